Background: an optimization exercise with open tools, aiming at small area. Do not read the settings as production practice.
At most, simulation tests tie the RTL to the original design; equivalence was not proved.
Order is by start time. A run may have started before the one above it ended, and the first run may already hold edits.
Some runs may be left out. An edit can pass the tests and still lose a function that they never use.
For runs 1, 3 and 4, only the layout was checked, not whether the RTL still works.

`run.sh`:
```
#!/bin/bash
# synth_recipe.tcl (not shown) runs the flow's synth.tcl, then flattens the netlist and writes it again
# the make line also repeats each setting of config.mk as NAME=value (left out here)
make -C /OpenROAD-flow-scripts/flow DESIGN_CONFIG=/design/flow/config.mk WORK_HOME=/design/flow/orfs CLKGATE_MAP_FILE= SYNTH_SCRIPT=/design/flow/synth_recipe.tcl finish
```
`design.v`:
```
module fft_compute #(
  parameter DATA_WIDTH = 16
) (
  input  logic clk,
  input  logic [DATA_WIDTH-1:0] x_N,
  input  logic [DATA_WIDTH-1:0] x_M,
  input  logic [DATA_WIDTH-1:0] w_N,
  output logic [DATA_WIDTH-1:0] y_N,
  output logic [DATA_WIDTH-1:0] y_M
);
  logic [1*DATA_WIDTH-1:0] reg_x_N;
  logic [1*DATA_WIDTH-1:0] reg_x_M;
  logic [1*DATA_WIDTH-1:0] reg_w_N;
  logic [2*DATA_WIDTH-1:0] mul_y_N;
  logic [2*DATA_WIDTH-1:0] mul_y_M;
  always_ff @(posedge clk) begin
    reg_x_N <= x_N;
    reg_x_M <= x_M;
    reg_w_N <= w_N;
  end
  always_ff @(posedge clk) begin
    mul_y_N <= {{DATA_WIDTH{reg_x_N[DATA_WIDTH-1]}},reg_x_N} + reg_w_N*reg_x_M;
    mul_y_M <= {{DATA_WIDTH{reg_x_N[DATA_WIDTH-1]}},reg_x_N} - reg_w_N*reg_x_M;
  end
  assign y_N = mul_y_N[2*DATA_WIDTH-1:DATA_WIDTH] ^ mul_y_N[DATA_WIDTH-1:0];
  assign y_M = mul_y_M[2*DATA_WIDTH-1:DATA_WIDTH] ^ mul_y_M[DATA_WIDTH-1:0];
endmodule
module fft_n_point_core #(
  parameter NO_STAGES = 4,
  parameter DATA_WIDTH = 16,
  parameter N_POINT_FFT = 2**NO_STAGES
) (
  input  logic clk,
  input  logic [N_POINT_FFT*DATA_WIDTH-1:0] x_N,
  input  logic [NO_STAGES*N_POINT_FFT/2*DATA_WIDTH-1:0] w_N,
  output logic [N_POINT_FFT*DATA_WIDTH-1:0] y_N
);
  logic [N_POINT_FFT*DATA_WIDTH-1:0] x_i[NO_STAGES+1];
  assign x_i[0] = x_N;
  genvar i;
  generate for (i=1; i<=NO_STAGES; i++) begin : gen
    fft_n_point_stage #(i,DATA_WIDTH,N_POINT_FFT) fft_stage_inst (
      .clk (clk),
      .x_N (x_i[i-1]),
      .w_N (w_N[(i-1)*N_POINT_FFT/2*DATA_WIDTH +: N_POINT_FFT/2*DATA_WIDTH]),
      .y_N (x_i[i])
    );
  end endgenerate
  assign y_N = x_i[NO_STAGES];
endmodule
module fft_n_point_stage #(
  parameter STAGE = 1,
  parameter DATA_WIDTH = 16,
  parameter N_POINT_FFT = 16
) (
  input  logic clk,
  input  logic [N_POINT_FFT*DATA_WIDTH-1:0] x_N,
  input  logic [N_POINT_FFT/2*DATA_WIDTH-1:0] w_N,
  output logic [N_POINT_FFT*DATA_WIDTH-1:0] y_N
);
  localparam N_POINT_DFT = 2**STAGE;
  genvar i;
  generate for (i=0; i<N_POINT_FFT/N_POINT_DFT; i++) begin : gen
    fft_n_point_compute #(DATA_WIDTH,N_POINT_DFT) dft_n_point_inst (
      .clk (clk),
      .x_N (x_N[N_POINT_DFT*i*DATA_WIDTH   +: N_POINT_DFT*DATA_WIDTH]),
      .w_N (w_N[N_POINT_DFT/2*i*DATA_WIDTH +: N_POINT_DFT/2*DATA_WIDTH]),
      .y_N (y_N[N_POINT_DFT*i*DATA_WIDTH   +: N_POINT_DFT*DATA_WIDTH])
    );
  end endgenerate
endmodule
module fft_n_point_compute #(
  parameter DATA_WIDTH = 16,
  parameter N_POINT_FFT = 16
) (
  input  logic clk,
  input  logic [N_POINT_FFT*DATA_WIDTH-1:0] x_N,
  input  logic [N_POINT_FFT/2*DATA_WIDTH-1:0] w_N,
  output logic [N_POINT_FFT*DATA_WIDTH-1:0] y_N
);
  genvar i;
  generate for (i=0; i<N_POINT_FFT/2; i++) begin : gen
    fft_compute #(DATA_WIDTH) fft_compute_inst (
      .clk (clk),
      .x_N (x_N[i*DATA_WIDTH +: DATA_WIDTH]),
      .x_M (x_N[(i+N_POINT_FFT/2)*DATA_WIDTH +: DATA_WIDTH]),
      .w_N (w_N[i*DATA_WIDTH +: DATA_WIDTH]),
      .y_N (y_N[i*DATA_WIDTH +: DATA_WIDTH]),
      .y_M (y_N[(i+N_POINT_FFT/2)*DATA_WIDTH +: DATA_WIDTH])
    );
  end endgenerate
endmodule
module fft8_top (
  input  logic         clk,
  input  logic [127:0] x_flat,   
  input  logic [191:0] w_flat,   
  output logic [127:0] y_flat    
);
  fft_n_point_core #(3,16) fft_core_inst (
    .clk (clk),
    .x_N (x_flat),
    .w_N (w_flat),
    .y_N (y_flat)
  );
endmodule
```
`constraint.sdc`:
```
create_clock -name core_clock -period 10.0 [get_ports {clk}]
set_input_delay 2.0000 -clock core_clock [delete_from_list [all_inputs] [get_ports {clk}]]
set_output_delay 2.0000 -clock core_clock [all_outputs]
set_load 0.01 [all_outputs]
```
`config.mk`:
```
export PLATFORM = sky130hd
export DESIGN_NAME = fft8_top
export DESIGN_NICKNAME = fft8_top
export VERILOG_FILES = /design/flow/design.v
export SDC_FILE = /design/flow/constraint.sdc
export NUM_CORES = 4
export LEC_CHECK = 0
export CAP_MARGIN = 20
export CORE_MARGIN = 2
export CORE_UTILIZATION = 40
export SLEW_MARGIN = 20
```
==> flow_metrics.tcl, run 1 <==
set metrics [dict create \
    outcome "timing/DRC/antenna clean" \
    min_period_ns 8.866 \
    cp_common_cell "fa_1" \
    hold_viol_final 0 \
    drive_gt1_share_pct 2.390 \
    postCtsResizedCells 0 \
    top_usage_layer "met2" \
    htree_levels 4 \
    port-buffer-count 448 \
    grt_pass1_wl_um 716300 \
    ys.flop_type "dfxtp_1" \
    dp_hpwl_um 373900 \
    dr.pass1.iters 6 \
    gr-usage-all-layers_pct 21.47 \
    drc 0 \
    cp-end-kind "flop" \
    layout.nets 23400 \
    async_flop_share_pct 0 \
    fillers 40780 \
    cts.sinks 1332 \
    viasPerCell 4.989 \
    fp.coreArea_um2 415700 \
    finalCritPeriodShare_pct 88.66 \
    seq_area_um2 26670 \
    synth_edf_count 0 \
    place.gp.congestion 0.9083 \
    met3_usage_pct 2.865 \
    cts_buffer_depth 4 \
    post_synth_inst_count 18610 \
    max_freq_mhz 112.8 \
    critPathMaxStageDelay_ns 0.82 \
    ys_seq_area_share_pct 16.00 \
    grt-ovfl-total 0 \
    critical_path_class "reg -> reg" \
    cts.reportedPaths.clkPinSlew_ns 0.07 \
    ys_types 86 \
    hold_class "reg -> reg" \
    cts_hold_buf 0 \
    rows 237 \
    fin_skew_ns 0.07804 \
    place_ws_ns 1.283 \
    critPathRequiredTime_ns 10.81 \
    tns_ns 0 \
    dieArea_um2 421800 \
    tightest_slew_ns 1.084 \
    area_growth_pct 9.364 \
    ys_seq_elements 1332 \
    worst_slack_ns 1.134 \
    drt_iter0_markers 7369 \
    yosysMostFrequentCell "inv_1" \
    cts_setup_buffers 0 \
    max_slew_margin_pct 27.48 \
    grtUsageMet2_pct 34.85 \
    wl_per_cell_um 18.63 \
    grt_max_degree 42 \
    ant_nets 0 \
    crit_path_max_fanout 16 \
    yosysWarnings 4 \
    syn-cell-area_um2 166600 \
    die-height_um 649.5 \
    pin_count 449 \
    fp.dieW_um 649.5 \
    initial_core_util_pct 40.08 \
    yosys.area.top_type "fa_1" \
    synthTopCellsByArea "fa_1 28%, dfxtp_1 16%, ha_1 15%" \
    final_util_pct 43.84 \
    clock_latency_ns 0.93 \
    vias 121600 \
    cp.arrival_ns 9.68 \
    worst_path_max_delay_cell "dfxtp_1" \
    grt_antenna_before_repair 47 \
    totalWireLength_um 454000 \
    rsz0062_at_grt "false" \
    slew_violations 0 \
    setup_viol 0 \
    max_cap_viol_count 0 \
    grt_pass1_vias 124800 \
    cts_buffers 169 \
    cts_tree "done" \
    hold_slack_ns 0.3907 \
    use_met1_pct 29.67 \
    cts-root-buf "clkbuf_16" \
    syn_avg_cell_area_um2 8.954 \
    cp-start-kind "flop" \
    multi_input_area_um2 124600 \
    yosys-top-cells-count "3456 x inv_1, 2352 x fa_1, 2034 x ha_1, 1931 x nand2_1, 1430 x and2_1" \
    yosysTopAreaCellShare_pct 28.25 \
]
metal layers:
layer	share of wire, %	routed length [µm]	vias to the layer above
met4	3.4	15420	14
met2	45	206100	3024
met1	46	208600	60020
met3	5.3	23920	583
met5	0.019	87	-
li1	-	-	57910
through the flow:
stage	instances	area [µm²]
after floorplan	18610	166600
after global placement	24020	176300
after detailed placement	24020	176300
after CTS	24330	182100
after global routing	24360	182200
final	24370	182200
cell usage in the layout (no fill, tap or decap), types with 21 or more instances in the layout:
master	n
o31ai_1	56
nand4_1	44
a211oi_1	52
o21a_1	104
a21o_1	300
nand2_1	1931
o211ai_1	43
clkdlybuf4s50_1	448
and2_1	1430
or2_2	25
o21ai_1	105
a21oi_1	860
nor2_1	747
xnor2_1	775
inv_2	24
fa_1	2352
nor4_1	41
a31oi_1	76
o21bai_1	229
diode_2	41
dfxtp_1	1332
and3_1	50
nand3_1	125
inv_6	23
or4_1	25
or3_1	53
o21ai_0	265
o22ai_1	21
nor2b_1	118
nor3_1	156
clkinv_2	22
o31a_1	31
buf_4	82
nand2b_1	129
xor2_1	669
clkbuf_16	170
ha_1	2034
inv_1	3456
critical path: cells and delay by family (launching register included):
family	cells	cell delay [ns]
xor gates and xnor gates	2	0.30
AOI/OAI and AO/OA	10	2.51
buffers and inverters	3	0.14
DFF	1	0.82
and+or+nand+nor	6	1.24
adders and majority gates	8	3.75
cells by family (layout without fill, tap and decap cells):
logic type / count (synthesis) / after routing / synth area share [%]
DFF: 1332 / 1332 / 16.00
buffers and inverters: 4100 / 4317 / 9.243
AOI/OAI and AO/OA: 2421 / 2421 / 9.289
and+or+nand+nor: 4926 / 4926 / 14.34
adders and majority gates: 4386 / 4386 / 43.53
other: 0 / 41 / 0
xor gates and xnor gates: 1444 / 1444 / 7.589
muxes: 2 / 2 / 0.01276
path summary, 6_finish.rpt:
| check | startpoint | depth (start not counted) | end | slack [ns] |
|---|---|---|---|---|
| worst max-delay path | flop | 29 | flop | 1.13 |
| worst min-delay path | flop | 1 | flop | 0.39 |
| worst max register to register | flop | 29 | flop | 1.13 |
| worst min register to register | flop | 1 | flop | 0.39 |
area by class of cell:
cell class	count	share of cell area, %
Antenna cell	41	0.05630
Clock buffer	203	2.507
Clock inverter	104	0.7112
Inverter	3480	7.167
Multi-Input combinational cell	13180	68.35
Sequential cell	1332	14.63
Tap cell	5497	3.774
Timing Repair Buffer	530	2.798
Power of run 1 is not shown: default switching activity piles up to over one toggle a cycle in this logic, so the estimate is an artifact.
==> run 2: changes to the inputs <==
==> design.v (replaced) <==
module fft_compute #(
  parameter DATA_WIDTH = 16
) (
  input  logic [15:0] x_N,
  input  logic [15:0] x_M,
  input  logic [15:0] w_N,
  output logic [15:0] y_N,
  output logic [15:0] y_M
);
  wire [255:0] npp;
  wire [15:0] na;
  genvar gi, gj;
  generate
    for (gi = 0; gi < 16; gi++) begin : g_pp
      for (gj = 0; gj < 16; gj++) begin : g_b
        bf_nand2 u_pp (.a(w_N[gi]), .b(x_M[gj]), .y(npp[16*gi+gj]));
      end
      bf_inv u_na (.a(x_N[gi]), .y(na[gi]));
    end
  endgenerate
  wire n1;
  bf_inv u1_1 (.a(na[11]), .y(n1));
  wire n2;
  bf_xnor2 u2_3 (.a(na[12]), .b(npp[12]), .y(n2));
  wire n3;
  bf_or2 u3_5 (.a(na[12]), .b(npp[12]), .y(n3));
  wire n4, n5;
  bf_ha u5_7 (.a(npp[27]), .b(npp[42]), .s(n4), .co(n5));
  wire n6;
  bf_xnor2 u6_9 (.a(na[13]), .b(npp[13]), .y(n6));
  wire n7;
  bf_or2 u7_11 (.a(na[13]), .b(npp[13]), .y(n7));
  wire n8, n9;
  bf_fa u9_13 (.a(npp[28]), .b(npp[43]), .c(npp[58]), .s(n8), .co(n9));
  wire n10, n11;
  bf_ha u11_15 (.a(npp[73]), .b(npp[88]), .s(n10), .co(n11));
  wire n12;
  bf_xnor2 u12_17 (.a(na[14]), .b(npp[14]), .y(n12));
  wire n13;
  bf_or2 u13_19 (.a(na[14]), .b(npp[14]), .y(n13));
  wire n14, n15;
  bf_fa u15_21 (.a(npp[29]), .b(npp[44]), .c(npp[59]), .s(n14), .co(n15));
  wire n16, n17;
  bf_fa u17_23 (.a(npp[74]), .b(npp[89]), .c(npp[104]), .s(n16), .co(n17));
  wire n18, n19;
  bf_ha u19_25 (.a(npp[119]), .b(npp[134]), .s(n18), .co(n19));
  wire n20, n21;
  bf_fa u21_27 (.a(x_N[15]), .b(npp[15]), .c(npp[30]), .s(n20), .co(n21));
  wire n22, n23;
  bf_fa u23_29 (.a(npp[45]), .b(npp[60]), .c(npp[75]), .s(n22), .co(n23));
  wire n24, n25;
  bf_fa u25_31 (.a(npp[90]), .b(npp[105]), .c(npp[120]), .s(n24), .co(n25));
  wire n26, n27;
  bf_fa u27_33 (.a(npp[135]), .b(npp[150]), .c(npp[165]), .s(n26), .co(n27));
  wire n28;
  bf_xnor2 u28_35 (.a(npp[31]), .b(npp[46]), .y(n28));
  wire n29;
  bf_or2 u29_37 (.a(npp[31]), .b(npp[46]), .y(n29));
  wire n30, n31;
  bf_fa u31_39 (.a(npp[61]), .b(npp[76]), .c(npp[91]), .s(n30), .co(n31));
  wire n32, n33;
  bf_fa u33_41 (.a(npp[106]), .b(npp[121]), .c(npp[136]), .s(n32), .co(n33));
  wire n34, n35;
  bf_ha u35_43 (.a(npp[151]), .b(npp[166]), .s(n34), .co(n35));
  wire n36, n37;
  bf_fa u37_45 (.a(npp[47]), .b(npp[62]), .c(npp[77]), .s(n36), .co(n37));
  wire n38, n39;
  bf_fa u39_47 (.a(npp[92]), .b(npp[107]), .c(npp[122]), .s(n38), .co(n39));
  wire n40, n41;
  bf_ha u41_49 (.a(npp[137]), .b(npp[152]), .s(n40), .co(n41));
  wire n42, n43;
  bf_fa u43_51 (.a(npp[63]), .b(npp[78]), .c(npp[93]), .s(n42), .co(n43));
  wire n44, n45;
  bf_ha u45_53 (.a(npp[108]), .b(npp[123]), .s(n44), .co(n45));
  wire n46, n47;
  bf_ha u47_55 (.a(npp[79]), .b(npp[94]), .s(n46), .co(n47));
  wire n48;
  bf_inv u48_57 (.a(na[7]), .y(n48));
  wire n49;
  bf_xnor2 u49_59 (.a(na[8]), .b(npp[8]), .y(n49));
  wire n50;
  bf_or2 u50_61 (.a(na[8]), .b(npp[8]), .y(n50));
  wire n51, n52;
  bf_ha u52_63 (.a(npp[23]), .b(npp[38]), .s(n51), .co(n52));
  wire n53;
  bf_xnor2 u53_65 (.a(na[9]), .b(npp[9]), .y(n53));
  wire n54;
  bf_or2 u54_67 (.a(na[9]), .b(npp[9]), .y(n54));
  wire n55, n56;
  bf_fa u56_69 (.a(npp[24]), .b(npp[39]), .c(npp[54]), .s(n55), .co(n56));
  wire n57, n58;
  bf_ha u58_71 (.a(npp[69]), .b(npp[84]), .s(n57), .co(n58));
  wire n59;
  bf_xnor2 u59_73 (.a(na[10]), .b(npp[10]), .y(n59));
  wire n60;
  bf_or2 u60_75 (.a(na[10]), .b(npp[10]), .y(n60));
  wire n61, n62;
  bf_fa u62_77 (.a(npp[25]), .b(npp[40]), .c(npp[55]), .s(n61), .co(n62));
  wire n63, n64;
  bf_fa u64_79 (.a(npp[70]), .b(npp[85]), .c(npp[100]), .s(n63), .co(n64));
  wire n65, n66;
  bf_ha u66_81 (.a(npp[115]), .b(npp[130]), .s(n65), .co(n66));
  wire n67, n68;
  bf_fa u68_83 (.a(n1), .b(npp[11]), .c(npp[26]), .s(n67), .co(n68));
  wire n69, n70;
  bf_fa u70_85 (.a(npp[41]), .b(npp[56]), .c(npp[71]), .s(n69), .co(n70));
  wire n71, n72;
  bf_fa u72_87 (.a(npp[86]), .b(npp[101]), .c(npp[116]), .s(n71), .co(n72));
  wire n73, n74;
  bf_fa u74_89 (.a(npp[131]), .b(npp[146]), .c(npp[161]), .s(n73), .co(n74));
  wire n75, n76;
  bf_fa u76_91 (.a(na[11]), .b(npp[57]), .c(npp[72]), .s(n75), .co(n76));
  wire n77, n78;
  bf_fa u78_93 (.a(npp[87]), .b(npp[102]), .c(npp[117]), .s(n77), .co(n78));
  wire n79, n80;
  bf_fa u80_95 (.a(npp[132]), .b(npp[147]), .c(npp[162]), .s(n79), .co(n80));
  wire n81, n82;
  bf_fa u82_97 (.a(npp[177]), .b(npp[192]), .c(n2), .s(n81), .co(n82));
  wire n83, n84;
  bf_fa u84_99 (.a(npp[103]), .b(npp[118]), .c(npp[133]), .s(n83), .co(n84));
  wire n85, n86;
  bf_fa u86_101 (.a(npp[148]), .b(npp[163]), .c(npp[178]), .s(n85), .co(n86));
  wire n87, n88;
  bf_fa u88_103 (.a(npp[193]), .b(npp[208]), .c(n3), .s(n87), .co(n88));
  wire n89, n90;
  bf_fa u90_105 (.a(n5), .b(n6), .c(n10), .s(n89), .co(n90));
  wire n91, n92;
  bf_fa u92_107 (.a(npp[149]), .b(npp[164]), .c(npp[179]), .s(n91), .co(n92));
  wire n93, n94;
  bf_fa u94_109 (.a(npp[194]), .b(npp[209]), .c(npp[224]), .s(n93), .co(n94));
  wire n95, n96;
  bf_fa u96_111 (.a(n7), .b(n11), .c(n12), .s(n95), .co(n96));
  wire n97, n98;
  bf_fa u98_113 (.a(n18), .b(n9), .c(n14), .s(n97), .co(n98));
  wire n99, n100;
  bf_fa u100_115 (.a(npp[180]), .b(npp[195]), .c(npp[210]), .s(n99), .co(n100));
  wire n101, n102;
  bf_fa u102_117 (.a(npp[225]), .b(npp[240]), .c(n13), .s(n101), .co(n102));
  wire n103, n104;
  bf_fa u104_119 (.a(n19), .b(n15), .c(n17), .s(n103), .co(n104));
  wire n105, n106;
  bf_fa u106_121 (.a(n20), .b(n22), .c(n24), .s(n105), .co(n106));
  wire n107, n108;
  bf_fa u108_123 (.a(npp[181]), .b(npp[196]), .c(npp[211]), .s(n107), .co(n108));
  wire n109, n110;
  bf_fa u110_125 (.a(npp[226]), .b(npp[241]), .c(n28), .s(n109), .co(n110));
  wire n111, n112;
  bf_fa u112_127 (.a(n34), .b(n21), .c(n23), .s(n111), .co(n112));
  wire n113, n114;
  bf_fa u114_129 (.a(n25), .b(n27), .c(n30), .s(n113), .co(n114));
  wire n115, n116;
  bf_fa u116_131 (.a(npp[167]), .b(npp[182]), .c(npp[197]), .s(n115), .co(n116));
  wire n117, n118;
  bf_fa u118_133 (.a(npp[212]), .b(npp[227]), .c(npp[242]), .s(n117), .co(n118));
  wire n119, n120;
  bf_fa u120_135 (.a(n29), .b(n35), .c(n40), .s(n119), .co(n120));
  wire n121, n122;
  bf_fa u122_137 (.a(n31), .b(n33), .c(n36), .s(n121), .co(n122));
  wire n123, n124;
  bf_fa u124_139 (.a(npp[138]), .b(npp[153]), .c(npp[168]), .s(n123), .co(n124));
  wire n125, n126;
  bf_fa u126_141 (.a(npp[183]), .b(npp[198]), .c(npp[213]), .s(n125), .co(n126));
  wire n127, n128;
  bf_fa u128_143 (.a(npp[228]), .b(npp[243]), .c(n41), .s(n127), .co(n128));
  wire n129, n130;
  bf_fa u130_145 (.a(n44), .b(n37), .c(n39), .s(n129), .co(n130));
  wire n131, n132;
  bf_fa u132_147 (.a(npp[109]), .b(npp[124]), .c(npp[139]), .s(n131), .co(n132));
  wire n133, n134;
  bf_fa u134_149 (.a(npp[154]), .b(npp[169]), .c(npp[184]), .s(n133), .co(n134));
  wire n135, n136;
  bf_fa u136_151 (.a(npp[199]), .b(npp[214]), .c(npp[229]), .s(n135), .co(n136));
  wire n137, n138;
  bf_fa u138_153 (.a(npp[244]), .b(n45), .c(n46), .s(n137), .co(n138));
  wire n139, n140;
  bf_fa u140_155 (.a(npp[95]), .b(npp[110]), .c(npp[125]), .s(n139), .co(n140));
  wire n141, n142;
  bf_fa u142_157 (.a(npp[140]), .b(npp[155]), .c(npp[170]), .s(n141), .co(n142));
  wire n143, n144;
  bf_fa u144_159 (.a(npp[185]), .b(npp[200]), .c(npp[215]), .s(n143), .co(n144));
  wire n145, n146;
  bf_ha u146_161 (.a(npp[230]), .b(npp[245]), .s(n145), .co(n146));
  wire n147, n148;
  bf_fa u148_163 (.a(npp[111]), .b(npp[126]), .c(npp[141]), .s(n147), .co(n148));
  wire n149, n150;
  bf_fa u150_165 (.a(npp[156]), .b(npp[171]), .c(npp[186]), .s(n149), .co(n150));
  wire n151, n152;
  bf_ha u152_167 (.a(npp[201]), .b(npp[216]), .s(n151), .co(n152));
  wire n153, n154;
  bf_fa u154_169 (.a(npp[127]), .b(npp[142]), .c(npp[157]), .s(n153), .co(n154));
  wire n155, n156;
  bf_ha u156_171 (.a(npp[172]), .b(npp[187]), .s(n155), .co(n156));
  wire n157, n158;
  bf_ha u158_173 (.a(npp[143]), .b(npp[158]), .s(n157), .co(n158));
  wire n159;
  bf_inv u159_175 (.a(na[4]), .y(n159));
  wire n160;
  bf_xnor2 u160_177 (.a(na[5]), .b(npp[5]), .y(n160));
  wire n161;
  bf_or2 u161_179 (.a(na[5]), .b(npp[5]), .y(n161));
  wire n162, n163;
  bf_ha u163_181 (.a(npp[20]), .b(npp[35]), .s(n162), .co(n163));
  wire n164;
  bf_xnor2 u164_183 (.a(na[6]), .b(npp[6]), .y(n164));
  wire n165;
  bf_or2 u165_185 (.a(na[6]), .b(npp[6]), .y(n165));
  wire n166, n167;
  bf_fa u167_187 (.a(npp[21]), .b(npp[36]), .c(npp[51]), .s(n166), .co(n167));
  wire n168, n169;
  bf_ha u169_189 (.a(npp[66]), .b(npp[81]), .s(n168), .co(n169));
  wire n170, n171;
  bf_fa u171_191 (.a(n48), .b(npp[7]), .c(npp[22]), .s(n170), .co(n171));
  wire n172, n173;
  bf_fa u173_193 (.a(npp[37]), .b(npp[52]), .c(npp[67]), .s(n172), .co(n173));
  wire n174, n175;
  bf_fa u175_195 (.a(npp[82]), .b(npp[97]), .c(npp[112]), .s(n174), .co(n175));
  wire n176, n177;
  bf_fa u177_197 (.a(na[7]), .b(npp[53]), .c(npp[68]), .s(n176), .co(n177));
  wire n178, n179;
  bf_fa u179_199 (.a(npp[83]), .b(npp[98]), .c(npp[113]), .s(n178), .co(n179));
  wire n180, n181;
  bf_fa u181_201 (.a(npp[128]), .b(n49), .c(n51), .s(n180), .co(n181));
  wire n182, n183;
  bf_fa u183_203 (.a(npp[99]), .b(npp[114]), .c(npp[129]), .s(n182), .co(n183));
  wire n184, n185;
  bf_fa u185_205 (.a(npp[144]), .b(n50), .c(n52), .s(n184), .co(n185));
  wire n186, n187;
  bf_fa u187_207 (.a(n53), .b(n57), .c(n55), .s(n186), .co(n187));
  wire n188, n189;
  bf_fa u189_209 (.a(npp[145]), .b(npp[160]), .c(n54), .s(n188), .co(n189));
  wire n190, n191;
  bf_fa u191_211 (.a(n58), .b(n59), .c(n65), .s(n190), .co(n191));
  wire n192, n193;
  bf_fa u193_213 (.a(n56), .b(n61), .c(n63), .s(n192), .co(n193));
  wire n194, n195;
  bf_fa u195_215 (.a(npp[176]), .b(n60), .c(n66), .s(n194), .co(n195));
  wire n196, n197;
  bf_fa u197_217 (.a(n62), .b(n64), .c(n67), .s(n196), .co(n197));
  wire n198, n199;
  bf_fa u199_219 (.a(n69), .b(n71), .c(n73), .s(n198), .co(n199));
  wire n200, n201;
  bf_fa u201_221 (.a(n4), .b(n68), .c(n70), .s(n200), .co(n201));
  wire n202, n203;
  bf_fa u203_223 (.a(n72), .b(n74), .c(n75), .s(n202), .co(n203));
  wire n204, n205;
  bf_fa u205_225 (.a(n77), .b(n79), .c(n81), .s(n204), .co(n205));
  wire n206, n207;
  bf_fa u207_227 (.a(n76), .b(n78), .c(n80), .s(n206), .co(n207));
  wire n208, n209;
  bf_fa u209_229 (.a(n83), .b(n85), .c(n8), .s(n208), .co(n209));
  wire n210, n211;
  bf_fa u211_231 (.a(n82), .b(n87), .c(n89), .s(n210), .co(n211));
  wire n212, n213;
  bf_fa u213_233 (.a(n84), .b(n86), .c(n91), .s(n212), .co(n213));
  wire n214, n215;
  bf_fa u215_235 (.a(n93), .b(n16), .c(n88), .s(n214), .co(n215));
  wire n216, n217;
  bf_fa u217_237 (.a(n90), .b(n95), .c(n97), .s(n216), .co(n217));
  wire n218, n219;
  bf_fa u219_239 (.a(n92), .b(n94), .c(n99), .s(n218), .co(n219));
  wire n220, n221;
  bf_fa u221_241 (.a(n26), .b(n96), .c(n101), .s(n220), .co(n221));
  wire n222, n223;
  bf_fa u223_243 (.a(n98), .b(n103), .c(n105), .s(n222), .co(n223));
  wire n224, n225;
  bf_fa u225_245 (.a(n100), .b(n107), .c(n32), .s(n224), .co(n225));
  wire n226, n227;
  bf_fa u227_247 (.a(n102), .b(n109), .c(n104), .s(n226), .co(n227));
  wire n228, n229;
  bf_fa u229_249 (.a(n106), .b(n111), .c(n113), .s(n228), .co(n229));
  wire n230, n231;
  bf_fa u231_251 (.a(n108), .b(n115), .c(n117), .s(n230), .co(n231));
  wire n232, n233;
  bf_fa u233_253 (.a(n38), .b(n110), .c(n119), .s(n232), .co(n233));
  wire n234, n235;
  bf_fa u235_255 (.a(n112), .b(n114), .c(n121), .s(n234), .co(n235));
  wire n236, n237;
  bf_fa u237_257 (.a(n116), .b(n118), .c(n123), .s(n236), .co(n237));
  wire n238, n239;
  bf_fa u239_259 (.a(n125), .b(n42), .c(n120), .s(n238), .co(n239));
  wire n240, n241;
  bf_fa u241_261 (.a(n127), .b(n122), .c(n129), .s(n240), .co(n241));
  wire n242, n243;
  bf_fa u243_263 (.a(n124), .b(n126), .c(n43), .s(n242), .co(n243));
  wire n244, n245;
  bf_fa u245_265 (.a(n131), .b(n133), .c(n135), .s(n244), .co(n245));
  wire n246, n247;
  bf_fa u247_267 (.a(n128), .b(n137), .c(n130), .s(n246), .co(n247));
  wire n248, n249;
  bf_fa u249_269 (.a(n47), .b(n145), .c(n132), .s(n248), .co(n249));
  wire n250, n251;
  bf_fa u251_271 (.a(n134), .b(n136), .c(n139), .s(n250), .co(n251));
  wire n252, n253;
  bf_fa u253_273 (.a(n141), .b(n143), .c(n138), .s(n252), .co(n253));
  wire n254, n255;
  bf_fa u255_275 (.a(npp[231]), .b(npp[246]), .c(n146), .s(n254), .co(n255));
  wire n256, n257;
  bf_fa u257_277 (.a(n151), .b(n140), .c(n142), .s(n256), .co(n257));
  wire n258, n259;
  bf_fa u259_279 (.a(n144), .b(n147), .c(n149), .s(n258), .co(n259));
  wire n260, n261;
  bf_fa u261_281 (.a(npp[202]), .b(npp[217]), .c(npp[232]), .s(n260), .co(n261));
  wire n262, n263;
  bf_fa u263_283 (.a(npp[247]), .b(n152), .c(n155), .s(n262), .co(n263));
  wire n264, n265;
  bf_fa u265_285 (.a(n148), .b(n150), .c(n153), .s(n264), .co(n265));
  wire n266, n267;
  bf_fa u267_287 (.a(npp[173]), .b(npp[188]), .c(npp[203]), .s(n266), .co(n267));
  wire n268, n269;
  bf_fa u269_289 (.a(npp[218]), .b(npp[233]), .c(npp[248]), .s(n268), .co(n269));
  wire n270, n271;
  bf_fa u271_291 (.a(n156), .b(n157), .c(n154), .s(n270), .co(n271));
  wire n272, n273;
  bf_fa u273_293 (.a(npp[159]), .b(npp[174]), .c(npp[189]), .s(n272), .co(n273));
  wire n274, n275;
  bf_fa u275_295 (.a(npp[204]), .b(npp[219]), .c(npp[234]), .s(n274), .co(n275));
  wire n276, n277;
  bf_ha u277_297 (.a(npp[249]), .b(n158), .s(n276), .co(n277));
  wire n278, n279;
  bf_fa u279_299 (.a(npp[175]), .b(npp[190]), .c(npp[205]), .s(n278), .co(n279));
  wire n280, n281;
  bf_ha u281_301 (.a(npp[220]), .b(npp[235]), .s(n280), .co(n281));
  wire n282, n283;
  bf_ha u283_303 (.a(npp[191]), .b(npp[206]), .s(n282), .co(n283));
  wire n284;
  bf_inv u284_305 (.a(na[2]), .y(n284));
  wire n285;
  bf_xnor2 u285_307 (.a(na[3]), .b(npp[3]), .y(n285));
  wire n286;
  bf_or2 u286_309 (.a(na[3]), .b(npp[3]), .y(n286));
  wire n287, n288;
  bf_ha u288_311 (.a(npp[18]), .b(npp[33]), .s(n287), .co(n288));
  wire n289, n290;
  bf_fa u290_313 (.a(n159), .b(npp[4]), .c(npp[19]), .s(n289), .co(n290));
  wire n291, n292;
  bf_fa u292_315 (.a(npp[34]), .b(npp[49]), .c(npp[64]), .s(n291), .co(n292));
  wire n293, n294;
  bf_fa u294_317 (.a(na[4]), .b(npp[50]), .c(npp[65]), .s(n293), .co(n294));
  wire n295, n296;
  bf_fa u296_319 (.a(npp[80]), .b(n160), .c(n162), .s(n295), .co(n296));
  wire n297, n298;
  bf_fa u298_321 (.a(npp[96]), .b(n161), .c(n163), .s(n297), .co(n298));
  wire n299, n300;
  bf_fa u300_323 (.a(n164), .b(n168), .c(n166), .s(n299), .co(n300));
  wire n301, n302;
  bf_fa u302_325 (.a(n165), .b(n169), .c(n167), .s(n301), .co(n302));
  wire n303, n304;
  bf_fa u304_327 (.a(n170), .b(n172), .c(n174), .s(n303), .co(n304));
  wire n305, n306;
  bf_fa u306_329 (.a(n171), .b(n173), .c(n175), .s(n305), .co(n306));
  wire n307, n308;
  bf_fa u308_331 (.a(n176), .b(n178), .c(n180), .s(n307), .co(n308));
  wire n309, n310;
  bf_fa u310_333 (.a(n177), .b(n179), .c(n182), .s(n309), .co(n310));
  wire n311, n312;
  bf_fa u312_335 (.a(n181), .b(n184), .c(n186), .s(n311), .co(n312));
  wire n313, n314;
  bf_fa u314_337 (.a(n183), .b(n185), .c(n188), .s(n313), .co(n314));
  wire n315, n316;
  bf_fa u316_339 (.a(n190), .b(n187), .c(n192), .s(n315), .co(n316));
  wire n317, n318;
  bf_fa u318_341 (.a(n189), .b(n191), .c(n194), .s(n317), .co(n318));
  wire n319, n320;
  bf_fa u320_343 (.a(n193), .b(n196), .c(n198), .s(n319), .co(n320));
  wire n321, n322;
  bf_fa u322_345 (.a(n195), .b(n197), .c(n199), .s(n321), .co(n322));
  wire n323, n324;
  bf_fa u324_347 (.a(n200), .b(n202), .c(n204), .s(n323), .co(n324));
  wire n325, n326;
  bf_fa u326_349 (.a(n201), .b(n203), .c(n206), .s(n325), .co(n326));
  wire n327, n328;
  bf_fa u328_351 (.a(n208), .b(n205), .c(n210), .s(n327), .co(n328));
  wire n329, n330;
  bf_fa u330_353 (.a(n207), .b(n209), .c(n212), .s(n329), .co(n330));
  wire n331, n332;
  bf_fa u332_355 (.a(n214), .b(n211), .c(n216), .s(n331), .co(n332));
  wire n333, n334;
  bf_fa u334_357 (.a(n213), .b(n215), .c(n218), .s(n333), .co(n334));
  wire n335, n336;
  bf_fa u336_359 (.a(n220), .b(n217), .c(n222), .s(n335), .co(n336));
  wire n337, n338;
  bf_fa u338_361 (.a(n219), .b(n224), .c(n221), .s(n337), .co(n338));
  wire n339, n340;
  bf_fa u340_363 (.a(n226), .b(n223), .c(n228), .s(n339), .co(n340));
  wire n341, n342;
  bf_fa u342_365 (.a(n225), .b(n230), .c(n227), .s(n341), .co(n342));
  wire n343, n344;
  bf_fa u344_367 (.a(n232), .b(n229), .c(n234), .s(n343), .co(n344));
  wire n345, n346;
  bf_fa u346_369 (.a(n231), .b(n236), .c(n233), .s(n345), .co(n346));
  wire n347, n348;
  bf_fa u348_371 (.a(n238), .b(n235), .c(n240), .s(n347), .co(n348));
  wire n349, n350;
  bf_fa u350_373 (.a(n237), .b(n242), .c(n244), .s(n349), .co(n350));
  wire n351, n352;
  bf_fa u352_375 (.a(n239), .b(n241), .c(n246), .s(n351), .co(n352));
  wire n353, n354;
  bf_fa u354_377 (.a(n243), .b(n245), .c(n248), .s(n353), .co(n354));
  wire n355, n356;
  bf_fa u356_379 (.a(n250), .b(n252), .c(n247), .s(n355), .co(n356));
  wire n357, n358;
  bf_fa u358_381 (.a(n254), .b(n249), .c(n251), .s(n357), .co(n358));
  wire n359, n360;
  bf_fa u360_383 (.a(n256), .b(n258), .c(n253), .s(n359), .co(n360));
  wire n361, n362;
  bf_fa u362_385 (.a(n260), .b(n255), .c(n262), .s(n361), .co(n362));
  wire n363, n364;
  bf_fa u364_387 (.a(n257), .b(n259), .c(n264), .s(n363), .co(n364));
  wire n365, n366;
  bf_fa u366_389 (.a(n261), .b(n266), .c(n268), .s(n365), .co(n366));
  wire n367, n368;
  bf_fa u368_391 (.a(n263), .b(n265), .c(n270), .s(n367), .co(n368));
  wire n369, n370;
  bf_fa u370_393 (.a(n267), .b(n269), .c(n276), .s(n369), .co(n370));
  wire n371, n372;
  bf_fa u372_395 (.a(n272), .b(n274), .c(n271), .s(n371), .co(n372));
  wire n373, n374;
  bf_fa u374_397 (.a(npp[250]), .b(n280), .c(n273), .s(n373), .co(n374));
  wire n375, n376;
  bf_fa u376_399 (.a(n275), .b(n277), .c(n278), .s(n375), .co(n376));
  wire n377, n378;
  bf_fa u378_401 (.a(npp[221]), .b(npp[236]), .c(npp[251]), .s(n377), .co(n378));
  wire n379, n380;
  bf_fa u380_403 (.a(n281), .b(n282), .c(n279), .s(n379), .co(n380));
  wire n381, n382;
  bf_fa u382_405 (.a(npp[207]), .b(npp[222]), .c(npp[237]), .s(n381), .co(n382));
  wire n383, n384;
  bf_ha u384_407 (.a(npp[252]), .b(n283), .s(n383), .co(n384));
  wire n385, n386;
  bf_ha u386_409 (.a(npp[223]), .b(npp[238]), .s(n385), .co(n386));
  wire n387;
  bf_inv u387_411 (.a(na[1]), .y(n387));
  wire n388, n389;
  bf_fa u389_413 (.a(n284), .b(npp[2]), .c(npp[17]), .s(n388), .co(n389));
  wire n390, n391;
  bf_fa u391_415 (.a(na[2]), .b(npp[48]), .c(n285), .s(n390), .co(n391));
  wire n392, n393;
  bf_fa u393_417 (.a(n286), .b(n288), .c(n289), .s(n392), .co(n393));
  wire n394, n395;
  bf_fa u395_419 (.a(n290), .b(n292), .c(n293), .s(n394), .co(n395));
  wire n396, n397;
  bf_fa u397_421 (.a(n294), .b(n296), .c(n297), .s(n396), .co(n397));
  wire n398, n399;
  bf_fa u399_423 (.a(n298), .b(n300), .c(n301), .s(n398), .co(n399));
  wire n400, n401;
  bf_fa u401_425 (.a(n302), .b(n304), .c(n305), .s(n400), .co(n401));
  wire n402, n403;
  bf_fa u403_427 (.a(n306), .b(n309), .c(n308), .s(n402), .co(n403));
  wire n404, n405;
  bf_fa u405_429 (.a(n310), .b(n313), .c(n312), .s(n404), .co(n405));
  wire n406, n407;
  bf_fa u407_431 (.a(n314), .b(n317), .c(n316), .s(n406), .co(n407));
  wire n408, n409;
  bf_fa u409_433 (.a(n318), .b(n320), .c(n321), .s(n408), .co(n409));
  wire n410, n411;
  bf_fa u411_435 (.a(n322), .b(n325), .c(n324), .s(n410), .co(n411));
  wire n412, n413;
  bf_fa u413_437 (.a(n326), .b(n329), .c(n328), .s(n412), .co(n413));
  wire n414, n415;
  bf_fa u415_439 (.a(n330), .b(n333), .c(n332), .s(n414), .co(n415));
  wire n416, n417;
  bf_fa u417_441 (.a(n334), .b(n337), .c(n336), .s(n416), .co(n417));
  wire n418, n419;
  bf_fa u419_443 (.a(n338), .b(n341), .c(n340), .s(n418), .co(n419));
  wire n420, n421;
  bf_fa u421_445 (.a(n342), .b(n345), .c(n344), .s(n420), .co(n421));
  wire n422, n423;
  bf_fa u423_447 (.a(n349), .b(n346), .c(n348), .s(n422), .co(n423));
  wire n424, n425;
  bf_fa u425_449 (.a(n350), .b(n353), .c(n352), .s(n424), .co(n425));
  wire n426, n427;
  bf_fa u427_451 (.a(n354), .b(n357), .c(n359), .s(n426), .co(n427));
  wire n428, n429;
  bf_fa u429_453 (.a(n361), .b(n358), .c(n360), .s(n428), .co(n429));
  wire n430, n431;
  bf_fa u431_455 (.a(n365), .b(n362), .c(n364), .s(n430), .co(n431));
  wire n432, n433;
  bf_fa u433_457 (.a(n366), .b(n369), .c(n368), .s(n432), .co(n433));
  wire n434, n435;
  bf_fa u435_459 (.a(n370), .b(n373), .c(n375), .s(n434), .co(n435));
  wire n436, n437;
  bf_fa u437_461 (.a(n377), .b(n374), .c(n376), .s(n436), .co(n437));
  wire n438, n439;
  bf_fa u439_463 (.a(n378), .b(n383), .c(n381), .s(n438), .co(n439));
  wire n440, n441;
  bf_fa u441_465 (.a(npp[253]), .b(n385), .c(n382), .s(n440), .co(n441));
  wire n442, n443;
  bf_ha u443_467 (.a(npp[239]), .b(npp[254]), .s(n442), .co(n443));
  wire n444;
  bf_inv u444_469 (.a(na[0]), .y(n444));
  wire n445, n446;
  bf_fa u446_471 (.a(n387), .b(npp[1]), .c(npp[16]), .s(n445), .co(n446));
  wire n447, n448;
  bf_fa u448_473 (.a(na[1]), .b(npp[32]), .c(n388), .s(n447), .co(n448));
  wire n449, n450;
  bf_fa u450_475 (.a(n287), .b(n389), .c(n390), .s(n449), .co(n450));
  wire n451, n452;
  bf_fa u452_477 (.a(n291), .b(n391), .c(n392), .s(n451), .co(n452));
  wire n453, n454;
  bf_fa u454_479 (.a(n295), .b(n393), .c(n394), .s(n453), .co(n454));
  wire n455, n456;
  bf_fa u456_481 (.a(n395), .b(n299), .c(n396), .s(n455), .co(n456));
  wire n457, n458;
  bf_fa u458_483 (.a(n303), .b(n397), .c(n398), .s(n457), .co(n458));
  wire n459, n460;
  bf_fa u460_485 (.a(n307), .b(n399), .c(n400), .s(n459), .co(n460));
  wire n461, n462;
  bf_fa u462_487 (.a(n401), .b(n311), .c(n402), .s(n461), .co(n462));
  wire n463, n464;
  bf_fa u464_489 (.a(n315), .b(n403), .c(n404), .s(n463), .co(n464));
  wire n465, n466;
  bf_fa u466_491 (.a(n319), .b(n405), .c(n406), .s(n465), .co(n466));
  wire n467, n468;
  bf_fa u468_493 (.a(n323), .b(n407), .c(n408), .s(n467), .co(n468));
  wire n469, n470;
  bf_fa u470_495 (.a(n327), .b(n409), .c(n410), .s(n469), .co(n470));
  wire n471, n472;
  bf_fa u472_497 (.a(n331), .b(n411), .c(n412), .s(n471), .co(n472));
  wire n473, n474;
  bf_fa u474_499 (.a(n335), .b(n413), .c(n414), .s(n473), .co(n474));
  wire n475, n476;
  bf_fa u476_501 (.a(n339), .b(n415), .c(n416), .s(n475), .co(n476));
  wire n477, n478;
  bf_fa u478_503 (.a(n343), .b(n417), .c(n418), .s(n477), .co(n478));
  wire n479, n480;
  bf_fa u480_505 (.a(n347), .b(n419), .c(n420), .s(n479), .co(n480));
  wire n481, n482;
  bf_fa u482_507 (.a(n351), .b(n421), .c(n422), .s(n481), .co(n482));
  wire n483, n484;
  bf_fa u484_509 (.a(n355), .b(n423), .c(n424), .s(n483), .co(n484));
  wire n485, n486;
  bf_fa u486_511 (.a(n356), .b(n426), .c(n425), .s(n485), .co(n486));
  wire n487, n488;
  bf_fa u488_513 (.a(n363), .b(n427), .c(n428), .s(n487), .co(n488));
  wire n489, n490;
  bf_fa u490_515 (.a(n367), .b(n429), .c(n430), .s(n489), .co(n490));
  wire n491, n492;
  bf_fa u492_517 (.a(n371), .b(n431), .c(n432), .s(n491), .co(n492));
  wire n493, n494;
  bf_fa u494_519 (.a(n372), .b(n434), .c(n433), .s(n493), .co(n494));
  wire n495, n496;
  bf_fa u496_521 (.a(n379), .b(n435), .c(n436), .s(n495), .co(n496));
  wire n497, n498;
  bf_fa u498_523 (.a(n380), .b(n438), .c(n437), .s(n497), .co(n498));
  wire n499, n500;
  bf_fa u500_525 (.a(n384), .b(n439), .c(n440), .s(n499), .co(n500));
  wire n501, n502;
  bf_fa u502_527 (.a(n386), .b(n442), .c(n441), .s(n501), .co(n502));
  wire n503, n504;
  bf_ha u504_529 (.a(npp[255]), .b(n443), .s(n503), .co(n504));
  wire n505;
  bf_inv u505_531 (.a(na[15]), .y(n505));
  wire n506;
  bf_inv u506_533 (.a(n476), .y(n506));
  wire n507;
  bf_inv u507_535 (.a(n478), .y(n507));
  wire n508;
  bf_inv u508_537 (.a(n480), .y(n508));
  wire n509;
  bf_inv u509_539 (.a(n482), .y(n509));
  wire n510;
  bf_inv u510_541 (.a(n484), .y(n510));
  wire n511;
  bf_inv u511_543 (.a(n487), .y(n511));
  wire n512;
  bf_inv u512_545 (.a(n488), .y(n512));
  wire n513;
  bf_inv u513_547 (.a(n490), .y(n513));
  wire n514;
  bf_inv u514_549 (.a(n492), .y(n514));
  wire n515;
  bf_inv u515_551 (.a(n495), .y(n515));
  wire n516;
  bf_inv u516_553 (.a(n496), .y(n516));
  wire n517;
  bf_inv u517_555 (.a(n499), .y(n517));
  wire n518;
  bf_inv u518_557 (.a(n500), .y(n518));
  wire n519;
  bf_inv u519_559 (.a(n503), .y(n519));
  wire n520;
  bf_inv u520_561 (.a(n444), .y(n520));
  wire n521, n522;
  bf_fa u522_563 (.a(x_N[0]), .b(na[0]), .c(n445), .s(n521), .co(n522));
  wire n523, n524;
  bf_fa u524_565 (.a(x_N[1]), .b(n446), .c(n447), .s(n523), .co(n524));
  wire n525, n526;
  bf_fa u526_567 (.a(x_N[2]), .b(n448), .c(n449), .s(n525), .co(n526));
  wire n527, n528;
  bf_fa u528_569 (.a(x_N[3]), .b(n450), .c(n451), .s(n527), .co(n528));
  wire n529, n530;
  bf_fa u530_571 (.a(x_N[4]), .b(n452), .c(n453), .s(n529), .co(n530));
  wire n531, n532;
  bf_fa u532_573 (.a(x_N[5]), .b(n454), .c(n455), .s(n531), .co(n532));
  wire n533, n534;
  bf_fa u534_575 (.a(x_N[6]), .b(n456), .c(n457), .s(n533), .co(n534));
  wire n535, n536;
  bf_fa u536_577 (.a(x_N[7]), .b(n458), .c(n459), .s(n535), .co(n536));
  wire n537, n538;
  bf_fa u538_579 (.a(x_N[8]), .b(n460), .c(n461), .s(n537), .co(n538));
  wire n539, n540;
  bf_fa u540_581 (.a(x_N[9]), .b(n462), .c(n463), .s(n539), .co(n540));
  wire n541, n542;
  bf_fa u542_583 (.a(x_N[10]), .b(n464), .c(n465), .s(n541), .co(n542));
  wire n543, n544;
  bf_fa u544_585 (.a(x_N[11]), .b(n466), .c(n467), .s(n543), .co(n544));
  wire n545, n546;
  bf_fa u546_587 (.a(x_N[12]), .b(n468), .c(n469), .s(n545), .co(n546));
  wire n547, n548;
  bf_fa u548_589 (.a(x_N[13]), .b(n470), .c(n471), .s(n547), .co(n548));
  wire n549, n550;
  bf_fa u550_591 (.a(x_N[14]), .b(n472), .c(n473), .s(n549), .co(n550));
  wire n551, n552;
  bf_fa u552_593 (.a(n505), .b(n474), .c(n475), .s(n551), .co(n552));
  wire n553, n554;
  bf_fa u554_595 (.a(na[15]), .b(n506), .c(n477), .s(n553), .co(n554));
  wire n555, n556;
  bf_fa u556_597 (.a(n476), .b(n507), .c(n479), .s(n555), .co(n556));
  wire n557, n558;
  bf_fa u558_599 (.a(n478), .b(n481), .c(n508), .s(n557), .co(n558));
  wire n559, n560;
  bf_fa u560_601 (.a(n483), .b(n509), .c(n480), .s(n559), .co(n560));
  wire n561, n562;
  bf_fa u562_603 (.a(n485), .b(n510), .c(n482), .s(n561), .co(n562));
  wire n563, n564;
  bf_fa u564_605 (.a(n511), .b(n486), .c(n484), .s(n563), .co(n564));
  wire n565, n566;
  bf_fa u566_607 (.a(n512), .b(n489), .c(n487), .s(n565), .co(n566));
  wire n567, n568;
  bf_fa u568_609 (.a(n491), .b(n488), .c(n513), .s(n567), .co(n568));
  wire n569, n570;
  bf_fa u570_611 (.a(n493), .b(n514), .c(n490), .s(n569), .co(n570));
  wire n571, n572;
  bf_fa u572_613 (.a(n515), .b(n494), .c(n492), .s(n571), .co(n572));
  wire n573, n574;
  bf_fa u574_615 (.a(n497), .b(n516), .c(n495), .s(n573), .co(n574));
  wire n575, n576;
  bf_fa u576_617 (.a(n517), .b(n498), .c(n496), .s(n575), .co(n576));
  wire n577, n578;
  bf_fa u578_619 (.a(n501), .b(n518), .c(n499), .s(n577), .co(n578));
  wire n579, n580;
  bf_fa u580_621 (.a(n519), .b(n502), .c(n500), .s(n579), .co(n580));
  wire n581;
  bf_xnor2 u581_623 (.a(n504), .b(n503), .y(n581));
  wire n582;
  bf_or2 u582_625 (.a(n504), .b(n503), .y(n582));
  wire n583, n584;
  bf_ha u584_627 (.a(n444), .b(npp[0]), .s(n583), .co(n584));
  wire n585, n586;
  bf_fa u586_629 (.a(na[0]), .b(n445), .c(n584), .s(n585), .co(n586));
  wire n587, n588;
  bf_fa u588_631 (.a(n446), .b(n447), .c(n586), .s(n587), .co(n588));
  wire n589, n590;
  bf_fa u590_633 (.a(n448), .b(n449), .c(n588), .s(n589), .co(n590));
  wire n591, n592;
  bf_fa u592_635 (.a(n450), .b(n451), .c(n590), .s(n591), .co(n592));
  wire n593, n594;
  bf_fa u594_637 (.a(n452), .b(n453), .c(n592), .s(n593), .co(n594));
  wire n595, n596;
  bf_fa u596_639 (.a(n454), .b(n455), .c(n594), .s(n595), .co(n596));
  wire n597, n598;
  bf_fa u598_641 (.a(n456), .b(n457), .c(n596), .s(n597), .co(n598));
  wire n599, n600;
  bf_fa u600_643 (.a(n458), .b(n459), .c(n598), .s(n599), .co(n600));
  wire n601, n602;
  bf_ha u602_645 (.a(n460), .b(n461), .s(n601), .co(n602));
  wire n603, n604;
  bf_ha u604_647 (.a(n462), .b(n463), .s(n603), .co(n604));
  wire n605, n606;
  bf_ha u606_649 (.a(n464), .b(n465), .s(n605), .co(n606));
  wire n607, n608;
  bf_ha u608_651 (.a(n466), .b(n467), .s(n607), .co(n608));
  wire n609, n610;
  bf_ha u610_653 (.a(n468), .b(n469), .s(n609), .co(n610));
  wire n611, n612;
  bf_ha u612_655 (.a(n470), .b(n471), .s(n611), .co(n612));
  wire n613, n614;
  bf_ha u614_657 (.a(n472), .b(n473), .s(n613), .co(n614));
  wire n615, n616;
  bf_ha u616_659 (.a(n474), .b(n475), .s(n615), .co(n616));
  wire n617, n618;
  bf_ha u618_661 (.a(n476), .b(n477), .s(n617), .co(n618));
  wire n619, n620;
  bf_ha u620_663 (.a(n478), .b(n479), .s(n619), .co(n620));
  wire n621, n622;
  bf_ha u622_665 (.a(n480), .b(n481), .s(n621), .co(n622));
  wire n623, n624;
  bf_ha u624_667 (.a(n482), .b(n483), .s(n623), .co(n624));
  wire n625, n626;
  bf_ha u626_669 (.a(n484), .b(n485), .s(n625), .co(n626));
  wire n627, n628;
  bf_ha u628_671 (.a(n486), .b(n487), .s(n627), .co(n628));
  wire n629, n630;
  bf_ha u630_673 (.a(n488), .b(n489), .s(n629), .co(n630));
  wire n631, n632;
  bf_ha u632_675 (.a(n490), .b(n491), .s(n631), .co(n632));
  wire n633, n634;
  bf_ha u634_677 (.a(n492), .b(n493), .s(n633), .co(n634));
  wire n635, n636;
  bf_ha u636_679 (.a(n494), .b(n495), .s(n635), .co(n636));
  wire n637, n638;
  bf_ha u638_681 (.a(n496), .b(n497), .s(n637), .co(n638));
  wire n639, n640;
  bf_ha u640_683 (.a(n498), .b(n499), .s(n639), .co(n640));
  wire n641, n642;
  bf_ha u642_685 (.a(n500), .b(n501), .s(n641), .co(n642));
  wire n643, n644;
  bf_ha u644_687 (.a(n502), .b(n503), .s(n643), .co(n644));
  wire n645;
  bf_a21oi u645_689 (.a1(n601), .a2(n600), .b1(n602), .y(n645));
  wire n646;
  bf_inv u646_691 (.a(n645), .y(n646));
  wire n647;
  bf_a21oi u647_693 (.a1(n603), .a2(n646), .b1(n604), .y(n647));
  wire n648;
  bf_nand2 u648_695 (.a(n603), .b(n601), .y(n648));
  wire n649;
  bf_a21oi u649_697 (.a1(n607), .a2(n606), .b1(n608), .y(n649));
  wire n650;
  bf_nand2 u650_699 (.a(n607), .b(n605), .y(n650));
  wire n651;
  bf_a21oi u651_701 (.a1(n611), .a2(n610), .b1(n612), .y(n651));
  wire n652;
  bf_nand2 u652_703 (.a(n611), .b(n609), .y(n652));
  wire n653;
  bf_a21oi u653_705 (.a1(n615), .a2(n614), .b1(n616), .y(n653));
  wire n654;
  bf_nand2 u654_707 (.a(n615), .b(n613), .y(n654));
  wire n655;
  bf_a21oi u655_709 (.a1(n619), .a2(n618), .b1(n620), .y(n655));
  wire n656;
  bf_nand2 u656_711 (.a(n619), .b(n617), .y(n656));
  wire n657;
  bf_a21oi u657_713 (.a1(n623), .a2(n622), .b1(n624), .y(n657));
  wire n658;
  bf_nand2 u658_715 (.a(n623), .b(n621), .y(n658));
  wire n659;
  bf_a21oi u659_717 (.a1(n627), .a2(n626), .b1(n628), .y(n659));
  wire n660;
  bf_nand2 u660_719 (.a(n627), .b(n625), .y(n660));
  wire n661;
  bf_a21oi u661_721 (.a1(n631), .a2(n630), .b1(n632), .y(n661));
  wire n662;
  bf_nand2 u662_723 (.a(n631), .b(n629), .y(n662));
  wire n663;
  bf_a21oi u663_725 (.a1(n635), .a2(n634), .b1(n636), .y(n663));
  wire n664;
  bf_nand2 u664_727 (.a(n635), .b(n633), .y(n664));
  wire n665;
  bf_a21oi u665_729 (.a1(n639), .a2(n638), .b1(n640), .y(n665));
  wire n666;
  bf_nand2 u666_731 (.a(n639), .b(n637), .y(n666));
  wire n667;
  bf_a21oi u667_733 (.a1(n643), .a2(n642), .b1(n644), .y(n667));
  wire n668;
  bf_nand2 u668_735 (.a(n643), .b(n641), .y(n668));
  wire n669;
  bf_o21ai u669_737 (.a1(n650), .a2(n647), .b1(n649), .y(n669));
  wire n670;
  bf_nor2 u670_739 (.a(n650), .b(n648), .y(n670));
  wire n671;
  bf_o21ai u671_741 (.a1(n654), .a2(n651), .b1(n653), .y(n671));
  wire n672;
  bf_nor2 u672_743 (.a(n654), .b(n652), .y(n672));
  wire n673;
  bf_o21ai u673_745 (.a1(n658), .a2(n655), .b1(n657), .y(n673));
  wire n674;
  bf_nor2 u674_747 (.a(n658), .b(n656), .y(n674));
  wire n675;
  bf_o21ai u675_749 (.a1(n662), .a2(n659), .b1(n661), .y(n675));
  wire n676;
  bf_nor2 u676_751 (.a(n662), .b(n660), .y(n676));
  wire n677;
  bf_o21ai u677_753 (.a1(n666), .a2(n663), .b1(n665), .y(n677));
  wire n678;
  bf_nor2 u678_755 (.a(n666), .b(n664), .y(n678));
  wire n679;
  bf_a21oi u679_757 (.a1(n672), .a2(n669), .b1(n671), .y(n679));
  wire n680;
  bf_nand2 u680_759 (.a(n672), .b(n670), .y(n680));
  wire n681;
  bf_a21oi u681_761 (.a1(n676), .a2(n673), .b1(n675), .y(n681));
  wire n682;
  bf_nand2 u682_763 (.a(n676), .b(n674), .y(n682));
  wire n683;
  bf_o21ai u683_765 (.a1(n682), .a2(n679), .b1(n681), .y(n683));
  wire n684;
  bf_nor2 u684_767 (.a(n682), .b(n680), .y(n684));
  wire n685;
  bf_inv u685_769 (.a(n679), .y(n685));
  wire n686;
  bf_a21oi u686_771 (.a1(n674), .a2(n685), .b1(n673), .y(n686));
  wire n687;
  bf_inv u687_773 (.a(n680), .y(n687));
  wire n688;
  bf_nand2 u688_775 (.a(n674), .b(n687), .y(n688));
  wire n689;
  bf_a21oi u689_777 (.a1(n678), .a2(n683), .b1(n677), .y(n689));
  wire n690;
  bf_nand2 u690_779 (.a(n678), .b(n684), .y(n690));
  wire n691;
  bf_inv u691_781 (.a(n669), .y(n691));
  wire n692;
  bf_o21ai u692_783 (.a1(n652), .a2(n691), .b1(n651), .y(n692));
  wire n693;
  bf_inv u693_785 (.a(n652), .y(n693));
  wire n694;
  bf_nand2 u694_787 (.a(n693), .b(n670), .y(n694));
  wire n695;
  bf_o21ai u695_789 (.a1(n656), .a2(n679), .b1(n655), .y(n695));
  wire n696;
  bf_nor2 u696_791 (.a(n656), .b(n680), .y(n696));
  wire n697;
  bf_o21ai u697_793 (.a1(n660), .a2(n686), .b1(n659), .y(n697));
  wire n698;
  bf_nor2 u698_795 (.a(n660), .b(n688), .y(n698));
  wire n699;
  bf_inv u699_797 (.a(n683), .y(n699));
  wire n700;
  bf_o21ai u700_799 (.a1(n664), .a2(n699), .b1(n663), .y(n700));
  wire n701;
  bf_inv u701_801 (.a(n664), .y(n701));
  wire n702;
  bf_nand2 u702_803 (.a(n701), .b(n684), .y(n702));
  wire n703;
  bf_o21ai u703_805 (.a1(n668), .a2(n689), .b1(n667), .y(n703));
  wire n704;
  bf_nor2 u704_807 (.a(n668), .b(n690), .y(n704));
  wire n705;
  bf_inv u705_809 (.a(n647), .y(n705));
  wire n706;
  bf_a21oi u706_811 (.a1(n605), .a2(n705), .b1(n606), .y(n706));
  wire n707;
  bf_inv u707_813 (.a(n648), .y(n707));
  wire n708;
  bf_nand2 u708_815 (.a(n605), .b(n707), .y(n708));
  wire n709;
  bf_a21oi u709_817 (.a1(n609), .a2(n669), .b1(n610), .y(n709));
  wire n710;
  bf_nand2 u710_819 (.a(n609), .b(n670), .y(n710));
  wire n711;
  bf_a21oi u711_821 (.a1(n613), .a2(n692), .b1(n614), .y(n711));
  wire n712;
  bf_inv u712_823 (.a(n694), .y(n712));
  wire n713;
  bf_nand2 u713_825 (.a(n613), .b(n712), .y(n713));
  wire n714;
  bf_inv u714_827 (.a(n679), .y(n714));
  wire n715;
  bf_a21oi u715_829 (.a1(n617), .a2(n714), .b1(n618), .y(n715));
  wire n716;
  bf_inv u716_831 (.a(n680), .y(n716));
  wire n717;
  bf_nand2 u717_833 (.a(n617), .b(n716), .y(n717));
  wire n718;
  bf_a21oi u718_835 (.a1(n621), .a2(n695), .b1(n622), .y(n718));
  wire n719;
  bf_nand2 u719_837 (.a(n621), .b(n696), .y(n719));
  wire n720;
  bf_inv u720_839 (.a(n686), .y(n720));
  wire n721;
  bf_a21oi u721_841 (.a1(n625), .a2(n720), .b1(n626), .y(n721));
  wire n722;
  bf_inv u722_843 (.a(n688), .y(n722));
  wire n723;
  bf_nand2 u723_845 (.a(n625), .b(n722), .y(n723));
  wire n724;
  bf_a21oi u724_847 (.a1(n629), .a2(n697), .b1(n630), .y(n724));
  wire n725;
  bf_nand2 u725_849 (.a(n629), .b(n698), .y(n725));
  wire n726;
  bf_a21oi u726_851 (.a1(n633), .a2(n683), .b1(n634), .y(n726));
  wire n727;
  bf_nand2 u727_853 (.a(n633), .b(n684), .y(n727));
  wire n728;
  bf_a21oi u728_855 (.a1(n637), .a2(n700), .b1(n638), .y(n728));
  wire n729;
  bf_inv u729_857 (.a(n702), .y(n729));
  wire n730;
  bf_nand2 u730_859 (.a(n637), .b(n729), .y(n730));
  wire n731;
  bf_inv u731_861 (.a(n689), .y(n731));
  wire n732;
  bf_a21oi u732_863 (.a1(n641), .a2(n731), .b1(n642), .y(n732));
  wire n733;
  bf_inv u733_865 (.a(n690), .y(n733));
  wire n734;
  bf_nand2 u734_867 (.a(n641), .b(n733), .y(n734));
  wire n735;
  bf_nand2 u735_869 (.a(n504), .b(n703), .y(n735));
  wire n736;
  bf_nand2 u736_871 (.a(n504), .b(n704), .y(n736));
  wire n737;
  bf_xor2 u737_873 (.a(n601), .b(n600), .y(n737));
  wire n738;
  bf_xnor2 u738_875 (.a(n603), .b(n645), .y(n738));
  wire n739;
  bf_xnor2 u739_877 (.a(n605), .b(n647), .y(n739));
  wire n740;
  bf_xnor2 u740_879 (.a(n607), .b(n706), .y(n740));
  wire n741;
  bf_xor2 u741_881 (.a(n609), .b(n669), .y(n741));
  wire n742;
  bf_xnor2 u742_883 (.a(n611), .b(n709), .y(n742));
  wire n743;
  bf_xor2 u743_885 (.a(n613), .b(n692), .y(n743));
  wire n744;
  bf_xnor2 u744_887 (.a(n615), .b(n711), .y(n744));
  wire n745;
  bf_xnor2 u745_889 (.a(n617), .b(n679), .y(n745));
  wire n746;
  bf_xnor2 u746_891 (.a(n619), .b(n715), .y(n746));
  wire n747;
  bf_xor2 u747_893 (.a(n621), .b(n695), .y(n747));
  wire n748;
  bf_xnor2 u748_895 (.a(n623), .b(n718), .y(n748));
  wire n749;
  bf_xnor2 u749_897 (.a(n625), .b(n686), .y(n749));
  wire n750;
  bf_xnor2 u750_899 (.a(n627), .b(n721), .y(n750));
  wire n751;
  bf_xor2 u751_901 (.a(n629), .b(n697), .y(n751));
  wire n752;
  bf_xnor2 u752_903 (.a(n631), .b(n724), .y(n752));
  wire n753;
  bf_xor2 u753_905 (.a(n633), .b(n683), .y(n753));
  wire n754;
  bf_xnor2 u754_907 (.a(n635), .b(n726), .y(n754));
  wire n755;
  bf_xor2 u755_909 (.a(n637), .b(n700), .y(n755));
  wire n756;
  bf_xnor2 u756_911 (.a(n639), .b(n728), .y(n756));
  wire n757;
  bf_xnor2 u757_913 (.a(n641), .b(n689), .y(n757));
  wire n758;
  bf_xnor2 u758_915 (.a(n643), .b(n732), .y(n758));
  wire n759;
  bf_xor2 u759_917 (.a(n504), .b(n703), .y(n759));
  wire n760, n761;
  bf_ha u761_919 (.a(n520), .b(npp[0]), .s(n760), .co(n761));
  wire n762, n763;
  bf_fa u763_921 (.a(n444), .b(n521), .c(n761), .s(n762), .co(n763));
  wire n764, n765;
  bf_fa u765_923 (.a(n522), .b(n523), .c(n763), .s(n764), .co(n765));
  wire n766, n767;
  bf_fa u767_925 (.a(n524), .b(n525), .c(n765), .s(n766), .co(n767));
  wire n768, n769;
  bf_fa u769_927 (.a(n526), .b(n527), .c(n767), .s(n768), .co(n769));
  wire n770, n771;
  bf_fa u771_929 (.a(n528), .b(n529), .c(n769), .s(n770), .co(n771));
  wire n772, n773;
  bf_fa u773_931 (.a(n530), .b(n531), .c(n771), .s(n772), .co(n773));
  wire n774, n775;
  bf_fa u775_933 (.a(n532), .b(n533), .c(n773), .s(n774), .co(n775));
  wire n776, n777;
  bf_fa u777_935 (.a(n534), .b(n535), .c(n775), .s(n776), .co(n777));
  wire n778, n779;
  bf_ha u779_937 (.a(n536), .b(n537), .s(n778), .co(n779));
  wire n780, n781;
  bf_ha u781_939 (.a(n538), .b(n539), .s(n780), .co(n781));
  wire n782, n783;
  bf_ha u783_941 (.a(n540), .b(n541), .s(n782), .co(n783));
  wire n784, n785;
  bf_ha u785_943 (.a(n542), .b(n543), .s(n784), .co(n785));
  wire n786, n787;
  bf_ha u787_945 (.a(n544), .b(n545), .s(n786), .co(n787));
  wire n788, n789;
  bf_ha u789_947 (.a(n546), .b(n547), .s(n788), .co(n789));
  wire n790, n791;
  bf_ha u791_949 (.a(n548), .b(n549), .s(n790), .co(n791));
  wire n792, n793;
  bf_ha u793_951 (.a(n550), .b(n551), .s(n792), .co(n793));
  wire n794, n795;
  bf_ha u795_953 (.a(n552), .b(n553), .s(n794), .co(n795));
  wire n796, n797;
  bf_ha u797_955 (.a(n554), .b(n555), .s(n796), .co(n797));
  wire n798, n799;
  bf_ha u799_957 (.a(n556), .b(n557), .s(n798), .co(n799));
  wire n800, n801;
  bf_ha u801_959 (.a(n558), .b(n559), .s(n800), .co(n801));
  wire n802, n803;
  bf_ha u803_961 (.a(n560), .b(n561), .s(n802), .co(n803));
  wire n804, n805;
  bf_ha u805_963 (.a(n562), .b(n563), .s(n804), .co(n805));
  wire n806, n807;
  bf_ha u807_965 (.a(n564), .b(n565), .s(n806), .co(n807));
  wire n808, n809;
  bf_ha u809_967 (.a(n566), .b(n567), .s(n808), .co(n809));
  wire n810, n811;
  bf_ha u811_969 (.a(n568), .b(n569), .s(n810), .co(n811));
  wire n812, n813;
  bf_ha u813_971 (.a(n570), .b(n571), .s(n812), .co(n813));
  wire n814, n815;
  bf_ha u815_973 (.a(n572), .b(n573), .s(n814), .co(n815));
  wire n816, n817;
  bf_ha u817_975 (.a(n574), .b(n575), .s(n816), .co(n817));
  wire n818, n819;
  bf_ha u819_977 (.a(n576), .b(n577), .s(n818), .co(n819));
  wire n820, n821;
  bf_ha u821_979 (.a(n578), .b(n579), .s(n820), .co(n821));
  wire n822, n823;
  bf_ha u823_981 (.a(n580), .b(n581), .s(n822), .co(n823));
  wire n824;
  bf_a21oi u824_983 (.a1(n778), .a2(n777), .b1(n779), .y(n824));
  wire n825;
  bf_inv u825_985 (.a(n824), .y(n825));
  wire n826;
  bf_a21oi u826_987 (.a1(n780), .a2(n825), .b1(n781), .y(n826));
  wire n827;
  bf_nand2 u827_989 (.a(n780), .b(n778), .y(n827));
  wire n828;
  bf_a21oi u828_991 (.a1(n784), .a2(n783), .b1(n785), .y(n828));
  wire n829;
  bf_nand2 u829_993 (.a(n784), .b(n782), .y(n829));
  wire n830;
  bf_a21oi u830_995 (.a1(n788), .a2(n787), .b1(n789), .y(n830));
  wire n831;
  bf_nand2 u831_997 (.a(n788), .b(n786), .y(n831));
  wire n832;
  bf_a21oi u832_999 (.a1(n792), .a2(n791), .b1(n793), .y(n832));
  wire n833;
  bf_nand2 u833_1001 (.a(n792), .b(n790), .y(n833));
  wire n834;
  bf_a21oi u834_1003 (.a1(n796), .a2(n795), .b1(n797), .y(n834));
  wire n835;
  bf_nand2 u835_1005 (.a(n796), .b(n794), .y(n835));
  wire n836;
  bf_a21oi u836_1007 (.a1(n800), .a2(n799), .b1(n801), .y(n836));
  wire n837;
  bf_nand2 u837_1009 (.a(n800), .b(n798), .y(n837));
  wire n838;
  bf_a21oi u838_1011 (.a1(n804), .a2(n803), .b1(n805), .y(n838));
  wire n839;
  bf_nand2 u839_1013 (.a(n804), .b(n802), .y(n839));
  wire n840;
  bf_a21oi u840_1015 (.a1(n808), .a2(n807), .b1(n809), .y(n840));
  wire n841;
  bf_nand2 u841_1017 (.a(n808), .b(n806), .y(n841));
  wire n842;
  bf_a21oi u842_1019 (.a1(n812), .a2(n811), .b1(n813), .y(n842));
  wire n843;
  bf_nand2 u843_1021 (.a(n812), .b(n810), .y(n843));
  wire n844;
  bf_a21oi u844_1023 (.a1(n816), .a2(n815), .b1(n817), .y(n844));
  wire n845;
  bf_nand2 u845_1025 (.a(n816), .b(n814), .y(n845));
  wire n846;
  bf_a21oi u846_1027 (.a1(n820), .a2(n819), .b1(n821), .y(n846));
  wire n847;
  bf_nand2 u847_1029 (.a(n820), .b(n818), .y(n847));
  wire n848;
  bf_o21ai u848_1031 (.a1(n829), .a2(n826), .b1(n828), .y(n848));
  wire n849;
  bf_nor2 u849_1033 (.a(n829), .b(n827), .y(n849));
  wire n850;
  bf_o21ai u850_1035 (.a1(n833), .a2(n830), .b1(n832), .y(n850));
  wire n851;
  bf_nor2 u851_1037 (.a(n833), .b(n831), .y(n851));
  wire n852;
  bf_o21ai u852_1039 (.a1(n837), .a2(n834), .b1(n836), .y(n852));
  wire n853;
  bf_nor2 u853_1041 (.a(n837), .b(n835), .y(n853));
  wire n854;
  bf_o21ai u854_1043 (.a1(n841), .a2(n838), .b1(n840), .y(n854));
  wire n855;
  bf_nor2 u855_1045 (.a(n841), .b(n839), .y(n855));
  wire n856;
  bf_o21ai u856_1047 (.a1(n845), .a2(n842), .b1(n844), .y(n856));
  wire n857;
  bf_nor2 u857_1049 (.a(n845), .b(n843), .y(n857));
  wire n858;
  bf_a21oi u858_1051 (.a1(n851), .a2(n848), .b1(n850), .y(n858));
  wire n859;
  bf_nand2 u859_1053 (.a(n851), .b(n849), .y(n859));
  wire n860;
  bf_a21oi u860_1055 (.a1(n855), .a2(n852), .b1(n854), .y(n860));
  wire n861;
  bf_nand2 u861_1057 (.a(n855), .b(n853), .y(n861));
  wire n862;
  bf_o21ai u862_1059 (.a1(n861), .a2(n858), .b1(n860), .y(n862));
  wire n863;
  bf_nor2 u863_1061 (.a(n861), .b(n859), .y(n863));
  wire n864;
  bf_inv u864_1063 (.a(n858), .y(n864));
  wire n865;
  bf_a21oi u865_1065 (.a1(n853), .a2(n864), .b1(n852), .y(n865));
  wire n866;
  bf_inv u866_1067 (.a(n859), .y(n866));
  wire n867;
  bf_nand2 u867_1069 (.a(n853), .b(n866), .y(n867));
  wire n868;
  bf_a21oi u868_1071 (.a1(n857), .a2(n862), .b1(n856), .y(n868));
  wire n869;
  bf_nand2 u869_1073 (.a(n857), .b(n863), .y(n869));
  wire n870;
  bf_inv u870_1075 (.a(n848), .y(n870));
  wire n871;
  bf_o21ai u871_1077 (.a1(n831), .a2(n870), .b1(n830), .y(n871));
  wire n872;
  bf_inv u872_1079 (.a(n831), .y(n872));
  wire n873;
  bf_nand2 u873_1081 (.a(n872), .b(n849), .y(n873));
  wire n874;
  bf_o21ai u874_1083 (.a1(n835), .a2(n858), .b1(n834), .y(n874));
  wire n875;
  bf_nor2 u875_1085 (.a(n835), .b(n859), .y(n875));
  wire n876;
  bf_o21ai u876_1087 (.a1(n839), .a2(n865), .b1(n838), .y(n876));
  wire n877;
  bf_nor2 u877_1089 (.a(n839), .b(n867), .y(n877));
  wire n878;
  bf_inv u878_1091 (.a(n862), .y(n878));
  wire n879;
  bf_o21ai u879_1093 (.a1(n843), .a2(n878), .b1(n842), .y(n879));
  wire n880;
  bf_inv u880_1095 (.a(n843), .y(n880));
  wire n881;
  bf_nand2 u881_1097 (.a(n880), .b(n863), .y(n881));
  wire n882;
  bf_o21ai u882_1099 (.a1(n847), .a2(n868), .b1(n846), .y(n882));
  wire n883;
  bf_nor2 u883_1101 (.a(n847), .b(n869), .y(n883));
  wire n884;
  bf_inv u884_1103 (.a(n826), .y(n884));
  wire n885;
  bf_a21oi u885_1105 (.a1(n782), .a2(n884), .b1(n783), .y(n885));
  wire n886;
  bf_inv u886_1107 (.a(n827), .y(n886));
  wire n887;
  bf_nand2 u887_1109 (.a(n782), .b(n886), .y(n887));
  wire n888;
  bf_a21oi u888_1111 (.a1(n786), .a2(n848), .b1(n787), .y(n888));
  wire n889;
  bf_nand2 u889_1113 (.a(n786), .b(n849), .y(n889));
  wire n890;
  bf_a21oi u890_1115 (.a1(n790), .a2(n871), .b1(n791), .y(n890));
  wire n891;
  bf_inv u891_1117 (.a(n873), .y(n891));
  wire n892;
  bf_nand2 u892_1119 (.a(n790), .b(n891), .y(n892));
  wire n893;
  bf_inv u893_1121 (.a(n858), .y(n893));
  wire n894;
  bf_a21oi u894_1123 (.a1(n794), .a2(n893), .b1(n795), .y(n894));
  wire n895;
  bf_inv u895_1125 (.a(n859), .y(n895));
  wire n896;
  bf_nand2 u896_1127 (.a(n794), .b(n895), .y(n896));
  wire n897;
  bf_a21oi u897_1129 (.a1(n798), .a2(n874), .b1(n799), .y(n897));
  wire n898;
  bf_nand2 u898_1131 (.a(n798), .b(n875), .y(n898));
  wire n899;
  bf_inv u899_1133 (.a(n865), .y(n899));
  wire n900;
  bf_a21oi u900_1135 (.a1(n802), .a2(n899), .b1(n803), .y(n900));
  wire n901;
  bf_inv u901_1137 (.a(n867), .y(n901));
  wire n902;
  bf_nand2 u902_1139 (.a(n802), .b(n901), .y(n902));
  wire n903;
  bf_a21oi u903_1141 (.a1(n806), .a2(n876), .b1(n807), .y(n903));
  wire n904;
  bf_nand2 u904_1143 (.a(n806), .b(n877), .y(n904));
  wire n905;
  bf_a21oi u905_1145 (.a1(n810), .a2(n862), .b1(n811), .y(n905));
  wire n906;
  bf_nand2 u906_1147 (.a(n810), .b(n863), .y(n906));
  wire n907;
  bf_a21oi u907_1149 (.a1(n814), .a2(n879), .b1(n815), .y(n907));
  wire n908;
  bf_inv u908_1151 (.a(n881), .y(n908));
  wire n909;
  bf_nand2 u909_1153 (.a(n814), .b(n908), .y(n909));
  wire n910;
  bf_inv u910_1155 (.a(n868), .y(n910));
  wire n911;
  bf_a21oi u911_1157 (.a1(n818), .a2(n910), .b1(n819), .y(n911));
  wire n912;
  bf_inv u912_1159 (.a(n869), .y(n912));
  wire n913;
  bf_nand2 u913_1161 (.a(n818), .b(n912), .y(n913));
  wire n914;
  bf_a21oi u914_1163 (.a1(n822), .a2(n882), .b1(n823), .y(n914));
  wire n915;
  bf_nand2 u915_1165 (.a(n822), .b(n883), .y(n915));
  wire n916;
  bf_xor2 u916_1167 (.a(n778), .b(n777), .y(n916));
  wire n917;
  bf_xnor2 u917_1169 (.a(n780), .b(n824), .y(n917));
  wire n918;
  bf_xnor2 u918_1171 (.a(n782), .b(n826), .y(n918));
  wire n919;
  bf_xnor2 u919_1173 (.a(n784), .b(n885), .y(n919));
  wire n920;
  bf_xor2 u920_1175 (.a(n786), .b(n848), .y(n920));
  wire n921;
  bf_xnor2 u921_1177 (.a(n788), .b(n888), .y(n921));
  wire n922;
  bf_xor2 u922_1179 (.a(n790), .b(n871), .y(n922));
  wire n923;
  bf_xnor2 u923_1181 (.a(n792), .b(n890), .y(n923));
  wire n924;
  bf_xnor2 u924_1183 (.a(n794), .b(n858), .y(n924));
  wire n925;
  bf_xnor2 u925_1185 (.a(n796), .b(n894), .y(n925));
  wire n926;
  bf_xor2 u926_1187 (.a(n798), .b(n874), .y(n926));
  wire n927;
  bf_xnor2 u927_1189 (.a(n800), .b(n897), .y(n927));
  wire n928;
  bf_xnor2 u928_1191 (.a(n802), .b(n865), .y(n928));
  wire n929;
  bf_xnor2 u929_1193 (.a(n804), .b(n900), .y(n929));
  wire n930;
  bf_xor2 u930_1195 (.a(n806), .b(n876), .y(n930));
  wire n931;
  bf_xnor2 u931_1197 (.a(n808), .b(n903), .y(n931));
  wire n932;
  bf_xor2 u932_1199 (.a(n810), .b(n862), .y(n932));
  wire n933;
  bf_xnor2 u933_1201 (.a(n812), .b(n905), .y(n933));
  wire n934;
  bf_xor2 u934_1203 (.a(n814), .b(n879), .y(n934));
  wire n935;
  bf_xnor2 u935_1205 (.a(n816), .b(n907), .y(n935));
  wire n936;
  bf_xnor2 u936_1207 (.a(n818), .b(n868), .y(n936));
  wire n937;
  bf_xnor2 u937_1209 (.a(n820), .b(n911), .y(n937));
  wire n938;
  bf_xor2 u938_1211 (.a(n822), .b(n882), .y(n938));
  wire n939;
  bf_xor2 u939_1213 (.a(n744), .b(n583), .y(n939));
  wire n940;
  bf_xor2 u940_1215 (.a(n745), .b(n585), .y(n940));
  wire n941;
  bf_xor2 u941_1217 (.a(n746), .b(n587), .y(n941));
  wire n942;
  bf_xor2 u942_1219 (.a(n747), .b(n589), .y(n942));
  wire n943;
  bf_xor2 u943_1221 (.a(n748), .b(n591), .y(n943));
  wire n944;
  bf_xor2 u944_1223 (.a(n749), .b(n593), .y(n944));
  wire n945;
  bf_xor2 u945_1225 (.a(n750), .b(n595), .y(n945));
  wire n946;
  bf_xor2 u946_1227 (.a(n751), .b(n597), .y(n946));
  wire n947;
  bf_xor2 u947_1229 (.a(n752), .b(n599), .y(n947));
  wire n948;
  bf_xor2 u948_1231 (.a(n753), .b(n737), .y(n948));
  wire n949;
  bf_xor2 u949_1233 (.a(n754), .b(n738), .y(n949));
  wire n950;
  bf_xor2 u950_1235 (.a(n755), .b(n739), .y(n950));
  wire n951;
  bf_xor2 u951_1237 (.a(n756), .b(n740), .y(n951));
  wire n952;
  bf_xor2 u952_1239 (.a(n757), .b(n741), .y(n952));
  wire n953;
  bf_xor2 u953_1241 (.a(n758), .b(n742), .y(n953));
  wire n954;
  bf_xor2 u954_1243 (.a(n759), .b(n743), .y(n954));
  wire n955;
  bf_xor2 u955_1245 (.a(n923), .b(n760), .y(n955));
  wire n956;
  bf_xor2 u956_1247 (.a(n924), .b(n762), .y(n956));
  wire n957;
  bf_xor2 u957_1249 (.a(n925), .b(n764), .y(n957));
  wire n958;
  bf_xor2 u958_1251 (.a(n926), .b(n766), .y(n958));
  wire n959;
  bf_xor2 u959_1253 (.a(n927), .b(n768), .y(n959));
  wire n960;
  bf_xor2 u960_1255 (.a(n928), .b(n770), .y(n960));
  wire n961;
  bf_xor2 u961_1257 (.a(n929), .b(n772), .y(n961));
  wire n962;
  bf_xor2 u962_1259 (.a(n930), .b(n774), .y(n962));
  wire n963;
  bf_xor2 u963_1261 (.a(n931), .b(n776), .y(n963));
  wire n964;
  bf_xor2 u964_1263 (.a(n932), .b(n916), .y(n964));
  wire n965;
  bf_xor2 u965_1265 (.a(n933), .b(n917), .y(n965));
  wire n966;
  bf_xor2 u966_1267 (.a(n934), .b(n918), .y(n966));
  wire n967;
  bf_xor2 u967_1269 (.a(n935), .b(n919), .y(n967));
  wire n968;
  bf_xor2 u968_1271 (.a(n936), .b(n920), .y(n968));
  wire n969;
  bf_xor2 u969_1273 (.a(n937), .b(n921), .y(n969));
  wire n970;
  bf_xor2 u970_1275 (.a(n938), .b(n922), .y(n970));
  assign y_N = {n954, n953, n952, n951, n950, n949, n948, n947, n946, n945, n944, n943, n942, n941, n940, n939};
  assign y_M = {n970, n969, n968, n967, n966, n965, n964, n963, n962, n961, n960, n959, n958, n957, n956, n955};
endmodule
module bf_a21oi (
  input  logic a1,
  input  logic a2,
  input  logic b1,
  output logic y
);
  assign y = ~((a1 & a2) | b1);
endmodule
module bf_fa (
  input  logic a,
  input  logic b,
  input  logic c,
  output logic s,
  output logic co
);
  assign s  = a ^ b ^ c;
  assign co = (a & b) | (a & c) | (b & c);
endmodule
module bf_ha (
  input  logic a,
  input  logic b,
  output logic s,
  output logic co
);
  assign s  = a ^ b;
  assign co = a & b;
endmodule
module bf_inv (
  input  logic a,
  output logic y
);
  assign y = ~a;
endmodule
module bf_nand2 (
  input  logic a,
  input  logic b,
  output logic y
);
  assign y = ~(a & b);
endmodule
module bf_nor2 (
  input  logic a,
  input  logic b,
  output logic y
);
  assign y = ~(a | b);
endmodule
module bf_o21ai (
  input  logic a1,
  input  logic a2,
  input  logic b1,
  output logic y
);
  assign y = ~((a1 | a2) & b1);
endmodule
module bf_or2 (
  input  logic a,
  input  logic b,
  output logic y
);
  assign y = a | b;
endmodule
module bf_xnor2 (
  input  logic a,
  input  logic b,
  output logic y
);
  assign y = ~(a ^ b);
endmodule
module bf_xor2 (
  input  logic a,
  input  logic b,
  output logic y
);
  assign y = a ^ b;
endmodule
module fft_n_point_stage #(
  parameter STAGE = 1,
  parameter DATA_WIDTH = 16,
  parameter N_POINT_FFT = 8
) (
  input  logic [N_POINT_FFT*DATA_WIDTH-1:0]   x_N,
  input  logic [N_POINT_FFT/2*DATA_WIDTH-1:0] w_N,
  output logic [N_POINT_FFT*DATA_WIDTH-1:0]   y_N
);
  localparam N_POINT_DFT = 2**STAGE;
  localparam H = N_POINT_DFT/2;
  genvar g, i;
  generate
    for (g = 0; g < N_POINT_FFT/N_POINT_DFT; g++) begin : grp
      for (i = 0; i < H; i++) begin : bf
        fft_compute #(DATA_WIDTH) u (
          .x_N (x_N[(N_POINT_DFT*g+i)*DATA_WIDTH   +: DATA_WIDTH]),
          .x_M (x_N[(N_POINT_DFT*g+i+H)*DATA_WIDTH +: DATA_WIDTH]),
          .w_N (w_N[(H*g+i)*DATA_WIDTH             +: DATA_WIDTH]),
          .y_N (y_N[(N_POINT_DFT*g+i)*DATA_WIDTH   +: DATA_WIDTH]),
          .y_M (y_N[(N_POINT_DFT*g+i+H)*DATA_WIDTH +: DATA_WIDTH])
        );
      end
    end
  endgenerate
endmodule
module fft8_top (
  input  logic         clk,
  input  logic [127:0] x_flat,
  input  logic [191:0] w_flat,
  output logic [127:0] y_flat
);
  logic [127:0] s0, s1, s2;
  logic [127:0] r1, r2, r3, r4, r5, r6;
  fft_n_point_stage #(1,16,8) st0 (.x_N(x_flat), .w_N(w_flat[  0 +: 64]), .y_N(s0));
  fft_n_point_stage #(2,16,8) st1 (.x_N(r2),     .w_N(w_flat[ 64 +: 64]), .y_N(s1));
  fft_n_point_stage #(3,16,8) st2 (.x_N(r4),     .w_N(w_flat[128 +: 64]), .y_N(s2));
  always_ff @(posedge clk) begin
    r1 <= s0;
    r2 <= r1;
    r3 <= s1;
    r4 <= r3;
    r5 <= s2;
    r6 <= r5;
  end
  assign y_flat = r6;
endmodule
--- a/config.mk
+++ b/config.mk
@@ -5,7 +5,10 @@
 export SDC_FILE = /design/flow/constraint.sdc
 export NUM_CORES = 4
 export LEC_CHECK = 0
+export ABC_AREA = 0
 export CAP_MARGIN = 20
 export CORE_MARGIN = 2
 export CORE_UTILIZATION = 40
 export SLEW_MARGIN = 20
+export SYNTH_HIERARCHICAL = 1
+export SYNTH_MINIMUM_KEEP_SIZE = 0
==> flow_metrics.tcl, run 2 <==
set metrics [dict create \
    ant_nets 0 \
    drt_iter0_markers 5848 \
    final_common_cell "nand2_1" \
    grt_antenna_before_repair 70 \
    yosysWarnings 7 \
    design_area_um2 134900 \
    cts.reportedPaths.clkPinSlew_ns 0.06 \
    gr-usage-all-layers_pct 22.97 \
    synth_edf_count 0 \
    layout.nets 15920 \
    yosys-top-cells-count "3336 x nand2_1, 3132 x fa_1, 852 x ha_1, 768 x dfxtp_1, 648 x inv_1" \
    critical_path_class "in -> reg" \
    ys_types 12 \
    dp_hpwl_um 296600 \
    die-height_um 560.4 \
    cts_hold_buf 0 \
    ys_seq_elements 768 \
    min_period_ns 8.610 \
    wl_per_cell_um 22.62 \
    synth_fa_ha_area_share_pct 59.25 \
    synthTopCellsByArea "fa_1 51%, dfxtp_1 12%, nand2_1 10%" \
    dr.pass1.iters 6 \
    max_slew_margin_pct 27.48 \
    yosysMostFrequentCell "nand2_1" \
    setup_viol 0 \
    synth_xor_area_share_pct 7.554 \
    dieArea_um2 314000 \
    rows 204 \
    synth-simple-area-share_pct 11.01 \
    postCtsResizedCells 0 \
    cts_setup_buffers 0 \
    grt-ovfl-total 0 \
    syn_avg_cell_area_um2 10.97 \
    grt_pass1_vias 90270 \
    viasPerCell 5.181 \
    cp-end-kind "flop" \
    rsz0062_at_grt "false" \
    max_freq_mhz 116.1 \
    cp-start-kind "primary input" \
    synth_top_family_by_area "adder cells" \
    critPathRequiredTime_ns 10.63 \
    initial_core_util_pct 40.16 \
    cts_tree "done" \
    cts.sinks 768 \
    max_cap_viol_count 0 \
    vias 82050 \
    fin_skew_ns 0.04354 \
    pin_count 449 \
    fp.coreArea_um2 308300 \
    drc 0 \
    placed_cell_area_um2 131900 \
    syn-cell-area_um2 123800 \
    totalWireLength_um 358200 \
    yosysTopAreaCellShare_pct 50.64 \
    ys_seq_area_share_pct 12.42 \
    grt_pass1_wl_um 550200 \
    clock_latency_ns 0.71 \
    ys.flop_type "dfxtp_1" \
    area_growth_pct 8.906 \
    cp.arrival_ns 9.24 \
    tightest_slew_ns 1.084 \
    crit_path_max_fanout 10 \
    synth_compound_area_share_pct 5.481 \
    cts_buffer_depth 3 \
    tns_ns 0 \
    outcome "timing/DRC/antenna clean" \
    finalCritPeriodShare_pct 86.10 \
    fp.dieW_um 560.4 \
    cts_buffers 84 \
    slew_violations 0 \
    cts-root-buf "clkbuf_16" \
    drive_gt1_share_pct 8.062 \
    synthMuxAreaShare_pct 0 \
    layout_common_cells "3336 x nand2_1, 3132 x fa_1, 852 x ha_1, 768 x dfxtp_1, 648 x inv_1" \
    async_flop_share_pct 0 \
    port-buffer-count 448 \
    grt_max_degree 17 \
    post_synth_inst_count 11290 \
    place.gp.congestion 0.9341 \
    hold_class "reg -> reg" \
    yosys.area.top_type "fa_1" \
    htree_levels 3 \
    hold_viol_final 0 \
]
[run 2: changes by cell type in the layout (fill, tap and decap cells not counted), moves of 229 or more]
cell / previous run / this run
inv_1: 3456 / 648
and2_1: 1430 / 0
nand2_1: 1931 / 3336
ha_1: 2034 / 852
a21oi_1: 860 / 0
fa_1: 2352 / 3132
nor2_1: 747 / 96
a21oi_2: 2 / 624
dfxtp_1: 1332 / 768
a21o_1: 300 / 0
xnor2_1: 775 / 492
o21ai_0: 265 / 0
o21bai_1: 229 / 0
[run 2: routing by layer]
metal / track usage [%] / vias up / share of wire (%)
met4: 6.417 / 30 / 2.6
met3: 4.864 / 479 / 8.5
met2: 35.91 / 3377 / 46
met1: 32.23 / 42680 / 43
met5: 0 / - / 0.052
li1: - / 35480 / -
[run 2: area by class of cell]
type,count,area [µm²]
inverters,648,2432
repair buffers,624,5806
clock inverters,47,556.8
fillers,29420,173500
diodes,32,80.08
multi-input cells,9492,103100
clock buffers,105,2313
well taps,4120,5155
flip-flops and latches,768,15370
[run 2: through the flow]
stage	utilization [%]	hold WS [ns]	worst slack, ns	instances
after floorplan	-	0.3096	1.867	11290
after global placement	42.78	0.3095	0.8480	15650
after detailed placement	42.78	0.3121	0.7623	15650
after CTS	43.71	0.3158	1.533	15800
after global routing	43.73	0.3192	1.153	15830
final	43.74	0.3174	1.390	15840
[run 2: logic make-up (layout without fill, tap and decap cells)]
| family | Yosys count | in the layout |
|---|---|---|
| buffers and inverters | 1032 | 1424 |
| AO/OA/AOI/OAI | 888 | 888 |
| adder cells (fa/ha/maj) | 3984 | 3984 |
| flip-flops | 768 | 768 |
| AND/OR/NAND/NOR | 3552 | 3552 |
| XOR/XNOR | 1068 | 1068 |
| other | 0 | 32 |
[run 2: worst paths after layout]
kind                  startpoint         endpoint  slack [ns]  cells past startpoint
setup / recovery      w_flat[16]   r1[62]$_DFF_P_        1.39                     23
hold / removal    r5[51]$_DFF_P_   r6[51]$_DFF_P_        0.32                      0
setup reg to reg  r2[98]$_DFF_P_  r3[110]$_DFF_P_        2.61                     22
hold reg to reg   r5[51]$_DFF_P_   r6[51]$_DFF_P_        0.32                      0
[run 2: Yosys stat by module (local to each module, per instance), a selection]
module / flip-flops and latches / copies in the design
bf_ha: 0 / 852
bf_or2: 0 / 120
bf_nand2: 0 / 3336
bf_xnor2: 0 / 492
bf_inv: 0 / 648
bf_xor2: 0 / 576
[run 2: worst max-delay path, stage by stage]
cell and delay (ns):
clkdlybuf4s50_1 0.71, nand2_1 0.13, fa_1 0.49, fa_1 0.56, fa_1 0.45, fa_1 0.41, fa_1 0.41, fa_1 0.40
fa_1 0.41, fa_1 0.39, fa_1 0.41, fa_1 0.47, a21oi_2 0.20, inv_1 0.07, a21oi_2 0.18, o21ai_1 0.19
a21oi_2 0.36, o21ai_1 0.24, a21oi_2 0.25, inv_1 0.07, a21oi_2 0.14, xnor2_1 0.14, xor2_1 0.16
Power of run 2 is left out for the same reason.
==> run 3: changes to the inputs <==
==> design.v (replaced) <==
module fft_compute #(
  parameter DATA_WIDTH = 16
) (
  input  logic [15:0] x_N,
  input  logic [15:0] x_M,
  input  logic [15:0] w_N,
  output logic [15:0] y_N,
  output logic [15:0] y_M
);
  wire [15:0] na, nb, nw;
  wire [7:0] none, ntwo, t2;
  wire [135:0] nbe;
  wire [135:0] sel;
  wire [15:0] npp8;
  genvar gi, gj;
  generate
    for (gi = 0; gi < 16; gi++) begin : g_inv
      bf_inv u_na (.a(x_N[gi]), .y(na[gi]));
      bf_inv u_nb (.a(x_M[gi]), .y(nb[gi]));
      bf_inv u_nw (.a(w_N[gi]), .y(nw[gi]));
      bf_nand2 u_pp8 (.a(x_M[15]), .b(w_N[gi]), .y(npp8[gi]));
    end
    for (gj = 0; gj < 8; gj++) begin : g_row
      if (gj == 0) begin : g_e0
        assign none[0] = nb[0];
        bf_xor2  u_t2 (.a(x_M[1]), .b(x_M[0]), .y(t2[0]));
        bf_nand2 u_n2 (.a(nb[0]), .b(t2[0]), .y(ntwo[0]));
      end else begin : g_enc
        bf_xnor2 u_n1 (.a(x_M[2*gj]), .b(x_M[2*gj-1]), .y(none[gj]));
        bf_xor2  u_t2 (.a(x_M[2*gj+1]), .b(x_M[2*gj]), .y(t2[gj]));
        bf_nand2 u_n2 (.a(none[gj]), .b(t2[gj]), .y(ntwo[gj]));
      end
      bf_nor2 u_s0 (.a(none[gj]), .b(nw[0]), .y(sel[17*gj]));
      for (gi = 1; gi < 16; gi++) begin : g_sel
        bf_o22ai u_s (.a1(none[gj]), .a2(nw[gi]), .b1(ntwo[gj]), .b2(nw[gi-1]), .y(sel[17*gj+gi]));
      end
      bf_nor2 u_s16 (.a(ntwo[gj]), .b(nw[15]), .y(sel[17*gj+16]));
      for (gi = 0; gi < 17; gi++) begin : g_e
        bf_xnor2 u_e (.a(sel[17*gj+gi]), .b(x_M[2*gj+1]), .y(nbe[17*gj+gi]));
      end
    end
  endgenerate
  wire n1, n2;
  bf_ha u2_1 (.a(na[14]), .b(nb[15]), .s(n1), .co(n2));
  wire n3;
  bf_xnor2 u3_3 (.a(x_N[15]), .b(nbe[15]), .y(n3));
  wire n4;
  bf_or2 u4_5 (.a(x_N[15]), .b(nbe[15]), .y(n4));
  wire n5, n6;
  bf_ha u6_7 (.a(npp8[0]), .b(nbe[16]), .s(n5), .co(n6));
  wire n7;
  bf_xnor2 u7_9 (.a(x_M[1]), .b(npp8[1]), .y(n7));
  wire n8;
  bf_or2 u8_11 (.a(x_M[1]), .b(npp8[1]), .y(n8));
  wire n9;
  bf_inv u9_13 (.a(npp8[2]), .y(n9));
  wire n10, n11;
  bf_ha u11_15 (.a(na[8]), .b(nb[9]), .s(n10), .co(n11));
  wire n12, n13;
  bf_ha u13_17 (.a(na[9]), .b(nbe[9]), .s(n12), .co(n13));
  wire n14, n15;
  bf_fa u15_19 (.a(na[10]), .b(nb[11]), .c(nbe[10]), .s(n14), .co(n15));
  wire n16, n17;
  bf_ha u17_21 (.a(nbe[25]), .b(nbe[40]), .s(n16), .co(n17));
  wire n18, n19;
  bf_fa u19_23 (.a(na[11]), .b(nbe[11]), .c(nbe[26]), .s(n18), .co(n19));
  wire n20, n21;
  bf_ha u21_25 (.a(nbe[41]), .b(nbe[56]), .s(n20), .co(n21));
  wire n22, n23;
  bf_fa u23_27 (.a(na[12]), .b(nb[13]), .c(nbe[12]), .s(n22), .co(n23));
  wire n24, n25;
  bf_fa u25_29 (.a(nbe[27]), .b(nbe[42]), .c(nbe[57]), .s(n24), .co(n25));
  wire n26, n27;
  bf_ha u27_31 (.a(nbe[72]), .b(nbe[87]), .s(n26), .co(n27));
  wire n28, n29;
  bf_fa u29_33 (.a(na[13]), .b(nbe[13]), .c(nbe[28]), .s(n28), .co(n29));
  wire n30, n31;
  bf_fa u31_35 (.a(nbe[43]), .b(nbe[58]), .c(nbe[73]), .s(n30), .co(n31));
  wire n32, n33;
  bf_ha u33_37 (.a(nbe[88]), .b(nbe[103]), .s(n32), .co(n33));
  wire n34, n35;
  bf_fa u35_39 (.a(n1), .b(nbe[14]), .c(nbe[29]), .s(n34), .co(n35));
  wire n36, n37;
  bf_fa u37_41 (.a(nbe[44]), .b(nbe[59]), .c(nbe[74]), .s(n36), .co(n37));
  wire n38, n39;
  bf_fa u39_43 (.a(nbe[89]), .b(nbe[104]), .c(nbe[119]), .s(n38), .co(n39));
  wire n40, n41;
  bf_fa u41_45 (.a(n2), .b(nbe[30]), .c(nbe[45]), .s(n40), .co(n41));
  wire n42, n43;
  bf_fa u43_47 (.a(nbe[60]), .b(nbe[75]), .c(nbe[90]), .s(n42), .co(n43));
  wire n44, n45;
  bf_fa u45_49 (.a(nbe[105]), .b(nbe[120]), .c(n3), .s(n44), .co(n45));
  wire n46, n47;
  bf_fa u47_51 (.a(nbe[31]), .b(nbe[46]), .c(nbe[61]), .s(n46), .co(n47));
  wire n48, n49;
  bf_fa u49_53 (.a(nbe[76]), .b(nbe[91]), .c(nbe[106]), .s(n48), .co(n49));
  wire n50, n51;
  bf_fa u51_55 (.a(nbe[121]), .b(n4), .c(n5), .s(n50), .co(n51));
  wire n52, n53;
  bf_fa u53_57 (.a(n7), .b(nbe[32]), .c(nbe[47]), .s(n52), .co(n53));
  wire n54, n55;
  bf_fa u55_59 (.a(nbe[62]), .b(nbe[77]), .c(nbe[92]), .s(n54), .co(n55));
  wire n56, n57;
  bf_fa u57_61 (.a(nbe[107]), .b(nbe[122]), .c(n6), .s(n56), .co(n57));
  wire n58, n59;
  bf_fa u59_63 (.a(n9), .b(n8), .c(nbe[33]), .s(n58), .co(n59));
  wire n60, n61;
  bf_fa u61_65 (.a(nbe[48]), .b(nbe[63]), .c(nbe[78]), .s(n60), .co(n61));
  wire n62, n63;
  bf_fa u63_67 (.a(nbe[93]), .b(nbe[108]), .c(nbe[123]), .s(n62), .co(n63));
  wire n64, n65;
  bf_fa u65_69 (.a(npp8[2]), .b(x_M[3]), .c(npp8[3]), .s(n64), .co(n65));
  wire n66, n67;
  bf_fa u67_71 (.a(nbe[49]), .b(nbe[64]), .c(nbe[79]), .s(n66), .co(n67));
  wire n68, n69;
  bf_fa u69_73 (.a(nbe[94]), .b(nbe[109]), .c(nbe[124]), .s(n68), .co(n69));
  wire n70;
  bf_xnor2 u70_75 (.a(npp8[4]), .b(nbe[50]), .y(n70));
  wire n71;
  bf_or2 u71_77 (.a(npp8[4]), .b(nbe[50]), .y(n71));
  wire n72, n73;
  bf_fa u73_79 (.a(nbe[65]), .b(nbe[80]), .c(nbe[95]), .s(n72), .co(n73));
  wire n74, n75;
  bf_ha u75_81 (.a(nbe[110]), .b(nbe[125]), .s(n74), .co(n75));
  wire n76, n77;
  bf_fa u77_83 (.a(x_M[5]), .b(npp8[5]), .c(nbe[66]), .s(n76), .co(n77));
  wire n78, n79;
  bf_fa u79_85 (.a(nbe[81]), .b(nbe[96]), .c(nbe[111]), .s(n78), .co(n79));
  wire n80;
  bf_xnor2 u80_87 (.a(npp8[6]), .b(nbe[67]), .y(n80));
  wire n81;
  bf_or2 u81_89 (.a(npp8[6]), .b(nbe[67]), .y(n81));
  wire n82, n83;
  bf_ha u83_91 (.a(nbe[82]), .b(nbe[97]), .s(n82), .co(n83));
  wire n84, n85;
  bf_fa u85_93 (.a(x_M[7]), .b(npp8[7]), .c(nbe[83]), .s(n84), .co(n85));
  wire n86;
  bf_inv u86_95 (.a(npp8[8]), .y(n86));
  wire n87, n88;
  bf_ha u88_97 (.a(na[4]), .b(nb[5]), .s(n87), .co(n88));
  wire n89, n90;
  bf_ha u90_99 (.a(na[5]), .b(nbe[5]), .s(n89), .co(n90));
  wire n91, n92;
  bf_fa u92_101 (.a(na[6]), .b(nb[7]), .c(nbe[6]), .s(n91), .co(n92));
  wire n93, n94;
  bf_ha u94_103 (.a(nbe[21]), .b(nbe[36]), .s(n93), .co(n94));
  wire n95, n96;
  bf_fa u96_105 (.a(na[7]), .b(nbe[7]), .c(nbe[22]), .s(n95), .co(n96));
  wire n97, n98;
  bf_ha u98_107 (.a(nbe[37]), .b(nbe[52]), .s(n97), .co(n98));
  wire n99, n100;
  bf_fa u100_109 (.a(n10), .b(nbe[8]), .c(nbe[23]), .s(n99), .co(n100));
  wire n101, n102;
  bf_fa u102_111 (.a(nbe[38]), .b(nbe[53]), .c(nbe[68]), .s(n101), .co(n102));
  wire n103, n104;
  bf_fa u104_113 (.a(n11), .b(nbe[24]), .c(nbe[39]), .s(n103), .co(n104));
  wire n105, n106;
  bf_fa u106_115 (.a(nbe[54]), .b(nbe[69]), .c(n12), .s(n105), .co(n106));
  wire n107, n108;
  bf_fa u108_117 (.a(nbe[55]), .b(nbe[70]), .c(nbe[85]), .s(n107), .co(n108));
  wire n109, n110;
  bf_fa u110_119 (.a(n13), .b(n16), .c(n14), .s(n109), .co(n110));
  wire n111, n112;
  bf_fa u112_121 (.a(nbe[71]), .b(nbe[86]), .c(n17), .s(n111), .co(n112));
  wire n113, n114;
  bf_fa u114_123 (.a(n20), .b(n15), .c(n18), .s(n113), .co(n114));
  wire n115, n116;
  bf_fa u116_125 (.a(nbe[102]), .b(n21), .c(n26), .s(n115), .co(n116));
  wire n117, n118;
  bf_fa u118_127 (.a(n19), .b(n22), .c(n24), .s(n117), .co(n118));
  wire n119, n120;
  bf_fa u120_129 (.a(n27), .b(n32), .c(n23), .s(n119), .co(n120));
  wire n121, n122;
  bf_fa u122_131 (.a(n25), .b(n28), .c(n30), .s(n121), .co(n122));
  wire n123, n124;
  bf_fa u124_133 (.a(n33), .b(n29), .c(n31), .s(n123), .co(n124));
  wire n125, n126;
  bf_fa u126_135 (.a(n34), .b(n36), .c(n38), .s(n125), .co(n126));
  wire n127, n128;
  bf_fa u128_137 (.a(n35), .b(n37), .c(n39), .s(n127), .co(n128));
  wire n129, n130;
  bf_fa u130_139 (.a(n40), .b(n42), .c(n44), .s(n129), .co(n130));
  wire n131, n132;
  bf_fa u132_141 (.a(n41), .b(n43), .c(n46), .s(n131), .co(n132));
  wire n133, n134;
  bf_fa u134_143 (.a(n48), .b(n45), .c(n50), .s(n133), .co(n134));
  wire n135, n136;
  bf_fa u136_145 (.a(n47), .b(n49), .c(n52), .s(n135), .co(n136));
  wire n137, n138;
  bf_fa u138_147 (.a(n54), .b(n51), .c(n56), .s(n137), .co(n138));
  wire n139, n140;
  bf_fa u140_149 (.a(n53), .b(n55), .c(n58), .s(n139), .co(n140));
  wire n141, n142;
  bf_fa u142_151 (.a(n60), .b(n62), .c(n57), .s(n141), .co(n142));
  wire n143, n144;
  bf_fa u144_153 (.a(n64), .b(n59), .c(n61), .s(n143), .co(n144));
  wire n145, n146;
  bf_fa u146_155 (.a(n63), .b(n66), .c(n68), .s(n145), .co(n146));
  wire n147, n148;
  bf_fa u148_157 (.a(n65), .b(n70), .c(n74), .s(n147), .co(n148));
  wire n149, n150;
  bf_fa u150_159 (.a(n67), .b(n69), .c(n72), .s(n149), .co(n150));
  wire n151, n152;
  bf_fa u152_161 (.a(nbe[126]), .b(n71), .c(n75), .s(n151), .co(n152));
  wire n153, n154;
  bf_fa u154_163 (.a(n73), .b(n76), .c(n78), .s(n153), .co(n154));
  wire n155, n156;
  bf_fa u156_165 (.a(nbe[112]), .b(nbe[127]), .c(n80), .s(n155), .co(n156));
  wire n157, n158;
  bf_fa u158_167 (.a(n82), .b(n77), .c(n79), .s(n157), .co(n158));
  wire n159, n160;
  bf_fa u160_169 (.a(nbe[98]), .b(nbe[113]), .c(nbe[128]), .s(n159), .co(n160));
  wire n161, n162;
  bf_fa u162_171 (.a(n81), .b(n83), .c(n84), .s(n161), .co(n162));
  wire n163, n164;
  bf_fa u164_173 (.a(n86), .b(nbe[84]), .c(nbe[99]), .s(n163), .co(n164));
  wire n165, n166;
  bf_fa u166_175 (.a(nbe[114]), .b(nbe[129]), .c(n85), .s(n165), .co(n166));
  wire n167, n168;
  bf_fa u168_177 (.a(npp8[8]), .b(x_M[9]), .c(npp8[9]), .s(n167), .co(n168));
  wire n169, n170;
  bf_fa u170_179 (.a(nbe[100]), .b(nbe[115]), .c(nbe[130]), .s(n169), .co(n170));
  wire n171;
  bf_xnor2 u171_181 (.a(npp8[10]), .b(nbe[101]), .y(n171));
  wire n172;
  bf_or2 u172_183 (.a(npp8[10]), .b(nbe[101]), .y(n172));
  wire n173, n174;
  bf_ha u174_185 (.a(nbe[116]), .b(nbe[131]), .s(n173), .co(n174));
  wire n175, n176;
  bf_fa u176_187 (.a(x_M[11]), .b(npp8[11]), .c(nbe[117]), .s(n175), .co(n176));
  wire n177;
  bf_inv u177_189 (.a(npp8[12]), .y(n177));
  wire n178, n179;
  bf_ha u179_191 (.a(na[2]), .b(nb[3]), .s(n178), .co(n179));
  wire n180, n181;
  bf_ha u181_193 (.a(na[3]), .b(nbe[3]), .s(n180), .co(n181));
  wire n182, n183;
  bf_fa u183_195 (.a(n87), .b(nbe[4]), .c(nbe[19]), .s(n182), .co(n183));
  wire n184, n185;
  bf_fa u185_197 (.a(n88), .b(nbe[20]), .c(nbe[35]), .s(n184), .co(n185));
  wire n186, n187;
  bf_fa u187_199 (.a(nbe[51]), .b(n90), .c(n93), .s(n186), .co(n187));
  wire n188, n189;
  bf_fa u189_201 (.a(n94), .b(n97), .c(n92), .s(n188), .co(n189));
  wire n190, n191;
  bf_fa u191_203 (.a(n98), .b(n96), .c(n99), .s(n190), .co(n191));
  wire n192, n193;
  bf_fa u193_205 (.a(n100), .b(n102), .c(n103), .s(n192), .co(n193));
  wire n194, n195;
  bf_fa u195_207 (.a(n104), .b(n107), .c(n106), .s(n194), .co(n195));
  wire n196, n197;
  bf_fa u197_209 (.a(n108), .b(n111), .c(n110), .s(n196), .co(n197));
  wire n198, n199;
  bf_fa u199_211 (.a(n112), .b(n115), .c(n114), .s(n198), .co(n199));
  wire n200, n201;
  bf_fa u201_213 (.a(n116), .b(n118), .c(n119), .s(n200), .co(n201));
  wire n202, n203;
  bf_fa u203_215 (.a(n120), .b(n122), .c(n123), .s(n202), .co(n203));
  wire n204, n205;
  bf_fa u205_217 (.a(n124), .b(n126), .c(n127), .s(n204), .co(n205));
  wire n206, n207;
  bf_fa u207_219 (.a(n128), .b(n131), .c(n130), .s(n206), .co(n207));
  wire n208, n209;
  bf_fa u209_221 (.a(n132), .b(n135), .c(n134), .s(n208), .co(n209));
  wire n210, n211;
  bf_fa u211_223 (.a(n136), .b(n139), .c(n138), .s(n210), .co(n211));
  wire n212, n213;
  bf_fa u213_225 (.a(n140), .b(n143), .c(n142), .s(n212), .co(n213));
  wire n214, n215;
  bf_fa u215_227 (.a(n147), .b(n144), .c(n146), .s(n214), .co(n215));
  wire n216, n217;
  bf_fa u217_229 (.a(n148), .b(n151), .c(n150), .s(n216), .co(n217));
  wire n218, n219;
  bf_fa u219_231 (.a(n152), .b(n155), .c(n154), .s(n218), .co(n219));
  wire n220, n221;
  bf_fa u221_233 (.a(n159), .b(n156), .c(n158), .s(n220), .co(n221));
  wire n222, n223;
  bf_fa u223_235 (.a(n160), .b(n163), .c(n162), .s(n222), .co(n223));
  wire n224, n225;
  bf_fa u225_237 (.a(n167), .b(n164), .c(n169), .s(n224), .co(n225));
  wire n226, n227;
  bf_fa u227_239 (.a(n168), .b(n171), .c(n173), .s(n226), .co(n227));
  wire n228, n229;
  bf_fa u229_241 (.a(nbe[132]), .b(n172), .c(n174), .s(n228), .co(n229));
  wire n230, n231;
  bf_fa u231_243 (.a(n177), .b(nbe[118]), .c(nbe[133]), .s(n230), .co(n231));
  wire n232, n233;
  bf_fa u233_245 (.a(npp8[12]), .b(x_M[13]), .c(npp8[13]), .s(n232), .co(n233));
  wire n234;
  bf_inv u234_247 (.a(npp8[14]), .y(n234));
  wire n235, n236;
  bf_ha u236_249 (.a(na[0]), .b(nb[1]), .s(n235), .co(n236));
  wire n237, n238;
  bf_ha u238_251 (.a(na[1]), .b(nbe[1]), .s(n237), .co(n238));
  wire n239, n240;
  bf_fa u240_253 (.a(n178), .b(nbe[2]), .c(nbe[17]), .s(n239), .co(n240));
  wire n241, n242;
  bf_fa u242_255 (.a(n179), .b(nbe[18]), .c(n180), .s(n241), .co(n242));
  wire n243, n244;
  bf_fa u244_257 (.a(nbe[34]), .b(n181), .c(n182), .s(n243), .co(n244));
  wire n245, n246;
  bf_fa u246_259 (.a(n89), .b(n183), .c(n184), .s(n245), .co(n246));
  wire n247, n248;
  bf_fa u248_261 (.a(n185), .b(n91), .c(n186), .s(n247), .co(n248));
  wire n249, n250;
  bf_fa u250_263 (.a(n95), .b(n187), .c(n188), .s(n249), .co(n250));
  wire n251, n252;
  bf_fa u252_265 (.a(n101), .b(n189), .c(n190), .s(n251), .co(n252));
  wire n253, n254;
  bf_fa u254_267 (.a(n105), .b(n191), .c(n192), .s(n253), .co(n254));
  wire n255, n256;
  bf_fa u256_269 (.a(n193), .b(n109), .c(n194), .s(n255), .co(n256));
  wire n257, n258;
  bf_fa u258_271 (.a(n113), .b(n195), .c(n196), .s(n257), .co(n258));
  wire n259, n260;
  bf_fa u260_273 (.a(n117), .b(n197), .c(n198), .s(n259), .co(n260));
  wire n261, n262;
  bf_fa u262_275 (.a(n121), .b(n199), .c(n200), .s(n261), .co(n262));
  wire n263, n264;
  bf_fa u264_277 (.a(n125), .b(n201), .c(n202), .s(n263), .co(n264));
  wire n265, n266;
  bf_fa u266_279 (.a(n129), .b(n203), .c(n204), .s(n265), .co(n266));
  wire n267, n268;
  bf_fa u268_281 (.a(n133), .b(n205), .c(n206), .s(n267), .co(n268));
  wire n269, n270;
  bf_fa u270_283 (.a(n137), .b(n207), .c(n208), .s(n269), .co(n270));
  wire n271, n272;
  bf_fa u272_285 (.a(n141), .b(n209), .c(n210), .s(n271), .co(n272));
  wire n273, n274;
  bf_fa u274_287 (.a(n145), .b(n211), .c(n212), .s(n273), .co(n274));
  wire n275, n276;
  bf_fa u276_289 (.a(n149), .b(n213), .c(n214), .s(n275), .co(n276));
  wire n277, n278;
  bf_fa u278_291 (.a(n153), .b(n215), .c(n216), .s(n277), .co(n278));
  wire n279, n280;
  bf_fa u280_293 (.a(n157), .b(n217), .c(n218), .s(n279), .co(n280));
  wire n281, n282;
  bf_fa u282_295 (.a(n161), .b(n219), .c(n220), .s(n281), .co(n282));
  wire n283, n284;
  bf_fa u284_297 (.a(n165), .b(n221), .c(n222), .s(n283), .co(n284));
  wire n285, n286;
  bf_fa u286_299 (.a(n166), .b(n224), .c(n223), .s(n285), .co(n286));
  wire n287, n288;
  bf_fa u288_301 (.a(n170), .b(n226), .c(n225), .s(n287), .co(n288));
  wire n289, n290;
  bf_fa u290_303 (.a(n175), .b(n227), .c(n228), .s(n289), .co(n290));
  wire n291, n292;
  bf_fa u292_305 (.a(n176), .b(n230), .c(n229), .s(n291), .co(n292));
  wire n293, n294;
  bf_fa u294_307 (.a(nbe[134]), .b(n232), .c(n231), .s(n293), .co(n294));
  wire n295, n296;
  bf_fa u296_309 (.a(n234), .b(n233), .c(nbe[135]), .s(n295), .co(n296));
  wire n297, n298;
  bf_fa u298_311 (.a(npp8[14]), .b(x_M[15]), .c(npp8[15]), .s(n297), .co(n298));
  wire n299;
  bf_inv u299_313 (.a(na[15]), .y(n299));
  wire n300;
  bf_inv u300_315 (.a(n268), .y(n300));
  wire n301;
  bf_inv u301_317 (.a(n270), .y(n301));
  wire n302;
  bf_inv u302_319 (.a(n272), .y(n302));
  wire n303;
  bf_inv u303_321 (.a(n274), .y(n303));
  wire n304;
  bf_inv u304_323 (.a(n276), .y(n304));
  wire n305;
  bf_inv u305_325 (.a(n278), .y(n305));
  wire n306;
  bf_inv u306_327 (.a(n280), .y(n306));
  wire n307;
  bf_inv u307_329 (.a(n282), .y(n307));
  wire n308;
  bf_inv u308_331 (.a(n284), .y(n308));
  wire n309;
  bf_inv u309_333 (.a(n287), .y(n309));
  wire n310;
  bf_inv u310_335 (.a(n289), .y(n310));
  wire n311;
  bf_inv u311_337 (.a(n290), .y(n311));
  wire n312;
  bf_inv u312_339 (.a(n293), .y(n312));
  wire n313;
  bf_inv u313_341 (.a(n295), .y(n313));
  wire n314;
  bf_inv u314_343 (.a(n297), .y(n314));
  wire n315;
  bf_inv u315_345 (.a(n235), .y(n315));
  wire n316, n317;
  bf_fa u317_347 (.a(x_N[0]), .b(n236), .c(n237), .s(n316), .co(n317));
  wire n318, n319;
  bf_fa u319_349 (.a(x_N[1]), .b(n238), .c(n239), .s(n318), .co(n319));
  wire n320, n321;
  bf_fa u321_351 (.a(x_N[2]), .b(n240), .c(n241), .s(n320), .co(n321));
  wire n322, n323;
  bf_fa u323_353 (.a(x_N[3]), .b(n242), .c(n243), .s(n322), .co(n323));
  wire n324, n325;
  bf_fa u325_355 (.a(x_N[4]), .b(n244), .c(n245), .s(n324), .co(n325));
  wire n326, n327;
  bf_fa u327_357 (.a(x_N[5]), .b(n246), .c(n247), .s(n326), .co(n327));
  wire n328, n329;
  bf_fa u329_359 (.a(x_N[6]), .b(n248), .c(n249), .s(n328), .co(n329));
  wire n330, n331;
  bf_fa u331_361 (.a(x_N[7]), .b(n250), .c(n251), .s(n330), .co(n331));
  wire n332, n333;
  bf_fa u333_363 (.a(x_N[8]), .b(n252), .c(n253), .s(n332), .co(n333));
  wire n334, n335;
  bf_fa u335_365 (.a(x_N[9]), .b(n254), .c(n255), .s(n334), .co(n335));
  wire n336, n337;
  bf_fa u337_367 (.a(x_N[10]), .b(n256), .c(n257), .s(n336), .co(n337));
  wire n338, n339;
  bf_fa u339_369 (.a(x_N[11]), .b(n258), .c(n259), .s(n338), .co(n339));
  wire n340, n341;
  bf_fa u341_371 (.a(x_N[12]), .b(n260), .c(n261), .s(n340), .co(n341));
  wire n342, n343;
  bf_fa u343_373 (.a(x_N[13]), .b(n262), .c(n263), .s(n342), .co(n343));
  wire n344, n345;
  bf_fa u345_375 (.a(x_N[14]), .b(n264), .c(n265), .s(n344), .co(n345));
  wire n346, n347;
  bf_fa u347_377 (.a(n299), .b(n266), .c(n267), .s(n346), .co(n347));
  wire n348, n349;
  bf_fa u349_379 (.a(na[15]), .b(n300), .c(n269), .s(n348), .co(n349));
  wire n350, n351;
  bf_fa u351_381 (.a(n268), .b(n301), .c(n271), .s(n350), .co(n351));
  wire n352, n353;
  bf_fa u353_383 (.a(n273), .b(n270), .c(n302), .s(n352), .co(n353));
  wire n354, n355;
  bf_fa u355_385 (.a(n275), .b(n303), .c(n272), .s(n354), .co(n355));
  wire n356, n357;
  bf_fa u357_387 (.a(n304), .b(n274), .c(n277), .s(n356), .co(n357));
  wire n358, n359;
  bf_fa u359_389 (.a(n276), .b(n305), .c(n279), .s(n358), .co(n359));
  wire n360, n361;
  bf_fa u361_391 (.a(n278), .b(n281), .c(n306), .s(n360), .co(n361));
  wire n362, n363;
  bf_fa u363_393 (.a(n307), .b(n280), .c(n283), .s(n362), .co(n363));
  wire n364, n365;
  bf_fa u365_395 (.a(n282), .b(n285), .c(n308), .s(n364), .co(n365));
  wire n366, n367;
  bf_fa u367_397 (.a(n309), .b(n286), .c(n284), .s(n366), .co(n367));
  wire n368, n369;
  bf_fa u369_399 (.a(n310), .b(n288), .c(n287), .s(n368), .co(n369));
  wire n370, n371;
  bf_fa u371_401 (.a(n291), .b(n311), .c(n289), .s(n370), .co(n371));
  wire n372, n373;
  bf_fa u373_403 (.a(n312), .b(n292), .c(n290), .s(n372), .co(n373));
  wire n374, n375;
  bf_fa u375_405 (.a(n313), .b(n294), .c(n293), .s(n374), .co(n375));
  wire n376, n377;
  bf_fa u377_407 (.a(n314), .b(n296), .c(n295), .s(n376), .co(n377));
  wire n378, n379;
  bf_ha u379_409 (.a(n235), .b(nbe[0]), .s(n378), .co(n379));
  wire n380, n381;
  bf_fa u381_411 (.a(n236), .b(n237), .c(n379), .s(n380), .co(n381));
  wire n382, n383;
  bf_fa u383_413 (.a(n238), .b(n239), .c(n381), .s(n382), .co(n383));
  wire n384, n385;
  bf_fa u385_415 (.a(n240), .b(n241), .c(n383), .s(n384), .co(n385));
  wire n386, n387;
  bf_fa u387_417 (.a(n242), .b(n243), .c(n385), .s(n386), .co(n387));
  wire n388, n389;
  bf_fa u389_419 (.a(n244), .b(n245), .c(n387), .s(n388), .co(n389));
  wire n390, n391;
  bf_fa u391_421 (.a(n246), .b(n247), .c(n389), .s(n390), .co(n391));
  wire n392, n393;
  bf_fa u393_423 (.a(n248), .b(n249), .c(n391), .s(n392), .co(n393));
  wire n394, n395;
  bf_fa u395_425 (.a(n250), .b(n251), .c(n393), .s(n394), .co(n395));
  wire n396, n397;
  bf_ha u397_427 (.a(n252), .b(n253), .s(n396), .co(n397));
  wire n398, n399;
  bf_ha u399_429 (.a(n254), .b(n255), .s(n398), .co(n399));
  wire n400, n401;
  bf_ha u401_431 (.a(n256), .b(n257), .s(n400), .co(n401));
  wire n402, n403;
  bf_ha u403_433 (.a(n258), .b(n259), .s(n402), .co(n403));
  wire n404, n405;
  bf_ha u405_435 (.a(n260), .b(n261), .s(n404), .co(n405));
  wire n406, n407;
  bf_ha u407_437 (.a(n262), .b(n263), .s(n406), .co(n407));
  wire n408, n409;
  bf_ha u409_439 (.a(n264), .b(n265), .s(n408), .co(n409));
  wire n410, n411;
  bf_ha u411_441 (.a(n266), .b(n267), .s(n410), .co(n411));
  wire n412, n413;
  bf_ha u413_443 (.a(n268), .b(n269), .s(n412), .co(n413));
  wire n414, n415;
  bf_ha u415_445 (.a(n270), .b(n271), .s(n414), .co(n415));
  wire n416, n417;
  bf_ha u417_447 (.a(n272), .b(n273), .s(n416), .co(n417));
  wire n418, n419;
  bf_ha u419_449 (.a(n274), .b(n275), .s(n418), .co(n419));
  wire n420, n421;
  bf_ha u421_451 (.a(n276), .b(n277), .s(n420), .co(n421));
  wire n422, n423;
  bf_ha u423_453 (.a(n278), .b(n279), .s(n422), .co(n423));
  wire n424, n425;
  bf_ha u425_455 (.a(n280), .b(n281), .s(n424), .co(n425));
  wire n426, n427;
  bf_ha u427_457 (.a(n282), .b(n283), .s(n426), .co(n427));
  wire n428, n429;
  bf_ha u429_459 (.a(n284), .b(n285), .s(n428), .co(n429));
  wire n430, n431;
  bf_ha u431_461 (.a(n286), .b(n287), .s(n430), .co(n431));
  wire n432, n433;
  bf_ha u433_463 (.a(n288), .b(n289), .s(n432), .co(n433));
  wire n434, n435;
  bf_ha u435_465 (.a(n290), .b(n291), .s(n434), .co(n435));
  wire n436, n437;
  bf_ha u437_467 (.a(n292), .b(n293), .s(n436), .co(n437));
  wire n438, n439;
  bf_ha u439_469 (.a(n294), .b(n295), .s(n438), .co(n439));
  wire n440, n441;
  bf_ha u441_471 (.a(n296), .b(n297), .s(n440), .co(n441));
  wire n442;
  bf_a21oi u442_473 (.a1(n396), .a2(n395), .b1(n397), .y(n442));
  wire n443;
  bf_inv u443_475 (.a(n442), .y(n443));
  wire n444;
  bf_a21oi u444_477 (.a1(n398), .a2(n443), .b1(n399), .y(n444));
  wire n445;
  bf_nand2 u445_479 (.a(n398), .b(n396), .y(n445));
  wire n446;
  bf_a21oi u446_481 (.a1(n402), .a2(n401), .b1(n403), .y(n446));
  wire n447;
  bf_nand2 u447_483 (.a(n402), .b(n400), .y(n447));
  wire n448;
  bf_a21oi u448_485 (.a1(n406), .a2(n405), .b1(n407), .y(n448));
  wire n449;
  bf_nand2 u449_487 (.a(n406), .b(n404), .y(n449));
  wire n450;
  bf_a21oi u450_489 (.a1(n410), .a2(n409), .b1(n411), .y(n450));
  wire n451;
  bf_nand2 u451_491 (.a(n410), .b(n408), .y(n451));
  wire n452;
  bf_a21oi u452_493 (.a1(n414), .a2(n413), .b1(n415), .y(n452));
  wire n453;
  bf_nand2 u453_495 (.a(n414), .b(n412), .y(n453));
  wire n454;
  bf_a21oi u454_497 (.a1(n418), .a2(n417), .b1(n419), .y(n454));
  wire n455;
  bf_nand2 u455_499 (.a(n418), .b(n416), .y(n455));
  wire n456;
  bf_a21oi u456_501 (.a1(n422), .a2(n421), .b1(n423), .y(n456));
  wire n457;
  bf_nand2 u457_503 (.a(n422), .b(n420), .y(n457));
  wire n458;
  bf_a21oi u458_505 (.a1(n426), .a2(n425), .b1(n427), .y(n458));
  wire n459;
  bf_nand2 u459_507 (.a(n426), .b(n424), .y(n459));
  wire n460;
  bf_a21oi u460_509 (.a1(n430), .a2(n429), .b1(n431), .y(n460));
  wire n461;
  bf_nand2 u461_511 (.a(n430), .b(n428), .y(n461));
  wire n462;
  bf_a21oi u462_513 (.a1(n434), .a2(n433), .b1(n435), .y(n462));
  wire n463;
  bf_nand2 u463_515 (.a(n434), .b(n432), .y(n463));
  wire n464;
  bf_a21oi u464_517 (.a1(n438), .a2(n437), .b1(n439), .y(n464));
  wire n465;
  bf_nand2 u465_519 (.a(n438), .b(n436), .y(n465));
  wire n466;
  bf_o21ai u466_521 (.a1(n447), .a2(n444), .b1(n446), .y(n466));
  wire n467;
  bf_nor2 u467_523 (.a(n447), .b(n445), .y(n467));
  wire n468;
  bf_o21ai u468_525 (.a1(n451), .a2(n448), .b1(n450), .y(n468));
  wire n469;
  bf_nor2 u469_527 (.a(n451), .b(n449), .y(n469));
  wire n470;
  bf_o21ai u470_529 (.a1(n455), .a2(n452), .b1(n454), .y(n470));
  wire n471;
  bf_nor2 u471_531 (.a(n455), .b(n453), .y(n471));
  wire n472;
  bf_o21ai u472_533 (.a1(n459), .a2(n456), .b1(n458), .y(n472));
  wire n473;
  bf_nor2 u473_535 (.a(n459), .b(n457), .y(n473));
  wire n474;
  bf_o21ai u474_537 (.a1(n463), .a2(n460), .b1(n462), .y(n474));
  wire n475;
  bf_nor2 u475_539 (.a(n463), .b(n461), .y(n475));
  wire n476;
  bf_a21oi u476_541 (.a1(n469), .a2(n466), .b1(n468), .y(n476));
  wire n477;
  bf_nand2 u477_543 (.a(n469), .b(n467), .y(n477));
  wire n478;
  bf_a21oi u478_545 (.a1(n473), .a2(n470), .b1(n472), .y(n478));
  wire n479;
  bf_nand2 u479_547 (.a(n473), .b(n471), .y(n479));
  wire n480;
  bf_o21ai u480_549 (.a1(n479), .a2(n476), .b1(n478), .y(n480));
  wire n481;
  bf_nor2 u481_551 (.a(n479), .b(n477), .y(n481));
  wire n482;
  bf_inv u482_553 (.a(n476), .y(n482));
  wire n483;
  bf_a21oi u483_555 (.a1(n471), .a2(n482), .b1(n470), .y(n483));
  wire n484;
  bf_inv u484_557 (.a(n477), .y(n484));
  wire n485;
  bf_nand2 u485_559 (.a(n471), .b(n484), .y(n485));
  wire n486;
  bf_a21oi u486_561 (.a1(n475), .a2(n480), .b1(n474), .y(n486));
  wire n487;
  bf_nand2 u487_563 (.a(n475), .b(n481), .y(n487));
  wire n488;
  bf_inv u488_565 (.a(n466), .y(n488));
  wire n489;
  bf_o21ai u489_567 (.a1(n449), .a2(n488), .b1(n448), .y(n489));
  wire n490;
  bf_inv u490_569 (.a(n449), .y(n490));
  wire n491;
  bf_nand2 u491_571 (.a(n490), .b(n467), .y(n491));
  wire n492;
  bf_o21ai u492_573 (.a1(n453), .a2(n476), .b1(n452), .y(n492));
  wire n493;
  bf_nor2 u493_575 (.a(n453), .b(n477), .y(n493));
  wire n494;
  bf_o21ai u494_577 (.a1(n457), .a2(n483), .b1(n456), .y(n494));
  wire n495;
  bf_nor2 u495_579 (.a(n457), .b(n485), .y(n495));
  wire n496;
  bf_inv u496_581 (.a(n480), .y(n496));
  wire n497;
  bf_o21ai u497_583 (.a1(n461), .a2(n496), .b1(n460), .y(n497));
  wire n498;
  bf_inv u498_585 (.a(n461), .y(n498));
  wire n499;
  bf_nand2 u499_587 (.a(n498), .b(n481), .y(n499));
  wire n500;
  bf_o21ai u500_589 (.a1(n465), .a2(n486), .b1(n464), .y(n500));
  wire n501;
  bf_nor2 u501_591 (.a(n465), .b(n487), .y(n501));
  wire n502;
  bf_inv u502_593 (.a(n444), .y(n502));
  wire n503;
  bf_a21oi u503_595 (.a1(n400), .a2(n502), .b1(n401), .y(n503));
  wire n504;
  bf_inv u504_597 (.a(n445), .y(n504));
  wire n505;
  bf_nand2 u505_599 (.a(n400), .b(n504), .y(n505));
  wire n506;
  bf_a21oi u506_601 (.a1(n404), .a2(n466), .b1(n405), .y(n506));
  wire n507;
  bf_nand2 u507_603 (.a(n404), .b(n467), .y(n507));
  wire n508;
  bf_a21oi u508_605 (.a1(n408), .a2(n489), .b1(n409), .y(n508));
  wire n509;
  bf_inv u509_607 (.a(n491), .y(n509));
  wire n510;
  bf_nand2 u510_609 (.a(n408), .b(n509), .y(n510));
  wire n511;
  bf_inv u511_611 (.a(n476), .y(n511));
  wire n512;
  bf_a21oi u512_613 (.a1(n412), .a2(n511), .b1(n413), .y(n512));
  wire n513;
  bf_inv u513_615 (.a(n477), .y(n513));
  wire n514;
  bf_nand2 u514_617 (.a(n412), .b(n513), .y(n514));
  wire n515;
  bf_a21oi u515_619 (.a1(n416), .a2(n492), .b1(n417), .y(n515));
  wire n516;
  bf_nand2 u516_621 (.a(n416), .b(n493), .y(n516));
  wire n517;
  bf_inv u517_623 (.a(n483), .y(n517));
  wire n518;
  bf_a21oi u518_625 (.a1(n420), .a2(n517), .b1(n421), .y(n518));
  wire n519;
  bf_inv u519_627 (.a(n485), .y(n519));
  wire n520;
  bf_nand2 u520_629 (.a(n420), .b(n519), .y(n520));
  wire n521;
  bf_a21oi u521_631 (.a1(n424), .a2(n494), .b1(n425), .y(n521));
  wire n522;
  bf_nand2 u522_633 (.a(n424), .b(n495), .y(n522));
  wire n523;
  bf_a21oi u523_635 (.a1(n428), .a2(n480), .b1(n429), .y(n523));
  wire n524;
  bf_nand2 u524_637 (.a(n428), .b(n481), .y(n524));
  wire n525;
  bf_a21oi u525_639 (.a1(n432), .a2(n497), .b1(n433), .y(n525));
  wire n526;
  bf_inv u526_641 (.a(n499), .y(n526));
  wire n527;
  bf_nand2 u527_643 (.a(n432), .b(n526), .y(n527));
  wire n528;
  bf_inv u528_645 (.a(n486), .y(n528));
  wire n529;
  bf_a21oi u529_647 (.a1(n436), .a2(n528), .b1(n437), .y(n529));
  wire n530;
  bf_inv u530_649 (.a(n487), .y(n530));
  wire n531;
  bf_nand2 u531_651 (.a(n436), .b(n530), .y(n531));
  wire n532;
  bf_a21oi u532_653 (.a1(n440), .a2(n500), .b1(n441), .y(n532));
  wire n533;
  bf_nand2 u533_655 (.a(n440), .b(n501), .y(n533));
  wire n534;
  bf_xor2 u534_657 (.a(n396), .b(n395), .y(n534));
  wire n535;
  bf_xnor2 u535_659 (.a(n398), .b(n442), .y(n535));
  wire n536;
  bf_xnor2 u536_661 (.a(n400), .b(n444), .y(n536));
  wire n537;
  bf_xnor2 u537_663 (.a(n402), .b(n503), .y(n537));
  wire n538;
  bf_xor2 u538_665 (.a(n404), .b(n466), .y(n538));
  wire n539;
  bf_xnor2 u539_667 (.a(n406), .b(n506), .y(n539));
  wire n540;
  bf_xor2 u540_669 (.a(n408), .b(n489), .y(n540));
  wire n541;
  bf_xnor2 u541_671 (.a(n410), .b(n508), .y(n541));
  wire n542;
  bf_xnor2 u542_673 (.a(n412), .b(n476), .y(n542));
  wire n543;
  bf_xnor2 u543_675 (.a(n414), .b(n512), .y(n543));
  wire n544;
  bf_xor2 u544_677 (.a(n416), .b(n492), .y(n544));
  wire n545;
  bf_xnor2 u545_679 (.a(n418), .b(n515), .y(n545));
  wire n546;
  bf_xnor2 u546_681 (.a(n420), .b(n483), .y(n546));
  wire n547;
  bf_xnor2 u547_683 (.a(n422), .b(n518), .y(n547));
  wire n548;
  bf_xor2 u548_685 (.a(n424), .b(n494), .y(n548));
  wire n549;
  bf_xnor2 u549_687 (.a(n426), .b(n521), .y(n549));
  wire n550;
  bf_xor2 u550_689 (.a(n428), .b(n480), .y(n550));
  wire n551;
  bf_xnor2 u551_691 (.a(n430), .b(n523), .y(n551));
  wire n552;
  bf_xor2 u552_693 (.a(n432), .b(n497), .y(n552));
  wire n553;
  bf_xnor2 u553_695 (.a(n434), .b(n525), .y(n553));
  wire n554;
  bf_xnor2 u554_697 (.a(n436), .b(n486), .y(n554));
  wire n555;
  bf_xnor2 u555_699 (.a(n438), .b(n529), .y(n555));
  wire n556;
  bf_xor2 u556_701 (.a(n440), .b(n500), .y(n556));
  wire n557, n558;
  bf_ha u558_703 (.a(n315), .b(nbe[0]), .s(n557), .co(n558));
  wire n559, n560;
  bf_fa u560_705 (.a(n235), .b(n316), .c(n558), .s(n559), .co(n560));
  wire n561, n562;
  bf_fa u562_707 (.a(n317), .b(n318), .c(n560), .s(n561), .co(n562));
  wire n563, n564;
  bf_fa u564_709 (.a(n319), .b(n320), .c(n562), .s(n563), .co(n564));
  wire n565, n566;
  bf_fa u566_711 (.a(n321), .b(n322), .c(n564), .s(n565), .co(n566));
  wire n567, n568;
  bf_fa u568_713 (.a(n323), .b(n324), .c(n566), .s(n567), .co(n568));
  wire n569, n570;
  bf_fa u570_715 (.a(n325), .b(n326), .c(n568), .s(n569), .co(n570));
  wire n571, n572;
  bf_fa u572_717 (.a(n327), .b(n328), .c(n570), .s(n571), .co(n572));
  wire n573, n574;
  bf_fa u574_719 (.a(n329), .b(n330), .c(n572), .s(n573), .co(n574));
  wire n575, n576;
  bf_ha u576_721 (.a(n331), .b(n332), .s(n575), .co(n576));
  wire n577, n578;
  bf_ha u578_723 (.a(n333), .b(n334), .s(n577), .co(n578));
  wire n579, n580;
  bf_ha u580_725 (.a(n335), .b(n336), .s(n579), .co(n580));
  wire n581, n582;
  bf_ha u582_727 (.a(n337), .b(n338), .s(n581), .co(n582));
  wire n583, n584;
  bf_ha u584_729 (.a(n339), .b(n340), .s(n583), .co(n584));
  wire n585, n586;
  bf_ha u586_731 (.a(n341), .b(n342), .s(n585), .co(n586));
  wire n587, n588;
  bf_ha u588_733 (.a(n343), .b(n344), .s(n587), .co(n588));
  wire n589, n590;
  bf_ha u590_735 (.a(n345), .b(n346), .s(n589), .co(n590));
  wire n591, n592;
  bf_ha u592_737 (.a(n347), .b(n348), .s(n591), .co(n592));
  wire n593, n594;
  bf_ha u594_739 (.a(n349), .b(n350), .s(n593), .co(n594));
  wire n595, n596;
  bf_ha u596_741 (.a(n351), .b(n352), .s(n595), .co(n596));
  wire n597, n598;
  bf_ha u598_743 (.a(n353), .b(n354), .s(n597), .co(n598));
  wire n599, n600;
  bf_ha u600_745 (.a(n355), .b(n356), .s(n599), .co(n600));
  wire n601, n602;
  bf_ha u602_747 (.a(n357), .b(n358), .s(n601), .co(n602));
  wire n603, n604;
  bf_ha u604_749 (.a(n359), .b(n360), .s(n603), .co(n604));
  wire n605, n606;
  bf_ha u606_751 (.a(n361), .b(n362), .s(n605), .co(n606));
  wire n607, n608;
  bf_ha u608_753 (.a(n363), .b(n364), .s(n607), .co(n608));
  wire n609, n610;
  bf_ha u610_755 (.a(n365), .b(n366), .s(n609), .co(n610));
  wire n611, n612;
  bf_ha u612_757 (.a(n367), .b(n368), .s(n611), .co(n612));
  wire n613, n614;
  bf_ha u614_759 (.a(n369), .b(n370), .s(n613), .co(n614));
  wire n615, n616;
  bf_ha u616_761 (.a(n371), .b(n372), .s(n615), .co(n616));
  wire n617, n618;
  bf_ha u618_763 (.a(n373), .b(n374), .s(n617), .co(n618));
  wire n619, n620;
  bf_ha u620_765 (.a(n375), .b(n376), .s(n619), .co(n620));
  wire n621;
  bf_a21oi u621_767 (.a1(n575), .a2(n574), .b1(n576), .y(n621));
  wire n622;
  bf_inv u622_769 (.a(n621), .y(n622));
  wire n623;
  bf_a21oi u623_771 (.a1(n577), .a2(n622), .b1(n578), .y(n623));
  wire n624;
  bf_nand2 u624_773 (.a(n577), .b(n575), .y(n624));
  wire n625;
  bf_a21oi u625_775 (.a1(n581), .a2(n580), .b1(n582), .y(n625));
  wire n626;
  bf_nand2 u626_777 (.a(n581), .b(n579), .y(n626));
  wire n627;
  bf_a21oi u627_779 (.a1(n585), .a2(n584), .b1(n586), .y(n627));
  wire n628;
  bf_nand2 u628_781 (.a(n585), .b(n583), .y(n628));
  wire n629;
  bf_a21oi u629_783 (.a1(n589), .a2(n588), .b1(n590), .y(n629));
  wire n630;
  bf_nand2 u630_785 (.a(n589), .b(n587), .y(n630));
  wire n631;
  bf_a21oi u631_787 (.a1(n593), .a2(n592), .b1(n594), .y(n631));
  wire n632;
  bf_nand2 u632_789 (.a(n593), .b(n591), .y(n632));
  wire n633;
  bf_a21oi u633_791 (.a1(n597), .a2(n596), .b1(n598), .y(n633));
  wire n634;
  bf_nand2 u634_793 (.a(n597), .b(n595), .y(n634));
  wire n635;
  bf_a21oi u635_795 (.a1(n601), .a2(n600), .b1(n602), .y(n635));
  wire n636;
  bf_nand2 u636_797 (.a(n601), .b(n599), .y(n636));
  wire n637;
  bf_a21oi u637_799 (.a1(n605), .a2(n604), .b1(n606), .y(n637));
  wire n638;
  bf_nand2 u638_801 (.a(n605), .b(n603), .y(n638));
  wire n639;
  bf_a21oi u639_803 (.a1(n609), .a2(n608), .b1(n610), .y(n639));
  wire n640;
  bf_nand2 u640_805 (.a(n609), .b(n607), .y(n640));
  wire n641;
  bf_a21oi u641_807 (.a1(n613), .a2(n612), .b1(n614), .y(n641));
  wire n642;
  bf_nand2 u642_809 (.a(n613), .b(n611), .y(n642));
  wire n643;
  bf_a21oi u643_811 (.a1(n617), .a2(n616), .b1(n618), .y(n643));
  wire n644;
  bf_nand2 u644_813 (.a(n617), .b(n615), .y(n644));
  wire n645;
  bf_o21ai u645_815 (.a1(n626), .a2(n623), .b1(n625), .y(n645));
  wire n646;
  bf_nor2 u646_817 (.a(n626), .b(n624), .y(n646));
  wire n647;
  bf_o21ai u647_819 (.a1(n630), .a2(n627), .b1(n629), .y(n647));
  wire n648;
  bf_nor2 u648_821 (.a(n630), .b(n628), .y(n648));
  wire n649;
  bf_o21ai u649_823 (.a1(n634), .a2(n631), .b1(n633), .y(n649));
  wire n650;
  bf_nor2 u650_825 (.a(n634), .b(n632), .y(n650));
  wire n651;
  bf_o21ai u651_827 (.a1(n638), .a2(n635), .b1(n637), .y(n651));
  wire n652;
  bf_nor2 u652_829 (.a(n638), .b(n636), .y(n652));
  wire n653;
  bf_o21ai u653_831 (.a1(n642), .a2(n639), .b1(n641), .y(n653));
  wire n654;
  bf_nor2 u654_833 (.a(n642), .b(n640), .y(n654));
  wire n655;
  bf_a21oi u655_835 (.a1(n648), .a2(n645), .b1(n647), .y(n655));
  wire n656;
  bf_nand2 u656_837 (.a(n648), .b(n646), .y(n656));
  wire n657;
  bf_a21oi u657_839 (.a1(n652), .a2(n649), .b1(n651), .y(n657));
  wire n658;
  bf_nand2 u658_841 (.a(n652), .b(n650), .y(n658));
  wire n659;
  bf_o21ai u659_843 (.a1(n658), .a2(n655), .b1(n657), .y(n659));
  wire n660;
  bf_nor2 u660_845 (.a(n658), .b(n656), .y(n660));
  wire n661;
  bf_inv u661_847 (.a(n655), .y(n661));
  wire n662;
  bf_a21oi u662_849 (.a1(n650), .a2(n661), .b1(n649), .y(n662));
  wire n663;
  bf_inv u663_851 (.a(n656), .y(n663));
  wire n664;
  bf_nand2 u664_853 (.a(n650), .b(n663), .y(n664));
  wire n665;
  bf_a21oi u665_855 (.a1(n654), .a2(n659), .b1(n653), .y(n665));
  wire n666;
  bf_nand2 u666_857 (.a(n654), .b(n660), .y(n666));
  wire n667;
  bf_inv u667_859 (.a(n645), .y(n667));
  wire n668;
  bf_o21ai u668_861 (.a1(n628), .a2(n667), .b1(n627), .y(n668));
  wire n669;
  bf_inv u669_863 (.a(n628), .y(n669));
  wire n670;
  bf_nand2 u670_865 (.a(n669), .b(n646), .y(n670));
  wire n671;
  bf_o21ai u671_867 (.a1(n632), .a2(n655), .b1(n631), .y(n671));
  wire n672;
  bf_nor2 u672_869 (.a(n632), .b(n656), .y(n672));
  wire n673;
  bf_o21ai u673_871 (.a1(n636), .a2(n662), .b1(n635), .y(n673));
  wire n674;
  bf_nor2 u674_873 (.a(n636), .b(n664), .y(n674));
  wire n675;
  bf_inv u675_875 (.a(n659), .y(n675));
  wire n676;
  bf_o21ai u676_877 (.a1(n640), .a2(n675), .b1(n639), .y(n676));
  wire n677;
  bf_inv u677_879 (.a(n640), .y(n677));
  wire n678;
  bf_nand2 u678_881 (.a(n677), .b(n660), .y(n678));
  wire n679;
  bf_o21ai u679_883 (.a1(n644), .a2(n665), .b1(n643), .y(n679));
  wire n680;
  bf_nor2 u680_885 (.a(n644), .b(n666), .y(n680));
  wire n681;
  bf_inv u681_887 (.a(n623), .y(n681));
  wire n682;
  bf_a21oi u682_889 (.a1(n579), .a2(n681), .b1(n580), .y(n682));
  wire n683;
  bf_inv u683_891 (.a(n624), .y(n683));
  wire n684;
  bf_nand2 u684_893 (.a(n579), .b(n683), .y(n684));
  wire n685;
  bf_a21oi u685_895 (.a1(n583), .a2(n645), .b1(n584), .y(n685));
  wire n686;
  bf_nand2 u686_897 (.a(n583), .b(n646), .y(n686));
  wire n687;
  bf_a21oi u687_899 (.a1(n587), .a2(n668), .b1(n588), .y(n687));
  wire n688;
  bf_inv u688_901 (.a(n670), .y(n688));
  wire n689;
  bf_nand2 u689_903 (.a(n587), .b(n688), .y(n689));
  wire n690;
  bf_inv u690_905 (.a(n655), .y(n690));
  wire n691;
  bf_a21oi u691_907 (.a1(n591), .a2(n690), .b1(n592), .y(n691));
  wire n692;
  bf_inv u692_909 (.a(n656), .y(n692));
  wire n693;
  bf_nand2 u693_911 (.a(n591), .b(n692), .y(n693));
  wire n694;
  bf_a21oi u694_913 (.a1(n595), .a2(n671), .b1(n596), .y(n694));
  wire n695;
  bf_nand2 u695_915 (.a(n595), .b(n672), .y(n695));
  wire n696;
  bf_inv u696_917 (.a(n662), .y(n696));
  wire n697;
  bf_a21oi u697_919 (.a1(n599), .a2(n696), .b1(n600), .y(n697));
  wire n698;
  bf_inv u698_921 (.a(n664), .y(n698));
  wire n699;
  bf_nand2 u699_923 (.a(n599), .b(n698), .y(n699));
  wire n700;
  bf_a21oi u700_925 (.a1(n603), .a2(n673), .b1(n604), .y(n700));
  wire n701;
  bf_nand2 u701_927 (.a(n603), .b(n674), .y(n701));
  wire n702;
  bf_a21oi u702_929 (.a1(n607), .a2(n659), .b1(n608), .y(n702));
  wire n703;
  bf_nand2 u703_931 (.a(n607), .b(n660), .y(n703));
  wire n704;
  bf_a21oi u704_933 (.a1(n611), .a2(n676), .b1(n612), .y(n704));
  wire n705;
  bf_inv u705_935 (.a(n678), .y(n705));
  wire n706;
  bf_nand2 u706_937 (.a(n611), .b(n705), .y(n706));
  wire n707;
  bf_inv u707_939 (.a(n665), .y(n707));
  wire n708;
  bf_a21oi u708_941 (.a1(n615), .a2(n707), .b1(n616), .y(n708));
  wire n709;
  bf_inv u709_943 (.a(n666), .y(n709));
  wire n710;
  bf_nand2 u710_945 (.a(n615), .b(n709), .y(n710));
  wire n711;
  bf_a21oi u711_947 (.a1(n619), .a2(n679), .b1(n620), .y(n711));
  wire n712;
  bf_nand2 u712_949 (.a(n619), .b(n680), .y(n712));
  wire n713;
  bf_xor2 u713_951 (.a(n575), .b(n574), .y(n713));
  wire n714;
  bf_xnor2 u714_953 (.a(n577), .b(n621), .y(n714));
  wire n715;
  bf_xnor2 u715_955 (.a(n579), .b(n623), .y(n715));
  wire n716;
  bf_xnor2 u716_957 (.a(n581), .b(n682), .y(n716));
  wire n717;
  bf_xor2 u717_959 (.a(n583), .b(n645), .y(n717));
  wire n718;
  bf_xnor2 u718_961 (.a(n585), .b(n685), .y(n718));
  wire n719;
  bf_xor2 u719_963 (.a(n587), .b(n668), .y(n719));
  wire n720;
  bf_xnor2 u720_965 (.a(n589), .b(n687), .y(n720));
  wire n721;
  bf_xnor2 u721_967 (.a(n591), .b(n655), .y(n721));
  wire n722;
  bf_xnor2 u722_969 (.a(n593), .b(n691), .y(n722));
  wire n723;
  bf_xor2 u723_971 (.a(n595), .b(n671), .y(n723));
  wire n724;
  bf_xnor2 u724_973 (.a(n597), .b(n694), .y(n724));
  wire n725;
  bf_xnor2 u725_975 (.a(n599), .b(n662), .y(n725));
  wire n726;
  bf_xnor2 u726_977 (.a(n601), .b(n697), .y(n726));
  wire n727;
  bf_xor2 u727_979 (.a(n603), .b(n673), .y(n727));
  wire n728;
  bf_xnor2 u728_981 (.a(n605), .b(n700), .y(n728));
  wire n729;
  bf_xor2 u729_983 (.a(n607), .b(n659), .y(n729));
  wire n730;
  bf_xnor2 u730_985 (.a(n609), .b(n702), .y(n730));
  wire n731;
  bf_xor2 u731_987 (.a(n611), .b(n676), .y(n731));
  wire n732;
  bf_xnor2 u732_989 (.a(n613), .b(n704), .y(n732));
  wire n733;
  bf_xnor2 u733_991 (.a(n615), .b(n665), .y(n733));
  wire n734;
  bf_xnor2 u734_993 (.a(n617), .b(n708), .y(n734));
  wire n735;
  bf_xor2 u735_995 (.a(n619), .b(n679), .y(n735));
  wire n736;
  bf_xor2 u736_997 (.a(n541), .b(n378), .y(n736));
  wire n737;
  bf_xor2 u737_999 (.a(n542), .b(n380), .y(n737));
  wire n738;
  bf_xor2 u738_1001 (.a(n543), .b(n382), .y(n738));
  wire n739;
  bf_xor2 u739_1003 (.a(n544), .b(n384), .y(n739));
  wire n740;
  bf_xor2 u740_1005 (.a(n545), .b(n386), .y(n740));
  wire n741;
  bf_xor2 u741_1007 (.a(n546), .b(n388), .y(n741));
  wire n742;
  bf_xor2 u742_1009 (.a(n547), .b(n390), .y(n742));
  wire n743;
  bf_xor2 u743_1011 (.a(n548), .b(n392), .y(n743));
  wire n744;
  bf_xor2 u744_1013 (.a(n549), .b(n394), .y(n744));
  wire n745;
  bf_xor2 u745_1015 (.a(n550), .b(n534), .y(n745));
  wire n746;
  bf_xor2 u746_1017 (.a(n551), .b(n535), .y(n746));
  wire n747;
  bf_xor2 u747_1019 (.a(n552), .b(n536), .y(n747));
  wire n748;
  bf_xor2 u748_1021 (.a(n553), .b(n537), .y(n748));
  wire n749;
  bf_xor2 u749_1023 (.a(n554), .b(n538), .y(n749));
  wire n750;
  bf_xor2 u750_1025 (.a(n555), .b(n539), .y(n750));
  wire n751;
  bf_xor2 u751_1027 (.a(n556), .b(n540), .y(n751));
  wire n752;
  bf_xor2 u752_1029 (.a(n720), .b(n557), .y(n752));
  wire n753;
  bf_xor2 u753_1031 (.a(n721), .b(n559), .y(n753));
  wire n754;
  bf_xor2 u754_1033 (.a(n722), .b(n561), .y(n754));
  wire n755;
  bf_xor2 u755_1035 (.a(n723), .b(n563), .y(n755));
  wire n756;
  bf_xor2 u756_1037 (.a(n724), .b(n565), .y(n756));
  wire n757;
  bf_xor2 u757_1039 (.a(n725), .b(n567), .y(n757));
  wire n758;
  bf_xor2 u758_1041 (.a(n726), .b(n569), .y(n758));
  wire n759;
  bf_xor2 u759_1043 (.a(n727), .b(n571), .y(n759));
  wire n760;
  bf_xor2 u760_1045 (.a(n728), .b(n573), .y(n760));
  wire n761;
  bf_xor2 u761_1047 (.a(n729), .b(n713), .y(n761));
  wire n762;
  bf_xor2 u762_1049 (.a(n730), .b(n714), .y(n762));
  wire n763;
  bf_xor2 u763_1051 (.a(n731), .b(n715), .y(n763));
  wire n764;
  bf_xor2 u764_1053 (.a(n732), .b(n716), .y(n764));
  wire n765;
  bf_xor2 u765_1055 (.a(n733), .b(n717), .y(n765));
  wire n766;
  bf_xor2 u766_1057 (.a(n734), .b(n718), .y(n766));
  wire n767;
  bf_xor2 u767_1059 (.a(n735), .b(n719), .y(n767));
  assign y_N = {n751, n750, n749, n748, n747, n746, n745, n744, n743, n742, n741, n740, n739, n738, n737, n736};
  assign y_M = {n767, n766, n765, n764, n763, n762, n761, n760, n759, n758, n757, n756, n755, n754, n753, n752};
endmodule
module bf_a21oi (
  input  logic a1,
  input  logic a2,
  input  logic b1,
  output logic y
);
  assign y = ~((a1 & a2) | b1);
endmodule
module bf_fa (
  input  logic a,
  input  logic b,
  input  logic c,
  output logic s,
  output logic co
);
  assign s  = a ^ b ^ c;
  assign co = (a & b) | (a & c) | (b & c);
endmodule
module bf_ha (
  input  logic a,
  input  logic b,
  output logic s,
  output logic co
);
  assign s  = a ^ b;
  assign co = a & b;
endmodule
module bf_inv (
  input  logic a,
  output logic y
);
  assign y = ~a;
endmodule
module bf_nand2 (
  input  logic a,
  input  logic b,
  output logic y
);
  assign y = ~(a & b);
endmodule
module bf_nor2 (
  input  logic a,
  input  logic b,
  output logic y
);
  assign y = ~(a | b);
endmodule
module bf_o21ai (
  input  logic a1,
  input  logic a2,
  input  logic b1,
  output logic y
);
  assign y = ~((a1 | a2) & b1);
endmodule
module bf_o22ai (
  input  logic a1,
  input  logic a2,
  input  logic b1,
  input  logic b2,
  output logic y
);
  assign y = ~((a1 | a2) & (b1 | b2));
endmodule
module bf_or2 (
  input  logic a,
  input  logic b,
  output logic y
);
  assign y = a | b;
endmodule
module bf_xnor2 (
  input  logic a,
  input  logic b,
  output logic y
);
  assign y = ~(a ^ b);
endmodule
module bf_xor2 (
  input  logic a,
  input  logic b,
  output logic y
);
  assign y = a ^ b;
endmodule
module fft_n_point_stage #(
  parameter STAGE = 1,
  parameter DATA_WIDTH = 16,
  parameter N_POINT_FFT = 8
) (
  input  logic [N_POINT_FFT*DATA_WIDTH-1:0]   x_N,
  input  logic [N_POINT_FFT/2*DATA_WIDTH-1:0] w_N,
  output logic [N_POINT_FFT*DATA_WIDTH-1:0]   y_N
);
  localparam N_POINT_DFT = 2**STAGE;
  localparam H = N_POINT_DFT/2;
  genvar g, i;
  generate
    for (g = 0; g < N_POINT_FFT/N_POINT_DFT; g++) begin : grp
      for (i = 0; i < H; i++) begin : bf
        fft_compute #(DATA_WIDTH) u (
          .x_N (x_N[(N_POINT_DFT*g+i)*DATA_WIDTH   +: DATA_WIDTH]),
          .x_M (x_N[(N_POINT_DFT*g+i+H)*DATA_WIDTH +: DATA_WIDTH]),
          .w_N (w_N[(H*g+i)*DATA_WIDTH             +: DATA_WIDTH]),
          .y_N (y_N[(N_POINT_DFT*g+i)*DATA_WIDTH   +: DATA_WIDTH]),
          .y_M (y_N[(N_POINT_DFT*g+i+H)*DATA_WIDTH +: DATA_WIDTH])
        );
      end
    end
  endgenerate
endmodule
module fft8_top (
  input  logic         clk,
  input  logic [127:0] x_flat,
  input  logic [191:0] w_flat,
  output logic [127:0] y_flat
);
  logic [127:0] s0, s1, s2;
  logic [127:0] r1, r2, r3, r4, r5, r6;
  fft_n_point_stage #(1,16,8) st0 (.x_N(x_flat), .w_N(w_flat[  0 +: 64]), .y_N(s0));
  fft_n_point_stage #(2,16,8) st1 (.x_N(r2),     .w_N(w_flat[ 64 +: 64]), .y_N(s1));
  fft_n_point_stage #(3,16,8) st2 (.x_N(r4),     .w_N(w_flat[128 +: 64]), .y_N(s2));
  always_ff @(posedge clk) begin
    r1 <= s0;
    r2 <= r1;
    r3 <= s1;
    r4 <= r3;
    r5 <= s2;
    r6 <= r5;
  end
  assign y_flat = r6;
endmodule
--- a/config.mk
+++ b/config.mk
@@ -8,7 +8,9 @@
 export ABC_AREA = 0
 export CAP_MARGIN = 20
 export CORE_MARGIN = 2
-export CORE_UTILIZATION = 40
+export CORE_UTILIZATION = 60
+export CTS_BUF_LIST = sky130_fd_sc_hd__clkbuf_4 sky130_fd_sc_hd__clkbuf_8
+export PLACE_DENSITY = 0.7
 export SLEW_MARGIN = 20
 export SYNTH_HIERARCHICAL = 1
 export SYNTH_MINIMUM_KEEP_SIZE = 0
==> flow_metrics.tcl, run 3 <==
set metrics [dict create \
    r2r_slack_ns 1.82 \
    crit_path_max_fanout 16 \
    reg2reg_to "r5[78]$_DFF_P_" \
    critical_path_class "in -> reg" \
    slew_violations 0 \
    dr.pass1.iters 8 \
    grt_pass1_wl_um 536000 \
    crit_path_start "w_flat[161]" \
    worstHoldPathCells 0 \
    grt_pass1_vias 89900 \
    ys.flop_type "dfxtp_1" \
    cts.sinks 768 \
    grt_max_degree 37 \
    critPathRequiredTime_ns 10.74 \
    synthTopCellsByArea "fa_1 35%, xnor2_1 16%, dfxtp_1 13%" \
    ys_seq_elements 768 \
    yosys.area.top_type "fa_1" \
    drc 0 \
    syn-cell-area_um2 116600 \
    dieArea_um2 197900 \
    grt_antenna_before_repair 26 \
    yosysWarnings 7 \
    dp_hpwl_um 279900 \
    fin_skew_ns 0.07509 \
    port-buffer-count 448 \
    syn_avg_cell_area_um2 10.63 \
    ys_types 13 \
    final_common_cell "xnor2_1" \
    synth_top_family_by_area "adder cells" \
    async_flop_share_pct 0 \
    drt_iter0_markers 8467 \
    vias 85760 \
    r2r_start "r4[64]$_DFF_P_" \
    cts_setup_buffers 0 \
    clock_latency_ns 0.90 \
    outcome "timing/DRC/antenna clean" \
    wl_per_cell_um 24.86 \
    tns_ns 0 \
    cp.depth 25 \
    layout_common_cells "2113 x xnor2_1, 2040 x fa_1, 1440 x o22ai_1, 936 x inv_1, 804 x ha_1" \
    cp_common_cell "fa_1" \
    synth_xor_area_share_pct 21.09 \
    fillers 15620 \
    fp.coreArea_um2 192800 \
    setup_viol 0 \
    initial_core_util_pct 60.48 \
    area_growth_pct 8.250 \
    cts_buffers 131 \
    cts_buffer_depth 3 \
    gr-usage-all-layers_pct 35.11 \
    htree_levels 4 \
    die-height_um 444.8 \
    post_synth_inst_count 10970 \
    crit_family "adder cells" \
    dp.cells 13800 \
    cp.arrival_ns 9.40 \
    rsz0062_at_grt "false" \
    worst_path_max_delay_cell "inv_1" \
    fin_cells 14050 \
    finalCritPeriodShare_pct 86.64 \
    min_period_ns 8.664 \
    pin_count 449 \
    tightest_slew_ns 1.187 \
    max_freq_mhz 115.4 \
    reg2reg_depth 25 \
    yosysMostFrequentCell "xnor2_1" \
    cp-start-kind "primary input" \
    cts_tree "done" \
    critPathCapture "r5[110]$_DFF_P_" \
    cp-end-kind "flop" \
    synth-simple-area-share_pct 3.026 \
    postCtsResizedCells 0 \
    cts_hold_buf 0 \
    fp.dieW_um 444.8 \
    synthMuxAreaShare_pct 0 \
    rows 161 \
    max_slew_margin_pct 20.48 \
    synth_edf_count 0 \
    grt-ovfl-total 0 \
    synth_fa_ha_area_share_pct 43.66 \
    drive_gt1_share_pct 9.790 \
    yosys-top-cells-count "2136 x xnor2_1, 2040 x fa_1, 1440 x o22ai_1, 936 x inv_1, 804 x ha_1" \
    layout.nets 14570 \
    max_cap_viol_count 0 \
    ys_seq_area_share_pct 13.19 \
    synth_compound_area_share_pct 13.55 \
    path_buf_inv 4 \
    place.gp.congestion 0.9998 \
    critPathMaxStageDelay_ns 0.49 \
    ant_nets 0 \
    yosysTopAreaCellShare_pct 35.03 \
    viasPerCell 6.102 \
    hold_class "reg -> reg" \
    cts-root-buf "clkbuf_8" \
    totalWireLength_um 349300 \
    cts.reportedPaths.clkPinSlew_ns 0.06 \
    hold_viol_final 0 \
]
run 3: worst min-delay path by stage:
stage                 endpoint  slack, ns             from
2_1_floorplan    r2[0]$_DFF_P_       0.31    r1[0]$_DFF_P_
3_3_place_gp   r2[100]$_DFF_P_       0.31  r1[100]$_DFF_P_
3_5_place_dp    r2[80]$_DFF_P_       0.31   r1[80]$_DFF_P_
4_1_cts         r4[28]$_DFF_P_       0.27   r3[28]$_DFF_P_
5_1_grt         r4[28]$_DFF_P_       0.28   r3[28]$_DFF_P_
6_report        r4[28]$_DFF_P_       0.28   r3[28]$_DFF_P_
run 3: per-module statistics from Yosys, one instance, submodules excluded, excerpt:
module / copies in the design / cells / flip-flops and latches
fft8_top: 1 / 768 / 768
bf_fa: 2040 / 1 / 0
bf_ha: 804 / 1 / 0
bf_a21oi: 624 / 1 / 0
bf_xnor2: 2136 / 1 / 0
bf_xor2: 672 / 1 / 0
bf_o22ai: 1440 / 1 / 0
bf_or2: 60 / 1 / 0
bf_o21ai: 264 / 1 / 0
bf_inv: 936 / 1 / 0
bf_nand2: 552 / 1 / 0
bf_nor2: 288 / 1 / 0
run 3: metrics by stage:
stage	utilization [%]	cell area, µm²	hold slack, ns	setup WS (ns)
after floorplan	-	116600	0.3096	1.239
after detailed placement	63.96	123300	0.3121	0.5355
after global placement	63.96	123300	0.3095	0.6562
after CTS	65.43	126100	0.2675	1.493
after global routing	65.46	126200	0.2824	1.006
final	65.47	126200	0.2802	1.336
run 3: logic make-up after synthesis:
family                   after synthesis
buffers and inverters               1320
XOR/XNOR                            2808
flip-flops                           768
AND/OR/NAND/NOR                      900
AO/OA/AOI/OAI                       2328
adder cells (fa/ha/maj)             2844
run 3: metal layers:
layer / routed length [µm] / vias up / global-route usage (%)
met5: 41 / - / 0
li1: - / 37340 / -
met4: 14940 / 6 / 13.50
met2: 159600 / 4461 / 55.17
met1: 143600 / 43260 / 48.66
met3: 31150 / 690 / 6.061
run 3: area by class of cell:
cell class / instances / area [µm²] / area share, %
multi-input combinational: 8880 / 94990 / 75.27
clock inverter: 56 / 585.6 / 0.4640
sequential: 768 / 15380 / 12.19
timing repair buffer: 687 / 6264 / 4.963
inverter: 936 / 3513 / 2.784
antenna: 26 / 65.06 / 0.05155
tap: 2526 / 3161 / 2.504
clock buffer: 175 / 2246 / 1.780
run 3: worst register-to-register path, stage by stage, from the launching register on:
cell and delay [ns]:
dfxtp_1 0.32, inv_1 0.53, nand2_1 0.66, o22ai_1 0.44
xnor2_1 0.18, ha_1 0.30, fa_1 0.47, fa_1 0.42
fa_1 0.40, fa_1 0.40, fa_1 0.39, fa_1 0.38
fa_1 0.40, fa_1 0.39, fa_1 0.43, a21oi_2 0.19
inv_1 0.07, a21oi_2 0.20, o21ai_1 0.23, a21oi_2 0.38
o21ai_1 0.25, a21oi_2 0.24, inv_1 0.07, a21oi_2 0.14
xnor2_1 0.15, xor2_1 0.15
Power of run 3 is left out for the same reason.
==> run 4: changes to the inputs <==
--- a/design.v
+++ b/design.v
@@ -451,7 +451,7 @@
   wire n378, n379;
   bf_ha u379_409 (.a(n235), .b(nbe[0]), .s(n378), .co(n379));
   wire n380, n381;
-  bf_fa u381_411 (.a(n236), .b(n237), .c(n379), .s(n380), .co(n381));
+  bf_fa u381_411 (.a(n236), .b(n379), .c(n237), .s(n380), .co(n381));
   wire n382, n383;
   bf_fa u383_413 (.a(n238), .b(n239), .c(n381), .s(n382), .co(n383));
   wire n384, n385;
@@ -467,9 +467,9 @@
   wire n394, n395;
   bf_fa u395_425 (.a(n250), .b(n251), .c(n393), .s(n394), .co(n395));
   wire n396, n397;
-  bf_ha u397_427 (.a(n252), .b(n253), .s(n396), .co(n397));
+  bf_fa u397_427 (.a(n252), .b(n253), .c(n395), .s(n396), .co(n397));
   wire n398, n399;
-  bf_ha u399_429 (.a(n254), .b(n255), .s(n398), .co(n399));
+  bf_fa u399_429 (.a(n254), .b(n255), .c(n397), .s(n398), .co(n399));
   wire n400, n401;
   bf_ha u401_431 (.a(n256), .b(n257), .s(n400), .co(n401));
   wire n402, n403;
@@ -513,595 +513,579 @@
   wire n440, n441;
   bf_ha u441_471 (.a(n296), .b(n297), .s(n440), .co(n441));
   wire n442;
-  bf_a21oi u442_473 (.a1(n396), .a2(n395), .b1(n397), .y(n442));
+  bf_a21oi u442_473 (.a1(n400), .a2(n399), .b1(n401), .y(n442));
   wire n443;
   bf_inv u443_475 (.a(n442), .y(n443));
   wire n444;
-  bf_a21oi u444_477 (.a1(n398), .a2(n443), .b1(n399), .y(n444));
+  bf_a21oi u444_477 (.a1(n402), .a2(n443), .b1(n403), .y(n444));
   wire n445;
-  bf_nand2 u445_479 (.a(n398), .b(n396), .y(n445));
+  bf_nand2 u445_479 (.a(n402), .b(n400), .y(n445));
   wire n446;
-  bf_a21oi u446_481 (.a1(n402), .a2(n401), .b1(n403), .y(n446));
+  bf_a21oi u446_481 (.a1(n406), .a2(n405), .b1(n407), .y(n446));
   wire n447;
-  bf_nand2 u447_483 (.a(n402), .b(n400), .y(n447));
+  bf_nand2 u447_483 (.a(n406), .b(n404), .y(n447));
   wire n448;
-  bf_a21oi u448_485 (.a1(n406), .a2(n405), .b1(n407), .y(n448));
+  bf_a21oi u448_485 (.a1(n410), .a2(n409), .b1(n411), .y(n448));
   wire n449;
-  bf_nand2 u449_487 (.a(n406), .b(n404), .y(n449));
+  bf_nand2 u449_487 (.a(n410), .b(n408), .y(n449));
   wire n450;
-  bf_a21oi u450_489 (.a1(n410), .a2(n409), .b1(n411), .y(n450));
+  bf_a21oi u450_489 (.a1(n414), .a2(n413), .b1(n415), .y(n450));
   wire n451;
-  bf_nand2 u451_491 (.a(n410), .b(n408), .y(n451));
+  bf_nand2 u451_491 (.a(n414), .b(n412), .y(n451));
   wire n452;
-  bf_a21oi u452_493 (.a1(n414), .a2(n413), .b1(n415), .y(n452));
+  bf_a21oi u452_493 (.a1(n418), .a2(n417), .b1(n419), .y(n452));
   wire n453;
-  bf_nand2 u453_495 (.a(n414), .b(n412), .y(n453));
+  bf_nand2 u453_495 (.a(n418), .b(n416), .y(n453));
   wire n454;
-  bf_a21oi u454_497 (.a1(n418), .a2(n417), .b1(n419), .y(n454));
+  bf_a21oi u454_497 (.a1(n422), .a2(n421), .b1(n423), .y(n454));
   wire n455;
-  bf_nand2 u455_499 (.a(n418), .b(n416), .y(n455));
+  bf_nand2 u455_499 (.a(n422), .b(n420), .y(n455));
   wire n456;
-  bf_a21oi u456_501 (.a1(n422), .a2(n421), .b1(n423), .y(n456));
+  bf_a21oi u456_501 (.a1(n426), .a2(n425), .b1(n427), .y(n456));
   wire n457;
-  bf_nand2 u457_503 (.a(n422), .b(n420), .y(n457));
+  bf_nand2 u457_503 (.a(n426), .b(n424), .y(n457));
   wire n458;
-  bf_a21oi u458_505 (.a1(n426), .a2(n425), .b1(n427), .y(n458));
+  bf_a21oi u458_505 (.a1(n430), .a2(n429), .b1(n431), .y(n458));
   wire n459;
-  bf_nand2 u459_507 (.a(n426), .b(n424), .y(n459));
+  bf_nand2 u459_507 (.a(n430), .b(n428), .y(n459));
   wire n460;
-  bf_a21oi u460_509 (.a1(n430), .a2(n429), .b1(n431), .y(n460));
+  bf_a21oi u460_509 (.a1(n434), .a2(n433), .b1(n435), .y(n460));
   wire n461;
-  bf_nand2 u461_511 (.a(n430), .b(n428), .y(n461));
+  bf_nand2 u461_511 (.a(n434), .b(n432), .y(n461));
   wire n462;
-  bf_a21oi u462_513 (.a1(n434), .a2(n433), .b1(n435), .y(n462));
+  bf_a21oi u462_513 (.a1(n438), .a2(n437), .b1(n439), .y(n462));
   wire n463;
-  bf_nand2 u463_515 (.a(n434), .b(n432), .y(n463));
+  bf_nand2 u463_515 (.a(n438), .b(n436), .y(n463));
   wire n464;
-  bf_a21oi u464_517 (.a1(n438), .a2(n437), .b1(n439), .y(n464));
+  bf_o21ai u464_517 (.a1(n447), .a2(n444), .b1(n446), .y(n464));
   wire n465;
-  bf_nand2 u465_519 (.a(n438), .b(n436), .y(n465));
+  bf_nor2 u465_519 (.a(n447), .b(n445), .y(n465));
   wire n466;
-  bf_o21ai u466_521 (.a1(n447), .a2(n444), .b1(n446), .y(n466));
+  bf_o21ai u466_521 (.a1(n451), .a2(n448), .b1(n450), .y(n466));
   wire n467;
-  bf_nor2 u467_523 (.a(n447), .b(n445), .y(n467));
+  bf_nor2 u467_523 (.a(n451), .b(n449), .y(n467));
   wire n468;
-  bf_o21ai u468_525 (.a1(n451), .a2(n448), .b1(n450), .y(n468));
+  bf_o21ai u468_525 (.a1(n455), .a2(n452), .b1(n454), .y(n468));
   wire n469;
-  bf_nor2 u469_527 (.a(n451), .b(n449), .y(n469));
+  bf_nor2 u469_527 (.a(n455), .b(n453), .y(n469));
   wire n470;
-  bf_o21ai u470_529 (.a1(n455), .a2(n452), .b1(n454), .y(n470));
+  bf_o21ai u470_529 (.a1(n459), .a2(n456), .b1(n458), .y(n470));
   wire n471;
-  bf_nor2 u471_531 (.a(n455), .b(n453), .y(n471));
+  bf_nor2 u471_531 (.a(n459), .b(n457), .y(n471));
   wire n472;
-  bf_o21ai u472_533 (.a1(n459), .a2(n456), .b1(n458), .y(n472));
+  bf_o21ai u472_533 (.a1(n463), .a2(n460), .b1(n462), .y(n472));
   wire n473;
-  bf_nor2 u473_535 (.a(n459), .b(n457), .y(n473));
+  bf_nor2 u473_535 (.a(n463), .b(n461), .y(n473));
   wire n474;
-  bf_o21ai u474_537 (.a1(n463), .a2(n460), .b1(n462), .y(n474));
+  bf_a21oi u474_537 (.a1(n467), .a2(n464), .b1(n466), .y(n474));
   wire n475;
-  bf_nor2 u475_539 (.a(n463), .b(n461), .y(n475));
+  bf_nand2 u475_539 (.a(n467), .b(n465), .y(n475));
   wire n476;
-  bf_a21oi u476_541 (.a1(n469), .a2(n466), .b1(n468), .y(n476));
+  bf_a21oi u476_541 (.a1(n471), .a2(n468), .b1(n470), .y(n476));
   wire n477;
-  bf_nand2 u477_543 (.a(n469), .b(n467), .y(n477));
+  bf_nand2 u477_543 (.a(n471), .b(n469), .y(n477));
   wire n478;
-  bf_a21oi u478_545 (.a1(n473), .a2(n470), .b1(n472), .y(n478));
+  bf_o21ai u478_545 (.a1(n477), .a2(n474), .b1(n476), .y(n478));
   wire n479;
-  bf_nand2 u479_547 (.a(n473), .b(n471), .y(n479));
+  bf_nor2 u479_547 (.a(n477), .b(n475), .y(n479));
   wire n480;
-  bf_o21ai u480_549 (.a1(n479), .a2(n476), .b1(n478), .y(n480));
+  bf_inv u480_549 (.a(n474), .y(n480));
   wire n481;
-  bf_nor2 u481_551 (.a(n479), .b(n477), .y(n481));
+  bf_a21oi u481_551 (.a1(n469), .a2(n480), .b1(n468), .y(n481));
   wire n482;
-  bf_inv u482_553 (.a(n476), .y(n482));
+  bf_inv u482_553 (.a(n475), .y(n482));
   wire n483;
-  bf_a21oi u483_555 (.a1(n471), .a2(n482), .b1(n470), .y(n483));
+  bf_nand2 u483_555 (.a(n469), .b(n482), .y(n483));
   wire n484;
-  bf_inv u484_557 (.a(n477), .y(n484));
+  bf_a21oi u484_557 (.a1(n473), .a2(n478), .b1(n472), .y(n484));
   wire n485;
-  bf_nand2 u485_559 (.a(n471), .b(n484), .y(n485));
+  bf_nand2 u485_559 (.a(n473), .b(n479), .y(n485));
   wire n486;
-  bf_a21oi u486_561 (.a1(n475), .a2(n480), .b1(n474), .y(n486));
+  bf_inv u486_561 (.a(n464), .y(n486));
   wire n487;
-  bf_nand2 u487_563 (.a(n475), .b(n481), .y(n487));
+  bf_o21ai u487_563 (.a1(n449), .a2(n486), .b1(n448), .y(n487));
   wire n488;
-  bf_inv u488_565 (.a(n466), .y(n488));
+  bf_inv u488_565 (.a(n449), .y(n488));
   wire n489;
-  bf_o21ai u489_567 (.a1(n449), .a2(n488), .b1(n448), .y(n489));
+  bf_nand2 u489_567 (.a(n488), .b(n465), .y(n489));
   wire n490;
-  bf_inv u490_569 (.a(n449), .y(n490));
+  bf_o21ai u490_569 (.a1(n453), .a2(n474), .b1(n452), .y(n490));
   wire n491;
-  bf_nand2 u491_571 (.a(n490), .b(n467), .y(n491));
+  bf_nor2 u491_571 (.a(n453), .b(n475), .y(n491));
   wire n492;
-  bf_o21ai u492_573 (.a1(n453), .a2(n476), .b1(n452), .y(n492));
+  bf_o21ai u492_573 (.a1(n457), .a2(n481), .b1(n456), .y(n492));
   wire n493;
-  bf_nor2 u493_575 (.a(n453), .b(n477), .y(n493));
+  bf_nor2 u493_575 (.a(n457), .b(n483), .y(n493));
   wire n494;
-  bf_o21ai u494_577 (.a1(n457), .a2(n483), .b1(n456), .y(n494));
+  bf_inv u494_577 (.a(n478), .y(n494));
   wire n495;
-  bf_nor2 u495_579 (.a(n457), .b(n485), .y(n495));
+  bf_o21ai u495_579 (.a1(n461), .a2(n494), .b1(n460), .y(n495));
   wire n496;
-  bf_inv u496_581 (.a(n480), .y(n496));
+  bf_inv u496_581 (.a(n461), .y(n496));
   wire n497;
-  bf_o21ai u497_583 (.a1(n461), .a2(n496), .b1(n460), .y(n497));
+  bf_nand2 u497_583 (.a(n496), .b(n479), .y(n497));
   wire n498;
-  bf_inv u498_585 (.a(n461), .y(n498));
+  bf_inv u498_585 (.a(n444), .y(n498));
   wire n499;
-  bf_nand2 u499_587 (.a(n498), .b(n481), .y(n499));
+  bf_a21oi u499_587 (.a1(n404), .a2(n498), .b1(n405), .y(n499));
   wire n500;
-  bf_o21ai u500_589 (.a1(n465), .a2(n486), .b1(n464), .y(n500));
+  bf_inv u500_589 (.a(n445), .y(n500));
   wire n501;
-  bf_nor2 u501_591 (.a(n465), .b(n487), .y(n501));
+  bf_nand2 u501_591 (.a(n404), .b(n500), .y(n501));
   wire n502;
-  bf_inv u502_593 (.a(n444), .y(n502));
+  bf_a21oi u502_593 (.a1(n408), .a2(n464), .b1(n409), .y(n502));
   wire n503;
-  bf_a21oi u503_595 (.a1(n400), .a2(n502), .b1(n401), .y(n503));
+  bf_nand2 u503_595 (.a(n408), .b(n465), .y(n503));
   wire n504;
-  bf_inv u504_597 (.a(n445), .y(n504));
+  bf_a21oi u504_597 (.a1(n412), .a2(n487), .b1(n413), .y(n504));
   wire n505;
-  bf_nand2 u505_599 (.a(n400), .b(n504), .y(n505));
+  bf_inv u505_599 (.a(n489), .y(n505));
   wire n506;
-  bf_a21oi u506_601 (.a1(n404), .a2(n466), .b1(n405), .y(n506));
+  bf_nand2 u506_601 (.a(n412), .b(n505), .y(n506));
   wire n507;
-  bf_nand2 u507_603 (.a(n404), .b(n467), .y(n507));
+  bf_inv u507_603 (.a(n474), .y(n507));
   wire n508;
-  bf_a21oi u508_605 (.a1(n408), .a2(n489), .b1(n409), .y(n508));
+  bf_a21oi u508_605 (.a1(n416), .a2(n507), .b1(n417), .y(n508));
   wire n509;
-  bf_inv u509_607 (.a(n491), .y(n509));
+  bf_inv u509_607 (.a(n475), .y(n509));
   wire n510;
-  bf_nand2 u510_609 (.a(n408), .b(n509), .y(n510));
+  bf_nand2 u510_609 (.a(n416), .b(n509), .y(n510));
   wire n511;
-  bf_inv u511_611 (.a(n476), .y(n511));
+  bf_a21oi u511_611 (.a1(n420), .a2(n490), .b1(n421), .y(n511));
   wire n512;
-  bf_a21oi u512_613 (.a1(n412), .a2(n511), .b1(n413), .y(n512));
+  bf_nand2 u512_613 (.a(n420), .b(n491), .y(n512));
   wire n513;
-  bf_inv u513_615 (.a(n477), .y(n513));
+  bf_inv u513_615 (.a(n481), .y(n513));
   wire n514;
-  bf_nand2 u514_617 (.a(n412), .b(n513), .y(n514));
+  bf_a21oi u514_617 (.a1(n424), .a2(n513), .b1(n425), .y(n514));
   wire n515;
-  bf_a21oi u515_619 (.a1(n416), .a2(n492), .b1(n417), .y(n515));
+  bf_inv u515_619 (.a(n483), .y(n515));
   wire n516;
-  bf_nand2 u516_621 (.a(n416), .b(n493), .y(n516));
+  bf_nand2 u516_621 (.a(n424), .b(n515), .y(n516));
   wire n517;
-  bf_inv u517_623 (.a(n483), .y(n517));
+  bf_a21oi u517_623 (.a1(n428), .a2(n492), .b1(n429), .y(n517));
   wire n518;
-  bf_a21oi u518_625 (.a1(n420), .a2(n517), .b1(n421), .y(n518));
+  bf_nand2 u518_625 (.a(n428), .b(n493), .y(n518));
   wire n519;
-  bf_inv u519_627 (.a(n485), .y(n519));
+  bf_a21oi u519_627 (.a1(n432), .a2(n478), .b1(n433), .y(n519));
   wire n520;
-  bf_nand2 u520_629 (.a(n420), .b(n519), .y(n520));
+  bf_nand2 u520_629 (.a(n432), .b(n479), .y(n520));
   wire n521;
-  bf_a21oi u521_631 (.a1(n424), .a2(n494), .b1(n425), .y(n521));
+  bf_a21oi u521_631 (.a1(n436), .a2(n495), .b1(n437), .y(n521));
   wire n522;
-  bf_nand2 u522_633 (.a(n424), .b(n495), .y(n522));
+  bf_inv u522_633 (.a(n497), .y(n522));
   wire n523;
-  bf_a21oi u523_635 (.a1(n428), .a2(n480), .b1(n429), .y(n523));
+  bf_nand2 u523_635 (.a(n436), .b(n522), .y(n523));
   wire n524;
-  bf_nand2 u524_637 (.a(n428), .b(n481), .y(n524));
+  bf_inv u524_637 (.a(n484), .y(n524));
   wire n525;
-  bf_a21oi u525_639 (.a1(n432), .a2(n497), .b1(n433), .y(n525));
+  bf_a21oi u525_639 (.a1(n440), .a2(n524), .b1(n441), .y(n525));
   wire n526;
-  bf_inv u526_641 (.a(n499), .y(n526));
+  bf_inv u526_641 (.a(n485), .y(n526));
   wire n527;
-  bf_nand2 u527_643 (.a(n432), .b(n526), .y(n527));
+  bf_nand2 u527_643 (.a(n440), .b(n526), .y(n527));
   wire n528;
-  bf_inv u528_645 (.a(n486), .y(n528));
+  bf_xor2 u528_645 (.a(n400), .b(n399), .y(n528));
   wire n529;
-  bf_a21oi u529_647 (.a1(n436), .a2(n528), .b1(n437), .y(n529));
+  bf_xnor2 u529_647 (.a(n402), .b(n442), .y(n529));
   wire n530;
-  bf_inv u530_649 (.a(n487), .y(n530));
+  bf_xnor2 u530_649 (.a(n404), .b(n444), .y(n530));
   wire n531;
-  bf_nand2 u531_651 (.a(n436), .b(n530), .y(n531));
+  bf_xnor2 u531_651 (.a(n406), .b(n499), .y(n531));
   wire n532;
-  bf_a21oi u532_653 (.a1(n440), .a2(n500), .b1(n441), .y(n532));
+  bf_xor2 u532_653 (.a(n408), .b(n464), .y(n532));
   wire n533;
-  bf_nand2 u533_655 (.a(n440), .b(n501), .y(n533));
+  bf_xnor2 u533_655 (.a(n410), .b(n502), .y(n533));
   wire n534;
-  bf_xor2 u534_657 (.a(n396), .b(n395), .y(n534));
+  bf_xor2 u534_657 (.a(n412), .b(n487), .y(n534));
   wire n535;
-  bf_xnor2 u535_659 (.a(n398), .b(n442), .y(n535));
+  bf_xnor2 u535_659 (.a(n414), .b(n504), .y(n535));
   wire n536;
-  bf_xnor2 u536_661 (.a(n400), .b(n444), .y(n536));
+  bf_xnor2 u536_661 (.a(n416), .b(n474), .y(n536));
   wire n537;
-  bf_xnor2 u537_663 (.a(n402), .b(n503), .y(n537));
+  bf_xnor2 u537_663 (.a(n418), .b(n508), .y(n537));
   wire n538;
-  bf_xor2 u538_665 (.a(n404), .b(n466), .y(n538));
+  bf_xor2 u538_665 (.a(n420), .b(n490), .y(n538));
   wire n539;
-  bf_xnor2 u539_667 (.a(n406), .b(n506), .y(n539));
+  bf_xnor2 u539_667 (.a(n422), .b(n511), .y(n539));
   wire n540;
-  bf_xor2 u540_669 (.a(n408), .b(n489), .y(n540));
+  bf_xnor2 u540_669 (.a(n424), .b(n481), .y(n540));
   wire n541;
-  bf_xnor2 u541_671 (.a(n410), .b(n508), .y(n541));
+  bf_xnor2 u541_671 (.a(n426), .b(n514), .y(n541));
   wire n542;
-  bf_xnor2 u542_673 (.a(n412), .b(n476), .y(n542));
+  bf_xor2 u542_673 (.a(n428), .b(n492), .y(n542));
   wire n543;
-  bf_xnor2 u543_675 (.a(n414), .b(n512), .y(n543));
+  bf_xnor2 u543_675 (.a(n430), .b(n517), .y(n543));
   wire n544;
-  bf_xor2 u544_677 (.a(n416), .b(n492), .y(n544));
+  bf_xor2 u544_677 (.a(n432), .b(n478), .y(n544));
   wire n545;
-  bf_xnor2 u545_679 (.a(n418), .b(n515), .y(n545));
+  bf_xnor2 u545_679 (.a(n434), .b(n519), .y(n545));
   wire n546;
-  bf_xnor2 u546_681 (.a(n420), .b(n483), .y(n546));
+  bf_xor2 u546_681 (.a(n436), .b(n495), .y(n546));
   wire n547;
-  bf_xnor2 u547_683 (.a(n422), .b(n518), .y(n547));
+  bf_xnor2 u547_683 (.a(n438), .b(n521), .y(n547));
   wire n548;
-  bf_xor2 u548_685 (.a(n424), .b(n494), .y(n548));
-  wire n549;
-  bf_xnor2 u549_687 (.a(n426), .b(n521), .y(n549));
-  wire n550;
-  bf_xor2 u550_689 (.a(n428), .b(n480), .y(n550));
-  wire n551;
-  bf_xnor2 u551_691 (.a(n430), .b(n523), .y(n551));
-  wire n552;
-  bf_xor2 u552_693 (.a(n432), .b(n497), .y(n552));
-  wire n553;
-  bf_xnor2 u553_695 (.a(n434), .b(n525), .y(n553));
-  wire n554;
-  bf_xnor2 u554_697 (.a(n436), .b(n486), .y(n554));
-  wire n555;
-  bf_xnor2 u555_699 (.a(n438), .b(n529), .y(n555));
-  wire n556;
-  bf_xor2 u556_701 (.a(n440), .b(n500), .y(n556));
+  bf_xnor2 u548_685 (.a(n440), .b(n484), .y(n548));
+  wire n549, n550;
+  bf_ha u550_687 (.a(n315), .b(nbe[0]), .s(n549), .co(n550));
+  wire n551, n552;
+  bf_fa u552_689 (.a(n235), .b(n550), .c(n316), .s(n551), .co(n552));
+  wire n553, n554;
+  bf_fa u554_691 (.a(n317), .b(n318), .c(n552), .s(n553), .co(n554));
+  wire n555, n556;
+  bf_fa u556_693 (.a(n319), .b(n320), .c(n554), .s(n555), .co(n556));
   wire n557, n558;
-  bf_ha u558_703 (.a(n315), .b(nbe[0]), .s(n557), .co(n558));
+  bf_fa u558_695 (.a(n321), .b(n322), .c(n556), .s(n557), .co(n558));
   wire n559, n560;
-  bf_fa u560_705 (.a(n235), .b(n316), .c(n558), .s(n559), .co(n560));
+  bf_fa u560_697 (.a(n323), .b(n324), .c(n558), .s(n559), .co(n560));
   wire n561, n562;
-  bf_fa u562_707 (.a(n317), .b(n318), .c(n560), .s(n561), .co(n562));
+  bf_fa u562_699 (.a(n325), .b(n326), .c(n560), .s(n561), .co(n562));
   wire n563, n564;
-  bf_fa u564_709 (.a(n319), .b(n320), .c(n562), .s(n563), .co(n564));
+  bf_fa u564_701 (.a(n327), .b(n328), .c(n562), .s(n563), .co(n564));
   wire n565, n566;
-  bf_fa u566_711 (.a(n321), .b(n322), .c(n564), .s(n565), .co(n566));
+  bf_fa u566_703 (.a(n329), .b(n330), .c(n564), .s(n565), .co(n566));
   wire n567, n568;
-  bf_fa u568_713 (.a(n323), .b(n324), .c(n566), .s(n567), .co(n568));
+  bf_ha u568_705 (.a(n331), .b(n332), .s(n567), .co(n568));
   wire n569, n570;
-  bf_fa u570_715 (.a(n325), .b(n326), .c(n568), .s(n569), .co(n570));
+  bf_ha u570_707 (.a(n333), .b(n334), .s(n569), .co(n570));
   wire n571, n572;
-  bf_fa u572_717 (.a(n327), .b(n328), .c(n570), .s(n571), .co(n572));
+  bf_ha u572_709 (.a(n335), .b(n336), .s(n571), .co(n572));
   wire n573, n574;
-  bf_fa u574_719 (.a(n329), .b(n330), .c(n572), .s(n573), .co(n574));
+  bf_ha u574_711 (.a(n337), .b(n338), .s(n573), .co(n574));
   wire n575, n576;
-  bf_ha u576_721 (.a(n331), .b(n332), .s(n575), .co(n576));
+  bf_ha u576_713 (.a(n339), .b(n340), .s(n575), .co(n576));
   wire n577, n578;
-  bf_ha u578_723 (.a(n333), .b(n334), .s(n577), .co(n578));
+  bf_ha u578_715 (.a(n341), .b(n342), .s(n577), .co(n578));
   wire n579, n580;
-  bf_ha u580_725 (.a(n335), .b(n336), .s(n579), .co(n580));
+  bf_ha u580_717 (.a(n343), .b(n344), .s(n579), .co(n580));
   wire n581, n582;
-  bf_ha u582_727 (.a(n337), .b(n338), .s(n581), .co(n582));
+  bf_ha u582_719 (.a(n345), .b(n346), .s(n581), .co(n582));
   wire n583, n584;
-  bf_ha u584_729 (.a(n339), .b(n340), .s(n583), .co(n584));
+  bf_ha u584_721 (.a(n347), .b(n348), .s(n583), .co(n584));
   wire n585, n586;
-  bf_ha u586_731 (.a(n341), .b(n342), .s(n585), .co(n586));
+  bf_ha u586_723 (.a(n349), .b(n350), .s(n585), .co(n586));
   wire n587, n588;
-  bf_ha u588_733 (.a(n343), .b(n344), .s(n587), .co(n588));
+  bf_ha u588_725 (.a(n351), .b(n352), .s(n587), .co(n588));
   wire n589, n590;
-  bf_ha u590_735 (.a(n345), .b(n346), .s(n589), .co(n590));
+  bf_ha u590_727 (.a(n353), .b(n354), .s(n589), .co(n590));
   wire n591, n592;
-  bf_ha u592_737 (.a(n347), .b(n348), .s(n591), .co(n592));
+  bf_ha u592_729 (.a(n355), .b(n356), .s(n591), .co(n592));
   wire n593, n594;
-  bf_ha u594_739 (.a(n349), .b(n350), .s(n593), .co(n594));
+  bf_ha u594_731 (.a(n357), .b(n358), .s(n593), .co(n594));
   wire n595, n596;
-  bf_ha u596_741 (.a(n351), .b(n352), .s(n595), .co(n596));
+  bf_ha u596_733 (.a(n359), .b(n360), .s(n595), .co(n596));
   wire n597, n598;
-  bf_ha u598_743 (.a(n353), .b(n354), .s(n597), .co(n598));
+  bf_ha u598_735 (.a(n361), .b(n362), .s(n597), .co(n598));
   wire n599, n600;
-  bf_ha u600_745 (.a(n355), .b(n356), .s(n599), .co(n600));
+  bf_ha u600_737 (.a(n363), .b(n364), .s(n599), .co(n600));
   wire n601, n602;
-  bf_ha u602_747 (.a(n357), .b(n358), .s(n601), .co(n602));
+  bf_ha u602_739 (.a(n365), .b(n366), .s(n601), .co(n602));
   wire n603, n604;
-  bf_ha u604_749 (.a(n359), .b(n360), .s(n603), .co(n604));
+  bf_ha u604_741 (.a(n367), .b(n368), .s(n603), .co(n604));
   wire n605, n606;
-  bf_ha u606_751 (.a(n361), .b(n362), .s(n605), .co(n606));
+  bf_ha u606_743 (.a(n369), .b(n370), .s(n605), .co(n606));
   wire n607, n608;
-  bf_ha u608_753 (.a(n363), .b(n364), .s(n607), .co(n608));
+  bf_ha u608_745 (.a(n371), .b(n372), .s(n607), .co(n608));
   wire n609, n610;
-  bf_ha u610_755 (.a(n365), .b(n366), .s(n609), .co(n610));
+  bf_ha u610_747 (.a(n373), .b(n374), .s(n609), .co(n610));
   wire n611, n612;
-  bf_ha u612_757 (.a(n367), .b(n368), .s(n611), .co(n612));
-  wire n613, n614;
-  bf_ha u614_759 (.a(n369), .b(n370), .s(n613), .co(n614));
-  wire n615, n616;
-  bf_ha u616_761 (.a(n371), .b(n372), .s(n615), .co(n616));
-  wire n617, n618;
-  bf_ha u618_763 (.a(n373), .b(n374), .s(n617), .co(n618));
-  wire n619, n620;
-  bf_ha u620_765 (.a(n375), .b(n376), .s(n619), .co(n620));
+  bf_ha u612_749 (.a(n375), .b(n376), .s(n611), .co(n612));
+  wire n613;
+  bf_a21oi u613_751 (.a1(n567), .a2(n566), .b1(n568), .y(n613));
+  wire n614;
+  bf_inv u614_753 (.a(n613), .y(n614));
+  wire n615;
+  bf_a21oi u615_755 (.a1(n569), .a2(n614), .b1(n570), .y(n615));
+  wire n616;
+  bf_nand2 u616_757 (.a(n569), .b(n567), .y(n616));
+  wire n617;
+  bf_a21oi u617_759 (.a1(n573), .a2(n572), .b1(n574), .y(n617));
+  wire n618;
+  bf_nand2 u618_761 (.a(n573), .b(n571), .y(n618));
+  wire n619;
+  bf_a21oi u619_763 (.a1(n577), .a2(n576), .b1(n578), .y(n619));
+  wire n620;
+  bf_nand2 u620_765 (.a(n577), .b(n575), .y(n620));
   wire n621;
-  bf_a21oi u621_767 (.a1(n575), .a2(n574), .b1(n576), .y(n621));
+  bf_a21oi u621_767 (.a1(n581), .a2(n580), .b1(n582), .y(n621));
   wire n622;
-  bf_inv u622_769 (.a(n621), .y(n622));
+  bf_nand2 u622_769 (.a(n581), .b(n579), .y(n622));
   wire n623;
-  bf_a21oi u623_771 (.a1(n577), .a2(n622), .b1(n578), .y(n623));
+  bf_a21oi u623_771 (.a1(n585), .a2(n584), .b1(n586), .y(n623));
   wire n624;
-  bf_nand2 u624_773 (.a(n577), .b(n575), .y(n624));
+  bf_nand2 u624_773 (.a(n585), .b(n583), .y(n624));
   wire n625;
-  bf_a21oi u625_775 (.a1(n581), .a2(n580), .b1(n582), .y(n625));
+  bf_a21oi u625_775 (.a1(n589), .a2(n588), .b1(n590), .y(n625));
   wire n626;
-  bf_nand2 u626_777 (.a(n581), .b(n579), .y(n626));
+  bf_nand2 u626_777 (.a(n589), .b(n587), .y(n626));
   wire n627;
-  bf_a21oi u627_779 (.a1(n585), .a2(n584), .b1(n586), .y(n627));
+  bf_a21oi u627_779 (.a1(n593), .a2(n592), .b1(n594), .y(n627));
   wire n628;
-  bf_nand2 u628_781 (.a(n585), .b(n583), .y(n628));
+  bf_nand2 u628_781 (.a(n593), .b(n591), .y(n628));
   wire n629;
-  bf_a21oi u629_783 (.a1(n589), .a2(n588), .b1(n590), .y(n629));
+  bf_a21oi u629_783 (.a1(n597), .a2(n596), .b1(n598), .y(n629));
   wire n630;
-  bf_nand2 u630_785 (.a(n589), .b(n587), .y(n630));
+  bf_nand2 u630_785 (.a(n597), .b(n595), .y(n630));
   wire n631;
-  bf_a21oi u631_787 (.a1(n593), .a2(n592), .b1(n594), .y(n631));
+  bf_a21oi u631_787 (.a1(n601), .a2(n600), .b1(n602), .y(n631));
   wire n632;
-  bf_nand2 u632_789 (.a(n593), .b(n591), .y(n632));
+  bf_nand2 u632_789 (.a(n601), .b(n599), .y(n632));
   wire n633;
-  bf_a21oi u633_791 (.a1(n597), .a2(n596), .b1(n598), .y(n633));
+  bf_a21oi u633_791 (.a1(n605), .a2(n604), .b1(n606), .y(n633));
   wire n634;
-  bf_nand2 u634_793 (.a(n597), .b(n595), .y(n634));
+  bf_nand2 u634_793 (.a(n605), .b(n603), .y(n634));
   wire n635;
-  bf_a21oi u635_795 (.a1(n601), .a2(n600), .b1(n602), .y(n635));
+  bf_a21oi u635_795 (.a1(n609), .a2(n608), .b1(n610), .y(n635));
   wire n636;
-  bf_nand2 u636_797 (.a(n601), .b(n599), .y(n636));
+  bf_nand2 u636_797 (.a(n609), .b(n607), .y(n636));
   wire n637;
-  bf_a21oi u637_799 (.a1(n605), .a2(n604), .b1(n606), .y(n637));
+  bf_o21ai u637_799 (.a1(n618), .a2(n615), .b1(n617), .y(n637));
   wire n638;
-  bf_nand2 u638_801 (.a(n605), .b(n603), .y(n638));
+  bf_nor2 u638_801 (.a(n618), .b(n616), .y(n638));
   wire n639;
-  bf_a21oi u639_803 (.a1(n609), .a2(n608), .b1(n610), .y(n639));
+  bf_o21ai u639_803 (.a1(n622), .a2(n619), .b1(n621), .y(n639));
   wire n640;
-  bf_nand2 u640_805 (.a(n609), .b(n607), .y(n640));
+  bf_nor2 u640_805 (.a(n622), .b(n620), .y(n640));
   wire n641;
-  bf_a21oi u641_807 (.a1(n613), .a2(n612), .b1(n614), .y(n641));
+  bf_o21ai u641_807 (.a1(n626), .a2(n623), .b1(n625), .y(n641));
   wire n642;
-  bf_nand2 u642_809 (.a(n613), .b(n611), .y(n642));
+  bf_nor2 u642_809 (.a(n626), .b(n624), .y(n642));
   wire n643;
-  bf_a21oi u643_811 (.a1(n617), .a2(n616), .b1(n618), .y(n643));
+  bf_o21ai u643_811 (.a1(n630), .a2(n627), .b1(n629), .y(n643));
   wire n644;
-  bf_nand2 u644_813 (.a(n617), .b(n615), .y(n644));
+  bf_nor2 u644_813 (.a(n630), .b(n628), .y(n644));
   wire n645;
-  bf_o21ai u645_815 (.a1(n626), .a2(n623), .b1(n625), .y(n645));
+  bf_o21ai u645_815 (.a1(n634), .a2(n631), .b1(n633), .y(n645));
   wire n646;
-  bf_nor2 u646_817 (.a(n626), .b(n624), .y(n646));
+  bf_nor2 u646_817 (.a(n634), .b(n632), .y(n646));
   wire n647;
-  bf_o21ai u647_819 (.a1(n630), .a2(n627), .b1(n629), .y(n647));
+  bf_a21oi u647_819 (.a1(n640), .a2(n637), .b1(n639), .y(n647));
   wire n648;
-  bf_nor2 u648_821 (.a(n630), .b(n628), .y(n648));
+  bf_nand2 u648_821 (.a(n640), .b(n638), .y(n648));
   wire n649;
-  bf_o21ai u649_823 (.a1(n634), .a2(n631), .b1(n633), .y(n649));
+  bf_a21oi u649_823 (.a1(n644), .a2(n641), .b1(n643), .y(n649));
   wire n650;
-  bf_nor2 u650_825 (.a(n634), .b(n632), .y(n650));
+  bf_nand2 u650_825 (.a(n644), .b(n642), .y(n650));
   wire n651;
-  bf_o21ai u651_827 (.a1(n638), .a2(n635), .b1(n637), .y(n651));
+  bf_o21ai u651_827 (.a1(n650), .a2(n647), .b1(n649), .y(n651));
   wire n652;
-  bf_nor2 u652_829 (.a(n638), .b(n636), .y(n652));
+  bf_nor2 u652_829 (.a(n650), .b(n648), .y(n652));
   wire n653;
-  bf_o21ai u653_831 (.a1(n642), .a2(n639), .b1(n641), .y(n653));
+  bf_inv u653_831 (.a(n647), .y(n653));
   wire n654;
-  bf_nor2 u654_833 (.a(n642), .b(n640), .y(n654));
+  bf_a21oi u654_833 (.a1(n642), .a2(n653), .b1(n641), .y(n654));
   wire n655;
-  bf_a21oi u655_835 (.a1(n648), .a2(n645), .b1(n647), .y(n655));
+  bf_inv u655_835 (.a(n648), .y(n655));
   wire n656;
-  bf_nand2 u656_837 (.a(n648), .b(n646), .y(n656));
+  bf_nand2 u656_837 (.a(n642), .b(n655), .y(n656));
   wire n657;
-  bf_a21oi u657_839 (.a1(n652), .a2(n649), .b1(n651), .y(n657));
+  bf_a21oi u657_839 (.a1(n646), .a2(n651), .b1(n645), .y(n657));
   wire n658;
-  bf_nand2 u658_841 (.a(n652), .b(n650), .y(n658));
+  bf_nand2 u658_841 (.a(n646), .b(n652), .y(n658));
   wire n659;
-  bf_o21ai u659_843 (.a1(n658), .a2(n655), .b1(n657), .y(n659));
+  bf_inv u659_843 (.a(n637), .y(n659));
   wire n660;
-  bf_nor2 u660_845 (.a(n658), .b(n656), .y(n660));
+  bf_o21ai u660_845 (.a1(n620), .a2(n659), .b1(n619), .y(n660));
   wire n661;
-  bf_inv u661_847 (.a(n655), .y(n661));
+  bf_inv u661_847 (.a(n620), .y(n661));
   wire n662;
-  bf_a21oi u662_849 (.a1(n650), .a2(n661), .b1(n649), .y(n662));
+  bf_nand2 u662_849 (.a(n661), .b(n638), .y(n662));
   wire n663;
-  bf_inv u663_851 (.a(n656), .y(n663));
+  bf_o21ai u663_851 (.a1(n624), .a2(n647), .b1(n623), .y(n663));
   wire n664;
-  bf_nand2 u664_853 (.a(n650), .b(n663), .y(n664));
+  bf_nor2 u664_853 (.a(n624), .b(n648), .y(n664));
   wire n665;
-  bf_a21oi u665_855 (.a1(n654), .a2(n659), .b1(n653), .y(n665));
+  bf_o21ai u665_855 (.a1(n628), .a2(n654), .b1(n627), .y(n665));
   wire n666;
-  bf_nand2 u666_857 (.a(n654), .b(n660), .y(n666));
+  bf_nor2 u666_857 (.a(n628), .b(n656), .y(n666));
   wire n667;
-  bf_inv u667_859 (.a(n645), .y(n667));
+  bf_inv u667_859 (.a(n651), .y(n667));
   wire n668;
-  bf_o21ai u668_861 (.a1(n628), .a2(n667), .b1(n627), .y(n668));
+  bf_o21ai u668_861 (.a1(n632), .a2(n667), .b1(n631), .y(n668));
   wire n669;
-  bf_inv u669_863 (.a(n628), .y(n669));
+  bf_inv u669_863 (.a(n632), .y(n669));
   wire n670;
-  bf_nand2 u670_865 (.a(n669), .b(n646), .y(n670));
+  bf_nand2 u670_865 (.a(n669), .b(n652), .y(n670));
   wire n671;
-  bf_o21ai u671_867 (.a1(n632), .a2(n655), .b1(n631), .y(n671));
+  bf_o21ai u671_867 (.a1(n636), .a2(n657), .b1(n635), .y(n671));
   wire n672;
-  bf_nor2 u672_869 (.a(n632), .b(n656), .y(n672));
+  bf_nor2 u672_869 (.a(n636), .b(n658), .y(n672));
   wire n673;
-  bf_o21ai u673_871 (.a1(n636), .a2(n662), .b1(n635), .y(n673));
+  bf_inv u673_871 (.a(n615), .y(n673));
   wire n674;
-  bf_nor2 u674_873 (.a(n636), .b(n664), .y(n674));
+  bf_a21oi u674_873 (.a1(n571), .a2(n673), .b1(n572), .y(n674));
   wire n675;
-  bf_inv u675_875 (.a(n659), .y(n675));
+  bf_inv u675_875 (.a(n616), .y(n675));
   wire n676;
-  bf_o21ai u676_877 (.a1(n640), .a2(n675), .b1(n639), .y(n676));
+  bf_nand2 u676_877 (.a(n571), .b(n675), .y(n676));
   wire n677;
-  bf_inv u677_879 (.a(n640), .y(n677));
+  bf_a21oi u677_879 (.a1(n575), .a2(n637), .b1(n576), .y(n677));
   wire n678;
-  bf_nand2 u678_881 (.a(n677), .b(n660), .y(n678));
+  bf_nand2 u678_881 (.a(n575), .b(n638), .y(n678));
   wire n679;
-  bf_o21ai u679_883 (.a1(n644), .a2(n665), .b1(n643), .y(n679));
+  bf_a21oi u679_883 (.a1(n579), .a2(n660), .b1(n580), .y(n679));
   wire n680;
-  bf_nor2 u680_885 (.a(n644), .b(n666), .y(n680));
+  bf_inv u680_885 (.a(n662), .y(n680));
   wire n681;
-  bf_inv u681_887 (.a(n623), .y(n681));
+  bf_nand2 u681_887 (.a(n579), .b(n680), .y(n681));
   wire n682;
-  bf_a21oi u682_889 (.a1(n579), .a2(n681), .b1(n580), .y(n682));
+  bf_inv u682_889 (.a(n647), .y(n682));
   wire n683;
-  bf_inv u683_891 (.a(n624), .y(n683));
+  bf_a21oi u683_891 (.a1(n583), .a2(n682), .b1(n584), .y(n683));
   wire n684;
-  bf_nand2 u684_893 (.a(n579), .b(n683), .y(n684));
+  bf_inv u684_893 (.a(n648), .y(n684));
   wire n685;
-  bf_a21oi u685_895 (.a1(n583), .a2(n645), .b1(n584), .y(n685));
+  bf_nand2 u685_895 (.a(n583), .b(n684), .y(n685));
   wire n686;
-  bf_nand2 u686_897 (.a(n583), .b(n646), .y(n686));
+  bf_a21oi u686_897 (.a1(n587), .a2(n663), .b1(n588), .y(n686));
   wire n687;
-  bf_a21oi u687_899 (.a1(n587), .a2(n668), .b1(n588), .y(n687));
+  bf_nand2 u687_899 (.a(n587), .b(n664), .y(n687));
   wire n688;
-  bf_inv u688_901 (.a(n670), .y(n688));
+  bf_inv u688_901 (.a(n654), .y(n688));
   wire n689;
-  bf_nand2 u689_903 (.a(n587), .b(n688), .y(n689));
+  bf_a21oi u689_903 (.a1(n591), .a2(n688), .b1(n592), .y(n689));
   wire n690;
-  bf_inv u690_905 (.a(n655), .y(n690));
+  bf_inv u690_905 (.a(n656), .y(n690));
   wire n691;
-  bf_a21oi u691_907 (.a1(n591), .a2(n690), .b1(n592), .y(n691));
+  bf_nand2 u691_907 (.a(n591), .b(n690), .y(n691));
   wire n692;
-  bf_inv u692_909 (.a(n656), .y(n692));
+  bf_a21oi u692_909 (.a1(n595), .a2(n665), .b1(n596), .y(n692));
   wire n693;
-  bf_nand2 u693_911 (.a(n591), .b(n692), .y(n693));
+  bf_nand2 u693_911 (.a(n595), .b(n666), .y(n693));
   wire n694;
-  bf_a21oi u694_913 (.a1(n595), .a2(n671), .b1(n596), .y(n694));
+  bf_a21oi u694_913 (.a1(n599), .a2(n651), .b1(n600), .y(n694));
   wire n695;
-  bf_nand2 u695_915 (.a(n595), .b(n672), .y(n695));
+  bf_nand2 u695_915 (.a(n599), .b(n652), .y(n695));
   wire n696;
-  bf_inv u696_917 (.a(n662), .y(n696));
+  bf_a21oi u696_917 (.a1(n603), .a2(n668), .b1(n604), .y(n696));
   wire n697;
-  bf_a21oi u697_919 (.a1(n599), .a2(n696), .b1(n600), .y(n697));
+  bf_inv u697_919 (.a(n670), .y(n697));
   wire n698;
-  bf_inv u698_921 (.a(n664), .y(n698));
+  bf_nand2 u698_921 (.a(n603), .b(n697), .y(n698));
   wire n699;
-  bf_nand2 u699_923 (.a(n599), .b(n698), .y(n699));
+  bf_inv u699_923 (.a(n657), .y(n699));
   wire n700;
-  bf_a21oi u700_925 (.a1(n603), .a2(n673), .b1(n604), .y(n700));
+  bf_a21oi u700_925 (.a1(n607), .a2(n699), .b1(n608), .y(n700));
   wire n701;
-  bf_nand2 u701_927 (.a(n603), .b(n674), .y(n701));
+  bf_inv u701_927 (.a(n658), .y(n701));
   wire n702;
-  bf_a21oi u702_929 (.a1(n607), .a2(n659), .b1(n608), .y(n702));
+  bf_nand2 u702_929 (.a(n607), .b(n701), .y(n702));
   wire n703;
-  bf_nand2 u703_931 (.a(n607), .b(n660), .y(n703));
+  bf_a21oi u703_931 (.a1(n611), .a2(n671), .b1(n612), .y(n703));
   wire n704;
-  bf_a21oi u704_933 (.a1(n611), .a2(n676), .b1(n612), .y(n704));
+  bf_nand2 u704_933 (.a(n611), .b(n672), .y(n704));
   wire n705;
-  bf_inv u705_935 (.a(n678), .y(n705));
+  bf_xor2 u705_935 (.a(n567), .b(n566), .y(n705));
   wire n706;
-  bf_nand2 u706_937 (.a(n611), .b(n705), .y(n706));
+  bf_xnor2 u706_937 (.a(n569), .b(n613), .y(n706));
   wire n707;
-  bf_inv u707_939 (.a(n665), .y(n707));
+  bf_xnor2 u707_939 (.a(n571), .b(n615), .y(n707));
   wire n708;
-  bf_a21oi u708_941 (.a1(n615), .a2(n707), .b1(n616), .y(n708));
+  bf_xnor2 u708_941 (.a(n573), .b(n674), .y(n708));
   wire n709;
-  bf_inv u709_943 (.a(n666), .y(n709));
+  bf_xor2 u709_943 (.a(n575), .b(n637), .y(n709));
   wire n710;
-  bf_nand2 u710_945 (.a(n615), .b(n709), .y(n710));
+  bf_xnor2 u710_945 (.a(n577), .b(n677), .y(n710));
   wire n711;
-  bf_a21oi u711_947 (.a1(n619), .a2(n679), .b1(n620), .y(n711));
+  bf_xor2 u711_947 (.a(n579), .b(n660), .y(n711));
   wire n712;
-  bf_nand2 u712_949 (.a(n619), .b(n680), .y(n712));
+  bf_xnor2 u712_949 (.a(n581), .b(n679), .y(n712));
   wire n713;
-  bf_xor2 u713_951 (.a(n575), .b(n574), .y(n713));
+  bf_xnor2 u713_951 (.a(n583), .b(n647), .y(n713));
   wire n714;
-  bf_xnor2 u714_953 (.a(n577), .b(n621), .y(n714));
+  bf_xnor2 u714_953 (.a(n585), .b(n683), .y(n714));
   wire n715;
-  bf_xnor2 u715_955 (.a(n579), .b(n623), .y(n715));
+  bf_xor2 u715_955 (.a(n587), .b(n663), .y(n715));
   wire n716;
-  bf_xnor2 u716_957 (.a(n581), .b(n682), .y(n716));
+  bf_xnor2 u716_957 (.a(n589), .b(n686), .y(n716));
   wire n717;
-  bf_xor2 u717_959 (.a(n583), .b(n645), .y(n717));
+  bf_xnor2 u717_959 (.a(n591), .b(n654), .y(n717));
   wire n718;
-  bf_xnor2 u718_961 (.a(n585), .b(n685), .y(n718));
+  bf_xnor2 u718_961 (.a(n593), .b(n689), .y(n718));
   wire n719;
-  bf_xor2 u719_963 (.a(n587), .b(n668), .y(n719));
+  bf_xor2 u719_963 (.a(n595), .b(n665), .y(n719));
   wire n720;
-  bf_xnor2 u720_965 (.a(n589), .b(n687), .y(n720));
+  bf_xnor2 u720_965 (.a(n597), .b(n692), .y(n720));
   wire n721;
-  bf_xnor2 u721_967 (.a(n591), .b(n655), .y(n721));
+  bf_xor2 u721_967 (.a(n599), .b(n651), .y(n721));
   wire n722;
-  bf_xnor2 u722_969 (.a(n593), .b(n691), .y(n722));
+  bf_xnor2 u722_969 (.a(n601), .b(n694), .y(n722));
   wire n723;
-  bf_xor2 u723_971 (.a(n595), .b(n671), .y(n723));
+  bf_xor2 u723_971 (.a(n603), .b(n668), .y(n723));
   wire n724;
-  bf_xnor2 u724_973 (.a(n597), .b(n694), .y(n724));
+  bf_xnor2 u724_973 (.a(n605), .b(n696), .y(n724));
   wire n725;
-  bf_xnor2 u725_975 (.a(n599), .b(n662), .y(n725));
+  bf_xnor2 u725_975 (.a(n607), .b(n657), .y(n725));
   wire n726;
-  bf_xnor2 u726_977 (.a(n601), .b(n697), .y(n726));
+  bf_xnor2 u726_977 (.a(n609), .b(n700), .y(n726));
   wire n727;
-  bf_xor2 u727_979 (.a(n603), .b(n673), .y(n727));
+  bf_xor2 u727_979 (.a(n611), .b(n671), .y(n727));
   wire n728;
-  bf_xnor2 u728_981 (.a(n605), .b(n700), .y(n728));
+  bf_xor2 u728_981 (.a(n533), .b(n378), .y(n728));
   wire n729;
-  bf_xor2 u729_983 (.a(n607), .b(n659), .y(n729));
+  bf_xor2 u729_983 (.a(n534), .b(n380), .y(n729));
   wire n730;
-  bf_xnor2 u730_985 (.a(n609), .b(n702), .y(n730));
+  bf_xor2 u730_985 (.a(n535), .b(n382), .y(n730));
   wire n731;
-  bf_xor2 u731_987 (.a(n611), .b(n676), .y(n731));
+  bf_xor2 u731_987 (.a(n536), .b(n384), .y(n731));
   wire n732;
-  bf_xnor2 u732_989 (.a(n613), .b(n704), .y(n732));
+  bf_xor2 u732_989 (.a(n537), .b(n386), .y(n732));
   wire n733;
-  bf_xnor2 u733_991 (.a(n615), .b(n665), .y(n733));
+  bf_xor2 u733_991 (.a(n538), .b(n388), .y(n733));
   wire n734;
-  bf_xnor2 u734_993 (.a(n617), .b(n708), .y(n734));
+  bf_xor2 u734_993 (.a(n539), .b(n390), .y(n734));
   wire n735;
-  bf_xor2 u735_995 (.a(n619), .b(n679), .y(n735));
+  bf_xor2 u735_995 (.a(n540), .b(n392), .y(n735));
   wire n736;
-  bf_xor2 u736_997 (.a(n541), .b(n378), .y(n736));
+  bf_xor2 u736_997 (.a(n541), .b(n394), .y(n736));
   wire n737;
-  bf_xor2 u737_999 (.a(n542), .b(n380), .y(n737));
+  bf_xor2 u737_999 (.a(n542), .b(n396), .y(n737));
   wire n738;
-  bf_xor2 u738_1001 (.a(n543), .b(n382), .y(n738));
+  bf_xor2 u738_1001 (.a(n543), .b(n398), .y(n738));
   wire n739;
-  bf_xor2 u739_1003 (.a(n544), .b(n384), .y(n739));
+  bf_xor2 u739_1003 (.a(n544), .b(n528), .y(n739));
   wire n740;
-  bf_xor2 u740_1005 (.a(n545), .b(n386), .y(n740));
+  bf_xor2 u740_1005 (.a(n545), .b(n529), .y(n740));
   wire n741;
-  bf_xor2 u741_1007 (.a(n546), .b(n388), .y(n741));
+  bf_xor2 u741_1007 (.a(n546), .b(n530), .y(n741));
   wire n742;
-  bf_xor2 u742_1009 (.a(n547), .b(n390), .y(n742));
+  bf_xor2 u742_1009 (.a(n547), .b(n531), .y(n742));
   wire n743;
-  bf_xor2 u743_1011 (.a(n548), .b(n392), .y(n743));
+  bf_xor2 u743_1011 (.a(n548), .b(n532), .y(n743));
   wire n744;
-  bf_xor2 u744_1013 (.a(n549), .b(n394), .y(n744));
+  bf_xor2 u744_1013 (.a(n712), .b(n549), .y(n744));
   wire n745;
-  bf_xor2 u745_1015 (.a(n550), .b(n534), .y(n745));
+  bf_xor2 u745_1015 (.a(n713), .b(n551), .y(n745));
   wire n746;
-  bf_xor2 u746_1017 (.a(n551), .b(n535), .y(n746));
+  bf_xor2 u746_1017 (.a(n714), .b(n553), .y(n746));
   wire n747;
-  bf_xor2 u747_1019 (.a(n552), .b(n536), .y(n747));
+  bf_xor2 u747_1019 (.a(n715), .b(n555), .y(n747));
   wire n748;
-  bf_xor2 u748_1021 (.a(n553), .b(n537), .y(n748));
+  bf_xor2 u748_1021 (.a(n716), .b(n557), .y(n748));
   wire n749;
-  bf_xor2 u749_1023 (.a(n554), .b(n538), .y(n749));
+  bf_xor2 u749_1023 (.a(n717), .b(n559), .y(n749));
   wire n750;
-  bf_xor2 u750_1025 (.a(n555), .b(n539), .y(n750));
+  bf_xor2 u750_1025 (.a(n718), .b(n561), .y(n750));
   wire n751;
-  bf_xor2 u751_1027 (.a(n556), .b(n540), .y(n751));
+  bf_xor2 u751_1027 (.a(n719), .b(n563), .y(n751));
   wire n752;
-  bf_xor2 u752_1029 (.a(n720), .b(n557), .y(n752));
+  bf_xor2 u752_1029 (.a(n720), .b(n565), .y(n752));
   wire n753;
-  bf_xor2 u753_1031 (.a(n721), .b(n559), .y(n753));
+  bf_xor2 u753_1031 (.a(n721), .b(n705), .y(n753));
   wire n754;
-  bf_xor2 u754_1033 (.a(n722), .b(n561), .y(n754));
+  bf_xor2 u754_1033 (.a(n722), .b(n706), .y(n754));
   wire n755;
-  bf_xor2 u755_1035 (.a(n723), .b(n563), .y(n755));
+  bf_xor2 u755_1035 (.a(n723), .b(n707), .y(n755));
   wire n756;
-  bf_xor2 u756_1037 (.a(n724), .b(n565), .y(n756));
+  bf_xor2 u756_1037 (.a(n724), .b(n708), .y(n756));
   wire n757;
-  bf_xor2 u757_1039 (.a(n725), .b(n567), .y(n757));
+  bf_xor2 u757_1039 (.a(n725), .b(n709), .y(n757));
   wire n758;
-  bf_xor2 u758_1041 (.a(n726), .b(n569), .y(n758));
+  bf_xor2 u758_1041 (.a(n726), .b(n710), .y(n758));
   wire n759;
-  bf_xor2 u759_1043 (.a(n727), .b(n571), .y(n759));
-  wire n760;
-  bf_xor2 u760_1045 (.a(n728), .b(n573), .y(n760));
-  wire n761;
-  bf_xor2 u761_1047 (.a(n729), .b(n713), .y(n761));
-  wire n762;
-  bf_xor2 u762_1049 (.a(n730), .b(n714), .y(n762));
-  wire n763;
-  bf_xor2 u763_1051 (.a(n731), .b(n715), .y(n763));
-  wire n764;
-  bf_xor2 u764_1053 (.a(n732), .b(n716), .y(n764));
-  wire n765;
-  bf_xor2 u765_1055 (.a(n733), .b(n717), .y(n765));
-  wire n766;
-  bf_xor2 u766_1057 (.a(n734), .b(n718), .y(n766));
-  wire n767;
-  bf_xor2 u767_1059 (.a(n735), .b(n719), .y(n767));
-  assign y_N = {n751, n750, n749, n748, n747, n746, n745, n744, n743, n742, n741, n740, n739, n738, n737, n736};
-  assign y_M = {n767, n766, n765, n764, n763, n762, n761, n760, n759, n758, n757, n756, n755, n754, n753, n752};
+  bf_xor2 u759_1043 (.a(n727), .b(n711), .y(n759));
+  assign y_N = {n743, n742, n741, n740, n739, n738, n737, n736, n735, n734, n733, n732, n731, n730, n729, n728};
+  assign y_M = {n759, n758, n757, n756, n755, n754, n753, n752, n751, n750, n749, n748, n747, n746, n745, n744};
 endmodule
 module bf_a21oi (
   input  logic a1,
==> flow/run.sh (new file) <==
#!/bin/bash
# Own layout flow: the standard flow (standard.sh, with its synthesis unchanged), with
# the port buffers made of the smallest buffer cell (buf_1) and clock tree synthesis
# without dummy loads.  Each tool's output goes to a log file of its own in this folder.
set -euo pipefail
bash standard.sh synth > synth.log 2>&1
export BUFFER_PORTS_ARGS="-buffer_cell sky130_fd_sc_hd__buf_1"
export CTS_ARGS="-sink_clustering_enable -repair_clock_nets -dont_use_dummy_load -buf_list {sky130_fd_sc_hd__clkbuf_4 sky130_fd_sc_hd__clkbuf_8}"
bash standard.sh finish > layout.log 2>&1
==> standard.sh (new file) <==
#!/bin/bash
# synth_recipe.tcl (not shown) runs the flow's synth.tcl, then flattens the netlist and writes it again
# the make line also repeats each setting of config.mk as NAME=value (left out here)
make -C /OpenROAD-flow-scripts/flow DESIGN_CONFIG=/design/flow/config.mk WORK_HOME=/design/flow/orfs CLKGATE_MAP_FILE= SYNTH_SCRIPT=/design/flow/synth_recipe.tcl "${@:-finish}"
--- a/config.mk
+++ b/config.mk
@@ -9,7 +9,6 @@
 export CAP_MARGIN = 20
 export CORE_MARGIN = 2
 export CORE_UTILIZATION = 60
-export CTS_BUF_LIST = sky130_fd_sc_hd__clkbuf_4 sky130_fd_sc_hd__clkbuf_8
 export PLACE_DENSITY = 0.7
 export SLEW_MARGIN = 20
 export SYNTH_HIERARCHICAL = 1
removed: run.sh
==> flow_metrics.tcl, run 4 <==
set metrics [dict create \
    dr.pass1.iters 6 \
    cts.sinks 768 \
    clock_latency_ns 0.89 \
    path_buf_inv 3 \
    drt_iter0_markers 8522 \
    synthMuxAreaShare_pct 0 \
    synth_fa_ha_area_share_pct 43.96 \
    yosys-top-cells-count "2124 x xnor2_1, 2064 x fa_1, 1440 x o22ai_1, 924 x inv_1, 780 x ha_1" \
    max_cap_viol_count 0 \
    ys_seq_area_share_pct 13.23 \
    reg2reg_depth 25 \
    grt_pass1_wl_um 521000 \
    hold_viol_final 0 \
    hold_slack_ns 0.2005 \
    yosysWarnings 7 \
    finalCritPeriodShare_pct 86.88 \
    critPathRequiredTime_ns 10.77 \
    yosysTopAreaCellShare_pct 35.56 \
    synth_xor_area_share_pct 20.98 \
    r2r_slack_ns 1.53 \
    pin_count 449 \
    cts-root-buf "clkbuf_8" \
    synth-simple-area-share_pct 2.998 \
    critPathMaxStageDelay_ns 0.57 \
    hold_end "r4[44]$_DFF_P_" \
    async_flop_share_pct 0 \
    drc 0 \
    ys_types 13 \
    synthTopCellsByArea "fa_1 36%, xnor2_1 16%, dfxtp_1 13%" \
    ys_seq_elements 768 \
    rows 161 \
    rsz0062_at_grt "false" \
    port-buffer-count 448 \
    max_freq_mhz 115.1 \
    worstHoldPathCells 0 \
    syn-cell-area_um2 116200 \
    cts_setup_buffers 0 \
    gr-usage-all-layers_pct 33.92 \
    grt_pass1_vias 88740 \
    cts_buffers 117 \
    reg2reg_to "r5[126]$_DFF_P_" \
    layout_common_cells "2095 x xnor2_1, 2064 x fa_1, 1440 x o22ai_1, 924 x inv_1, 780 x ha_1" \
    wl_per_cell_um 24.30 \
    setup_viol 0 \
    synth_top_family_by_area "adder cells" \
    outcome "timing/DRC/antenna clean" \
    fp.dieW_um 444.1 \
    totalWireLength_um 336600 \
    hp-start "r3[44]$_DFF_P_" \
    placed_cell_area_um2 120200 \
    htree_levels 3 \
    cp.arrival_ns 9.46 \
    worst_path_max_delay_cell "xnor2_1" \
    critical_path_class "in -> reg" \
    final_common_cell "xnor2_1" \
    yosys.area.top_type "fa_1" \
    initial_core_util_pct 60.34 \
    dp_hpwl_um 268700 \
    cts.reportedPaths.clkPinSlew_ns 0.06 \
    yosysMostFrequentCell "xnor2_1" \
    max_slew_margin_pct 23.36 \
    drive_gt1_share_pct 8.788 \
    synth_edf_count 0 \
    ant_nets 0 \
    layout.nets 14470 \
    ys.flop_type "dfxtp_1" \
    dieArea_um2 197200 \
    synth_compound_area_share_pct 13.36 \
    crit_family "adder cells" \
    syn_avg_cell_area_um2 10.68 \
    vias 84880 \
    cts_tree "done" \
    slew_violations 0 \
    fp.coreArea_um2 192600 \
    tightest_slew_ns 1.144 \
    postCtsResizedCells 0 \
    crit_path_max_fanout 16 \
    grt_antenna_before_repair 30 \
    area_growth_pct 4.856 \
    die-height_um 444.1 \
    grt_max_degree 37 \
    place.gp.congestion 0.9849 \
    min_period_ns 8.688 \
    hold_class "reg -> reg" \
    cts_hold_buf 0 \
    fin_skew_ns 0.1260 \
    cp-start-kind "primary input" \
    cp_common_cell "fa_1" \
    design_area_um2 121800 \
    r2r_start "r4[112]$_DFF_P_" \
    post_synth_inst_count 10880 \
    final_util_pct 63.27 \
    cts_buffer_depth 3 \
    viasPerCell 6.128 \
    tns_ns 0 \
    cp-end-kind "flop" \
    grt-ovfl-total 0 \
]
## run 4: cell count changes after synthesis
cell / previous run / this run
xnor2_1: 2136 / 2124
xor2_1: 672 / 660
o21ai_1: 264 / 252
nand2_1: 552 / 540
ha_1: 804 / 780
inv_1: 936 / 924
fa_1: 2040 / 2064
a21oi_2: 624 / 600
## run 4: per-stage QoR
stage	std cells	setup WS, ns
2_1_floorplan	10880	1.029
3_3_place_gp	13710	0.7474
3_5_place_dp	13710	0.5209
4_1_cts	13830	1.441
5_1_grt	13850	0.8823
6_report	13850	1.312
## run 4: Yosys stat by module, one instance, submodules excluded, a selection
| module | cells | copies in the design | cell area [µm²] | flip-flops and latches |
|---|---|---|---|---|
| bf_inv | 1 | 924 | 3.754 | 0 |
| bf_nor2 | 1 | 288 | 3.754 | 0 |
| bf_ha | 1 | 780 | 12.51 | 0 |
| bf_xnor2 | 1 | 2124 | 8.758 | 0 |
| fft8_top | 768 | 1 | 15370 | 768 |
| bf_fa | 1 | 2064 | 20.02 | 0 |
| bf_o21ai | 1 | 252 | 5.005 | 0 |
| bf_nand2 | 1 | 540 | 3.754 | 0 |
| bf_or2 | 1 | 60 | 6.256 | 0 |
| bf_a21oi | 1 | 600 | 8.758 | 0 |
| bf_o22ai | 1 | 1440 | 6.256 | 0 |
| bf_xor2 | 1 | 660 | 8.758 | 0 |
## run 4: worst max-delay path by stage
stage                start  cells past startpoint               to  slack [ns]
6_report       x_flat[113]                     25  r1[110]$_DFF_P_        1.31
5_1_grt        x_flat[113]                     25  r1[110]$_DFF_P_        0.88
4_1_cts        x_flat[113]                     25  r1[110]$_DFF_P_        1.44
3_5_place_dp   x_flat[113]                     25  r1[110]$_DFF_P_        0.52
3_3_place_gp    x_flat[81]                     27   r1[78]$_DFF_P_        0.75
2_1_floorplan  x_flat[113]                     25  r1[106]$_DFF_P_        1.03
## run 4: metal layers
| layer | vias to the layer above | GRT usage [%] | wire length (µm) |
|---|---|---|---|
| li1 | 36920 | - | - |
| met1 | 42440 | 46.63 | 136100 |
| met2 | 4835 | 53.83 | 153400 |
| met3 | 683 | 6.080 | 32830 |
| met4 | 4 | 12.67 | 14190 |
| met5 | - | 0 | 27 |
## run 4: kinds of logic after synthesis
| family | Yosys count |
|---|---|
| simple gates | 888 |
| flops | 768 |
| fa+ha+maj | 2844 |
| buf+inv | 1308 |
| xor+xnor | 2784 |
| compound gates | 2292 |
## run 4: cell type report
type / count / area (µm²)
Clock buffer: 117 / 1610
Timing Repair Buffer: 683 / 3451
Fill cell: 15850 / 70740
Sequential cell: 768 / 15380
Inverter: 924 / 3468
Antenna cell: 26 / 65.06
Multi-Input combinational cell: 8808 / 94700
Tap cell: 2526 / 3161
Power of run 4 is left out for the same reason.
==> run 5: changes to the inputs <==
==> design.v (replaced) <==
module fft_compute_front (
  input  logic [15:0] x_N,
  input  logic [15:0] x_M,
  input  logic [15:0] w_N,
  output logic [31:0] xs
);
  wire [15:0] na, nb, nw;
  wire [7:0] none, ntwo, t2;
  wire [135:0] nbe;
  wire [135:0] sel;
  wire [15:0] npp8;
  genvar gi, gj;
  generate
    for (gi = 0; gi < 16; gi++) begin : g_inv
      bf_inv u_na (.a(x_N[gi]), .y(na[gi]));
      bf_inv u_nb (.a(x_M[gi]), .y(nb[gi]));
      bf_inv u_nw (.a(w_N[gi]), .y(nw[gi]));
      bf_nand2 u_pp8 (.a(x_M[15]), .b(w_N[gi]), .y(npp8[gi]));
    end
    for (gj = 0; gj < 8; gj++) begin : g_row
      if (gj == 0) begin : g_e0
        assign none[0] = nb[0];
        bf_xor2  u_t2 (.a(x_M[1]), .b(x_M[0]), .y(t2[0]));
        bf_nand2 u_n2 (.a(nb[0]), .b(t2[0]), .y(ntwo[0]));
      end else begin : g_enc
        bf_xnor2 u_n1 (.a(x_M[2*gj]), .b(x_M[2*gj-1]), .y(none[gj]));
        bf_xor2  u_t2 (.a(x_M[2*gj+1]), .b(x_M[2*gj]), .y(t2[gj]));
        bf_nand2 u_n2 (.a(none[gj]), .b(t2[gj]), .y(ntwo[gj]));
      end
      bf_nor2 u_s0 (.a(none[gj]), .b(nw[0]), .y(sel[17*gj]));
      for (gi = 1; gi < 16; gi++) begin : g_sel
        bf_o22ai u_s (.a1(none[gj]), .a2(nw[gi]), .b1(ntwo[gj]), .b2(nw[gi-1]), .y(sel[17*gj+gi]));
      end
      bf_nor2 u_s16 (.a(ntwo[gj]), .b(nw[15]), .y(sel[17*gj+16]));
      for (gi = 0; gi < 17; gi++) begin : g_e
        bf_xnor2 u_e (.a(sel[17*gj+gi]), .b(x_M[2*gj+1]), .y(nbe[17*gj+gi]));
      end
    end
  endgenerate
  wire n1, n2;
  bf_ha u2_1 (.a(na[14]), .b(nb[15]), .s(n1), .co(n2));
  wire n3;
  bf_xnor2 u3_3 (.a(x_N[15]), .b(nbe[15]), .y(n3));
  wire n4;
  bf_or2 u4_5 (.a(x_N[15]), .b(nbe[15]), .y(n4));
  wire n5, n6;
  bf_ha u6_7 (.a(npp8[0]), .b(nbe[16]), .s(n5), .co(n6));
  wire n7;
  bf_xnor2 u7_9 (.a(x_M[1]), .b(npp8[1]), .y(n7));
  wire n8;
  bf_or2 u8_11 (.a(x_M[1]), .b(npp8[1]), .y(n8));
  wire n9;
  bf_inv u9_13 (.a(npp8[2]), .y(n9));
  wire n10, n11;
  bf_ha u11_15 (.a(na[8]), .b(nb[9]), .s(n10), .co(n11));
  wire n12, n13;
  bf_ha u13_17 (.a(na[9]), .b(nbe[9]), .s(n12), .co(n13));
  wire n14, n15;
  bf_fa u15_19 (.a(na[10]), .b(nb[11]), .c(nbe[10]), .s(n14), .co(n15));
  wire n16, n17;
  bf_ha u17_21 (.a(nbe[25]), .b(nbe[40]), .s(n16), .co(n17));
  wire n18, n19;
  bf_fa u19_23 (.a(na[11]), .b(nbe[11]), .c(nbe[26]), .s(n18), .co(n19));
  wire n20, n21;
  bf_ha u21_25 (.a(nbe[41]), .b(nbe[56]), .s(n20), .co(n21));
  wire n22, n23;
  bf_fa u23_27 (.a(na[12]), .b(nb[13]), .c(nbe[12]), .s(n22), .co(n23));
  wire n24, n25;
  bf_fa u25_29 (.a(nbe[27]), .b(nbe[42]), .c(nbe[57]), .s(n24), .co(n25));
  wire n26, n27;
  bf_ha u27_31 (.a(nbe[72]), .b(nbe[87]), .s(n26), .co(n27));
  wire n28, n29;
  bf_fa u29_33 (.a(na[13]), .b(nbe[13]), .c(nbe[28]), .s(n28), .co(n29));
  wire n30, n31;
  bf_fa u31_35 (.a(nbe[43]), .b(nbe[58]), .c(nbe[73]), .s(n30), .co(n31));
  wire n32, n33;
  bf_ha u33_37 (.a(nbe[88]), .b(nbe[103]), .s(n32), .co(n33));
  wire n34, n35;
  bf_fa u35_39 (.a(n1), .b(nbe[14]), .c(nbe[29]), .s(n34), .co(n35));
  wire n36, n37;
  bf_fa u37_41 (.a(nbe[44]), .b(nbe[59]), .c(nbe[74]), .s(n36), .co(n37));
  wire n38, n39;
  bf_fa u39_43 (.a(nbe[89]), .b(nbe[104]), .c(nbe[119]), .s(n38), .co(n39));
  wire n40, n41;
  bf_fa u41_45 (.a(n2), .b(nbe[30]), .c(nbe[45]), .s(n40), .co(n41));
  wire n42, n43;
  bf_fa u43_47 (.a(nbe[60]), .b(nbe[75]), .c(nbe[90]), .s(n42), .co(n43));
  wire n44, n45;
  bf_fa u45_49 (.a(nbe[105]), .b(nbe[120]), .c(n3), .s(n44), .co(n45));
  wire n46, n47;
  bf_fa u47_51 (.a(nbe[31]), .b(nbe[46]), .c(nbe[61]), .s(n46), .co(n47));
  wire n48, n49;
  bf_fa u49_53 (.a(nbe[76]), .b(nbe[91]), .c(nbe[106]), .s(n48), .co(n49));
  wire n50, n51;
  bf_fa u51_55 (.a(nbe[121]), .b(n4), .c(n5), .s(n50), .co(n51));
  wire n52, n53;
  bf_fa u53_57 (.a(n7), .b(nbe[32]), .c(nbe[47]), .s(n52), .co(n53));
  wire n54, n55;
  bf_fa u55_59 (.a(nbe[62]), .b(nbe[77]), .c(nbe[92]), .s(n54), .co(n55));
  wire n56, n57;
  bf_fa u57_61 (.a(nbe[107]), .b(nbe[122]), .c(n6), .s(n56), .co(n57));
  wire n58, n59;
  bf_fa u59_63 (.a(n9), .b(n8), .c(nbe[33]), .s(n58), .co(n59));
  wire n60, n61;
  bf_fa u61_65 (.a(nbe[48]), .b(nbe[63]), .c(nbe[78]), .s(n60), .co(n61));
  wire n62, n63;
  bf_fa u63_67 (.a(nbe[93]), .b(nbe[108]), .c(nbe[123]), .s(n62), .co(n63));
  wire n64, n65;
  bf_fa u65_69 (.a(npp8[2]), .b(x_M[3]), .c(npp8[3]), .s(n64), .co(n65));
  wire n66, n67;
  bf_fa u67_71 (.a(nbe[49]), .b(nbe[64]), .c(nbe[79]), .s(n66), .co(n67));
  wire n68, n69;
  bf_fa u69_73 (.a(nbe[94]), .b(nbe[109]), .c(nbe[124]), .s(n68), .co(n69));
  wire n70;
  bf_xnor2 u70_75 (.a(npp8[4]), .b(nbe[50]), .y(n70));
  wire n71;
  bf_or2 u71_77 (.a(npp8[4]), .b(nbe[50]), .y(n71));
  wire n72, n73;
  bf_fa u73_79 (.a(nbe[65]), .b(nbe[80]), .c(nbe[95]), .s(n72), .co(n73));
  wire n74, n75;
  bf_ha u75_81 (.a(nbe[110]), .b(nbe[125]), .s(n74), .co(n75));
  wire n76, n77;
  bf_fa u77_83 (.a(x_M[5]), .b(npp8[5]), .c(nbe[66]), .s(n76), .co(n77));
  wire n78, n79;
  bf_fa u79_85 (.a(nbe[81]), .b(nbe[96]), .c(nbe[111]), .s(n78), .co(n79));
  wire n80;
  bf_xnor2 u80_87 (.a(npp8[6]), .b(nbe[67]), .y(n80));
  wire n81;
  bf_or2 u81_89 (.a(npp8[6]), .b(nbe[67]), .y(n81));
  wire n82, n83;
  bf_ha u83_91 (.a(nbe[82]), .b(nbe[97]), .s(n82), .co(n83));
  wire n84, n85;
  bf_fa u85_93 (.a(x_M[7]), .b(npp8[7]), .c(nbe[83]), .s(n84), .co(n85));
  wire n86;
  bf_inv u86_95 (.a(npp8[8]), .y(n86));
  wire n87, n88;
  bf_ha u88_97 (.a(na[4]), .b(nb[5]), .s(n87), .co(n88));
  wire n89, n90;
  bf_ha u90_99 (.a(na[5]), .b(nbe[5]), .s(n89), .co(n90));
  wire n91, n92;
  bf_fa u92_101 (.a(na[6]), .b(nb[7]), .c(nbe[6]), .s(n91), .co(n92));
  wire n93, n94;
  bf_ha u94_103 (.a(nbe[21]), .b(nbe[36]), .s(n93), .co(n94));
  wire n95, n96;
  bf_fa u96_105 (.a(na[7]), .b(nbe[7]), .c(nbe[22]), .s(n95), .co(n96));
  wire n97, n98;
  bf_ha u98_107 (.a(nbe[37]), .b(nbe[52]), .s(n97), .co(n98));
  wire n99, n100;
  bf_fa u100_109 (.a(n10), .b(nbe[8]), .c(nbe[23]), .s(n99), .co(n100));
  wire n101, n102;
  bf_fa u102_111 (.a(nbe[38]), .b(nbe[53]), .c(nbe[68]), .s(n101), .co(n102));
  wire n103, n104;
  bf_fa u104_113 (.a(n11), .b(nbe[24]), .c(nbe[39]), .s(n103), .co(n104));
  wire n105, n106;
  bf_fa u106_115 (.a(nbe[54]), .b(nbe[69]), .c(n12), .s(n105), .co(n106));
  wire n107, n108;
  bf_fa u108_117 (.a(nbe[55]), .b(nbe[70]), .c(nbe[85]), .s(n107), .co(n108));
  wire n109, n110;
  bf_fa u110_119 (.a(n13), .b(n16), .c(n14), .s(n109), .co(n110));
  wire n111, n112;
  bf_fa u112_121 (.a(nbe[71]), .b(nbe[86]), .c(n17), .s(n111), .co(n112));
  wire n113, n114;
  bf_fa u114_123 (.a(n20), .b(n15), .c(n18), .s(n113), .co(n114));
  wire n115, n116;
  bf_fa u116_125 (.a(nbe[102]), .b(n21), .c(n26), .s(n115), .co(n116));
  wire n117, n118;
  bf_fa u118_127 (.a(n19), .b(n22), .c(n24), .s(n117), .co(n118));
  wire n119, n120;
  bf_fa u120_129 (.a(n27), .b(n32), .c(n23), .s(n119), .co(n120));
  wire n121, n122;
  bf_fa u122_131 (.a(n25), .b(n28), .c(n30), .s(n121), .co(n122));
  wire n123, n124;
  bf_fa u124_133 (.a(n33), .b(n29), .c(n31), .s(n123), .co(n124));
  wire n125, n126;
  bf_fa u126_135 (.a(n34), .b(n36), .c(n38), .s(n125), .co(n126));
  wire n127, n128;
  bf_fa u128_137 (.a(n35), .b(n37), .c(n39), .s(n127), .co(n128));
  wire n129, n130;
  bf_fa u130_139 (.a(n40), .b(n42), .c(n44), .s(n129), .co(n130));
  wire n131, n132;
  bf_fa u132_141 (.a(n41), .b(n43), .c(n46), .s(n131), .co(n132));
  wire n133, n134;
  bf_fa u134_143 (.a(n48), .b(n45), .c(n50), .s(n133), .co(n134));
  wire n135, n136;
  bf_fa u136_145 (.a(n47), .b(n49), .c(n52), .s(n135), .co(n136));
  wire n137, n138;
  bf_fa u138_147 (.a(n54), .b(n51), .c(n56), .s(n137), .co(n138));
  wire n139, n140;
  bf_fa u140_149 (.a(n53), .b(n55), .c(n58), .s(n139), .co(n140));
  wire n141, n142;
  bf_fa u142_151 (.a(n60), .b(n62), .c(n57), .s(n141), .co(n142));
  wire n143, n144;
  bf_fa u144_153 (.a(n64), .b(n59), .c(n61), .s(n143), .co(n144));
  wire n145, n146;
  bf_fa u146_155 (.a(n63), .b(n66), .c(n68), .s(n145), .co(n146));
  wire n147, n148;
  bf_fa u148_157 (.a(n65), .b(n70), .c(n74), .s(n147), .co(n148));
  wire n149, n150;
  bf_fa u150_159 (.a(n67), .b(n69), .c(n72), .s(n149), .co(n150));
  wire n151, n152;
  bf_fa u152_161 (.a(nbe[126]), .b(n71), .c(n75), .s(n151), .co(n152));
  wire n153, n154;
  bf_fa u154_163 (.a(n73), .b(n76), .c(n78), .s(n153), .co(n154));
  wire n155, n156;
  bf_fa u156_165 (.a(nbe[112]), .b(nbe[127]), .c(n80), .s(n155), .co(n156));
  wire n157, n158;
  bf_fa u158_167 (.a(n82), .b(n77), .c(n79), .s(n157), .co(n158));
  wire n159, n160;
  bf_fa u160_169 (.a(nbe[98]), .b(nbe[113]), .c(nbe[128]), .s(n159), .co(n160));
  wire n161, n162;
  bf_fa u162_171 (.a(n81), .b(n83), .c(n84), .s(n161), .co(n162));
  wire n163, n164;
  bf_fa u164_173 (.a(n86), .b(nbe[84]), .c(nbe[99]), .s(n163), .co(n164));
  wire n165, n166;
  bf_fa u166_175 (.a(nbe[114]), .b(nbe[129]), .c(n85), .s(n165), .co(n166));
  wire n167, n168;
  bf_fa u168_177 (.a(npp8[8]), .b(x_M[9]), .c(npp8[9]), .s(n167), .co(n168));
  wire n169, n170;
  bf_fa u170_179 (.a(nbe[100]), .b(nbe[115]), .c(nbe[130]), .s(n169), .co(n170));
  wire n171;
  bf_xnor2 u171_181 (.a(npp8[10]), .b(nbe[101]), .y(n171));
  wire n172;
  bf_or2 u172_183 (.a(npp8[10]), .b(nbe[101]), .y(n172));
  wire n173, n174;
  bf_ha u174_185 (.a(nbe[116]), .b(nbe[131]), .s(n173), .co(n174));
  wire n175, n176;
  bf_fa u176_187 (.a(x_M[11]), .b(npp8[11]), .c(nbe[117]), .s(n175), .co(n176));
  wire n177;
  bf_inv u177_189 (.a(npp8[12]), .y(n177));
  wire n178, n179;
  bf_ha u179_191 (.a(na[2]), .b(nb[3]), .s(n178), .co(n179));
  wire n180, n181;
  bf_ha u181_193 (.a(na[3]), .b(nbe[3]), .s(n180), .co(n181));
  wire n182, n183;
  bf_fa u183_195 (.a(n87), .b(nbe[4]), .c(nbe[19]), .s(n182), .co(n183));
  wire n184, n185;
  bf_fa u185_197 (.a(n88), .b(nbe[20]), .c(nbe[35]), .s(n184), .co(n185));
  wire n186, n187;
  bf_fa u187_199 (.a(nbe[51]), .b(n90), .c(n93), .s(n186), .co(n187));
  wire n188, n189;
  bf_fa u189_201 (.a(n94), .b(n97), .c(n92), .s(n188), .co(n189));
  wire n190, n191;
  bf_fa u191_203 (.a(n98), .b(n96), .c(n99), .s(n190), .co(n191));
  wire n192, n193;
  bf_fa u193_205 (.a(n100), .b(n102), .c(n103), .s(n192), .co(n193));
  wire n194, n195;
  bf_fa u195_207 (.a(n104), .b(n107), .c(n106), .s(n194), .co(n195));
  wire n196, n197;
  bf_fa u197_209 (.a(n108), .b(n111), .c(n110), .s(n196), .co(n197));
  wire n198, n199;
  bf_fa u199_211 (.a(n112), .b(n115), .c(n114), .s(n198), .co(n199));
  wire n200, n201;
  bf_fa u201_213 (.a(n116), .b(n118), .c(n119), .s(n200), .co(n201));
  wire n202, n203;
  bf_fa u203_215 (.a(n120), .b(n122), .c(n123), .s(n202), .co(n203));
  wire n204, n205;
  bf_fa u205_217 (.a(n124), .b(n126), .c(n127), .s(n204), .co(n205));
  wire n206, n207;
  bf_fa u207_219 (.a(n128), .b(n131), .c(n130), .s(n206), .co(n207));
  wire n208, n209;
  bf_fa u209_221 (.a(n132), .b(n135), .c(n134), .s(n208), .co(n209));
  wire n210, n211;
  bf_fa u211_223 (.a(n136), .b(n139), .c(n138), .s(n210), .co(n211));
  wire n212, n213;
  bf_fa u213_225 (.a(n140), .b(n143), .c(n142), .s(n212), .co(n213));
  wire n214, n215;
  bf_fa u215_227 (.a(n147), .b(n144), .c(n146), .s(n214), .co(n215));
  wire n216, n217;
  bf_fa u217_229 (.a(n148), .b(n151), .c(n150), .s(n216), .co(n217));
  wire n218, n219;
  bf_fa u219_231 (.a(n152), .b(n155), .c(n154), .s(n218), .co(n219));
  wire n220, n221;
  bf_fa u221_233 (.a(n159), .b(n156), .c(n158), .s(n220), .co(n221));
  wire n222, n223;
  bf_fa u223_235 (.a(n160), .b(n163), .c(n162), .s(n222), .co(n223));
  wire n224, n225;
  bf_fa u225_237 (.a(n167), .b(n164), .c(n169), .s(n224), .co(n225));
  wire n226, n227;
  bf_fa u227_239 (.a(n168), .b(n171), .c(n173), .s(n226), .co(n227));
  wire n228, n229;
  bf_fa u229_241 (.a(nbe[132]), .b(n172), .c(n174), .s(n228), .co(n229));
  wire n230, n231;
  bf_fa u231_243 (.a(n177), .b(nbe[118]), .c(nbe[133]), .s(n230), .co(n231));
  wire n232, n233;
  bf_fa u233_245 (.a(npp8[12]), .b(x_M[13]), .c(npp8[13]), .s(n232), .co(n233));
  wire n234;
  bf_inv u234_247 (.a(npp8[14]), .y(n234));
  wire n235, n236;
  bf_ha u236_249 (.a(na[0]), .b(nb[1]), .s(n235), .co(n236));
  wire n237, n238;
  bf_ha u238_251 (.a(na[1]), .b(nbe[1]), .s(n237), .co(n238));
  wire n239, n240;
  bf_fa u240_253 (.a(n178), .b(nbe[2]), .c(nbe[17]), .s(n239), .co(n240));
  wire n241, n242;
  bf_fa u242_255 (.a(n179), .b(nbe[18]), .c(n180), .s(n241), .co(n242));
  wire n243, n244;
  bf_fa u244_257 (.a(nbe[34]), .b(n181), .c(n182), .s(n243), .co(n244));
  wire n245, n246;
  bf_fa u246_259 (.a(n89), .b(n183), .c(n184), .s(n245), .co(n246));
  wire n247, n248;
  bf_fa u248_261 (.a(n185), .b(n91), .c(n186), .s(n247), .co(n248));
  wire n249, n250;
  bf_fa u250_263 (.a(n95), .b(n187), .c(n188), .s(n249), .co(n250));
  wire n251, n252;
  bf_fa u252_265 (.a(n101), .b(n189), .c(n190), .s(n251), .co(n252));
  wire n253, n254;
  bf_fa u254_267 (.a(n105), .b(n191), .c(n192), .s(n253), .co(n254));
  wire n255, n256;
  bf_fa u256_269 (.a(n193), .b(n109), .c(n194), .s(n255), .co(n256));
  wire n257, n258;
  bf_fa u258_271 (.a(n113), .b(n195), .c(n196), .s(n257), .co(n258));
  wire n259, n260;
  bf_fa u260_273 (.a(n117), .b(n197), .c(n198), .s(n259), .co(n260));
  wire n261, n262;
  bf_fa u262_275 (.a(n121), .b(n199), .c(n200), .s(n261), .co(n262));
  wire n263, n264;
  bf_fa u264_277 (.a(n125), .b(n201), .c(n202), .s(n263), .co(n264));
  wire n265, n266;
  bf_fa u266_279 (.a(n129), .b(n203), .c(n204), .s(n265), .co(n266));
  wire n267, n268;
  bf_fa u268_281 (.a(n133), .b(n205), .c(n206), .s(n267), .co(n268));
  wire n269, n270;
  bf_fa u270_283 (.a(n137), .b(n207), .c(n208), .s(n269), .co(n270));
  wire n271, n272;
  bf_fa u272_285 (.a(n141), .b(n209), .c(n210), .s(n271), .co(n272));
  wire n273, n274;
  bf_fa u274_287 (.a(n145), .b(n211), .c(n212), .s(n273), .co(n274));
  wire n275, n276;
  bf_fa u276_289 (.a(n149), .b(n213), .c(n214), .s(n275), .co(n276));
  wire n277, n278;
  bf_fa u278_291 (.a(n153), .b(n215), .c(n216), .s(n277), .co(n278));
  wire n279, n280;
  bf_fa u280_293 (.a(n157), .b(n217), .c(n218), .s(n279), .co(n280));
  wire n281, n282;
  bf_fa u282_295 (.a(n161), .b(n219), .c(n220), .s(n281), .co(n282));
  wire n283, n284;
  bf_fa u284_297 (.a(n165), .b(n221), .c(n222), .s(n283), .co(n284));
  wire n285, n286;
  bf_fa u286_299 (.a(n166), .b(n224), .c(n223), .s(n285), .co(n286));
  wire n287, n288;
  bf_fa u288_301 (.a(n170), .b(n226), .c(n225), .s(n287), .co(n288));
  wire n289, n290;
  bf_fa u290_303 (.a(n175), .b(n227), .c(n228), .s(n289), .co(n290));
  wire n291, n292;
  bf_fa u292_305 (.a(n176), .b(n230), .c(n229), .s(n291), .co(n292));
  wire n293, n294;
  bf_fa u294_307 (.a(nbe[134]), .b(n232), .c(n231), .s(n293), .co(n294));
  wire n295, n296;
  bf_fa u296_309 (.a(n234), .b(n233), .c(nbe[135]), .s(n295), .co(n296));
  wire n297, n298;
  bf_fa u298_311 (.a(npp8[14]), .b(x_M[15]), .c(npp8[15]), .s(n297), .co(n298));
  wire n299, n300;
  bf_ha u300_313 (.a(n235), .b(nbe[0]), .s(n299), .co(n300));
  wire n301, n302;
  bf_fa u302_315 (.a(n236), .b(n300), .c(n237), .s(n301), .co(n302));
  wire n303, n304;
  bf_fa u304_317 (.a(n238), .b(n239), .c(n302), .s(n303), .co(n304));
  wire n305, n306;
  bf_fa u306_319 (.a(n240), .b(n241), .c(n304), .s(n305), .co(n306));
  wire n307, n308;
  bf_fa u308_321 (.a(n242), .b(n243), .c(n306), .s(n307), .co(n308));
  wire n309, n310;
  bf_fa u310_323 (.a(n244), .b(n245), .c(n308), .s(n309), .co(n310));
  wire n311, n312;
  bf_fa u312_325 (.a(n246), .b(n247), .c(n310), .s(n311), .co(n312));
  wire n313, n314;
  bf_fa u314_327 (.a(n248), .b(n249), .c(n312), .s(n313), .co(n314));
  wire n315, n316;
  bf_fa u316_329 (.a(n250), .b(n251), .c(n314), .s(n315), .co(n316));
  wire n317, n318;
  bf_fa u318_331 (.a(n252), .b(n253), .c(n316), .s(n317), .co(n318));
  wire n319, n320;
  bf_fa u320_333 (.a(n254), .b(n255), .c(n318), .s(n319), .co(n320));
  wire n321, n322;
  bf_fa u322_335 (.a(n256), .b(n257), .c(n320), .s(n321), .co(n322));
  wire n323, n324;
  bf_ha u324_337 (.a(n258), .b(n259), .s(n323), .co(n324));
  wire n325, n326;
  bf_ha u326_339 (.a(n260), .b(n261), .s(n325), .co(n326));
  wire n327, n328;
  bf_ha u328_341 (.a(n262), .b(n263), .s(n327), .co(n328));
  wire n329, n330;
  bf_ha u330_343 (.a(n264), .b(n265), .s(n329), .co(n330));
  wire n331, n332;
  bf_ha u332_345 (.a(n266), .b(n267), .s(n331), .co(n332));
  wire n333, n334;
  bf_ha u334_347 (.a(n268), .b(n269), .s(n333), .co(n334));
  wire n335, n336;
  bf_ha u336_349 (.a(n270), .b(n271), .s(n335), .co(n336));
  wire n337, n338;
  bf_ha u338_351 (.a(n272), .b(n273), .s(n337), .co(n338));
  wire n339, n340;
  bf_ha u340_353 (.a(n274), .b(n275), .s(n339), .co(n340));
  wire n341, n342;
  bf_ha u342_355 (.a(n276), .b(n277), .s(n341), .co(n342));
  wire n343, n344;
  bf_ha u344_357 (.a(n278), .b(n279), .s(n343), .co(n344));
  wire n345, n346;
  bf_ha u346_359 (.a(n280), .b(n281), .s(n345), .co(n346));
  wire n347, n348;
  bf_ha u348_361 (.a(n282), .b(n283), .s(n347), .co(n348));
  wire n349, n350;
  bf_ha u350_363 (.a(n284), .b(n285), .s(n349), .co(n350));
  wire n351, n352;
  bf_ha u352_365 (.a(n286), .b(n287), .s(n351), .co(n352));
  wire n353, n354;
  bf_ha u354_367 (.a(n288), .b(n289), .s(n353), .co(n354));
  wire n355, n356;
  bf_ha u356_369 (.a(n290), .b(n291), .s(n355), .co(n356));
  wire n357, n358;
  bf_ha u358_371 (.a(n292), .b(n293), .s(n357), .co(n358));
  wire n359, n360;
  bf_ha u360_373 (.a(n294), .b(n295), .s(n359), .co(n360));
  wire n361, n362;
  bf_ha u362_375 (.a(n296), .b(n297), .s(n361), .co(n362));
  wire n363;
  bf_a21oi u363_377 (.a1(n323), .a2(n322), .b1(n324), .y(n363));
  wire n364;
  bf_inv u364_379 (.a(n363), .y(n364));
  wire n365;
  bf_a21oi u365_381 (.a1(n325), .a2(n364), .b1(n326), .y(n365));
  wire n366;
  bf_nand2 u366_383 (.a(n325), .b(n323), .y(n366));
  wire n367;
  bf_a21oi u367_385 (.a1(n329), .a2(n328), .b1(n330), .y(n367));
  wire n368;
  bf_nand2 u368_387 (.a(n329), .b(n327), .y(n368));
  wire n369;
  bf_a21oi u369_389 (.a1(n333), .a2(n332), .b1(n334), .y(n369));
  wire n370;
  bf_nand2 u370_391 (.a(n333), .b(n331), .y(n370));
  wire n371;
  bf_a21oi u371_393 (.a1(n337), .a2(n336), .b1(n338), .y(n371));
  wire n372;
  bf_nand2 u372_395 (.a(n337), .b(n335), .y(n372));
  wire n373;
  bf_a21oi u373_397 (.a1(n341), .a2(n340), .b1(n342), .y(n373));
  wire n374;
  bf_nand2 u374_399 (.a(n341), .b(n339), .y(n374));
  wire n375;
  bf_a21oi u375_401 (.a1(n345), .a2(n344), .b1(n346), .y(n375));
  wire n376;
  bf_nand2 u376_403 (.a(n345), .b(n343), .y(n376));
  wire n377;
  bf_a21oi u377_405 (.a1(n349), .a2(n348), .b1(n350), .y(n377));
  wire n378;
  bf_nand2 u378_407 (.a(n349), .b(n347), .y(n378));
  wire n379;
  bf_a21oi u379_409 (.a1(n353), .a2(n352), .b1(n354), .y(n379));
  wire n380;
  bf_nand2 u380_411 (.a(n353), .b(n351), .y(n380));
  wire n381;
  bf_a21oi u381_413 (.a1(n357), .a2(n356), .b1(n358), .y(n381));
  wire n382;
  bf_nand2 u382_415 (.a(n357), .b(n355), .y(n382));
  wire n383;
  bf_a21oi u383_417 (.a1(n361), .a2(n360), .b1(n362), .y(n383));
  wire n384;
  bf_nand2 u384_419 (.a(n361), .b(n359), .y(n384));
  wire n385;
  bf_o21ai u385_421 (.a1(n368), .a2(n365), .b1(n367), .y(n385));
  wire n386;
  bf_nor2 u386_423 (.a(n368), .b(n366), .y(n386));
  wire n387;
  bf_o21ai u387_425 (.a1(n372), .a2(n369), .b1(n371), .y(n387));
  wire n388;
  bf_nor2 u388_427 (.a(n372), .b(n370), .y(n388));
  wire n389;
  bf_o21ai u389_429 (.a1(n376), .a2(n373), .b1(n375), .y(n389));
  wire n390;
  bf_nor2 u390_431 (.a(n376), .b(n374), .y(n390));
  wire n391;
  bf_o21ai u391_433 (.a1(n380), .a2(n377), .b1(n379), .y(n391));
  wire n392;
  bf_nor2 u392_435 (.a(n380), .b(n378), .y(n392));
  wire n393;
  bf_o21ai u393_437 (.a1(n384), .a2(n381), .b1(n383), .y(n393));
  wire n394;
  bf_nor2 u394_439 (.a(n384), .b(n382), .y(n394));
  wire n395;
  bf_a21oi u395_441 (.a1(n388), .a2(n385), .b1(n387), .y(n395));
  wire n396;
  bf_nand2 u396_443 (.a(n388), .b(n386), .y(n396));
  wire n397;
  bf_a21oi u397_445 (.a1(n392), .a2(n389), .b1(n391), .y(n397));
  wire n398;
  bf_nand2 u398_447 (.a(n392), .b(n390), .y(n398));
  wire n399;
  bf_o21ai u399_449 (.a1(n398), .a2(n395), .b1(n397), .y(n399));
  wire n400;
  bf_nor2 u400_451 (.a(n398), .b(n396), .y(n400));
  wire n401;
  bf_inv u401_453 (.a(n395), .y(n401));
  wire n402;
  bf_a21oi u402_455 (.a1(n390), .a2(n401), .b1(n389), .y(n402));
  wire n403;
  bf_inv u403_457 (.a(n396), .y(n403));
  wire n404;
  bf_nand2 u404_459 (.a(n390), .b(n403), .y(n404));
  wire n405;
  bf_a21oi u405_461 (.a1(n394), .a2(n399), .b1(n393), .y(n405));
  wire n406;
  bf_nand2 u406_463 (.a(n394), .b(n400), .y(n406));
  wire n407;
  bf_inv u407_465 (.a(n385), .y(n407));
  wire n408;
  bf_o21ai u408_467 (.a1(n370), .a2(n407), .b1(n369), .y(n408));
  wire n409;
  bf_inv u409_469 (.a(n370), .y(n409));
  wire n410;
  bf_nand2 u410_471 (.a(n409), .b(n386), .y(n410));
  wire n411;
  bf_o21ai u411_473 (.a1(n374), .a2(n395), .b1(n373), .y(n411));
  wire n412;
  bf_nor2 u412_475 (.a(n374), .b(n396), .y(n412));
  wire n413;
  bf_o21ai u413_477 (.a1(n378), .a2(n402), .b1(n377), .y(n413));
  wire n414;
  bf_nor2 u414_479 (.a(n378), .b(n404), .y(n414));
  wire n415;
  bf_inv u415_481 (.a(n399), .y(n415));
  wire n416;
  bf_o21ai u416_483 (.a1(n382), .a2(n415), .b1(n381), .y(n416));
  wire n417;
  bf_inv u417_485 (.a(n382), .y(n417));
  wire n418;
  bf_nand2 u418_487 (.a(n417), .b(n400), .y(n418));
  wire n419;
  bf_inv u419_489 (.a(n365), .y(n419));
  wire n420;
  bf_a21oi u420_491 (.a1(n327), .a2(n419), .b1(n328), .y(n420));
  wire n421;
  bf_inv u421_493 (.a(n366), .y(n421));
  wire n422;
  bf_nand2 u422_495 (.a(n327), .b(n421), .y(n422));
  wire n423;
  bf_a21oi u423_497 (.a1(n331), .a2(n385), .b1(n332), .y(n423));
  wire n424;
  bf_nand2 u424_499 (.a(n331), .b(n386), .y(n424));
  wire n425;
  bf_a21oi u425_501 (.a1(n335), .a2(n408), .b1(n336), .y(n425));
  wire n426;
  bf_inv u426_503 (.a(n410), .y(n426));
  wire n427;
  bf_nand2 u427_505 (.a(n335), .b(n426), .y(n427));
  wire n428;
  bf_inv u428_507 (.a(n395), .y(n428));
  wire n429;
  bf_a21oi u429_509 (.a1(n339), .a2(n428), .b1(n340), .y(n429));
  wire n430;
  bf_inv u430_511 (.a(n396), .y(n430));
  wire n431;
  bf_nand2 u431_513 (.a(n339), .b(n430), .y(n431));
  wire n432;
  bf_a21oi u432_515 (.a1(n343), .a2(n411), .b1(n344), .y(n432));
  wire n433;
  bf_nand2 u433_517 (.a(n343), .b(n412), .y(n433));
  wire n434;
  bf_inv u434_519 (.a(n402), .y(n434));
  wire n435;
  bf_a21oi u435_521 (.a1(n347), .a2(n434), .b1(n348), .y(n435));
  wire n436;
  bf_inv u436_523 (.a(n404), .y(n436));
  wire n437;
  bf_nand2 u437_525 (.a(n347), .b(n436), .y(n437));
  wire n438;
  bf_a21oi u438_527 (.a1(n351), .a2(n413), .b1(n352), .y(n438));
  wire n439;
  bf_nand2 u439_529 (.a(n351), .b(n414), .y(n439));
  wire n440;
  bf_a21oi u440_531 (.a1(n355), .a2(n399), .b1(n356), .y(n440));
  wire n441;
  bf_nand2 u441_533 (.a(n355), .b(n400), .y(n441));
  wire n442;
  bf_a21oi u442_535 (.a1(n359), .a2(n416), .b1(n360), .y(n442));
  wire n443;
  bf_inv u443_537 (.a(n418), .y(n443));
  wire n444;
  bf_nand2 u444_539 (.a(n359), .b(n443), .y(n444));
  wire n445;
  bf_xor2 u445_541 (.a(n323), .b(n322), .y(n445));
  wire n446;
  bf_xnor2 u446_543 (.a(n325), .b(n363), .y(n446));
  wire n447;
  bf_xnor2 u447_545 (.a(n327), .b(n365), .y(n447));
  wire n448;
  bf_xnor2 u448_547 (.a(n329), .b(n420), .y(n448));
  wire n449;
  bf_xor2 u449_549 (.a(n331), .b(n385), .y(n449));
  wire n450;
  bf_xnor2 u450_551 (.a(n333), .b(n423), .y(n450));
  wire n451;
  bf_xor2 u451_553 (.a(n335), .b(n408), .y(n451));
  wire n452;
  bf_xnor2 u452_555 (.a(n337), .b(n425), .y(n452));
  wire n453;
  bf_xnor2 u453_557 (.a(n339), .b(n395), .y(n453));
  wire n454;
  bf_xnor2 u454_559 (.a(n341), .b(n429), .y(n454));
  wire n455;
  bf_xor2 u455_561 (.a(n343), .b(n411), .y(n455));
  wire n456;
  bf_xnor2 u456_563 (.a(n345), .b(n432), .y(n456));
  wire n457;
  bf_xnor2 u457_565 (.a(n347), .b(n402), .y(n457));
  wire n458;
  bf_xnor2 u458_567 (.a(n349), .b(n435), .y(n458));
  wire n459;
  bf_xor2 u459_569 (.a(n351), .b(n413), .y(n459));
  wire n460;
  bf_xnor2 u460_571 (.a(n353), .b(n438), .y(n460));
  wire n461;
  bf_xor2 u461_573 (.a(n355), .b(n399), .y(n461));
  wire n462;
  bf_xnor2 u462_575 (.a(n357), .b(n440), .y(n462));
  wire n463;
  bf_xor2 u463_577 (.a(n359), .b(n416), .y(n463));
  wire n464;
  bf_xnor2 u464_579 (.a(n361), .b(n442), .y(n464));
  assign xs = {n464, n463, n462, n461, n460, n459, n458, n457, n456, n455, n454, n453, n452, n451, n450, n449, n448, n447, n446, n445, n321, n319, n317, n315, n313, n311, n309, n307, n305, n303, n301, n299};
endmodule
module fft_compute_back (
  input  logic [31:0] xs,
  input  logic [15:0] x_N,
  output logic [15:0] y_N,
  output logic [15:0] y_M
);
  wire [16:0] c;
  wire [31:0] d;
  assign c[1] = xs[0];
  bf_inv u_d0 (.a(xs[0]), .y(d[0]));
  genvar k;
  generate
    for (k = 1; k < 16; k++) begin : g_lo
      bf_fa u_fa (.a(x_N[k-1]), .b(xs[k]), .c(c[k]), .s(d[k]), .co(c[k+1]));
    end
  endgenerate
  bf_incdec u_hi (.x(xs[31:16]), .c16(c[16]), .a15(x_N[15]), .y(d[31:16]));
  assign y_N = xs[31:16] ^ xs[15:0];
  assign y_M = d[31:16] ^ d[15:0];
endmodule
module bf_incdec (
  input  logic [15:0] x,
  input  logic        c16,
  input  logic        a15,
  output logic [15:0] y
);
  wire inc = c16 & ~a15;
  wire dec = a15 & ~c16;
  wire [15:0] p1, p0;
  assign p1[0] = 1'b1;
  assign p0[0] = 1'b1;
  genvar k;
  generate
    for (k = 1; k < 16; k++) begin : g_p
      assign p1[k] = p1[k-1] & x[k-1];
      assign p0[k] = p0[k-1] & ~x[k-1];
    end
  endgenerate
  assign y = x ^ (({16{inc}} & p1) | ({16{dec}} & p0));
endmodule
module bf_a21oi (
  input  logic a1,
  input  logic a2,
  input  logic b1,
  output logic y
);
  assign y = ~((a1 & a2) | b1);
endmodule
module bf_fa (
  input  logic a,
  input  logic b,
  input  logic c,
  output logic s,
  output logic co
);
  assign s  = a ^ b ^ c;
  assign co = (a & b) | (a & c) | (b & c);
endmodule
module bf_ha (
  input  logic a,
  input  logic b,
  output logic s,
  output logic co
);
  assign s  = a ^ b;
  assign co = a & b;
endmodule
module bf_inv (
  input  logic a,
  output logic y
);
  assign y = ~a;
endmodule
module bf_nand2 (
  input  logic a,
  input  logic b,
  output logic y
);
  assign y = ~(a & b);
endmodule
module bf_nor2 (
  input  logic a,
  input  logic b,
  output logic y
);
  assign y = ~(a | b);
endmodule
module bf_o21ai (
  input  logic a1,
  input  logic a2,
  input  logic b1,
  output logic y
);
  assign y = ~((a1 | a2) & b1);
endmodule
module bf_o22ai (
  input  logic a1,
  input  logic a2,
  input  logic b1,
  input  logic b2,
  output logic y
);
  assign y = ~((a1 | a2) & (b1 | b2));
endmodule
module bf_or2 (
  input  logic a,
  input  logic b,
  output logic y
);
  assign y = a | b;
endmodule
module bf_xnor2 (
  input  logic a,
  input  logic b,
  output logic y
);
  assign y = ~(a ^ b);
endmodule
module bf_xor2 (
  input  logic a,
  input  logic b,
  output logic y
);
  assign y = a ^ b;
endmodule
module fft_stage_front #(
  parameter STAGE = 1
) (
  input  logic [127:0] x_N,
  input  logic [63:0]  w_N,
  output logic [127:0] xs_N,    
  output logic [63:0]  a_N      
);
  localparam H = 2**(STAGE-1);
  genvar g, i;
  generate
    for (g = 0; g < 4/H; g++) begin : grp
      for (i = 0; i < H; i++) begin : bf
        localparam N = H*g + i;
        localparam A = 2*H*g + i;
        assign a_N[16*N +: 16] = x_N[16*A +: 16];
        fft_compute_front u (
          .x_N (x_N[16*A +: 16]),
          .x_M (x_N[16*(A+H) +: 16]),
          .w_N (w_N[16*N +: 16]),
          .xs  (xs_N[32*N +: 32])
        );
      end
    end
  endgenerate
endmodule
module fft_stage_back #(
  parameter STAGE = 1
) (
  input  logic [127:0] xs_N,
  input  logic [63:0]  a_N,
  output logic [127:0] y_N
);
  localparam H = 2**(STAGE-1);
  genvar g, i;
  generate
    for (g = 0; g < 4/H; g++) begin : grp
      for (i = 0; i < H; i++) begin : bf
        localparam N = H*g + i;
        localparam A = 2*H*g + i;
        fft_compute_back u (
          .xs  (xs_N[32*N +: 32]),
          .x_N (a_N[16*N +: 16]),
          .y_N (y_N[16*A +: 16]),
          .y_M (y_N[16*(A+H) +: 16])
        );
      end
    end
  endgenerate
endmodule
module fft8_top (
  input  logic         clk,
  input  logic [127:0] x_flat,
  input  logic [191:0] w_flat,
  output logic [127:0] y_flat
);
  logic [127:0] f0_x, f1_x, f2_x;    
  logic [63:0]  f0_a, f1_a, f2_a;    
  logic [127:0] b0_y, b1_y, b2_y;    
  logic [127:0] r1x, r3x, r5x;
  logic [63:0]  r1a, r3a, r5a;
  logic [127:0] r2, r4, r6;
  fft_stage_front #(1) sf0 (.x_N(x_flat), .w_N(w_flat[  0 +: 64]), .xs_N(f0_x), .a_N(f0_a));
  fft_stage_back  #(1) sb0 (.xs_N(r1x), .a_N(r1a), .y_N(b0_y));
  fft_stage_front #(2) sf1 (.x_N(r2),     .w_N(w_flat[ 64 +: 64]), .xs_N(f1_x), .a_N(f1_a));
  fft_stage_back  #(2) sb1 (.xs_N(r3x), .a_N(r3a), .y_N(b1_y));
  fft_stage_front #(3) sf2 (.x_N(r4),     .w_N(w_flat[128 +: 64]), .xs_N(f2_x), .a_N(f2_a));
  fft_stage_back  #(3) sb2 (.xs_N(r5x), .a_N(r5a), .y_N(b2_y));
  always_ff @(posedge clk) begin
    r1x <= f0_x;
    r1a <= f0_a;
    r2  <= b0_y;
    r3x <= f1_x;
    r3a <= f1_a;
    r4  <= b1_y;
    r5x <= f2_x;
    r5a <= f2_a;
    r6  <= b2_y;
  end
  assign y_flat = r6;
endmodule
==> run.sh (new file) <==
#!/bin/bash
# synth_recipe.tcl (not shown) runs the flow's synth.tcl, then flattens the netlist and writes it again
# the make line also repeats each setting of config.mk as NAME=value (left out here)
make -C /OpenROAD-flow-scripts/flow DESIGN_CONFIG=/design/flow/config.mk WORK_HOME=/design/flow/orfs CLKGATE_MAP_FILE= SYNTH_SCRIPT=/design/flow/synth_recipe.tcl finish
--- a/config.mk
+++ b/config.mk
@@ -9,6 +9,7 @@
 export CAP_MARGIN = 20
 export CORE_MARGIN = 2
 export CORE_UTILIZATION = 60
+export CTS_BUF_LIST = sky130_fd_sc_hd__clkbuf_4 sky130_fd_sc_hd__clkbuf_8
 export PLACE_DENSITY = 0.7
 export SLEW_MARGIN = 20
 export SYNTH_HIERARCHICAL = 1
removed: flow/run.sh
removed: standard.sh
==> flow_metrics.tcl, run 5 <==
set metrics [dict create \
    crit_path_max_fanout 21 \
    port-buffer-count 448 \
    totalWireLength_um 320500 \
    synth_compound_area_share_pct 11.56 \
    fin_skew_ns 0.06862 \
    dp.cells 12850 \
    cp-end-kind "flop" \
    r2r_slack_ns 1.61 \
    postCtsResizedCells 0 \
    drc 0 \
    rows 157 \
    worstHoldPathCells 0 \
    ant_nets 0 \
    grt_max_degree 37 \
    ys.flop_type "dfxtp_1" \
    synth_edf_count 0 \
    cts_buffers 166 \
    pin_count 449 \
    htree_levels 4 \
    hold_class "reg -> reg" \
    hp-start "r4[39]$_DFF_P_" \
    final_util_pct 65.29 \
    finalCritPeriodShare_pct 89.37 \
    max_slew_margin_pct 23.69 \
    fp.dieW_um 434 \
    cts_setup_buffers 0 \
    die-height_um 434 \
    post_synth_inst_count 10300 \
    dp_hpwl_um 246900 \
    max_cap_viol_count 0 \
    cts_tree "done" \
    layout_common_cells "2005 x xnor2_1, 1788 x fa_1, 1452 x o22ai_1, 953 x dfxtp_1" \
    yosysTopAreaCellShare_pct 32.26 \
    rsz0062_at_grt "false" \
    fp.coreArea_um2 183500 \
    viasPerCell 6.096 \
    syn-cell-area_um2 110900 \
    cts_buffer_depth 3 \
    ys_seq_elements 960 \
    async_flop_share_pct 0 \
    grt_antenna_before_repair 32 \
    synth_fa_ha_area_share_pct 37.95 \
    cp-start-kind "primary input" \
    hold_end "r5a[39]$_DFF_P_" \
    wl_per_cell_um 24.34 \
    cts.reportedPaths.clkPinSlew_ns 0.07 \
    critical_path_class "in -> reg" \
    syn_avg_cell_area_um2 10.78 \
    crit_family "adder cells" \
    ys_types 35 \
    worst_path_max_delay_cell "clkdlybuf4s50_1" \
    drive_gt1_share_pct 9.173 \
    reg2reg_depth 26 \
    hold_viol_final 0 \
    critPathRequiredTime_ns 10.89 \
    synth_xor_area_share_pct 21.22 \
    layout.nets 13170 \
    drt_iter0_markers 8558 \
    cts_hold_buf 0 \
    ys_seq_area_share_pct 17.32 \
    synth_top_family_by_area "adder cells" \
    gr-usage-all-layers_pct 33.75 \
    cts.sinks 960 \
    yosys.area.top_type "fa_1" \
    initial_core_util_pct 60.47 \
    setup_viol 0 \
    reg2reg_to "r5x[27]$_DFF_P_" \
    min_period_ns 8.937 \
    dr.pass1.iters 6 \
    path_buf_inv 5 \
    cts-root-buf "clkbuf_8" \
    synthTopCellsByArea "fa_1 32%, dfxtp_1 17%, xnor2_1 16%" \
    synth-simple-area-share_pct 5.143 \
    outcome "timing/DRC/antenna clean" \
    final_common_cell "xnor2_1" \
    clock_latency_ns 0.98 \
    r2r_start "r4[64]$_DFF_P_" \
    place.gp.congestion 0.9796 \
    grt_pass1_vias 82680 \
    vias 80280 \
    yosysWarnings 7 \
    tightest_slew_ns 1.139 \
    tns_ns 0 \
    fillers 14800 \
    dieArea_um2 188400 \
    synthMuxAreaShare_pct 0.2165 \
    cp_common_cell "fa_1" \
    grt_pass1_wl_um 490600 \
    cp.arrival_ns 9.83 \
    grt-ovfl-total 0 \
    critPathMaxStageDelay_ns 0.53 \
    slew_violations 0 \
    area_growth_pct 7.981 \
    yosysMostFrequentCell "xnor2_1" \
    max_freq_mhz 111.9 \
    fin_cells 13170 \
    yosys-top-cells-count "2028 x xnor2_1, 1788 x fa_1, 1452 x o22ai_1, 960 x dfxtp_1" \
]
-- run 5: changes by cell type in the layout (fill, tap and decap cells not counted), moves of 48 or more --
| cell | delta |
|---|---|
| nor3_1 | +48 |
| clkdlybuf4s50_1 | +446 |
| fa_1 | -276 |
| nand2_1 | -48 |
| a21oi_2 | -336 |
| inv_1 | -264 |
| xnor2_1 | -90 |
| ha_1 | -276 |
| buf_1 | -444 |
| dfxtp_1 | +193 |
| clkbuf_8 | +76 |
| buf_4 | +53 |
| o21ai_1 | -144 |
-- run 5: worst register-to-register path, cell delays in order, from the launching register on --
cell and delay [ns]:
dfxtp_1 0.31, inv_1 0.45, nand2_1 0.57, o22ai_1 0.38, xnor2_1 0.20, ha_1 0.29, fa_1 0.39, fa_1 0.39
fa_1 0.40, fa_1 0.39, fa_1 0.42, fa_1 0.41, fa_1 0.39, fa_1 0.40, fa_1 0.43, fa_1 0.40
fa_1 0.43, a21oi_2 0.19, inv_1 0.07, a21oi_2 0.19, o21ai_1 0.19, a21oi_2 0.30, inv_1 0.09, a21oi_2 0.20
o21ai_1 0.15, a21oi_2 0.15, xnor2_1 0.12
-- run 5: through the flow --
step	hold WS [ns]	area, µm²	setup slack, ns
final	0.3356	119800	1.063
after global placement	0.3376	116000	0.3374
after detailed placement	0.3407	116000	0.1785
after global routing	0.3437	119800	0.8525
after CTS	0.3328	119700	1.250
after floorplan	0.4220	110900	0.8438
-- run 5: modules after synthesis (local to each module, per instance), a selection --
module             area (µm²)  flip-flops and latches  copies in the design
bf_xor2                 8.758                       0                   180
bf_o22ai                6.256                       0                  1440
bf_ha                   12.51                       0                   480
bf_a21oi                8.758                       0                   264
bf_nor2                 3.754                       0                   228
fft_compute_back        280.3                       0                    12
bf_or2                  6.256                       0                    60
bf_nand2                3.754                       0                   396
bf_incdec               568.0                       0                    12
bf_inv                  3.754                       0                   624
bf_fa                   20.02                       0                  1788
bf_xnor2                8.758                       0                  1932
fft8_top                19220                     960                     1
fft_compute_front       240.2                       0                    12
bf_o21ai                5.005                       0                   108
-- run 5: layer usage --
| layer | wire length (µm) | GRT usage (%) | vias up |
|---|---|---|---|
| met1 | 131800 | 47.06 | 39910 |
| li1 | - | - | 34890 |
| met2 | 143700 | 51.65 | 4771 |
| met3 | 32050 | 7.198 | 701 |
| met5 | 44 | 0 | - |
| met4 | 12870 | 12.99 | 6 |
-- run 5: kinds of logic after synthesis --
kind of cell / after synthesis
mux: 24
fa+ha+maj: 2292
xor+xnor: 2688
simple gates: 1080
flops: 960
compound gates: 1944
buf+inv: 1308
-- run 5: layout make-up --
cell class	count	area (µm²)	area share [%]
Timing Repair Buffer	737	6648	5.549
Antenna cell	20	50.05	0.04178
Sequential cell	960	19230	16.05
Multi-Input combinational cell	8028	84580	70.61
Clock buffer	230	2934	2.449
Inverter	660	2477	2.068
Tap cell	2464	3083	2.574
Clock inverter	69	793.3	0.6622
-- run 5: how the worst max path moves through the flow --
stage | end | slack, ns | depth (start not counted) | startpoint
2_1_floorplan | r1x[123]$_DFF_P_ | 0.84 | 25 | x_flat[113]
3_3_place_gp | r1x[123]$_DFF_P_ | 0.34 | 27 | x_flat[113]
3_5_place_dp | r1x[59]$_DFF_P_ | 0.18 | 26 | x_flat[49]
4_1_cts | r1x[59]$_DFF_P_ | 1.25 | 26 | x_flat[49]
5_1_grt | r1x[123]$_DFF_P_ | 0.85 | 27 | x_flat[113]
6_report | r1x[59]$_DFF_P_ | 1.06 | 26 | x_flat[49]
Power of run 5 is left out for the same reason.
==> run 6: changes to the inputs <==
--- a/design.v
+++ b/design.v
@@ -645,19 +645,26 @@
   input  logic        a15,
   output logic [15:0] y
 );
-  wire inc = c16 & ~a15;
-  wire dec = a15 & ~c16;
-  wire [15:0] p1, p0;
-  assign p1[0] = 1'b1;
-  assign p0[0] = 1'b1;
+  wire nc16, inc, ndec, f0;
+  wire [15:0] p1, np0, flip;
+  bf_inv   u_nc (.a(c16), .y(nc16));
+  bf_nor2  u_inc (.a(nc16), .b(a15), .y(inc));
+  bf_nand2 u_dec (.a(a15), .b(nc16), .y(ndec));
+  bf_xor2  u_f0 (.a(c16), .b(a15), .y(f0));
+  bf_xor2  u_y0 (.a(x[0]), .b(f0), .y(y[0]));
+  assign p1[1] = x[0];
+  assign np0[1] = x[0];
   genvar k;
   generate
-    for (k = 1; k < 16; k++) begin : g_p
-      assign p1[k] = p1[k-1] & x[k-1];
-      assign p0[k] = p0[k-1] & ~x[k-1];
+    for (k = 2; k < 16; k++) begin : g_p
+      bf_and2 u_p1 (.a(p1[k-1]), .b(x[k-1]), .y(p1[k]));
+      bf_or2  u_p0 (.a(np0[k-1]), .b(x[k-1]), .y(np0[k]));
+    end
+    for (k = 1; k < 16; k++) begin : g_y
+      bf_a2bb2o u_f (.a1_n(np0[k]), .a2_n(ndec), .b1(inc), .b2(p1[k]), .x(flip[k]));
+      bf_xor2   u_y (.a(x[k]), .b(flip[k]), .y(y[k]));
     end
   endgenerate
-  assign y = x ^ (({16{inc}} & p1) | ({16{dec}} & p0));
 endmodule
 module bf_a21oi (
   input  logic a1,
@@ -667,6 +674,22 @@
 );
   assign y = ~((a1 & a2) | b1);
 endmodule
+module bf_a2bb2o (
+  input  logic a1_n,
+  input  logic a2_n,
+  input  logic b1,
+  input  logic b2,
+  output logic x
+);
+  assign x = (~a1_n & ~a2_n) | (b1 & b2);
+endmodule
+module bf_and2 (
+  input  logic a,
+  input  logic b,
+  output logic y
+);
+  assign y = a & b;
+endmodule
 module bf_fa (
   input  logic a,
   input  logic b,
==> flow/run.sh (new file) <==
#!/bin/bash
# Own layout flow: the standard flow (standard.sh, with its synthesis unchanged), with
# the port buffers made of the smallest buffer cell (buf_1) and clock tree synthesis
# without dummy loads.  Each tool's output goes to a log file of its own in this folder.
set -euo pipefail
bash standard.sh synth > synth.log 2>&1
export BUFFER_PORTS_ARGS="-buffer_cell sky130_fd_sc_hd__buf_1"
export CTS_ARGS="-sink_clustering_enable -repair_clock_nets -dont_use_dummy_load -buf_list {sky130_fd_sc_hd__clkbuf_4 sky130_fd_sc_hd__clkbuf_8}"
bash standard.sh finish > layout.log 2>&1
==> standard.sh (new file) <==
#!/bin/bash
# synth_recipe.tcl (not shown) runs the flow's synth.tcl, then flattens the netlist and writes it again
# the make line also repeats each setting of config.mk as NAME=value (left out here)
make -C /OpenROAD-flow-scripts/flow DESIGN_CONFIG=/design/flow/config.mk WORK_HOME=/design/flow/orfs CLKGATE_MAP_FILE= SYNTH_SCRIPT=/design/flow/synth_recipe.tcl "${@:-finish}"
--- a/config.mk
+++ b/config.mk
@@ -9,7 +9,6 @@
 export CAP_MARGIN = 20
 export CORE_MARGIN = 2
 export CORE_UTILIZATION = 60
-export CTS_BUF_LIST = sky130_fd_sc_hd__clkbuf_4 sky130_fd_sc_hd__clkbuf_8
 export PLACE_DENSITY = 0.7
 export SLEW_MARGIN = 20
 export SYNTH_HIERARCHICAL = 1
removed: run.sh
==> flow_metrics.tcl, run 6 <==
set metrics [dict create \
    layout.nets 13090 \
    cts-root-buf "clkbuf_8" \
    fin_skew_ns 0.09052 \
    fp.dieW_um 433.8 \
    cp.arrival_ns 9.78 \
    syn-cell-area_um2 110900 \
    viasPerCell 6.077 \
    grt_pass1_wl_um 481700 \
    vias 79000 \
    initial_core_util_pct 60.48 \
    gr-usage-all-layers_pct 33.00 \
    area_growth_pct 4.691 \
    dp_hpwl_um 239700 \
    cts.sinks 960 \
    drive_gt1_share_pct 8.913 \
    dr.pass1.iters 7 \
    finalCritPeriodShare_pct 89.71 \
    place.gp.congestion 0.9772 \
    hold_class "reg -> reg" \
    yosysTopAreaCellShare_pct 32.29 \
    cts_hold_buf 0 \
    synth_edf_count 0 \
    ys_seq_elements 960 \
    synth_top_family_by_area "adder cells" \
    cts_tree "done" \
    cts.reportedPaths.clkPinSlew_ns 0.06 \
    dieArea_um2 188200 \
    max_freq_mhz 111.5 \
    pin_count 449 \
    synthMuxAreaShare_pct 0 \
    synthTopCellsByArea "fa_1 32%, dfxtp_1 17%, xnor2_1 15%" \
    yosysMostFrequentCell "xnor2_1" \
    critical_path_class "in -> reg" \
    drt_iter0_markers 7843 \
    grt_max_degree 37 \
    drc 0 \
    tightest_slew_ns 1.151 \
    ant_nets 1 \
    cp-start-kind "primary input" \
    cts_buffers 167 \
    hold_viol_final 0 \
    max_slew_margin_pct 22.86 \
    async_flop_share_pct 0 \
    syn_avg_cell_area_um2 10.89 \
    ys.flop_type "dfxtp_1" \
    grt-ovfl-total 0 \
    synth_fa_ha_area_share_pct 37.71 \
    synth_xor_area_share_pct 21.33 \
    r2r_start "r2[112]$_DFF_P_" \
    ys_seq_area_share_pct 17.34 \
    grt_pass1_vias 82980 \
    yosys-top-cells-count "1932 x xnor2_1, 1788 x fa_1, 1440 x o22ai_1, 960 x dfxtp_1, 768 x xor2_1" \
    max_cap_viol_count 0 \
    clock_latency_ns 0.93 \
    cts_setup_buffers 0 \
    die-height_um 433.8 \
    tns_ns 0 \
    cts_buffer_depth 3 \
    final_common_cell "xnor2_1" \
    critPathRequiredTime_ns 10.81 \
    crit_path_start "x_flat[48]" \
    outcome "failed layout checks" \
    yosys.area.top_type "fa_1" \
    yosysWarnings 7 \
    ys_types 15 \
    totalWireLength_um 311100 \
    post_synth_inst_count 10180 \
    rows 157 \
    min_period_ns 8.971 \
    crit_path_max_fanout 17 \
    fp.coreArea_um2 183300 \
    setup_viol 0 \
    cp-end-kind "flop" \
    htree_levels 4 \
    port-buffer-count 448 \
    rsz0062_at_grt "false" \
    synth_compound_area_share_pct 13.14 \
    slew_violations 0 \
    wl_per_cell_um 23.93 \
    hp-start "r4[20]$_DFF_P_" \
    postCtsResizedCells 0 \
    synth-simple-area-share_pct 4.429 \
    grt_antenna_before_repair 44 \
    so_faults "antenna violations" \
    layout_common_cells "1904 x xnor2_1, 1788 x fa_1, 1440 x o22ai_1, 953 x dfxtp_1, 768 x xor2_1" \
]
-- run 6: cell types whose count changed after synthesis, moves of 36 or more --
cell and delta:
or2_1 +168, o21ai_0 -36, and2_1 +156, nand4_1 -36, o2bb2ai_2 +180, nor4_1 -36, a31oi_1 -36, buf_2 -48
nor3_1 -48, xor2_1 +108, nand2_1 -84, xnor2_1 -96
-- run 6: per-layer routing --
metal  wire [µm]  global-route usage (%)
met3       30050                   6.971
met2      141200                   50.90
met1      126600                   45.25
met5          51                       0
met4       13180                   13.80
-- run 6: logic make-up after synthesis --
family                   after synthesis
adder cells (fa/ha/maj)             2268
flip-flops                           960
buffers and inverters               1212
AO/OA/AOI/OAI                       1992
AND/OR/NAND/NOR                     1044
XOR/XNOR                            2700
-- run 6: area by class of cell --
type / instances / area [µm²]
Antenna cell: 36 / 90.09
Clock buffer: 167 / 2298
Fill cell: 14970 / 67230
Inverter: 636 / 2387
Multi-Input combinational cell: 8004 / 85130
Sequential cell: 960 / 19230
Tap cell: 2464 / 3083
Timing Repair Buffer: 734 / 3834
-- run 6: stage by stage --
stage               utilization [%]  area [µm²]  std cells  setup WS [ns]  hold slack, ns
global placement              62.02      113700      12800         0.3397          0.3392
global route                  63.31      116000      12990         0.5448          0.3558
finish                        63.32      116100      13000          1.029          0.3470
CTS                           63.27      116000      12970          1.191          0.3511
detailed placement            62.02      113700      12800         0.1722          0.3400
floorplan                         -      110900      10180         0.8438          0.4236
-- run 6: final timing paths --
kind	end	slack, ns	depth (start not counted)
max	r1x[59]$_DFF_P_	1.03	27
min	r5a[20]$_DFF_P_	0.35	0
max reg2reg	r3x[123]$_DFF_P_	1.55	26
min reg2reg	r5a[20]$_DFF_P_	0.35	0
-- run 6: worst max-delay path, stage by stage --
cell     delay [ns]
buf_1          0.10
inv_1          0.41
nand2_1        0.47
o22ai_1        0.29
xnor2_1        0.19
ha_1           0.28
fa_1           0.38
fa_1           0.38
fa_1           0.38
fa_1           0.38
fa_1           0.41
fa_1           0.45
fa_1           0.40
fa_1           0.41
fa_1           0.41
fa_1           0.41
fa_1           0.43
a21oi_2        0.18
inv_1          0.07
a21oi_2        0.18
o21ai_1        0.18
a21oi_2        0.30
inv_1          0.09
a21oi_2        0.19
o21ai_1        0.14
a21oi_2        0.15
xnor2_1        0.12
-- run 6: Yosys stat by module, one instance, submodules excluded, excerpt --
| module | copies in the design | flip-flops and latches |
|---|---|---|
| bf_a21oi | 264 | 0 |
| bf_a2bb2o | 180 | 0 |
| bf_and2 | 168 | 0 |
| bf_fa | 1788 | 0 |
| bf_ha | 480 | 0 |
| bf_inv | 636 | 0 |
| bf_o22ai | 1440 | 0 |
| bf_xnor2 | 1932 | 0 |
| fft8_top | 1 | 960 |
Power of run 6 is left out for the same reason.
==> run 7: changes to the inputs <==
==> flow/run.sh (replaced) <==
#!/bin/bash
# Own layout flow: the standard flow (standard.sh, with its synthesis unchanged), with
# the port buffers made of the smallest buffer cell (buf_1) and clock tree synthesis
# without dummy loads, and non-critical gates downsized (RECOVER_POWER) after global routing.  Each tool's output goes to a log file of its own in this folder.
set -euo pipefail
bash standard.sh synth > synth.log 2>&1
export BUFFER_PORTS_ARGS="-buffer_cell sky130_fd_sc_hd__buf_1"
export CTS_ARGS="-sink_clustering_enable -repair_clock_nets -dont_use_dummy_load -buf_list {sky130_fd_sc_hd__clkbuf_4 sky130_fd_sc_hd__clkbuf_8}"
export RECOVER_POWER=100
bash standard.sh finish > layout.log 2>&1
==> flow_metrics.tcl, run 7 <==
set metrics [dict create \
    outcome "failed layout checks" \
    so_faults "antenna violations, max-capacitance violations, max-slew violations" \
    grt_antenna_before_repair 44 \
    fin_skew_ns 0.09199 \
    ys_types 15 \
    syn_avg_cell_area_um2 10.89 \
    dieArea_um2 188200 \
    drive_gt1_share_pct 6.399 \
    tightest_slew_ns 1.657 \
    design_area_um2 114600 \
    dp.cells 12800 \
    synth_edf_count 0 \
    layout_common_cells "1904 x xnor2_1, 1788 x fa_1, 1440 x o22ai_1, 953 x dfxtp_1, 768 x xor2_1" \
    critical_path_class "in -> reg" \
    dp_hpwl_um 239700 \
    drt_iter0_markers 7790 \
    port-buffer-count 448 \
    cts-root-buf "clkbuf_8" \
    cp-end-kind "flop" \
    cts_hold_buf 0 \
    place.gp.congestion 0.9772 \
    fin_cells 13000 \
    highest_layer "met5" \
    crit_path_max_fanout 18 \
    grt_pass1_vias 82980 \
    worstHoldPathCells 0 \
    finalCritPeriodShare_pct 93.11 \
    setup_viol 0 \
    max_slew_margin_pct -10.48 \
    grt-ovfl-total 0 \
    yosysWarnings 7 \
    cts.sinks 960 \
    multi_input_area_um2 83720 \
    yosys.area.top_type "fa_1" \
    hold_viol_final 0 \
    min_period_ns 9.311 \
    cts_setup_buffers 0 \
    dr_wl_met3_um 30340 \
    ys.flop_type "dfxtp_1" \
    dr.pass1.iters 6 \
    post_synth_inst_count 10180 \
    ys_seq_area_share_pct 17.34 \
    rows 157 \
    met2_length_um 140900 \
    tns_ns 0 \
    final_util_pct 62.53 \
    max_cap_viol_count 2 \
    totalWireLength_um 311000 \
    hp-start "r4[20]$_DFF_P_" \
    drc 0 \
    placed_cell_area_um2 113700 \
    gr-usage-all-layers_pct 33.00 \
    cp.arrival_ns 10.12 \
    slew_violations 46 \
    fp.dieW_um 433.8 \
    final_common_cell "xnor2_1" \
    grt_max_degree 37 \
    viasPerCell 6.075 \
    yosysTopAreaCellShare_pct 32.29 \
    die-height_um 433.8 \
    r2r_start "r2[33]$_DFF_P_" \
    cts_buffers 167 \
    clock_latency_ns 0.93 \
    seq_area_um2 19230 \
    vias 78980 \
    cts_tree "done" \
    grt_pass1_wl_um 481700 \
    yosysMostFrequentCell "xnor2_1" \
    pin_count 449 \
    async_flop_share_pct 0 \
    fillers 15330 \
    fp.coreArea_um2 183300 \
    layout.nets 13090 \
    area_growth_pct 3.388 \
    htree_levels 4 \
    rsz0062_at_grt "false" \
    ant_nets 1 \
    reg2reg_depth 27 \
    synthTopCellsByArea "fa_1 32%, dfxtp_1 17%, xnor2_1 15%" \
    syn-cell-area_um2 110900 \
    critPathRequiredTime_ns 10.81 \
    cp-start-kind "primary input" \
    hold_class "reg -> reg" \
    met1Wirelength_um 126300 \
    cts.reportedPaths.clkPinSlew_ns 0.06 \
    wl_per_cell_um 23.92 \
    crit_path_start "x_flat[113]" \
    max_freq_mhz 107.4 \
    postCtsResizedCells 0 \
    cts_buffer_depth 3 \
    initial_core_util_pct 60.48 \
    yosys-top-cells-count "1932 x xnor2_1, 1788 x fa_1, 1440 x o22ai_1, 960 x dfxtp_1, 768 x xor2_1" \
    ys_seq_elements 960 \
]
==> run 7: cell count changes in the layout (fill, tap and decap cells not counted), sizes merged <==
| cell | before | now |
|---|---|---|
| buf | 730 | 707 |
| clkbuf | 171 | 194 |
| diode | 36 | 35 |
==> run 7: path summary, 6_finish.rpt <==
kind,to,slack (ns)
min reg2reg,r5a[20]$_DFF_P_,0.35
max reg2reg,r3x[31]$_DFF_P_,0.81
max,r1x[127]$_DFF_P_,0.69
min,r5a[20]$_DFF_P_,0.35
==> run 7: final cells by class <==
cell class              instances  share of cell area (%)
well taps                    2464                   2.690
flip-flops and latches        960                   16.78
multi-input cells            8004                   73.05
inverters                     636                   2.083
diodes                         35                 0.07642
clock buffers                 167                   2.006
repair buffers                734                   3.322
==> run 7: per-layer routing <==
layer / GRT usage (%) / vias up
met3: 6.971 / 735
met5: 0 / -
met4: 13.80 / 8
met2: 50.90 / 4528
met1: 45.25 / 39420
li1: - / 34290
==> run 7: worst max-delay path, cell delays in order <==
cell	delay [ns]
clkbuf_1	0.32
clkbuf_1	0.87
inv_1	0.12
ha_1	0.31
ha_1	0.22
fa_1	0.40
fa_1	0.39
fa_1	0.40
fa_1	0.40
fa_1	0.40
fa_1	0.40
fa_1	0.42
fa_1	0.40
fa_1	0.39
fa_1	0.39
fa_1	0.42
a21oi_2	0.17
inv_1	0.07
a21oi_2	0.18
o21ai_1	0.24
a21oi_2	0.39
o21ai_0	0.26
inv_1	0.10
o21ai_0	0.15
a21oi_2	0.16
xnor2_1	0.07
==> run 7: cells by family after synthesis <==
group / count (synthesis) / share of synthesized area (%)
AO/OA/AOI/OAI: 1992 / 13.14
XOR/XNOR: 2700 / 21.33
adder cells (fa/ha/maj): 2268 / 37.71
buffers and inverters: 1212 / 6.054
flip-flops: 960 / 17.34
AND/OR/NAND/NOR: 1044 / 4.429
==> run 7: per-module statistics from Yosys, one instance, submodules excluded, excerpt <==
module,flip-flops and latches,times used,cells,area [µm²]
bf_o21ai,0,108,1,5.005
bf_o22ai,0,1440,1,6.256
bf_inv,0,636,1,3.754
fft_compute_back,0,12,32,280.3
bf_a2bb2o,0,180,1,15.01
bf_fa,0,1788,1,20.02
fft_compute_front,0,12,32,240.2
bf_nand2,0,408,1,3.754
bf_xnor2,0,1932,1,8.758
bf_or2,0,228,1,6.256
bf_a21oi,0,264,1,8.758
bf_nor2,0,240,1,3.754
bf_and2,0,168,1,6.256
==> run 7: through the flow <==
step                setup WS, ns  hold slack (ns)
finish                    0.6895           0.3455
global route              0.2732           0.3558
CTS                        1.191           0.3511
detailed placement        0.1722           0.3400
global placement          0.3397           0.3392
floorplan                 0.8438           0.4236
Power of run 7 is left out for the same reason.
==> run 8: changes to the inputs <==
==> flow/run.sh (replaced) <==
#!/bin/bash
# Own layout flow: the standard flow (standard.sh, with its synthesis unchanged) with
# - the port buffers made of the smallest buffer cell (buf_1),
# - the standard timing-driven placement (it removes the buffers ABC inserted),
# - clock tree synthesis without dummy loads.
# If the routed layout still has an antenna violation, the layout (not the synthesis) is
# made again with a slightly different placement density.
# Each tool's output goes to a log file of its own in this folder.
set -uo pipefail
bash standard.sh synth > synth.log 2>&1 || exit 1
export BUFFER_PORTS_ARGS="-buffer_cell sky130_fd_sc_hd__buf_1"
export CTS_ARGS="-sink_clustering_enable -repair_clock_nets -dont_use_dummy_load -buf_list {sky130_fd_sc_hd__clkbuf_4 sky130_fd_sc_hd__clkbuf_8}"
RES=orfs/results/${FLOW_PLATFORM}/fft8_top/base
for addon in "" 0.12 0.2; do
  tag=${addon:-0}
  if [[ -n "$addon" ]]; then
    export PLACE_DENSITY_LB_ADDON=$addon
    # keep the synthesis, redo everything from the floorplan on
    find "$RES" -maxdepth 1 -type f ! -name '1_*' -delete
    rm -f out/final.def
  fi
  bash standard.sh finish > layout_$tag.log 2>&1 || continue
  printf 'read_db %s\nputs "ANTENNAS [check_antennas]"\n' "$RES/6_final.odb" > ant_$tag.tcl
  openroad -no_init -exit ant_$tag.tcl > antenna_$tag.log 2>&1
  if grep -q "^ANTENNAS 0$" antenna_$tag.log; then exit 0; fi
done
exit 0
==> flow_metrics.tcl, run 8 <==
set metrics [dict create \
    outcome "timing/DRC/antenna clean" \
    syn-cell-area_um2 110900 \
    final_common_cell "xnor2_1" \
    post_synth_inst_count 10180 \
    critPathMaxStageDelay_ns 0.74 \
    hold_class "reg -> reg" \
    cp_common_cell "fa_1" \
    yosysWarnings 7 \
    slew_violations 0 \
    tns_ns 0 \
    grtUsageMet2_pct 51.44 \
    max_freq_mhz 112.1 \
    placed_cell_area_um2 113600 \
    critical_path_class "in -> reg" \
    synth_edf_count 0 \
    finalCritPeriodShare_pct 89.19 \
    critPathRequiredTime_ns 10.81 \
    ys_types 15 \
    max_cap_viol_count 0 \
    dp.cells 12790 \
    tightest_slew_ns 1.139 \
    use_met1_pct 45.73 \
    clock_latency_ns 0.97 \
    cp.arrival_ns 9.73 \
    viasPerCell 6.065 \
    rows 157 \
    drc 0 \
    drive_gt1_share_pct 8.834 \
    wl_per_cell_um 23.97 \
    drt_iter0_markers 7779 \
    rsz0062_at_grt "false" \
    pin_count 449 \
    cp-end-kind "flop" \
    dr.pass1.iters 8 \
    fin_cells 12990 \
    fp.coreArea_um2 183300 \
    totalWireLength_um 311400 \
    gr-usage-all-layers_pct 32.98 \
    r2r_slack_ns 1.53 \
    yosysMostFrequentCell "xnor2_1" \
    syn_avg_cell_area_um2 10.89 \
    place.gp.congestion 0.9747 \
    dieArea_um2 188200 \
    dp_hpwl_um 240300 \
    cp-start-kind "primary input" \
    met3_usage_pct 6.658 \
    yosysTopAreaCellShare_pct 32.29 \
    fp.dieW_um 433.8 \
    final_util_pct 63.27 \
    fin_skew_ns 0.1001 \
    vias 78800 \
    ant_nets 0 \
    async_flop_share_pct 0 \
    max_slew_margin_pct 23.71 \
    hold_viol_final 0 \
    min_period_ns 8.919 \
    grt-ovfl-total 0 \
    yosys-top-cells-count "1932 x xnor2_1, 1788 x fa_1, 1440 x o22ai_1, 960 x dfxtp_1, 768 x xor2_1" \
    yosys.area.top_type "fa_1" \
    cts.reportedPaths.clkPinSlew_ns 0.06 \
    setup_viol 0 \
    initial_core_util_pct 60.48 \
    htree_levels 4 \
    cts-root-buf "clkbuf_8" \
    crit_path_max_fanout 16 \
    top_usage_layer "met2" \
    ys_seq_elements 960 \
    ys_seq_area_share_pct 17.34 \
    grt_pass1_vias 82350 \
    worst_path_max_delay_cell "xnor2_1" \
    cts.sinks 960 \
    cts_setup_buffers 0 \
    grt_antenna_before_repair 42 \
    postCtsResizedCells 0 \
    synthTopCellsByArea "fa_1 32%, dfxtp_1 17%, xnor2_1 15%" \
    grt_pass1_wl_um 480600 \
    cts_tree "done" \
    ys.flop_type "dfxtp_1" \
    cts_buffers 163 \
    grt_max_degree 37 \
    cts_hold_buf 0 \
    die-height_um 433.8 \
    port-buffer-count 448 \
    layout_common_cells "1905 x xnor2_1, 1788 x fa_1, 1440 x o22ai_1, 953 x dfxtp_1, 768 x xor2_1" \
    area_growth_pct 4.603 \
    layout.nets 13080 \
    cts_buffer_depth 3 \
    design_area_um2 116000 \
]
[run 8: cells by family (layout without fill, tap and decap cells)]
logic type / Yosys count / after routing / share of synthesized area [%]
DFF: 960 / 960 / 17.34
adders and majority gates: 2268 / 2268 / 37.71
buffers and inverters: 1212 / 1529 / 6.054
xor gates and xnor gates: 2700 / 2700 / 21.33
other: 0 / 34 / 0
and+or+nand+nor: 1044 / 1044 / 4.429
AOI/OAI and AO/OA: 1992 / 1992 / 13.14
[run 8: per-module statistics from Yosys (local to each module, per instance), excerpt]
module	cells inside	area, µm²
bf_o22ai	1	6.256
bf_a2bb2o	1	15.01
bf_nor2	1	3.754
bf_fa	1	20.02
bf_xnor2	1	8.758
bf_nand2	1	3.754
bf_or2	1	6.256
fft_compute_front	32	240.2
[run 8: worst paths after layout]
path | to | startpoint | depth (start not counted)
max | r1x[91]$_DFF_P_ | x_flat[81] | 25
min | r5a[48]$_DFF_P_ | r4[48]$_DFF_P_ | 0
max reg2reg | r3x[91]$_DFF_P_ | r2[96]$_DFF_P_ | 26
min reg2reg | r5a[48]$_DFF_P_ | r4[48]$_DFF_P_ | 0
[run 8: critical path: cells and delay by family]
| family | cells | cell delay [ns] |
|---|---|---|
| buffers and inverters | 3 | 0.28 |
| xor gates and xnor gates | 3 | 1.06 |
| and+or+nand+nor | 1 | 0.55 |
| adders and majority gates | 10 | 4.13 |
| AOI/OAI and AO/OA | 8 | 1.68 |
[run 8: cell type report]
| cell class | count | area [µm²] |
|---|---|---|
| well taps | 2464 | 3083 |
| inverters | 636 | 2387 |
| diodes | 34 | 85.08 |
| flip-flops and latches | 960 | 19230 |
| clock buffers | 163 | 2243 |
| repair buffers | 730 | 3804 |
| multi-input cells | 8004 | 85120 |
| fillers | 15150 | 67320 |
[run 8: layer usage]
metal | vias to the layer above | part of all wire (%)
li1 | 34310 | -
met1 | 39420 | 41
met2 | 4366 | 46
met3 | 696 | 9.8
met4 | 4 | 3.6
met5 | - | 0.0090
[run 8: metrics by stage]
step | worst slack, ns | hold slack (ns)
final | 1.081 | 0.3461
after global routing | 0.6979 | 0.3506
after CTS | 1.244 | 0.3402
after detailed placement | 0.2594 | 0.3369
after global placement | 0.4497 | 0.3372
after floorplan | 0.8438 | 0.4236
Power of run 8 is left out for the same reason.
==> run 9: changes to the inputs <==
--- a/flow/run.sh
+++ b/flow/run.sh
@@ -1,7 +1,6 @@
 #!/bin/bash
 # Own layout flow: the standard flow (standard.sh, with its synthesis unchanged) with
 # - the port buffers made of the smallest buffer cell (buf_1),
-# - the standard timing-driven placement (it removes the buffers ABC inserted),
 # - clock tree synthesis without dummy loads.
 # If the routed layout still has an antenna violation, the layout (not the synthesis) is
 # made again with a slightly different placement density.
@@ -9,6 +8,7 @@
 set -uo pipefail
 bash standard.sh synth > synth.log 2>&1 || exit 1
 export BUFFER_PORTS_ARGS="-buffer_cell sky130_fd_sc_hd__buf_1"
+export REMOVE_ABC_BUFFERS=1
 export CTS_ARGS="-sink_clustering_enable -repair_clock_nets -dont_use_dummy_load -buf_list {sky130_fd_sc_hd__clkbuf_4 sky130_fd_sc_hd__clkbuf_8}"
 RES=orfs/results/${FLOW_PLATFORM}/fft8_top/base
 for addon in "" 0.12 0.2; do
--- a/config.mk
+++ b/config.mk
@@ -9,6 +9,7 @@
 export CAP_MARGIN = 20
 export CORE_MARGIN = 2
 export CORE_UTILIZATION = 60
+export GPL_TIMING_DRIVEN = 0
 export PLACE_DENSITY = 0.7
 export SLEW_MARGIN = 20
 export SYNTH_HIERARCHICAL = 1
==> flow_metrics.tcl, run 9 <==
set metrics [dict create \
    port-buffer-count 448 \
    yosysTopAreaCellShare_pct 32.29 \
    place.gp.congestion 0.9673 \
    drc 0 \
    cts.sinks 960 \
    fp.coreArea_um2 183300 \
    critPathMaxStageDelay_ns 0.78 \
    place_ws_ns -0.3554 \
    die-height_um 433.8 \
    syn-cell-area_um2 110900 \
    fillers 14870 \
    worst_slack_ns 0.2275 \
    viasPerCell 6.221 \
    initial_core_util_pct 60.48 \
    grt_max_degree 32 \
    rsz0062_at_grt "false" \
    cp-end-kind "flop" \
    grt_pass1_wl_um 484000 \
    totalWireLength_um 313000 \
    seq_area_um2 19300 \
    async_flop_share_pct 0 \
    cts_buffer_depth 3 \
    cts_setup_buffers 0 \
    crit_family "adder cells" \
    worst_path_max_delay_cell "nand2_1" \
    slew_violations 0 \
    layout_common_cells "1848 x xnor2_1, 1788 x fa_1, 1440 x o22ai_1, 896 x dfxtp_1, 768 x xor2_1" \
    fp.dieW_um 433.8 \
    cp.arrival_ns 10.49 \
    max_slew_margin_pct 33.54 \
    fin_skew_ns 0.08230 \
    critical_path_class "in -> reg" \
    yosys-top-cells-count "1932 x xnor2_1, 1788 x fa_1, 1440 x o22ai_1, 960 x dfxtp_1, 768 x xor2_1" \
    dieArea_um2 188200 \
    design_area_um2 115700 \
    critPathRequiredTime_ns 10.72 \
    ant_nets 0 \
    placed_cell_area_um2 113300 \
    cts.reportedPaths.clkPinSlew_ns 0.06 \
    hold_viol_final 0 \
    synth_edf_count 0 \
    final_common_cell "xnor2_1" \
    ys_seq_elements 960 \
    syn_avg_cell_area_um2 10.89 \
    layout.nets 12900 \
    cts_tree "done" \
    path_buf_inv 3 \
    drive_gt1_share_pct 8.701 \
    hold_class "reg -> reg" \
    met3_usage_pct 7.823 \
    yosysWarnings 7 \
    pin_count 449 \
    top_usage_layer "met2" \
    area_growth_pct 4.367 \
    cp_common_cell "fa_1" \
    reg2reg_depth 26 \
    rows 157 \
    multi_input_area_um2 85580 \
    synthTopCellsByArea "fa_1 32%, dfxtp_1 17%, xnor2_1 15%" \
    vias 79710 \
    setup_viol 0 \
    max_cap_viol_count 0 \
    htree_levels 4 \
    min_period_ns 9.772 \
    dr.pass1.iters 6 \
    grt-ovfl-total 0 \
    cts_hold_buf 0 \
    cp-start-kind "primary input" \
    grtUsageMet2_pct 52.46 \
    ys_seq_area_share_pct 17.34 \
    clock_latency_ns 0.94 \
    drt_iter0_markers 7613 \
    final_util_pct 63.12 \
    max_freq_mhz 102.3 \
    post_synth_inst_count 10180 \
    gr-usage-all-layers_pct 33.16 \
    use_met1_pct 42.97 \
    cp.depth 25 \
    cts-root-buf "clkbuf_8" \
    outcome "timing/DRC/antenna clean" \
    tightest_slew_ns 0.9920 \
    hold_slack_ns 0.3221 \
    grt_antenna_before_repair 65 \
    yosysMostFrequentCell "xnor2_1" \
    crit_path_max_fanout 22 \
    postCtsResizedCells 0 \
    ys.flop_type "dfxtp_1" \
    dp_hpwl_um 237800 \
    ys_types 15 \
    worstHoldPathCells 0 \
    cts_buffers 163 \
    finalCritPeriodShare_pct 97.72 \
    grt_pass1_vias 85480 \
    wl_per_cell_um 24.43 \
    yosys.area.top_type "fa_1" \
]
==> run 9: per-layer routing <==
layer  up-vias  part of all wire [%]
li1      33970                     -
met1     39730                    39
met2      4996                    46
met3      1008                    10
met4         8                   4.9
met5         -                 0.017
==> run 9: path summary, 6_finish.rpt <==
check,from,end,slack [ns]
hold / removal,r4[58]$_DFF_P_,r5a[58]$_DFF_P_,0.32
setup / recovery,x_flat[113],r1x[123]$_DFF_P_,0.23
hold reg to reg,r4[58]$_DFF_P_,r5a[58]$_DFF_P_,0.32
setup reg to reg,r4[112]$_DFF_P_,r5x[123]$_DFF_P_,1.20
==> run 9: logic make-up after synthesis <==
logic type                 count (synthesis)  share of synthesized area [%]
DFF                                      960                          17.34
and+or+nand+nor                         1044                          4.429
AOI/OAI and AO/OA                       1992                          13.14
xor gates and xnor gates                2700                          21.33
adders and majority gates               2268                          37.71
buffers and inverters                   1212                          6.054
==> run 9: area by class of cell <==
class / count / share of cell area [%]
Multi-Input combinational cell: 8004 / 73.97
Sequential cell: 960 / 16.68
Tap cell: 2464 / 2.665
Timing Repair Buffer: 546 / 2.591
Inverter: 636 / 2.063
Clock buffer: 163 / 1.939
Antenna cell: 40 / 0.08652
==> run 9: per-module statistics from Yosys, one instance, submodules excluded, excerpt <==
module	cell area, µm²	cells	times used
bf_xnor2	8.758	1	1932
bf_fa	20.02	1	1788
fft_compute_front	240.2	32	12
bf_a2bb2o	15.01	1	180
bf_nand2	3.754	1	408
bf_and2	6.256	1	168
bf_or2	6.256	1	228
bf_o22ai	6.256	1	1440
fft_compute_back	280.3	32	12
bf_inv	3.754	1	636
fft8_top	19220	960	1
bf_xor2	8.758	1	384
bf_o21ai	5.005	1	108
bf_ha	12.51	1	480
bf_a21oi	8.758	1	264
==> run 9: through the flow <==
step / std cells / TNS (ns)
detailed placement: 12610 / -5.192
global placement: 12510 / -85.57
CTS: 12770 / 0
floorplan: 9600 / 0
finish: 12810 / 0
global route: 12810 / 0
Power of run 9 is left out for the same reason.
==> run 10: changes to the inputs <==
--- a/design.v
+++ b/design.v
@@ -372,7 +372,7 @@
   wire n319, n320;
   bf_fa u320_333 (.a(n254), .b(n255), .c(n318), .s(n319), .co(n320));
   wire n321, n322;
-  bf_fa u322_335 (.a(n256), .b(n257), .c(n320), .s(n321), .co(n322));
+  bf_ha u322_335 (.a(n256), .b(n257), .s(n321), .co(n322));
   wire n323, n324;
   bf_ha u324_337 (.a(n258), .b(n259), .s(n323), .co(n324));
   wire n325, n326;
@@ -414,49 +414,49 @@
   wire n361, n362;
   bf_ha u362_375 (.a(n296), .b(n297), .s(n361), .co(n362));
   wire n363;
-  bf_a21oi u363_377 (.a1(n323), .a2(n322), .b1(n324), .y(n363));
+  bf_a21oi u363_377 (.a1(n321), .a2(n320), .b1(n322), .y(n363));
   wire n364;
   bf_inv u364_379 (.a(n363), .y(n364));
   wire n365;
-  bf_a21oi u365_381 (.a1(n325), .a2(n364), .b1(n326), .y(n365));
+  bf_a21oi u365_381 (.a1(n323), .a2(n364), .b1(n324), .y(n365));
   wire n366;
-  bf_nand2 u366_383 (.a(n325), .b(n323), .y(n366));
+  bf_nand2 u366_383 (.a(n323), .b(n321), .y(n366));
   wire n367;
-  bf_a21oi u367_385 (.a1(n329), .a2(n328), .b1(n330), .y(n367));
+  bf_a21oi u367_385 (.a1(n327), .a2(n326), .b1(n328), .y(n367));
   wire n368;
-  bf_nand2 u368_387 (.a(n329), .b(n327), .y(n368));
+  bf_nand2 u368_387 (.a(n327), .b(n325), .y(n368));
   wire n369;
-  bf_a21oi u369_389 (.a1(n333), .a2(n332), .b1(n334), .y(n369));
+  bf_a21oi u369_389 (.a1(n331), .a2(n330), .b1(n332), .y(n369));
   wire n370;
-  bf_nand2 u370_391 (.a(n333), .b(n331), .y(n370));
+  bf_nand2 u370_391 (.a(n331), .b(n329), .y(n370));
   wire n371;
-  bf_a21oi u371_393 (.a1(n337), .a2(n336), .b1(n338), .y(n371));
+  bf_a21oi u371_393 (.a1(n335), .a2(n334), .b1(n336), .y(n371));
   wire n372;
-  bf_nand2 u372_395 (.a(n337), .b(n335), .y(n372));
+  bf_nand2 u372_395 (.a(n335), .b(n333), .y(n372));
   wire n373;
-  bf_a21oi u373_397 (.a1(n341), .a2(n340), .b1(n342), .y(n373));
+  bf_a21oi u373_397 (.a1(n339), .a2(n338), .b1(n340), .y(n373));
   wire n374;
-  bf_nand2 u374_399 (.a(n341), .b(n339), .y(n374));
+  bf_nand2 u374_399 (.a(n339), .b(n337), .y(n374));
   wire n375;
-  bf_a21oi u375_401 (.a1(n345), .a2(n344), .b1(n346), .y(n375));
+  bf_a21oi u375_401 (.a1(n343), .a2(n342), .b1(n344), .y(n375));
   wire n376;
-  bf_nand2 u376_403 (.a(n345), .b(n343), .y(n376));
+  bf_nand2 u376_403 (.a(n343), .b(n341), .y(n376));
   wire n377;
-  bf_a21oi u377_405 (.a1(n349), .a2(n348), .b1(n350), .y(n377));
+  bf_a21oi u377_405 (.a1(n347), .a2(n346), .b1(n348), .y(n377));
   wire n378;
-  bf_nand2 u378_407 (.a(n349), .b(n347), .y(n378));
+  bf_nand2 u378_407 (.a(n347), .b(n345), .y(n378));
   wire n379;
-  bf_a21oi u379_409 (.a1(n353), .a2(n352), .b1(n354), .y(n379));
+  bf_a21oi u379_409 (.a1(n351), .a2(n350), .b1(n352), .y(n379));
   wire n380;
-  bf_nand2 u380_411 (.a(n353), .b(n351), .y(n380));
+  bf_nand2 u380_411 (.a(n351), .b(n349), .y(n380));
   wire n381;
-  bf_a21oi u381_413 (.a1(n357), .a2(n356), .b1(n358), .y(n381));
+  bf_a21oi u381_413 (.a1(n355), .a2(n354), .b1(n356), .y(n381));
   wire n382;
-  bf_nand2 u382_415 (.a(n357), .b(n355), .y(n382));
+  bf_nand2 u382_415 (.a(n355), .b(n353), .y(n382));
   wire n383;
-  bf_a21oi u383_417 (.a1(n361), .a2(n360), .b1(n362), .y(n383));
+  bf_a21oi u383_417 (.a1(n359), .a2(n358), .b1(n360), .y(n383));
   wire n384;
-  bf_nand2 u384_419 (.a(n361), .b(n359), .y(n384));
+  bf_nand2 u384_419 (.a(n359), .b(n357), .y(n384));
   wire n385;
   bf_o21ai u385_421 (.a1(n368), .a2(n365), .b1(n367), .y(n385));
   wire n386;
@@ -528,96 +528,106 @@
   wire n419;
   bf_inv u419_489 (.a(n365), .y(n419));
   wire n420;
-  bf_a21oi u420_491 (.a1(n327), .a2(n419), .b1(n328), .y(n420));
+  bf_a21oi u420_491 (.a1(n325), .a2(n419), .b1(n326), .y(n420));
   wire n421;
   bf_inv u421_493 (.a(n366), .y(n421));
   wire n422;
-  bf_nand2 u422_495 (.a(n327), .b(n421), .y(n422));
+  bf_nand2 u422_495 (.a(n325), .b(n421), .y(n422));
   wire n423;
-  bf_a21oi u423_497 (.a1(n331), .a2(n385), .b1(n332), .y(n423));
+  bf_a21oi u423_497 (.a1(n329), .a2(n385), .b1(n330), .y(n423));
   wire n424;
-  bf_nand2 u424_499 (.a(n331), .b(n386), .y(n424));
+  bf_nand2 u424_499 (.a(n329), .b(n386), .y(n424));
   wire n425;
-  bf_a21oi u425_501 (.a1(n335), .a2(n408), .b1(n336), .y(n425));
+  bf_a21oi u425_501 (.a1(n333), .a2(n408), .b1(n334), .y(n425));
   wire n426;
   bf_inv u426_503 (.a(n410), .y(n426));
   wire n427;
-  bf_nand2 u427_505 (.a(n335), .b(n426), .y(n427));
+  bf_nand2 u427_505 (.a(n333), .b(n426), .y(n427));
   wire n428;
   bf_inv u428_507 (.a(n395), .y(n428));
   wire n429;
-  bf_a21oi u429_509 (.a1(n339), .a2(n428), .b1(n340), .y(n429));
+  bf_a21oi u429_509 (.a1(n337), .a2(n428), .b1(n338), .y(n429));
   wire n430;
   bf_inv u430_511 (.a(n396), .y(n430));
   wire n431;
-  bf_nand2 u431_513 (.a(n339), .b(n430), .y(n431));
+  bf_nand2 u431_513 (.a(n337), .b(n430), .y(n431));
   wire n432;
-  bf_a21oi u432_515 (.a1(n343), .a2(n411), .b1(n344), .y(n432));
+  bf_a21oi u432_515 (.a1(n341), .a2(n411), .b1(n342), .y(n432));
   wire n433;
-  bf_nand2 u433_517 (.a(n343), .b(n412), .y(n433));
+  bf_nand2 u433_517 (.a(n341), .b(n412), .y(n433));
   wire n434;
   bf_inv u434_519 (.a(n402), .y(n434));
   wire n435;
-  bf_a21oi u435_521 (.a1(n347), .a2(n434), .b1(n348), .y(n435));
+  bf_a21oi u435_521 (.a1(n345), .a2(n434), .b1(n346), .y(n435));
   wire n436;
   bf_inv u436_523 (.a(n404), .y(n436));
   wire n437;
-  bf_nand2 u437_525 (.a(n347), .b(n436), .y(n437));
+  bf_nand2 u437_525 (.a(n345), .b(n436), .y(n437));
   wire n438;
-  bf_a21oi u438_527 (.a1(n351), .a2(n413), .b1(n352), .y(n438));
+  bf_a21oi u438_527 (.a1(n349), .a2(n413), .b1(n350), .y(n438));
   wire n439;
-  bf_nand2 u439_529 (.a(n351), .b(n414), .y(n439));
+  bf_nand2 u439_529 (.a(n349), .b(n414), .y(n439));
   wire n440;
-  bf_a21oi u440_531 (.a1(n355), .a2(n399), .b1(n356), .y(n440));
+  bf_a21oi u440_531 (.a1(n353), .a2(n399), .b1(n354), .y(n440));
   wire n441;
-  bf_nand2 u441_533 (.a(n355), .b(n400), .y(n441));
+  bf_nand2 u441_533 (.a(n353), .b(n400), .y(n441));
   wire n442;
-  bf_a21oi u442_535 (.a1(n359), .a2(n416), .b1(n360), .y(n442));
+  bf_a21oi u442_535 (.a1(n357), .a2(n416), .b1(n358), .y(n442));
   wire n443;
   bf_inv u443_537 (.a(n418), .y(n443));
   wire n444;
-  bf_nand2 u444_539 (.a(n359), .b(n443), .y(n444));
+  bf_nand2 u444_539 (.a(n357), .b(n443), .y(n444));
   wire n445;
-  bf_xor2 u445_541 (.a(n323), .b(n322), .y(n445));
+  bf_inv u445_541 (.a(n405), .y(n445));
   wire n446;
-  bf_xnor2 u446_543 (.a(n325), .b(n363), .y(n446));
+  bf_a21oi u446_543 (.a1(n361), .a2(n445), .b1(n362), .y(n446));
   wire n447;
-  bf_xnor2 u447_545 (.a(n327), .b(n365), .y(n447));
+  bf_inv u447_545 (.a(n406), .y(n447));
   wire n448;
-  bf_xnor2 u448_547 (.a(n329), .b(n420), .y(n448));
+  bf_nand2 u448_547 (.a(n361), .b(n447), .y(n448));
   wire n449;
-  bf_xor2 u449_549 (.a(n331), .b(n385), .y(n449));
+  bf_xor2 u449_549 (.a(n321), .b(n320), .y(n449));
   wire n450;
-  bf_xnor2 u450_551 (.a(n333), .b(n423), .y(n450));
+  bf_xnor2 u450_551 (.a(n323), .b(n363), .y(n450));
   wire n451;
-  bf_xor2 u451_553 (.a(n335), .b(n408), .y(n451));
+  bf_xnor2 u451_553 (.a(n325), .b(n365), .y(n451));
   wire n452;
-  bf_xnor2 u452_555 (.a(n337), .b(n425), .y(n452));
+  bf_xnor2 u452_555 (.a(n327), .b(n420), .y(n452));
   wire n453;
-  bf_xnor2 u453_557 (.a(n339), .b(n395), .y(n453));
+  bf_xor2 u453_557 (.a(n329), .b(n385), .y(n453));
   wire n454;
-  bf_xnor2 u454_559 (.a(n341), .b(n429), .y(n454));
+  bf_xnor2 u454_559 (.a(n331), .b(n423), .y(n454));
   wire n455;
-  bf_xor2 u455_561 (.a(n343), .b(n411), .y(n455));
+  bf_xor2 u455_561 (.a(n333), .b(n408), .y(n455));
   wire n456;
-  bf_xnor2 u456_563 (.a(n345), .b(n432), .y(n456));
+  bf_xnor2 u456_563 (.a(n335), .b(n425), .y(n456));
   wire n457;
-  bf_xnor2 u457_565 (.a(n347), .b(n402), .y(n457));
+  bf_xnor2 u457_565 (.a(n337), .b(n395), .y(n457));
   wire n458;
-  bf_xnor2 u458_567 (.a(n349), .b(n435), .y(n458));
+  bf_xnor2 u458_567 (.a(n339), .b(n429), .y(n458));
   wire n459;
-  bf_xor2 u459_569 (.a(n351), .b(n413), .y(n459));
+  bf_xor2 u459_569 (.a(n341), .b(n411), .y(n459));
   wire n460;
-  bf_xnor2 u460_571 (.a(n353), .b(n438), .y(n460));
+  bf_xnor2 u460_571 (.a(n343), .b(n432), .y(n460));
   wire n461;
-  bf_xor2 u461_573 (.a(n355), .b(n399), .y(n461));
+  bf_xnor2 u461_573 (.a(n345), .b(n402), .y(n461));
   wire n462;
-  bf_xnor2 u462_575 (.a(n357), .b(n440), .y(n462));
+  bf_xnor2 u462_575 (.a(n347), .b(n435), .y(n462));
   wire n463;
-  bf_xor2 u463_577 (.a(n359), .b(n416), .y(n463));
+  bf_xor2 u463_577 (.a(n349), .b(n413), .y(n463));
   wire n464;
-  bf_xnor2 u464_579 (.a(n361), .b(n442), .y(n464));
-  assign xs = {n464, n463, n462, n461, n460, n459, n458, n457, n456, n455, n454, n453, n452, n451, n450, n449, n448, n447, n446, n445, n321, n319, n317, n315, n313, n311, n309, n307, n305, n303, n301, n299};
+  bf_xnor2 u464_579 (.a(n351), .b(n438), .y(n464));
+  wire n465;
+  bf_xor2 u465_581 (.a(n353), .b(n399), .y(n465));
+  wire n466;
+  bf_xnor2 u466_583 (.a(n355), .b(n440), .y(n466));
+  wire n467;
+  bf_xor2 u467_585 (.a(n357), .b(n416), .y(n467));
+  wire n468;
+  bf_xnor2 u468_587 (.a(n359), .b(n442), .y(n468));
+  wire n469;
+  bf_xnor2 u469_589 (.a(n361), .b(n405), .y(n469));
+  assign xs = {n469, n468, n467, n466, n465, n464, n463, n462, n461, n460, n459, n458, n457, n456, n455, n454, n453, n452, n451, n450, n449, n319, n317, n315, n313, n311, n309, n307, n305, n303, n301, n299};
 endmodule
 module fft_compute_back (
   input  logic [31:0] xs,
==> flow_metrics.tcl, run 10 <==
set metrics [dict create \
    dp_hpwl_um 240100 \
    outcome "timing/DRC/antenna clean" \
    cp-end-kind "flop" \
    min_period_ns 9.312 \
    syn-cell-area_um2 111200 \
    ys_types 15 \
    fillers 15090 \
    cts_setup_buffers 0 \
    yosys-top-cells-count "1944 x xnor2_1, 1776 x fa_1, 1440 x o22ai_1, 960 x dfxtp_1, 768 x xor2_1" \
    wl_per_cell_um 24.39 \
    area_growth_pct 4.322 \
    cts_buffer_depth 3 \
    drive_gt1_share_pct 8.846 \
    viasPerCell 6.175 \
    cp.arrival_ns 10.03 \
    pin_count 449 \
    max_slew_margin_pct 31.85 \
    yosysMostFrequentCell "xnor2_1" \
    dieArea_um2 188800 \
    die-height_um 434.6 \
    async_flop_share_pct 0 \
    setup_viol 0 \
    fp.dieW_um 434.6 \
    seq_area_um2 19300 \
    layout_common_cells "1860 x xnor2_1, 1776 x fa_1, 1440 x o22ai_1, 896 x dfxtp_1, 768 x xor2_1" \
    cts.sinks 960 \
    initial_core_util_pct 60.17 \
    htree_levels 4 \
    yosysTopAreaCellShare_pct 31.97 \
    post_synth_inst_count 10250 \
    ys_seq_elements 960 \
    multi_input_area_um2 85960 \
    grt-ovfl-total 0 \
    hold_slack_ns 0.3354 \
    tightest_slew_ns 1.017 \
    synth_edf_count 0 \
    cts_hold_buf 0 \
    syn_avg_cell_area_um2 10.85 \
    grt_pass1_vias 85820 \
    dr.pass1.iters 14 \
    grt_antenna_before_repair 72 \
    hold_viol_final 0 \
    vias 79670 \
    finalCritPeriodShare_pct 93.12 \
    rsz0062_at_grt "false" \
    clock_latency_ns 0.91 \
    cts.reportedPaths.clkPinSlew_ns 0.06 \
    layout.nets 12970 \
    hold_class "reg -> reg" \
    gr-usage-all-layers_pct 33.23 \
    synthTopCellsByArea "fa_1 32%, dfxtp_1 17%, xnor2_1 15%" \
    ys.flop_type "dfxtp_1" \
    drt_iter0_markers 7461 \
    yosysWarnings 7 \
    totalWireLength_um 314700 \
    place.gp.congestion 0.9566 \
    rows 158 \
    yosys.area.top_type "fa_1" \
    cts-root-buf "clkbuf_8" \
    slew_violations 0 \
    final_common_cell "xnor2_1" \
    cts_buffers 158 \
    fin_skew_ns 0.07784 \
    drc 0 \
    postCtsResizedCells 0 \
    ys_seq_area_share_pct 17.28 \
    critPathRequiredTime_ns 10.72 \
    cts_tree "done" \
    port-buffer-count 448 \
    max_cap_viol_count 0 \
    grt_pass1_wl_um 485700 \
    grt_max_degree 33 \
    max_freq_mhz 107.4 \
    crit_path_max_fanout 22 \
    fp.coreArea_um2 184800 \
    cp-start-kind "primary input" \
    final_util_pct 62.78 \
    ant_nets 0 \
    critical_path_class "in -> reg" \
]
## run 10: final cells by class
| class | instances | share of cell area (%) |
|---|---|---|
| well taps | 2480 | 2.674 |
| multi-input cells | 8076 | 74.08 |
| repair buffers | 548 | 2.590 |
| clock buffers | 158 | 1.874 |
| flip-flops and latches | 960 | 16.63 |
| inverters | 636 | 2.057 |
| diodes | 43 | 0.09273 |
## run 10: per-module statistics from Yosys, one instance, submodules excluded, a selection
module	cell area, µm²	flops+latches	copies in the design	cells
fft8_top	19220	960	1	960
fft_compute_back	280.3	0	12	32
fft_compute_front	240.2	0	12	32
bf_fa	20.02	0	1776	1
bf_a2bb2o	15.01	0	180	1
bf_ha	12.51	0	492	1
bf_xnor2	8.758	0	1944	1
bf_xor2	8.758	0	384	1
bf_and2	6.256	0	168	1
bf_o22ai	6.256	0	1440	1
bf_o21ai	5.005	0	120	1
bf_nand2	3.754	0	420	1
bf_inv	3.754	0	636	1
bf_nor2	3.754	0	252	1
## run 10: path summary, 6_finish.rpt
check | slack [ns] | cells past startpoint | start | end
max | 0.69 | 23 | x_flat[17] | r1x[25]$_DFF_P_
min | 0.34 | 0 | r4[62]$_DFF_P_ | r5a[62]$_DFF_P_
max reg2reg | 1.59 | 25 | r4[112]$_DFF_P_ | r5x[122]$_DFF_P_
min reg2reg | 0.34 | 0 | r4[62]$_DFF_P_ | r5a[62]$_DFF_P_
## run 10: logic make-up after synthesis
group           count (synthesis)  share of synthesized area [%]
compound gates               2028                          13.34
xor+xnor                     2712                          21.36
fa+ha+maj                    2268                          37.50
buf+inv                      1212                          6.034
flops                         960                          17.28
simple gates                 1068                          4.495
## run 10: layer usage
layer	wire [µm]	vias up	GRT usage (%)
met5	119	-	0
li1	-	34250	-
met1	122300	39600	42.84
met2	145500	4806	52.99
met3	31780	987	8.054
met4	14990	18	15.24
## run 10: stage by stage
| stage | instances | setup TNS, ns | area (µm²) | worst slack, ns |
|---|---|---|---|---|
| floorplan | 9672 | 0 | 106900 | 1.341 |
| global placement | 12600 | -48.91 | 111700 | -1.141 |
| detailed placement | 12700 | 0 | 113800 | 0.02931 |
| CTS | 12860 | 0 | 115900 | 1.002 |
| global route | 12900 | 0 | 116000 | 0.4235 |
| finish | 12900 | 0 | 116000 | 0.6879 |
## run 10: critical path, cell delays in order
cell and delay, ns:
buf_2 0.33, xnor2_2 0.83, nand2_1 0.62, o22ai_1 0.35, xnor2_1 0.21, fa_1 0.49, fa_1 0.42, fa_1 0.39
fa_1 0.39, fa_1 0.40, fa_1 0.41, fa_1 0.39, fa_1 0.40, fa_1 0.43, a21oi_2 0.18, inv_1 0.07
a21oi_2 0.20, o21ai_1 0.23, a21oi_2 0.35, inv_1 0.09, a21oi_2 0.23, o21ai_1 0.16, xor2_1 0.45
Power of run 10 is left out for the same reason.

==> re-timing with driven ports <==
No port has a modelled driver above. Below, the same layouts with a new extraction and two added sets of constraints. Step 1 (the two cells are an assumption about what drives the block):
set clk [get_ports {clk}]
set_driving_cell -lib_cell sky130_fd_sc_hd__clkbuf_16 $clk
set_driving_cell -lib_cell sky130_fd_sc_hd__buf_2 [delete_from_list [all_inputs] $clk]
Step 2 also shifts input and output timing later by t, the mid clock arrival at the registers, as if the neighbouring blocks saw the same clock. Slacks: ideal ports / drivers / drivers and shift; pairs: ideal ports / drivers.
run | shift t [ns] | setup WS [ns] | hold WS [ns] | worst setup path after step 2 | worst data-port slew with drivers (ns)
run 1 | 0.997 | 1.134 / 1.134 / 1.134 | 0.391 / 0.391 / 0.391 | register to register | 0.24
run 2 | 0.772 | 1.390 / 1.443 / 0.671 | 0.317 / 0.317 / 0.317 | input to register | 0.20
run 3 | 0.948 | 1.336 / 1.385 / 0.437 | 0.280 / 0.280 / 0.280 | input to register | 0.23
run 4 | 0.894 | 1.312 / 1.342 / 0.447 | 0.201 / 0.201 / 0.201 | input to register | 0.20
run 5 | 1.023 | 1.063 / 1.103 / 0.080 | 0.336 / 0.336 / 0.336 | input to register | 0.21
run 6 | 0.972 | 1.029 / 1.092 / 0.121 | 0.347 / 0.347 / 0.347 | input to register | 0.23
run 7 | 0.971 | 0.689 / 0.744 / -0.226 | 0.345 / 0.345 / 0.345 | input to register | 0.23
run 8 | 0.988 | 1.081 / 1.117 / 0.128 | 0.346 / 0.346 / 0.346 | input to register | 0.20
run 9 | 0.970 | 0.228 / 0.291 / -0.679 | 0.322 / 0.322 / 0.322 | input to register | 0.21
run 10 | 0.964 | 0.688 / 0.753 / -0.211 | 0.335 / 0.335 / 0.335 | input to register | 0.22
For run 5, which loses most, drivers alone change the setup slack by +0.040 ns; drivers and shift together by -0.983 ns.
